Context: an optimization exercise on an open-source flow, tuned for small area and a short achievable clock period. The choices shown serve that exercise and are no tape-out recipe.
RTL that was checked went through simulation tests only; none was proved equivalent to the original.
Order is by start time. A run may have started before the one above it ended, and the first run may already hold edits.
Some runs may be left out. An edit can pass the tests and still lose a function that they never use.
The RTL of runs 2 and 13 was laid out without a check of its function.

===== flow/config.mk =====
export PLATFORM = sky130hd
export DESIGN_NAME = ParzenWindow_NP
export DESIGN_NICKNAME = ParzenWindow_NP
export VERILOG_FILES = /design/flow/design.v
export SDC_FILE = /design/flow/constraint.sdc
export NUM_CORES = 4
export LEC_CHECK = 0
export CAP_MARGIN = 20
export CORE_MARGIN = 2
export CORE_UTILIZATION = 40
export SLEW_MARGIN = 20

===== flow/design.v =====
`default_nettype none
module ParzenWindow_NP #(
    parameter WINDOW_SIZE_POW2 = 10,
    parameter INTERNAL_FRAC = 16,
    parameter OUTPUT_INT = 10, 
    parameter OUTPUT_FRAC = 16
) (
    input logic clk_i,
    input logic rst_i,
    input logic[WINDOW_SIZE_POW2-1:0] tri_i,
    output logic[OUTPUT_INT+OUTPUT_FRAC-1:0] win_o
);
localparam B_INT = WINDOW_SIZE_POW2;
localparam B2_INT = B_INT + B_INT;
localparam B3_INT = B2_INT + B_INT;
localparam B_SCALE_INT = B_INT + 3;
localparam B_FRAC = INTERNAL_FRAC;
localparam B2_FRAC = B_FRAC + B_FRAC;
localparam B3_FRAC = B2_FRAC + B_FRAC;
localparam B_SCALE_FRAC = B_FRAC;
logic[B_INT-1:-B_FRAC] abs_n;
logic[B_INT-1:-B_FRAC] b;
logic[B2_INT-1:-B2_FRAC] b2;
logic[B3_INT-1:-B3_FRAC] b3;
logic[B_SCALE_INT-1:-B_SCALE_FRAC] c6b1;
logic[B_SCALE_INT-1:-B_SCALE_FRAC] c6b2;
logic[B_SCALE_INT-1:-B_SCALE_FRAC] c6b3;
logic[B_SCALE_INT-1:-B_SCALE_FRAC] c2b3;
logic[B_INT-1:-B_FRAC] one_constant;
logic[B_INT-1:-B_FRAC] two_constant;
logic[B_INT-1:-B_FRAC] f1;
logic[B_INT-1:-B_FRAC] f2;
assign abs_n[B_INT-1:0] = tri_i;
assign abs_n[-1:-B_FRAC] = '0;
assign b = abs_n >> (WINDOW_SIZE_POW2-1);
assign b2 = b*b; 
assign b3 = b2*b; 
assign c6b1 = b*6;
assign c6b2 = b2[B_INT-1:-B_FRAC]*6;
assign c6b3 = b3[B_INT-1:-B_FRAC]*6;
assign c2b3 = b3[B_INT-1:-B_FRAC]*2;
assign one_constant[B_INT-1:0] = 1;
assign one_constant[-1:-B_FRAC] = '0;
assign two_constant[B_INT-1:0] = 2;
assign two_constant[-1:-B_FRAC] = '0;
assign f1 = one_constant - c6b2 + c6b3;
assign f2 = two_constant - c6b1 + c6b2 - c2b3;
always_ff @(posedge clk_i) begin
    if (rst_i == 1'b0) begin
        win_o <= '0;
    end else begin
        if (tri_i[WINDOW_SIZE_POW2-1:WINDOW_SIZE_POW2-2] > 0) begin
            win_o <= f1;
        end else begin
            win_o <= f2;
        end
    end
end
endmodule

===== flow/run.sh =====
#!/bin/bash
# synth_recipe.tcl (not shown) runs the flow's synth.tcl, then flattens the netlist and writes it again
# the make line also repeats each setting of config.mk as NAME=value (left out here)
make -C /OpenROAD-flow-scripts/flow DESIGN_CONFIG=/design/flow/config.mk WORK_HOME=/design/flow/orfs CLKGATE_MAP_FILE= SYNTH_SCRIPT=/design/flow/synth_recipe.tcl finish

===== flow/constraint.sdc =====
create_clock -name core_clock -period 16.0 [get_ports {clk_i}]
set_input_delay 3.2000 -clock core_clock [delete_from_list [all_inputs] [get_ports {clk_i}]]
set_output_delay 3.2000 -clock core_clock [all_outputs]
set_load 0.01 [all_outputs]

==> notes.md, run 1 <==
Outcome
The flow ran to the end and the layout has no timing, DRC or antenna violations.

Cells and area
The number of antenna diodes in the final layout is 0. The area growth from synthesis to layout is 16.4%. The largest registers in the layout are win_o: 23 flops. The number of nets in the layout is 2,326. The largest register by flop count is win_o. The final standard cell count with taps included and fillers excluded is about 2,400. The register with the most flip-flops in the layout has 23 of them. Summing all non-filler instances in the final layout gives an area of between 15,000 and 20,000 um2.

The share of layout cells above drive strength 1 is 13.0%.

Timing
The peak clock frequency supported by timing is 0.0645 GHz. The number of hold-slack violations in the final timing report is 0. The count of pins over their slew limit came to 0. The post-route worst setup slack is between 400 and 500 ps. The part of the cycle the worst path needs is a little under 100%. Summed over all failing endpoints, the final setup total negative slack is 0 ps. The pin slew with the least headroom to its limit is between 800 and 900 ps. The shortest period the worst path allows is around 16,000 ps. The final count of negative-setup-slack endpoints is 0. In this run the tightest slew margin relative to its limit is a little under half.

Place
The final estimated routing congestion in global placement is between 0.9 and 1. Once placement finished, the instance area stood at approximately 16,000 um2. The worst slack at placement is -486 ps. The count of placed standard cells including taps is between 2,000 and 2,500.

The count of input and output buffers is 36. The placed wire-length estimate after detailed placement is 32.2 mm.

Setup path
On the critical path, the stage with the largest delay is an instance of sky130_fd_sc_hd__fa_1. STA puts the critical path data required time at 16,140 ps. The launching element type of the critical path is an input pin. The element type at the critical path end is a flop. The most frequent cell on the critical path is sky130_fd_sc_hd__fa_1. Data on the critical path arrives at its endpoint at 15,650 ps. The maximum single-stage delay on the critical path is 550 ps. Of all nets on the critical path, the largest fanout is 9. The critical path starts at tri_i[4]. The critical path is of the input pin to flop type.

Global routing
Entering global routing, the biggest net connects 29 pins. Across every metal layer, demand over resource in global routing totals about a fifth. The via count of the first global-routing pass is about 13,000. Global routing finished with a remaining overflow of 0. The initial antenna violation count came to 0.

The wire length of the first global-routing pass is around 62 mm.

Die
The site row count is a little under 70. The initial core utilization is between 40% and 50%. The full die area is 37,400 um2. For this design the top-level I/O count stands at 38. The core region is ~35,000 um2. The overall die width is just under 200 um. The die is around 190 um tall.

Clock network
The clock transition time at the flip-flop clock pins of the worst setup and hold paths is about 60 ps. The CTS tree is done. Clock tree synthesis found a total of 23 sinks. The number of buffers inserted by hold repair at cts is 0. No sink is reached through more buffers than the 2 on the longest clock path. The master cell of the clock root buffer is sky130_fd_sc_hd__clkbuf_16. In this run the number of H-tree levels came out at 1. The total clock buffers created by CTS is 3.

Drt
The first detailed-routing pass ran for 5 iterations. In this run the remaining antenna-violating nets after routing total 0. Dividing the detail-routed wire length by the instance count gives between 15 and 20 um.

The ratio of routed vias to standard cells is between 5 and 6. The final routed wirelength across all metal layers is 37.3 mm. The number of DRC markers in iteration 0 is between 500 and 600.

The routed via count is 12,200. In the routed design, unresolved DRC markers number 0.

Synth
The top cell type by area accounts for a little over a quarter of the synthesized area. The post-synthesis average cell area is 8.22 um2. The biggest area consumer among synthesized cells is sky130_fd_sc_hd__fa_1. In the synthesized netlist, the cells that appear most often are sky130_fd_sc_hd__inv_1, sky130_fd_sc_hd__ha_1, sky130_fd_sc_hd__fa_1, sky130_fd_sc_hd__nand2_1, sky130_fd_sc_hd__and2_1. The synthesized instance count is 1,746. After synthesis the netlist holds a flip-flop and latch count of 23. The sequential element share of the synthesized area is between 3 and 4%.

The cell with the most instances after synthesis is sky130_fd_sc_hd__inv_1. For this run, the number of Yosys warnings is 1. The number of unique standard cell types used by synthesis is 89. The dominant register cell in the synthesized netlist is sky130_fd_sc_hd__dfxtp_1. By area the synthesized netlist is led by sky130_fd_sc_hd__fa_1, sky130_fd_sc_hd__ha_1, sky130_fd_sc_hd__inv_1. Counting flops with a built-in enable in the synthesized netlist gives 0. The total standard cell area after synthesis is between 10,000 and 15,000 um2. The fraction of synthesis flops using an asynchronous set or reset pin is 0%.

Hold path
The worst hold path begins at rst_i. The path class of the tightest hold or removal check is input pin to flop.

Job
The tool flagged a number of max-cap violations equal to 0.
## final timing paths
| check | to | slack (ps) | depth (start not counted) |
|---|---|---|---|
| worst max-delay path | win_o[20] | 480 | 49 |
| worst min-delay path | win_o[18] | 3690 | 3 |
## layer usage
| layer | share of wire (%) | global-route usage, % | routed length, um | vias to the layer above |
|---|---|---|---|---|
| li1 | - | - | - | 6056 |
| met1 | 48 | 27.6 | 17800 | 5876 |
| met2 | 48 | 35.5 | 17900 | 216 |
| met3 | 2.5 | 0.384 | 930 | 43 |
| met4 | 1.8 | 3.45 | 665 | 0 |
| met5 | 0 | 0 | 0 | - |
## metrics by stage
| stage | hold slack (ps) | util [%] |
|---|---|---|
| after CTS | 3690 | 46.0 |
| after global placement | 3930 | 45.6 |
| after floorplan | 3390 | - |
| after detailed placement | 3930 | 45.6 |
| after global routing | 3710 | 47.1 |
| final | 3690 | 47.1 |
## worst max-delay path: cells and delay by family
kind            cells  cell delay [ps]
buf+inv            13             1960
simple gates        7             1190
compound gates     11             2490
fa+ha+maj          15             6240
xor+xnor            3              570
## cell families after synthesis
group           after synthesis  share of synthesized area (%)
simple gates                522                           18.5
fa+ha+maj                   414                           46.1
buf+inv                     332                           8.91
compound gates              316                           14.6
xor+xnor                    133                           8.35
flops                        23                           3.21
mux                           5                          0.357
other cells                   1                         0.0261
## cells in the final DEF, fill, tap and decap left out, types with 7 or more instances in the layout
cell	synthesis	final
sky130_fd_sc_hd__nor3_1	27	26
sky130_fd_sc_hd__inv_1	274	273
sky130_fd_sc_hd__nand2b_1	7	7
sky130_fd_sc_hd__buf_4	3	163
sky130_fd_sc_hd__dfxtp_1	23	23
sky130_fd_sc_hd__o21a_1	14	14
sky130_fd_sc_hd__o21ai_1	4	11
sky130_fd_sc_hd__a21oi_2	2	10
sky130_fd_sc_hd__and3_1	15	15
sky130_fd_sc_hd__nand3_1	24	24
sky130_fd_sc_hd__ha_1	222	219
sky130_fd_sc_hd__a21oi_1	88	80
sky130_fd_sc_hd__and2_1	107	104
sky130_fd_sc_hd__xnor2_1	87	82
sky130_fd_sc_hd__a31oi_1	8	7
sky130_fd_sc_hd__nor2b_1	15	15
sky130_fd_sc_hd__a211oi_1	15	13
sky130_fd_sc_hd__o21bai_1	16	14
sky130_fd_sc_hd__fa_1	192	192
sky130_fd_sc_hd__o21ai_0	56	48
sky130_fd_sc_hd__a21o_1	39	39
sky130_fd_sc_hd__or3_1	12	12
sky130_fd_sc_hd__clkdlybuf4s50_1	0	31
sky130_fd_sc_hd__nand2_1	174	171
sky130_fd_sc_hd__nand4_1	11	11
sky130_fd_sc_hd__xor2_1	43	41
sky130_fd_sc_hd__nor2_1	88	84
## repair_timing
action,4_1_cts,5_1_grt
setup endpoints to repair,4,8
resized for setup,6,69
pin swaps,0,22
buffers inserted,0,15
## final cells by class
cell class	instances	area, um2
multi-input combinational	1391	12900
tap	461	577
clock buffer	3	75.1
fill	3517	18800
timing repair buffer	202	1630
sequential	23	460
clock inverter	1	5.00
inverter	279	1050
Power of run 1 is not shown: default switching activity piles up to over one toggle a cycle in this logic, so the estimate is an artifact.
==> inputs of run 2 (changes only) <==
==> flow/design.v (replaced) <==
`default_nettype none
module ParzenWindow_NP (
    input  logic        clk_i,
    input  logic        rst_i,
    input  logic [9:0]  tri_i,
    output logic [25:0] win_o
);
wire [9:0] t = tri_i;
wire sel = |t[9:8];
wire [19:0] S;
reg  [9:0]  tr;
reg  [19:2] S_q;
reg  nsel_r, k1_r, u_r;
wire nsel_n = ~nsel_r;
wire tr0_n = ~tr[0];
wire [19:0] Sr = {S_q, 2'b00};
wire [19:0] Yp;
wire [19:0] Z;
wire nt0;
wire nt1;
wire nt2;
wire nt3;
wire nt4;
wire nt5;
wire nt6;
wire nt7;
wire nt8;
wire nt9;
wire p10;
wire p11;
wire p12;
wire p13;
wire p14;
wire p15;
wire p16;
wire p17;
wire p18;
wire p19;
wire p20;
wire p21;
wire p22;
wire p23;
wire p24;
wire p25;
wire p26;
wire p27;
wire p28;
wire p29;
wire p30;
wire p31;
wire p32;
wire p33;
wire p34;
wire p35;
wire p36;
wire p37;
wire p38;
wire p39;
wire p40;
wire p41;
wire p42;
wire p43;
wire p44;
wire p45;
wire p46;
wire p47;
wire p48;
wire p49;
wire p50;
wire p51;
wire p52;
wire p53;
wire p54;
wire s55;
wire c56;
wire s58;
wire c59;
wire s61;
wire c62;
wire s64;
wire c65;
wire s67;
wire c68;
wire s70;
wire c71;
wire s73;
wire c74;
wire s76;
wire c77;
wire s79;
wire c80;
wire s82;
wire c83;
wire s85;
wire c86;
wire s88;
wire c89;
wire s91;
wire c92;
wire s94;
wire c95;
wire s97;
wire c98;
wire s100;
wire c101;
wire s103;
wire c104;
wire s106;
wire c107;
wire s109;
wire c110;
wire s112;
wire c113;
wire s115;
wire c116;
wire s118;
wire c119;
wire s121;
wire c122;
wire s124;
wire c125;
wire s127;
wire c128;
wire s130;
wire c131;
wire s133;
wire c134;
wire s136;
wire c137;
wire g139;
wire p140;
wire g141;
wire p142;
wire g143;
wire p144;
wire g145;
wire p146;
wire g147;
wire p148;
wire g149;
wire p150;
wire g151;
wire p152;
wire g153;
wire p154;
wire g155;
wire p156;
wire g157;
wire p158;
wire g159;
wire p160;
wire g161;
wire p162;
wire g163;
wire p164;
wire g165;
wire p166;
wire g167;
wire p168;
wire g169;
wire p170;
wire G171;
wire Q172;
wire G173;
wire Q174;
wire G175;
wire Q176;
wire G177;
wire Q178;
wire G179;
wire Q180;
wire G181;
wire Q182;
wire G183;
wire Q184;
wire G185;
wire Q186;
wire G187;
wire Q188;
wire G189;
wire Q190;
wire G191;
wire Q192;
wire G193;
wire G194;
wire Q195;
wire G196;
wire G197;
wire G198;
wire G199;
wire G200;
wire G201;
wire G202;
wire G203;
wire G204;
wire G205;
wire G206;
wire G207;
wire G208;
wire G209;
wire sn210;
wire sn211;
wire sn212;
wire sn213;
wire sn214;
wire sn215;
wire sn216;
wire sn217;
wire sn218;
wire sn219;
wire sn220;
wire sn221;
wire sn222;
wire sn223;
wire sn224;
wire sn225;
wire sn226;
wire sn227;
wire sn228;
wire p229;
wire p230;
wire p231;
wire p232;
wire p233;
wire p234;
wire p235;
wire p236;
wire p237;
wire p238;
wire p239;
wire p240;
wire p241;
wire p242;
wire p243;
wire p244;
wire p245;
wire p246;
wire p247;
wire p248;
wire p249;
wire p250;
wire p251;
wire p252;
wire p253;
wire p254;
wire p255;
wire p256;
wire p257;
wire p258;
wire p259;
wire p260;
wire p261;
wire p262;
wire p263;
wire p264;
wire p265;
wire p266;
wire p267;
wire p268;
wire p269;
wire p270;
wire p271;
wire p272;
wire p273;
wire p274;
wire p275;
wire p276;
wire p277;
wire p278;
wire p279;
wire p280;
wire p281;
wire p282;
wire p283;
wire p284;
wire p285;
wire p286;
wire p287;
wire p288;
wire p289;
wire p290;
wire p291;
wire p292;
wire p293;
wire p294;
wire p295;
wire p296;
wire p297;
wire p298;
wire p299;
wire p300;
wire p301;
wire p302;
wire p303;
wire p304;
wire p305;
wire p306;
wire p307;
wire p308;
wire p309;
wire p310;
wire p311;
wire p312;
wire p313;
wire p314;
wire p315;
wire p316;
wire p317;
wire p318;
wire p319;
wire p320;
wire p321;
wire p322;
wire p323;
wire p324;
wire p325;
wire p326;
wire p327;
wire p328;
wire p329;
wire p330;
wire p331;
wire p332;
wire p333;
wire p334;
wire p335;
wire p336;
wire p337;
wire p338;
wire p339;
wire p340;
wire p341;
wire p342;
wire p343;
wire p344;
wire p345;
wire p346;
wire p347;
wire p348;
wire p349;
wire p350;
wire p351;
wire p352;
wire p353;
wire p354;
wire p355;
wire p356;
wire p357;
wire p358;
wire p359;
wire p360;
wire p361;
wire p362;
wire p363;
wire p364;
wire p365;
wire p366;
wire p367;
wire p368;
wire p369;
wire p370;
wire p371;
wire p372;
wire p373;
wire p374;
wire p375;
wire p376;
wire p377;
wire p378;
wire p379;
wire p380;
wire p381;
wire p382;
wire p383;
wire p384;
wire p385;
wire p386;
wire p387;
wire p388;
wire p389;
wire p390;
wire p391;
wire p392;
wire p393;
wire p394;
wire p395;
wire p396;
wire p397;
wire p398;
wire p399;
wire p400;
wire p401;
wire p402;
wire p403;
wire p404;
wire p405;
wire p406;
wire p407;
wire p408;
wire p409;
wire p410;
wire p411;
wire p412;
wire p413;
wire p414;
wire p415;
wire p416;
wire p417;
wire p418;
wire p419;
wire p420;
wire p421;
wire p422;
wire p423;
wire p424;
wire p425;
wire p426;
wire p427;
wire p428;
wire p429;
wire p430;
wire s431;
wire c432;
wire s433;
wire c434;
wire s436;
wire c437;
wire s439;
wire c440;
wire s442;
wire c443;
wire s445;
wire c446;
wire s448;
wire c449;
wire s451;
wire c452;
wire s454;
wire c455;
wire s457;
wire c458;
wire s460;
wire c461;
wire s463;
wire c464;
wire s466;
wire c467;
wire s469;
wire c470;
wire s472;
wire c473;
wire s475;
wire c476;
wire s478;
wire c479;
wire s481;
wire c482;
wire s483;
wire c484;
wire s486;
wire c487;
wire s489;
wire c490;
wire s491;
wire c492;
wire s494;
wire c495;
wire s497;
wire c498;
wire s500;
wire c501;
wire s502;
wire c503;
wire s505;
wire c506;
wire s508;
wire c509;
wire s511;
wire c512;
wire s514;
wire c515;
wire s517;
wire c518;
wire s520;
wire c521;
wire s523;
wire c524;
wire s526;
wire c527;
wire s529;
wire c530;
wire s532;
wire c533;
wire s535;
wire c536;
wire s538;
wire c539;
wire s541;
wire c542;
wire s544;
wire c545;
wire s547;
wire c548;
wire s550;
wire c551;
wire s553;
wire c554;
wire s556;
wire c557;
wire s559;
wire c560;
wire s562;
wire c563;
wire s565;
wire c566;
wire s568;
wire c569;
wire s571;
wire c572;
wire s574;
wire c575;
wire s577;
wire c578;
wire s580;
wire c581;
wire s583;
wire c584;
wire s586;
wire c587;
wire s589;
wire c590;
wire s592;
wire c593;
wire s595;
wire c596;
wire s598;
wire c599;
wire s601;
wire c602;
wire s604;
wire c605;
wire s607;
wire c608;
wire s610;
wire c611;
wire s613;
wire c614;
wire s616;
wire c617;
wire s619;
wire c620;
wire s622;
wire c623;
wire s625;
wire c626;
wire s628;
wire c629;
wire s631;
wire c632;
wire s634;
wire c635;
wire s637;
wire c638;
wire s640;
wire c641;
wire s643;
wire c644;
wire s646;
wire c647;
wire s649;
wire c650;
wire s652;
wire c653;
wire s655;
wire c656;
wire s658;
wire c659;
wire s661;
wire c662;
wire s664;
wire c665;
wire s667;
wire c668;
wire s670;
wire c671;
wire s673;
wire c674;
wire s676;
wire c677;
wire s679;
wire c680;
wire s682;
wire c683;
wire s685;
wire c686;
wire s688;
wire c689;
wire s691;
wire c692;
wire s694;
wire c695;
wire s697;
wire c698;
wire s700;
wire c701;
wire s703;
wire c704;
wire s706;
wire c707;
wire s709;
wire c710;
wire s712;
wire c713;
wire s714;
wire c715;
wire s717;
wire c718;
wire s719;
wire c720;
wire s722;
wire c723;
wire s724;
wire c725;
wire s727;
wire c728;
wire s730;
wire c731;
wire s733;
wire c734;
wire s736;
wire c737;
wire s739;
wire c740;
wire s742;
wire c743;
wire s745;
wire c746;
wire s748;
wire c749;
wire s751;
wire c752;
wire s754;
wire c755;
wire s757;
wire c758;
wire s760;
wire c761;
wire s763;
wire c764;
wire s766;
wire c767;
wire s769;
wire c770;
wire s772;
wire c773;
wire s775;
wire c776;
wire s778;
wire c779;
wire s781;
wire c782;
wire s784;
wire c785;
wire s787;
wire c788;
wire s790;
wire c791;
wire s793;
wire c794;
wire s796;
wire c797;
wire s799;
wire c800;
wire s802;
wire c803;
wire s805;
wire c806;
wire s808;
wire c809;
wire s811;
wire c812;
wire s814;
wire c815;
wire s817;
wire c818;
wire s820;
wire c821;
wire s823;
wire c824;
wire s826;
wire c827;
wire s829;
wire c830;
wire s831;
wire c832;
wire s834;
wire c835;
wire s837;
wire c838;
wire s840;
wire c841;
wire s842;
wire c843;
wire s845;
wire c846;
wire s848;
wire c849;
wire s851;
wire c852;
wire s854;
wire c855;
wire s857;
wire c858;
wire s860;
wire c861;
wire s863;
wire c864;
wire s866;
wire c867;
wire s869;
wire c870;
wire s872;
wire c873;
wire s875;
wire c876;
wire s878;
wire c879;
wire s881;
wire c882;
wire s884;
wire c885;
wire s887;
wire c888;
wire s890;
wire c891;
wire s893;
wire c894;
wire s896;
wire c897;
wire s899;
wire c900;
wire s902;
wire c903;
wire s905;
wire c906;
wire s908;
wire c909;
wire s911;
wire c912;
wire s914;
wire c915;
wire s916;
wire c917;
wire s918;
wire c919;
wire s921;
wire c922;
wire s924;
wire c925;
wire s927;
wire c928;
wire s930;
wire c931;
wire s933;
wire c934;
wire s936;
wire c937;
wire s939;
wire c940;
wire s942;
wire c943;
wire s945;
wire c946;
wire s948;
wire c949;
wire s951;
wire c952;
wire s954;
wire c955;
wire s957;
wire c958;
wire s960;
wire c961;
wire s963;
wire c964;
wire s966;
wire c967;
wire s969;
wire c970;
wire s972;
wire c973;
wire s975;
wire c976;
wire s978;
wire c979;
wire s981;
wire c982;
wire s984;
wire c985;
wire s987;
wire c988;
wire s990;
wire c991;
wire s992;
wire c993;
wire g994;
wire p995;
wire g996;
wire p997;
wire g998;
wire p999;
wire g1000;
wire p1001;
wire g1002;
wire p1003;
wire g1004;
wire p1005;
wire g1006;
wire p1007;
wire g1008;
wire p1009;
wire g1010;
wire p1011;
wire g1012;
wire p1013;
wire g1014;
wire p1015;
wire g1016;
wire p1017;
wire g1018;
wire p1019;
wire g1020;
wire p1021;
wire g1022;
wire p1023;
wire g1024;
wire p1025;
wire g1026;
wire p1027;
wire g1028;
wire p1029;
wire g1030;
wire p1031;
wire g1032;
wire p1033;
wire g1034;
wire p1035;
wire g1036;
wire p1037;
wire g1038;
wire p1039;
wire g1040;
wire p1041;
wire g1042;
wire p1043;
wire g1044;
wire p1045;
wire g1046;
wire p1047;
wire g1048;
wire p1049;
wire g1050;
wire p1051;
wire Q1052;
wire G1053;
wire Q1054;
wire G1055;
wire Q1056;
wire G1057;
wire Q1058;
wire G1059;
wire Q1060;
wire G1061;
wire Q1062;
wire G1063;
wire Q1064;
wire G1065;
wire Q1066;
wire G1067;
wire Q1068;
wire G1069;
wire Q1070;
wire G1071;
wire Q1072;
wire G1073;
wire Q1074;
wire G1075;
wire Q1076;
wire G1077;
wire Q1078;
wire G1079;
wire Q1080;
wire Q1081;
wire Q1082;
wire G1083;
wire Q1084;
wire G1085;
wire Q1086;
wire G1087;
wire Q1088;
wire G1089;
wire Q1090;
wire G1091;
wire Q1092;
wire G1093;
wire Q1094;
wire G1095;
wire Q1096;
wire G1097;
wire Q1098;
wire G1099;
wire Q1100;
wire G1101;
wire Q1102;
wire G1103;
wire Q1104;
wire G1105;
wire Q1106;
wire G1107;
wire Q1108;
wire G1109;
wire Q1110;
wire G1111;
wire Q1112;
wire G1113;
wire Q1114;
wire G1115;
wire Q1116;
wire G1117;
wire Q1118;
wire G1119;
wire Q1120;
wire G1121;
wire Q1122;
wire G1123;
wire Q1124;
wire G1125;
wire Q1126;
wire G1127;
wire Q1128;
wire G1129;
wire Q1130;
wire G1131;
wire Q1132;
wire G1133;
wire Q1134;
wire G1135;
wire Q1136;
wire G1137;
wire Q1138;
wire G1139;
wire Q1140;
wire G1141;
wire Q1142;
wire G1143;
wire Q1144;
wire G1145;
wire Q1146;
wire G1147;
wire Q1148;
wire G1149;
wire Q1150;
wire G1151;
wire Q1152;
wire G1153;
wire Q1154;
wire G1155;
wire Q1156;
wire G1157;
wire Q1158;
wire G1159;
wire Q1160;
wire G1161;
wire Q1162;
wire G1163;
wire Q1164;
wire G1165;
wire Q1166;
wire G1167;
wire Q1168;
wire G1169;
wire Q1170;
wire G1171;
wire Q1172;
wire G1173;
wire Q1174;
wire G1175;
wire Q1176;
wire G1177;
wire Q1178;
wire G1179;
wire Q1180;
wire G1181;
wire Q1182;
wire G1183;
wire Q1184;
wire G1185;
wire Q1186;
wire G1187;
wire Q1188;
wire G1189;
wire Q1190;
wire G1191;
wire Q1192;
wire G1193;
wire Q1194;
wire G1195;
wire Q1196;
wire G1197;
wire Q1198;
wire y1199;
wire y1200;
wire y1201;
wire y1202;
wire y1203;
wire y1204;
wire y1205;
wire y1206;
wire y1207;
wire y1208;
wire y1209;
wire y1210;
wire y1211;
wire y1212;
wire y1213;
wire y1214;
wire y1215;
wire y1216;
wire y1217;
wire y1218;
wire za1219;
wire za1220;
wire za1221;
wire za1222;
wire za1223;
wire za1224;
wire za1225;
wire za1226;
wire za1227;
wire za1228;
wire za1229;
wire za1230;
wire za1231;
wire za1232;
wire za1233;
wire za1234;
wire za1235;
wire za1236;
wire za1237;
wire za1238;
wire zb1239;
wire zb1240;
wire zb1241;
wire zb1242;
wire zb1243;
wire zb1244;
wire zb1245;
wire zb1246;
wire zb1247;
wire zb1248;
wire zb1249;
wire zb1250;
wire zb1251;
wire zb1252;
wire zb1253;
wire zb1254;
wire zb1255;
wire zb1256;
wire zb1257;
wire g1258;
wire p1259;
wire g1260;
wire p1261;
wire g1262;
wire p1263;
wire g1264;
wire p1265;
wire g1266;
wire p1267;
wire g1268;
wire p1269;
wire g1270;
wire p1271;
wire g1272;
wire p1273;
wire g1274;
wire p1275;
wire g1276;
wire p1277;
wire g1278;
wire p1279;
wire g1280;
wire p1281;
wire g1282;
wire p1283;
wire g1284;
wire p1285;
wire g1286;
wire p1287;
wire g1288;
wire p1289;
wire g1290;
wire p1291;
wire g1292;
wire p1293;
wire g1294;
wire p1295;
wire Q1296;
wire G1297;
wire Q1298;
wire G1299;
wire Q1300;
wire G1301;
wire Q1302;
wire G1303;
wire Q1304;
wire G1305;
wire Q1306;
wire G1307;
wire Q1308;
wire G1309;
wire Q1310;
wire G1311;
wire Q1312;
wire G1313;
wire Q1314;
wire G1315;
wire Q1316;
wire G1317;
wire Q1318;
wire G1319;
wire Q1320;
wire G1321;
wire Q1322;
wire G1323;
wire Q1324;
wire G1325;
wire Q1326;
wire G1327;
wire Q1328;
wire G1329;
wire Q1330;
wire G1331;
wire Q1332;
wire G1333;
wire Q1334;
wire G1335;
wire Q1336;
wire G1337;
wire Q1338;
wire G1339;
wire Q1340;
wire G1341;
wire Q1342;
wire G1343;
wire Q1344;
wire G1345;
wire Q1346;
wire G1347;
wire Q1348;
wire G1349;
wire Q1350;
wire G1351;
wire Q1352;
wire G1353;
wire Q1354;
wire G1355;
wire Q1356;
wire G1357;
wire Q1358;
wire G1359;
wire Q1360;
wire G1361;
wire Q1362;
wire G1363;
wire Q1364;
wire G1365;
wire Q1366;
wire G1367;
wire Q1368;
wire G1369;
wire Q1370;
wire G1371;
wire Q1372;
wire G1373;
wire Q1374;
wire z1375;
wire z1376;
wire z1377;
wire z1378;
wire z1379;
wire z1380;
wire z1381;
wire z1382;
wire z1383;
wire z1384;
wire z1385;
wire z1386;
wire z1387;
wire z1388;
wire z1389;
wire z1390;
wire z1391;
wire z1392;
wire z1393;
assign nt0 = ~t[0];
assign nt1 = ~t[1];
assign nt2 = ~t[2];
assign nt3 = ~t[3];
assign nt4 = ~t[4];
assign nt5 = ~t[5];
assign nt6 = ~t[6];
assign nt7 = ~t[7];
assign nt8 = ~t[8];
assign nt9 = ~t[9];
assign p10 = t[0] & t[1];
assign p11 = t[0] & t[2];
assign p12 = t[0] & t[3];
assign p13 = t[0] & t[4];
assign p14 = t[0] & t[5];
assign p15 = t[0] & t[6];
assign p16 = t[0] & t[7];
assign p17 = t[0] & t[8];
assign p18 = t[0] & t[9];
assign p19 = t[1] & t[2];
assign p20 = t[1] & t[3];
assign p21 = t[1] & t[4];
assign p22 = t[1] & t[5];
assign p23 = t[1] & t[6];
assign p24 = t[1] & t[7];
assign p25 = t[1] & t[8];
assign p26 = t[1] & t[9];
assign p27 = t[2] & t[3];
assign p28 = t[2] & t[4];
assign p29 = t[2] & t[5];
assign p30 = t[2] & t[6];
assign p31 = t[2] & t[7];
assign p32 = t[2] & t[8];
assign p33 = t[2] & t[9];
assign p34 = t[3] & t[4];
assign p35 = t[3] & t[5];
assign p36 = t[3] & t[6];
assign p37 = t[3] & t[7];
assign p38 = t[3] & t[8];
assign p39 = t[3] & t[9];
assign p40 = t[4] & t[5];
assign p41 = t[4] & t[6];
assign p42 = t[4] & t[7];
assign p43 = t[4] & t[8];
assign p44 = t[4] & t[9];
assign p45 = t[5] & t[6];
assign p46 = t[5] & t[7];
assign p47 = t[5] & t[8];
assign p48 = t[5] & t[9];
assign p49 = t[6] & t[7];
assign p50 = t[6] & t[8];
assign p51 = t[6] & t[9];
assign p52 = t[7] & t[8];
assign p53 = t[7] & t[9];
assign p54 = t[8] & t[9];
pw_ha u57 (.a(p16), .b(p23), .s(s55), .co(c56));
pw_ha u60 (.a(p17), .b(p24), .s(s58), .co(c59));
pw_fa u63 (.a(p18), .b(p25), .c(p31), .s(s61), .co(c62));
pw_ha u66 (.a(p36), .b(p40), .s(s64), .co(c65));
pw_fa u69 (.a(p26), .b(p32), .c(p37), .s(s67), .co(c68));
pw_fa u72 (.a(p33), .b(p38), .c(p42), .s(s70), .co(c71));
pw_ha u75 (.a(p14), .b(p21), .s(s73), .co(c74));
pw_ha u78 (.a(p15), .b(p22), .s(s76), .co(c77));
pw_fa u81 (.a(s55), .b(p29), .c(p34), .s(s79), .co(c80));
pw_fa u84 (.a(s58), .b(p30), .c(p35), .s(s82), .co(c83));
pw_fa u87 (.a(s61), .b(s64), .c(t[5]), .s(s85), .co(c86));
pw_fa u90 (.a(s67), .b(p41), .c(c62), .s(s88), .co(c89));
pw_fa u93 (.a(s70), .b(p45), .c(t[6]), .s(s91), .co(c92));
pw_fa u96 (.a(p39), .b(p43), .c(p46), .s(s94), .co(c95));
pw_fa u99 (.a(p44), .b(p47), .c(p49), .s(s97), .co(c98));
pw_ha u102 (.a(p12), .b(p19), .s(s100), .co(c101));
pw_ha u105 (.a(p13), .b(p20), .s(s103), .co(c104));
pw_fa u108 (.a(s73), .b(p27), .c(t[3]), .s(s106), .co(c107));
pw_fa u111 (.a(s76), .b(p28), .c(c74), .s(s109), .co(c110));
pw_fa u114 (.a(s79), .b(t[4]), .c(c77), .s(s112), .co(c113));
pw_fa u117 (.a(s82), .b(c56), .c(c80), .s(s115), .co(c116));
pw_fa u120 (.a(s85), .b(c59), .c(c83), .s(s118), .co(c119));
pw_fa u123 (.a(s88), .b(c65), .c(c86), .s(s121), .co(c122));
pw_fa u126 (.a(s91), .b(c68), .c(c89), .s(s124), .co(c125));
pw_fa u129 (.a(s94), .b(c71), .c(c92), .s(s127), .co(c128));
pw_fa u132 (.a(s97), .b(t[7]), .c(c95), .s(s130), .co(c131));
pw_fa u135 (.a(p48), .b(p50), .c(c98), .s(s133), .co(c134));
pw_fa u138 (.a(p51), .b(p52), .c(t[8]), .s(s136), .co(c137));
assign g139 = p10 & t[1];
assign p140 = p10 ^ t[1];
assign g141 = s100 & t[2];
assign p142 = s100 ^ t[2];
assign g143 = s103 & c101;
assign p144 = s103 ^ c101;
assign g145 = s106 & c104;
assign p146 = s106 ^ c104;
assign g147 = s109 & c107;
assign p148 = s109 ^ c107;
assign g149 = s112 & c110;
assign p150 = s112 ^ c110;
assign g151 = s115 & c113;
assign p152 = s115 ^ c113;
assign g153 = s118 & c116;
assign p154 = s118 ^ c116;
assign g155 = s121 & c119;
assign p156 = s121 ^ c119;
assign g157 = s124 & c122;
assign p158 = s124 ^ c122;
assign g159 = s127 & c125;
assign p160 = s127 ^ c125;
assign g161 = s130 & c128;
assign p162 = s130 ^ c128;
assign g163 = s133 & c131;
assign p164 = s133 ^ c131;
assign g165 = s136 & c134;
assign p166 = s136 ^ c134;
assign g167 = p53 & c137;
assign p168 = p53 ^ c137;
assign g169 = p54 & t[9];
assign p170 = p54 ^ t[9];
assign G171 = p11 & g139;
assign Q172 = p11 & p140;
assign G173 = g143 | (p144 & g141);
assign Q174 = p144 & p142;
assign G175 = g147 | (p148 & g145);
assign Q176 = p148 & p146;
assign G177 = g151 | (p152 & g149);
assign Q178 = p152 & p150;
assign G179 = g155 | (p156 & g153);
assign Q180 = p156 & p154;
assign G181 = g159 | (p160 & g157);
assign Q182 = p160 & p158;
assign G183 = g163 | (p164 & g161);
assign Q184 = p164 & p162;
assign G185 = g167 | (p168 & g165);
assign Q186 = p168 & p166;
assign G187 = G175 | (Q176 & G173);
assign Q188 = Q176 & Q174;
assign G189 = G179 | (Q180 & G177);
assign Q190 = Q180 & Q178;
assign G191 = G183 | (Q184 & G181);
assign Q192 = Q184 & Q182;
assign G193 = G187 | (Q188 & G171);
assign G194 = G191 | (Q192 & G189);
assign Q195 = Q192 & Q190;
assign G196 = G194 | (Q195 & G193);
assign G197 = G189 | (Q190 & G193);
assign G198 = G173 | (Q174 & G171);
assign G199 = G177 | (Q178 & G193);
assign G200 = G181 | (Q182 & G197);
assign G201 = G185 | (Q186 & G196);
assign G202 = g141 | (p142 & G171);
assign G203 = g145 | (p146 & G198);
assign G204 = g149 | (p150 & G193);
assign G205 = g153 | (p154 & G199);
assign G206 = g157 | (p158 & G197);
assign G207 = g161 | (p162 & G200);
assign G208 = g165 | (p166 & G196);
assign G209 = g169 | (p170 & G201);
assign sn210 = 1'b0 ^ 1'b0;
assign sn211 = p140 ^ 1'b0;
assign sn212 = p11 ^ g139;
assign sn213 = p142 ^ G171;
assign sn214 = p144 ^ G202;
assign sn215 = p146 ^ G198;
assign sn216 = p148 ^ G203;
assign sn217 = p150 ^ G193;
assign sn218 = p152 ^ G204;
assign sn219 = p154 ^ G199;
assign sn220 = p156 ^ G205;
assign sn221 = p158 ^ G197;
assign sn222 = p160 ^ G206;
assign sn223 = p162 ^ G200;
assign sn224 = p164 ^ G207;
assign sn225 = p166 ^ G196;
assign sn226 = p168 ^ G208;
assign sn227 = p170 ^ G201;
assign sn228 = 1'b0 ^ G209;
assign S[2] = sn211;
assign S[3] = sn212;
assign S[4] = sn213;
assign S[5] = sn214;
assign S[6] = sn215;
assign S[7] = sn216;
assign S[8] = sn217;
assign S[9] = sn218;
assign S[10] = sn219;
assign S[11] = sn220;
assign S[12] = sn221;
assign S[13] = sn222;
assign S[14] = sn223;
assign S[15] = sn224;
assign S[16] = sn225;
assign S[17] = sn226;
assign S[18] = sn227;
assign S[19] = sn228;
assign p229 = ~(tr[0] & tr[0]);
assign p230 = ~(Sr[2] & tr[0]);
assign p231 = ~(Sr[3] & tr[0]);
assign p232 = ~(Sr[4] & tr[0]);
assign p233 = ~(Sr[5] & tr[0]);
assign p234 = ~(Sr[6] & tr[0]);
assign p235 = ~(Sr[7] & tr[0]);
assign p236 = ~(Sr[8] & tr[0]);
assign p237 = ~(Sr[9] & tr[0]);
assign p238 = ~(Sr[10] & tr[0]);
assign p239 = ~(Sr[11] & tr[0]);
assign p240 = ~(Sr[12] & tr[0]);
assign p241 = ~(Sr[13] & tr[0]);
assign p242 = ~(Sr[14] & tr[0]);
assign p243 = ~(Sr[15] & tr[0]);
assign p244 = ~(Sr[16] & tr[0]);
assign p245 = ~(Sr[17] & tr[0]);
assign p246 = ~(Sr[18] & tr[0]);
assign p247 = ~(Sr[19] & tr[0]);
assign p248 = ~(tr[0] & tr[1]);
assign p249 = ~(Sr[2] & tr[1]);
assign p250 = ~(Sr[3] & tr[1]);
assign p251 = ~(Sr[4] & tr[1]);
assign p252 = ~(Sr[5] & tr[1]);
assign p253 = ~(Sr[6] & tr[1]);
assign p254 = ~(Sr[7] & tr[1]);
assign p255 = ~(Sr[8] & tr[1]);
assign p256 = ~(Sr[9] & tr[1]);
assign p257 = ~(Sr[10] & tr[1]);
assign p258 = ~(Sr[11] & tr[1]);
assign p259 = ~(Sr[12] & tr[1]);
assign p260 = ~(Sr[13] & tr[1]);
assign p261 = ~(Sr[14] & tr[1]);
assign p262 = ~(Sr[15] & tr[1]);
assign p263 = ~(Sr[16] & tr[1]);
assign p264 = ~(Sr[17] & tr[1]);
assign p265 = ~(Sr[18] & tr[1]);
assign p266 = ~(Sr[19] & tr[1]);
assign p267 = ~(tr[0] & tr[2]);
assign p268 = ~(Sr[2] & tr[2]);
assign p269 = ~(Sr[3] & tr[2]);
assign p270 = ~(Sr[4] & tr[2]);
assign p271 = ~(Sr[5] & tr[2]);
assign p272 = ~(Sr[6] & tr[2]);
assign p273 = ~(Sr[7] & tr[2]);
assign p274 = ~(Sr[8] & tr[2]);
assign p275 = ~(Sr[9] & tr[2]);
assign p276 = ~(Sr[10] & tr[2]);
assign p277 = ~(Sr[11] & tr[2]);
assign p278 = ~(Sr[12] & tr[2]);
assign p279 = ~(Sr[13] & tr[2]);
assign p280 = ~(Sr[14] & tr[2]);
assign p281 = ~(Sr[15] & tr[2]);
assign p282 = ~(Sr[16] & tr[2]);
assign p283 = ~(Sr[17] & tr[2]);
assign p284 = ~(Sr[18] & tr[2]);
assign p285 = ~(Sr[19] & tr[2]);
assign p286 = ~(tr[0] & tr[3]);
assign p287 = ~(Sr[2] & tr[3]);
assign p288 = ~(Sr[3] & tr[3]);
assign p289 = ~(Sr[4] & tr[3]);
assign p290 = ~(Sr[5] & tr[3]);
assign p291 = ~(Sr[6] & tr[3]);
assign p292 = ~(Sr[7] & tr[3]);
assign p293 = ~(Sr[8] & tr[3]);
assign p294 = ~(Sr[9] & tr[3]);
assign p295 = ~(Sr[10] & tr[3]);
assign p296 = ~(Sr[11] & tr[3]);
assign p297 = ~(Sr[12] & tr[3]);
assign p298 = ~(Sr[13] & tr[3]);
assign p299 = ~(Sr[14] & tr[3]);
assign p300 = ~(Sr[15] & tr[3]);
assign p301 = ~(Sr[16] & tr[3]);
assign p302 = ~(Sr[17] & tr[3]);
assign p303 = ~(Sr[18] & tr[3]);
assign p304 = ~(Sr[19] & tr[3]);
assign p305 = ~(tr[0] & tr[4]);
assign p306 = ~(Sr[2] & tr[4]);
assign p307 = ~(Sr[3] & tr[4]);
assign p308 = ~(Sr[4] & tr[4]);
assign p309 = ~(Sr[5] & tr[4]);
assign p310 = ~(Sr[6] & tr[4]);
assign p311 = ~(Sr[7] & tr[4]);
assign p312 = ~(Sr[8] & tr[4]);
assign p313 = ~(Sr[9] & tr[4]);
assign p314 = ~(Sr[10] & tr[4]);
assign p315 = ~(Sr[11] & tr[4]);
assign p316 = ~(Sr[12] & tr[4]);
assign p317 = ~(Sr[13] & tr[4]);
assign p318 = ~(Sr[14] & tr[4]);
assign p319 = ~(Sr[15] & tr[4]);
assign p320 = ~(Sr[16] & tr[4]);
assign p321 = ~(Sr[17] & tr[4]);
assign p322 = ~(Sr[18] & tr[4]);
assign p323 = ~(Sr[19] & tr[4]);
assign p324 = ~(tr[0] & tr[5]);
assign p325 = ~(Sr[2] & tr[5]);
assign p326 = ~(Sr[3] & tr[5]);
assign p327 = ~(Sr[4] & tr[5]);
assign p328 = ~(Sr[5] & tr[5]);
assign p329 = ~(Sr[6] & tr[5]);
assign p330 = ~(Sr[7] & tr[5]);
assign p331 = ~(Sr[8] & tr[5]);
assign p332 = ~(Sr[9] & tr[5]);
assign p333 = ~(Sr[10] & tr[5]);
assign p334 = ~(Sr[11] & tr[5]);
assign p335 = ~(Sr[12] & tr[5]);
assign p336 = ~(Sr[13] & tr[5]);
assign p337 = ~(Sr[14] & tr[5]);
assign p338 = ~(Sr[15] & tr[5]);
assign p339 = ~(Sr[16] & tr[5]);
assign p340 = ~(Sr[17] & tr[5]);
assign p341 = ~(Sr[18] & tr[5]);
assign p342 = ~(Sr[19] & tr[5]);
assign p343 = ~(tr[0] & tr[6]);
assign p344 = ~(Sr[2] & tr[6]);
assign p345 = ~(Sr[3] & tr[6]);
assign p346 = ~(Sr[4] & tr[6]);
assign p347 = ~(Sr[5] & tr[6]);
assign p348 = ~(Sr[6] & tr[6]);
assign p349 = ~(Sr[7] & tr[6]);
assign p350 = ~(Sr[8] & tr[6]);
assign p351 = ~(Sr[9] & tr[6]);
assign p352 = ~(Sr[10] & tr[6]);
assign p353 = ~(Sr[11] & tr[6]);
assign p354 = ~(Sr[12] & tr[6]);
assign p355 = ~(Sr[13] & tr[6]);
assign p356 = ~(Sr[14] & tr[6]);
assign p357 = ~(Sr[15] & tr[6]);
assign p358 = ~(Sr[16] & tr[6]);
assign p359 = ~(Sr[17] & tr[6]);
assign p360 = ~(Sr[18] & tr[6]);
assign p361 = ~(Sr[19] & tr[6]);
assign p362 = ~(tr[0] & tr[7]);
assign p363 = ~(Sr[2] & tr[7]);
assign p364 = ~(Sr[3] & tr[7]);
assign p365 = ~(Sr[4] & tr[7]);
assign p366 = ~(Sr[5] & tr[7]);
assign p367 = ~(Sr[6] & tr[7]);
assign p368 = ~(Sr[7] & tr[7]);
assign p369 = ~(Sr[8] & tr[7]);
assign p370 = ~(Sr[9] & tr[7]);
assign p371 = ~(Sr[10] & tr[7]);
assign p372 = ~(Sr[11] & tr[7]);
assign p373 = ~(Sr[12] & tr[7]);
assign p374 = ~(Sr[13] & tr[7]);
assign p375 = ~(Sr[14] & tr[7]);
assign p376 = ~(Sr[15] & tr[7]);
assign p377 = ~(Sr[16] & tr[7]);
assign p378 = ~(Sr[17] & tr[7]);
assign p379 = ~(Sr[18] & tr[7]);
assign p380 = ~(Sr[19] & tr[7]);
assign p381 = ~((tr[8] & tr[0]));
assign p382 = ~((tr[8] & Sr[2]) | (nsel_r & ~tr[0]));
assign p383 = ~((tr[8] & Sr[3]) | nsel_r);
assign p384 = ~((tr[8] & Sr[4]) | (nsel_r & ~Sr[2]));
assign p385 = ~((tr[8] & Sr[5]) | (nsel_r & ~Sr[3]));
assign p386 = ~((tr[8] & Sr[6]) | (nsel_r & ~Sr[4]));
assign p387 = ~((tr[8] & Sr[7]) | (nsel_r & ~Sr[5]));
assign p388 = ~((tr[8] & Sr[8]) | (nsel_r & ~Sr[6]));
assign p389 = ~((tr[8] & Sr[9]) | (nsel_r & ~Sr[7]));
assign p390 = ~((tr[8] & Sr[10]) | (nsel_r & ~Sr[8]));
assign p391 = ~((tr[8] & Sr[11]) | (nsel_r & ~Sr[9]));
assign p392 = ~((tr[8] & Sr[12]) | (nsel_r & ~Sr[10]));
assign p393 = ~((tr[8] & Sr[13]) | (nsel_r & ~Sr[11]));
assign p394 = ~((tr[8] & Sr[14]) | (nsel_r & ~Sr[12]));
assign p395 = ~((tr[8] & Sr[15]) | (nsel_r & ~Sr[13]));
assign p396 = ~((tr[8] & Sr[16]) | (nsel_r & ~Sr[14]));
assign p397 = ~((tr[8] & Sr[17]) | (nsel_r & ~Sr[15]));
assign p398 = ~((tr[8] & Sr[18]) | (nsel_r & ~Sr[16]));
assign p399 = ~((tr[8] & Sr[19]) | (nsel_r & ~Sr[17]));
assign p400 = ~((nsel_r & ~Sr[18]));
assign p401 = ~((nsel_r & ~Sr[19]));
assign p402 = ~(nsel_r);
assign p403 = u_r & tr[0];
assign p404 = u_r & Sr[2];
assign p405 = u_r & Sr[3];
assign p406 = u_r & Sr[4];
assign p407 = u_r & Sr[5];
assign p408 = u_r & Sr[6];
assign p409 = u_r & Sr[7];
assign p410 = u_r & Sr[8];
assign p411 = u_r & Sr[9];
assign p412 = u_r & Sr[10];
assign p413 = u_r & Sr[11];
assign p414 = u_r & Sr[12];
assign p415 = u_r & Sr[13];
assign p416 = u_r & Sr[14];
assign p417 = u_r & Sr[15];
assign p418 = u_r & Sr[16];
assign p419 = u_r & Sr[17];
assign p420 = u_r & Sr[18];
assign p421 = u_r & Sr[19];
assign p422 = ~(nsel_r & tr[0]);
assign p423 = ~(nsel_r & tr[0]);
assign p424 = ~(nsel_r & tr[1]);
assign p425 = ~(nsel_r & tr[2]);
assign p426 = ~(nsel_r & tr[3]);
assign p427 = ~(nsel_r & tr[4]);
assign p428 = ~(nsel_r & tr[5]);
assign p429 = ~(nsel_r & tr[6]);
assign p430 = ~(nsel_r & tr[7]);
assign s431 = ~(p237 ^ p255);
assign c432 = p237 | p255;
pw_fa u435 (.a(p238), .b(p256), .c(p274), .s(s433), .co(c434));
pw_ha u438 (.a(p292), .b(p310), .s(s436), .co(c437));
pw_fa u441 (.a(p239), .b(p257), .c(p275), .s(s439), .co(c440));
pw_fa u444 (.a(p293), .b(p311), .c(p329), .s(s442), .co(c443));
pw_fa u447 (.a(p240), .b(p258), .c(p276), .s(s445), .co(c446));
pw_fa u450 (.a(p294), .b(p312), .c(p330), .s(s448), .co(c449));
pw_fa u453 (.a(p241), .b(p259), .c(p277), .s(s451), .co(c452));
pw_fa u456 (.a(p295), .b(p313), .c(p331), .s(s454), .co(c455));
pw_fa u459 (.a(p242), .b(p260), .c(p278), .s(s457), .co(c458));
pw_fa u462 (.a(p296), .b(p314), .c(p332), .s(s460), .co(c461));
pw_fa u465 (.a(p243), .b(p261), .c(p279), .s(s463), .co(c464));
pw_fa u468 (.a(p297), .b(p315), .c(p333), .s(s466), .co(c467));
pw_fa u471 (.a(p244), .b(p262), .c(p280), .s(s469), .co(c470));
pw_fa u474 (.a(p298), .b(p316), .c(p334), .s(s472), .co(c473));
pw_fa u477 (.a(p245), .b(p263), .c(p281), .s(s475), .co(c476));
pw_fa u480 (.a(p299), .b(p317), .c(p335), .s(s478), .co(c479));
assign s481 = ~(p246 ^ p264);
assign c482 = p246 | p264;
pw_fa u485 (.a(p282), .b(p300), .c(p318), .s(s483), .co(c484));
pw_fa u488 (.a(p336), .b(p354), .c(p372), .s(s486), .co(c487));
assign s489 = ~(p247 ^ p265);
assign c490 = p247 | p265;
pw_fa u493 (.a(p283), .b(p301), .c(p319), .s(s491), .co(c492));
pw_fa u496 (.a(p337), .b(p355), .c(p373), .s(s494), .co(c495));
pw_fa u499 (.a(p391), .b(p412), .c(p423), .s(s497), .co(c498));
assign s500 = ~(p266 ^ p284);
assign c501 = p266 | p284;
pw_fa u504 (.a(p302), .b(p320), .c(p338), .s(s502), .co(c503));
pw_fa u507 (.a(p356), .b(p374), .c(p392), .s(s505), .co(c506));
pw_fa u510 (.a(p413), .b(p424), .c(p425), .s(s508), .co(c509));
pw_fa u513 (.a(p285), .b(p303), .c(p321), .s(s511), .co(c512));
pw_fa u516 (.a(p339), .b(p357), .c(p375), .s(s514), .co(c515));
pw_fa u519 (.a(p393), .b(p414), .c(p425), .s(s517), .co(c518));
pw_fa u522 (.a(p304), .b(p322), .c(p340), .s(s520), .co(c521));
pw_fa u525 (.a(p358), .b(p376), .c(p394), .s(s523), .co(c524));
pw_fa u528 (.a(p323), .b(p341), .c(p359), .s(s526), .co(c527));
pw_ha u531 (.a(p234), .b(p252), .s(s529), .co(c530));
pw_fa u534 (.a(p235), .b(p253), .c(p271), .s(s532), .co(c533));
pw_ha u537 (.a(p289), .b(p307), .s(s535), .co(c536));
pw_fa u540 (.a(p236), .b(p254), .c(p272), .s(s538), .co(c539));
pw_fa u543 (.a(p290), .b(p308), .c(p326), .s(s541), .co(c542));
pw_ha u546 (.a(p344), .b(p381), .s(s544), .co(c545));
pw_fa u549 (.a(s431), .b(p273), .c(p291), .s(s547), .co(c548));
pw_fa u552 (.a(p309), .b(p327), .c(p345), .s(s550), .co(c551));
pw_fa u555 (.a(p363), .b(p403), .c(tr0_n), .s(s553), .co(c554));
pw_fa u558 (.a(s433), .b(s436), .c(p328), .s(s556), .co(c557));
pw_fa u561 (.a(p346), .b(p364), .c(p382), .s(s559), .co(c560));
pw_fa u564 (.a(nsel_n), .b(p422), .c(c432), .s(s562), .co(c563));
pw_fa u567 (.a(s439), .b(s442), .c(p347), .s(s565), .co(c566));
pw_fa u570 (.a(p365), .b(p383), .c(p404), .s(s568), .co(c569));
pw_fa u573 (.a(k1_r), .b(c434), .c(c437), .s(s571), .co(c572));
pw_fa u576 (.a(s445), .b(s448), .c(p348), .s(s574), .co(c575));
pw_fa u579 (.a(p366), .b(p384), .c(p405), .s(s577), .co(c578));
pw_fa u582 (.a(k1_r), .b(c440), .c(c443), .s(s580), .co(c581));
pw_fa u585 (.a(s451), .b(s454), .c(p349), .s(s583), .co(c584));
pw_fa u588 (.a(p367), .b(p385), .c(p406), .s(s586), .co(c587));
pw_fa u591 (.a(k1_r), .b(c446), .c(c449), .s(s589), .co(c590));
pw_fa u594 (.a(s457), .b(s460), .c(p350), .s(s592), .co(c593));
pw_fa u597 (.a(p368), .b(p386), .c(p407), .s(s595), .co(c596));
pw_fa u600 (.a(k1_r), .b(c452), .c(c455), .s(s598), .co(c599));
pw_fa u603 (.a(s463), .b(s466), .c(p351), .s(s601), .co(c602));
pw_fa u606 (.a(p369), .b(p387), .c(p408), .s(s604), .co(c605));
pw_fa u609 (.a(k1_r), .b(c458), .c(c461), .s(s607), .co(c608));
pw_fa u612 (.a(s469), .b(s472), .c(p352), .s(s610), .co(c611));
pw_fa u615 (.a(p370), .b(p388), .c(p409), .s(s613), .co(c614));
pw_fa u618 (.a(k1_r), .b(c464), .c(c467), .s(s616), .co(c617));
pw_fa u621 (.a(s475), .b(s478), .c(p353), .s(s619), .co(c620));
pw_fa u624 (.a(p371), .b(p389), .c(p410), .s(s622), .co(c623));
pw_fa u627 (.a(k1_r), .b(c470), .c(c473), .s(s625), .co(c626));
pw_fa u630 (.a(s481), .b(s483), .c(s486), .s(s628), .co(c629));
pw_fa u633 (.a(p390), .b(p411), .c(p423), .s(s631), .co(c632));
pw_fa u636 (.a(k1_r), .b(c476), .c(c479), .s(s634), .co(c635));
pw_fa u639 (.a(s489), .b(s491), .c(s494), .s(s637), .co(c638));
pw_fa u642 (.a(s497), .b(p424), .c(k1_r), .s(s640), .co(c641));
pw_fa u645 (.a(c482), .b(c484), .c(c487), .s(s643), .co(c644));
pw_fa u648 (.a(s500), .b(s502), .c(s505), .s(s646), .co(c647));
pw_fa u651 (.a(s508), .b(k1_r), .c(c490), .s(s649), .co(c650));
pw_fa u654 (.a(c492), .b(c495), .c(c498), .s(s652), .co(c653));
pw_fa u657 (.a(s511), .b(s514), .c(s517), .s(s655), .co(c656));
pw_fa u660 (.a(p426), .b(k1_r), .c(c501), .s(s658), .co(c659));
pw_fa u663 (.a(c503), .b(c506), .c(c509), .s(s661), .co(c662));
pw_fa u666 (.a(s520), .b(s523), .c(p415), .s(s664), .co(c665));
pw_fa u669 (.a(p426), .b(p427), .c(k1_r), .s(s667), .co(c668));
pw_fa u672 (.a(c512), .b(c515), .c(c518), .s(s670), .co(c671));
pw_fa u675 (.a(s526), .b(p377), .c(p395), .s(s673), .co(c674));
pw_fa u678 (.a(p416), .b(p427), .c(p428), .s(s676), .co(c677));
pw_fa u681 (.a(k1_r), .b(c521), .c(c524), .s(s679), .co(c680));
pw_fa u684 (.a(p342), .b(p360), .c(p378), .s(s682), .co(c683));
pw_fa u687 (.a(p396), .b(p417), .c(p428), .s(s685), .co(c686));
pw_fa u690 (.a(p429), .b(k1_r), .c(c527), .s(s688), .co(c689));
pw_fa u693 (.a(p361), .b(p379), .c(p397), .s(s691), .co(c692));
pw_fa u696 (.a(p418), .b(p429), .c(p430), .s(s694), .co(c695));
pw_ha u699 (.a(p380), .b(p398), .s(s697), .co(c698));
pw_ha u702 (.a(p232), .b(p250), .s(s700), .co(c701));
pw_fa u705 (.a(p233), .b(p251), .c(p269), .s(s703), .co(c704));
pw_ha u708 (.a(p287), .b(p324), .s(s706), .co(c707));
pw_fa u711 (.a(s529), .b(p270), .c(p288), .s(s709), .co(c710));
assign s712 = ~(p306 ^ p343);
assign c713 = p306 | p343;
pw_fa u716 (.a(s532), .b(s535), .c(p325), .s(s714), .co(c715));
assign s717 = ~(p362 ^ c530);
assign c718 = p362 | c530;
pw_fa u721 (.a(s538), .b(s541), .c(s544), .s(s719), .co(c720));
assign s722 = ~(c533 ^ c536);
assign c723 = c533 | c536;
pw_fa u726 (.a(s547), .b(s550), .c(s553), .s(s724), .co(c725));
pw_fa u729 (.a(c539), .b(c542), .c(c545), .s(s727), .co(c728));
pw_fa u732 (.a(s556), .b(s559), .c(s562), .s(s730), .co(c731));
pw_fa u735 (.a(c548), .b(c551), .c(c554), .s(s733), .co(c734));
pw_fa u738 (.a(s565), .b(s568), .c(s571), .s(s736), .co(c737));
pw_fa u741 (.a(c557), .b(c560), .c(c563), .s(s739), .co(c740));
pw_fa u744 (.a(s574), .b(s577), .c(s580), .s(s742), .co(c743));
pw_fa u747 (.a(c566), .b(c569), .c(c572), .s(s745), .co(c746));
pw_fa u750 (.a(s583), .b(s586), .c(s589), .s(s748), .co(c749));
pw_fa u753 (.a(c575), .b(c578), .c(c581), .s(s751), .co(c752));
pw_fa u756 (.a(s592), .b(s595), .c(s598), .s(s754), .co(c755));
pw_fa u759 (.a(c584), .b(c587), .c(c590), .s(s757), .co(c758));
pw_fa u762 (.a(s601), .b(s604), .c(s607), .s(s760), .co(c761));
pw_fa u765 (.a(c593), .b(c596), .c(c599), .s(s763), .co(c764));
pw_fa u768 (.a(s610), .b(s613), .c(s616), .s(s766), .co(c767));
pw_fa u771 (.a(c602), .b(c605), .c(c608), .s(s769), .co(c770));
pw_fa u774 (.a(s619), .b(s622), .c(s625), .s(s772), .co(c773));
pw_fa u777 (.a(c611), .b(c614), .c(c617), .s(s775), .co(c776));
pw_fa u780 (.a(s628), .b(s631), .c(s634), .s(s778), .co(c779));
pw_fa u783 (.a(c620), .b(c623), .c(c626), .s(s781), .co(c782));
pw_fa u786 (.a(s637), .b(s640), .c(s643), .s(s784), .co(c785));
pw_fa u789 (.a(c629), .b(c632), .c(c635), .s(s787), .co(c788));
pw_fa u792 (.a(s646), .b(s649), .c(s652), .s(s790), .co(c791));
pw_fa u795 (.a(c638), .b(c641), .c(c644), .s(s793), .co(c794));
pw_fa u798 (.a(s655), .b(s658), .c(s661), .s(s796), .co(c797));
pw_fa u801 (.a(c647), .b(c650), .c(c653), .s(s799), .co(c800));
pw_fa u804 (.a(s664), .b(s667), .c(s670), .s(s802), .co(c803));
pw_fa u807 (.a(c656), .b(c659), .c(c662), .s(s805), .co(c806));
pw_fa u810 (.a(s673), .b(s676), .c(s679), .s(s808), .co(c809));
pw_fa u813 (.a(c665), .b(c668), .c(c671), .s(s811), .co(c812));
pw_fa u816 (.a(s682), .b(s685), .c(s688), .s(s814), .co(c815));
pw_fa u819 (.a(c674), .b(c677), .c(c680), .s(s817), .co(c818));
pw_fa u822 (.a(s691), .b(s694), .c(k1_r), .s(s820), .co(c821));
pw_fa u825 (.a(c683), .b(c686), .c(c689), .s(s823), .co(c824));
pw_fa u828 (.a(s697), .b(p419), .c(p430), .s(s826), .co(c827));
assign s829 = ~(c692 ^ c695);
assign c830 = c692 | c695;
pw_fa u833 (.a(p399), .b(p420), .c(nsel_r), .s(s831), .co(c832));
pw_ha u836 (.a(p231), .b(p249), .s(s834), .co(c835));
pw_fa u839 (.a(s700), .b(p268), .c(p305), .s(s837), .co(c838));
assign s840 = ~(s703 ^ s706);
assign c841 = s703 | s706;
pw_fa u844 (.a(s709), .b(s712), .c(c704), .s(s842), .co(c843));
pw_fa u847 (.a(s714), .b(s717), .c(c710), .s(s845), .co(c846));
pw_fa u850 (.a(s719), .b(s722), .c(c715), .s(s848), .co(c849));
pw_fa u853 (.a(s724), .b(s727), .c(c720), .s(s851), .co(c852));
pw_fa u856 (.a(s730), .b(s733), .c(c725), .s(s854), .co(c855));
pw_fa u859 (.a(s736), .b(s739), .c(c731), .s(s857), .co(c858));
pw_fa u862 (.a(s742), .b(s745), .c(c737), .s(s860), .co(c861));
pw_fa u865 (.a(s748), .b(s751), .c(c743), .s(s863), .co(c864));
pw_fa u868 (.a(s754), .b(s757), .c(c749), .s(s866), .co(c867));
pw_fa u871 (.a(s760), .b(s763), .c(c755), .s(s869), .co(c870));
pw_fa u874 (.a(s766), .b(s769), .c(c761), .s(s872), .co(c873));
pw_fa u877 (.a(s772), .b(s775), .c(c767), .s(s875), .co(c876));
pw_fa u880 (.a(s778), .b(s781), .c(c773), .s(s878), .co(c879));
pw_fa u883 (.a(s784), .b(s787), .c(c779), .s(s881), .co(c882));
pw_fa u886 (.a(s790), .b(s793), .c(c785), .s(s884), .co(c885));
pw_fa u889 (.a(s796), .b(s799), .c(c791), .s(s887), .co(c888));
pw_fa u892 (.a(s802), .b(s805), .c(c797), .s(s890), .co(c891));
pw_fa u895 (.a(s808), .b(s811), .c(c803), .s(s893), .co(c894));
pw_fa u898 (.a(s814), .b(s817), .c(c809), .s(s896), .co(c897));
pw_fa u901 (.a(s820), .b(s823), .c(c815), .s(s899), .co(c900));
pw_fa u904 (.a(s826), .b(s829), .c(c821), .s(s902), .co(c903));
pw_fa u907 (.a(s831), .b(c698), .c(c827), .s(s905), .co(c906));
pw_fa u910 (.a(p400), .b(p421), .c(k1_r), .s(s908), .co(c909));
pw_ha u913 (.a(p230), .b(p267), .s(s911), .co(c912));
assign s914 = ~(s834 ^ p286);
assign c915 = s834 | p286;
assign s916 = ~(s837 ^ c835);
assign c917 = s837 | c835;
pw_fa u920 (.a(s840), .b(c701), .c(c838), .s(s918), .co(c919));
pw_fa u923 (.a(s842), .b(c707), .c(c841), .s(s921), .co(c922));
pw_fa u926 (.a(s845), .b(c713), .c(c843), .s(s924), .co(c925));
pw_fa u929 (.a(s848), .b(c718), .c(c846), .s(s927), .co(c928));
pw_fa u932 (.a(s851), .b(c723), .c(c849), .s(s930), .co(c931));
pw_fa u935 (.a(s854), .b(c728), .c(c852), .s(s933), .co(c934));
pw_fa u938 (.a(s857), .b(c734), .c(c855), .s(s936), .co(c937));
pw_fa u941 (.a(s860), .b(c740), .c(c858), .s(s939), .co(c940));
pw_fa u944 (.a(s863), .b(c746), .c(c861), .s(s942), .co(c943));
pw_fa u947 (.a(s866), .b(c752), .c(c864), .s(s945), .co(c946));
pw_fa u950 (.a(s869), .b(c758), .c(c867), .s(s948), .co(c949));
pw_fa u953 (.a(s872), .b(c764), .c(c870), .s(s951), .co(c952));
pw_fa u956 (.a(s875), .b(c770), .c(c873), .s(s954), .co(c955));
pw_fa u959 (.a(s878), .b(c776), .c(c876), .s(s957), .co(c958));
pw_fa u962 (.a(s881), .b(c782), .c(c879), .s(s960), .co(c961));
pw_fa u965 (.a(s884), .b(c788), .c(c882), .s(s963), .co(c964));
pw_fa u968 (.a(s887), .b(c794), .c(c885), .s(s966), .co(c967));
pw_fa u971 (.a(s890), .b(c800), .c(c888), .s(s969), .co(c970));
pw_fa u974 (.a(s893), .b(c806), .c(c891), .s(s972), .co(c973));
pw_fa u977 (.a(s896), .b(c812), .c(c894), .s(s975), .co(c976));
pw_fa u980 (.a(s899), .b(c818), .c(c897), .s(s978), .co(c979));
pw_fa u983 (.a(s902), .b(c824), .c(c900), .s(s981), .co(c982));
pw_fa u986 (.a(s905), .b(c830), .c(c903), .s(s984), .co(c985));
pw_fa u989 (.a(s908), .b(c832), .c(c906), .s(s987), .co(c988));
assign s990 = ~(p401 ^ c909);
assign c991 = p401 | c909;
assign s992 = ~(p402 ^ k1_r);
assign c993 = p402 | k1_r;
assign g994 = s911 & 1'b1;
assign p995 = s911 ^ 1'b1;
assign g996 = s914 & c912;
assign p997 = s914 ^ c912;
assign g998 = s916 & c915;
assign p999 = s916 ^ c915;
assign g1000 = s918 & c917;
assign p1001 = s918 ^ c917;
assign g1002 = s921 & c919;
assign p1003 = s921 ^ c919;
assign g1004 = s924 & c922;
assign p1005 = s924 ^ c922;
assign g1006 = s927 & c925;
assign p1007 = s927 ^ c925;
assign g1008 = s930 & c928;
assign p1009 = s930 ^ c928;
assign g1010 = s933 & c931;
assign p1011 = s933 ^ c931;
assign g1012 = s936 & c934;
assign p1013 = s936 ^ c934;
assign g1014 = s939 & c937;
assign p1015 = s939 ^ c937;
assign g1016 = s942 & c940;
assign p1017 = s942 ^ c940;
assign g1018 = s945 & c943;
assign p1019 = s945 ^ c943;
assign g1020 = s948 & c946;
assign p1021 = s948 ^ c946;
assign g1022 = s951 & c949;
assign p1023 = s951 ^ c949;
assign g1024 = s954 & c952;
assign p1025 = s954 ^ c952;
assign g1026 = s957 & c955;
assign p1027 = s957 ^ c955;
assign g1028 = s960 & c958;
assign p1029 = s960 ^ c958;
assign g1030 = s963 & c961;
assign p1031 = s963 ^ c961;
assign g1032 = s966 & c964;
assign p1033 = s966 ^ c964;
assign g1034 = s969 & c967;
assign p1035 = s969 ^ c967;
assign g1036 = s972 & c970;
assign p1037 = s972 ^ c970;
assign g1038 = s975 & c973;
assign p1039 = s975 ^ c973;
assign g1040 = s978 & c976;
assign p1041 = s978 ^ c976;
assign g1042 = s981 & c979;
assign p1043 = s981 ^ c979;
assign g1044 = s984 & c982;
assign p1045 = s984 ^ c982;
assign g1046 = s987 & c985;
assign p1047 = s987 ^ c985;
assign g1048 = s990 & c988;
assign p1049 = s990 ^ c988;
assign g1050 = s992 & c991;
assign p1051 = s992 ^ c991;
assign Q1052 = p248 & p229;
assign G1053 = g996 | (p997 & g994);
assign Q1054 = p997 & p995;
assign G1055 = g1000 | (p1001 & g998);
assign Q1056 = p1001 & p999;
assign G1057 = g1004 | (p1005 & g1002);
assign Q1058 = p1005 & p1003;
assign G1059 = g1008 | (p1009 & g1006);
assign Q1060 = p1009 & p1007;
assign G1061 = g1012 | (p1013 & g1010);
assign Q1062 = p1013 & p1011;
assign G1063 = g1016 | (p1017 & g1014);
assign Q1064 = p1017 & p1015;
assign G1065 = g1020 | (p1021 & g1018);
assign Q1066 = p1021 & p1019;
assign G1067 = g1024 | (p1025 & g1022);
assign Q1068 = p1025 & p1023;
assign G1069 = g1028 | (p1029 & g1026);
assign Q1070 = p1029 & p1027;
assign G1071 = g1032 | (p1033 & g1030);
assign Q1072 = p1033 & p1031;
assign G1073 = g1036 | (p1037 & g1034);
assign Q1074 = p1037 & p1035;
assign G1075 = g1040 | (p1041 & g1038);
assign Q1076 = p1041 & p1039;
assign G1077 = g1044 | (p1045 & g1042);
assign Q1078 = p1045 & p1043;
assign G1079 = g1048 | (p1049 & g1046);
assign Q1080 = p1049 & p1047;
assign Q1081 = p995 & Q1052;
assign Q1082 = Q1054 & Q1052;
assign G1083 = g1002 | (p1003 & G1055);
assign Q1084 = p1003 & Q1056;
assign G1085 = G1057 | (Q1058 & G1055);
assign Q1086 = Q1058 & Q1056;
assign G1087 = g1010 | (p1011 & G1059);
assign Q1088 = p1011 & Q1060;
assign G1089 = G1061 | (Q1062 & G1059);
assign Q1090 = Q1062 & Q1060;
assign G1091 = g1018 | (p1019 & G1063);
assign Q1092 = p1019 & Q1064;
assign G1093 = G1065 | (Q1066 & G1063);
assign Q1094 = Q1066 & Q1064;
assign G1095 = g1026 | (p1027 & G1067);
assign Q1096 = p1027 & Q1068;
assign G1097 = G1069 | (Q1070 & G1067);
assign Q1098 = Q1070 & Q1068;
assign G1099 = g1034 | (p1035 & G1071);
assign Q1100 = p1035 & Q1072;
assign G1101 = G1073 | (Q1074 & G1071);
assign Q1102 = Q1074 & Q1072;
assign G1103 = g1042 | (p1043 & G1075);
assign Q1104 = p1043 & Q1076;
assign G1105 = G1077 | (Q1078 & G1075);
assign Q1106 = Q1078 & Q1076;
assign G1107 = g1050 | (p1051 & G1079);
assign Q1108 = p1051 & Q1080;
assign G1109 = g998 | (p999 & G1053);
assign Q1110 = p999 & Q1082;
assign G1111 = G1055 | (Q1056 & G1053);
assign Q1112 = Q1056 & Q1082;
assign G1113 = G1083 | (Q1084 & G1053);
assign Q1114 = Q1084 & Q1082;
assign G1115 = G1085 | (Q1086 & G1053);
assign Q1116 = Q1086 & Q1082;
assign G1117 = g1014 | (p1015 & G1089);
assign Q1118 = p1015 & Q1090;
assign G1119 = G1063 | (Q1064 & G1089);
assign Q1120 = Q1064 & Q1090;
assign G1121 = G1091 | (Q1092 & G1089);
assign Q1122 = Q1092 & Q1090;
assign G1123 = G1093 | (Q1094 & G1089);
assign Q1124 = Q1094 & Q1090;
assign G1125 = g1030 | (p1031 & G1097);
assign Q1126 = p1031 & Q1098;
assign G1127 = G1071 | (Q1072 & G1097);
assign Q1128 = Q1072 & Q1098;
assign G1129 = G1099 | (Q1100 & G1097);
assign Q1130 = Q1100 & Q1098;
assign G1131 = G1101 | (Q1102 & G1097);
assign Q1132 = Q1102 & Q1098;
assign G1133 = g1046 | (p1047 & G1105);
assign Q1134 = p1047 & Q1106;
assign G1135 = G1079 | (Q1080 & G1105);
assign Q1136 = Q1080 & Q1106;
assign G1137 = G1107 | (Q1108 & G1105);
assign Q1138 = Q1108 & Q1106;
assign G1139 = g1006 | (p1007 & G1115);
assign Q1140 = p1007 & Q1116;
assign G1141 = G1059 | (Q1060 & G1115);
assign Q1142 = Q1060 & Q1116;
assign G1143 = G1087 | (Q1088 & G1115);
assign Q1144 = Q1088 & Q1116;
assign G1145 = G1089 | (Q1090 & G1115);
assign Q1146 = Q1090 & Q1116;
assign G1147 = G1117 | (Q1118 & G1115);
assign Q1148 = Q1118 & Q1116;
assign G1149 = G1119 | (Q1120 & G1115);
assign Q1150 = Q1120 & Q1116;
assign G1151 = G1121 | (Q1122 & G1115);
assign Q1152 = Q1122 & Q1116;
assign G1153 = G1123 | (Q1124 & G1115);
assign Q1154 = Q1124 & Q1116;
assign G1155 = g1038 | (p1039 & G1131);
assign Q1156 = p1039 & Q1132;
assign G1157 = G1075 | (Q1076 & G1131);
assign Q1158 = Q1076 & Q1132;
assign G1159 = G1103 | (Q1104 & G1131);
assign Q1160 = Q1104 & Q1132;
assign G1161 = G1105 | (Q1106 & G1131);
assign Q1162 = Q1106 & Q1132;
assign G1163 = G1133 | (Q1134 & G1131);
assign Q1164 = Q1134 & Q1132;
assign G1165 = G1135 | (Q1136 & G1131);
assign Q1166 = Q1136 & Q1132;
assign G1167 = G1137 | (Q1138 & G1131);
assign Q1168 = Q1138 & Q1132;
assign G1169 = g1022 | (p1023 & G1153);
assign Q1170 = p1023 & Q1154;
assign G1171 = G1067 | (Q1068 & G1153);
assign Q1172 = Q1068 & Q1154;
assign G1173 = G1095 | (Q1096 & G1153);
assign Q1174 = Q1096 & Q1154;
assign G1175 = G1097 | (Q1098 & G1153);
assign Q1176 = Q1098 & Q1154;
assign G1177 = G1125 | (Q1126 & G1153);
assign Q1178 = Q1126 & Q1154;
assign G1179 = G1127 | (Q1128 & G1153);
assign Q1180 = Q1128 & Q1154;
assign G1181 = G1129 | (Q1130 & G1153);
assign Q1182 = Q1130 & Q1154;
assign G1183 = G1131 | (Q1132 & G1153);
assign Q1184 = Q1132 & Q1154;
assign G1185 = G1155 | (Q1156 & G1153);
assign Q1186 = Q1156 & Q1154;
assign G1187 = G1157 | (Q1158 & G1153);
assign Q1188 = Q1158 & Q1154;
assign G1189 = G1159 | (Q1160 & G1153);
assign Q1190 = Q1160 & Q1154;
assign G1191 = G1161 | (Q1162 & G1153);
assign Q1192 = Q1162 & Q1154;
assign G1193 = G1163 | (Q1164 & G1153);
assign Q1194 = Q1164 & Q1154;
assign G1195 = G1165 | (Q1166 & G1153);
assign Q1196 = Q1166 & Q1154;
assign G1197 = G1167 | (Q1168 & G1153);
assign Q1198 = Q1168 & Q1154;
assign y1199 = p1013 ^ G1143;
assign y1200 = p1015 ^ G1145;
assign y1201 = p1017 ^ G1147;
assign y1202 = p1019 ^ G1149;
assign y1203 = p1021 ^ G1151;
assign y1204 = p1023 ^ G1153;
assign y1205 = p1025 ^ G1169;
assign y1206 = p1027 ^ G1171;
assign y1207 = p1029 ^ G1173;
assign y1208 = p1031 ^ G1175;
assign y1209 = p1033 ^ G1177;
assign y1210 = p1035 ^ G1179;
assign y1211 = p1037 ^ G1181;
assign y1212 = p1039 ^ G1183;
assign y1213 = p1041 ^ G1185;
assign y1214 = p1043 ^ G1187;
assign y1215 = p1045 ^ G1189;
assign y1216 = p1047 ^ G1191;
assign y1217 = p1049 ^ G1193;
assign y1218 = p1051 ^ G1195;
assign Yp[0] = y1199;
assign Yp[1] = y1200;
assign Yp[2] = y1201;
assign Yp[3] = y1202;
assign Yp[4] = y1203;
assign Yp[5] = y1204;
assign Yp[6] = y1205;
assign Yp[7] = y1206;
assign Yp[8] = y1207;
assign Yp[9] = y1208;
assign Yp[10] = y1209;
assign Yp[11] = y1210;
assign Yp[12] = y1211;
assign Yp[13] = y1212;
assign Yp[14] = y1213;
assign Yp[15] = y1214;
assign Yp[16] = y1215;
assign Yp[17] = y1216;
assign Yp[18] = y1217;
assign Yp[19] = y1218;
assign za1219 = Yp[0] ^ k1_r;
assign za1220 = Yp[1] ^ k1_r;
assign za1221 = Yp[2] ^ k1_r;
assign za1222 = Yp[3] ^ k1_r;
assign za1223 = Yp[4] ^ k1_r;
assign za1224 = Yp[5] ^ k1_r;
assign za1225 = Yp[6] ^ k1_r;
assign za1226 = Yp[7] ^ k1_r;
assign za1227 = Yp[8] ^ k1_r;
assign za1228 = Yp[9] ^ k1_r;
assign za1229 = Yp[10] ^ k1_r;
assign za1230 = Yp[11] ^ k1_r;
assign za1231 = Yp[12] ^ k1_r;
assign za1232 = Yp[13] ^ k1_r;
assign za1233 = Yp[14] ^ k1_r;
assign za1234 = Yp[15] ^ k1_r;
assign za1235 = Yp[16] ^ k1_r;
assign za1236 = Yp[17] ^ k1_r;
assign za1237 = Yp[18] ^ k1_r;
assign za1238 = Yp[19] ^ k1_r;
assign zb1239 = ~Yp[0] & k1_r;
assign zb1240 = ~Yp[1] & k1_r;
assign zb1241 = ~Yp[2] & k1_r;
assign zb1242 = ~Yp[3] & k1_r;
assign zb1243 = ~Yp[4] & k1_r;
assign zb1244 = ~Yp[5] & k1_r;
assign zb1245 = ~Yp[6] & k1_r;
assign zb1246 = ~Yp[7] & k1_r;
assign zb1247 = ~Yp[8] & k1_r;
assign zb1248 = ~Yp[9] & k1_r;
assign zb1249 = ~Yp[10] & k1_r;
assign zb1250 = ~Yp[11] & k1_r;
assign zb1251 = ~Yp[12] & k1_r;
assign zb1252 = ~Yp[13] & k1_r;
assign zb1253 = ~Yp[14] & k1_r;
assign zb1254 = ~Yp[15] & k1_r;
assign zb1255 = ~Yp[16] & k1_r;
assign zb1256 = ~Yp[17] & k1_r;
assign zb1257 = ~Yp[18] & k1_r;
assign g1258 = za1220 & zb1239;
assign p1259 = za1220 ^ zb1239;
assign g1260 = za1221 & zb1240;
assign p1261 = za1221 ^ zb1240;
assign g1262 = za1222 & zb1241;
assign p1263 = za1222 ^ zb1241;
assign g1264 = za1223 & zb1242;
assign p1265 = za1223 ^ zb1242;
assign g1266 = za1224 & zb1243;
assign p1267 = za1224 ^ zb1243;
assign g1268 = za1225 & zb1244;
assign p1269 = za1225 ^ zb1244;
assign g1270 = za1226 & zb1245;
assign p1271 = za1226 ^ zb1245;
assign g1272 = za1227 & zb1246;
assign p1273 = za1227 ^ zb1246;
assign g1274 = za1228 & zb1247;
assign p1275 = za1228 ^ zb1247;
assign g1276 = za1229 & zb1248;
assign p1277 = za1229 ^ zb1248;
assign g1278 = za1230 & zb1249;
assign p1279 = za1230 ^ zb1249;
assign g1280 = za1231 & zb1250;
assign p1281 = za1231 ^ zb1250;
assign g1282 = za1232 & zb1251;
assign p1283 = za1232 ^ zb1251;
assign g1284 = za1233 & zb1252;
assign p1285 = za1233 ^ zb1252;
assign g1286 = za1234 & zb1253;
assign p1287 = za1234 ^ zb1253;
assign g1288 = za1235 & zb1254;
assign p1289 = za1235 ^ zb1254;
assign g1290 = za1236 & zb1255;
assign p1291 = za1236 ^ zb1255;
assign g1292 = za1237 & zb1256;
assign p1293 = za1237 ^ zb1256;
assign g1294 = za1238 & zb1257;
assign p1295 = za1238 ^ zb1257;
assign Q1296 = p1259 & za1219;
assign G1297 = g1262 | (p1263 & g1260);
assign Q1298 = p1263 & p1261;
assign G1299 = g1266 | (p1267 & g1264);
assign Q1300 = p1267 & p1265;
assign G1301 = g1270 | (p1271 & g1268);
assign Q1302 = p1271 & p1269;
assign G1303 = g1274 | (p1275 & g1272);
assign Q1304 = p1275 & p1273;
assign G1305 = g1278 | (p1279 & g1276);
assign Q1306 = p1279 & p1277;
assign G1307 = g1282 | (p1283 & g1280);
assign Q1308 = p1283 & p1281;
assign G1309 = g1286 | (p1287 & g1284);
assign Q1310 = p1287 & p1285;
assign G1311 = g1290 | (p1291 & g1288);
assign Q1312 = p1291 & p1289;
assign G1313 = g1294 | (p1295 & g1292);
assign Q1314 = p1295 & p1293;
assign G1315 = g1260 | (p1261 & g1258);
assign Q1316 = p1261 & Q1296;
assign G1317 = G1297 | (Q1298 & g1258);
assign Q1318 = Q1298 & Q1296;
assign G1319 = g1268 | (p1269 & G1299);
assign Q1320 = p1269 & Q1300;
assign G1321 = G1301 | (Q1302 & G1299);
assign Q1322 = Q1302 & Q1300;
assign G1323 = g1276 | (p1277 & G1303);
assign Q1324 = p1277 & Q1304;
assign G1325 = G1305 | (Q1306 & G1303);
assign Q1326 = Q1306 & Q1304;
assign G1327 = g1284 | (p1285 & G1307);
assign Q1328 = p1285 & Q1308;
assign G1329 = G1309 | (Q1310 & G1307);
assign Q1330 = Q1310 & Q1308;
assign G1331 = g1292 | (p1293 & G1311);
assign Q1332 = p1293 & Q1312;
assign G1333 = G1313 | (Q1314 & G1311);
assign Q1334 = Q1314 & Q1312;
assign G1335 = g1264 | (p1265 & G1317);
assign Q1336 = p1265 & Q1318;
assign G1337 = G1299 | (Q1300 & G1317);
assign Q1338 = Q1300 & Q1318;
assign G1339 = G1319 | (Q1320 & G1317);
assign Q1340 = Q1320 & Q1318;
assign G1341 = G1321 | (Q1322 & G1317);
assign Q1342 = Q1322 & Q1318;
assign G1343 = g1280 | (p1281 & G1325);
assign Q1344 = p1281 & Q1326;
assign G1345 = G1307 | (Q1308 & G1325);
assign Q1346 = Q1308 & Q1326;
assign G1347 = G1327 | (Q1328 & G1325);
assign Q1348 = Q1328 & Q1326;
assign G1349 = G1329 | (Q1330 & G1325);
assign Q1350 = Q1330 & Q1326;
assign G1351 = g1272 | (p1273 & G1341);
assign Q1352 = p1273 & Q1342;
assign G1353 = G1303 | (Q1304 & G1341);
assign Q1354 = Q1304 & Q1342;
assign G1355 = G1323 | (Q1324 & G1341);
assign Q1356 = Q1324 & Q1342;
assign G1357 = G1325 | (Q1326 & G1341);
assign Q1358 = Q1326 & Q1342;
assign G1359 = G1343 | (Q1344 & G1341);
assign Q1360 = Q1344 & Q1342;
assign G1361 = G1345 | (Q1346 & G1341);
assign Q1362 = Q1346 & Q1342;
assign G1363 = G1347 | (Q1348 & G1341);
assign Q1364 = Q1348 & Q1342;
assign G1365 = G1349 | (Q1350 & G1341);
assign Q1366 = Q1350 & Q1342;
assign G1367 = g1288 | (p1289 & G1365);
assign Q1368 = p1289 & Q1366;
assign G1369 = G1311 | (Q1312 & G1365);
assign Q1370 = Q1312 & Q1366;
assign G1371 = G1331 | (Q1332 & G1365);
assign Q1372 = Q1332 & Q1366;
assign G1373 = G1333 | (Q1334 & G1365);
assign Q1374 = Q1334 & Q1366;
assign z1375 = p1259 ^ 1'b0;
assign z1376 = p1261 ^ g1258;
assign z1377 = p1263 ^ G1315;
assign z1378 = p1265 ^ G1317;
assign z1379 = p1267 ^ G1335;
assign z1380 = p1269 ^ G1337;
assign z1381 = p1271 ^ G1339;
assign z1382 = p1273 ^ G1341;
assign z1383 = p1275 ^ G1351;
assign z1384 = p1277 ^ G1353;
assign z1385 = p1279 ^ G1355;
assign z1386 = p1281 ^ G1357;
assign z1387 = p1283 ^ G1359;
assign z1388 = p1285 ^ G1361;
assign z1389 = p1287 ^ G1363;
assign z1390 = p1289 ^ G1365;
assign z1391 = p1291 ^ G1367;
assign z1392 = p1293 ^ G1369;
assign z1393 = p1295 ^ G1371;
assign Z[0] = za1219;
assign Z[1] = z1375;
assign Z[2] = z1376;
assign Z[3] = z1377;
assign Z[4] = z1378;
assign Z[5] = z1379;
assign Z[6] = z1380;
assign Z[7] = z1381;
assign Z[8] = z1382;
assign Z[9] = z1383;
assign Z[10] = z1384;
assign Z[11] = z1385;
assign Z[12] = z1386;
assign Z[13] = z1387;
assign Z[14] = z1388;
assign Z[15] = z1389;
assign Z[16] = z1390;
assign Z[17] = z1391;
assign Z[18] = z1392;
assign Z[19] = z1393;
always_ff @(posedge clk_i) begin
    if (!rst_i) begin
        tr <= '0;
        nsel_r <= 1'b0;
        k1_r <= 1'b0;
        u_r <= 1'b0;
    end else begin
        tr <= t;
        nsel_r <= ~sel;
        k1_r <= sel;
        u_r <= ~t[9];
    end
    S_q <= S[19:2];
end
assign win_o = {5'b0, Z, 1'b0};
endmodule
module pw_fa(input wire a, input wire b, input wire c, output wire s, output wire co);
assign s = a ^ b ^ c;
assign co = (a & b) | (a & c) | (b & c);
endmodule
module pw_ha(input wire a, input wire b, output wire s, output wire co);
assign s = a ^ b;
assign co = a & b;
endmodule
--- a/flow/config.mk
+++ b/flow/config.mk
@@ -10,2 +10,4 @@
 export CORE_UTILIZATION = 40
 export SLEW_MARGIN = 20
+export SYNTH_HIERARCHICAL = 1
+export SYNTH_MINIMUM_KEEP_SIZE = 0
==> run 2 against run 1 <==
  * Setup slack gained 3500 ps
  * Hold slack gained 59 ps
  * Still clean on timing, DRC and antenna
  * First-iteration DRC count shrank 57%
  * Highest routed layer unchanged
  * Final area shrank 42%
  * Die area shrank 35%
  * Synthesized area shrank 36%
  * Flip-flop and latch count grew 7
  * Cell count shrank 50%
==> notes.md, run 2 <==
Timing
The number of hold-slack violations in the final timing report was 0 (unchanged). The final setup TNS came to 0 ps (unchanged). The pin slew with the least headroom to its limit is 730 ps (was 819 ps). Setup repair after global routing left no endpoint under its margin. The shortest period the worst path allows is 12,050 ps (was 15,520 ps).

The normalized max-slew margin is 51.2% (was 45.2%). The peak clock frequency supported by timing is 0.0830 GHz (was 0.0645 GHz). The part of the cycle the worst path needs came to 75.3% (was 97.0%).

The count of pins over their slew limit was 0 (unchanged). The final count of negative-setup-slack endpoints is 0 (unchanged).

Synth
The number of unique standard cell types used by synthesis is 52 (was 89). The biggest area consumer among synthesized cells is sky130_fd_sc_hd__fa_1 (unchanged). The dominant register cell in the synthesized netlist is sky130_fd_sc_hd__dfxtp_1 (unchanged). The fraction of synthesis flops using an asynchronous set or reset pin came to 0% (unchanged).

The cell with the most instances after synthesis is sky130_fd_sc_hd__fa_1 (was sky130_fd_sc_hd__inv_1). The Yosys warning count came to 7 (was 1). Biggest area contributors in the synthesized netlist: sky130_fd_sc_hd__fa_1, sky130_fd_sc_hd__ha_1, sky130_fd_sc_hd__nand2_1 (was sky130_fd_sc_hd__fa_1, sky130_fd_sc_hd__ha_1, sky130_fd_sc_hd__inv_1).

The synthesized instance count is 923 (was 1,746). List of most frequent post-synthesis cells: sky130_fd_sc_hd__fa_1, sky130_fd_sc_hd__nand2_1, sky130_fd_sc_hd__ha_1, sky130_fd_sc_hd__and2_1, sky130_fd_sc_hd__inv_1 (was sky130_fd_sc_hd__inv_1, sky130_fd_sc_hd__ha_1, sky130_fd_sc_hd__fa_1, sky130_fd_sc_hd__nand2_1, sky130_fd_sc_hd__and2_1). The post-synthesis average cell area is 9.95 um2 (was 8.22 um2).

The number of enable flip-flop cells after synthesis is 0 (unchanged). The area share of the largest cell type after synthesis is 44.2% (was 26.8%). The total standard cell area after synthesis is 9190 um2 (was 14,400 um2). The synthesis-stage register bit count is 30 (was 23). The sequential element share of the synthesized area is 6.54% (was 3.21%).

Cells and area
The count of inserted antenna diode cells is 0 (unchanged). The share of layout cells above drive strength 1 is 3.32% (was 13.0%). Registers with the most flip-flops: S_q: 18 flops, tr: 9 flops (was win_o: 23 flops). The largest register by flop count is S_q (was win_o). The most common library cell in the layout ignoring fill and taps is sky130_fd_sc_hd__fa_1 (was sky130_fd_sc_hd__inv_1). The flip-flop count of the largest register after layout is 18 (was 23). The final core utilization was 43.1% (was 47.1%). The synthesis-to-layout area growth is 5.92% (was 16.4%). The number of nets in the layout is 1,225 (was 2,326).

Highest-count cells in the layout ignoring fill and taps: sky130_fd_sc_hd__fa_1, sky130_fd_sc_hd__nand2_1, sky130_fd_sc_hd__ha_1 (was sky130_fd_sc_hd__inv_1, sky130_fd_sc_hd__ha_1, sky130_fd_sc_hd__fa_1). The count of filler cells inserted in the layout is 2,228 (was 3,517).

Clock network
The number of levels the H-tree was split into came to 2 (was 1). The clock transition time at the flip-flop clock pins of the worst setup and hold paths was 50 ps (was 60 ps). The clock sink total is 30 (was 23). The total clock buffers created by CTS came to 5 (was 3). The master cell of the clock root buffer is sky130_fd_sc_hd__clkbuf_16 (unchanged).

The CTS tree is done (unchanged). The buffer levels on the longest clock path is 2 (unchanged). The number of buffers inserted by hold repair at cts was 0 (unchanged). The number of instances resized during post-cts repair is 0 (was 6). The number of buffers inserted to repair setup after CTS came to 0 (unchanged).

Drt
The final routed wirelength across all metal layers is 18.9 mm (was 37.3 mm). The wire length per cell is 16.0 um (was 15.8 um). The final routed DRC violation total is 0 (unchanged). The total iterations of the first detailed-routing run is 5 (unchanged). The number of DRC markers in iteration 0 was 246 (was 571). The ratio of routed vias to standard cells came to 5.21 (was 5.17). The routed via count is 6,186 (was 12,200). The remaining number of nets flagged by the antenna check after routing is 0 (unchanged).

Global routing
The via count of the first global-routing pass came to 6,492 (was 12,600). The wire length of the first global-routing pass is 32.3 mm (was 62.0 mm). The largest net degree at the start of global routing is 36 (was 29). The global-route usage over all layers was 16.4% (was 20.0%). The total congestion overflow after global routing is 0 (unchanged). The initial antenna violation count was 0 (unchanged).

Place
The placed wire-length estimate after detailed placement is 15.2 mm (was 32.2 mm). The final estimated routing congestion in global placement is 0.833 (was 0.921). The count of input and output buffers is 31 (was 36).

Setup path
The worst endpoint required time is 12,800 ps (was 16,140 ps). The launching element type of the critical path is a flop (was input pin). The maximum fanout count along the critical path came to 20 (was 9). The family with the most delay on the worst path is adder cells (unchanged). The critical-path cell with the highest stage delay was sky130_fd_sc_hd__dfxtp_1 (was sky130_fd_sc_hd__fa_1).

The most frequent cell on the critical path is sky130_fd_sc_hd__fa_1 (unchanged). The element type at the critical path end is an output pin (was flop). The maximum single-stage delay on the critical path is 790 ps (was 550 ps). The worst endpoint data arrival time was 8850 ps (was 15,650 ps). The worst setup path category is flop to output pin (was input pin to flop). The count of buffering cells on the critical path with inverters included was 2 (was 13).

Die
The overall die width is 156 um (was 193 um). The full die area came to 24,200 um2 (was 37,400 um2). The site row count is 55 (was 69).

The height of the chip is 156 um (was 193 um). The initial core utilization is 40.7% (was 40.5%). The core area is 22,600 um2 (was 35,500 um2). The top-level I/O count came to 38 (unchanged).

Hold path
The class of the tightest hold or removal check is input pin to flop (unchanged).

Job
The max-cap violation count was 0 (unchanged).

Outcome
Status: complete, no violations (unchanged).
==> run 2: through the flow <==
step,instances,hold WS [ps],area [um2],setup slack [ps]
6_report,1188,3750,9730,3950
5_1_grt,1188,3830,9730,3410
4_1_cts,1188,3760,9730,3910
3_5_place_dp,1180,4050,9570,4250
3_3_place_gp,1180,4040,9570,4360
2_1_floorplan,928,3270,9210,5230
==> run 2: layout make-up <==
cell class,count,area (um2),share of cell area [%]
Multi-Input combinational cell,755,7970,81.9
Sequential cell,30,602,6.18
Timing Repair Buffer,39,370,3.81
Tap cell,285,357,3.66
Inverter,71,267,2.74
Clock buffer,5,125,1.29
Clock inverter,3,40.0,0.411
==> run 2: kinds of logic (layout without fill, tap and decap cells) <==
| logic type | count (synthesis) | in the layout | synth area share (%) |
|---|---|---|---|
| flip-flops | 30 | 30 | 6.54 |
| adder cells (fa/ha/maj) | 311 | 311 | 58.9 |
| buffers and inverters | 143 | 118 | 6.91 |
| AO/OA/AOI/OAI | 96 | 96 | 8.01 |
| XOR/XNOR | 36 | 36 | 3.43 |
| other | 1 | 6 | 0.0408 |
| AND/OR/NAND/NOR | 306 | 306 | 16.1 |
==> run 2: Yosys stat by module (local to each module, per instance) <==
module | cells | flops+latches | times used
pw_fa | 1 | 0 | 191
ParzenWindow_NP | 716 | 30 | 1
pw_ha | 1 | 0 | 16
==> run 2: final timing paths <==
check	cells after the start	slack, ps	from	to
hold / removal	2	3750	tri_i[0]	S_q[2]
setup / recovery	25	3950	tr[2]	win_o[20]
==> run 2: layer usage <==
metal,global-route usage [%],share of wire [%],vias up
li1,-,-,2888
met4,1.75,0.75,0
met5,0,0,-
met2,27.8,50,136
met1,23.8,46,3150
met3,1.44,3.7,12
Power of run 2 is left out for the same reason.
==> inputs of run 3 (changes only) <==
--- a/flow/design.v
+++ b/flow/design.v
@@ -1029,179 +1029,160 @@
 wire y1217;
 wire y1218;
-wire za1219;
-wire za1220;
-wire za1221;
-wire za1222;
-wire za1223;
-wire za1224;
-wire za1225;
-wire za1226;
-wire za1227;
-wire za1228;
-wire za1229;
-wire za1230;
-wire za1231;
-wire za1232;
-wire za1233;
-wire za1234;
-wire za1235;
-wire za1236;
-wire za1237;
-wire za1238;
-wire zb1239;
-wire zb1240;
-wire zb1241;
-wire zb1242;
-wire zb1243;
-wire zb1244;
-wire zb1245;
-wire zb1246;
-wire zb1247;
-wire zb1248;
-wire zb1249;
-wire zb1250;
-wire zb1251;
-wire zb1252;
-wire zb1253;
-wire zb1254;
-wire zb1255;
-wire zb1256;
-wire zb1257;
-wire g1258;
-wire p1259;
-wire g1260;
-wire p1261;
-wire g1262;
-wire p1263;
-wire g1264;
-wire p1265;
-wire g1266;
-wire p1267;
-wire g1268;
-wire p1269;
-wire g1270;
-wire p1271;
-wire g1272;
-wire p1273;
-wire g1274;
-wire p1275;
-wire g1276;
-wire p1277;
-wire g1278;
-wire p1279;
-wire g1280;
-wire p1281;
-wire g1282;
-wire p1283;
-wire g1284;
-wire p1285;
-wire g1286;
-wire p1287;
-wire g1288;
-wire p1289;
-wire g1290;
-wire p1291;
-wire g1292;
-wire p1293;
-wire g1294;
-wire p1295;
-wire Q1296;
-wire G1297;
-wire Q1298;
-wire G1299;
-wire Q1300;
-wire G1301;
-wire Q1302;
-wire G1303;
-wire Q1304;
-wire G1305;
-wire Q1306;
-wire G1307;
-wire Q1308;
-wire G1309;
-wire Q1310;
-wire G1311;
-wire Q1312;
-wire G1313;
-wire Q1314;
-wire G1315;
-wire Q1316;
-wire G1317;
-wire Q1318;
-wire G1319;
-wire Q1320;
-wire G1321;
-wire Q1322;
-wire G1323;
-wire Q1324;
-wire G1325;
-wire Q1326;
-wire G1327;
-wire Q1328;
-wire G1329;
-wire Q1330;
-wire G1331;
-wire Q1332;
-wire G1333;
-wire Q1334;
-wire G1335;
-wire Q1336;
-wire G1337;
-wire Q1338;
-wire G1339;
-wire Q1340;
-wire G1341;
-wire Q1342;
-wire G1343;
-wire Q1344;
-wire G1345;
-wire Q1346;
-wire G1347;
-wire Q1348;
-wire G1349;
-wire Q1350;
-wire G1351;
-wire Q1352;
-wire G1353;
-wire Q1354;
-wire G1355;
-wire Q1356;
-wire G1357;
-wire Q1358;
-wire G1359;
-wire Q1360;
-wire G1361;
-wire Q1362;
-wire G1363;
-wire Q1364;
-wire G1365;
-wire Q1366;
-wire G1367;
-wire Q1368;
-wire G1369;
-wire Q1370;
-wire G1371;
-wire Q1372;
-wire G1373;
-wire Q1374;
-wire z1375;
-wire z1376;
-wire z1377;
-wire z1378;
-wire z1379;
-wire z1380;
-wire z1381;
-wire z1382;
-wire z1383;
-wire z1384;
-wire z1385;
-wire z1386;
-wire z1387;
-wire z1388;
-wire z1389;
-wire z1390;
-wire z1391;
-wire z1392;
-wire z1393;
+wire ny1219;
+wire ny1220;
+wire ny1221;
+wire ny1222;
+wire ny1223;
+wire ny1224;
+wire ny1225;
+wire ny1226;
+wire ny1227;
+wire ny1228;
+wire ny1229;
+wire ny1230;
+wire ny1231;
+wire ny1232;
+wire ny1233;
+wire ny1234;
+wire ny1235;
+wire ny1236;
+wire ny1237;
+wire ny1238;
+wire g1239;
+wire p1240;
+wire g1241;
+wire p1242;
+wire g1243;
+wire p1244;
+wire g1245;
+wire p1246;
+wire g1247;
+wire p1248;
+wire g1249;
+wire p1250;
+wire g1251;
+wire p1252;
+wire g1253;
+wire p1254;
+wire g1255;
+wire p1256;
+wire g1257;
+wire p1258;
+wire g1259;
+wire p1260;
+wire g1261;
+wire p1262;
+wire g1263;
+wire p1264;
+wire g1265;
+wire p1266;
+wire g1267;
+wire p1268;
+wire g1269;
+wire p1270;
+wire g1271;
+wire p1272;
+wire g1273;
+wire p1274;
+wire g1275;
+wire p1276;
+wire Q1277;
+wire G1278;
+wire Q1279;
+wire G1280;
+wire Q1281;
+wire G1282;
+wire Q1283;
+wire G1284;
+wire Q1285;
+wire G1286;
+wire Q1287;
+wire G1288;
+wire Q1289;
+wire G1290;
+wire Q1291;
+wire G1292;
+wire Q1293;
+wire G1294;
+wire Q1295;
+wire G1296;
+wire Q1297;
+wire G1298;
+wire Q1299;
+wire G1300;
+wire Q1301;
+wire G1302;
+wire Q1303;
+wire G1304;
+wire Q1305;
+wire G1306;
+wire Q1307;
+wire G1308;
+wire Q1309;
+wire G1310;
+wire Q1311;
+wire G1312;
+wire Q1313;
+wire G1314;
+wire Q1315;
+wire G1316;
+wire Q1317;
+wire G1318;
+wire Q1319;
+wire G1320;
+wire Q1321;
+wire G1322;
+wire Q1323;
+wire G1324;
+wire Q1325;
+wire G1326;
+wire Q1327;
+wire G1328;
+wire Q1329;
+wire G1330;
+wire Q1331;
+wire G1332;
+wire Q1333;
+wire G1334;
+wire Q1335;
+wire G1336;
+wire Q1337;
+wire G1338;
+wire Q1339;
+wire G1340;
+wire Q1341;
+wire G1342;
+wire Q1343;
+wire G1344;
+wire Q1345;
+wire G1346;
+wire Q1347;
+wire G1348;
+wire Q1349;
+wire G1350;
+wire Q1351;
+wire G1352;
+wire Q1353;
+wire G1354;
+wire Q1355;
+wire t31356;
+wire t31357;
+wire t31358;
+wire t31359;
+wire t31360;
+wire t31361;
+wire t31362;
+wire t31363;
+wire t31364;
+wire t31365;
+wire t31366;
+wire t31367;
+wire t31368;
+wire t31369;
+wire t31370;
+wire t31371;
+wire t31372;
+wire t31373;
+wire t31374;
 assign nt0 = ~t[0];
 assign nt1 = ~t[1];
@@ -2047,199 +2028,180 @@
 assign Yp[18] = y1217;
 assign Yp[19] = y1218;
-assign za1219 = Yp[0] ^ k1_r;
-assign za1220 = Yp[1] ^ k1_r;
-assign za1221 = Yp[2] ^ k1_r;
-assign za1222 = Yp[3] ^ k1_r;
-assign za1223 = Yp[4] ^ k1_r;
-assign za1224 = Yp[5] ^ k1_r;
-assign za1225 = Yp[6] ^ k1_r;
-assign za1226 = Yp[7] ^ k1_r;
-assign za1227 = Yp[8] ^ k1_r;
-assign za1228 = Yp[9] ^ k1_r;
-assign za1229 = Yp[10] ^ k1_r;
-assign za1230 = Yp[11] ^ k1_r;
-assign za1231 = Yp[12] ^ k1_r;
-assign za1232 = Yp[13] ^ k1_r;
-assign za1233 = Yp[14] ^ k1_r;
-assign za1234 = Yp[15] ^ k1_r;
-assign za1235 = Yp[16] ^ k1_r;
-assign za1236 = Yp[17] ^ k1_r;
-assign za1237 = Yp[18] ^ k1_r;
-assign za1238 = Yp[19] ^ k1_r;
-assign zb1239 = ~Yp[0] & k1_r;
-assign zb1240 = ~Yp[1] & k1_r;
-assign zb1241 = ~Yp[2] & k1_r;
-assign zb1242 = ~Yp[3] & k1_r;
-assign zb1243 = ~Yp[4] & k1_r;
-assign zb1244 = ~Yp[5] & k1_r;
-assign zb1245 = ~Yp[6] & k1_r;
-assign zb1246 = ~Yp[7] & k1_r;
-assign zb1247 = ~Yp[8] & k1_r;
-assign zb1248 = ~Yp[9] & k1_r;
-assign zb1249 = ~Yp[10] & k1_r;
-assign zb1250 = ~Yp[11] & k1_r;
-assign zb1251 = ~Yp[12] & k1_r;
-assign zb1252 = ~Yp[13] & k1_r;
-assign zb1253 = ~Yp[14] & k1_r;
-assign zb1254 = ~Yp[15] & k1_r;
-assign zb1255 = ~Yp[16] & k1_r;
-assign zb1256 = ~Yp[17] & k1_r;
-assign zb1257 = ~Yp[18] & k1_r;
-assign g1258 = za1220 & zb1239;
-assign p1259 = za1220 ^ zb1239;
-assign g1260 = za1221 & zb1240;
-assign p1261 = za1221 ^ zb1240;
-assign g1262 = za1222 & zb1241;
-assign p1263 = za1222 ^ zb1241;
-assign g1264 = za1223 & zb1242;
-assign p1265 = za1223 ^ zb1242;
-assign g1266 = za1224 & zb1243;
-assign p1267 = za1224 ^ zb1243;
-assign g1268 = za1225 & zb1244;
-assign p1269 = za1225 ^ zb1244;
-assign g1270 = za1226 & zb1245;
-assign p1271 = za1226 ^ zb1245;
-assign g1272 = za1227 & zb1246;
-assign p1273 = za1227 ^ zb1246;
-assign g1274 = za1228 & zb1247;
-assign p1275 = za1228 ^ zb1247;
-assign g1276 = za1229 & zb1248;
-assign p1277 = za1229 ^ zb1248;
-assign g1278 = za1230 & zb1249;
-assign p1279 = za1230 ^ zb1249;
-assign g1280 = za1231 & zb1250;
-assign p1281 = za1231 ^ zb1250;
-assign g1282 = za1232 & zb1251;
-assign p1283 = za1232 ^ zb1251;
-assign g1284 = za1233 & zb1252;
-assign p1285 = za1233 ^ zb1252;
-assign g1286 = za1234 & zb1253;
-assign p1287 = za1234 ^ zb1253;
-assign g1288 = za1235 & zb1254;
-assign p1289 = za1235 ^ zb1254;
-assign g1290 = za1236 & zb1255;
-assign p1291 = za1236 ^ zb1255;
-assign g1292 = za1237 & zb1256;
-assign p1293 = za1237 ^ zb1256;
-assign g1294 = za1238 & zb1257;
-assign p1295 = za1238 ^ zb1257;
-assign Q1296 = p1259 & za1219;
-assign G1297 = g1262 | (p1263 & g1260);
-assign Q1298 = p1263 & p1261;
-assign G1299 = g1266 | (p1267 & g1264);
-assign Q1300 = p1267 & p1265;
-assign G1301 = g1270 | (p1271 & g1268);
-assign Q1302 = p1271 & p1269;
-assign G1303 = g1274 | (p1275 & g1272);
-assign Q1304 = p1275 & p1273;
-assign G1305 = g1278 | (p1279 & g1276);
-assign Q1306 = p1279 & p1277;
-assign G1307 = g1282 | (p1283 & g1280);
-assign Q1308 = p1283 & p1281;
-assign G1309 = g1286 | (p1287 & g1284);
-assign Q1310 = p1287 & p1285;
-assign G1311 = g1290 | (p1291 & g1288);
-assign Q1312 = p1291 & p1289;
-assign G1313 = g1294 | (p1295 & g1292);
-assign Q1314 = p1295 & p1293;
-assign G1315 = g1260 | (p1261 & g1258);
-assign Q1316 = p1261 & Q1296;
-assign G1317 = G1297 | (Q1298 & g1258);
-assign Q1318 = Q1298 & Q1296;
-assign G1319 = g1268 | (p1269 & G1299);
-assign Q1320 = p1269 & Q1300;
-assign G1321 = G1301 | (Q1302 & G1299);
-assign Q1322 = Q1302 & Q1300;
-assign G1323 = g1276 | (p1277 & G1303);
-assign Q1324 = p1277 & Q1304;
-assign G1325 = G1305 | (Q1306 & G1303);
-assign Q1326 = Q1306 & Q1304;
-assign G1327 = g1284 | (p1285 & G1307);
-assign Q1328 = p1285 & Q1308;
-assign G1329 = G1309 | (Q1310 & G1307);
-assign Q1330 = Q1310 & Q1308;
-assign G1331 = g1292 | (p1293 & G1311);
-assign Q1332 = p1293 & Q1312;
-assign G1333 = G1313 | (Q1314 & G1311);
-assign Q1334 = Q1314 & Q1312;
-assign G1335 = g1264 | (p1265 & G1317);
-assign Q1336 = p1265 & Q1318;
-assign G1337 = G1299 | (Q1300 & G1317);
-assign Q1338 = Q1300 & Q1318;
-assign G1339 = G1319 | (Q1320 & G1317);
-assign Q1340 = Q1320 & Q1318;
-assign G1341 = G1321 | (Q1322 & G1317);
-assign Q1342 = Q1322 & Q1318;
-assign G1343 = g1280 | (p1281 & G1325);
-assign Q1344 = p1281 & Q1326;
-assign G1345 = G1307 | (Q1308 & G1325);
-assign Q1346 = Q1308 & Q1326;
-assign G1347 = G1327 | (Q1328 & G1325);
-assign Q1348 = Q1328 & Q1326;
-assign G1349 = G1329 | (Q1330 & G1325);
-assign Q1350 = Q1330 & Q1326;
-assign G1351 = g1272 | (p1273 & G1341);
-assign Q1352 = p1273 & Q1342;
-assign G1353 = G1303 | (Q1304 & G1341);
-assign Q1354 = Q1304 & Q1342;
-assign G1355 = G1323 | (Q1324 & G1341);
-assign Q1356 = Q1324 & Q1342;
-assign G1357 = G1325 | (Q1326 & G1341);
-assign Q1358 = Q1326 & Q1342;
-assign G1359 = G1343 | (Q1344 & G1341);
-assign Q1360 = Q1344 & Q1342;
-assign G1361 = G1345 | (Q1346 & G1341);
-assign Q1362 = Q1346 & Q1342;
-assign G1363 = G1347 | (Q1348 & G1341);
-assign Q1364 = Q1348 & Q1342;
-assign G1365 = G1349 | (Q1350 & G1341);
-assign Q1366 = Q1350 & Q1342;
-assign G1367 = g1288 | (p1289 & G1365);
-assign Q1368 = p1289 & Q1366;
-assign G1369 = G1311 | (Q1312 & G1365);
-assign Q1370 = Q1312 & Q1366;
-assign G1371 = G1331 | (Q1332 & G1365);
-assign Q1372 = Q1332 & Q1366;
-assign G1373 = G1333 | (Q1334 & G1365);
-assign Q1374 = Q1334 & Q1366;
-assign z1375 = p1259 ^ 1'b0;
-assign z1376 = p1261 ^ g1258;
-assign z1377 = p1263 ^ G1315;
-assign z1378 = p1265 ^ G1317;
-assign z1379 = p1267 ^ G1335;
-assign z1380 = p1269 ^ G1337;
-assign z1381 = p1271 ^ G1339;
-assign z1382 = p1273 ^ G1341;
-assign z1383 = p1275 ^ G1351;
-assign z1384 = p1277 ^ G1353;
-assign z1385 = p1279 ^ G1355;
-assign z1386 = p1281 ^ G1357;
-assign z1387 = p1283 ^ G1359;
-assign z1388 = p1285 ^ G1361;
-assign z1389 = p1287 ^ G1363;
-assign z1390 = p1289 ^ G1365;
-assign z1391 = p1291 ^ G1367;
-assign z1392 = p1293 ^ G1369;
-assign z1393 = p1295 ^ G1371;
-assign Z[0] = za1219;
-assign Z[1] = z1375;
-assign Z[2] = z1376;
-assign Z[3] = z1377;
-assign Z[4] = z1378;
-assign Z[5] = z1379;
-assign Z[6] = z1380;
-assign Z[7] = z1381;
-assign Z[8] = z1382;
-assign Z[9] = z1383;
-assign Z[10] = z1384;
-assign Z[11] = z1385;
-assign Z[12] = z1386;
-assign Z[13] = z1387;
-assign Z[14] = z1388;
-assign Z[15] = z1389;
-assign Z[16] = z1390;
-assign Z[17] = z1391;
-assign Z[18] = z1392;
-assign Z[19] = z1393;
+assign ny1219 = ~Yp[0];
+assign ny1220 = ~Yp[1];
+assign ny1221 = ~Yp[2];
+assign ny1222 = ~Yp[3];
+assign ny1223 = ~Yp[4];
+assign ny1224 = ~Yp[5];
+assign ny1225 = ~Yp[6];
+assign ny1226 = ~Yp[7];
+assign ny1227 = ~Yp[8];
+assign ny1228 = ~Yp[9];
+assign ny1229 = ~Yp[10];
+assign ny1230 = ~Yp[11];
+assign ny1231 = ~Yp[12];
+assign ny1232 = ~Yp[13];
+assign ny1233 = ~Yp[14];
+assign ny1234 = ~Yp[15];
+assign ny1235 = ~Yp[16];
+assign ny1236 = ~Yp[17];
+assign ny1237 = ~Yp[18];
+assign ny1238 = ~Yp[19];
+assign g1239 = ny1220 & ny1219;
+assign p1240 = ny1220 ^ ny1219;
+assign g1241 = ny1221 & ny1220;
+assign p1242 = ny1221 ^ ny1220;
+assign g1243 = ny1222 & ny1221;
+assign p1244 = ny1222 ^ ny1221;
+assign g1245 = ny1223 & ny1222;
+assign p1246 = ny1223 ^ ny1222;
+assign g1247 = ny1224 & ny1223;
+assign p1248 = ny1224 ^ ny1223;
+assign g1249 = ny1225 & ny1224;
+assign p1250 = ny1225 ^ ny1224;
+assign g1251 = ny1226 & ny1225;
+assign p1252 = ny1226 ^ ny1225;
+assign g1253 = ny1227 & ny1226;
+assign p1254 = ny1227 ^ ny1226;
+assign g1255 = ny1228 & ny1227;
+assign p1256 = ny1228 ^ ny1227;
+assign g1257 = ny1229 & ny1228;
+assign p1258 = ny1229 ^ ny1228;
+assign g1259 = ny1230 & ny1229;
+assign p1260 = ny1230 ^ ny1229;
+assign g1261 = ny1231 & ny1230;
+assign p1262 = ny1231 ^ ny1230;
+assign g1263 = ny1232 & ny1231;
+assign p1264 = ny1232 ^ ny1231;
+assign g1265 = ny1233 & ny1232;
+assign p1266 = ny1233 ^ ny1232;
+assign g1267 = ny1234 & ny1233;
+assign p1268 = ny1234 ^ ny1233;
+assign g1269 = ny1235 & ny1234;
+assign p1270 = ny1235 ^ ny1234;
+assign g1271 = ny1236 & ny1235;
+assign p1272 = ny1236 ^ ny1235;
+assign g1273 = ny1237 & ny1236;
+assign p1274 = ny1237 ^ ny1236;
+assign g1275 = ny1238 & ny1237;
+assign p1276 = ny1238 ^ ny1237;
+assign Q1277 = p1240 & ny1219;
+assign G1278 = g1243 | (p1244 & g1241);
+assign Q1279 = p1244 & p1242;
+assign G1280 = g1247 | (p1248 & g1245);
+assign Q1281 = p1248 & p1246;
+assign G1282 = g1251 | (p1252 & g1249);
+assign Q1283 = p1252 & p1250;
+assign G1284 = g1255 | (p1256 & g1253);
+assign Q1285 = p1256 & p1254;
+assign G1286 = g1259 | (p1260 & g1257);
+assign Q1287 = p1260 & p1258;
+assign G1288 = g1263 | (p1264 & g1261);
+assign Q1289 = p1264 & p1262;
+assign G1290 = g1267 | (p1268 & g1265);
+assign Q1291 = p1268 & p1266;
+assign G1292 = g1271 | (p1272 & g1269);
+assign Q1293 = p1272 & p1270;
+assign G1294 = g1275 | (p1276 & g1273);
+assign Q1295 = p1276 & p1274;
+assign G1296 = g1241 | (p1242 & g1239);
+assign Q1297 = p1242 & Q1277;
+assign G1298 = G1278 | (Q1279 & g1239);
+assign Q1299 = Q1279 & Q1277;
+assign G1300 = g1249 | (p1250 & G1280);
+assign Q1301 = p1250 & Q1281;
+assign G1302 = G1282 | (Q1283 & G1280);
+assign Q1303 = Q1283 & Q1281;
+assign G1304 = g1257 | (p1258 & G1284);
+assign Q1305 = p1258 & Q1285;
+assign G1306 = G1286 | (Q1287 & G1284);
+assign Q1307 = Q1287 & Q1285;
+assign G1308 = g1265 | (p1266 & G1288);
+assign Q1309 = p1266 & Q1289;
+assign G1310 = G1290 | (Q1291 & G1288);
+assign Q1311 = Q1291 & Q1289;
+assign G1312 = g1273 | (p1274 & G1292);
+assign Q1313 = p1274 & Q1293;
+assign G1314 = G1294 | (Q1295 & G1292);
+assign Q1315 = Q1295 & Q1293;
+assign G1316 = g1245 | (p1246 & G1298);
+assign Q1317 = p1246 & Q1299;
+assign G1318 = G1280 | (Q1281 & G1298);
+assign Q1319 = Q1281 & Q1299;
+assign G1320 = G1300 | (Q1301 & G1298);
+assign Q1321 = Q1301 & Q1299;
+assign G1322 = G1302 | (Q1303 & G1298);
+assign Q1323 = Q1303 & Q1299;
+assign G1324 = g1261 | (p1262 & G1306);
+assign Q1325 = p1262 & Q1307;
+assign G1326 = G1288 | (Q1289 & G1306);
+assign Q1327 = Q1289 & Q1307;
+assign G1328 = G1308 | (Q1309 & G1306);
+assign Q1329 = Q1309 & Q1307;
+assign G1330 = G1310 | (Q1311 & G1306);
+assign Q1331 = Q1311 & Q1307;
+assign G1332 = g1253 | (p1254 & G1322);
+assign Q1333 = p1254 & Q1323;
+assign G1334 = G1284 | (Q1285 & G1322);
+assign Q1335 = Q1285 & Q1323;
+assign G1336 = G1304 | (Q1305 & G1322);
+assign Q1337 = Q1305 & Q1323;
+assign G1338 = G1306 | (Q1307 & G1322);
+assign Q1339 = Q1307 & Q1323;
+assign G1340 = G1324 | (Q1325 & G1322);
+assign Q1341 = Q1325 & Q1323;
+assign G1342 = G1326 | (Q1327 & G1322);
+assign Q1343 = Q1327 & Q1323;
+assign G1344 = G1328 | (Q1329 & G1322);
+assign Q1345 = Q1329 & Q1323;
+assign G1346 = G1330 | (Q1331 & G1322);
+assign Q1347 = Q1331 & Q1323;
+assign G1348 = g1269 | (p1270 & G1346);
+assign Q1349 = p1270 & Q1347;
+assign G1350 = G1292 | (Q1293 & G1346);
+assign Q1351 = Q1293 & Q1347;
+assign G1352 = G1312 | (Q1313 & G1346);
+assign Q1353 = Q1313 & Q1347;
+assign G1354 = G1314 | (Q1315 & G1346);
+assign Q1355 = Q1315 & Q1347;
+assign t31356 = p1240 ^ 1'b0;
+assign t31357 = p1242 ^ g1239;
+assign t31358 = p1244 ^ G1296;
+assign t31359 = p1246 ^ G1298;
+assign t31360 = p1248 ^ G1316;
+assign t31361 = p1250 ^ G1318;
+assign t31362 = p1252 ^ G1320;
+assign t31363 = p1254 ^ G1322;
+assign t31364 = p1256 ^ G1332;
+assign t31365 = p1258 ^ G1334;
+assign t31366 = p1260 ^ G1336;
+assign t31367 = p1262 ^ G1338;
+assign t31368 = p1264 ^ G1340;
+assign t31369 = p1266 ^ G1342;
+assign t31370 = p1268 ^ G1344;
+assign t31371 = p1270 ^ G1346;
+assign t31372 = p1272 ^ G1348;
+assign t31373 = p1274 ^ G1350;
+assign t31374 = p1276 ^ G1352;
+assign Z[0] = k1_r ? ny1219 : Yp[0];
+assign Z[1] = k1_r ? t31356 : Yp[1];
+assign Z[2] = k1_r ? t31357 : Yp[2];
+assign Z[3] = k1_r ? t31358 : Yp[3];
+assign Z[4] = k1_r ? t31359 : Yp[4];
+assign Z[5] = k1_r ? t31360 : Yp[5];
+assign Z[6] = k1_r ? t31361 : Yp[6];
+assign Z[7] = k1_r ? t31362 : Yp[7];
+assign Z[8] = k1_r ? t31363 : Yp[8];
+assign Z[9] = k1_r ? t31364 : Yp[9];
+assign Z[10] = k1_r ? t31365 : Yp[10];
+assign Z[11] = k1_r ? t31366 : Yp[11];
+assign Z[12] = k1_r ? t31367 : Yp[12];
+assign Z[13] = k1_r ? t31368 : Yp[13];
+assign Z[14] = k1_r ? t31369 : Yp[14];
+assign Z[15] = k1_r ? t31370 : Yp[15];
+assign Z[16] = k1_r ? t31371 : Yp[16];
+assign Z[17] = k1_r ? t31372 : Yp[17];
+assign Z[18] = k1_r ? t31373 : Yp[18];
+assign Z[19] = k1_r ? t31374 : Yp[19];
 always_ff @(posedge clk_i) begin
     if (!rst_i) begin
--- a/flow/config.mk
+++ b/flow/config.mk
@@ -9,4 +9,5 @@
 export CORE_MARGIN = 2
 export CORE_UTILIZATION = 40
+export SETUP_SLACK_MARGIN = 5
 export SLEW_MARGIN = 20
 export SYNTH_HIERARCHICAL = 1
==> run 3 against run 2 <==
  * Via count is 0.91% lower
  * Die area is 4.0% lower
  * Global-route usage is 0.54 points higher
  * Core utilization is 1.7 points higher
  * Cell count is 2.1% lower
  * Largest cell class unchanged
  * Highest routed layer unchanged
==> notes.md, run 3 <==
Outcome
Status: complete, no violations (unchanged).

Setup path
The family with the most delay on the worst path is adder cells (unchanged). The worst endpoint required time came to 12,800 ps (about the same). The critical-path cell with the highest stage delay is sky130_fd_sc_hd__fa_2 (was sky130_fd_sc_hd__dfxtp_1). The launching element type of the critical path is a flop (unchanged).

The worst setup path category is flop to output pin (unchanged). The maximum fanout count along the critical path came to 14 (was 20). The maximum single-stage delay on the critical path is 590 ps (was 790 ps). The most frequent cell on the critical path is sky130_fd_sc_hd__fa_1 (unchanged).

The count of buffering cells on the critical path with inverters included is 3 (was 2). The worst endpoint data arrival time is 7600 ps (was 8850 ps). The element type at the critical path end is an output pin (unchanged).

Clock network
The master cell of the clock root buffer was sky130_fd_sc_hd__clkbuf_16 (unchanged). The number of levels the H-tree was split into is 2 (unchanged). The clock sink total is 30 (unchanged). The total clock buffers created by CTS is 5 (unchanged). The clock transition time at the flip-flop clock pins of the worst setup and hold paths was 50 ps (about the same).

The CTS tree is done (unchanged). The buffer levels on the longest clock path was 2 (unchanged).

Synth
The fraction of synthesis flops using an asynchronous set or reset pin came to 0% (unchanged). The synthesis-stage register bit count came to 30 (unchanged). Biggest area contributors in the synthesized netlist: sky130_fd_sc_hd__fa_1, sky130_fd_sc_hd__ha_1, sky130_fd_sc_hd__nand2_1 (unchanged). The Yosys warning count is 7 (unchanged). The number of unique standard cell types used by synthesis is 54 (was 52).

The synthesized instance count came to 881 (was 923). The sequential element share of the synthesized area is 6.82% (was 6.54%). The dominant register cell in the synthesized netlist is sky130_fd_sc_hd__dfxtp_1 (unchanged). List of most frequent post-synthesis cells: sky130_fd_sc_hd__fa_1, sky130_fd_sc_hd__nand2_1, sky130_fd_sc_hd__ha_1, sky130_fd_sc_hd__and2_1, sky130_fd_sc_hd__inv_1 (unchanged). The post-synthesis average cell area is 10.0 um2 (was 9.95 um2). The area share of the largest cell type after synthesis is 46.1% (was 44.2%). The cell with the most instances after synthesis was sky130_fd_sc_hd__fa_1 (unchanged). The biggest area consumer among synthesized cells is sky130_fd_sc_hd__fa_1 (unchanged). The number of enable flip-flop cells after synthesis is 0 (unchanged). The total standard cell area after synthesis is 8810 um2 (was 9190 um2).

Drt
The final routed wirelength across all metal layers came to 19.3 mm (was 18.9 mm). The final routed DRC violation total came to 0 (unchanged). The wire length per cell was 16.6 um (was 16.0 um). The remaining number of nets flagged by the antenna check after routing is 0 (unchanged). The total iterations of the first detailed-routing run is 5 (unchanged). The routed via count is 6,130 (was 6,186). The ratio of routed vias to standard cells is 5.27 (was 5.21). The number of DRC markers in iteration 0 is 320 (was 246).

Timing
The final setup TNS was 0 ps (unchanged). The shortest period the worst path allows is 10,800 ps (was 12,050 ps). The pin slew with the least headroom to its limit came to 739 ps (was 730 ps). RSZ-0062 raised after global routing: true (was false). The peak clock frequency supported by timing is 0.0926 GHz (was 0.0830 GHz). The normalized max-slew margin is 50.8% (was 51.2%). The number of hold-slack violations in the final timing report was 0 (unchanged).

The final count of negative-setup-slack endpoints was 0 (unchanged). The count of pins over their slew limit is 0 (unchanged). The part of the cycle the worst path needs is 67.5% (was 75.3%).

Die
The full die area is 23,200 um2 (was 24,200 um2). The site row count is 54 (was 55). The initial core utilization came to 40.6% (was 40.7%). The top-level I/O count is 38 (unchanged). The core area is 21,700 um2 (was 22,600 um2). The overall die width came to 152 um (was 156 um). The height of the chip is 152 um (was 156 um).

Cells and area
The count of filler cells inserted in the layout is 2,077 (was 2,228). Registers with the most flip-flops: S_q: 18 flops, tr: 9 flops (unchanged). The most common library cell in the layout ignoring fill and taps is sky130_fd_sc_hd__fa_1 (unchanged). The final standard cell count with taps included and fillers excluded is 1,163 (was 1,188). The share of layout cells above drive strength 1 is 8.27% (was 3.32%). The flip-flop count of the largest register after layout is 18 (unchanged). The synthesis-to-layout area growth was 10.3% (was 5.92%).

The count of inserted antenna diode cells is 0 (unchanged). The number of nets in the layout was 1,185 (was 1,225). The largest register by flop count is S_q (unchanged). Highest-count cells in the layout ignoring fill and taps: sky130_fd_sc_hd__fa_1, sky130_fd_sc_hd__nand2_1, sky130_fd_sc_hd__ha_1 (unchanged).

Place
The count of placed standard cells including taps is 1,147 (was 1,180). The placed wire-length estimate after detailed placement is 14.6 mm (was 15.2 mm). The count of input and output buffers is 31 (unchanged).

The final estimated routing congestion in global placement is 0.835 (was 0.833).

Global routing
The via count of the first global-routing pass is 6,512 (was 6,492). The largest net degree at the start of global routing was 53 (was 36). The total congestion overflow after global routing is 0 (unchanged). The global-route usage over all layers was 16.9% (was 16.4%). The wire length of the first global-routing pass came to 32.5 mm (was 32.3 mm).

The initial antenna violation count came to 0 (unchanged).

Hold path
The class of the tightest hold or removal check is input pin to flop (unchanged).

Job
The max-cap violation count was 0 (unchanged).
run 3: cell count changes after synthesis, moves of 4 or more:
cell and change:
sky130_fd_sc_hd__a21o_1 +5, sky130_fd_sc_hd__and3_1 -5, sky130_fd_sc_hd__buf_4 -20, sky130_fd_sc_hd__ha_1 -20
sky130_fd_sc_hd__inv_1 -20, sky130_fd_sc_hd__nand2_1 +10, sky130_fd_sc_hd__nand2b_1 -4, sky130_fd_sc_hd__nand3_1 -4
sky130_fd_sc_hd__o21ai_0 +10
run 3: cell type report:
class                   instances  area (um2)  share of cell area (%)
clock inverters                 2        12.5                   0.129
well taps                     280         350                    3.61
flip-flops and latches         30         638                    6.57
inverters                      51         196                    2.02
clock buffers                   6         139                    1.43
multi-input cells             749        7890                    81.2
repair buffers                 45         489                    5.04
run 3: routing by layer:
layer	vias to the layer above	global-route usage, %	wire length, um
met5	-	0	0
met1	3185	23.4	8460
met2	124	30.1	10100
met4	0	2.18	118
li1	2811	-	-
met3	10	1.34	683
run 3: repair_timing:
| action | in CTS | in global routing |
|---|---|---|
| resized for setup | 38 | 22 |
| pin swaps | 6 | 9 |
| endpoints found under the hold margin | 0 | 0 |
| setup endpoints to repair | 9 | 8 |
| setup buffers | 4 | 3 |
| gates cloned | 0 | 1 |
| hold buffers | 0 | 0 |
run 3: final timing paths:
check,endpoint,slack [ps],from,depth (start not counted)
max,win_o[20],5200,tr[0],28
min,S_q[2],3720,tri_i[0],2
run 3: per-stage QoR:
stage | hold slack, ps | cell area (um2) | worst slack (ps) | utilization, %
floorplan | 3270 | 8830 | 5700 | -
global placement | 4030 | 9300 | 4530 | 42.9
detailed placement | 4010 | 9300 | 4330 | 42.9
CTS | 3730 | 9590 | 4990 | 44.2
global route | 3790 | 9710 | 4810 | 44.8
finish | 3720 | 9710 | 5200 | 44.8
run 3: logic make-up after synthesis:
family          after synthesis  share of synthesized area (%)
mux                           3                          0.341
other cells                   1                         0.0426
simple gates                300                           16.3
xor+xnor                     36                           3.75
flops                        30                           6.82
fa+ha+maj                   293                           58.9
buf+inv                     107                           4.81
compound gates              111                           9.03
run 3: per-module statistics from Yosys, one instance, submodules excluded:
module           area [um2]  flip-flops and latches
ParzenWindow_NP        4790                      30
pw_fa                  20.0                       0
pw_ha                  12.5                       0
Power of run 3 is left out for the same reason.
## Run 4: large edit since run 3, in outline
flow/design.v: 2229 -> 2156 lines; modules unchanged: 2
  ParzenWindow_NP: edited, 2220 -> 2147 lines, shown in part
==> module ParzenWindow_NP, changes in run 4, first 147 of 2403 lines <==
@@ -411,62 +411,58 @@
 wire p421;
 wire p422;
-wire p423;
-wire p424;
-wire p425;
-wire p426;
-wire p427;
-wire p428;
-wire p429;
-wire p430;
+wire s423;
+wire c424;
+wire s425;
+wire c426;
+wire s428;
+wire c429;
 wire s431;
 wire c432;
-wire s433;
-wire c434;
-wire s436;
-wire c437;
-wire s439;
-wire c440;
-wire s442;
-wire c443;
-wire s445;
-wire c446;
-wire s448;
-wire c449;
-wire s451;
-wire c452;
-wire s454;
-wire c455;
-wire s457;
-wire c458;
-wire s460;
-wire c461;
-wire s463;
-wire c464;
-wire s466;
-wire c467;
-wire s469;
-wire c470;
-wire s472;
-wire c473;
-wire s475;
-wire c476;
-wire s478;
-wire c479;
-wire s481;
-wire c482;
-wire s483;
-wire c484;
-wire s486;
-wire c487;
-wire s489;
-wire c490;
-wire s491;
-wire c492;
-wire s494;
-wire c495;
-wire s497;
-wire c498;
-wire s500;
-wire c501;
+wire s434;
+wire c435;
+wire s437;
+wire c438;
+wire s440;
+wire c441;
+wire s443;
+wire c444;
+wire s446;
+wire c447;
+wire s449;
+wire c450;
+wire s452;
+wire c453;
+wire s455;
+wire c456;
+wire s458;
+wire c459;
+wire s461;
+wire c462;
+wire s464;
+wire c465;
+wire s467;
+wire c468;
+wire s470;
+wire c471;
+wire s473;
+wire c474;
+wire s476;
+wire c477;
+wire s479;
+wire c480;
+wire s482;
+wire c483;
+wire s485;
+wire c486;
+wire s487;
+wire c488;
+wire s490;
+wire c491;
+wire s493;
+wire c494;
+wire s496;
+wire c497;
+wire s499;
+wire c500;
 wire s502;
 wire c503;
@@ -575,10 +571,12 @@
 wire s658;
 wire c659;
-wire s661;
-wire c662;
-wire s664;
-wire c665;
-wire s667;
-wire c668;
+wire s660;
+wire c661;
+wire s663;
+wire c664;
+wire s665;
+wire c666;
+wire s668;
+wire c669;
 wire s670;
 wire c671;
@@ -611,12 +609,10 @@
 wire s712;
 wire c713;
-wire s714;
-wire c715;
-wire s717;
-wire c718;
-wire s719;
-wire c720;
-wire s722;
-wire c723;
+wire s715;
+wire c716;
--- a/flow/config.mk
+++ b/flow/config.mk
@@ -8,5 +8,5 @@
 export CAP_MARGIN = 20
 export CORE_MARGIN = 2
-export CORE_UTILIZATION = 40
+export CORE_UTILIZATION = 60
 export SETUP_SLACK_MARGIN = 5
 export SLEW_MARGIN = 20
==> run 4 against run 3 <==
  * Setup slack improved by 78 ps
  * Synthesized cell count decreased by 2.2%
  * Count of clock-buffer cells in the layout is the same
  * Highest routed layer unchanged
  * Maximum frequency grew 0.73%
==> notes.md, run 4 <==
Outcome
Status: complete, no violations (unchanged).

Synth
The total standard cell area after synthesis came to 8480 um2 (was 8810 um2). The post-synthesis average cell area came to 9.83 um2 (was 10.0 um2). The post-synthesis adder-cell area fraction was 57.0% (was 58.9%). The biggest area consumer among synthesized cells is sky130_fd_sc_hd__fa_1 (unchanged). The synthesis-stage register bit count is 30 (unchanged).

The share of cell area taken by muxes after synthesis was 0.590% (was 0.341%). The cell with the most instances after synthesis is sky130_fd_sc_hd__fa_1 (unchanged). The post-synthesis share of cell area spent on and, or, nand and nor gates is 17.1% (was 16.3%). List of most frequent post-synthesis cells: sky130_fd_sc_hd__fa_1, sky130_fd_sc_hd__nand2_1, sky130_fd_sc_hd__ha_1, sky130_fd_sc_hd__and2_1, sky130_fd_sc_hd__inv_1 (unchanged).

The compound-cell area share of the yosys netlist is 9.21% (was 9.03%). The fraction of synthesis flops using an asynchronous set or reset pin came to 0% (unchanged). The sequential element share of the synthesized area is 7.08% (was 6.82%). Biggest area contributors in the synthesized netlist: sky130_fd_sc_hd__fa_1, sky130_fd_sc_hd__ha_1, sky130_fd_sc_hd__nand2_1 (unchanged).

The number of unique standard cell types used by synthesis is 52 (was 54). The area share of the largest cell type after synthesis came to 44.2% (was 46.1%). The number of enable flip-flop cells after synthesis is 0 (unchanged).

The synthesized instance count is 862 (was 881). The Yosys warning count was 7 (unchanged). The dominant combinational cell family by area after synthesis is adder cells (unchanged). The dominant register cell in the synthesized netlist is sky130_fd_sc_hd__dfxtp_1 (unchanged).

The area share of xor/xnor cells in the synthesized design is 4.07% (was 3.75%).

Global routing
The initial antenna violation count was 0 (unchanged). The via count of the first global-routing pass was 6,525 (was 6,512). The global-route usage over all layers is 26.2% (was 16.9%).

The largest net degree at the start of global routing is 49 (was 53). The wire length of the first global-routing pass came to 31.1 mm (was 32.5 mm). The total congestion overflow after global routing is 0 (unchanged).

Cells and area
The number of nets in the layout is 1,180 (was 1,185). The most common library cell in the layout ignoring fill and taps is sky130_fd_sc_hd__fa_1 (unchanged). The count of inserted antenna diode cells is 0 (unchanged). Highest-count cells in the layout ignoring fill and taps: sky130_fd_sc_hd__fa_1, sky130_fd_sc_hd__nand2_1, sky130_fd_sc_hd__and2_1, sky130_fd_sc_hd__ha_1, sky130_fd_sc_hd__inv_1 (was sky130_fd_sc_hd__fa_1, sky130_fd_sc_hd__nand2_1, sky130_fd_sc_hd__ha_1).

The share of layout cells above drive strength 1 is 13.2% (was 8.27%). The final standard cell count with taps included and fillers excluded is 1,075 (was 1,163). The synthesis-to-layout area growth came to 12.4% (was 10.3%).

Registers with the most flip-flops: S_q: 18 flops, tr: 9 flops (unchanged). The flip-flop count of the largest register after layout came to 18 (unchanged). The largest register by flop count is S_q (unchanged).

Drt
The final routed wirelength across all metal layers came to 19.0 mm (was 19.3 mm). The number of DRC markers in iteration 0 was 384 (was 320). The ratio of routed vias to standard cells is 5.76 (was 5.27).

The remaining number of nets flagged by the antenna check after routing came to 0 (unchanged). The final routed DRC violation total is 0 (unchanged). The wire length per cell is 17.7 um (was 16.6 um). The routed via count is 6,194 (was 6,130). The total iterations of the first detailed-routing run was 4 (was 5).

Die
The height of the chip is 123 um (was 152 um). The overall die width came to 123 um (was 152 um). The full die area came to 15,100 um2 (was 23,200 um2). The site row count is 43 (was 54).

The initial core utilization is 61.3% (was 40.6%). The core area is 13,800 um2 (was 21,700 um2). The top-level I/O count was 38 (unchanged).

Setup path
The launching element type of the critical path is a flop (unchanged). The worst endpoint required time came to 12,800 ps (about the same). The worst setup path category was flop to output pin (unchanged).

The critical-path cell with the highest stage delay is sky130_fd_sc_hd__fa_1 (was sky130_fd_sc_hd__fa_2). The maximum single-stage delay on the critical path came to 570 ps (was 590 ps). The worst endpoint data arrival time is 7520 ps (was 7600 ps). The element type at the critical path end is an output pin (unchanged). The maximum fanout count along the critical path is 7 (was 14).

Timing
The pin slew with the least headroom to its limit was 702 ps (was 739 ps). The part of the cycle the worst path needs is 67.0% (was 67.5%). RSZ-0062 raised after global routing: false (was true).

The normalized max-slew margin is 53.2% (was 50.8%). The count of pins over their slew limit is 0 (unchanged). The final count of negative-setup-slack endpoints is 0 (unchanged). The final setup TNS is 0 ps (unchanged). The peak clock frequency supported by timing is 0.0933 GHz (was 0.0926 GHz). The number of hold-slack violations in the final timing report is 0 (unchanged). The shortest period the worst path allows is 10,720 ps (was 10,800 ps).

Place
The placed wire-length estimate after detailed placement is 13.8 mm (was 14.6 mm). The count of placed standard cells including taps is 1,025 (was 1,147). The final estimated routing congestion in global placement was 0.821 (was 0.835). The count of input and output buffers is 31 (unchanged).

Clock network
The CTS tree is done (unchanged). The total clock buffers created by CTS is 5 (unchanged). The clock transition time at the flip-flop clock pins of the worst setup and hold paths was 50 ps (about the same).

The clock sink total is 30 (unchanged). The master cell of the clock root buffer is sky130_fd_sc_hd__clkbuf_16 (unchanged). The buffer levels on the longest clock path is 2 (unchanged).

The number of levels the H-tree was split into is 2 (unchanged).

Job
The max-cap violation count is 0 (unchanged).

Hold path
The cell depth of the worst min-delay path is 2 (unchanged). The hold-critical path endpoint is S_q[2] (unchanged). The class of the tightest hold or removal check is input pin to flop (unchanged). The start point of the worst min-delay path is tri_i[0] (unchanged).
[run 4: cell count changes in the layout (fill, tap and decap cells not counted), moves of 8 or more]
cell                      previous run  this run
sky130_fd_sc_hd__nor2_1              5        16
sky130_fd_sc_hd__nand2_1           172       164
sky130_fd_sc_hd__buf_4               8        41
sky130_fd_sc_hd__fa_1              202       184
sky130_fd_sc_hd__dfxtp_4             5        14
[run 4: timing repair]
item	CTS	global route
setup endpoints to repair	12	5
pin swaps	7	20
gates resized for setup	46	28
hold buffers	0	0
buffers inserted	28	14
[run 4: worst max-delay path by stage]
stage	end	from	depth (start not counted)	slack [ps]
3_5_place_dp	win_o[20]	tr[0]	28	4370
4_1_cts	win_o[20]	tr[1]	29	5000
5_1_grt	win_o[20]	S_q[12]	28	4930
6_report	win_o[20]	tr[1]	31	5280
3_3_place_gp	win_o[20]	tr[0]	28	4560
2_1_floorplan	win_o[20]	tr[3]	28	5580
[run 4: per-layer routing]
metal	wire, um	vias up	part of all wire, %	GRT usage, %
met2	9980	181	53	45.8
met3	950	29	5.0	3.25
li1	-	2815	-	-
met5	0	-	0	0
met1	7810	3169	41	35.5
met4	258	0	1.4	4.74
[run 4: stage by stage]
| step | util, % | setup slack [ps] | hold WS (ps) | cell area (um2) |
|---|---|---|---|---|
| global placement | 63.7 | 4560 | 4000 | 8810 |
| floorplan | - | 5580 | 3270 | 8500 |
| CTS | 67.4 | 5000 | 3720 | 9310 |
| finish | 68.9 | 5280 | 3710 | 9530 |
| global route | 68.9 | 4930 | 3760 | 9530 |
| detailed placement | 63.7 | 4370 | 4000 | 8810 |
[run 4: cell families (layout without fill, tap and decap cells)]
family | count (synthesis) | after routing
compound gates | 106 | 106
xor+xnor | 37 | 37
fa+ha+maj | 274 | 274
buf+inv | 105 | 133
flops | 30 | 30
mux | 5 | 5
other cells | 1 | 6
simple gates | 304 | 304
[run 4: critical path, delay by kind of cell (launching register included)]
| family | cells | cell delay, ps |
|---|---|---|
| flops | 1 | 390 |
| fa+ha+maj | 7 | 2830 |
| simple gates | 5 | 620 |
| buf+inv | 4 | 550 |
| mux | 1 | 180 |
| xor+xnor | 2 | 420 |
| compound gates | 12 | 2260 |
[run 4: Yosys stat by module, one instance, submodules excluded]
module,cells,times used,area (um2),flip-flops and latches
ParzenWindow_NP,670,1,4760,30
pw_fa,1,175,20.0,0
pw_ha,1,17,12.5,0
[run 4: cell type report]
cell class / instances / area, um2
Tap cell: 180 / 225
Clock buffer: 6 / 139
Fill cell: 1073 / 4300
Sequential cell: 30 / 668
Clock inverter: 2 / 12.5
Inverter: 51 / 196
Timing Repair Buffer: 74 / 653
Multi-Input combinational cell: 732 / 7630
Power of run 4 is left out for the same reason.
==> inputs of run 5 (changes only) <==
==> flow/design.v (replaced) <==
`default_nettype none
module ParzenWindow_NP (
    input  logic        clk_i,
    input  logic        rst_i,
    input  logic [9:0]  tri_i,
    output logic [25:0] win_o
);
wire [9:0] t = tri_i;
wire sel = |t[9:8];
wire nsel = ~sel;
wire u = ~t[9];
wire t0_n = ~t[0];
wire [19:0] S;
wire clo;
reg [19:0] ra_q, rb_q;
reg  clo_q, k1_q, yen_q;
wire [19:0] Yp;
wire [19:0] Z;
wire p0;
wire p1;
wire p2;
wire p3;
wire p4;
wire p5;
wire p6;
wire p7;
wire p8;
wire p9;
wire p10;
wire p11;
wire p12;
wire p13;
wire p14;
wire p15;
wire p16;
wire p17;
wire p18;
wire p19;
wire p20;
wire p21;
wire p22;
wire p23;
wire p24;
wire p25;
wire p26;
wire p27;
wire p28;
wire p29;
wire p30;
wire p31;
wire p32;
wire p33;
wire p34;
wire p35;
wire p36;
wire p37;
wire p38;
wire p39;
wire p40;
wire p41;
wire p42;
wire p43;
wire p44;
wire s45;
wire c46;
wire s48;
wire c49;
wire s51;
wire c52;
wire s54;
wire c55;
wire s57;
wire c58;
wire s60;
wire c61;
wire s63;
wire c64;
wire s66;
wire c67;
wire s69;
wire c70;
wire s72;
wire c73;
wire s75;
wire c76;
wire s78;
wire c79;
wire s81;
wire c82;
wire s84;
wire c85;
wire s87;
wire c88;
wire s90;
wire c91;
wire s93;
wire c94;
wire s96;
wire c97;
wire s99;
wire c100;
wire s102;
wire c103;
wire s105;
wire c106;
wire s108;
wire c109;
wire s111;
wire c112;
wire s114;
wire c115;
wire s117;
wire c118;
wire s120;
wire c121;
wire s123;
wire c124;
wire s126;
wire c127;
wire g129;
wire p130;
wire g131;
wire p132;
wire g133;
wire p134;
wire g135;
wire p136;
wire g137;
wire p138;
wire g139;
wire p140;
wire g141;
wire p142;
wire g143;
wire p144;
wire g145;
wire p146;
wire g147;
wire p148;
wire g149;
wire p150;
wire g151;
wire p152;
wire g153;
wire p154;
wire g155;
wire p156;
wire g157;
wire p158;
wire g159;
wire p160;
wire G161;
wire Q162;
wire G163;
wire Q164;
wire G165;
wire Q166;
wire G167;
wire Q168;
wire G169;
wire Q170;
wire G171;
wire Q172;
wire G173;
wire Q174;
wire G175;
wire Q176;
wire G177;
wire Q178;
wire G179;
wire Q180;
wire G181;
wire Q182;
wire G183;
wire Q184;
wire G185;
wire Q186;
wire G187;
wire Q188;
wire G189;
wire Q190;
wire G191;
wire G192;
wire G193;
wire G194;
wire G195;
wire Q196;
wire G197;
wire Q198;
wire G199;
wire Q200;
wire G201;
wire Q202;
wire G203;
wire G204;
wire G205;
wire G206;
wire G207;
wire G208;
wire G209;
wire G210;
wire G211;
wire G212;
wire G213;
wire sn214;
wire sn215;
wire sn216;
wire sn217;
wire sn218;
wire sn219;
wire sn220;
wire sn221;
wire sn222;
wire sn223;
wire sn224;
wire sn225;
wire sn226;
wire sn227;
wire sn228;
wire sn229;
wire sn230;
wire sn231;
wire sn232;
wire p233;
wire p234;
wire p235;
wire p236;
wire p237;
wire p238;
wire p239;
wire p240;
wire p241;
wire p242;
wire p243;
wire p244;
wire p245;
wire p246;
wire p247;
wire p248;
wire p249;
wire p250;
wire p251;
wire p252;
wire p253;
wire p254;
wire p255;
wire p256;
wire p257;
wire p258;
wire p259;
wire p260;
wire p261;
wire p262;
wire p263;
wire p264;
wire p265;
wire p266;
wire p267;
wire p268;
wire p269;
wire p270;
wire p271;
wire p272;
wire p273;
wire p274;
wire p275;
wire p276;
wire p277;
wire p278;
wire p279;
wire p280;
wire p281;
wire p282;
wire p283;
wire p284;
wire p285;
wire p286;
wire p287;
wire p288;
wire p289;
wire p290;
wire p291;
wire p292;
wire p293;
wire p294;
wire p295;
wire p296;
wire p297;
wire p298;
wire p299;
wire p300;
wire p301;
wire p302;
wire p303;
wire p304;
wire p305;
wire p306;
wire p307;
wire p308;
wire p309;
wire p310;
wire p311;
wire p312;
wire p313;
wire p314;
wire p315;
wire p316;
wire p317;
wire p318;
wire p319;
wire p320;
wire p321;
wire p322;
wire p323;
wire p324;
wire p325;
wire p326;
wire p327;
wire p328;
wire p329;
wire p330;
wire p331;
wire p332;
wire p333;
wire p334;
wire p335;
wire p336;
wire p337;
wire p338;
wire p339;
wire p340;
wire p341;
wire p342;
wire p343;
wire p344;
wire p345;
wire p346;
wire p347;
wire p348;
wire p349;
wire p350;
wire p351;
wire p352;
wire p353;
wire p354;
wire p355;
wire p356;
wire p357;
wire p358;
wire p359;
wire p360;
wire p361;
wire p362;
wire p363;
wire p364;
wire p365;
wire p366;
wire p367;
wire p368;
wire p369;
wire p370;
wire p371;
wire p372;
wire p373;
wire p374;
wire p375;
wire p376;
wire p377;
wire p378;
wire p379;
wire p380;
wire p381;
wire p382;
wire p383;
wire p384;
wire p385;
wire p386;
wire p387;
wire p388;
wire p389;
wire p390;
wire p391;
wire p392;
wire p393;
wire p394;
wire p395;
wire p396;
wire p397;
wire p398;
wire p399;
wire p400;
wire p401;
wire p402;
wire p403;
wire p404;
wire p405;
wire p406;
wire p407;
wire p408;
wire p409;
wire p410;
wire p411;
wire p412;
wire p413;
wire p414;
wire p415;
wire p416;
wire p417;
wire p418;
wire p419;
wire p420;
wire p421;
wire p422;
wire p423;
wire p424;
wire p425;
wire p426;
wire s427;
wire c428;
wire s429;
wire c430;
wire s432;
wire c433;
wire s435;
wire c436;
wire s438;
wire c439;
wire s441;
wire c442;
wire s444;
wire c445;
wire s447;
wire c448;
wire s450;
wire c451;
wire s453;
wire c454;
wire s456;
wire c457;
wire s459;
wire c460;
wire s462;
wire c463;
wire s465;
wire c466;
wire s468;
wire c469;
wire s471;
wire c472;
wire s474;
wire c475;
wire s477;
wire c478;
wire s480;
wire c481;
wire s483;
wire c484;
wire s486;
wire c487;
wire s489;
wire c490;
wire s492;
wire c493;
wire s495;
wire c496;
wire s498;
wire c499;
wire s501;
wire c502;
wire s504;
wire c505;
wire s507;
wire c508;
wire s510;
wire c511;
wire s513;
wire c514;
wire s516;
wire c517;
wire s519;
wire c520;
wire s522;
wire c523;
wire s525;
wire c526;
wire s528;
wire c529;
wire s531;
wire c532;
wire s534;
wire c535;
wire s537;
wire c538;
wire s540;
wire c541;
wire s543;
wire c544;
wire s546;
wire c547;
wire s549;
wire c550;
wire s552;
wire c553;
wire s555;
wire c556;
wire s558;
wire c559;
wire s561;
wire c562;
wire s564;
wire c565;
wire s567;
wire c568;
wire s570;
wire c571;
wire s573;
wire c574;
wire s576;
wire c577;
wire s579;
wire c580;
wire s582;
wire c583;
wire s585;
wire c586;
wire s588;
wire c589;
wire s591;
wire c592;
wire s594;
wire c595;
wire s597;
wire c598;
wire s600;
wire c601;
wire s603;
wire c604;
wire s606;
wire c607;
wire s609;
wire c610;
wire s612;
wire c613;
wire s615;
wire c616;
wire s618;
wire c619;
wire s621;
wire c622;
wire s624;
wire c625;
wire s627;
wire c628;
wire s630;
wire c631;
wire s633;
wire c634;
wire s636;
wire c637;
wire s639;
wire c640;
wire s642;
wire c643;
wire s645;
wire c646;
wire s648;
wire c649;
wire s651;
wire c652;
wire s654;
wire c655;
wire s657;
wire c658;
wire s660;
wire c661;
wire s663;
wire c664;
wire s665;
wire c666;
wire s668;
wire c669;
wire s670;
wire c671;
wire s673;
wire c674;
wire s675;
wire c676;
wire s678;
wire c679;
wire s681;
wire c682;
wire s684;
wire c685;
wire s687;
wire c688;
wire s690;
wire c691;
wire s693;
wire c694;
wire s696;
wire c697;
wire s699;
wire c700;
wire s702;
wire c703;
wire s705;
wire c706;
wire s708;
wire c709;
wire s711;
wire c712;
wire s714;
wire c715;
wire s717;
wire c718;
wire s720;
wire c721;
wire s723;
wire c724;
wire s726;
wire c727;
wire s729;
wire c730;
wire s732;
wire c733;
wire s735;
wire c736;
wire s738;
wire c739;
wire s741;
wire c742;
wire s744;
wire c745;
wire s747;
wire c748;
wire s750;
wire c751;
wire s753;
wire c754;
wire s756;
wire c757;
wire s759;
wire c760;
wire s762;
wire c763;
wire s765;
wire c766;
wire s768;
wire c769;
wire s771;
wire c772;
wire s774;
wire c775;
wire s777;
wire c778;
wire s780;
wire c781;
wire s783;
wire c784;
wire s786;
wire c787;
wire s788;
wire c789;
wire s791;
wire c792;
wire s794;
wire c795;
wire s797;
wire c798;
wire s800;
wire c801;
wire s803;
wire c804;
wire s806;
wire c807;
wire s809;
wire c810;
wire s812;
wire c813;
wire s815;
wire c816;
wire s818;
wire c819;
wire s821;
wire c822;
wire s824;
wire c825;
wire s827;
wire c828;
wire s830;
wire c831;
wire s833;
wire c834;
wire s836;
wire c837;
wire s839;
wire c840;
wire s842;
wire c843;
wire s845;
wire c846;
wire s848;
wire c849;
wire s851;
wire c852;
wire s854;
wire c855;
wire s857;
wire c858;
wire s860;
wire c861;
wire s862;
wire c863;
wire s864;
wire c865;
wire s867;
wire c868;
wire s870;
wire c871;
wire s873;
wire c874;
wire s876;
wire c877;
wire s879;
wire c880;
wire s882;
wire c883;
wire s885;
wire c886;
wire s888;
wire c889;
wire s891;
wire c892;
wire s894;
wire c895;
wire s897;
wire c898;
wire s900;
wire c901;
wire s903;
wire c904;
wire s906;
wire c907;
wire s909;
wire c910;
wire s912;
wire c913;
wire s915;
wire c916;
wire s918;
wire c919;
wire s921;
wire c922;
wire s924;
wire c925;
wire s927;
wire c928;
wire s930;
wire c931;
wire s933;
wire c934;
wire s936;
wire c937;
wire s939;
wire c940;
wire g942;
wire p943;
wire g944;
wire p945;
wire g946;
wire p947;
wire g948;
wire p949;
wire g950;
wire p951;
wire g952;
wire p953;
wire g954;
wire p955;
wire g956;
wire p957;
wire g958;
wire p959;
wire Q960;
wire G961;
wire Q962;
wire G963;
wire Q964;
wire G965;
wire Q966;
wire G967;
wire Q968;
wire Q969;
wire Q970;
wire G971;
wire Q972;
wire G973;
wire Q974;
wire G975;
wire Q976;
wire G977;
wire Q978;
wire G979;
wire Q980;
wire G981;
wire Q982;
wire G983;
wire Q984;
wire G985;
wire Q986;
wire G987;
wire Q988;
wire G989;
wire Q990;
wire g991;
wire p992;
wire g993;
wire p994;
wire g995;
wire p996;
wire g997;
wire p998;
wire g999;
wire p1000;
wire g1001;
wire p1002;
wire g1003;
wire p1004;
wire g1005;
wire p1006;
wire g1007;
wire p1008;
wire g1009;
wire p1010;
wire g1011;
wire p1012;
wire g1013;
wire p1014;
wire g1015;
wire p1016;
wire g1017;
wire p1018;
wire g1019;
wire p1020;
wire g1021;
wire p1022;
wire g1023;
wire p1024;
wire g1025;
wire p1026;
wire g1027;
wire p1028;
wire g1029;
wire p1030;
wire g1031;
wire G1032;
wire Q1033;
wire G1034;
wire Q1035;
wire G1036;
wire Q1037;
wire G1038;
wire Q1039;
wire G1040;
wire Q1041;
wire G1042;
wire Q1043;
wire G1044;
wire Q1045;
wire G1046;
wire Q1047;
wire G1048;
wire Q1049;
wire G1050;
wire Q1051;
wire G1052;
wire Q1053;
wire G1054;
wire Q1055;
wire G1056;
wire Q1057;
wire G1058;
wire Q1059;
wire G1060;
wire Q1061;
wire G1062;
wire Q1063;
wire G1064;
wire Q1065;
wire G1066;
wire Q1067;
wire G1068;
wire Q1069;
wire G1070;
wire Q1071;
wire G1072;
wire Q1073;
wire G1074;
wire Q1075;
wire G1076;
wire Q1077;
wire G1078;
wire Q1079;
wire G1080;
wire Q1081;
wire G1082;
wire Q1083;
wire G1084;
wire Q1085;
wire G1086;
wire Q1087;
wire G1088;
wire Q1089;
wire G1090;
wire Q1091;
wire G1092;
wire Q1093;
wire G1094;
wire Q1095;
wire G1096;
wire Q1097;
wire y1098;
wire y1099;
wire y1100;
wire y1101;
wire y1102;
wire y1103;
wire y1104;
wire y1105;
wire y1106;
wire y1107;
wire y1108;
wire y1109;
wire y1110;
wire y1111;
wire y1112;
wire y1113;
wire y1114;
wire y1115;
wire y1116;
wire y1117;
wire ny1118;
wire ny1119;
wire ny1120;
wire ny1121;
wire ny1122;
wire ny1123;
wire ny1124;
wire ny1125;
wire ny1126;
wire ny1127;
wire ny1128;
wire ny1129;
wire ny1130;
wire ny1131;
wire ny1132;
wire ny1133;
wire ny1134;
wire ny1135;
wire ny1136;
wire ny1137;
wire g1138;
wire p1139;
wire g1140;
wire p1141;
wire g1142;
wire p1143;
wire g1144;
wire p1145;
wire g1146;
wire p1147;
wire g1148;
wire p1149;
wire g1150;
wire p1151;
wire g1152;
wire p1153;
wire g1154;
wire p1155;
wire g1156;
wire p1157;
wire g1158;
wire p1159;
wire g1160;
wire p1161;
wire g1162;
wire p1163;
wire g1164;
wire p1165;
wire g1166;
wire p1167;
wire g1168;
wire p1169;
wire g1170;
wire p1171;
wire g1172;
wire p1173;
wire g1174;
wire p1175;
wire Q1176;
wire G1177;
wire Q1178;
wire G1179;
wire Q1180;
wire G1181;
wire Q1182;
wire G1183;
wire Q1184;
wire G1185;
wire Q1186;
wire G1187;
wire Q1188;
wire G1189;
wire Q1190;
wire G1191;
wire Q1192;
wire G1193;
wire Q1194;
wire G1195;
wire Q1196;
wire G1197;
wire Q1198;
wire G1199;
wire Q1200;
wire G1201;
wire Q1202;
wire G1203;
wire Q1204;
wire G1205;
wire Q1206;
wire G1207;
wire Q1208;
wire G1209;
wire Q1210;
wire G1211;
wire Q1212;
wire G1213;
wire Q1214;
wire G1215;
wire Q1216;
wire G1217;
wire Q1218;
wire G1219;
wire Q1220;
wire G1221;
wire Q1222;
wire G1223;
wire Q1224;
wire G1225;
wire Q1226;
wire G1227;
wire Q1228;
wire G1229;
wire Q1230;
wire G1231;
wire Q1232;
wire G1233;
wire Q1234;
wire G1235;
wire Q1236;
wire G1237;
wire Q1238;
wire G1239;
wire Q1240;
wire t31241;
wire t31242;
wire t31243;
wire t31244;
wire t31245;
wire t31246;
wire t31247;
wire t31248;
wire t31249;
wire t31250;
wire t31251;
wire t31252;
wire t31253;
wire t31254;
wire t31255;
wire t31256;
wire t31257;
wire t31258;
wire t31259;
assign p0 = t[0] & t[1];
assign p1 = t[0] & t[2];
assign p2 = t[0] & t[3];
assign p3 = t[0] & t[4];
assign p4 = t[0] & t[5];
assign p5 = t[0] & t[6];
assign p6 = t[0] & t[7];
assign p7 = t[0] & t[8];
assign p8 = t[0] & t[9];
assign p9 = t[1] & t[2];
assign p10 = t[1] & t[3];
assign p11 = t[1] & t[4];
assign p12 = t[1] & t[5];
assign p13 = t[1] & t[6];
assign p14 = t[1] & t[7];
assign p15 = t[1] & t[8];
assign p16 = t[1] & t[9];
assign p17 = t[2] & t[3];
assign p18 = t[2] & t[4];
assign p19 = t[2] & t[5];
assign p20 = t[2] & t[6];
assign p21 = t[2] & t[7];
assign p22 = t[2] & t[8];
assign p23 = t[2] & t[9];
assign p24 = t[3] & t[4];
assign p25 = t[3] & t[5];
assign p26 = t[3] & t[6];
assign p27 = t[3] & t[7];
assign p28 = t[3] & t[8];
assign p29 = t[3] & t[9];
assign p30 = t[4] & t[5];
assign p31 = t[4] & t[6];
assign p32 = t[4] & t[7];
assign p33 = t[4] & t[8];
assign p34 = t[4] & t[9];
assign p35 = t[5] & t[6];
assign p36 = t[5] & t[7];
assign p37 = t[5] & t[8];
assign p38 = t[5] & t[9];
assign p39 = t[6] & t[7];
assign p40 = t[6] & t[8];
assign p41 = t[6] & t[9];
assign p42 = t[7] & t[8];
assign p43 = t[7] & t[9];
assign p44 = t[8] & t[9];
pw_ha u47 (.a(p6), .b(p13), .s(s45), .co(c46));
pw_ha u50 (.a(p7), .b(p14), .s(s48), .co(c49));
pw_fa u53 (.a(p8), .b(p15), .c(p21), .s(s51), .co(c52));
pw_ha u56 (.a(p26), .b(p30), .s(s54), .co(c55));
pw_fa u59 (.a(p16), .b(p22), .c(p27), .s(s57), .co(c58));
pw_fa u62 (.a(p23), .b(p28), .c(p32), .s(s60), .co(c61));
pw_ha u65 (.a(p4), .b(p11), .s(s63), .co(c64));
pw_ha u68 (.a(p5), .b(p12), .s(s66), .co(c67));
pw_fa u71 (.a(s45), .b(p19), .c(p24), .s(s69), .co(c70));
pw_fa u74 (.a(s48), .b(p20), .c(p25), .s(s72), .co(c73));
pw_fa u77 (.a(s51), .b(s54), .c(t[5]), .s(s75), .co(c76));
pw_fa u80 (.a(s57), .b(p31), .c(c52), .s(s78), .co(c79));
pw_fa u83 (.a(s60), .b(p35), .c(t[6]), .s(s81), .co(c82));
pw_fa u86 (.a(p29), .b(p33), .c(p36), .s(s84), .co(c85));
pw_fa u89 (.a(p34), .b(p37), .c(p39), .s(s87), .co(c88));
pw_ha u92 (.a(p2), .b(p9), .s(s90), .co(c91));
pw_ha u95 (.a(p3), .b(p10), .s(s93), .co(c94));
pw_fa u98 (.a(s63), .b(p17), .c(t[3]), .s(s96), .co(c97));
pw_fa u101 (.a(s66), .b(p18), .c(c64), .s(s99), .co(c100));
pw_fa u104 (.a(s69), .b(t[4]), .c(c67), .s(s102), .co(c103));
pw_fa u107 (.a(s72), .b(c46), .c(c70), .s(s105), .co(c106));
pw_fa u110 (.a(s75), .b(c49), .c(c73), .s(s108), .co(c109));
pw_fa u113 (.a(s78), .b(c55), .c(c76), .s(s111), .co(c112));
pw_fa u116 (.a(s81), .b(c58), .c(c79), .s(s114), .co(c115));
pw_fa u119 (.a(s84), .b(c61), .c(c82), .s(s117), .co(c118));
pw_fa u122 (.a(s87), .b(t[7]), .c(c85), .s(s120), .co(c121));
pw_fa u125 (.a(p38), .b(p40), .c(c88), .s(s123), .co(c124));
pw_fa u128 (.a(p41), .b(p42), .c(t[8]), .s(s126), .co(c127));
assign g129 = p0 & t[1];
assign p130 = p0 ^ t[1];
assign g131 = s90 & t[2];
assign p132 = s90 ^ t[2];
assign g133 = s93 & c91;
assign p134 = s93 ^ c91;
assign g135 = s96 & c94;
assign p136 = s96 ^ c94;
assign g137 = s99 & c97;
assign p138 = s99 ^ c97;
assign g139 = s102 & c100;
assign p140 = s102 ^ c100;
assign g141 = s105 & c103;
assign p142 = s105 ^ c103;
assign g143 = s108 & c106;
assign p144 = s108 ^ c106;
assign g145 = s111 & c109;
assign p146 = s111 ^ c109;
assign g147 = s114 & c112;
assign p148 = s114 ^ c112;
assign g149 = s117 & c115;
assign p150 = s117 ^ c115;
assign g151 = s120 & c118;
assign p152 = s120 ^ c118;
assign g153 = s123 & c121;
assign p154 = s123 ^ c121;
assign g155 = s126 & c124;
assign p156 = s126 ^ c124;
assign g157 = p43 & c127;
assign p158 = p43 ^ c127;
assign g159 = p44 & t[9];
assign p160 = p44 ^ t[9];
assign G161 = p1 & g129;
assign Q162 = p1 & p130;
assign G163 = g133 | (p134 & g131);
assign Q164 = p134 & p132;
assign G165 = g137 | (p138 & g135);
assign Q166 = p138 & p136;
assign G167 = g141 | (p142 & g139);
assign Q168 = p142 & p140;
assign G169 = g145 | (p146 & g143);
assign Q170 = p146 & p144;
assign G171 = g149 | (p150 & g147);
assign Q172 = p150 & p148;
assign G173 = g153 | (p154 & g151);
assign Q174 = p154 & p152;
assign G175 = g157 | (p158 & g155);
assign Q176 = p158 & p156;
assign G177 = g135 | (p136 & G163);
assign Q178 = p136 & Q164;
assign G179 = G165 | (Q166 & G163);
assign Q180 = Q166 & Q164;
assign G181 = g143 | (p144 & G167);
assign Q182 = p144 & Q168;
assign G183 = G169 | (Q170 & G167);
assign Q184 = Q170 & Q168;
assign G185 = g151 | (p152 & G171);
assign Q186 = p152 & Q172;
assign G187 = G173 | (Q174 & G171);
assign Q188 = Q174 & Q172;
assign G189 = g159 | (p160 & G175);
assign Q190 = p160 & Q176;
assign G191 = g131 | (p132 & G161);
assign G192 = G163 | (Q164 & G161);
assign G193 = G177 | (Q178 & G161);
assign G194 = G179 | (Q180 & G161);
assign G195 = g147 | (p148 & G183);
assign Q196 = p148 & Q184;
assign G197 = G171 | (Q172 & G183);
assign Q198 = Q172 & Q184;
assign G199 = G185 | (Q186 & G183);
assign Q200 = Q186 & Q184;
assign G201 = G187 | (Q188 & G183);
assign Q202 = Q188 & Q184;
assign G203 = g139 | (p140 & G194);
assign G204 = G167 | (Q168 & G194);
assign G205 = G181 | (Q182 & G194);
assign G206 = G183 | (Q184 & G194);
assign G207 = G195 | (Q196 & G194);
assign G208 = G197 | (Q198 & G194);
assign G209 = G199 | (Q200 & G194);
assign G210 = G201 | (Q202 & G194);
assign G211 = g155 | (p156 & G210);
assign G212 = G175 | (Q176 & G210);
assign G213 = G189 | (Q190 & G210);
assign sn214 = 1'b0 ^ 1'b0;
assign sn215 = p130 ^ 1'b0;
assign sn216 = p1 ^ g129;
assign sn217 = p132 ^ G161;
assign sn218 = p134 ^ G191;
assign sn219 = p136 ^ G192;
assign sn220 = p138 ^ G193;
assign sn221 = p140 ^ G194;
assign sn222 = p142 ^ G203;
assign sn223 = p144 ^ G204;
assign sn224 = p146 ^ G205;
assign sn225 = p148 ^ G206;
assign sn226 = p150 ^ G207;
assign sn227 = p152 ^ G208;
assign sn228 = p154 ^ G209;
assign sn229 = p156 ^ G210;
assign sn230 = p158 ^ G211;
assign sn231 = p160 ^ G212;
assign sn232 = 1'b0 ^ G213;
assign S[2] = sn215;
assign S[3] = sn216;
assign S[4] = sn217;
assign S[5] = sn218;
assign S[6] = sn219;
assign S[7] = sn220;
assign S[8] = sn221;
assign S[9] = sn222;
assign S[10] = sn223;
assign S[11] = sn224;
assign S[12] = sn225;
assign S[13] = sn226;
assign S[14] = sn227;
assign S[15] = sn228;
assign S[16] = sn229;
assign S[17] = sn230;
assign S[18] = sn231 | nsel;
assign S[19] = sn232 | nsel;
assign p233 = ~(t[0] & t[0]);
assign p234 = ~(S[2] & t[0]);
assign p235 = ~(S[3] & t[0]);
assign p236 = ~(S[4] & t[0]);
assign p237 = ~(S[5] & t[0]);
assign p238 = ~(S[6] & t[0]);
assign p239 = ~(S[7] & t[0]);
assign p240 = ~(S[8] & t[0]);
assign p241 = ~(S[9] & t[0]);
assign p242 = ~(S[10] & t[0]);
assign p243 = ~(S[11] & t[0]);
assign p244 = ~(S[12] & t[0]);
assign p245 = ~(S[13] & t[0]);
assign p246 = ~(S[14] & t[0]);
assign p247 = ~(S[15] & t[0]);
assign p248 = ~(S[16] & t[0]);
assign p249 = ~(S[17] & t[0]);
assign p250 = ~(S[18] & t[0]);
assign p251 = ~(S[19] & t[0]);
assign p252 = ~(t[0] & t[1]);
assign p253 = ~(S[2] & t[1]);
assign p254 = ~(S[3] & t[1]);
assign p255 = ~(S[4] & t[1]);
assign p256 = ~(S[5] & t[1]);
assign p257 = ~(S[6] & t[1]);
assign p258 = ~(S[7] & t[1]);
assign p259 = ~(S[8] & t[1]);
assign p260 = ~(S[9] & t[1]);
assign p261 = ~(S[10] & t[1]);
assign p262 = ~(S[11] & t[1]);
assign p263 = ~(S[12] & t[1]);
assign p264 = ~(S[13] & t[1]);
assign p265 = ~(S[14] & t[1]);
assign p266 = ~(S[15] & t[1]);
assign p267 = ~(S[16] & t[1]);
assign p268 = ~(S[17] & t[1]);
assign p269 = ~(S[18] & t[1]);
assign p270 = ~(S[19] & t[1]);
assign p271 = ~(t[0] & t[2]);
assign p272 = ~(S[2] & t[2]);
assign p273 = ~(S[3] & t[2]);
assign p274 = ~(S[4] & t[2]);
assign p275 = ~(S[5] & t[2]);
assign p276 = ~(S[6] & t[2]);
assign p277 = ~(S[7] & t[2]);
assign p278 = ~(S[8] & t[2]);
assign p279 = ~(S[9] & t[2]);
assign p280 = ~(S[10] & t[2]);
assign p281 = ~(S[11] & t[2]);
assign p282 = ~(S[12] & t[2]);
assign p283 = ~(S[13] & t[2]);
assign p284 = ~(S[14] & t[2]);
assign p285 = ~(S[15] & t[2]);
assign p286 = ~(S[16] & t[2]);
assign p287 = ~(S[17] & t[2]);
assign p288 = ~(S[18] & t[2]);
assign p289 = ~(S[19] & t[2]);
assign p290 = ~(t[0] & t[3]);
assign p291 = ~(S[2] & t[3]);
assign p292 = ~(S[3] & t[3]);
assign p293 = ~(S[4] & t[3]);
assign p294 = ~(S[5] & t[3]);
assign p295 = ~(S[6] & t[3]);
assign p296 = ~(S[7] & t[3]);
assign p297 = ~(S[8] & t[3]);
assign p298 = ~(S[9] & t[3]);
assign p299 = ~(S[10] & t[3]);
assign p300 = ~(S[11] & t[3]);
assign p301 = ~(S[12] & t[3]);
assign p302 = ~(S[13] & t[3]);
assign p303 = ~(S[14] & t[3]);
assign p304 = ~(S[15] & t[3]);
assign p305 = ~(S[16] & t[3]);
assign p306 = ~(S[17] & t[3]);
assign p307 = ~(S[18] & t[3]);
assign p308 = ~(S[19] & t[3]);
assign p309 = ~(t[0] & t[4]);
assign p310 = ~(S[2] & t[4]);
assign p311 = ~(S[3] & t[4]);
assign p312 = ~(S[4] & t[4]);
assign p313 = ~(S[5] & t[4]);
assign p314 = ~(S[6] & t[4]);
assign p315 = ~(S[7] & t[4]);
assign p316 = ~(S[8] & t[4]);
assign p317 = ~(S[9] & t[4]);
assign p318 = ~(S[10] & t[4]);
assign p319 = ~(S[11] & t[4]);
assign p320 = ~(S[12] & t[4]);
assign p321 = ~(S[13] & t[4]);
assign p322 = ~(S[14] & t[4]);
assign p323 = ~(S[15] & t[4]);
assign p324 = ~(S[16] & t[4]);
assign p325 = ~(S[17] & t[4]);
assign p326 = ~(S[18] & t[4]);
assign p327 = ~(S[19] & t[4]);
assign p328 = ~(t[0] & t[5]);
assign p329 = ~(S[2] & t[5]);
assign p330 = ~(S[3] & t[5]);
assign p331 = ~(S[4] & t[5]);
assign p332 = ~(S[5] & t[5]);
assign p333 = ~(S[6] & t[5]);
assign p334 = ~(S[7] & t[5]);
assign p335 = ~(S[8] & t[5]);
assign p336 = ~(S[9] & t[5]);
assign p337 = ~(S[10] & t[5]);
assign p338 = ~(S[11] & t[5]);
assign p339 = ~(S[12] & t[5]);
assign p340 = ~(S[13] & t[5]);
assign p341 = ~(S[14] & t[5]);
assign p342 = ~(S[15] & t[5]);
assign p343 = ~(S[16] & t[5]);
assign p344 = ~(S[17] & t[5]);
assign p345 = ~(S[18] & t[5]);
assign p346 = ~(S[19] & t[5]);
assign p347 = ~(t[0] & t[6]);
assign p348 = ~(S[2] & t[6]);
assign p349 = ~(S[3] & t[6]);
assign p350 = ~(S[4] & t[6]);
assign p351 = ~(S[5] & t[6]);
assign p352 = ~(S[6] & t[6]);
assign p353 = ~(S[7] & t[6]);
assign p354 = ~(S[8] & t[6]);
assign p355 = ~(S[9] & t[6]);
assign p356 = ~(S[10] & t[6]);
assign p357 = ~(S[11] & t[6]);
assign p358 = ~(S[12] & t[6]);
assign p359 = ~(S[13] & t[6]);
assign p360 = ~(S[14] & t[6]);
assign p361 = ~(S[15] & t[6]);
assign p362 = ~(S[16] & t[6]);
assign p363 = ~(S[17] & t[6]);
assign p364 = ~(S[18] & t[6]);
assign p365 = ~(S[19] & t[6]);
assign p366 = ~(t[0] & t[7]);
assign p367 = ~(S[2] & t[7]);
assign p368 = ~(S[3] & t[7]);
assign p369 = ~(S[4] & t[7]);
assign p370 = ~(S[5] & t[7]);
assign p371 = ~(S[6] & t[7]);
assign p372 = ~(S[7] & t[7]);
assign p373 = ~(S[8] & t[7]);
assign p374 = ~(S[9] & t[7]);
assign p375 = ~(S[10] & t[7]);
assign p376 = ~(S[11] & t[7]);
assign p377 = ~(S[12] & t[7]);
assign p378 = ~(S[13] & t[7]);
assign p379 = ~(S[14] & t[7]);
assign p380 = ~(S[15] & t[7]);
assign p381 = ~(S[16] & t[7]);
assign p382 = ~(S[17] & t[7]);
assign p383 = ~(S[18] & t[7]);
assign p384 = ~(S[19] & t[7]);
assign p385 = ~((t[8] & t[0]));
assign p386 = ~((t[8] & S[2]) | (nsel & ~t[0]));
assign p387 = ~((t[8] & S[3]) | nsel);
assign p388 = ~((t[8] & S[4]) | (nsel & ~S[2]));
assign p389 = ~((t[8] & S[5]) | (nsel & ~S[3]));
assign p390 = ~((t[8] & S[6]) | (nsel & ~S[4]));
assign p391 = ~((t[8] & S[7]) | (nsel & ~S[5]));
assign p392 = ~((t[8] & S[8]) | (nsel & ~S[6]));
assign p393 = ~((t[8] & S[9]) | (nsel & ~S[7]));
assign p394 = ~((t[8] & S[10]) | (nsel & ~S[8]));
assign p395 = ~((t[8] & S[11]) | (nsel & ~S[9]));
assign p396 = ~((t[8] & S[12]) | (nsel & ~S[10]));
assign p397 = ~((t[8] & S[13]) | (nsel & ~S[11]));
assign p398 = ~((t[8] & S[14]) | (nsel & ~S[12]));
assign p399 = ~((t[8] & S[15]) | (nsel & ~S[13]));
assign p400 = ~((t[8] & S[16]) | (nsel & ~S[14]));
assign p401 = ~((t[8] & S[17]) | (nsel & ~S[15]));
assign p402 = ~((t[8] & S[18]) | (nsel & ~S[16]));
assign p403 = ~((t[8] & S[19]) | (nsel & ~S[17]));
assign p404 = ~((nsel & ~S[18]));
assign p405 = ~((nsel & ~S[19]));
assign p406 = ~(nsel);
assign p407 = u & t[0];
assign p408 = u & S[2];
assign p409 = u & S[3];
assign p410 = u & S[4];
assign p411 = u & S[5];
assign p412 = u & S[6];
assign p413 = u & S[7];
assign p414 = u & S[8];
assign p415 = u & S[9];
assign p416 = u & S[10];
assign p417 = u & S[11];
assign p418 = u & S[12];
assign p419 = u & S[13];
assign p420 = u & S[14];
assign p421 = u & S[15];
assign p422 = u & S[16];
assign p423 = u & S[17];
assign p424 = u & S[18];
assign p425 = u & S[19];
assign p426 = ~(nsel & t[0]);
assign s427 = ~(p241 ^ p259);
assign c428 = p241 | p259;
pw_fa u431 (.a(p242), .b(p260), .c(p278), .s(s429), .co(c430));
pw_ha u434 (.a(p296), .b(p314), .s(s432), .co(c433));
pw_fa u437 (.a(p243), .b(p261), .c(p279), .s(s435), .co(c436));
pw_fa u440 (.a(p297), .b(p315), .c(p333), .s(s438), .co(c439));
pw_fa u443 (.a(p244), .b(p262), .c(p280), .s(s441), .co(c442));
pw_fa u446 (.a(p298), .b(p316), .c(p334), .s(s444), .co(c445));
pw_fa u449 (.a(p245), .b(p263), .c(p281), .s(s447), .co(c448));
pw_fa u452 (.a(p299), .b(p317), .c(p335), .s(s450), .co(c451));
pw_fa u455 (.a(p246), .b(p264), .c(p282), .s(s453), .co(c454));
pw_fa u458 (.a(p300), .b(p318), .c(p336), .s(s456), .co(c457));
pw_fa u461 (.a(p247), .b(p265), .c(p283), .s(s459), .co(c460));
pw_fa u464 (.a(p301), .b(p319), .c(p337), .s(s462), .co(c463));
pw_fa u467 (.a(p248), .b(p266), .c(p284), .s(s465), .co(c466));
pw_fa u470 (.a(p302), .b(p320), .c(p338), .s(s468), .co(c469));
pw_fa u473 (.a(p249), .b(p267), .c(p285), .s(s471), .co(c472));
pw_fa u476 (.a(p303), .b(p321), .c(p339), .s(s474), .co(c475));
pw_fa u479 (.a(p250), .b(p268), .c(p286), .s(s477), .co(c478));
pw_fa u482 (.a(p304), .b(p322), .c(p340), .s(s480), .co(c481));
pw_fa u485 (.a(p251), .b(p269), .c(p287), .s(s483), .co(c484));
pw_fa u488 (.a(p305), .b(p323), .c(p341), .s(s486), .co(c487));
pw_fa u491 (.a(p270), .b(p288), .c(p306), .s(s489), .co(c490));
pw_ha u494 (.a(p324), .b(p342), .s(s492), .co(c493));
pw_ha u497 (.a(p289), .b(p307), .s(s495), .co(c496));
pw_ha u500 (.a(p238), .b(p256), .s(s498), .co(c499));
pw_fa u503 (.a(p239), .b(p257), .c(p275), .s(s501), .co(c502));
pw_ha u506 (.a(p293), .b(p311), .s(s504), .co(c505));
pw_fa u509 (.a(p240), .b(p258), .c(p276), .s(s507), .co(c508));
pw_fa u512 (.a(p294), .b(p312), .c(p330), .s(s510), .co(c511));
pw_ha u515 (.a(p348), .b(p385), .s(s513), .co(c514));
pw_fa u518 (.a(s427), .b(p277), .c(p295), .s(s516), .co(c517));
pw_fa u521 (.a(p313), .b(p331), .c(p349), .s(s519), .co(c520));
pw_fa u524 (.a(p367), .b(p407), .c(t0_n), .s(s522), .co(c523));
pw_fa u527 (.a(s429), .b(s432), .c(p332), .s(s525), .co(c526));
pw_fa u530 (.a(p350), .b(p368), .c(p386), .s(s528), .co(c529));
pw_fa u533 (.a(sel), .b(p426), .c(c428), .s(s531), .co(c532));
pw_fa u536 (.a(s435), .b(s438), .c(p351), .s(s534), .co(c535));
pw_fa u539 (.a(p369), .b(p387), .c(p408), .s(s537), .co(c538));
pw_fa u542 (.a(sel), .b(c430), .c(c433), .s(s540), .co(c541));
pw_fa u545 (.a(s441), .b(s444), .c(p352), .s(s543), .co(c544));
pw_fa u548 (.a(p370), .b(p388), .c(p409), .s(s546), .co(c547));
pw_fa u551 (.a(sel), .b(c436), .c(c439), .s(s549), .co(c550));
pw_fa u554 (.a(s447), .b(s450), .c(p353), .s(s552), .co(c553));
pw_fa u557 (.a(p371), .b(p389), .c(p410), .s(s555), .co(c556));
pw_fa u560 (.a(sel), .b(c442), .c(c445), .s(s558), .co(c559));
pw_fa u563 (.a(s453), .b(s456), .c(p354), .s(s561), .co(c562));
pw_fa u566 (.a(p372), .b(p390), .c(p411), .s(s564), .co(c565));
pw_fa u569 (.a(sel), .b(c448), .c(c451), .s(s567), .co(c568));
pw_fa u572 (.a(s459), .b(s462), .c(p355), .s(s570), .co(c571));
pw_fa u575 (.a(p373), .b(p391), .c(p412), .s(s573), .co(c574));
pw_fa u578 (.a(sel), .b(c454), .c(c457), .s(s576), .co(c577));
pw_fa u581 (.a(s465), .b(s468), .c(p356), .s(s579), .co(c580));
pw_fa u584 (.a(p374), .b(p392), .c(p413), .s(s582), .co(c583));
pw_fa u587 (.a(sel), .b(c460), .c(c463), .s(s585), .co(c586));
pw_fa u590 (.a(s471), .b(s474), .c(p357), .s(s588), .co(c589));
pw_fa u593 (.a(p375), .b(p393), .c(p414), .s(s591), .co(c592));
pw_fa u596 (.a(sel), .b(c466), .c(c469), .s(s594), .co(c595));
pw_fa u599 (.a(s477), .b(s480), .c(p358), .s(s597), .co(c598));
pw_fa u602 (.a(p376), .b(p394), .c(p415), .s(s600), .co(c601));
pw_fa u605 (.a(sel), .b(c472), .c(c475), .s(s603), .co(c604));
pw_fa u608 (.a(s483), .b(s486), .c(p359), .s(s606), .co(c607));
pw_fa u611 (.a(p377), .b(p395), .c(p416), .s(s609), .co(c610));
pw_fa u614 (.a(sel), .b(c478), .c(c481), .s(s612), .co(c613));
pw_fa u617 (.a(s489), .b(s492), .c(p360), .s(s615), .co(c616));
pw_fa u620 (.a(p378), .b(p396), .c(p417), .s(s618), .co(c619));
pw_fa u623 (.a(nsel), .b(c484), .c(c487), .s(s621), .co(c622));
pw_fa u626 (.a(s495), .b(p325), .c(p343), .s(s624), .co(c625));
pw_fa u629 (.a(p361), .b(p379), .c(p397), .s(s627), .co(c628));
pw_fa u632 (.a(p418), .b(c490), .c(c493), .s(s630), .co(c631));
pw_fa u635 (.a(p308), .b(p326), .c(p344), .s(s633), .co(c634));
pw_fa u638 (.a(p362), .b(p380), .c(p398), .s(s636), .co(c637));
pw_ha u641 (.a(p419), .b(c496), .s(s639), .co(c640));
pw_fa u644 (.a(p327), .b(p345), .c(p363), .s(s642), .co(c643));
pw_ha u647 (.a(p381), .b(p399), .s(s645), .co(c646));
pw_ha u650 (.a(p346), .b(p364), .s(s648), .co(c649));
pw_ha u653 (.a(p236), .b(p254), .s(s651), .co(c652));
pw_fa u656 (.a(p237), .b(p255), .c(p273), .s(s654), .co(c655));
pw_ha u659 (.a(p291), .b(p328), .s(s657), .co(c658));
pw_fa u662 (.a(s498), .b(p274), .c(p292), .s(s660), .co(c661));
assign s663 = ~(p310 ^ p347);
assign c664 = p310 | p347;
pw_fa u667 (.a(s501), .b(s504), .c(p329), .s(s665), .co(c666));
assign s668 = ~(p366 ^ c499);
assign c669 = p366 | c499;
pw_fa u672 (.a(s507), .b(s510), .c(s513), .s(s670), .co(c671));
assign s673 = ~(c502 ^ c505);
assign c674 = c502 | c505;
pw_fa u677 (.a(s516), .b(s519), .c(s522), .s(s675), .co(c676));
pw_fa u680 (.a(c508), .b(c511), .c(c514), .s(s678), .co(c679));
pw_fa u683 (.a(s525), .b(s528), .c(s531), .s(s681), .co(c682));
pw_fa u686 (.a(c517), .b(c520), .c(c523), .s(s684), .co(c685));
pw_fa u689 (.a(s534), .b(s537), .c(s540), .s(s687), .co(c688));
pw_fa u692 (.a(c526), .b(c529), .c(c532), .s(s690), .co(c691));
pw_fa u695 (.a(s543), .b(s546), .c(s549), .s(s693), .co(c694));
pw_fa u698 (.a(c535), .b(c538), .c(c541), .s(s696), .co(c697));
pw_fa u701 (.a(s552), .b(s555), .c(s558), .s(s699), .co(c700));
pw_fa u704 (.a(c544), .b(c547), .c(c550), .s(s702), .co(c703));
pw_fa u707 (.a(s561), .b(s564), .c(s567), .s(s705), .co(c706));
pw_fa u710 (.a(c553), .b(c556), .c(c559), .s(s708), .co(c709));
pw_fa u713 (.a(s570), .b(s573), .c(s576), .s(s711), .co(c712));
pw_fa u716 (.a(c562), .b(c565), .c(c568), .s(s714), .co(c715));
pw_fa u719 (.a(s579), .b(s582), .c(s585), .s(s717), .co(c718));
pw_fa u722 (.a(c571), .b(c574), .c(c577), .s(s720), .co(c721));
pw_fa u725 (.a(s588), .b(s591), .c(s594), .s(s723), .co(c724));
pw_fa u728 (.a(c580), .b(c583), .c(c586), .s(s726), .co(c727));
pw_fa u731 (.a(s597), .b(s600), .c(s603), .s(s729), .co(c730));
pw_fa u734 (.a(c589), .b(c592), .c(c595), .s(s732), .co(c733));
pw_fa u737 (.a(s606), .b(s609), .c(s612), .s(s735), .co(c736));
pw_fa u740 (.a(c598), .b(c601), .c(c604), .s(s738), .co(c739));
pw_fa u743 (.a(s615), .b(s618), .c(s621), .s(s741), .co(c742));
pw_fa u746 (.a(c607), .b(c610), .c(c613), .s(s744), .co(c745));
pw_fa u749 (.a(s624), .b(s627), .c(s630), .s(s747), .co(c748));
pw_fa u752 (.a(c616), .b(c619), .c(c622), .s(s750), .co(c751));
pw_fa u755 (.a(s633), .b(s636), .c(s639), .s(s753), .co(c754));
pw_fa u758 (.a(c625), .b(c628), .c(c631), .s(s756), .co(c757));
pw_fa u761 (.a(s642), .b(s645), .c(p420), .s(s759), .co(c760));
pw_fa u764 (.a(c634), .b(c637), .c(c640), .s(s762), .co(c763));
pw_fa u767 (.a(s648), .b(p382), .c(p400), .s(s765), .co(c766));
pw_fa u770 (.a(p421), .b(c643), .c(c646), .s(s768), .co(c769));
pw_fa u773 (.a(p365), .b(p383), .c(p401), .s(s771), .co(c772));
pw_ha u776 (.a(p422), .b(c649), .s(s774), .co(c775));
pw_fa u779 (.a(p384), .b(p402), .c(p423), .s(s777), .co(c778));
pw_ha u782 (.a(p235), .b(p253), .s(s780), .co(c781));
pw_fa u785 (.a(s651), .b(p272), .c(p309), .s(s783), .co(c784));
assign s786 = ~(s654 ^ s657);
assign c787 = s654 | s657;
pw_fa u790 (.a(s660), .b(s663), .c(c655), .s(s788), .co(c789));
pw_fa u793 (.a(s665), .b(s668), .c(c661), .s(s791), .co(c792));
pw_fa u796 (.a(s670), .b(s673), .c(c666), .s(s794), .co(c795));
pw_fa u799 (.a(s675), .b(s678), .c(c671), .s(s797), .co(c798));
pw_fa u802 (.a(s681), .b(s684), .c(c676), .s(s800), .co(c801));
pw_fa u805 (.a(s687), .b(s690), .c(c682), .s(s803), .co(c804));
pw_fa u808 (.a(s693), .b(s696), .c(c688), .s(s806), .co(c807));
pw_fa u811 (.a(s699), .b(s702), .c(c694), .s(s809), .co(c810));
pw_fa u814 (.a(s705), .b(s708), .c(c700), .s(s812), .co(c813));
pw_fa u817 (.a(s711), .b(s714), .c(c706), .s(s815), .co(c816));
pw_fa u820 (.a(s717), .b(s720), .c(c712), .s(s818), .co(c819));
pw_fa u823 (.a(s723), .b(s726), .c(c718), .s(s821), .co(c822));
pw_fa u826 (.a(s729), .b(s732), .c(c724), .s(s824), .co(c825));
pw_fa u829 (.a(s735), .b(s738), .c(c730), .s(s827), .co(c828));
pw_fa u832 (.a(s741), .b(s744), .c(c736), .s(s830), .co(c831));
pw_fa u835 (.a(s747), .b(s750), .c(c742), .s(s833), .co(c834));
pw_fa u838 (.a(s753), .b(s756), .c(c748), .s(s836), .co(c837));
pw_fa u841 (.a(s759), .b(s762), .c(c754), .s(s839), .co(c840));
pw_fa u844 (.a(s765), .b(s768), .c(c760), .s(s842), .co(c843));
pw_fa u847 (.a(s771), .b(s774), .c(c766), .s(s845), .co(c846));
pw_fa u850 (.a(s777), .b(sel), .c(c772), .s(s848), .co(c849));
pw_ha u853 (.a(p403), .b(p424), .s(s851), .co(c852));
pw_ha u856 (.a(p404), .b(p425), .s(s854), .co(c855));
pw_ha u859 (.a(p234), .b(p271), .s(s857), .co(c858));
assign s860 = ~(s780 ^ p290);
assign c861 = s780 | p290;
assign s862 = ~(s783 ^ c781);
assign c863 = s783 | c781;
pw_fa u866 (.a(s786), .b(c652), .c(c784), .s(s864), .co(c865));
pw_fa u869 (.a(s788), .b(c658), .c(c787), .s(s867), .co(c868));
pw_fa u872 (.a(s791), .b(c664), .c(c789), .s(s870), .co(c871));
pw_fa u875 (.a(s794), .b(c669), .c(c792), .s(s873), .co(c874));
pw_fa u878 (.a(s797), .b(c674), .c(c795), .s(s876), .co(c877));
pw_fa u881 (.a(s800), .b(c679), .c(c798), .s(s879), .co(c880));
pw_fa u884 (.a(s803), .b(c685), .c(c801), .s(s882), .co(c883));
pw_fa u887 (.a(s806), .b(c691), .c(c804), .s(s885), .co(c886));
pw_fa u890 (.a(s809), .b(c697), .c(c807), .s(s888), .co(c889));
pw_fa u893 (.a(s812), .b(c703), .c(c810), .s(s891), .co(c892));
pw_fa u896 (.a(s815), .b(c709), .c(c813), .s(s894), .co(c895));
pw_fa u899 (.a(s818), .b(c715), .c(c816), .s(s897), .co(c898));
pw_fa u902 (.a(s821), .b(c721), .c(c819), .s(s900), .co(c901));
pw_fa u905 (.a(s824), .b(c727), .c(c822), .s(s903), .co(c904));
pw_fa u908 (.a(s827), .b(c733), .c(c825), .s(s906), .co(c907));
pw_fa u911 (.a(s830), .b(c739), .c(c828), .s(s909), .co(c910));
pw_fa u914 (.a(s833), .b(c745), .c(c831), .s(s912), .co(c913));
pw_fa u917 (.a(s836), .b(c751), .c(c834), .s(s915), .co(c916));
pw_fa u920 (.a(s839), .b(c757), .c(c837), .s(s918), .co(c919));
pw_fa u923 (.a(s842), .b(c763), .c(c840), .s(s921), .co(c922));
pw_fa u926 (.a(s845), .b(c769), .c(c843), .s(s924), .co(c925));
pw_fa u929 (.a(s848), .b(c775), .c(c846), .s(s927), .co(c928));
pw_fa u932 (.a(s851), .b(c778), .c(c849), .s(s930), .co(c931));
pw_fa u935 (.a(s854), .b(nsel), .c(c852), .s(s933), .co(c934));
pw_fa u938 (.a(p405), .b(nsel), .c(c855), .s(s936), .co(c937));
pw_ha u941 (.a(p406), .b(sel), .s(s939), .co(c940));
assign g942 = s857 & 1'b1;
assign p943 = s857 ^ 1'b1;
assign g944 = s860 & c858;
assign p945 = s860 ^ c858;
assign g946 = s862 & c861;
assign p947 = s862 ^ c861;
assign g948 = s864 & c863;
assign p949 = s864 ^ c863;
assign g950 = s867 & c865;
assign p951 = s867 ^ c865;
assign g952 = s870 & c868;
assign p953 = s870 ^ c868;
assign g954 = s873 & c871;
assign p955 = s873 ^ c871;
assign g956 = s876 & c874;
assign p957 = s876 ^ c874;
assign g958 = s879 & c877;
assign p959 = s879 ^ c877;
assign Q960 = p252 & p233;
assign G961 = g944 | (p945 & g942);
assign Q962 = p945 & p943;
assign G963 = g948 | (p949 & g946);
assign Q964 = p949 & p947;
assign G965 = g952 | (p953 & g950);
assign Q966 = p953 & p951;
assign G967 = g956 | (p957 & g954);
assign Q968 = p957 & p955;
assign Q969 = p943 & Q960;
assign Q970 = Q962 & Q960;
assign G971 = g950 | (p951 & G963);
assign Q972 = p951 & Q964;
assign G973 = G965 | (Q966 & G963);
assign Q974 = Q966 & Q964;
assign G975 = g958 | (p959 & G967);
assign Q976 = p959 & Q968;
assign G977 = g946 | (p947 & G961);
assign Q978 = p947 & Q970;
assign G979 = G963 | (Q964 & G961);
assign Q980 = Q964 & Q970;
assign G981 = G971 | (Q972 & G961);
assign Q982 = Q972 & Q970;
assign G983 = G973 | (Q974 & G961);
assign Q984 = Q974 & Q970;
assign G985 = g954 | (p955 & G983);
assign Q986 = p955 & Q984;
assign G987 = G967 | (Q968 & G983);
assign Q988 = Q968 & Q984;
assign G989 = G975 | (Q976 & G983);
assign Q990 = Q976 & Q984;
assign clo = G989;
assign g991 = ra_q[0] & rb_q[0];
assign p992 = ra_q[0] ^ rb_q[0];
assign g993 = ra_q[1] & rb_q[1];
assign p994 = ra_q[1] ^ rb_q[1];
assign g995 = ra_q[2] & rb_q[2];
assign p996 = ra_q[2] ^ rb_q[2];
assign g997 = ra_q[3] & rb_q[3];
assign p998 = ra_q[3] ^ rb_q[3];
assign g999 = ra_q[4] & rb_q[4];
assign p1000 = ra_q[4] ^ rb_q[4];
assign g1001 = ra_q[5] & rb_q[5];
assign p1002 = ra_q[5] ^ rb_q[5];
assign g1003 = ra_q[6] & rb_q[6];
assign p1004 = ra_q[6] ^ rb_q[6];
assign g1005 = ra_q[7] & rb_q[7];
assign p1006 = ra_q[7] ^ rb_q[7];
assign g1007 = ra_q[8] & rb_q[8];
assign p1008 = ra_q[8] ^ rb_q[8];
assign g1009 = ra_q[9] & rb_q[9];
assign p1010 = ra_q[9] ^ rb_q[9];
assign g1011 = ra_q[10] & rb_q[10];
assign p1012 = ra_q[10] ^ rb_q[10];
assign g1013 = ra_q[11] & rb_q[11];
assign p1014 = ra_q[11] ^ rb_q[11];
assign g1015 = ra_q[12] & rb_q[12];
assign p1016 = ra_q[12] ^ rb_q[12];
assign g1017 = ra_q[13] & rb_q[13];
assign p1018 = ra_q[13] ^ rb_q[13];
assign g1019 = ra_q[14] & rb_q[14];
assign p1020 = ra_q[14] ^ rb_q[14];
assign g1021 = ra_q[15] & rb_q[15];
assign p1022 = ra_q[15] ^ rb_q[15];
assign g1023 = ra_q[16] & rb_q[16];
assign p1024 = ra_q[16] ^ rb_q[16];
assign g1025 = ra_q[17] & rb_q[17];
assign p1026 = ra_q[17] ^ rb_q[17];
assign g1027 = ra_q[18] & rb_q[18];
assign p1028 = ra_q[18] ^ rb_q[18];
assign g1029 = ra_q[19] & rb_q[19];
assign p1030 = ra_q[19] ^ rb_q[19];
assign g1031 = g991 | (p992 & clo_q);
assign G1032 = g993 | (p994 & g1031);
assign Q1033 = p994 & p992;
assign G1034 = g997 | (p998 & g995);
assign Q1035 = p998 & p996;
assign G1036 = g1001 | (p1002 & g999);
assign Q1037 = p1002 & p1000;
assign G1038 = g1005 | (p1006 & g1003);
assign Q1039 = p1006 & p1004;
assign G1040 = g1009 | (p1010 & g1007);
assign Q1041 = p1010 & p1008;
assign G1042 = g1013 | (p1014 & g1011);
assign Q1043 = p1014 & p1012;
assign G1044 = g1017 | (p1018 & g1015);
assign Q1045 = p1018 & p1016;
assign G1046 = g1021 | (p1022 & g1019);
assign Q1047 = p1022 & p1020;
assign G1048 = g1025 | (p1026 & g1023);
assign Q1049 = p1026 & p1024;
assign G1050 = g1029 | (p1030 & g1027);
assign Q1051 = p1030 & p1028;
assign G1052 = G1034 | (Q1035 & G1032);
assign Q1053 = Q1035 & Q1033;
assign G1054 = G1038 | (Q1039 & G1036);
assign Q1055 = Q1039 & Q1037;
assign G1056 = G1042 | (Q1043 & G1040);
assign Q1057 = Q1043 & Q1041;
assign G1058 = G1046 | (Q1047 & G1044);
assign Q1059 = Q1047 & Q1045;
assign G1060 = G1050 | (Q1051 & G1048);
assign Q1061 = Q1051 & Q1049;
assign G1062 = G1054 | (Q1055 & G1052);
assign Q1063 = Q1055 & Q1053;
assign G1064 = G1058 | (Q1059 & G1056);
assign Q1065 = Q1059 & Q1057;
assign G1066 = G1064 | (Q1065 & G1062);
assign Q1067 = Q1065 & Q1063;
assign G1068 = G1056 | (Q1057 & G1062);
assign Q1069 = Q1057 & Q1063;
assign G1070 = G1060 | (Q1061 & G1066);
assign Q1071 = Q1061 & Q1067;
assign G1072 = G1036 | (Q1037 & G1052);
assign Q1073 = Q1037 & Q1053;
assign G1074 = G1040 | (Q1041 & G1062);
assign Q1075 = Q1041 & Q1063;
assign G1076 = G1044 | (Q1045 & G1068);
assign Q1077 = Q1045 & Q1069;
assign G1078 = G1048 | (Q1049 & G1066);
assign Q1079 = Q1049 & Q1067;
assign G1080 = g995 | (p996 & G1032);
assign Q1081 = p996 & Q1033;
assign G1082 = g999 | (p1000 & G1052);
assign Q1083 = p1000 & Q1053;
assign G1084 = g1003 | (p1004 & G1072);
assign Q1085 = p1004 & Q1073;
assign G1086 = g1007 | (p1008 & G1062);
assign Q1087 = p1008 & Q1063;
assign G1088 = g1011 | (p1012 & G1074);
assign Q1089 = p1012 & Q1075;
assign G1090 = g1015 | (p1016 & G1068);
assign Q1091 = p1016 & Q1069;
assign G1092 = g1019 | (p1020 & G1076);
assign Q1093 = p1020 & Q1077;
assign G1094 = g1023 | (p1024 & G1066);
assign Q1095 = p1024 & Q1067;
assign G1096 = g1027 | (p1028 & G1078);
assign Q1097 = p1028 & Q1079;
assign y1098 = p992 ^ clo_q;
assign y1099 = p994 ^ g1031;
assign y1100 = p996 ^ G1032;
assign y1101 = p998 ^ G1080;
assign y1102 = p1000 ^ G1052;
assign y1103 = p1002 ^ G1082;
assign y1104 = p1004 ^ G1072;
assign y1105 = p1006 ^ G1084;
assign y1106 = p1008 ^ G1062;
assign y1107 = p1010 ^ G1086;
assign y1108 = p1012 ^ G1074;
assign y1109 = p1014 ^ G1088;
assign y1110 = p1016 ^ G1068;
assign y1111 = p1018 ^ G1090;
assign y1112 = p1020 ^ G1076;
assign y1113 = p1022 ^ G1092;
assign y1114 = p1024 ^ G1066;
assign y1115 = p1026 ^ G1094;
assign y1116 = p1028 ^ G1078;
assign y1117 = p1030 ^ G1096;
assign Yp[0] = y1098;
assign Yp[1] = y1099;
assign Yp[2] = y1100;
assign Yp[3] = y1101;
assign Yp[4] = y1102;
assign Yp[5] = y1103;
assign Yp[6] = y1104;
assign Yp[7] = y1105;
assign Yp[8] = y1106;
assign Yp[9] = y1107;
assign Yp[10] = y1108;
assign Yp[11] = y1109;
assign Yp[12] = y1110;
assign Yp[13] = y1111;
assign Yp[14] = y1112;
assign Yp[15] = y1113;
assign Yp[16] = y1114;
assign Yp[17] = y1115;
assign Yp[18] = y1116;
assign Yp[19] = y1117;
assign ny1118 = ~Yp[0];
assign ny1119 = ~Yp[1];
assign ny1120 = ~Yp[2];
assign ny1121 = ~Yp[3];
assign ny1122 = ~Yp[4];
assign ny1123 = ~Yp[5];
assign ny1124 = ~Yp[6];
assign ny1125 = ~Yp[7];
assign ny1126 = ~Yp[8];
assign ny1127 = ~Yp[9];
assign ny1128 = ~Yp[10];
assign ny1129 = ~Yp[11];
assign ny1130 = ~Yp[12];
assign ny1131 = ~Yp[13];
assign ny1132 = ~Yp[14];
assign ny1133 = ~Yp[15];
assign ny1134 = ~Yp[16];
assign ny1135 = ~Yp[17];
assign ny1136 = ~Yp[18];
assign ny1137 = ~Yp[19];
assign g1138 = ny1119 & ny1118;
assign p1139 = ny1119 ^ ny1118;
assign g1140 = ny1120 & ny1119;
assign p1141 = ny1120 ^ ny1119;
assign g1142 = ny1121 & ny1120;
assign p1143 = ny1121 ^ ny1120;
assign g1144 = ny1122 & ny1121;
assign p1145 = ny1122 ^ ny1121;
assign g1146 = ny1123 & ny1122;
assign p1147 = ny1123 ^ ny1122;
assign g1148 = ny1124 & ny1123;
assign p1149 = ny1124 ^ ny1123;
assign g1150 = ny1125 & ny1124;
assign p1151 = ny1125 ^ ny1124;
assign g1152 = ny1126 & ny1125;
assign p1153 = ny1126 ^ ny1125;
assign g1154 = ny1127 & ny1126;
assign p1155 = ny1127 ^ ny1126;
assign g1156 = ny1128 & ny1127;
assign p1157 = ny1128 ^ ny1127;
assign g1158 = ny1129 & ny1128;
assign p1159 = ny1129 ^ ny1128;
assign g1160 = ny1130 & ny1129;
assign p1161 = ny1130 ^ ny1129;
assign g1162 = ny1131 & ny1130;
assign p1163 = ny1131 ^ ny1130;
assign g1164 = ny1132 & ny1131;
assign p1165 = ny1132 ^ ny1131;
assign g1166 = ny1133 & ny1132;
assign p1167 = ny1133 ^ ny1132;
assign g1168 = ny1134 & ny1133;
assign p1169 = ny1134 ^ ny1133;
assign g1170 = ny1135 & ny1134;
assign p1171 = ny1135 ^ ny1134;
assign g1172 = ny1136 & ny1135;
assign p1173 = ny1136 ^ ny1135;
assign g1174 = ny1137 & ny1136;
assign p1175 = ny1137 ^ ny1136;
assign Q1176 = p1139 & ny1118;
assign G1177 = g1142 | (p1143 & g1140);
assign Q1178 = p1143 & p1141;
assign G1179 = g1146 | (p1147 & g1144);
assign Q1180 = p1147 & p1145;
assign G1181 = g1150 | (p1151 & g1148);
assign Q1182 = p1151 & p1149;
assign G1183 = g1154 | (p1155 & g1152);
assign Q1184 = p1155 & p1153;
assign G1185 = g1158 | (p1159 & g1156);
assign Q1186 = p1159 & p1157;
assign G1187 = g1162 | (p1163 & g1160);
assign Q1188 = p1163 & p1161;
assign G1189 = g1166 | (p1167 & g1164);
assign Q1190 = p1167 & p1165;
assign G1191 = g1170 | (p1171 & g1168);
assign Q1192 = p1171 & p1169;
assign G1193 = g1174 | (p1175 & g1172);
assign Q1194 = p1175 & p1173;
assign G1195 = G1177 | (Q1178 & g1138);
assign Q1196 = Q1178 & Q1176;
assign G1197 = G1181 | (Q1182 & G1179);
assign Q1198 = Q1182 & Q1180;
assign G1199 = G1185 | (Q1186 & G1183);
assign Q1200 = Q1186 & Q1184;
assign G1201 = G1189 | (Q1190 & G1187);
assign Q1202 = Q1190 & Q1188;
assign G1203 = G1193 | (Q1194 & G1191);
assign Q1204 = Q1194 & Q1192;
assign G1205 = G1197 | (Q1198 & G1195);
assign Q1206 = Q1198 & Q1196;
assign G1207 = G1201 | (Q1202 & G1199);
assign Q1208 = Q1202 & Q1200;
assign G1209 = G1207 | (Q1208 & G1205);
assign Q1210 = Q1208 & Q1206;
assign G1211 = G1199 | (Q1200 & G1205);
assign Q1212 = Q1200 & Q1206;
assign G1213 = G1203 | (Q1204 & G1209);
assign Q1214 = Q1204 & Q1210;
assign G1215 = G1179 | (Q1180 & G1195);
assign Q1216 = Q1180 & Q1196;
assign G1217 = G1183 | (Q1184 & G1205);
assign Q1218 = Q1184 & Q1206;
assign G1219 = G1187 | (Q1188 & G1211);
assign Q1220 = Q1188 & Q1212;
assign G1221 = G1191 | (Q1192 & G1209);
assign Q1222 = Q1192 & Q1210;
assign G1223 = g1140 | (p1141 & g1138);
assign Q1224 = p1141 & Q1176;
assign G1225 = g1144 | (p1145 & G1195);
assign Q1226 = p1145 & Q1196;
assign G1227 = g1148 | (p1149 & G1215);
assign Q1228 = p1149 & Q1216;
assign G1229 = g1152 | (p1153 & G1205);
assign Q1230 = p1153 & Q1206;
assign G1231 = g1156 | (p1157 & G1217);
assign Q1232 = p1157 & Q1218;
assign G1233 = g1160 | (p1161 & G1211);
assign Q1234 = p1161 & Q1212;
assign G1235 = g1164 | (p1165 & G1219);
assign Q1236 = p1165 & Q1220;
assign G1237 = g1168 | (p1169 & G1209);
assign Q1238 = p1169 & Q1210;
assign G1239 = g1172 | (p1173 & G1221);
assign Q1240 = p1173 & Q1222;
assign t31241 = p1139 ^ 1'b0;
assign t31242 = p1141 ^ g1138;
assign t31243 = p1143 ^ G1223;
assign t31244 = p1145 ^ G1195;
assign t31245 = p1147 ^ G1225;
assign t31246 = p1149 ^ G1215;
assign t31247 = p1151 ^ G1227;
assign t31248 = p1153 ^ G1205;
assign t31249 = p1155 ^ G1229;
assign t31250 = p1157 ^ G1217;
assign t31251 = p1159 ^ G1231;
assign t31252 = p1161 ^ G1211;
assign t31253 = p1163 ^ G1233;
assign t31254 = p1165 ^ G1219;
assign t31255 = p1167 ^ G1235;
assign t31256 = p1169 ^ G1209;
assign t31257 = p1171 ^ G1237;
assign t31258 = p1173 ^ G1221;
assign t31259 = p1175 ^ G1239;
assign Z[0] = (k1_q & ny1118) | (yen_q & Yp[0]);
assign Z[1] = (k1_q & t31241) | (yen_q & Yp[1]);
assign Z[2] = (k1_q & t31242) | (yen_q & Yp[2]);
assign Z[3] = (k1_q & t31243) | (yen_q & Yp[3]);
assign Z[4] = (k1_q & t31244) | (yen_q & Yp[4]);
assign Z[5] = (k1_q & t31245) | (yen_q & Yp[5]);
assign Z[6] = (k1_q & t31246) | (yen_q & Yp[6]);
assign Z[7] = (k1_q & t31247) | (yen_q & Yp[7]);
assign Z[8] = (k1_q & t31248) | (yen_q & Yp[8]);
assign Z[9] = (k1_q & t31249) | (yen_q & Yp[9]);
assign Z[10] = (k1_q & t31250) | (yen_q & Yp[10]);
assign Z[11] = (k1_q & t31251) | (yen_q & Yp[11]);
assign Z[12] = (k1_q & t31252) | (yen_q & Yp[12]);
assign Z[13] = (k1_q & t31253) | (yen_q & Yp[13]);
assign Z[14] = (k1_q & t31254) | (yen_q & Yp[14]);
assign Z[15] = (k1_q & t31255) | (yen_q & Yp[15]);
assign Z[16] = (k1_q & t31256) | (yen_q & Yp[16]);
assign Z[17] = (k1_q & t31257) | (yen_q & Yp[17]);
assign Z[18] = (k1_q & t31258) | (yen_q & Yp[18]);
assign Z[19] = (k1_q & t31259) | (yen_q & Yp[19]);
always_ff @(posedge clk_i) begin
    if (!rst_i) begin
        k1_q <= 1'b0;
        yen_q <= 1'b0;
    end else begin
        k1_q <= sel;
        yen_q <= nsel;
    end
    clo_q <= clo;
    ra_q[0] <= s882;
    rb_q[0] <= c880;
    ra_q[1] <= s885;
    rb_q[1] <= c883;
    ra_q[2] <= s888;
    rb_q[2] <= c886;
    ra_q[3] <= s891;
    rb_q[3] <= c889;
    ra_q[4] <= s894;
    rb_q[4] <= c892;
    ra_q[5] <= s897;
    rb_q[5] <= c895;
    ra_q[6] <= s900;
    rb_q[6] <= c898;
    ra_q[7] <= s903;
    rb_q[7] <= c901;
    ra_q[8] <= s906;
    rb_q[8] <= c904;
    ra_q[9] <= s909;
    rb_q[9] <= c907;
    ra_q[10] <= s912;
    rb_q[10] <= c910;
    ra_q[11] <= s915;
    rb_q[11] <= c913;
    ra_q[12] <= s918;
    rb_q[12] <= c916;
    ra_q[13] <= s921;
    rb_q[13] <= c919;
    ra_q[14] <= s924;
    rb_q[14] <= c922;
    ra_q[15] <= s927;
    rb_q[15] <= c925;
    ra_q[16] <= s930;
    rb_q[16] <= c928;
    ra_q[17] <= s933;
    rb_q[17] <= c931;
    ra_q[18] <= s936;
    rb_q[18] <= c934;
    ra_q[19] <= s939;
    rb_q[19] <= c937;
end
assign win_o = {5'b0, Z, 1'b0};
endmodule
module pw_fa(input wire a, input wire b, input wire c, output wire s, output wire co);
assign s = a ^ b ^ c;
assign co = (a & b) | (a & c) | (b & c);
endmodule
module pw_ha(input wire a, input wire b, output wire s, output wire co);
assign s = a ^ b;
assign co = a & b;
endmodule
==> flow/flow/run.sh (new file) <==
#!/bin/bash
# Layout flow: the standard flow (standard.sh, unchanged, including its
# synthesis) with two extra ORFS settings appended to the work copy of config.mk:
#  - a larger setup-slack target for OpenROAD's timing repair, so the resizer
#    keeps sizing/buffering critical paths past the default target;
set -euo pipefail
MARGIN=${PW_SETUP_MARGIN:-7}
{
  echo "export SETUP_SLACK_MARGIN = ${MARGIN}"
  echo "export BUFFER_PORTS_ARGS = -buffer_cell sky130_fd_sc_hd__buf_2"
} >> config.mk
bash standard.sh > flow_standard.log 2>&1
==> flow/standard.sh (new file) <==
#!/bin/bash
# synth_recipe.tcl (not shown) runs the flow's synth.tcl, then flattens the netlist and writes it again
# the make line also repeats each setting of config.mk as NAME=value (left out here)
make -C /OpenROAD-flow-scripts/flow DESIGN_CONFIG=/design/flow/config.mk WORK_HOME=/design/flow/orfs CLKGATE_MAP_FILE= SYNTH_SCRIPT=/design/flow/synth_recipe.tcl "${@:-finish}"
--- a/flow/config.mk
+++ b/flow/config.mk
@@ -6,9 +6,10 @@
 export NUM_CORES = 4
 export LEC_CHECK = 0
-export CAP_MARGIN = 20
+export CAP_MARGIN = 60
 export CORE_MARGIN = 2
 export CORE_UTILIZATION = 60
-export SETUP_SLACK_MARGIN = 5
-export SLEW_MARGIN = 20
+export SLEW_MARGIN = 60
 export SYNTH_HIERARCHICAL = 1
 export SYNTH_MINIMUM_KEEP_SIZE = 0
+export SETUP_SLACK_MARGIN = 7
+export BUFFER_PORTS_ARGS = -buffer_cell sky130_fd_sc_hd__buf_2
removed: flow/run.sh
==> run 5 against run 4 <==
  * Sequential share of layout area increased by 1.7 points
  * Setup slack improved by 1800 ps
  * Critical path depth decreased by 11
  * Cell count increased by 1.6%
  * Critical endpoint is now clo_q
  * Routed wire length increased by 2.6%
  * Final area increased by 3.9%
  * Count of clock-buffer cells in the layout decreased by 1
  * Via count increased by 1.8%
  * Core utilization increased by 2.1 points
  * Global-route usage increased by 0.33 points
  * Synthesized cell count increased by 0.58%
  * Critical path type is now input pin to flop
  * Flip-flop and latch count increased by 13
==> notes.md, run 5 <==
Timing
The count of pins over their slew limit came to 0 (unchanged). The final setup TNS is 0 ps (unchanged). The shortest period the worst path allows is 8920 ps (was 10,720 ps).

The part of the cycle the worst path needs is 55.7% (was 67.0%). The number of hold-slack violations in the final timing report came to 0 (unchanged). The normalized max-slew margin is 63.9% (was 53.2%). The peak clock frequency supported by timing is 0.112 GHz (was 0.0933 GHz). The final count of negative-setup-slack endpoints was 0 (unchanged). The pin slew with the least headroom to its limit is 541 ps (was 702 ps). RSZ-0062 raised after global routing: true (was false).

Synth
The biggest area consumer among synthesized cells is sky130_fd_sc_hd__fa_1 (unchanged). The post-synthesis average cell area is 9.90 um2 (was 9.83 um2). The fraction of synthesis flops using an asynchronous set or reset pin is 0% (unchanged).

The cell with the most instances after synthesis is sky130_fd_sc_hd__fa_1 (unchanged). The synthesis-stage register bit count is 43 (was 30). The total standard cell area after synthesis was 8580 um2 (was 8480 um2). The sequential element share of the synthesized area is 10.0% (was 7.08%). List of most frequent post-synthesis cells: sky130_fd_sc_hd__fa_1, sky130_fd_sc_hd__nand2_1, sky130_fd_sc_hd__ha_1, sky130_fd_sc_hd__inv_1, sky130_fd_sc_hd__and2_1 (was sky130_fd_sc_hd__fa_1, sky130_fd_sc_hd__nand2_1, sky130_fd_sc_hd__ha_1, sky130_fd_sc_hd__and2_1, sky130_fd_sc_hd__inv_1). The dominant register cell in the synthesized netlist was sky130_fd_sc_hd__dfxtp_1 (unchanged). The synthesized instance count is 867 (was 862). The area share of the largest cell type after synthesis came to 44.8% (was 44.2%). The number of enable flip-flop cells after synthesis is 0 (unchanged).

Biggest area contributors in the synthesized netlist: sky130_fd_sc_hd__fa_1, sky130_fd_sc_hd__ha_1, sky130_fd_sc_hd__dfxtp_1 (was sky130_fd_sc_hd__fa_1, sky130_fd_sc_hd__ha_1, sky130_fd_sc_hd__nand2_1). The Yosys warning count is 7 (unchanged). The number of unique standard cell types used by synthesis was 47 (was 52).

Drt
The detailed-route wire length on metal 1 is 7.95 mm (was 7.81 mm). The ratio of routed vias to standard cells is 5.78 (was 5.76). The total met2 wirelength after detailed routing is 10.0 mm (was 9.98 mm). The final routed DRC violation total is 0 (unchanged). The remaining number of nets flagged by the antenna check after routing was 0 (unchanged). The routed via count is 6,307 (was 6,194). The total iterations of the first detailed-routing run is 5 (was 4).

The met3 layer wire length in the routed design is 1.08 mm (was 950 um). The wire length per cell is 17.8 um (was 17.7 um). The number of DRC markers in iteration 0 is 360 (was 384). The highest metal layer used by the detailed router is met4 (unchanged). The final routed wirelength across all metal layers is 19.5 mm (was 19.0 mm).

Clock network
The clock sink total is 43 (was 30). The master cell of the clock root buffer is sky130_fd_sc_hd__clkbuf_16 (unchanged). The CTS tree is done (unchanged).

The number of levels the H-tree was split into is 2 (unchanged). The total clock buffers created by CTS is 5 (unchanged). The clock transition time at the flip-flop clock pins of the worst setup and hold paths was 60 ps (was 50 ps). The buffer levels on the longest clock path was 2 (unchanged).

Setup path
The critical-path cell with the highest stage delay is sky130_fd_sc_hd__fa_1 (unchanged). The critical path goes through buf_12 -> nand2_1 -> inv_1 -> ha_1 -> fa_1 -> ha_4 -> o21ai_1 -> o21bai_2 -> a21oi_1 -> fa_2 -> inv_4 -> nand2_1 -> fa_1 -> fa_1 -> fa_1 -> fa_1 -> fa_1 -> ha_1 -> a21oi_1 -> o21ai_1. The launching element type of the critical path is an input pin (was flop). The worst endpoint data arrival time is 9080 ps (was 7520 ps). The worst setup path category is input pin to flop (was flop to output pin).

The worst endpoint required time came to 16,160 ps (was 12,800 ps). The element type at the critical path end is a flop (was output pin). The maximum fanout count along the critical path is 28 (was 7). The most numerous cell type found on the critical path is sky130_fd_sc_hd__fa_1. The maximum single-stage delay on the critical path came to 580 ps (was 570 ps).

Place
The final estimated routing congestion in global placement is 0.846 (was 0.821). The placed wire-length estimate after detailed placement is 14.5 mm (was 13.8 mm). The count of input and output buffers is 31 (unchanged).

Die
The overall die width is 124 um (was 123 um). The full die area is 15,300 um2 (was 15,100 um2). The site row count is 43 (unchanged). The initial core utilization is 61.6% (was 61.3%).

The core area came to 13,900 um2 (was 13,800 um2). The top-level I/O count is 38 (unchanged). The height of the chip came to 124 um (was 123 um).

Outcome
Status: complete, no violations (unchanged).

Job
The max-cap violation count is 0 (unchanged).

Global routing
The wire length of the first global-routing pass is 31.2 mm (was 31.1 mm). The via count of the first global-routing pass is 6,597 (was 6,525). The largest net degree at the start of global routing is 34 (was 49). The global-route usage over all layers is 26.5% (was 26.2%). The total congestion overflow after global routing is 0 (unchanged).

The initial antenna violation count is 0 (unchanged).

Cells and area
Highest-count cells in the layout ignoring fill and taps: sky130_fd_sc_hd__fa_1, sky130_fd_sc_hd__nand2_1, sky130_fd_sc_hd__ha_1 (was sky130_fd_sc_hd__fa_1, sky130_fd_sc_hd__nand2_1, sky130_fd_sc_hd__and2_1, sky130_fd_sc_hd__ha_1, sky130_fd_sc_hd__inv_1). The count of inserted antenna diode cells is 0 (unchanged). The share of layout cells above drive strength 1 is 16.0% (was 13.2%). The synthesis-to-layout area growth is 15.3% (was 12.4%). The number of nets in the layout is 1,200 (was 1,180). Registers with the most flip-flops: ra_q: 20 flops, rb_q: 20 flops (was S_q: 18 flops, tr: 9 flops). The most common library cell in the layout ignoring fill and taps is sky130_fd_sc_hd__fa_1 (unchanged).

Hold path
The class of the tightest hold or removal check is input pin to flop (unchanged).
[run 5: changes by cell type in the layout (fill, tap and decap cells not counted), sizes merged, moves of 7 or more]
cell / delta
a2bb2oi: -12
buf: +33
nand2: -11
dfxtp: +13
nor2b: +13
clkdlybuf4s50: -27
o22ai: +12
nor2: +7
and2: -38
o21ai: -10
a21oi: +13
inv: +22
[run 5: per-stage QoR]
stage	util [%]	worst slack [ps]	cell area [um2]	hold WS, ps	cells
floorplan	-	6800	8770	3320	874
global placement	63.9	5960	8910	3410	1039
detailed placement	64.3	6080	8960	3430	1040
CTS	66.7	7000	9290	3130	1057
global route	71.0	6900	9900	3130	1092
finish	71.0	7080	9900	3140	1092
[run 5: layer usage]
metal / GRT usage [%] / vias to the layer above
met5: 0 / -
met4: 7.39 / 0
met3: 4.17 / 34
met2: 47.7 / 208
met1: 33.3 / 3236
li1: - / 2829
[run 5: cell type report]
type | count | area [um2]
tap | 180 | 225
inverter | 74 | 285
sequential | 43 | 861
clock buffer | 5 | 125
clock inverter | 3 | 43.8
fill | 1069 | 4040
timing repair buffer | 83 | 845
multi-input combinational | 704 | 7510
[run 5: kinds of logic (layout without fill, tap and decap cells)]
kind of cell | Yosys count | in the layout | share of synthesized area (%)
AOI/OAI and AO/OA | 110 | 110 | 8.37
xor gates and xnor gates | 37 | 37 | 3.86
adders and majority gates | 278 | 278 | 57.3
buffers and inverters | 127 | 165 | 5.98
DFF | 43 | 43 | 10.0
muxes | 1 | 1 | 0.117
other | 2 | 9 | 0.0875
and+or+nand+nor | 269 | 269 | 14.3
[run 5: path summary, 6_finish.rpt]
| kind | start | end | slack, ps | cells after the start |
|---|---|---|---|---|
| max | tri_i[5] | clo_q | 7080 | 20 |
| min | rst_i | k1_q | 3140 | 2 |
[run 5: Yosys stat by module, one instance, submodules excluded]
| module | area, um2 | flip-flops and latches |
|---|---|---|
| pw_ha | 12.5 | 0 |
| ParzenWindow_NP | 4860 | 43 |
| pw_fa | 20.0 | 0 |
[run 5: worst max-delay path: cells and delay by family]
kind / cells / cell delay [ps]
fa+ha+maj: 10 / 4530
simple gates: 2 / 230
buf+inv: 3 / 360
compound gates: 5 / 750
[run 5: timing repair]
action                                  CTS  global route
cloned                                    0             7
pin swaps                                 3            17
hold buffers                              0             0
gates resized for setup                  27            43
buffers inserted                          9            28
endpoints found under the setup margin   27            22
Power of run 5 is left out for the same reason.
==> run 6: too many edits to list; what changed since run 5 <==
flow/design.v: 2072 -> 2081 lines; modules unchanged: 2
  ParzenWindow_NP: edited, 2063 -> 2069 lines, shown in part
  pw_xor2: new, 3 lines
==> module ParzenWindow_NP, changes in run 6, first 145 of 3107 lines <==
@@ -117,128 +117,111 @@
 wire s126;
 wire c127;
-wire g129;
-wire p130;
-wire g131;
-wire p132;
-wire g133;
-wire p134;
-wire g135;
-wire p136;
-wire g137;
-wire p138;
-wire g139;
-wire p140;
-wire g141;
-wire p142;
-wire g143;
-wire p144;
-wire g145;
-wire p146;
-wire g147;
-wire p148;
-wire g149;
-wire p150;
-wire g151;
-wire p152;
-wire g153;
-wire p154;
-wire g155;
-wire p156;
-wire g157;
-wire p158;
-wire g159;
-wire p160;
-wire G161;
-wire Q162;
-wire G163;
-wire Q164;
-wire G165;
-wire Q166;
-wire G167;
-wire Q168;
-wire G169;
-wire Q170;
-wire G171;
-wire Q172;
-wire G173;
-wire Q174;
-wire G175;
-wire Q176;
-wire G177;
-wire Q178;
-wire G179;
-wire Q180;
-wire G181;
-wire Q182;
-wire G183;
-wire Q184;
-wire G185;
-wire Q186;
-wire G187;
-wire Q188;
-wire G189;
-wire Q190;
-wire G191;
-wire G192;
-wire G193;
-wire G194;
-wire G195;
-wire Q196;
-wire G197;
-wire Q198;
-wire G199;
-wire Q200;
-wire G201;
-wire Q202;
-wire G203;
-wire G204;
-wire G205;
-wire G206;
-wire G207;
-wire G208;
-wire G209;
-wire G210;
-wire G211;
-wire G212;
-wire G213;
-wire sn214;
-wire sn215;
-wire sn216;
-wire sn217;
-wire sn218;
-wire sn219;
-wire sn220;
-wire sn221;
-wire sn222;
-wire sn223;
-wire sn224;
-wire sn225;
-wire sn226;
-wire sn227;
-wire sn228;
-wire sn229;
-wire sn230;
-wire sn231;
-wire sn232;
-wire p233;
-wire p234;
-wire p235;
-wire p236;
-wire p237;
-wire p238;
-wire p239;
-wire p240;
-wire p241;
-wire p242;
-wire p243;
-wire p244;
-wire p245;
-wire p246;
-wire p247;
-wire p248;
-wire p249;
-wire p250;
-wire p251;
-wire p252;
+wire sg129;
+wire sp130;
+wire sg131;
+wire sp132;
+wire sg133;
+wire sp134;
+wire sg135;
+wire sp136;
+wire sg137;
+wire sp138;
+wire sg139;
+wire sp140;
+wire sg141;
+wire sp142;
+wire sg143;
+wire sp144;
+wire sg145;
+wire sp146;
==> module pw_xor2 as of run 6 <==
module pw_xor2(input wire a, input wire b, output wire y);
assign y = a ^ b;
endmodule
--- a/flow/flow/run.sh
+++ b/flow/flow/run.sh
@@ -5,5 +5,5 @@
 #    keeps sizing/buffering critical paths past the default target;
 set -euo pipefail
-MARGIN=${PW_SETUP_MARGIN:-7}
+MARGIN=${PW_SETUP_MARGIN:-6.5}
 {
   echo "export SETUP_SLACK_MARGIN = ${MARGIN}"
--- a/flow/config.mk
+++ b/flow/config.mk
@@ -12,4 +12,4 @@
 export SYNTH_HIERARCHICAL = 1
 export SYNTH_MINIMUM_KEEP_SIZE = 0
-export SETUP_SLACK_MARGIN = 7
+export SETUP_SLACK_MARGIN = 6.5
 export BUFFER_PORTS_ARGS = -buffer_cell sky130_fd_sc_hd__buf_2
==> run 6 against run 5 <==
  * Still clean on timing, DRC and antenna
  * Final area is 7.2% lower
  * Synthesized cell count stayed put
  * Setup slack worse by 360 ps
  * First-iteration DRC count is 19% lower
  * Hold slack worse by 13 ps
  * Critical path type unchanged
==> notes.md, run 6 <==
Timing
The final count of negative-setup-slack endpoints is 0 (unchanged). The count of pins over their slew limit is 0 (unchanged). The final setup TNS was 0 ps (unchanged). The post-route worst setup slack is 6720 ps (was 7080 ps).

RSZ-0062 raised after global routing: false (was true). The pin slew with the least headroom to its limit is 573 ps (was 541 ps). The peak clock frequency supported by timing is 0.108 GHz (was 0.112 GHz). The number of hold-slack violations in the final timing report came to 0 (unchanged).

The part of the cycle the worst path needs is 58.0% (was 55.7%). The shortest period the worst path allows is 9280 ps (was 8920 ps). The normalized max-slew margin came to 61.8% (was 63.9%).

Hold path
The class of the tightest hold or removal check was input pin to flop (unchanged).

Place
The final estimated routing congestion in global placement is 0.859 (was 0.846). The placed wire-length estimate after detailed placement is 14.0 mm (was 14.5 mm). The worst slack at placement is 5820 ps (was 6080 ps). The count of input and output buffers is 31 (unchanged). The instance area after placement is 8820 um2 (was 8960 um2).

Synth
List of most frequent post-synthesis cells: sky130_fd_sc_hd__fa_1, sky130_fd_sc_hd__nand2_1, sky130_fd_sc_hd__ha_1, sky130_fd_sc_hd__inv_1, sky130_fd_sc_hd__clkbuf_1 (was sky130_fd_sc_hd__fa_1, sky130_fd_sc_hd__nand2_1, sky130_fd_sc_hd__ha_1, sky130_fd_sc_hd__inv_1, sky130_fd_sc_hd__and2_1). The sequential element share of the synthesized area is 10.1% (was 10.0%). The area share of the largest cell type after synthesis is 44.4% (was 44.8%). Biggest area contributors in the synthesized netlist: sky130_fd_sc_hd__fa_1, sky130_fd_sc_hd__ha_1, sky130_fd_sc_hd__dfxtp_1 (unchanged). The synthesis-stage register bit count is 43 (unchanged). The number of unique standard cell types used by synthesis came to 44 (was 47). The number of enable flip-flop cells after synthesis was 0 (unchanged). The post-synthesis average cell area is 9.83 um2 (was 9.90 um2). The biggest area consumer among synthesized cells was sky130_fd_sc_hd__fa_1 (unchanged). The total standard cell area after synthesis is 8520 um2 (was 8580 um2). The synthesized instance count is 867 (unchanged). The Yosys warning count is 7 (unchanged).

The fraction of synthesis flops using an asynchronous set or reset pin is 0% (unchanged). The dominant register cell in the synthesized netlist is sky130_fd_sc_hd__dfxtp_1 (unchanged). The cell with the most instances after synthesis is sky130_fd_sc_hd__fa_1 (unchanged).

Clock network
The clock sink total came to 43 (unchanged). The number of buffers inserted by hold repair at cts is 0 (unchanged). The clock transition time at the flip-flop clock pins of the worst setup and hold paths is 60 ps (about the same).

The total clock buffers created by CTS is 5 (unchanged). The CTS tree was done (unchanged). The buffer levels on the longest clock path was 2 (unchanged).

The number of levels the H-tree was split into is 2 (unchanged). The master cell of the clock root buffer is sky130_fd_sc_hd__clkbuf_16 (unchanged).

Cells and area
The summed area of non-filler cells in the final layout is 9180 um2 (was 9900 um2). Registers with the most flip-flops: ra_q: 20 flops, rb_q: 20 flops (unchanged). The share of layout cells above drive strength 1 is 10.0% (was 16.0%).

The number of nets in the layout came to 1,153 (was 1,200). The count of inserted antenna diode cells is 0 (unchanged). Highest-count cells in the layout ignoring fill and taps: sky130_fd_sc_hd__fa_1, sky130_fd_sc_hd__nand2_1, sky130_fd_sc_hd__ha_1 (unchanged). The most common library cell in the layout ignoring fill and taps was sky130_fd_sc_hd__fa_1 (unchanged). The synthesis-to-layout area growth is 7.77% (was 15.3%). The count of filler cells inserted in the layout was 1,139 (was 1,069).

Setup path
The worst setup path category is input pin to flop (unchanged). The worst endpoint data arrival time is 9440 ps (was 9080 ps). The launching element type of the critical path was an input pin (unchanged). The element type at the critical path end is a flop (unchanged). The worst endpoint required time is 16,160 ps (about the same). The maximum fanout count along the critical path came to 30 (was 28).

Drt
The final routed DRC violation total is 0 (unchanged). The total iterations of the first detailed-routing run is 4 (was 5). The routed via count is 5,923 (was 6,307). The wire length per cell came to 16.5 um (was 17.8 um).

The ratio of routed vias to standard cells is 5.65 (was 5.78). The remaining number of nets flagged by the antenna check after routing is 0 (unchanged). The number of DRC markers in iteration 0 came to 291 (was 360).

The final routed wirelength across all metal layers is 17.3 mm (was 19.5 mm).

Global routing
The global-route usage over all layers is 25.1% (was 26.5%). The via count of the first global-routing pass is 6,140 (was 6,597). The total congestion overflow after global routing is 0 (unchanged). The wire length of the first global-routing pass is 29.6 mm (was 31.2 mm). The largest net degree at the start of global routing is 33 (was 34). The initial antenna violation count is 0 (unchanged).

Die
The height of the chip is 123 um (was 124 um). The core area is 13,900 um2 (about the same). The initial core utilization was 61.4% (was 61.6%). The overall die width is 123 um (was 124 um).

The top-level I/O count is 38 (unchanged). The full die area is 15,200 um2 (was 15,300 um2). The site row count was 43 (unchanged).

Outcome
Status: complete, no violations (unchanged).

Job
The max-cap violation count is 0 (unchanged).
run 6: cell types whose count changed in the layout (fill, tap and decap cells not counted), sizes merged, moves of 4 or more:
cell	previous run	this run
a2bb2oi	4	0
o21a	7	3
clkbuf	11	6
nand2	153	158
xor2	17	31
a21o	13	18
nand3	8	3
o211ai	7	3
xnor2	20	12
buf	76	45
inv	72	66
run 6: worst max-delay path, stage by stage:
cell and delay (ps):
sky130_fd_sc_hd__buf_8 150, sky130_fd_sc_hd__and2_1 190, sky130_fd_sc_hd__fa_1 560, sky130_fd_sc_hd__fa_1 460
sky130_fd_sc_hd__fa_1 490, sky130_fd_sc_hd__ha_1 340, sky130_fd_sc_hd__nand3_1 130, sky130_fd_sc_hd__nor2_1 60
sky130_fd_sc_hd__a211o_1 340, sky130_fd_sc_hd__a21o_1 220, sky130_fd_sc_hd__a21o_1 230, sky130_fd_sc_hd__xor2_2 200
sky130_fd_sc_hd__nand2b_4 200, sky130_fd_sc_hd__nand2_1 90, sky130_fd_sc_hd__fa_1 520, sky130_fd_sc_hd__fa_1 520
sky130_fd_sc_hd__fa_1 530, sky130_fd_sc_hd__fa_1 520, sky130_fd_sc_hd__fa_1 480
run 6: logic make-up after synthesis:
kind of cell	after synthesis	share of synthesized area [%]
flip-flops	43	10.1
AND/OR/NAND/NOR	271	14.4
XOR/XNOR	43	4.60
AO/OA/AOI/OAI	109	8.20
adder cells (fa/ha/maj)	274	56.9
buffers and inverters	125	5.77
other	2	0.0882
run 6: per-layer routing:
metal  wire [um]  up-vias  global-route usage (%)
li1            -     2715                       -
met1        7460     3046                    33.6
met2        8820      127                    43.1
met3         606       35                    3.60
met4         393        0                    6.75
met5           0        -                       0
run 6: Yosys stat by module (local to each module, per instance):
module / times used / cells
ParzenWindow_NP: 1 / 655
pw_fa: 171 / 1
pw_xor2: 17 / 1
pw_ha: 24 / 1
run 6: cell type report:
class                           instances  area (um2)  area share [%]
Multi-Input combinational cell        707        7380            80.4
Timing Repair Buffer                   45         327            3.56
Clock buffer                            6         129            1.40
Sequential cell                        43         861            9.38
Tap cell                              180         225            2.45
Clock inverter                          2        12.5           0.136
Inverter                               66         248            2.70
run 6: worst paths after layout:
| check | startpoint | end | slack, ps | cells past startpoint |
|---|---|---|---|---|
| worst max-delay path | tri_i[0] | ra_q[7] | 6720 | 19 |
| worst min-delay path | rst_i | yen_q | 3120 | 2 |
run 6: metrics by stage:
stage,instances,hold WS (ps),utilization (%)
after floorplan,875,3320,-
after global placement,1032,3410,62.9
after detailed placement,1032,3420,63.5
after CTS,1040,3110,65.0
after global routing,1049,3120,66.1
final,1049,3120,66.1
run 6: timing repair:
item / CTS / global route
gates resized for setup: 17 / 15
buffers inserted: 0 / 9
pin swaps: 0 / 4
endpoints found under the setup margin: 21 / 17
Power of run 6 is left out for the same reason.
==> inputs of run 7 (changes only) <==
--- a/flow/flow/run.sh
+++ b/flow/flow/run.sh
@@ -5,5 +5,5 @@
 #    keeps sizing/buffering critical paths past the default target;
 set -euo pipefail
-MARGIN=${PW_SETUP_MARGIN:-6.5}
+MARGIN=${PW_SETUP_MARGIN:-6.25}
 {
   echo "export SETUP_SLACK_MARGIN = ${MARGIN}"
--- a/flow/config.mk
+++ b/flow/config.mk
@@ -12,4 +12,4 @@
 export SYNTH_HIERARCHICAL = 1
 export SYNTH_MINIMUM_KEEP_SIZE = 0
-export SETUP_SLACK_MARGIN = 6.5
+export SETUP_SLACK_MARGIN = 6.25
 export BUFFER_PORTS_ARGS = -buffer_cell sky130_fd_sc_hd__buf_2
==> run 7 against run 6 <==
  * Cell count decreased by 0.76%
  * Core utilization fell by 0.31 points
  * Die area unchanged
  * Global-route usage increased by 0.65 points
  * Routed wire length fell by 0.11%
  * Critical path type unchanged
  * Largest cell class unchanged
==> notes.md, run 7 <==
Outcome
Status: complete, no violations (unchanged).

Synth
The cell with the most instances after synthesis is sky130_fd_sc_hd__fa_1 (unchanged). The fraction of synthesis flops using an asynchronous set or reset pin is 0% (unchanged). Biggest area contributors in the synthesized netlist: sky130_fd_sc_hd__fa_1, sky130_fd_sc_hd__ha_1, sky130_fd_sc_hd__dfxtp_1 (unchanged). The total standard cell area after synthesis was 8520 um2 (unchanged). The sequential element share of the synthesized area is 10.1% (unchanged).

The biggest area consumer among synthesized cells is sky130_fd_sc_hd__fa_1 (unchanged). The number of unique standard cell types used by synthesis is 44 (unchanged). The area share of the largest cell type after synthesis is 44.4% (unchanged). The Yosys warning count is 7 (unchanged).

The dominant register cell in the synthesized netlist is sky130_fd_sc_hd__dfxtp_1 (unchanged). The synthesized instance count was 867 (unchanged). List of most frequent post-synthesis cells: sky130_fd_sc_hd__fa_1, sky130_fd_sc_hd__nand2_1, sky130_fd_sc_hd__ha_1, sky130_fd_sc_hd__inv_1, sky130_fd_sc_hd__clkbuf_1 (unchanged). The number of enable flip-flop cells after synthesis is 0 (unchanged). The post-synthesis average cell area is 9.83 um2 (unchanged).

The synthesis-stage register bit count is 43 (unchanged).

Place
The final estimated routing congestion in global placement is 0.865 (was 0.859). The count of input and output buffers was 31 (unchanged). The placed wire-length estimate after detailed placement came to 14.0 mm (about the same).

Clock network
The clock transition time at the flip-flop clock pins of the worst setup and hold paths is 60 ps (about the same). The master cell of the clock root buffer is sky130_fd_sc_hd__clkbuf_16 (unchanged). The clock sink total was 43 (unchanged). The total clock buffers created by CTS came to 5 (unchanged).

The buffer levels on the longest clock path was 2 (unchanged). The number of levels the H-tree was split into is 2 (unchanged). The CTS tree was done (unchanged). The number of buffers inserted by hold repair at cts was 0 (unchanged).

Cells and area
The share of layout cells above drive strength 1 is 8.94% (was 10.0%). The synthesis-to-layout area growth came to 7.27% (was 7.77%). Registers with the most flip-flops: ra_q: 20 flops, rb_q: 20 flops (unchanged).

The most common library cell in the layout ignoring fill and taps was sky130_fd_sc_hd__fa_1 (unchanged). The count of filler cells inserted in the layout is 1,140 (was 1,139). The final core utilization is 65.8% (was 66.1%). Highest-count cells in the layout ignoring fill and taps: sky130_fd_sc_hd__fa_1, sky130_fd_sc_hd__nand2_1, sky130_fd_sc_hd__ha_1 (unchanged).

The count of inserted antenna diode cells is 0 (unchanged). The number of nets in the layout is 1,145 (was 1,153).

Global routing
The largest net degree at the start of global routing is 33 (unchanged). The initial antenna violation count is 0 (unchanged). The via count of the first global-routing pass was 6,437 (was 6,140). The wire length of the first global-routing pass is 30.2 mm (was 29.6 mm). The global-route usage over all layers is 25.8% (was 25.1%). The total congestion overflow after global routing is 0 (unchanged).

Setup path
The worst endpoint data arrival time is 9620 ps (was 9440 ps). The element type at the critical path end is a flop (unchanged). The launching element type of the critical path was an input pin (unchanged). The maximum fanout count along the critical path is 30 (unchanged).

The worst endpoint required time is 16,170 ps (was 16,160 ps). The worst setup path category was input pin to flop (unchanged).

Timing
The part of the cycle the worst path needs came to 59.0% (was 58.0%). The pin slew with the least headroom to its limit is 569 ps (was 573 ps). The final count of negative-setup-slack endpoints was 0 (unchanged). The number of hold-slack violations in the final timing report is 0 (unchanged). The peak clock frequency supported by timing is 0.106 GHz (was 0.108 GHz). The final setup TNS is 0 ps (unchanged).

The count of pins over their slew limit is 0 (unchanged). The shortest period the worst path allows is 9450 ps (was 9280 ps). The normalized max-slew margin is 62.0% (was 61.8%). RSZ-0062 raised after global routing: false (unchanged).

Die
The site row count is 43 (unchanged). The height of the chip is 123 um (unchanged). The overall die width is 123 um (unchanged). The initial core utilization is 61.4% (unchanged).

The top-level I/O count is 38 (unchanged). The core area is 13,900 um2 (unchanged). The full die area is 15,200 um2 (unchanged).

Drt
The total iterations of the first detailed-routing run is 5 (was 4). The final routed DRC violation total came to 0 (unchanged). The number of DRC markers in iteration 0 is 349 (was 291). The wire length per cell is 16.6 um (was 16.5 um). The ratio of routed vias to standard cells is 5.66 (was 5.65).

The routed via count is 5,895 (was 5,923). The final routed wirelength across all metal layers is 17.3 mm (about the same). The remaining number of nets flagged by the antenna check after routing is 0 (unchanged).

Hold path
The class of the tightest hold or removal check is input pin to flop (unchanged).

Job
The max-cap violation count was 0 (unchanged).
-- run 7: kinds of logic after synthesis --
logic type	share of synthesized area, %
other	0.0882
DFF	10.1
buffers and inverters	5.77
AOI/OAI and AO/OA	8.20
and+or+nand+nor	14.4
adders and majority gates	56.9
xor gates and xnor gates	4.60
-- run 7: worst paths after layout --
| check | startpoint | end | slack [ps] | depth (start not counted) |
|---|---|---|---|---|
| max | tri_i[0] | ra_q[2] | 6550 | 18 |
| min | rst_i | k1_q | 3120 | 2 |
-- run 7: layout make-up --
| type | instances | area (um2) | area share (%) |
|---|---|---|---|
| multi-input combinational | 707 | 7390 | 80.8 |
| sequential | 43 | 861 | 9.42 |
| timing repair buffer | 37 | 259 | 2.83 |
| inverter | 66 | 248 | 2.71 |
| tap | 180 | 225 | 2.46 |
| clock buffer | 7 | 153 | 1.67 |
| clock inverter | 1 | 7.51 | 0.0821 |
-- run 7: timing repair --
action	in CTS	in global routing
setup buffers	0	1
gates resized for setup	8	18
setup endpoints to repair	8	18
pin swaps	0	3
endpoints found under the hold margin	0	0
-- run 7: critical path, cell delays in order --
cell and delay (ps):
sky130_fd_sc_hd__buf_4 210, sky130_fd_sc_hd__and2_1 220, sky130_fd_sc_hd__fa_1 570, sky130_fd_sc_hd__fa_1 460, sky130_fd_sc_hd__fa_1 450, sky130_fd_sc_hd__ha_2 340
sky130_fd_sc_hd__a21oi_1 140, sky130_fd_sc_hd__o21ai_0 90, sky130_fd_sc_hd__a211o_2 320, sky130_fd_sc_hd__buf_4 170, sky130_fd_sc_hd__a21o_1 200, sky130_fd_sc_hd__xor2_2 490
sky130_fd_sc_hd__nand2_1 180, sky130_fd_sc_hd__fa_1 530, sky130_fd_sc_hd__fa_1 520, sky130_fd_sc_hd__fa_1 520, sky130_fd_sc_hd__fa_1 520, sky130_fd_sc_hd__fa_1 470
-- run 7: per-module statistics from Yosys, one instance, submodules excluded --
module           flops+latches  times used  cells inside
pw_xor2                      0          17             1
ParzenWindow_NP             43           1           655
pw_fa                        0         171             1
pw_ha                        0          24             1
-- run 7: layer usage --
layer,wire [um],GRT usage [%],share of wire (%),vias to the layer above
li1,-,-,-,2706
met1,7070,32.7,41,2953
met2,8840,45.6,51,193
met3,850,3.23,4.9,43
met4,510,8.81,3.0,0
met5,0,0,0,-
-- run 7: through the flow --
step           instances  instance area, um2  hold WS, ps  worst slack (ps)
6_report            1041                9140         3120              6550
3_5_place_dp        1032                8810         3420              5780
4_1_cts             1040                8990         3110              6270
5_1_grt             1041                9140         3130              6250
3_3_place_gp        1032                8720         3420              5890
2_1_floorplan        875                8550         3320              6290
Power of run 7 is left out for the same reason.
==> inputs of run 8 (changes only) <==
--- a/flow/flow/run.sh
+++ b/flow/flow/run.sh
@@ -5,5 +5,5 @@
 #    keeps sizing/buffering critical paths past the default target;
 set -euo pipefail
-MARGIN=${PW_SETUP_MARGIN:-6.25}
+MARGIN=${PW_SETUP_MARGIN:-6.75}
 {
   echo "export SETUP_SLACK_MARGIN = ${MARGIN}"
--- a/flow/config.mk
+++ b/flow/config.mk
@@ -12,4 +12,4 @@
 export SYNTH_HIERARCHICAL = 1
 export SYNTH_MINIMUM_KEEP_SIZE = 0
-export SETUP_SLACK_MARGIN = 6.25
+export SETUP_SLACK_MARGIN = 6.75
 export BUFFER_PORTS_ARGS = -buffer_cell sky130_fd_sc_hd__buf_2
==> run 8 against run 7 <==
  * Hold slack better by 13 ps
  * Still clean
  * Routed wire length is 2.4% higher
  * First-iteration DRC count is 17% higher
  * Die area stayed put
  * Critical path depth is 2 higher
==> notes.md, run 8 <==
Outcome
Status: complete, no violations (unchanged).

Global routing
The initial antenna violation count is 0 (unchanged). The global-route usage over all layers is 25.9% (was 25.8%). The largest net degree at the start of global routing is 33 (unchanged).

The via count of the first global-routing pass is 6,418 (was 6,437). The wire length of the first global-routing pass came to 30.6 mm (was 30.2 mm). The total congestion overflow after global routing is 0 (unchanged).

Cells and area
The count of filler cells inserted in the layout is 1,098 (was 1,140). The most common library cell in the layout ignoring fill and taps is sky130_fd_sc_hd__fa_1 (unchanged). The share of layout cells above drive strength 1 is 11.5% (was 8.94%).

The number of nets in the layout is 1,160 (was 1,145). Highest-count cells in the layout ignoring fill and taps: sky130_fd_sc_hd__fa_1, sky130_fd_sc_hd__nand2_1, sky130_fd_sc_hd__ha_1 (unchanged). The area of the multi-input gates is 7430 um2 (was 7390 um2).

Registers with the most flip-flops: ra_q: 20 flops, rb_q: 20 flops (unchanged). The synthesis-to-layout area growth is 9.85% (was 7.27%). The sequential standard cell area came to 861 um2 (unchanged). The count of inserted antenna diode cells was 0 (unchanged).

Place
The placed wire-length estimate after detailed placement came to 13.9 mm (was 14.0 mm). The final estimated routing congestion in global placement is 0.842 (was 0.865). The count of input and output buffers is 31 (unchanged).

Clock network
The buffer levels on the longest clock path came to 2 (unchanged). The total clock buffers created by CTS came to 5 (unchanged). The clock sink total is 43 (unchanged). The clock transition time at the flip-flop clock pins of the worst setup and hold paths is 60 ps (about the same).

The master cell of the clock root buffer is sky130_fd_sc_hd__clkbuf_16 (unchanged). The number of levels the H-tree was split into is 2 (unchanged). The CTS tree is done (unchanged).

Synth
List of most frequent post-synthesis cells: sky130_fd_sc_hd__fa_1, sky130_fd_sc_hd__nand2_1, sky130_fd_sc_hd__ha_1, sky130_fd_sc_hd__inv_1, sky130_fd_sc_hd__clkbuf_1 (unchanged). The cell with the most instances after synthesis was sky130_fd_sc_hd__fa_1 (unchanged). The total standard cell area after synthesis is 8520 um2 (unchanged). The number of unique standard cell types used by synthesis is 44 (unchanged). Biggest area contributors in the synthesized netlist: sky130_fd_sc_hd__fa_1, sky130_fd_sc_hd__ha_1, sky130_fd_sc_hd__dfxtp_1 (unchanged). The biggest area consumer among synthesized cells is sky130_fd_sc_hd__fa_1 (unchanged). The sequential element share of the synthesized area is 10.1% (unchanged). The area share of the largest cell type after synthesis is 44.4% (unchanged).

The number of enable flip-flop cells after synthesis came to 0 (unchanged). The synthesis-stage register bit count came to 43 (unchanged). The fraction of synthesis flops using an asynchronous set or reset pin is 0% (unchanged).

The post-synthesis average cell area came to 9.83 um2 (unchanged). The dominant register cell in the synthesized netlist is sky130_fd_sc_hd__dfxtp_1 (unchanged). The Yosys warning count is 7 (unchanged).

The synthesized instance count is 867 (unchanged).

Drt
The final routed wirelength across all metal layers came to 17.7 mm (was 17.3 mm). The ratio of routed vias to standard cells is 5.63 (was 5.66). The routed via count is 5,943 (was 5,895).

The final routed DRC violation total was 0 (unchanged). The remaining number of nets flagged by the antenna check after routing was 0 (unchanged). The wire length per cell is 16.7 um (was 16.6 um). The total iterations of the first detailed-routing run is 6 (was 5). The number of DRC markers in iteration 0 was 407 (was 349).

Timing
The part of the cycle the worst path needs is 56.7% (was 59.0%). The number of hold-slack violations in the final timing report is 0 (unchanged). The final setup TNS was 0 ps (unchanged). The pin slew with the least headroom to its limit is 559 ps (was 569 ps). The count of pins over their slew limit is 0 (unchanged).

RSZ-0062 raised after global routing: false (unchanged). The normalized max-slew margin is 62.7% (was 62.0%). The final count of negative-setup-slack endpoints came to 0 (unchanged). The shortest period the worst path allows is 9070 ps (was 9450 ps). The peak clock frequency supported by timing was 0.110 GHz (was 0.106 GHz).

Job
The max-cap violation count came to 0 (unchanged).

Die
The top-level I/O count is 38 (unchanged). The site row count is 43 (unchanged). The full die area is 15,200 um2 (unchanged). The overall die width came to 123 um (unchanged). The height of the chip is 123 um (unchanged). The initial core utilization was 61.4% (unchanged). The core area came to 13,900 um2 (unchanged).

Setup path
The launching element type of the critical path is an input pin (unchanged). The maximum fanout count along the critical path is 30 (unchanged). The worst endpoint required time is 16,170 ps (about the same).

The worst setup path category is input pin to flop (unchanged). The worst endpoint data arrival time is 9230 ps (was 9620 ps). The element type at the critical path end is a flop (unchanged).

Hold path
The class of the tightest hold or removal check was input pin to flop (unchanged). The cell depth of the worst min-delay path is 2 (unchanged).
## run 8: cell types whose count changed in the layout (fill, tap and decap cells not counted), sizes merged
cell      change
inv           +1
bufinv        +1
clkinvlp      -1
clkbuf        -1
buf          +15
## run 8: kinds of logic after synthesis
family / count (synthesis) / share of synthesized area, %
fa+ha+maj: 274 / 56.9
simple gates: 271 / 14.4
buf+inv: 125 / 5.77
compound gates: 109 / 8.20
xor+xnor: 43 / 4.60
flops: 43 / 10.1
other cells: 2 / 0.0882
## run 8: metrics by stage
step                hold WS, ps  std cells  util [%]  setup WS (ps)  instance area [um2]
floorplan                  3320        875         -           6750                 8670
global placement           3410       1033      63.2           5930                 8770
detailed placement         3430       1033      63.7           5990                 8840
CTS                        3130       1044      65.9           6760                 9150
global route               3130       1056      67.4           6730                 9360
finish                     3130       1056      67.4           6930                 9360
## run 8: per-layer routing
layer | GRT usage [%] | vias up | routed length, um
li1 | - | 2734 | -
met1 | 34.8 | 3042 | 7580
met2 | 45.2 | 141 | 8950
met3 | 4.01 | 26 | 876
met4 | 4.55 | 0 | 276
met5 | 0 | - | 0
## run 8: worst paths after layout
| path | to | from |
|---|---|---|
| setup / recovery | ra_q[9] | tri_i[2] |
| hold / removal | k1_q | rst_i |
## run 8: timing repair
| action | 4_1_cts | 5_1_grt |
|---|---|---|
| endpoints found under the hold margin | 0 | 0 |
| setup endpoints to repair | 26 | 19 |
| hold buffers | 0 | 0 |
| pin swaps | 1 | 13 |
| setup buffers | 3 | 12 |
| resized for setup | 27 | 14 |
## run 8: layout make-up
class,instances,share of cell area [%]
repair buffers,52,4.44
clock inverters,2,0.414
inverters,66,2.65
flip-flops and latches,43,9.20
multi-input cells,707,79.4
clock buffers,6,1.48
well taps,180,2.41
## run 8: worst max-delay path, stage by stage
cell,delay [ps]
sky130_fd_sc_hd__buf_6,220
sky130_fd_sc_hd__and2_1,210
sky130_fd_sc_hd__fa_1,450
sky130_fd_sc_hd__fa_1,510
sky130_fd_sc_hd__fa_1,450
sky130_fd_sc_hd__ha_4,280
sky130_fd_sc_hd__a21oi_2,120
sky130_fd_sc_hd__o21ai_1,70
sky130_fd_sc_hd__a211o_1,340
sky130_fd_sc_hd__a21o_1,200
sky130_fd_sc_hd__a21o_1,170
sky130_fd_sc_hd__o21a_1,190
sky130_fd_sc_hd__xor2_1,160
sky130_fd_sc_hd__nand2b_4,190
sky130_fd_sc_hd__nand2_2,110
sky130_fd_sc_hd__fa_1,420
sky130_fd_sc_hd__fa_2,550
sky130_fd_sc_hd__fa_2,460
sky130_fd_sc_hd__fa_1,510
sky130_fd_sc_hd__fa_1,410
## run 8: per-module statistics from Yosys, one instance, submodules excluded
| module | flops+latches | times used | cells | area, um2 |
|---|---|---|---|---|
| ParzenWindow_NP | 43 | 1 | 655 | 4650 |
| pw_fa | 0 | 171 | 1 | 20.0 |
| pw_ha | 0 | 24 | 1 | 12.5 |
| pw_xor2 | 0 | 17 | 1 | 8.76 |
Power of run 8 is left out for the same reason.
==> inputs of run 9 (changes only) <==
--- a/flow/config.mk
+++ b/flow/config.mk
@@ -9,4 +9,5 @@
 export CORE_MARGIN = 2
 export CORE_UTILIZATION = 60
+export CTS_BUF_LIST = sky130_fd_sc_hd__clkbuf_4 sky130_fd_sc_hd__clkbuf_8
 export SLEW_MARGIN = 60
 export SYNTH_HIERARCHICAL = 1
==> run 9 against run 8 <==
  * First-iteration DRC count down 11%
  * Sequential share of layout area about the same
  * Flip-flop and latch count unchanged
  * Count of clock-buffer cells in the layout unchanged
  * Maximum frequency up 0.15%
  * Hold slack worse by 19 ps
  * Routed wire length up 0.65%
==> notes.md, run 9 <==
Global routing
The global-route usage over all layers came to 25.8% (was 25.9%). The wire length of the first global-routing pass is 30.5 mm (was 30.6 mm). The total congestion overflow after global routing is 0 (unchanged). The via count of the first global-routing pass was 6,446 (was 6,418). The largest net degree at the start of global routing is 33 (unchanged). The initial antenna violation count is 0 (unchanged).

Synth
The number of enable flip-flop cells after synthesis is 0 (unchanged). The dominant register cell in the synthesized netlist is sky130_fd_sc_hd__dfxtp_1 (unchanged). The post-synthesis average cell area is 9.83 um2 (unchanged). The synthesis-stage register bit count is 43 (unchanged). The area share of xor/xnor cells in the synthesized design is 4.60% (unchanged).

The Yosys warning count is 7 (unchanged). The share of cell area taken by muxes after synthesis is 0% (unchanged). The post-synthesis share of cell area spent on and, or, nand and nor gates is 14.4% (unchanged). The total standard cell area after synthesis is 8520 um2 (unchanged).

The synthesized instance count is 867 (unchanged). Biggest area contributors in the synthesized netlist: sky130_fd_sc_hd__fa_1, sky130_fd_sc_hd__ha_1, sky130_fd_sc_hd__dfxtp_1 (unchanged). List of most frequent post-synthesis cells: sky130_fd_sc_hd__fa_1, sky130_fd_sc_hd__nand2_1, sky130_fd_sc_hd__ha_1, sky130_fd_sc_hd__inv_1, sky130_fd_sc_hd__clkbuf_1 (unchanged). The post-synthesis adder-cell area fraction is 56.9% (unchanged). The sequential element share of the synthesized area is 10.1% (unchanged). The number of unique standard cell types used by synthesis was 44 (unchanged). The biggest area consumer among synthesized cells is sky130_fd_sc_hd__fa_1 (unchanged).

The dominant combinational cell family by area after synthesis is adder cells (unchanged). The cell with the most instances after synthesis is sky130_fd_sc_hd__fa_1 (unchanged). The compound-cell area share of the yosys netlist came to 8.20% (unchanged). The fraction of synthesis flops using an asynchronous set or reset pin is 0% (unchanged). The area share of the largest cell type after synthesis is 44.4% (unchanged).

Clock network
The master cell of the clock root buffer was sky130_fd_sc_hd__clkbuf_8 (was sky130_fd_sc_hd__clkbuf_16). The clock transition time at the flip-flop clock pins of the worst setup and hold paths is 90 ps (was 60 ps). The CTS tree is done (unchanged). The total clock buffers created by CTS was 5 (unchanged). The number of levels the H-tree was split into is 2 (unchanged). The buffer levels on the longest clock path came to 2 (unchanged).

The clock sink total is 43 (unchanged).

Hold path
The class of the tightest hold or removal check is input pin to flop (unchanged).

Place
The worst slack at placement was 5990 ps (unchanged). The final estimated routing congestion in global placement is 0.842 (unchanged). The count of input and output buffers is 31 (unchanged).

The placed wire-length estimate after detailed placement is 13.9 mm (unchanged).

Drt
The final routed wirelength across all metal layers is 17.8 mm (was 17.7 mm). The detailed-route wire length on metal 1 was 7.81 mm (was 7.58 mm). The ratio of routed vias to standard cells was 5.63 (about the same).

The met3 layer wire length in the routed design is 731 um (was 876 um). The number of DRC markers in iteration 0 is 364 (was 407). The final routed DRC violation total came to 0 (unchanged). The total met2 wirelength after detailed routing is 8.89 mm (was 8.95 mm). The highest metal layer used by the detailed router is met4 (unchanged).

The remaining number of nets flagged by the antenna check after routing came to 0 (unchanged). The routed via count is 5,958 (was 5,943). The wire length per cell is 16.8 um (was 16.7 um). The total iterations of the first detailed-routing run was 5 (was 6).

Outcome
Status: complete, no violations (unchanged).

Die
The initial core utilization came to 61.4% (unchanged). The overall die width is 123 um (unchanged). The core area is 13,900 um2 (unchanged). The top-level I/O count came to 38 (unchanged). The height of the chip is 123 um (unchanged).

The full die area is 15,200 um2 (unchanged). The site row count is 43 (unchanged).

Timing
The peak clock frequency supported by timing is 0.110 GHz (about the same). The count of pins over their slew limit came to 0 (unchanged). RSZ-0062 raised after global routing: true (was false). The part of the cycle the worst path needs is 56.6% (was 56.7%).

The shortest period the worst path allows is 9050 ps (was 9070 ps). The final count of negative-setup-slack endpoints is 0 (unchanged). The final setup TNS is 0 ps (unchanged).

The pin slew with the least headroom to its limit came to 581 ps (was 559 ps). The normalized max-slew margin was 61.3% (was 62.7%). The number of hold-slack violations in the final timing report is 0 (unchanged). The post-route worst setup slack is 6950 ps (was 6930 ps).

Setup path
The worst setup path category is input pin to flop (unchanged). The element type at the critical path end was a flop (unchanged). The maximum single-stage delay on the critical path was 590 ps (was 550 ps). The worst endpoint required time is 16,190 ps (was 16,170 ps). The launching element type of the critical path is an input pin (unchanged). The most frequent cell on the critical path was sky130_fd_sc_hd__fa_1 (unchanged). The family with the most delay on the worst path was adder cells (unchanged).

The count of buffering cells on the critical path with inverters included is 1 (unchanged). The maximum fanout count along the critical path is 30 (unchanged). The critical-path cell with the highest stage delay is sky130_fd_sc_hd__fa_2 (unchanged). Series of cell instances along the critical path: buf_8 -> and2_1 -> fa_1 -> fa_2 -> fa_1 -> ha_4 -> nand3_1 -> nor2_1 -> a211o_1 -> a21o_1 -> a21o_1 -> o21a_1 -> xor2_1 -> nand2b_4 -> nand2_2 -> fa_1 -> fa_2 -> fa_2 -> fa_1 -> fa_1 (was buf_6 -> and2_1 -> fa_1 -> fa_1 -> fa_1 -> ha_4 -> a21oi_2 -> o21ai_1 -> a211o_1 -> a21o_1 -> a21o_1 -> o21a_1 -> xor2_1 -> nand2b_4 -> nand2_2 -> fa_1 -> fa_2 -> fa_2 -> fa_1 -> fa_1).

The worst endpoint data arrival time came to 9240 ps (was 9230 ps).

Cells and area
The number of nets in the layout was 1,162 (was 1,160). The count of inserted antenna diode cells is 0 (unchanged). The most common library cell in the layout ignoring fill and taps is sky130_fd_sc_hd__fa_1 (unchanged). Highest-count cells in the layout ignoring fill and taps: sky130_fd_sc_hd__fa_1, sky130_fd_sc_hd__nand2_1, sky130_fd_sc_hd__ha_1 (unchanged).

The synthesis-to-layout area growth is 9.53% (was 9.85%). The share of layout cells above drive strength 1 is 12.0% (was 11.5%). Registers with the most flip-flops: ra_q: 20 flops, rb_q: 20 flops (unchanged).

Job
The max-cap violation count was 0 (unchanged).
-- run 9: path summary, 6_finish.rpt --
| kind | from | endpoint | slack, ps | cells past startpoint |
|---|---|---|---|---|
| worst max-delay path | tri_i[0] | ra_q[9] | 6950 | 20 |
| worst min-delay path | rst_i | k1_q | 3110 | 2 |
-- run 9: repair_timing --
item / CTS / global route
pin swaps: 1 / 12
hold endpoints to repair: 0 / 0
gates resized for setup: 25 / 18
gates cloned: 0 / 1
setup endpoints to repair: 24 / 19
hold buffers: 0 / 0
buffers inserted: 2 / 14
-- run 9: area by class of cell --
class	count	area [um2]
Clock buffer	6	82.6
Clock inverter	2	38.8
Tap cell	180	225
Inverter	66	248
Sequential cell	43	861
Timing Repair Buffer	54	434
Multi-Input combinational cell	707	7440
Fill cell	1105	4550
-- run 9: kinds of logic (layout without fill, tap and decap cells) --
family	Yosys count	after routing
simple gates	271	271
buf+inv	125	128
other cells	2	10
flops	43	43
xor+xnor	43	43
compound gates	109	109
fa+ha+maj	274	274
-- run 9: routing by layer --
layer  up-vias  GRT usage, %
met3        37          3.69
met1      3038          34.5
met5         -             0
li1       2738             -
met4         0          4.83
met2       145          45.3
-- run 9: metrics by stage --
step           utilization, %  instance area [um2]  instances  hold WS (ps)
3_5_place_dp             63.7                 8840       1033          3430
3_3_place_gp             63.2                 8770       1033          3410
5_1_grt                  67.2                 9330       1058          3100
4_1_cts                  65.4                 9080       1043          3100
6_report                 67.2                 9330       1058          3110
2_1_floorplan               -                 8670        875          3320
-- run 9: per-module statistics from Yosys, one instance, submodules excluded --
module	area [um2]	flip-flops and latches	times used	cells
pw_fa	20.0	0	171	1
pw_xor2	8.76	0	17	1
pw_ha	12.5	0	24	1
ParzenWindow_NP	4650	43	1	655
Power of run 9 is left out for the same reason.
==> inputs of run 10 (changes only) <==
--- a/flow/config.mk
+++ b/flow/config.mk
@@ -9,5 +9,5 @@
 export CORE_MARGIN = 2
 export CORE_UTILIZATION = 60
-export CTS_BUF_LIST = sky130_fd_sc_hd__clkbuf_4 sky130_fd_sc_hd__clkbuf_8
+export CTS_BUF_LIST = sky130_fd_sc_hd__clkbuf_8
 export SLEW_MARGIN = 60
 export SYNTH_HIERARCHICAL = 1
==> run 10 against run 9 <==
  * Routed wire length stayed put
  * Hold slack stayed put
  * Via count is the same
  * Final area did not move
  * Synthesized area unchanged
  * Maximum frequency unchanged
  * Cell count unchanged
  * Die area did not move
  * Flip-flop and latch count did not move
  * Core utilization stayed put
  * Setup slack stayed put
  * Sequential share of layout area unchanged
  * Critical path type unchanged
  * Largest cell class unchanged
  * Highest routed layer unchanged
==> notes.md, run 10 <==
Cells and area
The share of layout cells above drive strength 1 is 12.0% (unchanged). Highest-count cells in the layout ignoring fill and taps: sky130_fd_sc_hd__fa_1, sky130_fd_sc_hd__nand2_1, sky130_fd_sc_hd__ha_1 (unchanged). The number of nets in the layout is 1,162 (unchanged). The synthesis-to-layout area growth is 9.53% (unchanged). The most common library cell in the layout ignoring fill and taps was sky130_fd_sc_hd__fa_1 (unchanged).

Registers with the most flip-flops: ra_q: 20 flops, rb_q: 20 flops (unchanged). The summed area of non-filler cells in the final layout was 9330 um2 (unchanged). The count of inserted antenna diode cells is 0 (unchanged). The final core utilization is 67.2% (unchanged).

Synth
The number of enable flip-flop cells after synthesis came to 0 (unchanged). The total standard cell area after synthesis was 8520 um2 (unchanged). Biggest area contributors in the synthesized netlist: sky130_fd_sc_hd__fa_1, sky130_fd_sc_hd__ha_1, sky130_fd_sc_hd__dfxtp_1 (unchanged). The synthesized instance count is 867 (unchanged). The synthesis-stage register bit count is 43 (unchanged). The area share of the largest cell type after synthesis is 44.4% (unchanged). The cell with the most instances after synthesis is sky130_fd_sc_hd__fa_1 (unchanged). List of most frequent post-synthesis cells: sky130_fd_sc_hd__fa_1, sky130_fd_sc_hd__nand2_1, sky130_fd_sc_hd__ha_1, sky130_fd_sc_hd__inv_1, sky130_fd_sc_hd__clkbuf_1 (unchanged).

The sequential element share of the synthesized area is 10.1% (unchanged). The post-synthesis average cell area came to 9.83 um2 (unchanged). The biggest area consumer among synthesized cells is sky130_fd_sc_hd__fa_1 (unchanged). The number of unique standard cell types used by synthesis is 44 (unchanged). The fraction of synthesis flops using an asynchronous set or reset pin is 0% (unchanged).

The Yosys warning count is 7 (unchanged). The dominant register cell in the synthesized netlist was sky130_fd_sc_hd__dfxtp_1 (unchanged).

Timing
The part of the cycle the worst path needs is 56.6% (unchanged). The peak clock frequency supported by timing is 0.110 GHz (unchanged). The pin slew with the least headroom to its limit is 581 ps (unchanged). The number of hold-slack violations in the final timing report was 0 (unchanged). The shortest period the worst path allows came to 9050 ps (unchanged). The normalized max-slew margin is 61.3% (unchanged).

The final count of negative-setup-slack endpoints is 0 (unchanged). The final setup TNS was 0 ps (unchanged). RSZ-0062 raised after global routing: true (unchanged).

The count of pins over their slew limit is 0 (unchanged).

Global routing
The met2 layer usage reported by global route came to 45.3% (unchanged). The wire length of the first global-routing pass was 30.5 mm (unchanged). The met1 usage is 34.5% (unchanged).

The largest net degree at the start of global routing is 33 (unchanged). The layer carrying the most global-route usage is met2 (unchanged). The global-route usage over all layers is 25.8% (unchanged). The total congestion overflow after global routing is 0 (unchanged). The met3 layer usage reported by global route is 3.69% (unchanged). The initial antenna violation count is 0 (unchanged). The via count of the first global-routing pass is 6,446 (unchanged).

Die
The full die area is 15,200 um2 (unchanged). The site row count came to 43 (unchanged). The height of the chip is 123 um (unchanged). The initial core utilization is 61.4% (unchanged).

The top-level I/O count is 38 (unchanged). The overall die width is 123 um (unchanged). The core area is 13,900 um2 (unchanged).

Clock network
The total clock buffers created by CTS is 5 (unchanged). The buffer levels on the longest clock path was 2 (unchanged). The number of levels the H-tree was split into is 2 (unchanged). The clock transition time at the flip-flop clock pins of the worst setup and hold paths came to 90 ps (about the same). The CTS tree is done (unchanged). The clock sink total was 43 (unchanged).

The master cell of the clock root buffer is sky130_fd_sc_hd__clkbuf_8 (unchanged).

Drt
The remaining number of nets flagged by the antenna check after routing is 0 (unchanged). The final routed DRC violation total is 0 (unchanged). The number of DRC markers in iteration 0 is 364 (unchanged). The total iterations of the first detailed-routing run is 5 (unchanged).

The wire length per cell is 16.8 um (unchanged). The ratio of routed vias to standard cells was 5.63 (unchanged). The final routed wirelength across all metal layers was 17.8 mm (unchanged). The routed via count is 5,958 (unchanged).

Place
The placed wire-length estimate after detailed placement was 13.9 mm (unchanged). The final estimated routing congestion in global placement is 0.842 (unchanged). The instance area after placement is 8840 um2 (unchanged). The count of input and output buffers is 31 (unchanged).

Setup path
The launching element type of the critical path is an input pin (unchanged). The worst setup path category is input pin to flop (unchanged). The element type at the critical path end is a flop (unchanged). The worst endpoint required time is 16,190 ps (about the same). The worst endpoint data arrival time is 9240 ps (about the same). The maximum fanout count along the critical path came to 30 (unchanged).

Job
The max-cap violation count is 0 (unchanged).

Outcome
Status: complete, no violations (unchanged).

Hold path
The class of the tightest hold or removal check is input pin to flop (unchanged).
## run 10: cell counts in the layout (fill, tap and decap cells not counted)
Identical to the previous run, type by type.
## run 10: final cells by class
class                           instances  area (um2)
Tap cell                              180         225
Sequential cell                        43         861
Timing Repair Buffer                   54         434
Clock buffer                            6        82.6
Clock inverter                          2        38.8
Multi-Input combinational cell        707        7440
Fill cell                            1105        4550
Inverter                               66         248
## run 10: worst paths after layout
| check | to | slack [ps] | startpoint | cells past startpoint |
|---|---|---|---|---|
| max | ra_q[9] | 6950 | tri_i[0] | 20 |
| min | k1_q | 3110 | rst_i | 2 |
## run 10: modules after synthesis (local to each module, per instance)
module           cells inside  times used  flops+latches
ParzenWindow_NP           655           1             43
pw_fa                       1         171              0
pw_xor2                     1          17              0
pw_ha                       1          24              0
## run 10: repair_timing
item | in CTS | in global routing
resized for setup | 25 | 18
cloned | 0 | 1
setup buffers | 2 | 14
hold buffers | 0 | 0
setup endpoints to repair | 24 | 19
pin swaps | 1 | 12
## run 10: critical path: stages
cell                       delay (ps)
sky130_fd_sc_hd__buf_8            160
sky130_fd_sc_hd__and2_1           200
sky130_fd_sc_hd__fa_1             520
sky130_fd_sc_hd__fa_2             590
sky130_fd_sc_hd__fa_1             450
sky130_fd_sc_hd__ha_4             260
sky130_fd_sc_hd__nand3_1          110
sky130_fd_sc_hd__nor2_1            60
sky130_fd_sc_hd__a211o_1          320
sky130_fd_sc_hd__a21o_1           200
sky130_fd_sc_hd__a21o_1           170
sky130_fd_sc_hd__o21a_1           190
sky130_fd_sc_hd__xor2_1           170
sky130_fd_sc_hd__nand2b_4         190
sky130_fd_sc_hd__nand2_2          110
sky130_fd_sc_hd__fa_1             420
sky130_fd_sc_hd__fa_2             550
sky130_fd_sc_hd__fa_2             460
sky130_fd_sc_hd__fa_1             510
sky130_fd_sc_hd__fa_1             410
## run 10: per-stage QoR
stage	hold slack, ps	setup WS, ps	std cells
4_1_cts	3100	6670	1043
2_1_floorplan	3320	6750	875
3_5_place_dp	3430	5990	1033
5_1_grt	3100	6730	1058
3_3_place_gp	3410	5930	1033
6_report	3110	6950	1058
## run 10: cells by family after synthesis
logic type,count (synthesis),synth area share (%)
AO/OA/AOI/OAI,109,8.20
XOR/XNOR,43,4.60
adder cells (fa/ha/maj),274,56.9
buffers and inverters,125,5.77
flip-flops,43,10.1
other,2,0.0882
AND/OR/NAND/NOR,271,14.4
## run 10: layer usage
layer	vias to the layer above	wire, um
met1	3038	7810
met2	145	8890
met3	37	731
met4	0	372
met5	-	0
li1	2738	-
Power of run 10 is left out for the same reason.
==> inputs of run 11 (changes only) <==
--- a/flow/flow/run.sh
+++ b/flow/flow/run.sh
@@ -5,5 +5,5 @@
 #    keeps sizing/buffering critical paths past the default target;
 set -euo pipefail
-MARGIN=${PW_SETUP_MARGIN:-6.75}
+MARGIN=${PW_SETUP_MARGIN:-7}
 {
   echo "export SETUP_SLACK_MARGIN = ${MARGIN}"
--- a/flow/config.mk
+++ b/flow/config.mk
@@ -13,4 +13,4 @@
 export SYNTH_HIERARCHICAL = 1
 export SYNTH_MINIMUM_KEEP_SIZE = 0
-export SETUP_SLACK_MARGIN = 6.75
+export SETUP_SLACK_MARGIN = 7
 export BUFFER_PORTS_ARGS = -buffer_cell sky130_fd_sc_hd__buf_2
==> run 11 against run 10 <==
  * Still clean on timing, DRC and antenna
  * Die area unchanged
  * Routed wire length up 7.4%
  * Synthesized cell count unchanged
  * Core utilization increased by 5.1 points
  * Maximum frequency decreased by 0.41%
  * Hold slack lost 7.6 ps
  * Critical path type unchanged
  * Largest cell class unchanged
==> notes.md, run 11 <==
Synth
The cell with the most instances after synthesis is sky130_fd_sc_hd__fa_1 (unchanged). List of most frequent post-synthesis cells: sky130_fd_sc_hd__fa_1, sky130_fd_sc_hd__nand2_1, sky130_fd_sc_hd__ha_1, sky130_fd_sc_hd__inv_1, sky130_fd_sc_hd__clkbuf_1 (unchanged). The synthesis-stage register bit count is 43 (unchanged). The total standard cell area after synthesis is 8520 um2 (unchanged). The number of enable flip-flop cells after synthesis is 0 (unchanged).

The fraction of synthesis flops using an asynchronous set or reset pin came to 0% (unchanged). The number of unique standard cell types used by synthesis is 44 (unchanged). Biggest area contributors in the synthesized netlist: sky130_fd_sc_hd__fa_1, sky130_fd_sc_hd__ha_1, sky130_fd_sc_hd__dfxtp_1 (unchanged).

The synthesized instance count is 867 (unchanged). The area share of the largest cell type after synthesis is 44.4% (unchanged). The post-synthesis average cell area is 9.83 um2 (unchanged). The Yosys warning count is 7 (unchanged). The sequential element share of the synthesized area is 10.1% (unchanged). The biggest area consumer among synthesized cells is sky130_fd_sc_hd__fa_1 (unchanged). The dominant register cell in the synthesized netlist is sky130_fd_sc_hd__dfxtp_1 (unchanged).

Global routing
The global-route usage over all layers is 27.3% (was 25.8%). The initial antenna violation count came to 0 (unchanged). The largest net degree at the start of global routing was 34 (was 33). The via count of the first global-routing pass was 6,643 (was 6,446). The total congestion overflow after global routing is 0 (unchanged). The wire length of the first global-routing pass is 31.8 mm (was 30.5 mm).

Timing
The final setup TNS is 0 ps (unchanged). The final count of negative-setup-slack endpoints is 0 (unchanged). The peak clock frequency supported by timing is 0.110 GHz (about the same).

The pin slew with the least headroom to its limit is 503 ps (was 581 ps). The shortest period the worst path allows is 9090 ps (was 9050 ps). The count of pins over their slew limit was 0 (unchanged). The part of the cycle the worst path needs came to 56.8% (was 56.6%). The normalized max-slew margin was 65.6% (was 61.3%). RSZ-0062 raised after global routing: true (unchanged). The number of hold-slack violations in the final timing report is 0 (unchanged).

Setup path
The maximum fanout count along the critical path is 8 (was 30). The maximum single-stage delay on the critical path is 600 ps (was 590 ps). The worst endpoint data arrival time is 9260 ps (was 9240 ps). The most frequent cell on the critical path is sky130_fd_sc_hd__fa_1 (unchanged).

The worst setup path category is input pin to flop (unchanged). The count of buffering cells on the critical path with inverters included was 1 (unchanged). The critical-path cell with the highest stage delay was sky130_fd_sc_hd__fa_1 (was sky130_fd_sc_hd__fa_2). The launching element type of the critical path is an input pin (unchanged). The element type at the critical path end is a flop (unchanged).

The worst endpoint required time is 16,170 ps (was 16,190 ps). Series of cell instances along the critical path: buf_16 -> and2_4 -> fa_1 -> fa_1 -> fa_1 -> ha_4 -> a21oi_2 -> o21ai_1 -> a211o_2 -> a21o_1 -> a21o_1 -> xor2_1 -> nand2b_4 -> nand2_2 -> fa_1 -> fa_1 -> fa_1 -> fa_1 -> fa_1 (was buf_8 -> and2_1 -> fa_1 -> fa_2 -> fa_1 -> ha_4 -> nand3_1 -> nor2_1 -> a211o_1 -> a21o_1 -> a21o_1 -> o21a_1 -> xor2_1 -> nand2b_4 -> nand2_2 -> fa_1 -> fa_2 -> fa_2 -> fa_1 -> fa_1). The family with the most delay on the worst path is adder cells (unchanged). The critical path launch point was tri_i[2] (was tri_i[0]).

Die
The site row count is 43 (unchanged). The top-level I/O count is 38 (unchanged). The full die area came to 15,200 um2 (unchanged). The initial core utilization is 61.4% (unchanged).

The overall die width is 123 um (unchanged). The height of the chip was 123 um (unchanged). The core area came to 13,900 um2 (unchanged).

Cells and area
The synthesis-to-layout area growth was 17.8% (was 9.53%). The share of layout cells above drive strength 1 was 18.6% (was 12.0%). The count of filler cells inserted in the layout was 1,006 (was 1,105). The sequential standard cell area is 861 um2 (unchanged). Highest-count cells in the layout ignoring fill and taps: sky130_fd_sc_hd__fa_1, sky130_fd_sc_hd__nand2_1, sky130_fd_sc_hd__ha_1 (unchanged). The number of nets in the layout came to 1,196 (was 1,162). The most common library cell in the layout ignoring fill and taps is sky130_fd_sc_hd__fa_1 (unchanged). The area of the multi-input gates is 7640 um2 (was 7440 um2). The count of inserted antenna diode cells is 0 (unchanged). Registers with the most flip-flops: ra_q: 20 flops, rb_q: 20 flops (unchanged).

Drt
The routed via count was 6,247 (was 5,958). The final routed DRC violation total was 0 (unchanged). The ratio of routed vias to standard cells was 5.73 (was 5.63). The total iterations of the first detailed-routing run was 5 (unchanged). The wire length per cell is 17.5 um (was 16.8 um). The remaining number of nets flagged by the antenna check after routing is 0 (unchanged).

The final routed wirelength across all metal layers was 19.1 mm (was 17.8 mm). The number of DRC markers in iteration 0 is 343 (was 364).

Outcome
Status: complete, no violations (unchanged).

Clock network
The clock transition time at the flip-flop clock pins of the worst setup and hold paths is 80 ps (was 90 ps). The clock sink total is 43 (unchanged). The number of levels the H-tree was split into was 2 (unchanged). The master cell of the clock root buffer is sky130_fd_sc_hd__clkbuf_8 (unchanged). The buffer levels on the longest clock path is 2 (unchanged).

The CTS tree is done (unchanged). The total clock buffers created by CTS is 5 (unchanged). The number of buffers inserted by hold repair at cts was 0 (unchanged).

Hold path
The start point of the worst min-delay path is rst_i (unchanged). The class of the tightest hold or removal check is input pin to flop (unchanged).

Place
The count of input and output buffers was 31 (unchanged). The placed wire-length estimate after detailed placement is 14.1 mm (was 13.9 mm). The final estimated routing congestion in global placement came to 0.814 (was 0.842).

Job
The max-cap violation count came to 0 (unchanged).
## run 11: Yosys stat by module (local to each module, per instance)
module,times used,cells,area [um2],flops+latches
ParzenWindow_NP,1,655,4650,43
pw_fa,171,1,20.0,0
pw_ha,24,1,12.5,0
pw_xor2,17,1,8.76,0
## run 11: through the flow
| stage | instance area, um2 | utilization, % | worst slack, ps | instances | hold WS, ps |
|---|---|---|---|---|---|
| after floorplan | 8750 | - | 6860 | 875 | 3320 |
| after global placement | 8810 | 63.5 | 6170 | 1032 | 3410 |
| after detailed placement | 8910 | 64.2 | 6050 | 1033 | 3420 |
| after CTS | 9600 | 69.1 | 6930 | 1058 | 3090 |
| after global routing | 10000 | 72.3 | 6770 | 1091 | 3100 |
| final | 10000 | 72.3 | 6910 | 1091 | 3100 |
## run 11: cells by family (layout without fill, tap and decap cells)
kind of cell	Yosys count	after routing	share of synthesized area (%)
AO/OA/AOI/OAI	109	109	8.20
XOR/XNOR	43	43	4.60
adder cells (fa/ha/maj)	274	274	56.9
buffers and inverters	125	160	5.77
flip-flops	43	43	10.1
other	2	10	0.0882
AND/OR/NAND/NOR	271	272	14.4
## run 11: final cells by class
type                       count  share of cell area, %
multi-input combinational    708                   76.2
clock inverter                 2                  0.337
clock buffer                   5                  0.686
inverter                      66                   2.47
sequential                    43                   8.58
tap                          180                   2.24
timing repair buffer          87                   9.50
## run 11: path summary, 6_finish.rpt
kind	to	cells after the start
setup / recovery	ra_q[7]	19
hold / removal	k1_q	2
## run 11: per-layer routing
metal / global-route usage (%) / vias up / wire length, um
met2: 48.1 / 227 / 9830
met3: 5.67 / 41 / 1330
met5: 0 / - / 0
li1: - / 2812 / -
met1: 35.0 / 3167 / 7500
met4: 5.89 / 0 / 447
## run 11: timing repair
| item | 4_1_cts | 5_1_grt |
|---|---|---|
| hold endpoints to repair | 0 | 0 |
| cloned | 7 | 0 |
| setup buffers | 11 | 33 |
| pin swaps | 20 | 49 |
| endpoints found under the setup margin | 29 | 24 |
| gates resized for setup | 61 | 25 |
Power of run 11 is left out for the same reason.
==> inputs of run 12 (changes only) <==
--- a/flow/flow/run.sh
+++ b/flow/flow/run.sh
@@ -5,5 +5,5 @@
 #    keeps sizing/buffering critical paths past the default target;
 set -euo pipefail
-MARGIN=${PW_SETUP_MARGIN:-7}
+MARGIN=${PW_SETUP_MARGIN:-6.75}
 {
   echo "export SETUP_SLACK_MARGIN = ${MARGIN}"
--- a/flow/config.mk
+++ b/flow/config.mk
@@ -6,4 +6,5 @@
 export NUM_CORES = 4
 export LEC_CHECK = 0
+export ABC_AREA = 1
 export CAP_MARGIN = 60
 export CORE_MARGIN = 2
@@ -13,4 +14,4 @@
 export SYNTH_HIERARCHICAL = 1
 export SYNTH_MINIMUM_KEEP_SIZE = 0
-export SETUP_SLACK_MARGIN = 7
+export SETUP_SLACK_MARGIN = 6.75
 export BUFFER_PORTS_ARGS = -buffer_cell sky130_fd_sc_hd__buf_2
==> run 12 against run 11 <==
  * Still clean
  * Routed wire length shrank 6.7%
  * Count of clock-buffer cells in the layout grew 2
  * Non-clock buffer count shrank 53
  * Highest routed layer unchanged
==> notes.md, run 12 <==
Outcome
Status: complete, no violations (unchanged).

Drt
The wire length per cell is 14.4 um (was 17.5 um). The routed via count came to 6,475 (was 6,247). The number of DRC markers in iteration 0 is 379 (was 343).

The total iterations of the first detailed-routing run was 5 (unchanged). The remaining number of nets flagged by the antenna check after routing is 0 (unchanged). The ratio of routed vias to standard cells is 5.24 (was 5.73). The final routed wirelength across all metal layers is 17.8 mm (was 19.1 mm).

The final routed DRC violation total is 0 (unchanged).

Timing
The shortest period the worst path allows came to 8940 ps (was 9090 ps). The count of pins over their slew limit came to 0 (unchanged). The part of the cycle the worst path needs is 55.9% (was 56.8%). The peak clock frequency supported by timing is 0.112 GHz (was 0.110 GHz).

The number of hold-slack violations in the final timing report was 0 (unchanged). The final count of negative-setup-slack endpoints is 0 (unchanged). The final setup TNS was 0 ps (unchanged). RSZ-0062 raised after global routing: true (unchanged).

Synth
The synthesis-stage register bit count is 43 (unchanged). List of most frequent post-synthesis cells: sky130_fd_sc_hd__nand2_1, sky130_fd_sc_hd__inv_1, sky130_fd_sc_hd__fa_1, sky130_fd_sc_hd__ha_1, sky130_fd_sc_hd__dfxtp_1 (was sky130_fd_sc_hd__fa_1, sky130_fd_sc_hd__nand2_1, sky130_fd_sc_hd__ha_1, sky130_fd_sc_hd__inv_1, sky130_fd_sc_hd__clkbuf_1). The Yosys warning count is 7 (unchanged). The cell with the most instances after synthesis is sky130_fd_sc_hd__nand2_1 (was sky130_fd_sc_hd__fa_1). The fraction of synthesis flops using an asynchronous set or reset pin came to 0% (unchanged). The synthesized instance count came to 1,057 (was 867).

The number of unique standard cell types used by synthesis is 37 (was 44). The biggest area consumer among synthesized cells is sky130_fd_sc_hd__fa_1 (unchanged). The area share of the largest cell type after synthesis was 42.5% (was 44.4%).

The number of enable flip-flop cells after synthesis is 0 (unchanged). The total standard cell area after synthesis is 8900 um2 (was 8520 um2). Biggest area contributors in the synthesized netlist: sky130_fd_sc_hd__fa_1, sky130_fd_sc_hd__nand2_1, sky130_fd_sc_hd__ha_1 (was sky130_fd_sc_hd__fa_1, sky130_fd_sc_hd__ha_1, sky130_fd_sc_hd__dfxtp_1). The post-synthesis average cell area is 8.42 um2 (was 9.83 um2).

The dominant register cell in the synthesized netlist is sky130_fd_sc_hd__dfxtp_1 (unchanged). The sequential element share of the synthesized area is 9.67% (was 10.1%).

Global routing
The wire length of the first global-routing pass is 32.4 mm (was 31.8 mm). The total congestion overflow after global routing is 0 (unchanged). The layer carrying the most global-route usage is met2 (unchanged). The met3 layer usage reported by global route is 2.63% (was 5.67%). The initial antenna violation count is 0 (unchanged). The met1 usage was 35.0% (about the same). The via count of the first global-routing pass is 6,820 (was 6,643). The global-route usage over all layers came to 25.2% (was 27.3%). The met2 layer usage reported by global route is 44.1% (was 48.1%). The largest net degree at the start of global routing is 31 (was 34).

Setup path
The maximum fanout count along the critical path came to 30 (was 8). The worst setup path endpoint is ra_q[9] (was ra_q[7]). The worst endpoint required time is 16,240 ps (was 16,170 ps). The total number of cells along the worst setup path is 24 (was 19). The critical path launch point is tri_i[0] (was tri_i[2]). The critical-path cell with the highest stage delay is sky130_fd_sc_hd__fa_1 (unchanged). The element type at the critical path end was a flop (unchanged). The worst endpoint data arrival time came to 9180 ps (was 9260 ps). The worst setup path category is input pin to flop (unchanged). The launching element type of the critical path is an input pin (unchanged). The maximum single-stage delay on the critical path is 540 ps (was 600 ps). The count of buffering cells on the critical path with inverters included was 5 (was 1). Series of cell instances along the critical path: buf_8 -> nand2_1 -> inv_1 -> fa_1 -> fa_1 -> fa_1 -> ha_4 -> nand2_1 -> o21ai_1 -> inv_1 -> o211ai_2 -> nand2_1 -> nand2_1 -> inv_1 -> nand2_1 -> nand2_1 -> nor2_1 -> inv_2 -> nand2_1 -> fa_1 -> fa_1 -> fa_1 -> fa_1 -> fa_1 (was buf_16 -> and2_4 -> fa_1 -> fa_1 -> fa_1 -> ha_4 -> a21oi_2 -> o21ai_1 -> a211o_2 -> a21o_1 -> a21o_1 -> xor2_1 -> nand2b_4 -> nand2_2 -> fa_1 -> fa_1 -> fa_1 -> fa_1 -> fa_1). The most frequent cell on the critical path is sky130_fd_sc_hd__fa_1 (unchanged). The family with the most delay on the worst path is adder cells (unchanged).

Clock network
The buffer levels on the longest clock path was 2 (unchanged). The CTS tree is done (unchanged). The clock transition time at the flip-flop clock pins of the worst setup and hold paths is 80 ps (about the same). The total clock buffers created by CTS came to 5 (unchanged). The clock sink total is 43 (unchanged). The number of buffers inserted by hold repair at cts is 0 (unchanged). The master cell of the clock root buffer is sky130_fd_sc_hd__clkbuf_8 (unchanged).

The number of levels the H-tree was split into is 2 (unchanged).

Cells and area
The area of the multi-input gates came to 7160 um2 (was 7640 um2). The synthesis-to-layout area growth is 5.10% (was 17.8%). The number of nets in the layout is 1,336 (was 1,196). The sequential standard cell area was 861 um2 (unchanged). The most common library cell in the layout ignoring fill and taps is sky130_fd_sc_hd__nand2_1 (was sky130_fd_sc_hd__fa_1). The count of filler cells inserted in the layout is 1,303 (was 1,006). Highest-count cells in the layout ignoring fill and taps: sky130_fd_sc_hd__nand2_1, sky130_fd_sc_hd__fa_1, sky130_fd_sc_hd__inv_1 (was sky130_fd_sc_hd__fa_1, sky130_fd_sc_hd__nand2_1, sky130_fd_sc_hd__ha_1).

The count of inserted antenna diode cells is 0 (unchanged). The share of layout cells above drive strength 1 is 5.99% (was 18.6%). Registers with the most flip-flops: ra_q: 20 flops, rb_q: 20 flops (unchanged).

Die
The top-level I/O count came to 38 (unchanged). The initial core utilization is 61.2% (was 61.4%). The height of the chip came to 126 um (was 123 um). The overall die width is 126 um (was 123 um).

The full die area is 15,800 um2 (was 15,200 um2). The site row count is 44 (was 43). The core area is 14,500 um2 (was 13,900 um2).

Hold path
The class of the tightest hold or removal check is input pin to flop (unchanged).

Place
The final estimated routing congestion in global placement is 0.850 (was 0.814). The count of input and output buffers came to 31 (unchanged). The placed wire-length estimate after detailed placement is 14.3 mm (was 14.1 mm).

Job
The max-cap violation count is 0 (unchanged).
## run 12: changes by cell type after synthesis, moves of 7 or more
cell	before	now
sky130_fd_sc_hd__and2_1	47	0
sky130_fd_sc_hd__nand2b_1	7	0
sky130_fd_sc_hd__a21oi_1	36	21
sky130_fd_sc_hd__clkbuf_1	52	40
sky130_fd_sc_hd__o21ai_1	8	0
sky130_fd_sc_hd__xor2_1	31	11
sky130_fd_sc_hd__nor2b_1	21	0
sky130_fd_sc_hd__nand2_1	158	320
sky130_fd_sc_hd__inv_2	10	1
sky130_fd_sc_hd__nor2_1	28	40
sky130_fd_sc_hd__a21o_1	18	10
sky130_fd_sc_hd__inv_1	56	190
sky130_fd_sc_hd__nand3_1	3	15
sky130_fd_sc_hd__a22oi_1	1	16
## run 12: kinds of logic (layout without fill, tap and decap cells)
group	after synthesis	in the layout	synth area share (%)
flip-flops	43	43	9.67
buffers and inverters	249	235	10.9
other	2	11	0.0844
AO/OA/AOI/OAI	87	87	6.30
AND/OR/NAND/NOR	387	387	17.1
adder cells (fa/ha/maj)	273	273	54.3
XOR/XNOR	16	16	1.57
## run 12: timing repair
action	CTS	global route
endpoints found under the setup margin	20	23
pin swaps	0	1
setup buffers	0	2
gates resized for setup	14	25
## run 12: Yosys stat by module, one instance, submodules excluded
module | times used | cell area [um2]
ParzenWindow_NP | 1 | 4860
pw_ha | 24 | 12.5
pw_xor2 | 17 | 18.8
pw_fa | 171 | 20.0
## run 12: worst min path at each step
stage                      from  endpoint  slack (ps)  cells past startpoint
after global placement    rst_i     yen_q        3440                      3
after floorplan           rst_i      k1_q        3330                      2
after detailed placement  rst_i     yen_q        3440                      3
after CTS                 rst_i     yen_q        3120                      3
final                     rst_i     yen_q        3140                      3
after global routing      rst_i      k1_q        3150                      3
## run 12: cell type report
| class | count | share of cell area [%] |
|---|---|---|
| Clock buffer | 7 | 1.03 |
| Clock inverter | 1 | 0.0401 |
| Inverter | 193 | 7.76 |
| Multi-Input combinational cell | 774 | 76.5 |
| Sequential cell | 43 | 9.20 |
| Tap cell | 184 | 2.46 |
| Timing Repair Buffer | 34 | 3.01 |
## run 12: tightest hold or removal path: stages
cell and delay (ps):
sky130_fd_sc_hd__buf_2 70, sky130_fd_sc_hd__inv_1 40, sky130_fd_sc_hd__nor2_1 80
## run 12: metal layers
metal | share of wire, % | up-vias
met5 | 0 | -
met4 | 1.3 | 0
met3 | 2.5 | 16
met2 | 50 | 93
met1 | 46 | 3210
li1 | - | 3156
## run 12: per-stage QoR
| stage | cell area (um2) | util, % | setup slack (ps) | cells | hold WS, ps |
|---|---|---|---|---|---|
| after global routing | 9350 | 64.4 | 6700 | 1236 | 3150 |
| after detailed placement | 9080 | 62.5 | 6150 | 1226 | 3440 |
| after CTS | 9230 | 63.5 | 6750 | 1234 | 3120 |
| final | 9350 | 64.4 | 7060 | 1236 | 3140 |
| after floorplan | 8940 | - | 6760 | 1066 | 3330 |
| after global placement | 9080 | 62.5 | 6240 | 1226 | 3440 |
Power of run 12 is left out for the same reason.
==> inputs of run 13 (changes only) <==
--- a/flow/design.v
+++ b/flow/design.v
@@ -12,6 +12,7 @@
 wire t0_n = ~t[0];
 wire [19:0] S;
-wire clo;
+wire clo, clo2;
 reg [19:0] ra_q, rb_q;
+reg [10:0] la_q, lb_q;
 reg  clo_q, k1_q, yen_q;
 wire [19:0] Yp;
@@ -781,12 +782,12 @@
 wire g974;
 wire p975;
-wire g976;
-wire p977;
-wire g978;
-wire p979;
+wire Q976;
+wire G977;
+wire Q978;
+wire G979;
 wire Q980;
 wire G981;
 wire Q982;
-wire G983;
+wire Q983;
 wire Q984;
 wire G985;
@@ -794,5 +795,5 @@
 wire G987;
 wire Q988;
-wire Q989;
+wire G989;
 wire Q990;
 wire G991;
@@ -804,123 +805,123 @@
 wire G997;
 wire Q998;
-wire G999;
-wire Q1000;
-wire G1001;
-wire Q1002;
-wire G1003;
-wire Q1004;
-wire G1005;
-wire Q1006;
-wire G1007;
-wire Q1008;
-wire G1009;
-wire Q1010;
-wire g1011;
-wire p1012;
-wire g1013;
-wire p1014;
-wire g1015;
-wire p1016;
-wire g1017;
-wire p1018;
-wire g1019;
-wire p1020;
-wire g1021;
-wire p1022;
-wire g1023;
-wire p1024;
-wire g1025;
-wire p1026;
-wire g1027;
-wire p1028;
-wire g1029;
-wire p1030;
-wire g1031;
-wire p1032;
-wire g1033;
-wire p1034;
-wire g1035;
-wire p1036;
-wire g1037;
-wire p1038;
-wire g1039;
-wire p1040;
-wire g1041;
-wire p1042;
-wire g1043;
-wire p1044;
-wire g1045;
-wire p1046;
-wire g1047;
-wire p1048;
-wire g1049;
-wire p1050;
-wire g1051;
-wire G1052;
-wire Q1053;
-wire G1054;
-wire Q1055;
-wire G1056;
-wire Q1057;
-wire G1058;
-wire Q1059;
-wire G1060;
-wire Q1061;
-wire G1062;
-wire Q1063;
-wire G1064;
-wire Q1065;
-wire G1066;
-wire Q1067;
-wire G1068;
-wire Q1069;
-wire G1070;
-wire Q1071;
-wire G1072;
-wire Q1073;
-wire G1074;
-wire Q1075;
-wire G1076;
-wire Q1077;
-wire G1078;
-wire Q1079;
-wire G1080;
-wire Q1081;
-wire G1082;
-wire Q1083;
-wire G1084;
-wire Q1085;
-wire G1086;
-wire Q1087;
-wire G1088;
-wire Q1089;
-wire G1090;
-wire Q1091;
-wire G1092;
-wire Q1093;
-wire G1094;
-wire Q1095;
-wire G1096;
-wire Q1097;
-wire G1098;
-wire Q1099;
-wire G1100;
-wire Q1101;
-wire G1102;
-wire Q1103;
-wire G1104;
-wire Q1105;
-wire G1106;
-wire Q1107;
-wire G1108;
-wire Q1109;
-wire G1110;
-wire Q1111;
-wire G1112;
-wire Q1113;
-wire G1114;
-wire Q1115;
-wire G1116;
-wire Q1117;
+wire g999;
+wire p1000;
+wire g1001;
+wire p1002;
+wire g1003;
+wire G1004;
+wire Q1005;
+wire g1006;
+wire p1007;
+wire g1008;
+wire p1009;
+wire g1010;
+wire p1011;
+wire g1012;
+wire p1013;
+wire g1014;
+wire p1015;
+wire g1016;
+wire p1017;
+wire g1018;
+wire p1019;
+wire g1020;
+wire p1021;
+wire g1022;
+wire p1023;
+wire g1024;
+wire p1025;
+wire g1026;
+wire p1027;
+wire g1028;
+wire p1029;
+wire g1030;
+wire p1031;
+wire g1032;
+wire p1033;
+wire g1034;
+wire p1035;
+wire g1036;
+wire p1037;
+wire g1038;
+wire p1039;
+wire g1040;
+wire p1041;
+wire g1042;
+wire p1043;
+wire g1044;
+wire p1045;
+wire g1046;
+wire G1047;
+wire Q1048;
+wire G1049;
+wire Q1050;
+wire G1051;
+wire Q1052;
+wire G1053;
+wire Q1054;
+wire G1055;
+wire Q1056;
+wire G1057;
+wire Q1058;
+wire G1059;
+wire Q1060;
+wire G1061;
+wire Q1062;
+wire G1063;
+wire Q1064;
+wire G1065;
+wire Q1066;
+wire G1067;
+wire Q1068;
+wire G1069;
+wire Q1070;
+wire G1071;
+wire Q1072;
+wire G1073;
+wire Q1074;
+wire G1075;
+wire Q1076;
+wire G1077;
+wire Q1078;
+wire G1079;
+wire Q1080;
+wire G1081;
+wire Q1082;
+wire G1083;
+wire Q1084;
+wire G1085;
+wire Q1086;
+wire G1087;
+wire Q1088;
+wire G1089;
+wire Q1090;
+wire G1091;
+wire Q1092;
+wire G1093;
+wire Q1094;
+wire G1095;
+wire Q1096;
+wire G1097;
+wire Q1098;
+wire G1099;
+wire Q1100;
+wire G1101;
+wire Q1102;
+wire G1103;
+wire Q1104;
+wire G1105;
+wire Q1106;
+wire G1107;
+wire Q1108;
+wire G1109;
+wire Q1110;
+wire G1111;
+wire Q1112;
+wire y1113;
+wire y1114;
+wire y1115;
+wire y1116;
+wire y1117;
 wire y1118;
 wire y1119;
@@ -938,9 +939,9 @@
 wire y1131;
 wire y1132;
-wire y1133;
-wire y1134;
-wire y1135;
-wire y1136;
-wire y1137;
+wire ny1133;
+wire ny1134;
+wire ny1135;
+wire ny1136;
+wire ny1137;
 wire ny1138;
 wire ny1139;
@@ -958,112 +959,112 @@
 wire ny1151;
 wire ny1152;
-wire ny1153;
-wire ny1154;
-wire ny1155;
-wire ny1156;
-wire ny1157;
-wire g1158;
-wire p1159;
-wire g1160;
-wire p1161;
-wire g1162;
-wire p1163;
-wire g1164;
-wire p1165;
-wire g1166;
-wire p1167;
-wire g1168;
-wire p1169;
-wire g1170;
-wire p1171;
-wire g1172;
-wire p1173;
-wire g1174;
-wire p1175;
-wire g1176;
-wire p1177;
-wire g1178;
-wire p1179;
-wire g1180;
-wire p1181;
-wire g1182;
-wire p1183;
-wire g1184;
-wire p1185;
-wire g1186;
-wire p1187;
-wire g1188;
-wire p1189;
-wire g1190;
-wire p1191;
-wire g1192;
-wire p1193;
-wire g1194;
-wire p1195;
-wire Q1196;
-wire G1197;
-wire Q1198;
-wire G1199;
-wire Q1200;
-wire G1201;
-wire Q1202;
-wire G1203;
-wire Q1204;
-wire G1205;
-wire Q1206;
-wire G1207;
-wire Q1208;
-wire G1209;
-wire Q1210;
-wire G1211;
-wire Q1212;
-wire G1213;
-wire Q1214;
-wire G1215;
-wire Q1216;
-wire G1217;
-wire Q1218;
-wire G1219;
-wire Q1220;
-wire G1221;
-wire Q1222;
-wire G1223;
-wire Q1224;
-wire G1225;
-wire Q1226;
-wire G1227;
-wire Q1228;
-wire G1229;
-wire Q1230;
-wire G1231;
-wire Q1232;
-wire G1233;
-wire Q1234;
-wire G1235;
-wire Q1236;
-wire G1237;
-wire Q1238;
-wire G1239;
-wire Q1240;
-wire G1241;
-wire Q1242;
-wire G1243;
-wire Q1244;
-wire G1245;
-wire Q1246;
-wire G1247;
-wire Q1248;
-wire G1249;
-wire Q1250;
-wire G1251;
-wire Q1252;
-wire G1253;
-wire Q1254;
-wire G1255;
-wire Q1256;
-wire G1257;
-wire Q1258;
-wire G1259;
-wire Q1260;
+wire g1153;
+wire p1154;
+wire g1155;
+wire p1156;
+wire g1157;
+wire p1158;
+wire g1159;
+wire p1160;
+wire g1161;
+wire p1162;
+wire g1163;
+wire p1164;
+wire g1165;
+wire p1166;
+wire g1167;
+wire p1168;
+wire g1169;
+wire p1170;
+wire g1171;
+wire p1172;
+wire g1173;
+wire p1174;
+wire g1175;
+wire p1176;
+wire g1177;
+wire p1178;
+wire g1179;
+wire p1180;
+wire g1181;
+wire p1182;
+wire g1183;
+wire p1184;
+wire g1185;
+wire p1186;
+wire g1187;
+wire p1188;
+wire g1189;
+wire p1190;
+wire Q1191;
+wire G1192;
+wire Q1193;
+wire G1194;
+wire Q1195;
+wire G1196;
+wire Q1197;
+wire G1198;
+wire Q1199;
+wire G1200;
+wire Q1201;
+wire G1202;
+wire Q1203;
+wire G1204;
+wire Q1205;
+wire G1206;
+wire Q1207;
+wire G1208;
+wire Q1209;
+wire G1210;
+wire Q1211;
+wire G1212;
+wire Q1213;
+wire G1214;
+wire Q1215;
+wire G1216;
+wire Q1217;
+wire G1218;
+wire Q1219;
+wire G1220;
+wire Q1221;
+wire G1222;
+wire Q1223;
+wire G1224;
+wire Q1225;
+wire G1226;
+wire Q1227;
+wire G1228;
+wire Q1229;
+wire G1230;
+wire Q1231;
+wire G1232;
+wire Q1233;
+wire G1234;
+wire Q1235;
+wire G1236;
+wire Q1237;
+wire G1238;
+wire Q1239;
+wire G1240;
+wire Q1241;
+wire G1242;
+wire Q1243;
+wire G1244;
+wire Q1245;
+wire G1246;
+wire Q1247;
+wire G1248;
+wire Q1249;
+wire G1250;
+wire Q1251;
+wire G1252;
+wire Q1253;
+wire G1254;
+wire Q1255;
+wire t31256;
+wire t31257;
+wire t31258;
+wire t31259;
+wire t31260;
 wire t31261;
 wire t31262;
@@ -1080,9 +1081,4 @@
 wire t31273;
 wire t31274;
-wire t31275;
-wire t31276;
-wire t31277;
-wire t31278;
-wire t31279;
 assign p0 = t[0] & t[1];
 assign p1 = t[0] & t[2];
@@ -1672,349 +1668,345 @@
 assign g974 = s893 & c891;
 assign p975 = s893 ^ c891;
-assign g976 = s896 & c894;
-assign p977 = s896 ^ c894;
-assign g978 = s899 & c897;
-assign p979 = s899 ^ c897;
-assign Q980 = p272 & p253;
-assign G981 = g964 | (p965 & g962);
-assign Q982 = p965 & p963;
-assign G983 = g968 | (p969 & g966);
-assign Q984 = p969 & p967;
-assign G985 = g972 | (p973 & g970);
-assign Q986 = p973 & p971;
-assign G987 = g976 | (p977 & g974);
-assign Q988 = p977 & p975;
-assign Q989 = p963 & Q980;
-assign Q990 = Q982 & Q980;
-assign G991 = g970 | (p971 & G983);
-assign Q992 = p971 & Q984;
-assign G993 = G985 | (Q986 & G983);
+assign Q976 = p272 & p253;
+assign G977 = g964 | (p965 & g962);
+assign Q978 = p965 & p963;
+assign G979 = g968 | (p969 & g966);
+assign Q980 = p969 & p967;
+assign G981 = g972 | (p973 & g970);
+assign Q982 = p973 & p971;
+assign Q983 = p963 & Q976;
+assign Q984 = Q978 & Q976;
+assign G985 = g970 | (p971 & G979);
+assign Q986 = p971 & Q980;
+assign G987 = G981 | (Q982 & G979);
+assign Q988 = Q982 & Q980;
+assign G989 = g966 | (p967 & G977);
+assign Q990 = p967 & Q984;
+assign G991 = G979 | (Q980 & G977);
+assign Q992 = Q980 & Q984;
+assign G993 = G985 | (Q986 & G977);
 assign Q994 = Q986 & Q984;
-assign G995 = g978 | (p979 & G987);
-assign Q996 = p979 & Q988;
-assign G997 = g966 | (p967 & G981);
-assign Q998 = p967 & Q990;
-assign G999 = G983 | (Q984 & G981);
-assign Q1000 = Q984 & Q990;
-assign G1001 = G991 | (Q992 & G981);
-assign Q1002 = Q992 & Q990;
-assign G1003 = G993 | (Q994 & G981);
-assign Q1004 = Q994 & Q990;
-assign G1005 = g974 | (p975 & G1003);
-assign Q1006 = p975 & Q1004;
-assign G1007 = G987 | (Q988 & G1003);
-assign Q1008 = Q988 & Q1004;
-assign G1009 = G995 | (Q996 & G1003);
-assign Q1010 = Q996 & Q1004;
-assign clo = G1009;
-assign g1011 = ra_q[0] & rb_q[0];
-assign p1012 = ra_q[0] ^ rb_q[0];
-assign g1013 = ra_q[1] & rb_q[1];
-assign p1014 = ra_q[1] ^ rb_q[1];
-assign g1015 = ra_q[2] & rb_q[2];
-assign p1016 = ra_q[2] ^ rb_q[2];
-assign g1017 = ra_q[3] & rb_q[3];
-assign p1018 = ra_q[3] ^ rb_q[3];
-assign g1019 = ra_q[4] & rb_q[4];
-assign p1020 = ra_q[4] ^ rb_q[4];
-assign g1021 = ra_q[5] & rb_q[5];
-assign p1022 = ra_q[5] ^ rb_q[5];
-assign g1023 = ra_q[6] & rb_q[6];
-assign p1024 = ra_q[6] ^ rb_q[6];
-assign g1025 = ra_q[7] & rb_q[7];
-assign p1026 = ra_q[7] ^ rb_q[7];
-assign g1027 = ra_q[8] & rb_q[8];
-assign p1028 = ra_q[8] ^ rb_q[8];
-assign g1029 = ra_q[9] & rb_q[9];
-assign p1030 = ra_q[9] ^ rb_q[9];
-assign g1031 = ra_q[10] & rb_q[10];
-assign p1032 = ra_q[10] ^ rb_q[10];
-assign g1033 = ra_q[11] & rb_q[11];
-assign p1034 = ra_q[11] ^ rb_q[11];
-assign g1035 = ra_q[12] & rb_q[12];
-assign p1036 = ra_q[12] ^ rb_q[12];
-assign g1037 = ra_q[13] & rb_q[13];
-assign p1038 = ra_q[13] ^ rb_q[13];
-assign g1039 = ra_q[14] & rb_q[14];
-assign p1040 = ra_q[14] ^ rb_q[14];
-assign g1041 = ra_q[15] & rb_q[15];
-assign p1042 = ra_q[15] ^ rb_q[15];
-assign g1043 = ra_q[16] & rb_q[16];
-assign p1044 = ra_q[16] ^ rb_q[16];
-assign g1045 = ra_q[17] & rb_q[17];
-assign p1046 = ra_q[17] ^ rb_q[17];
-assign g1047 = ra_q[18] & rb_q[18];
-assign p1048 = ra_q[18] ^ rb_q[18];
-assign g1049 = ra_q[19] & rb_q[19];
-assign p1050 = ra_q[19] ^ rb_q[19];
-assign g1051 = g1011 | (p1012 & clo_q);
-assign G1052 = g1013 | (p1014 & g1051);
-assign Q1053 = p1014 & p1012;
-assign G1054 = g1017 | (p1018 & g1015);
-assign Q1055 = p1018 & p1016;
-assign G1056 = g1021 | (p1022 & g1019);
-assign Q1057 = p1022 & p1020;
-assign G1058 = g1025 | (p1026 & g1023);
-assign Q1059 = p1026 & p1024;
-assign G1060 = g1029 | (p1030 & g1027);
-assign Q1061 = p1030 & p1028;
-assign G1062 = g1033 | (p1034 & g1031);
-assign Q1063 = p1034 & p1032;
-assign G1064 = g1037 | (p1038 & g1035);
-assign Q1065 = p1038 & p1036;
-assign G1066 = g1041 | (p1042 & g1039);
-assign Q1067 = p1042 & p1040;
-assign G1068 = g1045 | (p1046 & g1043);
-assign Q1069 = p1046 & p1044;
-assign G1070 = g1049 | (p1050 & g1047);
-assign Q1071 = p1050 & p1048;
-assign G1072 = G1054 | (Q1055 & G1052);
-assign Q1073 = Q1055 & Q1053;
-assign G1074 = G1058 | (Q1059 & G1056);
-assign Q1075 = Q1059 & Q1057;
-assign G1076 = G1062 | (Q1063 & G1060);
-assign Q1077 = Q1063 & Q1061;
-assign G1078 = G1066 | (Q1067 & G1064);
-assign Q1079 = Q1067 & Q1065;
-assign G1080 = G1070 | (Q1071 & G1068);
-assign Q1081 = Q1071 & Q1069;
-assign G1082 = G1074 | (Q1075 & G1072);
-assign Q1083 = Q1075 & Q1073;
-assign G1084 = G1078 | (Q1079 & G1076);
-assign Q1085 = Q1079 & Q1077;
-assign G1086 = G1084 | (Q1085 & G1082);
-assign Q1087 = Q1085 & Q1083;
-assign G1088 = G1076 | (Q1077 & G1082);
-assign Q1089 = Q1077 & Q1083;
-assign G1090 = G1080 | (Q1081 & G1086);
-assign Q1091 = Q1081 & Q1087;
-assign G1092 = G1056 | (Q1057 & G1072);
-assign Q1093 = Q1057 & Q1073;
-assign G1094 = G1060 | (Q1061 & G1082);
-assign Q1095 = Q1061 & Q1083;
-assign G1096 = G1064 | (Q1065 & G1088);
-assign Q1097 = Q1065 & Q1089;
-assign G1098 = G1068 | (Q1069 & G1086);
-assign Q1099 = Q1069 & Q1087;
-assign G1100 = g1015 | (p1016 & G1052);
-assign Q1101 = p1016 & Q1053;
-assign G1102 = g1019 | (p1020 & G1072);
-assign Q1103 = p1020 & Q1073;
-assign G1104 = g1023 | (p1024 & G1092);
-assign Q1105 = p1024 & Q1093;
-assign G1106 = g1027 | (p1028 & G1082);
-assign Q1107 = p1028 & Q1083;
-assign G1108 = g1031 | (p1032 & G1094);
-assign Q1109 = p1032 & Q1095;
-assign G1110 = g1035 | (p1036 & G1088);
-assign Q1111 = p1036 & Q1089;
-assign G1112 = g1039 | (p1040 & G1096);
-assign Q1113 = p1040 & Q1097;
-assign G1114 = g1043 | (p1044 & G1086);
-assign Q1115 = p1044 & Q1087;
-assign G1116 = g1047 | (p1048 & G1098);
-assign Q1117 = p1048 & Q1099;
-assign y1118 = p1012 ^ clo_q;
-assign y1119 = p1014 ^ g1051;
-assign y1120 = p1016 ^ G1052;
-assign y1121 = p1018 ^ G1100;
-assign y1122 = p1020 ^ G1072;
-assign y1123 = p1022 ^ G1102;
-assign y1124 = p1024 ^ G1092;
-assign y1125 = p1026 ^ G1104;
-assign y1126 = p1028 ^ G1082;
-assign y1127 = p1030 ^ G1106;
-assign y1128 = p1032 ^ G1094;
-assign y1129 = p1034 ^ G1108;
-assign y1130 = p1036 ^ G1088;
-assign y1131 = p1038 ^ G1110;
-assign y1132 = p1040 ^ G1096;
-assign y1133 = p1042 ^ G1112;
-assign y1134 = p1044 ^ G1086;
-assign y1135 = p1046 ^ G1114;
-assign y1136 = p1048 ^ G1098;
-assign y1137 = p1050 ^ G1116;
-assign Yp[0] = y1118;
-assign Yp[1] = y1119;
-assign Yp[2] = y1120;
-assign Yp[3] = y1121;
-assign Yp[4] = y1122;
-assign Yp[5] = y1123;
-assign Yp[6] = y1124;
-assign Yp[7] = y1125;
-assign Yp[8] = y1126;
-assign Yp[9] = y1127;
-assign Yp[10] = y1128;
-assign Yp[11] = y1129;
-assign Yp[12] = y1130;
-assign Yp[13] = y1131;
-assign Yp[14] = y1132;
-assign Yp[15] = y1133;
-assign Yp[16] = y1134;
-assign Yp[17] = y1135;
-assign Yp[18] = y1136;
-assign Yp[19] = y1137;
-assign ny1138 = ~Yp[0];
-assign ny1139 = ~Yp[1];
-assign ny1140 = ~Yp[2];
-assign ny1141 = ~Yp[3];
-assign ny1142 = ~Yp[4];
-assign ny1143 = ~Yp[5];
-assign ny1144 = ~Yp[6];
-assign ny1145 = ~Yp[7];
-assign ny1146 = ~Yp[8];
-assign ny1147 = ~Yp[9];
-assign ny1148 = ~Yp[10];
-assign ny1149 = ~Yp[11];
-assign ny1150 = ~Yp[12];
-assign ny1151 = ~Yp[13];
-assign ny1152 = ~Yp[14];
-assign ny1153 = ~Yp[15];
-assign ny1154 = ~Yp[16];
-assign ny1155 = ~Yp[17];
-assign ny1156 = ~Yp[18];
-assign ny1157 = ~Yp[19];
-assign g1158 = ny1139 & ny1138;
-assign p1159 = ny1139 ^ ny1138;
-assign g1160 = ny1140 & ny1139;
-assign p1161 = ny1140 ^ ny1139;
-assign g1162 = ny1141 & ny1140;
-assign p1163 = ny1141 ^ ny1140;
-assign g1164 = ny1142 & ny1141;
-assign p1165 = ny1142 ^ ny1141;
-assign g1166 = ny1143 & ny1142;
-assign p1167 = ny1143 ^ ny1142;
-assign g1168 = ny1144 & ny1143;
-assign p1169 = ny1144 ^ ny1143;
-assign g1170 = ny1145 & ny1144;
-assign p1171 = ny1145 ^ ny1144;
-assign g1172 = ny1146 & ny1145;
-assign p1173 = ny1146 ^ ny1145;
-assign g1174 = ny1147 & ny1146;
-assign p1175 = ny1147 ^ ny1146;
-assign g1176 = ny1148 & ny1147;
-assign p1177 = ny1148 ^ ny1147;
-assign g1178 = ny1149 & ny1148;
-assign p1179 = ny1149 ^ ny1148;
-assign g1180 = ny1150 & ny1149;
-assign p1181 = ny1150 ^ ny1149;
-assign g1182 = ny1151 & ny1150;
-assign p1183 = ny1151 ^ ny1150;
-assign g1184 = ny1152 & ny1151;
-assign p1185 = ny1152 ^ ny1151;
-assign g1186 = ny1153 & ny1152;
-assign p1187 = ny1153 ^ ny1152;
-assign g1188 = ny1154 & ny1153;
-assign p1189 = ny1154 ^ ny1153;
-assign g1190 = ny1155 & ny1154;
-assign p1191 = ny1155 ^ ny1154;
-assign g1192 = ny1156 & ny1155;
-assign p1193 = ny1156 ^ ny1155;
-assign g1194 = ny1157 & ny1156;
-assign p1195 = ny1157 ^ ny1156;
-assign Q1196 = p1159 & ny1138;
-assign G1197 = g1162 | (p1163 & g1160);
-assign Q1198 = p1163 & p1161;
-assign G1199 = g1166 | (p1167 & g1164);
-assign Q1200 = p1167 & p1165;
-assign G1201 = g1170 | (p1171 & g1168);
-assign Q1202 = p1171 & p1169;
-assign G1203 = g1174 | (p1175 & g1172);
-assign Q1204 = p1175 & p1173;
-assign G1205 = g1178 | (p1179 & g1176);
-assign Q1206 = p1179 & p1177;
-assign G1207 = g1182 | (p1183 & g1180);
-assign Q1208 = p1183 & p1181;
-assign G1209 = g1186 | (p1187 & g1184);
-assign Q1210 = p1187 & p1185;
-assign G1211 = g1190 | (p1191 & g1188);
-assign Q1212 = p1191 & p1189;
-assign G1213 = g1194 | (p1195 & g1192);
-assign Q1214 = p1195 & p1193;
-assign G1215 = G1197 | (Q1198 & g1158);
-assign Q1216 = Q1198 & Q1196;
-assign G1217 = G1201 | (Q1202 & G1199);
-assign Q1218 = Q1202 & Q1200;
-assign G1219 = G1205 | (Q1206 & G1203);
-assign Q1220 = Q1206 & Q1204;
-assign G1221 = G1209 | (Q1210 & G1207);
-assign Q1222 = Q1210 & Q1208;
-assign G1223 = G1213 | (Q1214 & G1211);
-assign Q1224 = Q1214 & Q1212;
-assign G1225 = G1217 | (Q1218 & G1215);
-assign Q1226 = Q1218 & Q1216;
-assign G1227 = G1221 | (Q1222 & G1219);
-assign Q1228 = Q1222 & Q1220;
-assign G1229 = G1227 | (Q1228 & G1225);
-assign Q1230 = Q1228 & Q1226;
-assign G1231 = G1219 | (Q1220 & G1225);
-assign Q1232 = Q1220 & Q1226;
-assign G1233 = G1223 | (Q1224 & G1229);
-assign Q1234 = Q1224 & Q1230;
-assign G1235 = G1199 | (Q1200 & G1215);
-assign Q1236 = Q1200 & Q1216;
-assign G1237 = G1203 | (Q1204 & G1225);
-assign Q1238 = Q1204 & Q1226;
-assign G1239 = G1207 | (Q1208 & G1231);
-assign Q1240 = Q1208 & Q1232;
-assign G1241 = G1211 | (Q1212 & G1229);
-assign Q1242 = Q1212 & Q1230;
-assign G1243 = g1160 | (p1161 & g1158);
-assign Q1244 = p1161 & Q1196;
-assign G1245 = g1164 | (p1165 & G1215);
-assign Q1246 = p1165 & Q1216;
-assign G1247 = g1168 | (p1169 & G1235);
-assign Q1248 = p1169 & Q1236;
-assign G1249 = g1172 | (p1173 & G1225);
-assign Q1250 = p1173 & Q1226;
-assign G1251 = g1176 | (p1177 & G1237);
-assign Q1252 = p1177 & Q1238;
-assign G1253 = g1180 | (p1181 & G1231);
-assign Q1254 = p1181 & Q1232;
-assign G1255 = g1184 | (p1185 & G1239);
-assign Q1256 = p1185 & Q1240;
-assign G1257 = g1188 | (p1189 & G1229);
-assign Q1258 = p1189 & Q1230;
-assign G1259 = g1192 | (p1193 & G1241);
-assign Q1260 = p1193 & Q1242;
-assign t31261 = p1159 ^ 1'b0;
-assign t31262 = p1161 ^ g1158;
-assign t31263 = p1163 ^ G1243;
-assign t31264 = p1165 ^ G1215;
-assign t31265 = p1167 ^ G1245;
-assign t31266 = p1169 ^ G1235;
-assign t31267 = p1171 ^ G1247;
-assign t31268 = p1173 ^ G1225;
-assign t31269 = p1175 ^ G1249;
-assign t31270 = p1177 ^ G1237;
-assign t31271 = p1179 ^ G1251;
-assign t31272 = p1181 ^ G1231;
-assign t31273 = p1183 ^ G1253;
-assign t31274 = p1185 ^ G1239;
-assign t31275 = p1187 ^ G1255;
-assign t31276 = p1189 ^ G1229;
-assign t31277 = p1191 ^ G1257;
-assign t31278 = p1193 ^ G1241;
-assign t31279 = p1195 ^ G1259;
-assign Z[0] = (k1_q & ny1138) | (yen_q & Yp[0]);
-assign Z[1] = (k1_q & t31261) | (yen_q & Yp[1]);
-assign Z[2] = (k1_q & t31262) | (yen_q & Yp[2]);
-assign Z[3] = (k1_q & t31263) | (yen_q & Yp[3]);
-assign Z[4] = (k1_q & t31264) | (yen_q & Yp[4]);
-assign Z[5] = (k1_q & t31265) | (yen_q & Yp[5]);
-assign Z[6] = (k1_q & t31266) | (yen_q & Yp[6]);
-assign Z[7] = (k1_q & t31267) | (yen_q & Yp[7]);
-assign Z[8] = (k1_q & t31268) | (yen_q & Yp[8]);
-assign Z[9] = (k1_q & t31269) | (yen_q & Yp[9]);
-assign Z[10] = (k1_q & t31270) | (yen_q & Yp[10]);
-assign Z[11] = (k1_q & t31271) | (yen_q & Yp[11]);
-assign Z[12] = (k1_q & t31272) | (yen_q & Yp[12]);
-assign Z[13] = (k1_q & t31273) | (yen_q & Yp[13]);
-assign Z[14] = (k1_q & t31274) | (yen_q & Yp[14]);
-assign Z[15] = (k1_q & t31275) | (yen_q & Yp[15]);
-assign Z[16] = (k1_q & t31276) | (yen_q & Yp[16]);
-assign Z[17] = (k1_q & t31277) | (yen_q & Yp[17]);
-assign Z[18] = (k1_q & t31278) | (yen_q & Yp[18]);
-assign Z[19] = (k1_q & t31279) | (yen_q & Yp[19]);
+assign G995 = G987 | (Q988 & G977);
+assign Q996 = Q988 & Q984;
+assign G997 = g974 | (p975 & G995);
+assign Q998 = p975 & Q996;
+assign clo = G997;
+assign g999 = la_q[0] & lb_q[0];
+assign p1000 = la_q[0] ^ lb_q[0];
+assign g1001 = la_q[1] & lb_q[1];
+assign p1002 = la_q[1] ^ lb_q[1];
+assign g1003 = g999 | (p1000 & clo_q);
+assign G1004 = g1001 | (p1002 & g1003);
+assign Q1005 = p1002 & p1000;
+assign clo2 = G1004;
+assign g1006 = ra_q[0] & rb_q[0];
+assign p1007 = ra_q[0] ^ rb_q[0];
+assign g1008 = ra_q[1] & rb_q[1];
+assign p1009 = ra_q[1] ^ rb_q[1];
+assign g1010 = ra_q[2] & rb_q[2];
+assign p1011 = ra_q[2] ^ rb_q[2];
+assign g1012 = ra_q[3] & rb_q[3];
+assign p1013 = ra_q[3] ^ rb_q[3];
+assign g1014 = ra_q[4] & rb_q[4];
+assign p1015 = ra_q[4] ^ rb_q[4];
+assign g1016 = ra_q[5] & rb_q[5];
+assign p1017 = ra_q[5] ^ rb_q[5];
+assign g1018 = ra_q[6] & rb_q[6];
+assign p1019 = ra_q[6] ^ rb_q[6];
+assign g1020 = ra_q[7] & rb_q[7];
+assign p1021 = ra_q[7] ^ rb_q[7];
+assign g1022 = ra_q[8] & rb_q[8];
+assign p1023 = ra_q[8] ^ rb_q[8];
+assign g1024 = ra_q[9] & rb_q[9];
+assign p1025 = ra_q[9] ^ rb_q[9];
+assign g1026 = ra_q[10] & rb_q[10];
+assign p1027 = ra_q[10] ^ rb_q[10];
+assign g1028 = ra_q[11] & rb_q[11];
+assign p1029 = ra_q[11] ^ rb_q[11];
+assign g1030 = ra_q[12] & rb_q[12];
+assign p1031 = ra_q[12] ^ rb_q[12];
+assign g1032 = ra_q[13] & rb_q[13];
+assign p1033 = ra_q[13] ^ rb_q[13];
+assign g1034 = ra_q[14] & rb_q[14];
+assign p1035 = ra_q[14] ^ rb_q[14];
+assign g1036 = ra_q[15] & rb_q[15];
+assign p1037 = ra_q[15] ^ rb_q[15];
+assign g1038 = ra_q[16] & rb_q[16];
+assign p1039 = ra_q[16] ^ rb_q[16];
+assign g1040 = ra_q[17] & rb_q[17];
+assign p1041 = ra_q[17] ^ rb_q[17];
+assign g1042 = ra_q[18] & rb_q[18];
+assign p1043 = ra_q[18] ^ rb_q[18];
+assign g1044 = ra_q[19] & rb_q[19];
+assign p1045 = ra_q[19] ^ rb_q[19];
+assign g1046 = g1006 | (p1007 & clo2);
+assign G1047 = g1008 | (p1009 & g1046);
+assign Q1048 = p1009 & p1007;
+assign G1049 = g1012 | (p1013 & g1010);
+assign Q1050 = p1013 & p1011;
+assign G1051 = g1016 | (p1017 & g1014);
+assign Q1052 = p1017 & p1015;
+assign G1053 = g1020 | (p1021 & g1018);
+assign Q1054 = p1021 & p1019;
+assign G1055 = g1024 | (p1025 & g1022);
+assign Q1056 = p1025 & p1023;
+assign G1057 = g1028 | (p1029 & g1026);
+assign Q1058 = p1029 & p1027;
+assign G1059 = g1032 | (p1033 & g1030);
+assign Q1060 = p1033 & p1031;
+assign G1061 = g1036 | (p1037 & g1034);
+assign Q1062 = p1037 & p1035;
+assign G1063 = g1040 | (p1041 & g1038);
+assign Q1064 = p1041 & p1039;
+assign G1065 = g1044 | (p1045 & g1042);
+assign Q1066 = p1045 & p1043;
+assign G1067 = G1049 | (Q1050 & G1047);
+assign Q1068 = Q1050 & Q1048;
+assign G1069 = G1053 | (Q1054 & G1051);
+assign Q1070 = Q1054 & Q1052;
+assign G1071 = G1057 | (Q1058 & G1055);
+assign Q1072 = Q1058 & Q1056;
+assign G1073 = G1061 | (Q1062 & G1059);
+assign Q1074 = Q1062 & Q1060;
+assign G1075 = G1065 | (Q1066 & G1063);
+assign Q1076 = Q1066 & Q1064;
+assign G1077 = G1069 | (Q1070 & G1067);
+assign Q1078 = Q1070 & Q1068;
+assign G1079 = G1073 | (Q1074 & G1071);
+assign Q1080 = Q1074 & Q1072;
+assign G1081 = G1079 | (Q1080 & G1077);
+assign Q1082 = Q1080 & Q1078;
+assign G1083 = G1071 | (Q1072 & G1077);
+assign Q1084 = Q1072 & Q1078;
+assign G1085 = G1075 | (Q1076 & G1081);
+assign Q1086 = Q1076 & Q1082;
+assign G1087 = G1051 | (Q1052 & G1067);
+assign Q1088 = Q1052 & Q1068;
+assign G1089 = G1055 | (Q1056 & G1077);
+assign Q1090 = Q1056 & Q1078;
+assign G1091 = G1059 | (Q1060 & G1083);
+assign Q1092 = Q1060 & Q1084;
+assign G1093 = G1063 | (Q1064 & G1081);
+assign Q1094 = Q1064 & Q1082;
+assign G1095 = g1010 | (p1011 & G1047);
+assign Q1096 = p1011 & Q1048;
+assign G1097 = g1014 | (p1015 & G1067);
+assign Q1098 = p1015 & Q1068;
+assign G1099 = g1018 | (p1019 & G1087);
+assign Q1100 = p1019 & Q1088;
+assign G1101 = g1022 | (p1023 & G1077);
+assign Q1102 = p1023 & Q1078;
+assign G1103 = g1026 | (p1027 & G1089);
+assign Q1104 = p1027 & Q1090;
+assign G1105 = g1030 | (p1031 & G1083);
+assign Q1106 = p1031 & Q1084;
+assign G1107 = g1034 | (p1035 & G1091);
+assign Q1108 = p1035 & Q1092;
+assign G1109 = g1038 | (p1039 & G1081);
+assign Q1110 = p1039 & Q1082;
+assign G1111 = g1042 | (p1043 & G1093);
+assign Q1112 = p1043 & Q1094;
+assign y1113 = p1007 ^ clo2;
+assign y1114 = p1009 ^ g1046;
+assign y1115 = p1011 ^ G1047;
+assign y1116 = p1013 ^ G1095;
+assign y1117 = p1015 ^ G1067;
+assign y1118 = p1017 ^ G1097;
+assign y1119 = p1019 ^ G1087;
+assign y1120 = p1021 ^ G1099;
+assign y1121 = p1023 ^ G1077;
+assign y1122 = p1025 ^ G1101;
+assign y1123 = p1027 ^ G1089;
+assign y1124 = p1029 ^ G1103;
+assign y1125 = p1031 ^ G1083;
+assign y1126 = p1033 ^ G1105;
+assign y1127 = p1035 ^ G1091;
+assign y1128 = p1037 ^ G1107;
+assign y1129 = p1039 ^ G1081;
+assign y1130 = p1041 ^ G1109;
+assign y1131 = p1043 ^ G1093;
+assign y1132 = p1045 ^ G1111;
+assign Yp[0] = y1113;
+assign Yp[1] = y1114;
+assign Yp[2] = y1115;
+assign Yp[3] = y1116;
+assign Yp[4] = y1117;
+assign Yp[5] = y1118;
+assign Yp[6] = y1119;
+assign Yp[7] = y1120;
+assign Yp[8] = y1121;
+assign Yp[9] = y1122;
+assign Yp[10] = y1123;
+assign Yp[11] = y1124;
+assign Yp[12] = y1125;
+assign Yp[13] = y1126;
+assign Yp[14] = y1127;
+assign Yp[15] = y1128;
+assign Yp[16] = y1129;
+assign Yp[17] = y1130;
+assign Yp[18] = y1131;
+assign Yp[19] = y1132;
+assign ny1133 = ~Yp[0];
+assign ny1134 = ~Yp[1];
+assign ny1135 = ~Yp[2];
+assign ny1136 = ~Yp[3];
+assign ny1137 = ~Yp[4];
+assign ny1138 = ~Yp[5];
+assign ny1139 = ~Yp[6];
+assign ny1140 = ~Yp[7];
+assign ny1141 = ~Yp[8];
+assign ny1142 = ~Yp[9];
+assign ny1143 = ~Yp[10];
+assign ny1144 = ~Yp[11];
+assign ny1145 = ~Yp[12];
+assign ny1146 = ~Yp[13];
+assign ny1147 = ~Yp[14];
+assign ny1148 = ~Yp[15];
+assign ny1149 = ~Yp[16];
+assign ny1150 = ~Yp[17];
+assign ny1151 = ~Yp[18];
+assign ny1152 = ~Yp[19];
+assign g1153 = ny1134 & ny1133;
+assign p1154 = ny1134 ^ ny1133;
+assign g1155 = ny1135 & ny1134;
+assign p1156 = ny1135 ^ ny1134;
+assign g1157 = ny1136 & ny1135;
+assign p1158 = ny1136 ^ ny1135;
+assign g1159 = ny1137 & ny1136;
+assign p1160 = ny1137 ^ ny1136;
+assign g1161 = ny1138 & ny1137;
+assign p1162 = ny1138 ^ ny1137;
+assign g1163 = ny1139 & ny1138;
+assign p1164 = ny1139 ^ ny1138;
+assign g1165 = ny1140 & ny1139;
+assign p1166 = ny1140 ^ ny1139;
+assign g1167 = ny1141 & ny1140;
+assign p1168 = ny1141 ^ ny1140;
+assign g1169 = ny1142 & ny1141;
+assign p1170 = ny1142 ^ ny1141;
+assign g1171 = ny1143 & ny1142;
+assign p1172 = ny1143 ^ ny1142;
+assign g1173 = ny1144 & ny1143;
+assign p1174 = ny1144 ^ ny1143;
+assign g1175 = ny1145 & ny1144;
+assign p1176 = ny1145 ^ ny1144;
+assign g1177 = ny1146 & ny1145;
+assign p1178 = ny1146 ^ ny1145;
+assign g1179 = ny1147 & ny1146;
+assign p1180 = ny1147 ^ ny1146;
+assign g1181 = ny1148 & ny1147;
+assign p1182 = ny1148 ^ ny1147;
+assign g1183 = ny1149 & ny1148;
+assign p1184 = ny1149 ^ ny1148;
+assign g1185 = ny1150 & ny1149;
+assign p1186 = ny1150 ^ ny1149;
+assign g1187 = ny1151 & ny1150;
+assign p1188 = ny1151 ^ ny1150;
+assign g1189 = ny1152 & ny1151;
+assign p1190 = ny1152 ^ ny1151;
+assign Q1191 = p1154 & ny1133;
+assign G1192 = g1157 | (p1158 & g1155);
+assign Q1193 = p1158 & p1156;
+assign G1194 = g1161 | (p1162 & g1159);
+assign Q1195 = p1162 & p1160;
+assign G1196 = g1165 | (p1166 & g1163);
+assign Q1197 = p1166 & p1164;
+assign G1198 = g1169 | (p1170 & g1167);
+assign Q1199 = p1170 & p1168;
+assign G1200 = g1173 | (p1174 & g1171);
+assign Q1201 = p1174 & p1172;
+assign G1202 = g1177 | (p1178 & g1175);
+assign Q1203 = p1178 & p1176;
+assign G1204 = g1181 | (p1182 & g1179);
+assign Q1205 = p1182 & p1180;
+assign G1206 = g1185 | (p1186 & g1183);
+assign Q1207 = p1186 & p1184;
+assign G1208 = g1189 | (p1190 & g1187);
+assign Q1209 = p1190 & p1188;
+assign G1210 = G1192 | (Q1193 & g1153);
+assign Q1211 = Q1193 & Q1191;
+assign G1212 = G1196 | (Q1197 & G1194);
+assign Q1213 = Q1197 & Q1195;
+assign G1214 = G1200 | (Q1201 & G1198);
+assign Q1215 = Q1201 & Q1199;
+assign G1216 = G1204 | (Q1205 & G1202);
+assign Q1217 = Q1205 & Q1203;
+assign G1218 = G1208 | (Q1209 & G1206);
+assign Q1219 = Q1209 & Q1207;
+assign G1220 = G1212 | (Q1213 & G1210);
+assign Q1221 = Q1213 & Q1211;
+assign G1222 = G1216 | (Q1217 & G1214);
+assign Q1223 = Q1217 & Q1215;
+assign G1224 = G1222 | (Q1223 & G1220);
+assign Q1225 = Q1223 & Q1221;
+assign G1226 = G1214 | (Q1215 & G1220);
+assign Q1227 = Q1215 & Q1221;
+assign G1228 = G1218 | (Q1219 & G1224);
+assign Q1229 = Q1219 & Q1225;
+assign G1230 = G1194 | (Q1195 & G1210);
+assign Q1231 = Q1195 & Q1211;
+assign G1232 = G1198 | (Q1199 & G1220);
+assign Q1233 = Q1199 & Q1221;
+assign G1234 = G1202 | (Q1203 & G1226);
+assign Q1235 = Q1203 & Q1227;
+assign G1236 = G1206 | (Q1207 & G1224);
+assign Q1237 = Q1207 & Q1225;
+assign G1238 = g1155 | (p1156 & g1153);
+assign Q1239 = p1156 & Q1191;
+assign G1240 = g1159 | (p1160 & G1210);
+assign Q1241 = p1160 & Q1211;
+assign G1242 = g1163 | (p1164 & G1230);
+assign Q1243 = p1164 & Q1231;
+assign G1244 = g1167 | (p1168 & G1220);
+assign Q1245 = p1168 & Q1221;
+assign G1246 = g1171 | (p1172 & G1232);
+assign Q1247 = p1172 & Q1233;
+assign G1248 = g1175 | (p1176 & G1226);
+assign Q1249 = p1176 & Q1227;
+assign G1250 = g1179 | (p1180 & G1234);
+assign Q1251 = p1180 & Q1235;
+assign G1252 = g1183 | (p1184 & G1224);
+assign Q1253 = p1184 & Q1225;
+assign G1254 = g1187 | (p1188 & G1236);
+assign Q1255 = p1188 & Q1237;
+assign t31256 = p1154 ^ 1'b0;
+assign t31257 = p1156 ^ g1153;
+assign t31258 = p1158 ^ G1238;
+assign t31259 = p1160 ^ G1210;
+assign t31260 = p1162 ^ G1240;
+assign t31261 = p1164 ^ G1230;
+assign t31262 = p1166 ^ G1242;
+assign t31263 = p1168 ^ G1220;
+assign t31264 = p1170 ^ G1244;
+assign t31265 = p1172 ^ G1232;
+assign t31266 = p1174 ^ G1246;
+assign t31267 = p1176 ^ G1226;
+assign t31268 = p1178 ^ G1248;
+assign t31269 = p1180 ^ G1234;
+assign t31270 = p1182 ^ G1250;
+assign t31271 = p1184 ^ G1224;
+assign t31272 = p1186 ^ G1252;
+assign t31273 = p1188 ^ G1236;
+assign t31274 = p1190 ^ G1254;
+assign Z[0] = (k1_q & ny1133) | (yen_q & Yp[0]);
+assign Z[1] = (k1_q & t31256) | (yen_q & Yp[1]);
+assign Z[2] = (k1_q & t31257) | (yen_q & Yp[2]);
+assign Z[3] = (k1_q & t31258) | (yen_q & Yp[3]);
+assign Z[4] = (k1_q & t31259) | (yen_q & Yp[4]);
+assign Z[5] = (k1_q & t31260) | (yen_q & Yp[5]);
+assign Z[6] = (k1_q & t31261) | (yen_q & Yp[6]);
+assign Z[7] = (k1_q & t31262) | (yen_q & Yp[7]);
+assign Z[8] = (k1_q & t31263) | (yen_q & Yp[8]);
+assign Z[9] = (k1_q & t31264) | (yen_q & Yp[9]);
+assign Z[10] = (k1_q & t31265) | (yen_q & Yp[10]);
+assign Z[11] = (k1_q & t31266) | (yen_q & Yp[11]);
+assign Z[12] = (k1_q & t31267) | (yen_q & Yp[12]);
+assign Z[13] = (k1_q & t31268) | (yen_q & Yp[13]);
+assign Z[14] = (k1_q & t31269) | (yen_q & Yp[14]);
+assign Z[15] = (k1_q & t31270) | (yen_q & Yp[15]);
+assign Z[16] = (k1_q & t31271) | (yen_q & Yp[16]);
+assign Z[17] = (k1_q & t31272) | (yen_q & Yp[17]);
+assign Z[18] = (k1_q & t31273) | (yen_q & Yp[18]);
+assign Z[19] = (k1_q & t31274) | (yen_q & Yp[19]);
 always_ff @(posedge clk_i) begin
     if (!rst_i) begin
@@ -2026,4 +2018,8 @@
     end
     clo_q <= clo;
+    la_q[0] <= s896;
+    lb_q[0] <= c894;
+    la_q[1] <= s899;
+    lb_q[1] <= c897;
     ra_q[0] <= s902;
     rb_q[0] <= c900;
==> run 13 against run 12 <==
  * Hold slack lost 31 ps
  * Global-route usage shrank 0.25 points
  * Maximum frequency shrank 0.27%
  * Setup slack lost 24 ps
  * First-iteration DRC count shrank 10%
  * Synthesized cell count shrank 0.57%
  * Highest routed layer unchanged
  * Synthesized area grew 0.46%
  * Die area grew 0.45%
  * Via count grew 0.48%
==> notes.md, run 13 <==
Die
The initial core utilization came to 61.5% (was 61.2%). The overall die width came to 126 um (about the same). The top-level I/O count came to 38 (unchanged).

The full die area is 15,900 um2 (was 15,800 um2). The height of the chip is 126 um (about the same). The core area is 14,500 um2 (unchanged). The site row count came to 44 (unchanged).

Place
The placed wire-length estimate after detailed placement is 14.3 mm (about the same). The count of placed standard cells including taps is 1,221 (was 1,226). The final estimated routing congestion in global placement is 0.830 (was 0.850). The count of input and output buffers is 31 (unchanged).

Timing
The shortest period the worst path allows was 8960 ps (was 8940 ps). The peak clock frequency supported by timing was 0.112 GHz (about the same). The final setup TNS is 0 ps (unchanged). The minimum hold slack is 3110 ps (was 3140 ps). The count of pins over their slew limit was 0 (unchanged).

The worst pin sits at a relative slew slack of roughly 66%. At the pin with the least slew margin, the transition time is about 510 ps. The number of hold-slack violations in the final timing report came to 0 (unchanged).

The part of the cycle the worst path needs is 56.0% (was 55.9%). The final count of negative-setup-slack endpoints came to 0 (unchanged). RSZ-0062 raised after global routing: true (unchanged).

Setup path
The family with the most delay on the worst path was adder cells (unchanged). The most frequent cell on the critical path is sky130_fd_sc_hd__fa_1 (unchanged). The worst endpoint data arrival time came to 9230 ps (was 9180 ps). The maximum fanout count along the critical path is 28 (was 30). The launching element type of the critical path is an input pin (unchanged). The maximum single-stage delay on the critical path is 540 ps (about the same). The critical-path cell with the highest stage delay was sky130_fd_sc_hd__fa_1 (unchanged). The worst endpoint required time is 16,270 ps (was 16,240 ps). Series of cell instances along the critical path: buf_8 -> nand2_1 -> inv_1 -> fa_1 -> fa_1 -> fa_1 -> ha_4 -> nand4_1 -> nor2_1 -> nand2_1 -> o211ai_4 -> nand2_1 -> nand2_1 -> nand2_1 -> nand2_1 -> nand2_1 -> fa_1 -> fa_1 -> fa_1 -> fa_1 -> fa_1 (was buf_8 -> nand2_1 -> inv_1 -> fa_1 -> fa_1 -> fa_1 -> ha_4 -> nand2_1 -> o21ai_1 -> inv_1 -> o211ai_2 -> nand2_1 -> nand2_1 -> inv_1 -> nand2_1 -> nand2_1 -> nor2_1 -> inv_2 -> nand2_1 -> fa_1 -> fa_1 -> fa_1 -> fa_1 -> fa_1).

The worst setup path category is input pin to flop (unchanged). The element type at the critical path end is a flop (unchanged). The count of buffering cells on the critical path with inverters included is 2 (was 5).

Synth
The share of cell area taken by muxes after synthesis is 0% (unchanged). The synthesis-stage register bit count came to 47 (was 43). The total standard cell area after synthesis is 8940 um2 (was 8900 um2). The biggest area consumer among synthesized cells is sky130_fd_sc_hd__fa_1 (unchanged). The number of unique standard cell types used by synthesis is 36 (was 37).

The fraction of synthesis flops using an asynchronous set or reset pin is 0% (unchanged). The post-synthesis share of cell area spent on and, or, nand and nor gates was 16.8% (was 17.1%). The area share of xor/xnor cells in the synthesized design is 1.57% (about the same). List of most frequent post-synthesis cells: sky130_fd_sc_hd__nand2_1, sky130_fd_sc_hd__fa_1, sky130_fd_sc_hd__inv_1, sky130_fd_sc_hd__ha_1, sky130_fd_sc_hd__dfxtp_1 (was sky130_fd_sc_hd__nand2_1, sky130_fd_sc_hd__inv_1, sky130_fd_sc_hd__fa_1, sky130_fd_sc_hd__ha_1, sky130_fd_sc_hd__dfxtp_1). The sequential element share of the synthesized area came to 10.5% (was 9.67%).

The area share of the largest cell type after synthesis is 42.3% (was 42.5%). The number of enable flip-flop cells after synthesis is 0 (unchanged). The cell with the most instances after synthesis is sky130_fd_sc_hd__nand2_1 (unchanged). The compound-cell area share of the yosys netlist is 6.44% (was 6.30%). The synthesized instance count is 1,051 (was 1,057). The dominant register cell in the synthesized netlist is sky130_fd_sc_hd__dfxtp_1 (unchanged). The dominant combinational cell family by area after synthesis is adder cells (unchanged). The Yosys warning count came to 7 (unchanged). The post-synthesis average cell area is 8.51 um2 (was 8.42 um2). Biggest area contributors in the synthesized netlist: sky130_fd_sc_hd__fa_1, sky130_fd_sc_hd__nand2_1, sky130_fd_sc_hd__ha_1 (unchanged).

The post-synthesis adder-cell area fraction is 54.1% (was 54.3%).

Cells and area
The number of nets in the layout is 1,334 (was 1,336). The final core utilization is 65.4% (was 64.4%). Highest-count cells in the layout ignoring fill and taps: sky130_fd_sc_hd__nand2_1, sky130_fd_sc_hd__fa_1, sky130_fd_sc_hd__inv_1 (unchanged).

The final standard cell count with taps included and fillers excluded came to 1,234 (was 1,236). The synthesis-to-layout area growth is 6.24% (was 5.10%). Registers with the most flip-flops: ra_q: 20 flops, rb_q: 20 flops (unchanged).

The most common library cell in the layout ignoring fill and taps is sky130_fd_sc_hd__nand2_1 (unchanged). The share of layout cells above drive strength 1 is 6.57% (was 5.99%). The count of inserted antenna diode cells was 0 (unchanged).

Clock network
The total clock buffers created by CTS is 5 (unchanged). The number of levels the H-tree was split into came to 2 (unchanged). The clock sink total is 47 (was 43). The buffer levels on the longest clock path came to 2 (unchanged).

The number of buffers inserted by hold repair at cts is 0 (unchanged). The master cell of the clock root buffer is sky130_fd_sc_hd__clkbuf_8 (unchanged). The CTS tree is done (unchanged). The clock transition time at the flip-flop clock pins of the worst setup and hold paths is 90 ps (was 80 ps).

Drt
The final routed wirelength across all metal layers is 17.9 mm (was 17.8 mm). The number of DRC markers in iteration 0 is 340 (was 379). The routed via count was 6,506 (was 6,475). The ratio of routed vias to standard cells is 5.27 (was 5.24). The wire length per cell is 14.5 um (was 14.4 um). The final routed DRC violation total is 0 (unchanged). The remaining number of nets flagged by the antenna check after routing was 0 (unchanged). The total iterations of the first detailed-routing run is 5 (unchanged).

Global routing
The via count of the first global-routing pass is 6,824 (was 6,820). The largest net degree at the start of global routing is 31 (unchanged). The total congestion overflow after global routing is 0 (unchanged). The global-route usage over all layers is 24.9% (was 25.2%).

The wire length of the first global-routing pass was 32.0 mm (was 32.4 mm). The initial antenna violation count is 0 (unchanged).

Hold path
The cell depth of the worst min-delay path is 3 (unchanged). The start point of the worst min-delay path is rst_i (unchanged). The class of the tightest hold or removal check was input pin to flop (unchanged). The hold-critical path endpoint is k1_q (was yen_q).

Job
The max-cap violation count came to 0 (unchanged).

Outcome
Status: complete, no violations (unchanged).
## run 13: cells by family (layout without fill, tap and decap cells)
kind of cell	after synthesis	in the layout
buffers and inverters	242	232
other	2	11
adders and majority gates	273	273
DFF	47	47
AOI/OAI and AO/OA	90	90
xor gates and xnor gates	16	16
and+or+nand+nor	381	381
## run 13: per-module statistics from Yosys, one instance, submodules excluded
module | flops+latches | area (um2) | copies in the design | cells
ParzenWindow_NP | 47 | 4900 | 1 | 771
pw_fa | 0 | 20.0 | 171 | 1
pw_xor2 | 0 | 18.8 | 17 | 5
pw_ha | 0 | 12.5 | 24 | 1
## run 13: layout make-up
type	instances	area (um2)
clock buffers	5	68.8
clock inverters	3	63.8
fillers	1265	5030
inverters	186	701
multi-input cells	771	7170
flip-flops and latches	47	941
well taps	184	230
repair buffers	38	322
## run 13: through the flow
step | worst slack (ps) | area [um2]
floorplan | 6760 | 8980
global placement | 6270 | 9130
detailed placement | 6160 | 9150
CTS | 6780 | 9330
global route | 6730 | 9500
finish | 7040 | 9500
## run 13: worst max path at each step
stage	from	endpoint	slack [ps]	depth (start not counted)
3_5_place_dp	tri_i[1]	ra_q[9]	6160	23
5_1_grt	tri_i[1]	ra_q[8]	6730	23
4_1_cts	tri_i[1]	ra_q[9]	6780	23
3_3_place_gp	tri_i[8]	ra_q[7]	6270	23
2_1_floorplan	tri_i[9]	ra_q[7]	6760	25
6_report	tri_i[1]	ra_q[6]	7040	21
## run 13: timing repair
item	CTS	global route
pin swaps	0	1
buffers inserted	0	4
gates resized for setup	15	27
endpoints found under the setup margin	19	22
## run 13: metal layers
metal	global-route usage (%)	vias to the layer above	share of wire, %
li1	-	3155	-
met1	33.6	3195	45
met2	44.1	139	50
met3	3.31	17	3.5
met4	4.14	0	1.4
met5	0	-	0
Power of run 13 is left out for the same reason.
==> inputs of run 14 (changes only) <==
==> flow/design.v: back to that of run 6 <==
--- a/flow/flow/run.sh
+++ b/flow/flow/run.sh
@@ -5,5 +5,5 @@
 #    keeps sizing/buffering critical paths past the default target;
 set -euo pipefail
-MARGIN=${PW_SETUP_MARGIN:-6.75}
+MARGIN=${PW_SETUP_MARGIN:-6.5}
 {
   echo "export SETUP_SLACK_MARGIN = ${MARGIN}"
--- a/flow/config.mk
+++ b/flow/config.mk
@@ -14,4 +14,4 @@
 export SYNTH_HIERARCHICAL = 1
 export SYNTH_MINIMUM_KEEP_SIZE = 0
-export SETUP_SLACK_MARGIN = 6.75
+export SETUP_SLACK_MARGIN = 6.5
 export BUFFER_PORTS_ARGS = -buffer_cell sky130_fd_sc_hd__buf_2
==> run 14 against run 13 <==
  * Count of clock-buffer cells in the layout unchanged
  * Still clean
  * Critical endpoint unchanged
  * Routed wire length decreased by 1.3%
  * Critical path type unchanged
  * Critical path depth increased by 1
  * Global-route usage decreased by 0.16 points
==> notes.md, run 14 <==
Synth
The synthesis-stage register bit count is 43 (was 47). The number of unique standard cell types used by synthesis is 37 (was 36). The cell with the most instances after synthesis is sky130_fd_sc_hd__nand2_1 (unchanged). The number of enable flip-flop cells after synthesis is 0 (unchanged). The fraction of synthesis flops using an asynchronous set or reset pin came to 0% (unchanged). The biggest area consumer among synthesized cells is sky130_fd_sc_hd__fa_1 (unchanged).

List of most frequent post-synthesis cells: sky130_fd_sc_hd__nand2_1, sky130_fd_sc_hd__inv_1, sky130_fd_sc_hd__fa_1, sky130_fd_sc_hd__ha_1, sky130_fd_sc_hd__dfxtp_1 (was sky130_fd_sc_hd__nand2_1, sky130_fd_sc_hd__fa_1, sky130_fd_sc_hd__inv_1, sky130_fd_sc_hd__ha_1, sky130_fd_sc_hd__dfxtp_1). The Yosys warning count was 7 (unchanged). The total standard cell area after synthesis is 8900 um2 (was 8940 um2). The post-synthesis average cell area was 8.42 um2 (was 8.51 um2). The sequential element share of the synthesized area was 9.67% (was 10.5%).

The synthesized instance count is 1,057 (was 1,051). The dominant register cell in the synthesized netlist is sky130_fd_sc_hd__dfxtp_1 (unchanged). The area share of the largest cell type after synthesis was 42.5% (was 42.3%). Biggest area contributors in the synthesized netlist: sky130_fd_sc_hd__fa_1, sky130_fd_sc_hd__nand2_1, sky130_fd_sc_hd__ha_1 (unchanged).

Drt
The routed via count is 6,500 (was 6,506). The final routed DRC violation total is 0 (unchanged). The number of DRC markers in iteration 0 is 381 (was 340).

The total iterations of the first detailed-routing run is 5 (unchanged). The remaining number of nets flagged by the antenna check after routing is 0 (unchanged). The wire length per cell is 14.3 um (was 14.5 um).

The final routed wirelength across all metal layers came to 17.7 mm (was 17.9 mm). The ratio of routed vias to standard cells is 5.27 (about the same).

Cells and area
The count of inserted antenna diode cells is 0 (unchanged). Registers with the most flip-flops: ra_q: 20 flops, rb_q: 20 flops (unchanged). The share of layout cells above drive strength 1 came to 4.86% (was 6.57%). Highest-count cells in the layout ignoring fill and taps: sky130_fd_sc_hd__nand2_1, sky130_fd_sc_hd__fa_1, sky130_fd_sc_hd__inv_1 (unchanged). The most common library cell in the layout ignoring fill and taps is sky130_fd_sc_hd__nand2_1 (unchanged). The number of nets in the layout is 1,335 (was 1,334).

The synthesis-to-layout area growth is 3.73% (was 6.24%). The count of filler cells inserted in the layout was 1,340 (was 1,265). The sequential standard cell area is 861 um2 (was 941 um2). The area of the multi-input gates is 7110 um2 (was 7170 um2).

Setup path
The maximum fanout count along the critical path is 28 (unchanged). The worst endpoint data arrival time came to 9240 ps (was 9230 ps). The critical path launch point is tri_i[2] (was tri_i[1]). The element type at the critical path end is a flop (unchanged). The worst endpoint required time is 16,170 ps (was 16,270 ps). The launching element type of the critical path is an input pin (unchanged). The worst setup path category is input pin to flop (unchanged).

Global routing
The via count of the first global-routing pass is 6,776 (was 6,824). The global-route usage over all layers came to 24.8% (was 24.9%). The largest net degree at the start of global routing was 31 (unchanged). The total congestion overflow after global routing is 0 (unchanged). The initial antenna violation count came to 0 (unchanged). The wire length of the first global-routing pass was 31.8 mm (was 32.0 mm).

Clock network
The number of buffers inserted to repair setup after CTS is 0 (unchanged). The number of buffers inserted by hold repair at cts is 0 (unchanged). The buffer levels on the longest clock path is 2 (unchanged). The CTS tree is done (unchanged).

The clock sink total is 43 (was 47). The clock transition time at the flip-flop clock pins of the worst setup and hold paths is 70 ps (was 90 ps). The number of levels the H-tree was split into is 2 (unchanged). The master cell of the clock root buffer was sky130_fd_sc_hd__clkbuf_8 (unchanged). The total clock buffers created by CTS is 5 (unchanged). The number of instances resized during post-cts repair is 5 (was 15).

Timing
The shortest period the worst path allows is 9070 ps (was 8960 ps). The peak clock frequency supported by timing was 0.110 GHz (was 0.112 GHz). The final setup TNS came to 0 ps (unchanged). The part of the cycle the worst path needs is 56.7% (was 56.0%). The count of pins over their slew limit is 0 (unchanged). The final count of negative-setup-slack endpoints was 0 (unchanged).

The number of hold-slack violations in the final timing report is 0 (unchanged). RSZ-0062 raised after global routing: false (was true).

Die
The initial core utilization is 61.2% (was 61.5%). The site row count came to 44 (unchanged). The overall die width was 126 um (about the same). The full die area came to 15,800 um2 (was 15,900 um2). The top-level I/O count came to 38 (unchanged). The core area is 14,500 um2 (unchanged).

The height of the chip is 126 um (about the same).

Place
The count of input and output buffers is 31 (unchanged). The placed wire-length estimate after detailed placement was 14.3 mm (about the same). The final estimated routing congestion in global placement came to 0.847 (was 0.830).

Hold path
The cell depth of the worst min-delay path is 3 (unchanged). The class of the tightest hold or removal check is input pin to flop (unchanged). The start point of the worst min-delay path is rst_i (unchanged). The hold-critical path endpoint is yen_q (was k1_q).

Job
The max-cap violation count was 0 (unchanged).

Outcome
Status: complete, no violations (unchanged).
==> run 14: cell count changes in the layout (fill, tap and decap cells not counted), sizes merged, moves of 4 or more <==
cell   before  now
a21oi      25   21
buf        38   33
dfxtp      47   43
inv       185  191
nand2     317  321
==> run 14: critical path, stage by stage <==
cell	delay, ps
sky130_fd_sc_hd__buf_6	170
sky130_fd_sc_hd__nand2_1	90
sky130_fd_sc_hd__inv_1	50
sky130_fd_sc_hd__fa_1	510
sky130_fd_sc_hd__fa_1	530
sky130_fd_sc_hd__fa_1	430
sky130_fd_sc_hd__ha_1	350
sky130_fd_sc_hd__a21oi_1	210
sky130_fd_sc_hd__o21bai_1	110
sky130_fd_sc_hd__a21oi_1	250
sky130_fd_sc_hd__o211ai_4	140
sky130_fd_sc_hd__nand2_1	80
sky130_fd_sc_hd__nand2_1	60
sky130_fd_sc_hd__inv_1	50
sky130_fd_sc_hd__nand2_1	40
sky130_fd_sc_hd__nand2_1	270
sky130_fd_sc_hd__nand2_1	130
sky130_fd_sc_hd__fa_1	520
sky130_fd_sc_hd__fa_1	520
sky130_fd_sc_hd__fa_1	520
sky130_fd_sc_hd__fa_1	530
sky130_fd_sc_hd__fa_1	480
==> run 14: layer usage <==
| layer | part of all wire, % | up-vias | global-route usage, % |
|---|---|---|---|
| met1 | 43 | 3186 | 33.1 |
| met5 | 0 | - | 0 |
| met2 | 50 | 136 | 43.8 |
| li1 | - | 3146 | - |
| met3 | 3.9 | 32 | 3.02 |
| met4 | 2.3 | 0 | 5.62 |
==> run 14: per-module statistics from Yosys (local to each module, per instance) <==
module	cells	copies in the design	flops+latches	area [um2]
pw_fa	1	171	0	20.0
ParzenWindow_NP	777	1	43	4860
pw_xor2	5	17	0	18.8
pw_ha	1	24	0	12.5
==> run 14: logic make-up (layout without fill, tap and decap cells) <==
group | count (synthesis) | after routing | share of synthesized area [%]
adders and majority gates | 273 | 273 | 54.3
buffers and inverters | 249 | 232 | 10.9
DFF | 43 | 43 | 9.67
and+or+nand+nor | 387 | 387 | 17.1
xor gates and xnor gates | 16 | 16 | 1.57
AOI/OAI and AO/OA | 87 | 87 | 6.30
other | 2 | 11 | 0.0844
==> run 14: how the worst max path moves through the flow <==
stage | end | slack (ps) | depth (start not counted)
floorplan | ra_q[6] | 6590 | 23
global route | ra_q[8] | 6520 | 23
finish | ra_q[6] | 6930 | 22
global placement | ra_q[9] | 6230 | 23
detailed placement | ra_q[8] | 6100 | 23
CTS | ra_q[8] | 6500 | 23
==> run 14: stage by stage <==
step	hold WS (ps)	utilization, %	setup slack, ps	cells	area, um2
after floorplan	3330	-	6590	1066	8930
after detailed placement	3450	62.5	6100	1226	9080
after global placement	3440	62.5	6230	1226	9080
final	3140	63.5	6930	1233	9230
after CTS	3130	63.1	6500	1232	9170
after global routing	3130	63.5	6520	1233	9230
==> run 14: area by class of cell <==
cell class,count,share of cell area (%)
Multi-Input combinational cell,774,77.1
Inverter,193,7.86
Tap cell,184,2.49
Timing Repair Buffer,33,2.48
Sequential cell,43,9.33
Clock inverter,1,0.0407
Clock buffer,5,0.745
Power of run 14 is left out for the same reason.
==> inputs of run 15 (changes only) <==
--- a/flow/flow/run.sh
+++ b/flow/flow/run.sh
@@ -5,5 +5,5 @@
 #    keeps sizing/buffering critical paths past the default target;
 set -euo pipefail
-MARGIN=${PW_SETUP_MARGIN:-6.5}
+MARGIN=${PW_SETUP_MARGIN:-7}
 {
   echo "export SETUP_SLACK_MARGIN = ${MARGIN}"
--- a/flow/config.mk
+++ b/flow/config.mk
@@ -14,4 +14,4 @@
 export SYNTH_HIERARCHICAL = 1
 export SYNTH_MINIMUM_KEEP_SIZE = 0
-export SETUP_SLACK_MARGIN = 6.5
+export SETUP_SLACK_MARGIN = 7
 export BUFFER_PORTS_ARGS = -buffer_cell sky130_fd_sc_hd__buf_2
==> run 15 against run 14 <==
  * Core utilization is 1.5 points higher
  * Final area is 2.4% higher
  * Setup slack better by 230 ps
  * Hold slack worse by 18 ps
  * Non-clock buffer count is 3 higher
  * Global-route usage hardly changed
==> notes.md, run 15 <==
Clock network
The total clock buffers created by CTS came to 5 (unchanged). The master cell of the clock root buffer is sky130_fd_sc_hd__clkbuf_8 (unchanged). The CTS tree is done (unchanged). The clock transition time at the flip-flop clock pins of the worst setup and hold paths came to 80 ps (was 70 ps). The buffer levels on the longest clock path is 2 (unchanged). The clock sink total came to 43 (unchanged).

The number of levels the H-tree was split into is 2 (unchanged). The number of buffers inserted by hold repair at cts is 0 (unchanged).

Setup path
The launching element type of the critical path is an input pin (unchanged). The critical-path cell with the highest stage delay is sky130_fd_sc_hd__fa_1 (unchanged). Series of cell instances along the critical path: buf_8 -> nand2_1 -> inv_1 -> fa_1 -> fa_1 -> fa_1 -> ha_4 -> nand2_1 -> o21ai_2 -> inv_1 -> o211ai_2 -> nand2_1 -> nand2_1 -> nand2_1 -> nand2_1 -> nor2_1 -> inv_2 -> nand2_1 -> fa_1 -> fa_1 -> fa_1 -> fa_1 -> fa_1 (was buf_6 -> nand2_1 -> inv_1 -> fa_1 -> fa_1 -> fa_1 -> ha_1 -> a21oi_1 -> o21bai_1 -> a21oi_1 -> o211ai_4 -> nand2_1 -> nand2_1 -> inv_1 -> nand2_1 -> nand2_1 -> nand2_1 -> fa_1 -> fa_1 -> fa_1 -> fa_1 -> fa_1). The most frequent cell on the critical path is sky130_fd_sc_hd__fa_1 (unchanged). The worst endpoint required time is 16,190 ps (was 16,170 ps). The maximum single-stage delay on the critical path is 570 ps (was 530 ps). The element type at the critical path end was a flop (unchanged).

The maximum fanout count along the critical path came to 30 (was 28). The worst setup path category is input pin to flop (unchanged). The worst endpoint data arrival time is 9030 ps (was 9240 ps).

Synth
The Yosys warning count is 7 (unchanged). Biggest area contributors in the synthesized netlist: sky130_fd_sc_hd__fa_1, sky130_fd_sc_hd__nand2_1, sky130_fd_sc_hd__ha_1 (unchanged). List of most frequent post-synthesis cells: sky130_fd_sc_hd__nand2_1, sky130_fd_sc_hd__inv_1, sky130_fd_sc_hd__fa_1, sky130_fd_sc_hd__ha_1, sky130_fd_sc_hd__dfxtp_1 (unchanged). The area share of the largest cell type after synthesis came to 42.5% (unchanged). The post-synthesis average cell area is 8.42 um2 (unchanged).

The dominant register cell in the synthesized netlist is sky130_fd_sc_hd__dfxtp_1 (unchanged). The synthesis-stage register bit count is 43 (unchanged). The number of enable flip-flop cells after synthesis is 0 (unchanged).

The number of unique standard cell types used by synthesis is 37 (unchanged). The synthesized instance count was 1,057 (unchanged). The cell with the most instances after synthesis was sky130_fd_sc_hd__nand2_1 (unchanged). The fraction of synthesis flops using an asynchronous set or reset pin was 0% (unchanged). The sequential element share of the synthesized area came to 9.67% (unchanged). The biggest area consumer among synthesized cells is sky130_fd_sc_hd__fa_1 (unchanged).

The total standard cell area after synthesis is 8900 um2 (unchanged).

Timing
The final count of negative-setup-slack endpoints was 0 (unchanged). The final setup TNS is 0 ps (unchanged). The peak clock frequency supported by timing is 0.113 GHz (was 0.110 GHz). The number of hold-slack violations in the final timing report came to 0 (unchanged).

The shortest period the worst path allows came to 8840 ps (was 9070 ps). The count of pins over their slew limit is 0 (unchanged). The part of the cycle the worst path needs is 55.3% (was 56.7%). RSZ-0062 raised after global routing: true (was false).

Drt
The highest metal layer used by the detailed router is met4 (unchanged). The ratio of routed vias to standard cells is 5.21 (was 5.27). The final routed wirelength across all metal layers is 17.8 mm (was 17.7 mm). The detailed-route wire length on metal 1 is 7.91 mm (was 7.68 mm).

The total iterations of the first detailed-routing run is 5 (unchanged). The final routed DRC violation total was 0 (unchanged). The remaining number of nets flagged by the antenna check after routing is 0 (unchanged). The wire length per cell is 14.4 um (was 14.3 um). The routed via count is 6,452 (was 6,500).

The met3 layer wire length in the routed design is 582 um (was 691 um). The total met2 wirelength after detailed routing is 9.06 mm (was 8.91 mm). The number of DRC markers in iteration 0 is 331 (was 381).

Die
The overall die width is 126 um (unchanged). The site row count is 44 (unchanged). The initial core utilization came to 61.2% (unchanged). The height of the chip came to 126 um (unchanged). The core area is 14,500 um2 (unchanged). The full die area is 15,800 um2 (unchanged). The top-level I/O count is 38 (unchanged).

Job
The max-cap violation count was 0 (unchanged).

Place
The placed wire-length estimate after detailed placement is 14.3 mm (about the same). The count of input and output buffers came to 31 (unchanged). The final estimated routing congestion in global placement is 0.839 (was 0.847).

Cells and area
The most common library cell in the layout ignoring fill and taps is sky130_fd_sc_hd__nand2_1 (unchanged). The count of inserted antenna diode cells is 0 (unchanged). Highest-count cells in the layout ignoring fill and taps: sky130_fd_sc_hd__nand2_1, sky130_fd_sc_hd__fa_1, sky130_fd_sc_hd__inv_1 (unchanged). The number of nets in the layout came to 1,338 (was 1,335). Registers with the most flip-flops: ra_q: 20 flops, rb_q: 20 flops (unchanged). The share of layout cells above drive strength 1 is 7.02% (was 4.86%). The synthesis-to-layout area growth is 6.17% (was 3.73%).

Global routing
The wire length of the first global-routing pass was 31.6 mm (was 31.8 mm). The largest net degree at the start of global routing is 31 (unchanged). The via count of the first global-routing pass was 6,817 (was 6,776). The global-route usage over all layers was 24.7% (was 24.8%). The total congestion overflow after global routing is 0 (unchanged). The initial antenna violation count is 0 (unchanged).

Outcome
Status: complete, no violations (unchanged).

Hold path
The class of the tightest hold or removal check is input pin to flop (unchanged).
run 15: cell types whose count changed in the layout (fill, tap and decap cells not counted), sizes merged:
cell / before / now
buf: 33 / 36
bufinv: 0 / 1
clkbuf: 5 / 6
run 15: final cells by class:
cell class | count | area, um2
Timing Repair Buffer | 36 | 312
Multi-Input combinational cell | 774 | 7200
Fill cell | 1295 | 5080
Sequential cell | 43 | 861
Inverter | 193 | 726
Tap cell | 184 | 230
Clock inverter | 2 | 35.0
Clock buffer | 6 | 82.6
run 15: kinds of logic after synthesis:
group | Yosys count | share of synthesized area [%]
flip-flops | 43 | 9.67
adder cells (fa/ha/maj) | 273 | 54.3
other | 2 | 0.0844
XOR/XNOR | 16 | 1.57
buffers and inverters | 249 | 10.9
AO/OA/AOI/OAI | 87 | 6.30
AND/OR/NAND/NOR | 387 | 17.1
run 15: per-stage QoR:
step                      std cells  worst slack (ps)  hold WS [ps]  util (%)  instance area [um2]
final                          1238              7160          3130      65.0                 9450
after floorplan                1066              7000          3330         -                 8990
after global placement         1226              6370          3440      62.7                 9120
after CTS                      1235              7000          3110      64.1                 9310
after detailed placement       1227              6260          3440      62.9                 9140
after global routing           1238              6970          3120      65.0                 9450
run 15: path summary, 6_finish.rpt:
path | startpoint | end | slack, ps | depth (start not counted)
setup / recovery | tri_i[9] | ra_q[8] | 7160 | 23
hold / removal | rst_i | yen_q | 3130 | 3
run 15: worst max-delay path, delay by kind of cell:
| family | cells | cell delay, ps |
|---|---|---|
| buffers and inverters | 4 | 470 |
| AOI/OAI and AO/OA | 2 | 400 |
| adders and majority gates | 9 | 4340 |
| and+or+nand+nor | 8 | 590 |
run 15: per-module statistics from Yosys (local to each module, per instance):
module,flip-flops and latches,copies in the design,cell area [um2],cells
ParzenWindow_NP,43,1,4860,777
pw_fa,0,171,20.0,1
pw_ha,0,24,12.5,1
pw_xor2,0,17,18.8,5
run 15: routing by layer:
metal,GRT usage [%],vias up
li1,-,3155
met1,32.9,3163
met2,44.4,110
met3,2.80,24
met4,4.59,0
met5,0,-
run 15: timing repair:
action / 4_1_cts / 5_1_grt
endpoints found under the setup margin: 24 / 23
pin swaps: 1 / 7
gates resized for setup: 17 / 23
setup buffers: 0 / 3
gates cloned: 0 / 0
hold endpoints to repair: 0 / 0
Power of run 15 is left out for the same reason.

## re-timing with driven ports
How much do the figures lean on ideal ports? The routed layouts below were timed once more, with nothing changed but the port constraints.
Step 1 (the two cells are an assumption about what drives the block):
set clk [get_ports {clk_i}]
set_driving_cell -lib_cell sky130_fd_sc_hd__clkbuf_16 $clk
set_driving_cell -lib_cell sky130_fd_sc_hd__buf_2 [delete_from_list [all_inputs] $clk]
Step 2, shift: input delay + t, output delay - t, t = (earliest + latest rising clock arrival at the registers) / 2. This alone moves slack from input paths to output paths.
Three values: no drivers, after step 1, after step 2; two values: the first two.
run	t (ns)	slack for setup (ns)	clock arrival spread, ns	slew at the worst register clock pin (ns)
run 1	0.289	0.485 / 0.481 / 0.192	0.006 / 0.006	0.06 / 0.06
run 2	0.299	3.950 / 3.920 / 4.219	0.005 / 0.005	0.05 / 0.05
run 3	0.303	5.200 / 5.168 / 5.471	0.004 / 0.004	0.05 / 0.05
run 4	0.302	5.278 / 5.249 / 5.551	0.005 / 0.005	0.05 / 0.05
run 5	0.319	7.082 / 7.043 / 6.724	0.008 / 0.008	0.06 / 0.06
run 6	0.320	6.717 / 6.713 / 6.393	0.006 / 0.006	0.06 / 0.06
run 7	0.326	6.554 / 6.568 / 6.242	0.010 / 0.010	0.06 / 0.06
run 8	0.318	6.933 / 6.928 / 6.610	0.007 / 0.007	0.06 / 0.06
run 9	0.327	6.946 / 6.929 / 6.602	0.012 / 0.012	0.09 / 0.09
run 10	0.327	6.946 / 6.929 / 6.602	0.012 / 0.012	0.09 / 0.09
run 11	0.328	6.909 / 6.844 / 6.517	0.012 / 0.013	0.08 / 0.08
run 12	0.325	7.061 / 7.044 / 6.719	0.007 / 0.007	0.08 / 0.08
run 13	0.348	7.037 / 7.024 / 6.675	0.007 / 0.007	0.09 / 0.09
run 14	0.328	6.931 / 6.928 / 6.601	0.011 / 0.011	0.08 / 0.08
run 15	0.336	7.157 / 7.136 / 6.800	0.004 / 0.004	0.08 / 0.08
After both steps setup and hold are still met in every run listed. For run 11, which loses most, drivers alone change the setup slack by -0.065 ns; drivers and shift together by -0.392 ns.
